Context: an optimization exercise on an open-source flow, tuned for small area, a short achievable clock period and few clock cycles per item. The choices shown serve that exercise and are no tape-out recipe. Where RTL was checked, it was by simulation tests only, not by an equivalence proof against the original. The runs stand in the order in which they began. Some may have run side by side, so a run need not build on the results above it, and the first need not be the original design. Some runs may be left out. An edit can pass the tests and still lose a function that they never use. Only the layout flow was run in runs 4 to 6, 8 to 10, 12 to 19, 21, 23, 25, 26 and 30 to 36; the RTL was not checked for function there. No activity file was given, so power comes from the tool's default toggle rates.

File: design.v
module SME(clk,reset,chardata,isstring,ispattern,valid,match,match_index);
input clk;
input reset;
input [7:0] chardata;
input isstring;
input ispattern;
output match;
output [4:0] match_index;
output valid;
parameter BYTE = 8 ;
parameter STR_LENGTH = 32 ;
parameter PATTERN_LENGTH = 8 ;
localparam [7:0] HAT = 8'h5E ;  
localparam [7:0] DOLLAR = 8'h24 ;  
localparam [7:0] POINT = 8'h2E ;  
localparam [7:0] STAR = 8'h2A ;  
localparam [7:0] SPACE = 8'h20 ;  
localparam RD_DATA      = 3'b001 ;
localparam STR_MATCHING = 3'b010 ;
localparam DONE         = 3'b100 ;
reg [2:0] l1_curState;
wire state_RD_DATA      = l1_curState[0];
wire state_STR_MATCHING = l1_curState[1];
wire state_DONE         = l1_curState[2];
reg [BYTE-1:0] str_B_rf[0:STR_LENGTH-1];
reg [BYTE-1:0] pattern_B_rf[0:PATTERN_LENGTH-1];
reg [5:0] str_length_cnt;
reg [3:0] pattern_length_cnt;
reg isstring_d, ispattern_d;
reg [5:0] str_frame_ptr;
reg [5:0] str_char_ptr;
reg [3:0] pattern_char_ptr;
reg       star_mode_state;
reg [5:0] star_str_ptr;
reg [3:0] star_pattern_ptr;
reg       match_r;
reg [4:0] match_index_r;
wire [4:0] str_prev_ptr = str_char_ptr[4:0] - 5'd1;
wire [BYTE-1:0] current_str_char     = str_B_rf[str_char_ptr[4:0]];
wire [BYTE-1:0] previous_str_char    = str_B_rf[str_prev_ptr];
wire [BYTE-1:0] current_pattern_char = pattern_B_rf[pattern_char_ptr[2:0]];
wire patternEnd_f = pattern_char_ptr == pattern_length_cnt;
wire strEnd_f     = str_char_ptr >= str_length_cnt;
wire isHat_f    = current_pattern_char == HAT;
wire isDollar_f = current_pattern_char == DOLLAR;
wire isStar_f   = current_pattern_char == STAR;
wire isPoint_f  = current_pattern_char == POINT;
wire hatOk_f    = (str_char_ptr == 6'd0) || (previous_str_char == SPACE);
wire dollarOk_f = strEnd_f || (current_str_char == SPACE);
wire charOk_f   = !strEnd_f && (isPoint_f || current_str_char == current_pattern_char);
wire success_f = patternEnd_f || (isDollar_f && dollarOk_f);
wire advance_f = !patternEnd_f && ((isHat_f && hatOk_f) || isStar_f ||
                 (!isHat_f && !isDollar_f && !isStar_f && charOk_f));
wire [5:0] star_str_nxt = star_str_ptr + 6'd1;
wire [5:0] frame_nxt    = str_frame_ptr + 6'd1;
wire give_up_f = star_mode_state ? (star_str_ptr >= str_length_cnt)
                                 : (frame_nxt >= str_length_cnt);
wire start_f = ispattern_d && !ispattern && !isstring;
always @(posedge clk)
begin: STR_RF
    if(isstring)
        str_B_rf[isstring_d ? str_length_cnt[4:0] : 5'd0] <= chardata;
end
always @(posedge clk)
begin: PATTERN_RF
    if(ispattern)
        pattern_B_rf[ispattern_d ? pattern_length_cnt[2:0] : 3'd0] <= chardata;
end
always @(posedge clk or posedge reset)
begin: LEN_CNT
    if(reset)
    begin
        str_length_cnt     <= 0;
        pattern_length_cnt <= 0;
        isstring_d         <= 0;
        ispattern_d        <= 0;
    end
    else
    begin
        isstring_d  <= isstring;
        ispattern_d <= ispattern;
        if(isstring)
            str_length_cnt <= isstring_d ? str_length_cnt + 6'd1 : 6'd1;
        if(ispattern)
            pattern_length_cnt <= ispattern_d ? pattern_length_cnt + 4'd1 : 4'd1;
    end
end
always @(posedge clk or posedge reset)
begin: MAIN
    if(reset)
    begin
        l1_curState      <= RD_DATA;
        str_frame_ptr    <= 0;
        str_char_ptr     <= 0;
        pattern_char_ptr <= 0;
        star_mode_state  <= 0;
        star_str_ptr     <= 0;
        star_pattern_ptr <= 0;
        match_r          <= 0;
        match_index_r    <= 0;
    end
    else if(state_RD_DATA)
    begin
        str_frame_ptr    <= 0;
        str_char_ptr     <= 0;
        pattern_char_ptr <= 0;
        star_mode_state  <= 0;
        if(start_f)
            l1_curState <= STR_MATCHING;
    end
    else if(state_STR_MATCHING)
    begin
        if(success_f)
        begin
            match_r       <= 1'b1;
            match_index_r <= str_frame_ptr[4:0];
            l1_curState   <= DONE;
        end
        else if(advance_f)
        begin
            pattern_char_ptr <= pattern_char_ptr + 4'd1;
            if(isStar_f)
            begin
                star_mode_state  <= 1'b1;
                star_str_ptr     <= str_char_ptr;
                star_pattern_ptr <= pattern_char_ptr + 4'd1;
            end
            else if(!isHat_f)
                str_char_ptr <= str_char_ptr + 6'd1;
        end
        else if(give_up_f)
        begin
            match_r     <= 1'b0;
            l1_curState <= DONE;
        end
        else if(star_mode_state)
        begin
            star_str_ptr     <= star_str_nxt;
            str_char_ptr     <= star_str_nxt;
            pattern_char_ptr <= star_pattern_ptr;
        end
        else
        begin
            str_frame_ptr    <= frame_nxt;
            str_char_ptr     <= frame_nxt;
            pattern_char_ptr <= 0;
        end
    end
    else
    begin
        l1_curState <= RD_DATA;
    end
end
assign valid       = state_DONE;
assign match       = state_DONE && match_r;
assign match_index = match_index_r;
endmodule
File: run.sh
#!/bin/bash
# synth_recipe.tcl (not shown) runs the flow's synth.tcl, then flattens the netlist and writes it again
# the make line also repeats each setting of config.mk as NAME=value (left out here)
make -C /OpenROAD-flow-scripts/flow DESIGN_CONFIG=/design/flow/config.mk WORK_HOME=/design/flow/orfs CLKGATE_MAP_FILE= SYNTH_SCRIPT=/design/flow/synth_recipe.tcl finish
File: config.mk
export PLATFORM = sky130hd
export DESIGN_NAME = SME
export DESIGN_NICKNAME = SME
export VERILOG_FILES = /design/flow/design.v
export SDC_FILE = /design/flow/constraint.sdc
export NUM_CORES = 4
export LEC_CHECK = 0
export CAP_MARGIN = 20
export CORE_MARGIN = 2
export CORE_UTILIZATION = 40
export SLEW_MARGIN = 20
File: constraint.sdc
create_clock -name core_clock -period 6.5 [get_ports {clk}]
set_input_delay 1.3000 -clock core_clock [delete_from_list [all_inputs] [get_ports {clk}]]
set_output_delay 1.3000 -clock core_clock [all_outputs]
set_load 0.01 [all_outputs]
==> results.ini, run 1 <==
[status]
status = finished clean

[timing]
layout_setup_ws_ns = 1.228
finalHoldViolCount = 0
slew_headroom = 0.3008
setup_tns_ns = 0
max_freq_ghz = 0.1897
setup_viol_count_final = 0
worst_pin_slew_ns = 1.049
period_share = 0.8111
min_period_ns = 5.272
fin_worst_skew_ns = 0.01941
rsz0062_at_grt = false
drv_slew = 0
hold_slack_ns = 0.4770

[drt]
postRouteAntennaNets = 0
routedWlPerCell_um = 24.70
num_vias = 11210
drc_errors = 0
drtIter0Drc = 1541
firstDrtPassIters = 5
viasPerCell = 5.958
drt_wl_total_um = 46480

[cells_and_area]
fin_cells = 1882
final_layout_size_suffix_gt1_frac = 0.1264
syn_to_final_growth_pct = 11.23
regArea_um2 = 10820
multi_input_area_um2 = 6236
antenna_cells = 0
nFillCells = 3806
nNetsFinal = 1303

[worst_hold_path]
hold_depth = 2
worstHoldPathType = reg -> reg
min_from = star_pattern_ptr[0]

[place]
io_buffers = 18
dp_hpwl_um = 30940
dp_worst_setup_slack_ns = 1.321
place_congestion = 0.9036
place_inst = 1809

[setup_path]
crit_fanout = 99
crit_arrival_ns = 5.69
crit_type = reg -> reg
required_ns = 6.92
reg2reg_to = pattern_char_ptr[2]
rrSetupSlack_ns = 1.23
worst_r2r_path_depth = 12
cp-startpoint = str_char_ptr[0]
cpPeakStageDelay_ns = 0.82
cp.depth = 12
worst_path_most_repeated_cell = a21oi_1
crit_family = compound AO/OA/AOI/OAI gates
cp-endpoint = pattern_char_ptr[2]
worst-path-buf-inv = 2
worst_setup_path_end_kind = register
path_cells = clkinv_1 > ha_4 > buf_4 > nor3_1 > a21oi_1 > mux4_2 > nor2_1 > o211ai_1 > o21a_1 > o2bb2ai_4 > a21oi_1 > a221o_1
worst_path_max_delay_cell = o2bb2ai_4
r2r_start = str_char_ptr[0]
startpoint_type = register

[yosys]
yosysUniqueCellTypes = 79
synth_cells = 1262
ys_seq_area_frac = 0.6151
postSynth.asyncResetShare = 0.1304
ys_ff_latch = 368
synth_area_um2 = 17580
yosysWarnings = 1
ys.flop_type = edfxtp_1
syn_nets = 1299
syn_avg_cell_area_um2 = 13.93
synth_edf_count = 320

[floorplanning]
num_io_pins = 19
rows = 76
core_area_um2 = 43270
die_x_um = 213.6
design.die.area_um2 = 45640
start_util = 0.4063
die_h_um = 213.6

[clock_network]
insertion_delay_ns = 0.55
clkTransAtPathRegs_ns = 0.06
htreeDepth = 2
cts_buffers = 40
clockBufferDepth = 3
tritoncts = yes
post_cts_buffers = 0
clockRootBuffer = clkbuf_16
clock_sinks = 368
hold_buffers = 0
cts-resized-gates = 0

[global_route]
track_usage = 0.2072
antenna_found_initial = 0
grt_pass1_wl_um = 69830
grt_max_degree = 100
grt_pass1_vias = 10810
grt_overflow = 0

[power_and_ir_drop]
power.total_mw = 5.578
p_leak_nw = 6.328
power_per_cell_area_nw_per_um2 = 285.3
max-vdd-ir-drop_v = 0.0001512

[run]
maxCapViolations = 0

[tightest hold or removal path, cell delays in order (launching register included)]
cell and delay [ns]:
dfrtp_1 0.34, nand2_1 0.04, o21ai_0 0.06
[routing by layer]
| metal | track usage | wire, um | part of all wire | vias to the layer above |
|---|---|---|---|---|
| met5 | 0 | 0 | 0 | - |
| met3 | 0.03178 | 3863 | 0.083 | 71 |
| met1 | 0.3083 | 20470 | 0.44 | 5688 |
| met4 | 0.05843 | 1078 | 0.023 | 0 |
| met2 | 0.3165 | 21060 | 0.45 | 500 |
| li1 | - | - | - | 4954 |
[cell families after synthesis]
kind of cell	synth area share
flops	0.6151
simple gates	0.09324
compound gates	0.09595
mux	0.1337
buf+inv	0.03132
xor+xnor	0.01295
fa+ha+maj	0.01779
[through the flow]
step	utilization	cell area (um2)
finish	0.4519	19550
global route	0.4519	19550
CTS	0.4519	19550
detailed placement	0.4222	18270
global placement	0.4222	18270
floorplan	-	17580
[power by group]
group          internal (mW)  switching, mW  total [mW]
sequential              2.62         0.0650        2.69
clock                   1.31          0.935        2.25
combinational          0.234          0.409       0.643
total                   4.17           1.41        5.58
[cells in the mapped netlist (6+ instances only)]
master / count / area [um2]
a21oi_1: 81 / 405.4
nor2_1: 134 / 503.0
mux4_1: 14 / 367.9
nand2_1: 40 / 150.1
nand4_1: 13 / 81.33
o221ai_1: 14 / 122.6
buf_4: 10 / 75.07
mux2_2: 13 / 146.4
o21ai_0: 21 / 105.1
inv_1: 36 / 135.1
a32oi_1: 16 / 140.1
dfrtp_1: 47 / 1176
o22ai_1: 6 / 37.54
a21o_1: 9 / 67.56
buf_6: 6 / 67.56
a211oi_1: 8 / 60.06
nor2b_1: 10 / 62.56
a22oi_1: 23 / 172.7
nor3_1: 65 / 325.3
ha_1: 25 / 312.8
and3_1: 7 / 43.79
nand3_1: 25 / 125.1
mux4_2: 49 / 1104
a22o_1: 10 / 87.58
edfxtp_1: 320 / 9609
mux2i_1: 72 / 720.7
nand2b_1: 9 / 56.30
a221o_1: 6 / 60.06
and2_1: 7 / 43.79
buf_2: 20 / 100.1
xnor2_1: 21 / 183.9
clkbuf_1: 38 / 142.6
[worst min path at each step]
stage                          endpoint  slack, ns
floorplan           star_pattern_ptr[0]       0.44
global placement    star_pattern_ptr[2]       0.46
detailed placement  star_pattern_ptr[0]       0.47
CTS                 star_pattern_ptr[0]       0.48
global route        star_pattern_ptr[0]       0.52
finish              star_pattern_ptr[0]       0.48
[sequential cells by signal (all words and copies together) (netlist names)]
name and flops:
str_char_ptr 6, match_r 1, pattern_length_cnt 4, star_str_ptr 6, pattern_B_rf 64, match_index_r 5, l1_curState 3, star_mode_state 1
str_length_cnt 6, str_frame_ptr 6, isstring_d 1, star_pattern_ptr 4, pattern_char_ptr 4, ispattern_d 1, str_B_rf 256
[cell usage in the layout, fill, tap and decap left out, types with 21 or more instances in the layout]
master and instances:
a21oi_1 81, a22oi_1 23, buf_4 21, clkbuf_16 41, dfrtp_1 44, edfxtp_1 320, ha_1 24, inv_1 35
mux2i_1 72, mux4_2 49, nand2_1 40, nand3_1 25, nor2_1 134, nor3_1 65, o21ai_0 21
[area by class of cell]
type | count | area share
clock buffers | 52 | 0.05612
clock inverters | 21 | 0.009599
inverters | 38 | 0.007359
multi-input cells | 779 | 0.3189
flip-flops and latches | 368 | 0.5533
well taps | 585 | 0.03744
repair buffers | 39 | 0.01728
Testbench counts, summed over its fixed seeds: cycles 34,524, items 1,114.
==> run 2: changes to the inputs <==
==> design.v (replaced) <==
module SME(clk,reset,chardata,isstring,ispattern,valid,match,match_index);
input clk;
input reset;
input [7:0] chardata;
input isstring;
input ispattern;
output match;
output [4:0] match_index;
output valid;
localparam [6:0] HAT    = 7'h5E ;  
localparam [6:0] DOLLAR = 7'h24 ;  
localparam [6:0] POINT  = 7'h2E ;  
localparam [6:0] STAR   = 7'h2A ;  
localparam [6:0] SPACE  = 7'h20 ;  
reg  [6:0] str_B_rf [0:31];
reg  [5:0] str_length_cnt;
reg        isstring_d, ispattern_d;
reg [32:0] F;
reg  [3:0] m;
reg        star_seen;
reg        valid_r, match_r;
reg  [4:0] match_index_r;
wire [6:0] c = chardata[6:0];
wire c_hat    = c == HAT;
wire c_dollar = c == DOLLAR;
wire c_star   = c == STAR;
wire c_point  = c == POINT;
wire first    = ispattern & ~ispattern_d;
wire [31:0] inS;      
wire [31:0] sp;       
wire [31:0] eq;       
genvar j;
generate
for (j = 0; j < 32; j = j + 1) begin: POS
    assign inS[j] = str_length_cnt > j;
    assign sp[j]  = str_B_rf[j] == SPACE;
    assign eq[j]  = inS[j] & (c_point | str_B_rf[j] == c);
end
endgenerate
wire [32:0] hatmask = {sp, 1'b1};
wire [32:0] dmask   = {1'b1, ~inS | sp};
wire [32:0] pre [0:6];
assign pre[0] = F;
genvar l;
generate
for (l = 0; l < 6; l = l + 1) begin: PRE
    for (j = 0; j < 33; j = j + 1) begin: B
        if ((j >> l) & 1)
            assign pre[l+1][j] = pre[l][j] | pre[l][((j >> l) << l) - 1];
        else
            assign pre[l+1][j] = pre[l][j];
    end
end
endgenerate
reg [4:0] fs;
integer k;
always @(*) begin
    fs = 5'd0;
    for (k = 32; k >= 0; k = k - 1)
        if (F[k]) fs = k[4:0];
end
wire [4:0] fs_idx = fs - {1'b0, m};
always @(posedge clk)
begin: STR_RF
    if(isstring)
        str_B_rf[isstring_d ? str_length_cnt[4:0] : 5'd0] <= c;
end
always @(posedge clk)
begin: LEN_CNT
    if(isstring)
        str_length_cnt <= isstring_d ? str_length_cnt + 6'd1 : 6'd1;
end
always @(posedge clk or posedge reset)
begin: FLAGS
    if(reset)
    begin
        isstring_d  <= 1'b0;
        ispattern_d <= 1'b0;
        valid_r     <= 1'b0;
        match_r     <= 1'b0;
    end
    else
    begin
        isstring_d  <= isstring;
        ispattern_d <= ispattern;
        valid_r     <= ispattern_d & ~ispattern;
        match_r     <= ispattern_d & ~ispattern & (|F);
    end
end
always @(posedge clk)
begin: MATCH
    if(ispattern)
    begin
        if(c_hat)
            F <= hatmask;
        else if(c_star)
            F <= first ? {33{1'b1}} : pre[6];
        else if(c_dollar)
            F <= F & dmask;
        else
            F <= {(first ? 32'hffffffff : F[31:0]) & eq, 1'b0};
        m         <= (first ? 4'd0 : m) + {3'd0, ~c_hat & ~c_star & ~c_dollar};
        star_seen <= (first ? 1'b0 : star_seen) | c_star;
    end
    if(first)
        match_index_r <= 5'd0;
    else if(!star_seen)
        match_index_r <= fs_idx;
end
assign valid       = valid_r;
assign match       = match_r;
assign match_index = match_index_r;
endmodule
==> run 2 against run 1 <==
Still clean on timing, DRC and antenna. Worst setup slack gained 1.3 ns. Count of clock-buffer cells in the layout shrank 16. Register-to-register slack gained 2.2 ns. Synthesized cell count shrank 7.5%. Non-clock buffer count shrank 7. Power shrank 30%. Largest cell class unchanged.
==> results.ini, run 2 <==
[cells_and_area]
final_common_cell = edfxtp_1
final_layout_size_suffix_gt1_frac = 0.08467
layout_common_cells = edfxtp_1 (268), xor2_1 (118), xnor2_1 (115)
antenna_cells = 0
syn_to_final_growth_pct = 9.968
largest_reg_flops = 224
nNetsFinal = 1185

[setup_path]
crit_type = in -> reg
crit_fanout = 30
startpoint_type = input pin
worst_path_max_delay_cell = nor3b_2
crit_family = simple AND/OR/NAND/NOR gates
crit_arrival_ns = 4.27
worst-path-buf-inv = 1
path_cells = buf_4 > nor3b_2 > nand2_1 > nor2_1 > nand3_1 > o32ai_1 > a31oi_1
cp.depth = 7
worst_r2r_path_depth = 6
worst_setup_path_end_kind = register
required_ns = 6.76
cpPeakStageDelay_ns = 0.64

[place]
io_buffers = 17
dp_hpwl_um = 22650
place_congestion = 0.8793

[power_and_ir_drop]
p_leak_nw = 4.934
swShare = 0.2301
power_per_cell_area_nw_per_um2 = 248.4
pwr-share-seq = 0.524
power.total_mw = 3.889
pwr-share-comb = 0.077
power_switching_mw = 0.8949
max-vdd-ir-drop_v = 0.0001874
p_int_mw = 2.994
clkPwrFrac = 0.399

[worst_hold_path]
hold_depth = 2
worstHoldPathType = reg -> reg

[drt]
drc_errors = 0
firstDrtPassIters = 5
drt_wl_total_um = 35690
viasPerCell = 5.836
num_vias = 9582
postRouteAntennaNets = 0
routedWlPerCell_um = 21.74
drtIter0Drc = 1046

[yosys]
synth.top_cell.area_share = 0.5654
synth_most_common_cell = edfxtp_1
syn_avg_cell_area_um2 = 12.20
yosys.area_share.xor_xnor = 0.1434
postSynth.asyncResetShare = 0.01444
synth_common_cells = edfxtp_1 (268), xor2_1 (118), xnor2_1 (115), nor2_1 (96), nor4_1 (70)
ys_seq_area_frac = 0.5795
synth.area.top_cells = edfxtp_1 (57%), xor2_1 (7.3%), xnor2_1 (7.1%)
ys_ff_latch = 277
synth_edf_count = 268
synth_mux_area_frac = 0.002198
synth_area_um2 = 14230
synth_area_leader_cell = edfxtp_1
ys.flop_type = edfxtp_1
synth-compound-area-share = 0.1039
synth_top_family_by_area = XOR/XNOR gates
synth-adder-area-share = 0.01020
synth-simple-area-share = 0.1355
yosysUniqueCellTypes = 69
yosysWarnings = 1
syn_nets = 1190
synth_cells = 1167

[clock_network]
hold_buffers = 0
clkTransAtPathRegs_ns = 0.06
post_cts_buffers = 0
cts_buffers = 29
tritoncts = yes
cts-resized-gates = 0
clockRootBuffer = clkbuf_16
clock_sinks = 277
insertion_delay_ns = 0.56
clockBufferDepth = 3
htreeDepth = 1

[floorplanning]
core_area_um2 = 35310
die_x_um = 192.6
start_util = 0.4031
design.die.area_um2 = 37110
die_h_um = 192.6
rows = 69
num_io_pins = 19

[run]
maxCapViolations = 0

[global_route]
grt_pass1_vias = 9334
grt_pass1_wl_um = 55200
antenna_found_initial = 1
grt_max_degree = 44
grt_overflow = 0
track_usage = 0.1944

[timing]
rsz0062_at_grt = false
setup_tns_ns = 0
slew_headroom = 0.2776
drv_slew = 0
fin_worst_skew_ns = 0.01694
min_period_ns = 4.009
max_freq_ghz = 0.2495
setup_viol_count_final = 0
finalHoldViolCount = 0
period_share = 0.6167
worst_pin_slew_ns = 1.084

[status]
status = finished clean

[run 2: cell types whose count changed in the layout (fill, tap and decap cells not counted), moves of 38 or more]
cell / before / now
xor2_1: 5 / 118
xnor2_1: 20 / 115
mux2i_1: 72 / 2
nor4_1: 4 / 70
edfxtp_1: 320 / 268
mux4_2: 49 / 0
nor3_1: 65 / 22
dfrtp_1: 44 / 4
nor2_1: 134 / 96
[run 2: power by group through the flow]
stage                     Sequential, mW  Combinational, mW  Clock [mW]
final                               2.04              0.301        1.55
after global routing                2.04              0.333        1.65
after CTS                           2.04              0.305        1.59
after detailed placement            2.07              0.303           0
after global placement              2.07              0.299           0
after floorplan                     2.05              0.204           0
[run 2: path summary, 6_finish.rpt]
path	endpoint	startpoint	slack [ns]
setup / recovery	F[29]	chardata[5]	2.49
hold / removal	match_index_r[0]	match_index_r[0]	0.49
setup reg to reg	F[26]	F[4]	3.41
hold reg to reg	match_index_r[0]	match_index_r[0]	0.49
max in group asynchronous	valid_r	reset	5.41
min in group asynchronous	isstring_d	reset	0.94
[run 2: routing by layer]
| metal | vias up | wire length, um | global-route usage |
|---|---|---|---|
| li1 | 4425 | - | - |
| met1 | 4752 | 15780 | 0.2686 |
| met2 | 337 | 16810 | 0.3197 |
| met3 | 66 | 2160 | 0.02364 |
| met4 | 2 | 930 | 0.06048 |
| met5 | - | 13 | 0 |
[run 2: metrics by stage]
step	setup WS (ns)	util	hold slack, ns	instances	cell area [um2]
4_1_cts	2.574	0.4433	0.5005	1642	15650
5_1_grt	2.384	0.4433	0.5243	1642	15650
6_report	2.491	0.4433	0.4894	1642	15650
2_1_floorplan	3.391	-	0.5068	1167	14230
3_3_place_gp	2.078	0.4187	0.4663	1592	14780
3_5_place_dp	1.988	0.4187	0.4841	1592	14780
[run 2: kinds of logic after synthesis]
kind of cell / after synthesis
AO/OA/AOI/OAI: 213
XOR/XNOR: 233
adder cells (fa/ha/maj): 11
buffers and inverters: 86
flip-flops: 277
multiplexers: 3
AND/OR/NAND/NOR: 344
[run 2: area by class of cell]
cell class,instances,area (um2)
repair buffers,32,260.3
inverters,18,67.56
well taps,461,576.8
clock inverters,14,116.4
multi-input cells,804,5632
flip-flops and latches,277,8248
fillers,3165,19660
clock buffers,36,752.0
[run 2: worst min-delay path: cells and delay by family (launching register included)]
kind             cells  cell delay, ns
AND/OR/NAND/NOR      1            0.07
AO/OA/AOI/OAI        1            0.06
flip-flops           1            0.32
Testbench counts for the RTL of run 2, summed over its fixed seeds: cycles 12,373, items 1,114.
==> run 3: changes to the inputs <==
--- a/design.v
+++ b/design.v
@@ -16,7 +16,7 @@
 reg  [5:0] str_length_cnt;
 reg        isstring_d, ispattern_d;
 reg [32:0] F;
-reg  [3:0] m;
+reg  [4:0] off;           
 reg        star_seen;
 reg        valid_r, match_r;
 reg  [4:0] match_index_r;
@@ -25,6 +25,7 @@
 wire c_dollar = c == DOLLAR;
 wire c_star   = c == STAR;
 wire c_point  = c == POINT;
+wire c_body   = ~c_hat & ~c_star & ~c_dollar;
 wire first    = ispattern & ~ispattern_d;
 wire [31:0] inS;      
 wire [31:0] sp;       
@@ -32,13 +33,13 @@
 genvar j;
 generate
 for (j = 0; j < 32; j = j + 1) begin: POS
-    assign inS[j] = str_length_cnt > j;
+    assign inS[j] = str_length_cnt > 31 - j;
     assign sp[j]  = str_B_rf[j] == SPACE;
-    assign eq[j]  = inS[j] & (c_point | str_B_rf[j] == c);
+    assign eq[j]  = c_point | str_B_rf[j] == c;
 end
 endgenerate
-wire [32:0] hatmask = {sp, 1'b1};
-wire [32:0] dmask   = {1'b1, ~inS | sp};
+wire [32:0] hatmask = {1'b0, inS & ~{inS[30:0], 1'b0} | inS & {sp[30:0], 1'b0}};
+wire [32:0] dmask   = {1'b1, sp};
 wire [32:0] pre [0:6];
 assign pre[0] = F;
 genvar l;
@@ -59,11 +60,16 @@
     for (k = 32; k >= 0; k = k - 1)
         if (F[k]) fs = k[4:0];
 end
-wire [4:0] fs_idx = fs - {1'b0, m};
+wire [4:0] fs_idx = fs + off;
+integer i;
 always @(posedge clk)
 begin: STR_RF
     if(isstring)
-        str_B_rf[isstring_d ? str_length_cnt[4:0] : 5'd0] <= c;
+    begin
+        for (i = 0; i < 31; i = i + 1)
+            str_B_rf[i] <= str_B_rf[i+1];
+        str_B_rf[31] <= c;
+    end
 end
 always @(posedge clk)
 begin: LEN_CNT
@@ -89,19 +95,16 @@
 end
 always @(posedge clk)
 begin: MATCH
-    if(ispattern)
-    begin
-        if(c_hat)
-            F <= hatmask;
-        else if(c_star)
-            F <= first ? {33{1'b1}} : pre[6];
-        else if(c_dollar)
-            F <= F & dmask;
-        else
-            F <= {(first ? 32'hffffffff : F[31:0]) & eq, 1'b0};
-        m         <= (first ? 4'd0 : m) + {3'd0, ~c_hat & ~c_star & ~c_dollar};
-        star_seen <= (first ? 1'b0 : star_seen) | c_star;
-    end
+    if(c_hat)
+        F <= hatmask;
+    else if(c_star)
+        F <= first ? {1'b1, inS} : pre[6];
+    else if(c_dollar)
+        F <= F & dmask;
+    else
+        F <= {(first ? inS : F[31:0]) & eq, 1'b0};
+    off       <= (first ? str_length_cnt[4:0] : off) - {4'd0, c_body};
+    star_seen <= (first ? 1'b0 : star_seen) | c_star;
     if(first)
         match_index_r <= 5'd0;
     else if(!star_seen)
==> run 3 against run 2 <==
Sequential share of layout area shrank 1.8 points. Power grew 9.8%. Worst setup slack gained 0.12 ns. Area after synthesis shrank 0.87%. Global-route usage shrank 0.20 points. Register-to-register slack gained 0.04 ns. Via count grew 2.1%. First-iteration DRC count shrank 22%. Largest cell class unchanged. Hold slack lost 0.0026 ns. Cell count grew 2.4%. Still clean. Critical path depth grew 4.
==> results.ini, run 3 <==
[place]
dp_worst_setup_slack_ns = 2.115
place_congestion = 0.8855
io_buffers = 17
dp_hpwl_um = 22950
place_inst = 1627
dpl_cell_area_um2 = 14620

[global_route]
grt_pass1_wl_um = 55180
grt_pass1_vias = 9547
grt_max_degree = 128
track_usage = 0.1924
grt_overflow = 0
antenna_found_initial = 0

[yosys]
synth.top_cell.area_share = 0.4916
synth_area_leader_cell = edfxtp_1
synth_area_um2 = 14110
yosysWarnings = 2
synth_common_cells = edfxtp_1 (231), xor2_1 (151), xnor2_1 (84), nor2_1 (69), a21oi_1 (65)
postSynth.asyncResetShare = 0.01439
ys.flop_type = edfxtp_1
synth_cells = 1213
syn_avg_cell_area_um2 = 11.63
ys_ff_latch = 278
synth.area.top_cells = edfxtp_1 (49%), xor2_1 (9.4%), dfxtp_1 (6.1%)
ys_seq_area_frac = 0.5597
synth_edf_count = 231
syn_nets = 1236
yosysUniqueCellTypes = 73
synth_most_common_cell = edfxtp_1

[status]
status = finished clean

[setup_path]
startpoint_type = input pin
crit_type = in -> reg
crit_fanout = 12
rrSetupSlack_ns = 3.45
worst_setup_path_end_kind = register
crit_arrival_ns = 4.41
required_ns = 7.02

[clock_network]
clockBufferDepth = 3
cts_buffers = 29
clockRootBuffer = clkbuf_16
hold_buffers = 0
post_cts_buffers = 0
insertion_delay_ns = 0.59
htreeDepth = 1
cts-resized-gates = 0
clkTransAtPathRegs_ns = 0.06
tritoncts = yes
clock_sinks = 278

[cells_and_area]
antenna_cells = 0
largest_reg_flops = 224
fin_cells = 1681
layout_common_cells = edfxtp_1 (231), xor2_1 (151), xnor2_1 (84)
post-route-cell-area_um2 = 15530
final_common_cell = edfxtp_1
regArea_um2 = 7898
final_layout_size_suffix_gt1_frac = 0.08728
nNetsFinal = 1226
nFillCells = 3146
multi_input_area_um2 = 5824
syn_to_final_growth_pct = 10.05
final_core_util = 0.4484

[power_and_ir_drop]
swShare = 0.2548
pwr-share-comb = 0.116
max-vdd-ir-drop_v = 0.0002361
clkPwrFrac = 0.375
p_int_mw = 3.183
power_switching_mw = 1.089
pwr-share-seq = 0.510
power_per_cell_area_nw_per_um2 = 275.1
power.total_mw = 4.272
p_leak_nw = 5.137

[worst_hold_path]
worstHoldPathType = reg -> reg

[timing]
fin_worst_skew_ns = 0.02704
slew_headroom = 0.2631
setup_viol_count_final = 0
setup_tns_ns = 0
min_period_ns = 3.888
max_freq_ghz = 0.2572
worst_pin_slew_ns = 1.103
period_share = 0.5981
hold_slack_ns = 0.4868
rsz0062_at_grt = false
layout_setup_ws_ns = 2.612
drv_slew = 0
finalHoldViolCount = 0

[run]
maxCapViolations = 0

[floorplanning]
die_h_um = 191.8
num_io_pins = 19
die_x_um = 191.8
start_util = 0.4075
core_area_um2 = 34630
design.die.area_um2 = 36790
rows = 68

[drt]
viasPerCell = 5.823
postRouteAntennaNets = 0
firstDrtPassIters = 5
drc_errors = 0
drtIter0Drc = 817
num_vias = 9788
routedWlPerCell_um = 20.79
drt_wl_total_um = 34950

==> run 3: cells by family (layout without fill, tap and decap cells) <==
| logic type | Yosys count | in the layout | synth area share |
|---|---|---|---|
| AND/OR/NAND/NOR | 341 | 341 | 0.1371 |
| flip-flops | 278 | 278 | 0.5597 |
| AO/OA/AOI/OAI | 254 | 254 | 0.1158 |
| XOR/XNOR | 235 | 235 | 0.1459 |
| buffers and inverters | 90 | 103 | 0.02838 |
| adder cells (fa/ha/maj) | 11 | 11 | 0.01029 |
| multiplexers | 4 | 4 | 0.002838 |
==> run 3: power groups by stage <==
stage	combinational [mW]	sequential (mW)	clock, mW
after floorplan	0.344	2.18	0
after global placement	0.486	2.21	0
after detailed placement	0.492	2.21	0
after CTS	0.495	2.18	1.64
after global routing	0.548	2.19	1.70
final	0.494	2.18	1.60
==> run 3: worst paths after layout <==
path | startpoint | to | cells past startpoint
setup / recovery | chardata[5] | off[4] | 11
hold / removal | str_B_rf[21][3] | str_B_rf[20][3] | 0
setup reg to reg | F[31] | match_index_r[4] | 12
hold reg to reg | str_B_rf[21][3] | str_B_rf[20][3] | 0
max in group asynchronous | reset | isstring_d | 2
min in group asynchronous | reset | match_r | 2
==> run 3: area by class of cell <==
type / instances / area share
sequential: 278 / 0.5086
multi-input combinational: 845 / 0.3751
tap: 455 / 0.03666
clock buffer: 46 / 0.05278
inverter: 17 / 0.004110
clock inverter: 8 / 0.005721
timing repair buffer: 32 / 0.01700
==> run 3: worst max-delay path: stages <==
cell and delay, ns:
buf_2 0.38, or4b_1 0.67, or2_1 0.55, nand2_2 0.43
nor2_1 0.18, ha_1 0.25, ha_1 0.23, nand2_1 0.10
xnor2_1 0.13, nor2_1 0.06, a21oi_1 0.12
==> run 3: per-layer routing <==
metal / global-route usage / part of all wire / vias to the layer above
li1: - / - / 4573
met1: 0.2762 / 0.46 / 4837
met2: 0.3014 / 0.45 / 305
met3: 0.02869 / 0.062 / 73
met4: 0.05651 / 0.026 / 0
met5: 0 / 0 / -
Testbench counts for the RTL of run 3, summed over its fixed seeds: cycles 12,373, items 1,114.
==> run 4: changes to the inputs <==
--- a/design.v
+++ b/design.v
@@ -15,7 +15,7 @@
 reg  [6:0] str_B_rf [0:31];
 reg  [5:0] str_length_cnt;
 reg        isstring_d, ispattern_d;
-reg [32:0] F;
+reg [33:0] F;
 reg  [4:0] off;           
 reg        star_seen;
 reg        valid_r, match_r;
@@ -25,23 +25,21 @@
 wire c_dollar = c == DOLLAR;
 wire c_star   = c == STAR;
 wire c_point  = c == POINT;
-wire c_body   = ~c_hat & ~c_star & ~c_dollar;
+wire c_body   = ~c_hat & ~c_star;
 wire first    = ispattern & ~ispattern_d;
+wire [6:0] cc = (c_hat | c_dollar) ? SPACE : c;
 wire [31:0] inS;      
-wire [31:0] sp;       
 wire [31:0] eq;       
 genvar j;
 generate
 for (j = 0; j < 32; j = j + 1) begin: POS
     assign inS[j] = str_length_cnt > 31 - j;
-    assign sp[j]  = str_B_rf[j] == SPACE;
-    assign eq[j]  = c_point | str_B_rf[j] == c;
+    assign eq[j]  = c_point | str_B_rf[j] == cc;
 end
 endgenerate
-wire [32:0] hatmask = {1'b0, inS & ~{inS[30:0], 1'b0} | inS & {sp[30:0], 1'b0}};
-wire [32:0] dmask   = {1'b1, sp};
+wire [32:0] start = {1'b0, inS & ~{inS[30:0], 1'b0}};
 wire [32:0] pre [0:6];
-assign pre[0] = F;
+assign pre[0] = F[32:0];
 genvar l;
 generate
 for (l = 0; l < 6; l = l + 1) begin: PRE
@@ -57,7 +55,7 @@
 integer k;
 always @(*) begin
     fs = 5'd0;
-    for (k = 32; k >= 0; k = k - 1)
+    for (k = 33; k >= 0; k = k - 1)
         if (F[k]) fs = k[4:0];
 end
 wire [4:0] fs_idx = fs + off;
@@ -95,14 +93,11 @@
 end
 always @(posedge clk)
 begin: MATCH
-    if(c_hat)
-        F <= hatmask;
-    else if(c_star)
-        F <= first ? {1'b1, inS} : pre[6];
-    else if(c_dollar)
-        F <= F & dmask;
+    if(c_star)
+        F <= first ? {2'b01, inS} : {1'b0, pre[6]};
     else
-        F <= {(first ? inS : F[31:0]) & eq, 1'b0};
+        F <= {(first ? 1'b0 : F[32]) & c_dollar,
+              (first ? inS : F[31:0]) & eq, 1'b0} | {1'b0, start & {33{c_hat}}};
     off       <= (first ? str_length_cnt[4:0] : off) - {4'd0, c_body};
     star_seen <= (first ? 1'b0 : star_seen) | c_star;
     if(first)
--- a/config.mk
+++ b/config.mk
@@ -5,7 +5,9 @@
 export SDC_FILE = /design/flow/constraint.sdc
 export NUM_CORES = 4
 export LEC_CHECK = 0
+export ABC_CLOCK_PERIOD_IN_PS = 1500
 export CAP_MARGIN = 20
 export CORE_MARGIN = 2
 export CORE_UTILIZATION = 40
+export SETUP_SLACK_MARGIN = 4.2
 export SLEW_MARGIN = 20
==> run 4 against run 3 <==
Register-to-register slack better by 0.31 ns. Area after synthesis rose by 2.3%. Routed wire length up 39%. First-iteration DRC count up 54%. Global-route usage grew 5.1 points. Clock power increased by 13%. Critical path type unchanged.
==> results.ini, run 4 <==
[cells_and_area]
largest_reg_flops = 224
layout_common_cells = edfxtp_1 (231), xnor2_1 (94), nor2_1 (85)
syn_to_final_growth_pct = 34.60
final_common_cell = edfxtp_1
final_layout_size_suffix_gt1_frac = 0.3018
nNetsFinal = 1480
regArea_um2 = 7949
post-route-cell-area_um2 = 19430
multi_input_area_um2 = 7495
fin_cells = 1942
antenna_cells = 0
nFillCells = 2893

[clock_network]
cts_buffers = 30
insertion_delay_ns = 0.58
clkTransAtPathRegs_ns = 0.07
clockBufferDepth = 3
tritoncts = yes
hold_buffers = 0
clockRootBuffer = clkbuf_16
htreeDepth = 1
clock_sinks = 279

[power_and_ir_drop]
p_leak_nw = 6.763
max-vdd-ir-drop_v = 0.0002484
power_per_cell_area_nw_per_um2 = 244.1
power.total_mw = 4.743

[yosys]
synth.area.top_cells = edfxtp_1 (48%), xnor2_1 (6.5%), dfxtp_1 (6.1%)
syn_avg_cell_area_um2 = 11.00
ys.flop_type = edfxtp_1
synth_common_cells = edfxtp_1 (231), xnor2_1 (107), nor2_1 (98), a21oi_1 (94), nand2_1 (82)
yosysUniqueCellTypes = 80
ys_seq_area_frac = 0.5484
synth_edf_count = 231
synth_cells = 1312
postSynth.asyncResetShare = 0.01434
synth_area_um2 = 14440
synth_most_common_cell = edfxtp_1
ys_ff_latch = 279
synth.top_cell.area_share = 0.4805
yosysWarnings = 2
syn_nets = 1335
synth_area_leader_cell = edfxtp_1

[setup_path]
crit_arrival_ns = 3.30
required_ns = 7.01
worst_r2r_path_depth = 13
reg2reg_to = match_index_r[4]
crit_fanout = 5
worst_setup_path_end_kind = register
crit_type = in -> reg
rrSetupSlack_ns = 3.76
r2r_start = F[10]
startpoint_type = input pin

[global_route]
track_usage = 0.2437
grt_pass1_vias = 11530
grt_pass1_wl_um = 70970
grt_overflow = 0
antenna_found_initial = 0
grt_max_degree = 143

[place]
place_congestion = 0.9402
dp_hpwl_um = 26530
dpl_cell_area_um2 = 15220
place_inst = 1738
io_buffers = 17

[floorplanning]
rows = 69
die_x_um = 194.0
core_area_um2 = 35570
num_io_pins = 19
start_util = 0.4059
design.die.area_um2 = 37630
die_h_um = 194.0

[drt]
drtIter0Drc = 1259
firstDrtPassIters = 5
routedWlPerCell_um = 25.01
drc_errors = 0
postRouteAntennaNets = 0
viasPerCell = 6.213
num_vias = 12070
drt_wl_total_um = 48570

[timing]
worst_pin_slew_ns = 0.8312
drv_slew = 0
rsz0062_at_grt = true
fin_worst_skew_ns = 0.01213
min_period_ns = 2.798
setup_tns_ns = 0
setup_viol_count_final = 0
period_share = 0.4304
slew_headroom = 0.4459
max_freq_ghz = 0.3574
finalHoldViolCount = 0
hold_slack_ns = 0.4661

[worst_hold_path]
worstHoldPathType = reg -> reg
min_from = str_B_rf[16][0]
hold_depth = 0
holdPathEnd = str_B_rf[15][0]

[status]
status = finished clean

[run]
maxCapViolations = 0

==> run 4: final cells by class <==
cell class	count	share of cell area
Sequential cell	279	0.4091
Multi-Input combinational cell	942	0.3857
Tap cell	461	0.02968
Clock inverter	22	0.01191
Timing Repair Buffer	186	0.1195
Inverter	18	0.003606
Clock buffer	34	0.04050
==> run 4: kinds of logic after synthesis <==
kind of cell	count (synthesis)	synth area share
adders and majority gates	11	0.01005
muxes	7	0.004940
AOI/OAI and AO/OA	372	0.1736
xor gates and xnor gates	161	0.09768
DFF	279	0.5484
buffers and inverters	96	0.02877
and+or+nand+nor	386	0.1365
==> run 4: timing repair <==
item,in CTS,in global routing
endpoints found under the setup margin,145,53
setup buffers,96,36
pin swaps,95,71
endpoints found under the hold margin,0,0
gates cloned,14,2
gates resized for setup,308,116
==> run 4: how the worst max path moves through the flow <==
stage / from / endpoint / slack, ns / depth (start not counted)
after floorplan: chardata[0] / F[18] / 3.43 / 8
after global placement: chardata[2] / F[6] / 1.63 / 7
after detailed placement: chardata[2] / F[6] / 1.58 / 7
after CTS: chardata[0] / F[18] / 3.71 / 7
after global routing: F[10] / match_index_r[4] / 3.66 / 13
final: chardata[0] / F[6] / 3.70 / 10
==> run 4: critical path: stages <==
cell      delay (ns)
buf_16          0.11
and4bb_4        0.42
buf_12          0.13
nand2_8         0.07
buf_12          0.13
buf_16          0.14
nor3b_2         0.19
a21oi_1         0.08
or4b_4          0.57
a31oi_1         0.13
==> run 4: layer usage <==
layer  routed length [um]  vias up  track usage
met3                 4139      166      0.04644
met5                    0        -            0
met1                19330     5990       0.3259
li1                     -     5299            -
met4                 2172        0      0.07772
met2                22930      611       0.4004
==> run 4: where the power goes <==
group,internal [mW],switching (mW)
Combinational,0.351,0.405
Sequential,2.07,0.110
Clock,1.06,0.744
Total,3.48,1.26
==> run 4: stage by stage <==
step           worst slack, ns  utilization
5_1_grt                  3.658       0.5463
6_report                 3.702       0.5463
3_5_place_dp             1.575       0.4280
3_3_place_gp             1.633       0.4280
2_1_floorplan            3.428            -
4_1_cts                  3.714       0.5225
==> run 5: changes to the inputs <==
==> config.mk (replaced) <==
export PLATFORM = sky130hd
export DESIGN_NAME = SME
export DESIGN_NICKNAME = SME
export VERILOG_FILES = /design/flow/design.v
export SDC_FILE = /design/flow/constraint.sdc
export NUM_CORES = 4
export LEC_CHECK = 0
export ABC_CLOCK_PERIOD_IN_PS = 2700
export CAP_MARGIN = 20
export CORE_MARGIN = 2
export CORE_UTILIZATION = 40
export SETUP_SLACK_MARGIN = 3.8
export SLEW_MARGIN = 20
==> run 5 against run 4 <==
First-iteration DRC count decreased by 19%. Register-to-register slack got worse by 0.05 ns. Sequential share of layout area up 3.4 points. Synthesized cell count is the same. Worst setup slack improved by 0.0078 ns. Hold slack improved by 0.0031 ns. Utilization shrank 4.4 points. Maximum frequency up 0.28%. Combinational power is 16% lower. Clock skew increased by 0.0032 ns. Critical path depth is 1 lower.
==> results.ini, run 5 <==
[global_route]
antenna_found_initial = 0
track_usage = 0.2206
grt_overflow = 0
grt_pass1_wl_um = 64590
grt_max_degree = 176
grt_pass1_vias = 10690

[clock_network]
clkTransAtPathRegs_ns = 0.06
tritoncts = yes
cts_buffers = 31
hold_buffers = 0
insertion_delay_ns = 0.58
clockBufferDepth = 3
htreeDepth = 1
clock_sinks = 279
clockRootBuffer = clkbuf_16

[cells_and_area]
final_common_cell = edfxtp_1
final_layout_size_suffix_gt1_frac = 0.2061
antenna_cells = 0
largest_reg_flops = 224
multi_input_area_um2 = 6804
layout_common_cells = edfxtp_1 (231), xnor2_1 (105), nor2_1 (88)
regArea_um2 = 7929
syn_to_final_growth_pct = 23.86
nFillCells = 3143
fin_cells = 1892
nNetsFinal = 1430

[yosys]
yosysWarnings = 2
synth.area.top_cells = edfxtp_1 (48%), xnor2_1 (6.5%), dfxtp_1 (6.1%)
yosysUniqueCellTypes = 80
synth_cells = 1312
synth-compound-area-share = 0.1736
synth_area_leader_cell = edfxtp_1
syn_nets = 1335
synth_mux_area_frac = 0.004940
synth_most_common_cell = edfxtp_1
synth.top_cell.area_share = 0.4805
postSynth.asyncResetShare = 0.01434
ys_seq_area_frac = 0.5484
synth-adder-area-share = 0.01005
yosys.area_share.xor_xnor = 0.09768
synth_top_family_by_area = compound AO/OA/AOI/OAI gates
ys.flop_type = edfxtp_1
synth_area_um2 = 14440
synth_edf_count = 231
syn_avg_cell_area_um2 = 11.00
synth_common_cells = edfxtp_1 (231), xnor2_1 (107), nor2_1 (98), a21oi_1 (94), nand2_1 (82)
synth-simple-area-share = 0.1365
ys_ff_latch = 279

[power_and_ir_drop]
swShare = 0.2659
pwr-share-comb = 0.142
p_leak_nw = 6.140
clkPwrFrac = 0.374
power_switching_mw = 1.195
pwr-share-seq = 0.484
p_int_mw = 3.299
max-vdd-ir-drop_v = 0.0002729
power_per_cell_area_nw_per_um2 = 251.4

[status]
status = finished clean

[timing]
max_freq_ghz = 0.3584
setup_tns_ns = 0
rsz0062_at_grt = true
slew_headroom = 0.2321
min_period_ns = 2.790
drv_slew = 0
finalHoldViolCount = 0
worst_pin_slew_ns = 1.152
period_share = 0.4292
fin_worst_skew_ns = 0.01536
setup_viol_count_final = 0

[drt]
viasPerCell = 5.995
dr_wl_met3_um = 3126
routed-wl-met2_um = 20700
num_vias = 11340
wl_met1_um = 18440
drc_errors = 0
routedWlPerCell_um = 23.04
postRouteAntennaNets = 0
drtIter0Drc = 1015
firstDrtPassIters = 7
drt_wl_total_um = 43600
routed.top_layer = met4

[floorplanning]
design.die.area_um2 = 37630
num_io_pins = 19
rows = 69
start_util = 0.4059
die_h_um = 194.0
core_area_um2 = 35570
die_x_um = 194.0

[place]
place_congestion = 0.9207
place_inst = 1743
io_buffers = 17
dp_hpwl_um = 26870

[setup_path]
required_ns = 7.00
crit_fanout = 11
worst_setup_path_end_kind = register
startpoint_type = input pin
crit_type = in -> reg
crit_arrival_ns = 3.29

[run]
maxCapViolations = 0

[worst_hold_path]
worstHoldPathType = reg -> reg

-- run 5: cell counts after synthesis --
No cell type changed its count.
-- run 5: cells by family after synthesis --
logic type               Yosys count
AO/OA/AOI/OAI                    372
XOR/XNOR                         161
adder cells (fa/ha/maj)           11
buffers and inverters             96
flip-flops                       279
multiplexers                       7
AND/OR/NAND/NOR                  386
-- run 5: critical path, cell delays in order --
cell and delay [ns]:
buf_6 0.11, and4bb_4 0.45, buf_12 0.14, nand2_8 0.09, buf_12 0.17, or4_4 0.42
a221oi_2 0.22, o211ai_1 0.22, a31oi_1 0.17
-- run 5: area by class of cell --
type,count,share of cell area
clock buffer,33,0.04380
clock inverter,24,0.009586
inverter,18,0.003849
multi-input combinational,940,0.3805
sequential,279,0.4434
tap,461,0.03226
timing repair buffer,137,0.08656
-- run 5: routing by layer --
metal  vias up  track usage
li1       5194            -
met1      5591       0.2980
met2       460       0.3642
met3        98      0.04035
met4         0      0.06145
met5         -            0
-- run 5: metrics by stage --
| step | utilization | power, mW | hold WS (ns) | worst slack, ns | area [um2] |
|---|---|---|---|---|---|
| final | 0.5027 | 4.495 | 0.4692 | 3.710 | 17880 |
| after floorplan | - | 2.559 | 0.4333 | 3.428 | 14700 |
| after global routing | 0.5027 | 4.670 | 0.4720 | 3.602 | 17880 |
| after CTS | 0.4786 | 4.477 | 0.4679 | 3.684 | 17030 |
| after detailed placement | 0.4285 | 2.759 | 0.4540 | 1.650 | 15240 |
| after global placement | 0.4285 | 2.745 | 0.4482 | 1.684 | 15240 |
-- run 5: power by group through the flow --
| stage | Combinational (mW) | Clock, mW | Sequential [mW] |
|---|---|---|---|
| after floorplan | 0.377 | 0 | 2.18 |
| after global placement | 0.543 | 0 | 2.20 |
| final | 0.637 | 1.68 | 2.18 |
| after CTS | 0.591 | 1.71 | 2.17 |
| after global routing | 0.695 | 1.78 | 2.19 |
| after detailed placement | 0.550 | 0 | 2.21 |
-- run 5: path summary, 6_finish.rpt --
| path | cells after the start | endpoint | slack [ns] | startpoint |
|---|---|---|---|---|
| setup / recovery | 9 | F[8] | 3.71 | chardata[5] |
| hold / removal | 0 | str_B_rf[27][3] | 0.47 | str_B_rf[28][3] |
| setup reg to reg | 12 | match_index_r[4] | 3.71 | F[23] |
| hold reg to reg | 0 | str_B_rf[27][3] | 0.47 | str_B_rf[28][3] |
| max in group asynchronous | 2 | isstring_d | 5.46 | reset |
| min in group asynchronous | 2 | valid_r | 0.89 | reset |
-- run 5: timing repair --
| item | in CTS | in global routing |
|---|---|---|
| cloned | 4 | 5 |
| hold endpoints to repair | 0 | 0 |
| gates resized for setup | 113 | 89 |
| buffers inserted | 36 | 47 |
| pin swaps | 25 | 35 |
| setup endpoints to repair | 52 | 30 |
==> run 6: changes to the inputs <==
--- a/config.mk
+++ b/config.mk
@@ -5,7 +5,7 @@
 export SDC_FILE = /design/flow/constraint.sdc
 export NUM_CORES = 4
 export LEC_CHECK = 0
-export ABC_CLOCK_PERIOD_IN_PS = 2700
+export ABC_AREA = 1
 export CAP_MARGIN = 20
 export CORE_MARGIN = 2
 export CORE_UTILIZATION = 40
==> run 6 against run 5 <==
Cell count is 9.8% lower. Critical path depth rose by 33. Non-clock buffer count shrank 27. Die area shrank 8.7%. Area after synthesis fell by 8.9%. Utilization grew 0.57 points. Synthesized cell count shrank 13%. Count of clock-buffer cells in the layout is 1 higher. Flip-flop and latch count unchanged. Largest cell class unchanged.
==> results.ini, run 6 <==
[drt]
firstDrtPassIters = 7
drt_wl_total_um = 32870
drc_errors = 0
postRouteAntennaNets = 0
num_vias = 9006
drtIter0Drc = 791
routedWlPerCell_um = 19.27
viasPerCell = 5.279

[yosys]
synth_edf_count = 231
synth_cells = 1143
synth_common_cells = edfxtp_1 (231), xor2_1 (128), nand2_1 (114), xnor2_1 (98), inv_1 (97)
syn_nets = 1166
synth_area_um2 = 13150
synth_most_common_cell = edfxtp_1
synth.area.top_cells = edfxtp_1 (53%), xor2_1 (8.5%), dfxtp_1 (6.7%)
synth_area_leader_cell = edfxtp_1
syn_avg_cell_area_um2 = 11.50
ys_ff_latch = 279
postSynth.asyncResetShare = 0.01434
ys_seq_area_frac = 0.6021
yosysUniqueCellTypes = 48
ys.flop_type = edfxtp_1
synth.top_cell.area_share = 0.5275
yosysWarnings = 2

[power_and_ir_drop]
p_leak_nw = 6.437
power_per_cell_area_nw_per_um2 = 270.7
power.total_mw = 4.466
max-vdd-ir-drop_v = 0.0001961

[clock_network]
cts_buffers = 30
clock_sinks = 279
clockBufferDepth = 3
hold_buffers = 0
insertion_delay_ns = 0.57
clockRootBuffer = clkbuf_16
tritoncts = yes
htreeDepth = 1
clkTransAtPathRegs_ns = 0.06

[timing]
drv_slew = 0
max_freq_ghz = 0.3001
setup_tns_ns = 0
finalHoldViolCount = 0
slew_headroom = 0.4246
setup_viol_count_final = 0
period_share = 0.5126
rsz0062_at_grt = true
fin_worst_skew_ns = 0.01421
min_period_ns = 3.332
worst_pin_slew_ns = 0.8630

[setup_path]
startpoint_type = register
worst_path_max_delay_cell = fa_2
crit_arrival_ns = 3.85
worst_path_most_repeated_cell = nand2_1
crit_fanout = 2
cpPeakStageDelay_ns = 0.35
required_ns = 7.02
crit_type = reg -> reg
worst_setup_path_end_kind = register

[cells_and_area]
layout_common_cells = edfxtp_1 (231), xor2_1 (127), nand2_1 (112)
antenna_cells = 0
syn_to_final_growth_pct = 25.48
nNetsFinal = 1265
nFillCells = 2764
largest_reg_flops = 224
final_common_cell = edfxtp_1
final_layout_size_suffix_gt1_frac = 0.1859

[run]
maxCapViolations = 0

[floorplanning]
start_util = 0.4052
num_io_pins = 19
core_area_um2 = 32450
die_h_um = 185.3
rows = 66
die_x_um = 185.3
design.die.area_um2 = 34340

[place]
dp_hpwl_um = 17250
place_congestion = 0.9086
io_buffers = 17

[global_route]
grt_max_degree = 154
grt_overflow = 0
track_usage = 0.1899
grt_pass1_wl_um = 49880
grt_pass1_vias = 8938
antenna_found_initial = 0

[worst_hold_path]
worstHoldPathType = reg -> reg

[status]
status = finished clean

## run 6: routing by layer
| layer | vias up | routed length (um) | track usage |
|---|---|---|---|
| met5 | - | 0 | 0 |
| met4 | 0 | 755 | 0.04254 |
| met3 | 55 | 1908 | 0.02654 |
| met2 | 237 | 15760 | 0.3225 |
| met1 | 4500 | 14450 | 0.2578 |
| li1 | 4214 | - | - |
## run 6: final timing paths
kind	from	to	slack [ns]	cells after the start
min reg2reg	str_B_rf[19][0]	str_B_rf[18][0]	0.46	0
min	str_B_rf[19][0]	str_B_rf[18][0]	0.46	0
max	F[32]	match_index_r[4]	3.17	42
max in group asynchronous	reset	match_r	5.44	2
min in group asynchronous	reset	valid_r	0.92	2
max reg2reg	F[32]	match_index_r[4]	3.17	42
## run 6: metrics by stage
stage,setup slack [ns],utilization,std cells,hold slack (ns),cell area (um2)
after detailed placement,1.577,0.4266,1571,0.4538,13840
after floorplan,3.165,-,1143,0.4422,13210
after global routing,2.747,0.5084,1706,0.4719,16500
after global placement,1.639,0.4266,1571,0.4481,13840
final,3.168,0.5084,1706,0.4628,16500
after CTS,3.098,0.4939,1682,0.4667,16030
## run 6: cells by family (layout without fill, tap and decap cells)
kind of cell,count (synthesis),in the layout,synth area share
and+or+nand+nor,287,289,0.09914
AOI/OAI and AO/OA,194,194,0.09306
xor gates and xnor gates,226,226,0.1505
DFF,279,279,0.6021
buffers and inverters,146,265,0.04415
adders and majority gates,11,11,0.01104
## run 6: cell type report
| cell class | instances | area [um2] | share of cell area |
|---|---|---|---|
| Sequential cell | 279 | 7920 | 0.4800 |
| Clock buffer | 34 | 787.0 | 0.04769 |
| Tap cell | 442 | 553.0 | 0.03352 |
| Inverter | 101 | 421.7 | 0.02555 |
| Timing Repair Buffer | 110 | 1364 | 0.08265 |
| Multi-Input combinational cell | 720 | 5265 | 0.3191 |
| Clock inverter | 20 | 190.2 | 0.01153 |
## run 6: where the power goes
group	internal (mW)	switching [mW]	total, mW
clock network	1.02	0.703	1.72
registers	2.07	0.0827	2.15
logic	0.261	0.335	0.597
total	3.35	1.12	4.47
## run 6: timing repair
action                     in CTS  in global routing
buffers inserted               47                 22
setup endpoints to repair      53                 38
resized for setup             137                 47
gates cloned                   10                  2
pin swaps                      40                 41
## run 6: worst max-delay path: cells and delay by family (launching register included)
family,cells,cell delay [ns]
buffers and inverters,2,0.09
AOI/OAI and AO/OA,2,0.15
and+or+nand+nor,35,2.05
xor gates and xnor gates,1,0.15
adders and majority gates,2,0.51
DFF,1,0.33
==> run 7: changes to the inputs <==
--- a/design.v
+++ b/design.v
@@ -15,7 +15,7 @@
 reg  [6:0] str_B_rf [0:31];
 reg  [5:0] str_length_cnt;
 reg        isstring_d, ispattern_d;
-reg [33:0] F;
+reg [32:0] F;
 reg  [4:0] off;           
 reg        star_seen;
 reg        valid_r, match_r;
@@ -25,21 +25,23 @@
 wire c_dollar = c == DOLLAR;
 wire c_star   = c == STAR;
 wire c_point  = c == POINT;
-wire c_body   = ~c_hat & ~c_star;
+wire c_body   = ~c_hat & ~c_star & ~c_dollar;
 wire first    = ispattern & ~ispattern_d;
-wire [6:0] cc = (c_hat | c_dollar) ? SPACE : c;
 wire [31:0] inS;      
+wire [31:0] sp;       
 wire [31:0] eq;       
 genvar j;
 generate
 for (j = 0; j < 32; j = j + 1) begin: POS
     assign inS[j] = str_length_cnt > 31 - j;
-    assign eq[j]  = c_point | str_B_rf[j] == cc;
+    assign sp[j]  = str_B_rf[j] == SPACE;
+    assign eq[j]  = c_point | str_B_rf[j] == c;
 end
 endgenerate
-wire [32:0] start = {1'b0, inS & ~{inS[30:0], 1'b0}};
+wire [32:0] hatmask = {1'b0, inS & ~{inS[30:0], 1'b0} | inS & {sp[30:0], 1'b0}};
+wire [32:0] dmask   = {1'b1, sp};
 wire [32:0] pre [0:6];
-assign pre[0] = F[32:0];
+assign pre[0] = F;
 genvar l;
 generate
 for (l = 0; l < 6; l = l + 1) begin: PRE
@@ -55,7 +57,7 @@
 integer k;
 always @(*) begin
     fs = 5'd0;
-    for (k = 33; k >= 0; k = k - 1)
+    for (k = 32; k >= 0; k = k - 1)
         if (F[k]) fs = k[4:0];
 end
 wire [4:0] fs_idx = fs + off;
@@ -93,11 +95,14 @@
 end
 always @(posedge clk)
 begin: MATCH
-    if(c_star)
-        F <= first ? {2'b01, inS} : {1'b0, pre[6]};
+    if(c_hat)
+        F <= hatmask;
+    else if(c_star)
+        F <= first ? {1'b1, inS} : pre[6];
+    else if(c_dollar)
+        F <= F & dmask;
     else
-        F <= {(first ? 1'b0 : F[32]) & c_dollar,
-              (first ? inS : F[31:0]) & eq, 1'b0} | {1'b0, start & {33{c_hat}}};
+        F <= {(first ? inS : F[31:0]) & eq, 1'b0};
     off       <= (first ? str_length_cnt[4:0] : off) - {4'd0, c_body};
     star_seen <= (first ? 1'b0 : star_seen) | c_star;
     if(first)
==> run 7 against run 6 <==
Still clean on timing, DRC and antenna. Cell count increased by 15%. First-iteration DRC count rose by 45%. Maximum frequency is 1.2% lower. Area after synthesis is 8.9% higher. Die area is 8.7% higher. Critical path type unchanged. Largest cell class unchanged. Largest power group unchanged. Highest routed layer unchanged.
==> results.ini, run 7 <==
[drt]
postRouteAntennaNets = 0
routedWlPerCell_um = 20.60
viasPerCell = 5.625
drt_wl_total_um = 40500
drtIter0Drc = 1150
drc_errors = 0
firstDrtPassIters = 7
num_vias = 11060

[timing]
layout_setup_ws_ns = 3.129
max_freq_ghz = 0.2966
fin_worst_skew_ns = 0.01309
setup_viol_count_final = 0
slew_headroom = 0.4207
setup_tns_ns = 0
rsz0062_at_grt = true
worst_pin_slew_ns = 0.8690
period_share = 0.5186
drv_slew = 0
min_period_ns = 3.371
finalHoldViolCount = 0

[floorplanning]
core_area_um2 = 35400
die_x_um = 193.2
num_io_pins = 19
start_util = 0.4045
rows = 69
design.die.area_um2 = 37330
die_h_um = 193.2

[yosys]
synth_cells = 1422
ys_seq_area_frac = 0.5516
ys.flop_type = edfxtp_1
postSynth.asyncResetShare = 0.01439
syn_avg_cell_area_um2 = 10.07
synth_area_leader_cell = edfxtp_1
synth_edf_count = 231
ys_ff_latch = 278
synth.top_cell.area_share = 0.4844
synth.area.top_cells = edfxtp_1 (48%), xnor2_1 (7.2%), dfxtp_1 (6.0%)
synth_common_cells = edfxtp_1 (231), nand2_1 (211), inv_1 (120), xnor2_1 (117), o21ai_0 (96)
yosysWarnings = 2
syn_nets = 1445
synth_most_common_cell = edfxtp_1
synth_area_um2 = 14320
yosysUniqueCellTypes = 55

[setup_path]
worst_path_most_repeated_cell = nand2_1
worst_path_max_delay_cell = fa_2
worst_setup_path_end_kind = register
crit_arrival_ns = 3.81
startpoint_type = register
crit_type = reg -> reg
r2r_start = F[30]
required_ns = 6.94
cp-startpoint = F[30]
crit_fanout = 2
cpPeakStageDelay_ns = 0.35

[clock_network]
tritoncts = yes
clkTransAtPathRegs_ns = 0.06
hold_buffers = 0
clock_sinks = 278
insertion_delay_ns = 0.55
cts_buffers = 29
clockBufferDepth = 3
htreeDepth = 1
clockRootBuffer = clkbuf_16

[place]
dp_worst_setup_slack_ns = 1.664
io_buffers = 17
dp_hpwl_um = 23310
place_congestion = 0.8923

[power_and_ir_drop]
power.total_mw = 4.329
max-vdd-ir-drop_v = 0.0001921
p_leak_nw = 6.378
power_per_cell_area_nw_per_um2 = 254.9

[status]
status = finished clean

[cells_and_area]
final_layout_size_suffix_gt1_frac = 0.1322
antenna_cells = 0
final_common_cell = edfxtp_1
layout_common_cells = edfxtp_1 (231), nand2_1 (209), xnor2_1 (115)
syn_to_final_growth_pct = 18.61
largest_reg_flops = 224
nNetsFinal = 1506

[worst_hold_path]
min_from = match_index_r[0]
worstHoldPathType = reg -> reg

[global_route]
grt_pass1_vias = 10630
track_usage = 0.2085
grt_overflow = 0
grt_pass1_wl_um = 61590
antenna_found_initial = 0
grt_max_degree = 149

[run]
maxCapViolations = 0

run 7: changes by cell type after synthesis, sizes merged, moves of 12 or more:
| cell | delta |
|---|---|
| nand2 | +96 |
| nor4 | +43 |
| or2 | +12 |
| a21oi | -17 |
| o211ai | +14 |
| o41ai | -16 |
| o21ai | +41 |
| xor2 | -62 |
| buf | +18 |
| inv | +32 |
| xnor2 | +19 |
| nand3 | +64 |
run 7: power breakdown:
group / switching, mW / internal [mW]
clock network: 0.681 / 0.896
registers: 0.103 / 2.06
logic: 0.340 / 0.245
run 7: worst paths after layout:
kind	to	slack (ns)	depth (start not counted)
setup / recovery	match_index_r[4]	3.13	40
hold / removal	match_index_r[0]	0.46	2
setup reg to reg	match_index_r[4]	3.13	40
hold reg to reg	match_index_r[0]	0.46	2
max in group asynchronous	match_r	5.43	2
min in group asynchronous	isstring_d	0.92	2
run 7: repair_timing:
| item | CTS | global route |
|---|---|---|
| endpoints found under the setup margin | 52 | 34 |
| hold endpoints to repair | 0 | 0 |
| resized for setup | 67 | 64 |
| setup buffers | 28 | 22 |
| gates cloned | 9 | 0 |
| pin swaps | 6 | 24 |
run 7: layer usage:
layer	track usage	share of wire	up-vias
li1	-	-	5149
met1	0.2862	0.44	5462
met5	0	0	-
met2	0.3446	0.47	374
met3	0.02999	0.066	74
met4	0.05966	0.025	0
run 7: cell type report:
class,count,area (um2)
tap,461,576.8
sequential,278,7901
fill,3233,18410
clock inverter,7,56.30
timing repair inverter,3,21.27
multi-input combinational,951,5923
inverter,132,614.3
clock buffer,46,819.5
timing repair buffer,88,1071
run 7: logic make-up after synthesis:
family | after synthesis | share of synthesized area
AOI/OAI and AO/OA | 227 | 0.09848
adders and majority gates | 11 | 0.01014
DFF | 278 | 0.5516
xor gates and xnor gates | 183 | 0.1119
buffers and inverters | 193 | 0.05365
and+or+nand+nor | 530 | 0.1742
run 7: stage by stage:
step	area, um2	cells	utilization	hold slack, ns
4_1_cts	16490	1944	0.4660	0.4576
3_5_place_dp	14950	1854	0.4223	0.4509
5_1_grt	16980	1966	0.4798	0.4637
6_report	16980	1966	0.4798	0.4600
3_3_place_gp	14950	1854	0.4223	0.4479
2_1_floorplan	14430	1422	-	0.4503
run 7: worst max-delay path, delay by kind of cell, from the launching register on:
| kind | cells | cell delay (ns) |
|---|---|---|
| AND/OR/NAND/NOR | 32 | 1.80 |
| adder cells (fa/ha/maj) | 2 | 0.51 |
| XOR/XNOR | 2 | 0.36 |
| flip-flops | 1 | 0.34 |
| AO/OA/AOI/OAI | 2 | 0.18 |
| buffers and inverters | 2 | 0.09 |
Testbench counts for the RTL of run 7, summed over its fixed seeds: cycles 12,373, items 1,114.
==> run 8: changes to the inputs <==
--- a/design.v
+++ b/design.v
@@ -15,7 +15,7 @@
 reg  [6:0] str_B_rf [0:31];
 reg  [5:0] str_length_cnt;
 reg        isstring_d, ispattern_d;
-reg [32:0] F;
+reg [33:0] F;
 reg  [4:0] off;           
 reg        star_seen;
 reg        valid_r, match_r;
@@ -25,7 +25,6 @@
 wire c_dollar = c == DOLLAR;
 wire c_star   = c == STAR;
 wire c_point  = c == POINT;
-wire c_body   = ~c_hat & ~c_star & ~c_dollar;
 wire first    = ispattern & ~ispattern_d;
 wire [31:0] inS;      
 wire [31:0] sp;       
@@ -38,10 +37,9 @@
     assign eq[j]  = c_point | str_B_rf[j] == c;
 end
 endgenerate
-wire [32:0] hatmask = {1'b0, inS & ~{inS[30:0], 1'b0} | inS & {sp[30:0], 1'b0}};
-wire [32:0] dmask   = {1'b1, sp};
+wire [31:0] start = inS & ~{inS[30:0], 1'b0};
 wire [32:0] pre [0:6];
-assign pre[0] = F;
+assign pre[0] = F[32:0];
 genvar l;
 generate
 for (l = 0; l < 6; l = l + 1) begin: PRE
@@ -53,14 +51,22 @@
     end
 end
 endgenerate
+wire [33:0] F_hat  = {2'b00, inS & sp, 1'b0} | {2'b00, start};
+wire [33:0] F_dol  = {F[32], F[31:0] & sp, 1'b0};
+wire [33:0] F_star = first ? {2'b01, inS} : {1'b0, pre[6]};
+wire [33:0] F_lit  = {1'b0, (first ? inS : F[31:0]) & eq, 1'b0};
 reg [4:0] fs;
 integer k;
 always @(*) begin
     fs = 5'd0;
-    for (k = 32; k >= 0; k = k - 1)
+    for (k = 33; k >= 0; k = k - 1)
         if (F[k]) fs = k[4:0];
 end
 wire [4:0] fs_idx = fs + off;
+wire [4:0] len5   = str_length_cnt[4:0];
+wire [4:0] len_m1 = len5 - 5'd1;
+wire [4:0] off_m1 = off - 5'd1;
+wire       c_cnt  = ~c_hat & ~c_star;
 integer i;
 always @(posedge clk)
 begin: STR_RF
@@ -95,15 +101,8 @@
 end
 always @(posedge clk)
 begin: MATCH
-    if(c_hat)
-        F <= hatmask;
-    else if(c_star)
-        F <= first ? {1'b1, inS} : pre[6];
-    else if(c_dollar)
-        F <= F & dmask;
-    else
-        F <= {(first ? inS : F[31:0]) & eq, 1'b0};
-    off       <= (first ? str_length_cnt[4:0] : off) - {4'd0, c_body};
+    F <= c_hat ? F_hat : c_dollar ? F_dol : c_star ? F_star : F_lit;
+    off <= first ? (c_cnt ? len_m1 : len5) : (c_cnt ? off_m1 : off);
     star_seen <= (first ? 1'b0 : star_seen) | c_star;
     if(first)
         match_index_r <= 5'd0;
--- a/config.mk
+++ b/config.mk
@@ -5,7 +5,7 @@
 export SDC_FILE = /design/flow/constraint.sdc
 export NUM_CORES = 4
 export LEC_CHECK = 0
-export ABC_AREA = 1
+export ABC_CLOCK_PERIOD_IN_PS = 2700
 export CAP_MARGIN = 20
 export CORE_MARGIN = 2
 export CORE_UTILIZATION = 40
==> run 8 against run 7 <==
Cell count shrank 13%. Cell area shrank 4.4%. Clock skew grew 0.0021 ns. Power grew 3.4%. Sequential share of layout area grew 2.6 points. Area after synthesis shrank 0.52%. Combinational power shrank about 10%.
==> results.ini, run 8 <==
[timing]
period_share = 0.4394
finalHoldViolCount = 0
setup_tns_ns = 0
drv_slew = 0
worst_pin_slew_ns = 1.057
fin_worst_skew_ns = 0.01517
max_freq_ghz = 0.3501
rsz0062_at_grt = true
slew_headroom = 0.2956
min_period_ns = 2.856
setup_viol_count_final = 0

[yosys]
synth_most_common_cell = edfxtp_1
postSynth.asyncResetShare = 0.01434
synth.area.top_cells = edfxtp_1 (50%), xnor2_1 (7.6%), xor2_1 (7.1%)
ys_ff_latch = 279
synth_cells = 1202
synth_common_cells = edfxtp_1 (236), xnor2_1 (123), xor2_1 (115), nor2_1 (74), nand2_1 (65)
ys.flop_type = edfxtp_1
synth.top_cell.area_share = 0.4975
synth_edf_count = 236
synth_area_um2 = 14240
yosysUniqueCellTypes = 69
synth_area_leader_cell = edfxtp_1
ys_seq_area_frac = 0.5593
syn_nets = 1224
yosysWarnings = 2
syn_avg_cell_area_um2 = 11.85

[setup_path]
crit_arrival_ns = 3.31
required_ns = 6.95
worst_setup_path_end_kind = register
worst_r2r_path_depth = 13
reg2reg_to = match_index_r[4]
crit_type = reg -> reg
crit_fanout = 9
startpoint_type = register
r2r_start = F[28]
rrSetupSlack_ns = 3.64

[global_route]
met3_usage = 0.03364
busiest_layer = met2
grt_overflow = 0
grt.met1_usage = 0.2812
track_usage = 0.1997
grt_pass1_vias = 9931
antenna_found_initial = 1
grt_max_degree = 126
met2_usage = 0.3135
grt_pass1_wl_um = 57370

[power_and_ir_drop]
max-vdd-ir-drop_v = 0.0002475
power_per_cell_area_nw_per_um2 = 275.8
p_leak_nw = 5.430
power.total_mw = 4.479

[floorplanning]
die_h_um = 192.7
rows = 69
design.die.area_um2 = 37140
num_io_pins = 19
die_x_um = 192.7
start_util = 0.4034
core_area_um2 = 35310

[clock_network]
clkTransAtPathRegs_ns = 0.06
clockRootBuffer = clkbuf_16
clockBufferDepth = 3
cts_buffers = 30
hold_buffers = 0
insertion_delay_ns = 0.57
htreeDepth = 1
tritoncts = yes
clock_sinks = 279

[drt]
routedWlPerCell_um = 21.79
viasPerCell = 5.979
drc_errors = 0
drtIter0Drc = 829
postRouteAntennaNets = 0
drt_wl_total_um = 37080
num_vias = 10180
firstDrtPassIters = 5

[cells_and_area]
nNetsFinal = 1239
final_core_util = 0.4600
syn_to_final_growth_pct = 14.02
post-route-cell-area_um2 = 16240
layout_common_cells = edfxtp_1 (236), xnor2_1 (123), xor2_1 (115)
nFillCells = 3194
final_layout_size_suffix_gt1_frac = 0.1394
antenna_cells = 0
final_common_cell = edfxtp_1
largest_reg_flops = 224

[worst_hold_path]
min_from = str_B_rf[12][3]
worstHoldPathType = reg -> reg
hold_depth = 0
holdPathEnd = str_B_rf[11][3]

[place]
io_buffers = 17
place_congestion = 0.9041
dpl_cell_area_um2 = 14760
dp_hpwl_um = 23200

[run]
maxCapViolations = 0

[status]
status = finished clean

## run 8: per-layer routing
metal | vias up | share of wire | wire [um]
li1 | 4633 | - | -
met1 | 5024 | 0.44 | 16440
met2 | 418 | 0.45 | 16810
met3 | 102 | 0.073 | 2696
met4 | 0 | 0.031 | 1131
met5 | - | 0 | 0
## run 8: critical path: stages, from the launching register on
cell and delay, ns:
dfxtp_2 0.37, o311a_1 0.39, o221ai_2 0.25, o2111ai_2 0.15, a221oi_2 0.32, ha_2 0.25, inv_2 0.04, fa_2 0.35
inv_2 0.05, a21o_1 0.12, a21oi_2 0.06, xnor2_1 0.16, xnor2_1 0.15, a21oi_1 0.08
## run 8: logic make-up after synthesis
logic type / synth area share
buf+inv: 0.02802
compound gates: 0.1188
flops: 0.5593
xor+xnor: 0.1463
mux: 0.002108
fa+ha+maj: 0.009311
simple gates: 0.1361
## run 8: per-stage QoR
stage          worst slack [ns]  instances  hold slack, ns
5_1_grt                   3.550       1702          0.5084
3_3_place_gp              2.462       1620          0.4680
6_report                  3.644       1702          0.4866
4_1_cts                   3.582       1697          0.4890
3_5_place_dp              2.422       1620          0.4707
2_1_floorplan             3.565       1202          0.4516
## run 8: power breakdown
group	switching, mW	total, mW	internal [mW]
logic	0.302	0.526	0.224
clock network	0.697	1.76	1.06
registers	0.116	2.20	2.08
## run 8: layout make-up
type                    instances  area (um2)  area share
clock buffers                  40       838.3     0.05161
multi-input cells             839        6076      0.3741
well taps                     461       576.8     0.03551
inverters                      17       63.81    0.003929
flip-flops and latches        279        7980      0.4913
repair buffers                 50       520.5     0.03205
clock inverters                16       186.4     0.01148
## run 8: worst max-delay path by stage
stage	startpoint	endpoint	depth (start not counted)
2_1_floorplan	chardata[2]	off[3]	7
3_3_place_gp	chardata[5]	F[14]	8
3_5_place_dp	chardata[5]	F[14]	8
4_1_cts	F[32]	match_index_r[4]	15
5_1_grt	F[32]	match_index_r[4]	15
6_report	F[28]	match_index_r[4]	13
## run 8: timing repair
action / in CTS / in global routing
buffers inserted: 16 / 5
setup endpoints to repair: 55 / 25
gates cloned: 5 / 0
resized for setup: 59 / 19
pin swaps: 18 / 13
==> run 9: changes to the inputs <==
==> config.mk (replaced) <==
export PLATFORM = sky130hd
export DESIGN_NAME = SME
export DESIGN_NICKNAME = SME
export VERILOG_FILES = /design/flow/design.v
export SDC_FILE = /design/flow/constraint.sdc
export NUM_CORES = 4
export LEC_CHECK = 0
export ABC_CLOCK_PERIOD_IN_PS = 2000
export CAP_MARGIN = 20
export CORE_MARGIN = 2
export CORE_UTILIZATION = 40
export SETUP_SLACK_MARGIN = 4.1
export SLEW_MARGIN = 20
==> run 9 against run 8 <==
Flip-flop and latch count unchanged. First-iteration DRC count rose by 55%. Worst setup slack lost 0.027 ns. Routed wire length rose by 14%.
==> results.ini, run 9 <==
[status]
status = finished clean

[place]
place_congestion = 0.9030
io_buffers = 17
dp_hpwl_um = 22860

[drt]
firstDrtPassIters = 5
viasPerCell = 6.066
postRouteAntennaNets = 0
num_vias = 10820
drt_wl_total_um = 42270
routedWlPerCell_um = 23.71
drc_errors = 0
drtIter0Drc = 1283

[cells_and_area]
antenna_cells = 0
multi_input_area_um2 = 6703
largest_reg_flops = 224
layout_common_cells = edfxtp_1 (236), xnor2_1 (120), xor2_1 (112)
nNetsFinal = 1319
final_common_cell = edfxtp_1
regArea_um2 = 7985
syn_to_final_growth_pct = 26.32
final_layout_size_suffix_gt1_frac = 0.2489
nFillCells = 2977

[setup_path]
crit_arrival_ns = 3.33
worst_setup_path_end_kind = register
cpPeakStageDelay_ns = 0.35
worst_path_max_delay_cell = a221oi_2
startpoint_type = register
rrSetupSlack_ns = 3.62
path_cells = inv_2 > a21oi_2 > o311a_4 > o221ai_4 > o2111ai_2 > a221oi_2 > ha_2 > inv_2 > fa_2 > buf_4 > buf_6 > xor2_1 > nor2_1 > a21oi_1 > nor2_1
crit_fanout = 2
crit_type = reg -> reg
required_ns = 6.95

[timing]
min_period_ns = 2.883
fin_worst_skew_ns = 0.01427
setup_tns_ns = 0
max_freq_ghz = 0.3469
rsz0062_at_grt = true
drv_slew = 0
finalHoldViolCount = 0
slew_headroom = 0.4443
setup_viol_count_final = 0
worst_pin_slew_ns = 0.8335
period_share = 0.4435

[run]
maxCapViolations = 0

[clock_network]
tritoncts = yes
clock_sinks = 279
hold_buffers = 0
clkTransAtPathRegs_ns = 0.06
clockBufferDepth = 3
insertion_delay_ns = 0.58
htreeDepth = 1
clockRootBuffer = clkbuf_16
cts_buffers = 31

[yosys]
synth_common_cells = edfxtp_1 (236), xnor2_1 (123), xor2_1 (115), nor2_1 (74), nand2_1 (65)
synth.top_cell.area_share = 0.4975
syn_nets = 1224
synth_area_leader_cell = edfxtp_1
yosysWarnings = 2
ys_ff_latch = 279
postSynth.asyncResetShare = 0.01434
synth.area.top_cells = edfxtp_1 (50%), xnor2_1 (7.6%), xor2_1 (7.1%)
yosysUniqueCellTypes = 69
synth_cells = 1202
synth_edf_count = 236
ys.flop_type = edfxtp_1
synth_most_common_cell = edfxtp_1
synth_area_um2 = 14240
syn_avg_cell_area_um2 = 11.85
ys_seq_area_frac = 0.5593

[global_route]
grt_pass1_wl_um = 59480
grt_overflow = 0
antenna_found_initial = 0
met3_usage = 0.04292
busiest_layer = met2
met2_usage = 0.3260
grt_max_degree = 135
grt.met1_usage = 0.2885
grt_pass1_vias = 10130
track_usage = 0.2092

[power_and_ir_drop]
max-vdd-ir-drop_v = 0.0002268
power_per_cell_area_nw_per_um2 = 259.6
p_leak_nw = 6.205
power.total_mw = 4.671

[floorplanning]
num_io_pins = 19
die_h_um = 192.7
start_util = 0.4034
design.die.area_um2 = 37140
die_x_um = 192.7
core_area_um2 = 35310
rows = 69

[worst_hold_path]
worstHoldPathType = reg -> reg

-- run 9: cell counts after synthesis --
No cell type changed its count.
-- run 9: critical path, delay by kind of cell, from the launching register on --
| family | cells | cell delay (ns) |
|---|---|---|
| flops | 1 | 0.32 |
| xor+xnor | 1 | 0.14 |
| fa+ha+maj | 2 | 0.58 |
| simple gates | 2 | 0.11 |
| buf+inv | 4 | 0.33 |
| compound gates | 6 | 1.25 |
-- run 9: layout make-up --
| cell class | instances | share of cell area |
|---|---|---|
| timing repair buffer | 127 | 0.08879 |
| clock buffer | 33 | 0.04353 |
| clock inverter | 25 | 0.01585 |
| multi-input combinational | 841 | 0.3725 |
| sequential | 279 | 0.4437 |
| tap | 461 | 0.03205 |
| inverter | 17 | 0.003546 |
-- run 9: logic make-up (layout without fill, tap and decap cells) --
family | after synthesis | after routing | synth area share
AND/OR/NAND/NOR | 343 | 347 | 0.1361
flip-flops | 279 | 279 | 0.5593
AO/OA/AOI/OAI | 241 | 243 | 0.1188
XOR/XNOR | 238 | 238 | 0.1463
buffers and inverters | 88 | 202 | 0.02802
adder cells (fa/ha/maj) | 10 | 10 | 0.009311
multiplexers | 3 | 3 | 0.002108
-- run 9: report_power, final --
group / total, mW / internal (mW) / switching, mW / leakage, nW
clock: 1.85 / 1.11 / 0.740 / 0.517
combinational: 0.630 / 0.276 / 0.354 / 3.00
sequential: 2.19 / 2.08 / 0.113 / 2.69
-- run 9: worst paths after layout --
path                             startpoint                to  depth (start not counted)
setup / recovery                      F[32]  match_index_r[2]                         15
hold / removal             match_index_r[2]  match_index_r[2]                          2
setup reg to reg                      F[32]  match_index_r[2]                         15
hold reg to reg            match_index_r[2]  match_index_r[2]                          2
max in group asynchronous             reset           match_r                          2
min in group asynchronous             reset        isstring_d                          2
-- run 9: repair_timing --
action	CTS	global route
gates resized for setup	146	103
endpoints found under the setup margin	57	161
buffers inserted	44	42
pin swaps	45	56
gates cloned	9	9
-- run 9: per-stage QoR --
step | hold WS (ns) | utilization | area (um2) | instances | worst slack (ns)
final | 0.4891 | 0.5096 | 17990 | 1783 | 3.617
after global routing | 0.5044 | 0.5096 | 17990 | 1783 | 3.497
after CTS | 0.4890 | 0.4776 | 16860 | 1732 | 3.679
after detailed placement | 0.4678 | 0.4187 | 14790 | 1621 | 2.523
after global placement | 0.4635 | 0.4187 | 14790 | 1621 | 2.584
after floorplan | 0.4482 | - | 14430 | 1202 | 3.566
-- run 9: routing by layer --
metal / part of all wire / vias up
li1: - / 4814
met1: 0.42 / 5320
met2: 0.45 / 542
met3: 0.088 / 139
met4: 0.041 / 0
met5: 0 / -
==> run 10: changes to the inputs <==
--- a/design.v
+++ b/design.v
@@ -28,13 +28,13 @@
 wire first    = ispattern & ~ispattern_d;
 wire [31:0] inS;      
 wire [31:0] sp;       
-wire [31:0] eq;       
+wire [31:0] eqc;      
 genvar j;
 generate
 for (j = 0; j < 32; j = j + 1) begin: POS
     assign inS[j] = str_length_cnt > 31 - j;
     assign sp[j]  = str_B_rf[j] == SPACE;
-    assign eq[j]  = c_point | str_B_rf[j] == c;
+    assign eqc[j] = str_B_rf[j] == c;
 end
 endgenerate
 wire [31:0] start = inS & ~{inS[30:0], 1'b0};
@@ -51,18 +51,54 @@
     end
 end
 endgenerate
+wire [31:0] Fin = first ? inS : F[31:0];
 wire [33:0] F_hat  = {2'b00, inS & sp, 1'b0} | {2'b00, start};
 wire [33:0] F_dol  = {F[32], F[31:0] & sp, 1'b0};
 wire [33:0] F_star = first ? {2'b01, inS} : {1'b0, pre[6]};
-wire [33:0] F_lit  = {1'b0, (first ? inS : F[31:0]) & eq, 1'b0};
-reg [4:0] fs;
-integer k;
-always @(*) begin
-    fs = 5'd0;
-    for (k = 33; k >= 0; k = k - 1)
-        if (F[k]) fs = k[4:0];
+wire [33:0] F_pt   = {1'b0, Fin, 1'b0};
+wire [33:0] F_fix  = ({34{c_hat}} & F_hat) | ({34{c_dollar}} & F_dol) |
+                     ({34{c_star}} & F_star) | ({34{c_point}} & F_pt);
+wire [33:0] F_lit  = {1'b0, Fin & eqc, 1'b0};
+wire [63:0] Fx = {30'd0, F};
+genvar g;
+wire        a1 [0:31]; wire [0:0] i1 [0:31];
+wire        a2 [0:15]; wire [1:0] i2 [0:15];
+wire        a3 [0:7];  wire [2:0] i3 [0:7];
+wire        a4 [0:3];  wire [3:0] i4 [0:3];
+wire        a5 [0:1];  wire [4:0] i5 [0:1];
+generate
+for (g = 0; g < 32; g = g + 1) begin: L1
+    assign a1[g] = Fx[2*g] | Fx[2*g+1];
+    assign i1[g] = ~Fx[2*g];
 end
-wire [4:0] fs_idx = fs + off;
+for (g = 0; g < 16; g = g + 1) begin: L2
+    assign a2[g] = a1[2*g] | a1[2*g+1];
+    assign i2[g] = a1[2*g] ? {1'b0, i1[2*g]} : {1'b1, i1[2*g+1]};
+end
+for (g = 0; g < 8; g = g + 1) begin: L3
+    assign a3[g] = a2[2*g] | a2[2*g+1];
+    assign i3[g] = a2[2*g] ? {1'b0, i2[2*g]} : {1'b1, i2[2*g+1]};
+end
+for (g = 0; g < 4; g = g + 1) begin: L4
+    assign a4[g] = a3[2*g] | a3[2*g+1];
+    assign i4[g] = a3[2*g] ? {1'b0, i3[2*g]} : {1'b1, i3[2*g+1]};
+end
+for (g = 0; g < 2; g = g + 1) begin: L5
+    assign a5[g] = a4[2*g] | a4[2*g+1];
+    assign i5[g] = a4[2*g] ? {1'b0, i4[2*g]} : {1'b1, i4[2*g+1]};
+end
+endgenerate
+wire [4:0] fs = a5[0] ? i5[0] : i5[1];
+wire [4:0] gen = fs & off;
+wire [4:0] prp = fs ^ off;
+wire [4:0] cry;
+assign cry[0] = 1'b0;
+assign cry[1] = gen[0];
+assign cry[2] = gen[1] | prp[1] & gen[0];
+assign cry[3] = gen[2] | prp[2] & gen[1] | prp[2] & prp[1] & gen[0];
+assign cry[4] = gen[3] | prp[3] & gen[2] | prp[3] & prp[2] & gen[1] |
+                prp[3] & prp[2] & prp[1] & gen[0];
+wire [4:0] fs_idx = prp ^ cry;
 wire [4:0] len5   = str_length_cnt[4:0];
 wire [4:0] len_m1 = len5 - 5'd1;
 wire [4:0] off_m1 = off - 5'd1;
@@ -101,7 +137,7 @@
 end
 always @(posedge clk)
 begin: MATCH
-    F <= c_hat ? F_hat : c_dollar ? F_dol : c_star ? F_star : F_lit;
+    F <= F_fix | F_lit;
     off <= first ? (c_cnt ? len_m1 : len5) : (c_cnt ? off_m1 : off);
     star_seen <= (first ? 1'b0 : star_seen) | c_star;
     if(first)
==> config.mk (replaced) <==
export PLATFORM = sky130hd
export DESIGN_NAME = SME
export DESIGN_NICKNAME = SME
export VERILOG_FILES = /design/flow/design.v
export SDC_FILE = /design/flow/constraint.sdc
export NUM_CORES = 4
export LEC_CHECK = 0
export ABC_CLOCK_PERIOD_IN_PS = 2700
export CAP_MARGIN = 20
export CORE_MARGIN = 2
export CORE_UTILIZATION = 40
export SETUP_SLACK_MARGIN = 3.8
export SLEW_MARGIN = 20
==> run 10 against run 9 <==
Still clean. Critical path depth fell by 4. Sequential power barely moved. Hold slack got worse by 0.0016 ns. Utilization fell by 5.3 points. Cell count fell by 5.6%. Maximum frequency rose by 1.7%. Critical path type unchanged. Largest power group unchanged.
==> results.ini, run 10 <==
[timing]
setup_tns_ns = 0
period_share = 0.4360
slew_headroom = 0.4067
drv_slew = 0
finalHoldViolCount = 0
fin_worst_skew_ns = 0.02500
worst_pin_slew_ns = 0.8859
max_freq_ghz = 0.3528
setup_viol_count_final = 0
min_period_ns = 2.834
rsz0062_at_grt = true

[yosys]
ys_ff_latch = 279
synth_area_leader_cell = edfxtp_1
yosysUniqueCellTypes = 72
synth_edf_count = 235
synth_area_um2 = 14250
synth_common_cells = edfxtp_1 (235), xnor2_1 (128), xor2_1 (109), nand2_1 (65), nor2_1 (49)
synth_most_common_cell = edfxtp_1
postSynth.asyncResetShare = 0.01434
ys.flop_type = edfxtp_1
synth_cells = 1187
synth.area.top_cells = edfxtp_1 (50%), xnor2_1 (7.9%), xor2_1 (6.7%)
ys_seq_area_frac = 0.5584
synth.top_cell.area_share = 0.4952
syn_avg_cell_area_um2 = 12.00
yosysWarnings = 2
syn_nets = 1211

[cells_and_area]
antenna_cells = 0
nFillCells = 3211
nNetsFinal = 1224
layout_common_cells = edfxtp_1 (235), xnor2_1 (128), xor2_1 (109)
largest_reg_flops = 224
final_core_util = 0.4569
final_layout_size_suffix_gt1_frac = 0.1259
final_common_cell = edfxtp_1
syn_to_final_growth_pct = 13.21
post-route-cell-area_um2 = 16130

[drt]
firstDrtPassIters = 7
viasPerCell = 5.920
drtIter0Drc = 794
drc_errors = 0
routedWlPerCell_um = 21.26
postRouteAntennaNets = 0
drt_wl_total_um = 35810
num_vias = 9969

[power_and_ir_drop]
max-vdd-ir-drop_v = 0.0002361
power_per_cell_area_nw_per_um2 = 279.3
p_leak_nw = 5.350

[setup_path]
worst_path_max_delay_cell = or4_4
cpPeakStageDelay_ns = 0.57
reg2reg_to = match_index_r[4]
worst_setup_path_end_kind = register
crit_family = simple AND/OR/NAND/NOR gates
cp-startpoint = F[3]
cp-endpoint = match_index_r[4]
startpoint_type = register
worst_r2r_path_depth = 11
crit_fanout = 5
path_cells = or4_4 > nor4_4 > a22o_1 > o311ai_1 > nand3_2 > ha_4 > a211oi_2 > o21bai_1 > xor2_1 > or3_1 > a31oi_1
cp.depth = 11
crit_type = reg -> reg
r2r_start = F[3]
rrSetupSlack_ns = 3.67
required_ns = 6.99
crit_arrival_ns = 3.33
worst-path-buf-inv = 0

[clock_network]
clockBufferDepth = 3
insertion_delay_ns = 0.58
tritoncts = yes
cts_buffers = 30
hold_buffers = 0
clockRootBuffer = clkbuf_16
clkTransAtPathRegs_ns = 0.06
clock_sinks = 279
htreeDepth = 1

[global_route]
grt_pass1_wl_um = 56270
grt_overflow = 0
grt_pass1_vias = 9662
track_usage = 0.1950
grt_max_degree = 109
antenna_found_initial = 0

[worst_hold_path]
worstHoldPathType = reg -> reg
hold_depth = 2

[floorplanning]
die_x_um = 192.7
rows = 69
die_h_um = 192.7
design.die.area_um2 = 37150
start_util = 0.4036
core_area_um2 = 35310
num_io_pins = 19

[status]
status = finished clean

[run]
maxCapViolations = 0

[place]
io_buffers = 17
place_congestion = 0.8496
dp_hpwl_um = 22720
dpl_cell_area_um2 = 14760

[run 10: tightest hold or removal path, delay by kind of cell, from the launching register on]
family           cells  cell delay (ns)
muxes                1             0.06
DFF                  1             0.32
and+or+nand+nor      1             0.07
[run 10: metal layers]
| metal | track usage | wire length [um] | vias to the layer above |
|---|---|---|---|
| met5 | 0 | 0 | - |
| met4 | 0.05109 | 809 | 0 |
| met3 | 0.03819 | 2134 | 66 |
| met2 | 0.3052 | 16500 | 340 |
| met1 | 0.2762 | 16360 | 5004 |
| li1 | - | - | 4559 |
[run 10: logic make-up (layout without fill, tap and decap cells)]
group | Yosys count | in the layout | synth area share
compound gates | 193 | 193 | 0.09500
buf+inv | 85 | 120 | 0.02722
simple gates | 371 | 372 | 0.1555
xor+xnor | 237 | 237 | 0.1457
mux | 10 | 10 | 0.007112
fa+ha+maj | 12 | 12 | 0.01106
flops | 279 | 279 | 0.5584
[run 10: power by group]
part,switching [mW],internal (mW)
clock,0.719,1.03
combinational,0.308,0.247
sequential,0.121,2.08
total,1.15,3.36
[run 10: final cells by class]
type / instances / area, um2 / share of cell area
clock inverters: 16 / 202.7 / 0.01256
clock buffers: 39 / 804.5 / 0.04987
repair buffers: 50 / 450.4 / 0.02792
flip-flops and latches: 279 / 7965 / 0.4937
inverters: 15 / 56.30 / 0.003490
well taps: 461 / 576.8 / 0.03575
multi-input cells: 824 / 6077 / 0.3767
[run 10: worst min-delay path by stage]
stage / slack [ns] / end / start
after floorplan: 0.46 / str_B_rf[14][5] / str_B_rf[15][5]
after global placement: 0.48 / str_B_rf[17][6] / str_B_rf[18][6]
after detailed placement: 0.48 / str_B_rf[14][6] / str_B_rf[15][6]
after CTS: 0.49 / str_B_rf[28][5] / str_B_rf[29][5]
after global routing: 0.51 / str_B_rf[17][6] / str_B_rf[18][6]
final: 0.49 / match_index_r[1] / match_index_r[1]
[run 10: stage by stage]
step	instances	power (mW)	setup WS, ns	hold WS, ns
finish	1684	4.507	3.666	0.4874
floorplan	1187	2.575	3.775	0.4621
CTS	1679	4.524	3.590	0.4896
detailed placement	1608	2.759	2.589	0.4794
global placement	1608	2.747	2.583	0.4750
global route	1684	4.676	3.522	0.5081
[run 10: timing repair]
action,in CTS,in global routing
setup buffers,15,5
resized for setup,39,30
cloned,1,0
endpoints found under the setup margin,50,39
pin swaps,11,8
==> run 11: changes to the inputs <==
==> design.v: back to that of run 3 <==
==> run 11 against run 10 <==
Critical path type is now in -> reg. Worst setup slack better by 0.13 ns. Via count is 2.3% higher. Clock power increased by 4%. Critical endpoint is now F[2]. Largest cell class unchanged. Area after synthesis is 0.98% lower.
==> results.ini, run 11 <==
[drt]
drc_errors = 0
num_vias = 10200
drtIter0Drc = 904
firstDrtPassIters = 5
routedWlPerCell_um = 21.30
viasPerCell = 5.863
drt_wl_total_um = 37060
postRouteAntennaNets = 0

[yosys]
ys_seq_area_frac = 0.5597
synth_area_leader_cell = edfxtp_1
synth_most_common_cell = edfxtp_1
synth_common_cells = edfxtp_1 (231), xor2_1 (151), xnor2_1 (84), nor2_1 (69), a21oi_1 (65)
synth_area_um2 = 14110
synth.top_cell.area_share = 0.4916
ys_ff_latch = 278
synth_cells = 1213
syn_avg_cell_area_um2 = 11.63
yosysUniqueCellTypes = 73
syn_nets = 1236
synth_edf_count = 231
ys.flop_type = edfxtp_1
postSynth.asyncResetShare = 0.01439
yosysWarnings = 2
synth.area.top_cells = edfxtp_1 (49%), xor2_1 (9.4%), dfxtp_1 (6.1%)

[timing]
slew_headroom = 0.3938
setup_viol_count_final = 0
finalHoldViolCount = 0
setup_tns_ns = 0
drv_slew = 0
min_period_ns = 2.708
rsz0062_at_grt = true
fin_worst_skew_ns = 0.02203
max_freq_ghz = 0.3693
worst_pin_slew_ns = 0.9024
period_share = 0.4166

[global_route]
grt_max_degree = 130
grt_pass1_vias = 9991
antenna_found_initial = 0
met2_usage = 0.3264
grt_pass1_wl_um = 57420
grt_overflow = 0
track_usage = 0.1992
met3_usage = 0.03198
busiest_layer = met2
grt.met1_usage = 0.2721

[cells_and_area]
largest_reg_flops = 224
nFillCells = 3040
nNetsFinal = 1283
antenna_cells = 0
final_core_util = 0.4819
final_common_cell = edfxtp_1
syn_to_final_growth_pct = 18.28
layout_common_cells = edfxtp_1 (231), xor2_1 (151), xnor2_1 (83)
final_layout_size_suffix_gt1_frac = 0.1860

[clock_network]
cts_buffers = 31
clockBufferDepth = 3
clkTransAtPathRegs_ns = 0.06
clock_sinks = 278
htreeDepth = 1
insertion_delay_ns = 0.58
tritoncts = yes
clockRootBuffer = clkbuf_16

[setup_path]
cp-startpoint = chardata[4]
r2r_start = F[27]
crit_arrival_ns = 3.20
crit_type = in -> reg
required_ns = 6.99
path_cells = buf_8 > or4b_4 > buf_6 > nor2_4 > buf_6 > buf_8 > a21oi_4 > o41ai_2 > o21ai_1 > o22ai_1
worst_path_max_delay_cell = or4b_4
worst_setup_path_end_kind = register
crit_fanout = 7
rrSetupSlack_ns = 3.83
cpPeakStageDelay_ns = 0.59
startpoint_type = input pin

[floorplanning]
die_h_um = 191.8
rows = 68
die_x_um = 191.8
num_io_pins = 19
start_util = 0.4075
design.die.area_um2 = 36790
core_area_um2 = 34630

[power_and_ir_drop]
power_per_cell_area_nw_per_um2 = 273.5
max-vdd-ir-drop_v = 0.0002318
p_leak_nw = 5.680

[status]
status = finished clean

[place]
io_buffers = 17
dp_hpwl_um = 23140
place_congestion = 0.8657

[worst_hold_path]
worstHoldPathType = reg -> reg
min_from = match_index_r[2]

[run]
maxCapViolations = 0

## run 11: path summary, 6_finish.rpt
check,to,cells after the start
max,F[2],10
min,match_index_r[2],2
max reg2reg,match_index_r[3],14
min reg2reg,match_index_r[2],2
max in group asynchronous,isstring_d,2
min in group asynchronous,ispattern_d,2
## run 11: cell families (layout without fill, tap and decap cells)
group | after synthesis | count (layout) | share of synthesized area
flops | 278 | 278 | 0.5597
xor+xnor | 235 | 235 | 0.1459
buf+inv | 90 | 158 | 0.02838
mux | 4 | 4 | 0.002838
fa+ha+maj | 11 | 11 | 0.01029
simple gates | 341 | 345 | 0.1371
compound gates | 254 | 254 | 0.1158
## run 11: repair_timing
action | 4_1_cts | 5_1_grt
pin swaps | 16 | 32
buffers inserted | 23 | 26
hold buffers | 0 | 0
cloned | 4 | 1
gates resized for setup | 68 | 61
endpoints found under the setup margin | 49 | 31
## run 11: critical path, delay by kind of cell
kind | cells | cell delay (ns)
AND/OR/NAND/NOR | 2 | 0.71
AO/OA/AOI/OAI | 4 | 0.64
buffers and inverters | 4 | 0.55
## run 11: power by group
group | switching, mW | internal (mW) | total [mW]
logic | 0.313 | 0.252 | 0.566
registers | 0.113 | 2.07 | 2.18
clock network | 0.715 | 1.11 | 1.82
## run 11: through the flow
| stage | instance area [um2] | hold WS, ns | worst slack (ns) | power [mW] | cells |
|---|---|---|---|---|---|
| 2_1_floorplan | 14230 | 0.4621 | 3.249 | 2.534 | 1213 |
| 3_3_place_gp | 14690 | 0.4725 | 2.094 | 2.704 | 1628 |
| 3_5_place_dp | 14690 | 0.4753 | 2.153 | 2.710 | 1628 |
| 4_1_cts | 16180 | 0.4837 | 3.689 | 4.553 | 1713 |
| 5_1_grt | 16690 | 0.4993 | 3.653 | 4.733 | 1740 |
| 6_report | 16690 | 0.4799 | 3.792 | 4.565 | 1740 |
## run 11: cell type report
class	instances	area [um2]	share of cell area
Multi-Input combinational cell	849	6216	0.3725
Clock inverter	16	161.4	0.009672
Timing Repair Buffer	83	844.6	0.05061
Tap cell	455	569.3	0.03411
Sequential cell	278	7914	0.4742
Inverter	17	63.81	0.003824
Clock buffer	42	919.6	0.05511
## run 11: routing by layer
| metal | part of all wire | wire [um] |
|---|---|---|
| met3 | 0.065 | 2422 |
| met2 | 0.47 | 17440 |
| met1 | 0.43 | 16110 |
| met5 | 0 | 0 |
| met4 | 0.029 | 1084 |
Testbench counts for the RTL of run 11, summed over its fixed seeds: cycles 12,373, items 1,114.
==> run 12: changes to the inputs <==
--- a/design.v
+++ b/design.v
@@ -15,9 +15,11 @@
 reg  [6:0] str_B_rf [0:31];
 reg  [5:0] str_length_cnt;
 reg        isstring_d, ispattern_d;
-reg [32:0] F;
+reg [33:0] F;
 reg  [4:0] off;           
 reg        star_seen;
+reg        star_d;          
+reg  [4:0] star_idx;
 reg        valid_r, match_r;
 reg  [4:0] match_index_r;
 wire [6:0] c = chardata[6:0];
@@ -25,23 +27,21 @@
 wire c_dollar = c == DOLLAR;
 wire c_star   = c == STAR;
 wire c_point  = c == POINT;
-wire c_body   = ~c_hat & ~c_star & ~c_dollar;
 wire first    = ispattern & ~ispattern_d;
 wire [31:0] inS;      
 wire [31:0] sp;       
-wire [31:0] eq;       
+wire [31:0] eqc;      
 genvar j;
 generate
 for (j = 0; j < 32; j = j + 1) begin: POS
     assign inS[j] = str_length_cnt > 31 - j;
     assign sp[j]  = str_B_rf[j] == SPACE;
-    assign eq[j]  = c_point | str_B_rf[j] == c;
+    assign eqc[j] = str_B_rf[j] == c;
 end
 endgenerate
-wire [32:0] hatmask = {1'b0, inS & ~{inS[30:0], 1'b0} | inS & {sp[30:0], 1'b0}};
-wire [32:0] dmask   = {1'b1, sp};
+wire [31:0] start = inS & ~{inS[30:0], 1'b0};
 wire [32:0] pre [0:6];
-assign pre[0] = F;
+assign pre[0] = F[32:0];
 genvar l;
 generate
 for (l = 0; l < 6; l = l + 1) begin: PRE
@@ -53,14 +53,35 @@
     end
 end
 endgenerate
+wire [31:0] Fin = first ? inS : F[31:0];
+wire [33:0] F_hat  = {2'b00, inS & sp, 1'b0} | {2'b00, start};
+wire [33:0] F_dol  = {F[32], F[31:0] & sp, 1'b0};
+wire [33:0] F_star = first ? {2'b01, inS} : {1'b0, pre[6]};
+wire [33:0] F_pt   = {1'b0, Fin, 1'b0};
+wire [33:0] F_fix  = ({34{c_hat}} & F_hat) | ({34{c_dollar}} & F_dol) |
+                     ({34{c_star}} & F_star) | ({34{c_point}} & F_pt);
+wire [33:0] F_lit  = {1'b0, Fin & eqc, 1'b0};
 reg [4:0] fs;
 integer k;
 always @(*) begin
     fs = 5'd0;
-    for (k = 32; k >= 0; k = k - 1)
+    for (k = 33; k >= 0; k = k - 1)
         if (F[k]) fs = k[4:0];
 end
-wire [4:0] fs_idx = fs + off;
+wire [4:0] gen = fs & off;
+wire [4:0] prp = fs ^ off;
+wire [4:0] cry;
+assign cry[0] = 1'b0;
+assign cry[1] = gen[0];
+assign cry[2] = gen[1] | prp[1] & gen[0];
+assign cry[3] = gen[2] | prp[2] & gen[1] | prp[2] & prp[1] & gen[0];
+assign cry[4] = gen[3] | prp[3] & gen[2] | prp[3] & prp[2] & gen[1] |
+                prp[3] & prp[2] & prp[1] & gen[0];
+wire [4:0] fs_idx = prp ^ cry;
+wire [4:0] len5   = str_length_cnt[4:0];
+wire [4:0] len_m1 = len5 - 5'd1;
+wire [4:0] off_m1 = off - 5'd1;
+wire       c_cnt  = ~c_hat & ~c_star;
 integer i;
 always @(posedge clk)
 begin: STR_RF
@@ -95,20 +116,13 @@
 end
 always @(posedge clk)
 begin: MATCH
-    if(c_hat)
-        F <= hatmask;
-    else if(c_star)
-        F <= first ? {1'b1, inS} : pre[6];
-    else if(c_dollar)
-        F <= F & dmask;
-    else
-        F <= {(first ? inS : F[31:0]) & eq, 1'b0};
-    off       <= (first ? str_length_cnt[4:0] : off) - {4'd0, c_body};
+    F <= F_fix | F_lit;
+    off <= first ? (c_cnt ? len_m1 : len5) : (c_cnt ? off_m1 : off);
     star_seen <= (first ? 1'b0 : star_seen) | c_star;
-    if(first)
-        match_index_r <= 5'd0;
-    else if(!star_seen)
-        match_index_r <= fs_idx;
+    star_d    <= ispattern & c_star;
+    if(star_d)
+        star_idx <= fs_idx;
+    match_index_r <= (star_seen & ~star_d) ? star_idx : fs_idx;
 end
 assign valid       = valid_r;
 assign match       = match_r;
--- a/config.mk
+++ b/config.mk
@@ -5,7 +5,6 @@
 export SDC_FILE = /design/flow/constraint.sdc
 export NUM_CORES = 4
 export LEC_CHECK = 0
-export ABC_CLOCK_PERIOD_IN_PS = 2700
 export CAP_MARGIN = 20
 export CORE_MARGIN = 2
 export CORE_UTILIZATION = 40
==> run 12 against run 11 <==
Power shrank 1.7%. Area after synthesis grew 1.6%. Still clean on timing, DRC and antenna. Non-clock buffer count shrank 23. Maximum frequency shrank 2.5%.
==> results.ini, run 12 <==
[timing]
min_period_ns = 2.777
slew_headroom = 0.3209
fin_worst_skew_ns = 0.01603
setup_tns_ns = 0
worst_pin_slew_ns = 1.009
finalHoldViolCount = 0
rsz0062_at_grt = true
period_share = 0.4273
max_freq_ghz = 0.3600
setup_viol_count_final = 0
drv_slew = 0

[clock_network]
clock_sinks = 285
clkTransAtPathRegs_ns = 0.06
insertion_delay_ns = 0.57
htreeDepth = 1
clockRootBuffer = clkbuf_16
cts_buffers = 31
clockBufferDepth = 3
hold_buffers = 0
tritoncts = yes

[cells_and_area]
nFillCells = 3218
regArea_um2 = 8137
final_common_cell = edfxtp_1
syn_to_final_growth_pct = 14.59
final_core_util = 0.4639
largest_reg_flops = 224
nNetsFinal = 1229
layout_common_cells = edfxtp_1 (240), xnor2_1 (129), xor2_1 (108)
final_layout_size_suffix_gt1_frac = 0.1437
multi_input_area_um2 = 5978
antenna_cells = 0

[setup_path]
worst_setup_path_end_kind = register
required_ns = 6.96
startpoint_type = register
crit_arrival_ns = 3.24
crit_type = reg -> reg
crit_fanout = 2

[global_route]
grt_max_degree = 122
antenna_found_initial = 0
grt_pass1_vias = 9767
grt_overflow = 0
track_usage = 0.1881
grt_pass1_wl_um = 56440

[drt]
drt_wl_total_um = 36330
drc_errors = 0
postRouteAntennaNets = 0
firstDrtPassIters = 5
viasPerCell = 5.817
routedWlPerCell_um = 21.46
drtIter0Drc = 733
num_vias = 9848

[yosys]
postSynth.asyncResetShare = 0.01404
synth_cells = 1181
synth_area_leader_cell = edfxtp_1
synth.area.top_cells = edfxtp_1 (50%), xnor2_1 (7.9%), xor2_1 (6.6%)
yosysUniqueCellTypes = 74
synth.top_cell.area_share = 0.5029
ys_ff_latch = 285
synth_area_um2 = 14330
syn_avg_cell_area_um2 = 12.13
yosysWarnings = 2
synth_most_common_cell = edfxtp_1
ys_seq_area_frac = 0.5672
synth_common_cells = edfxtp_1 (240), xnor2_1 (130), xor2_1 (108), nor4_1 (66), nand2_1 (57)
ys.flop_type = edfxtp_1
syn_nets = 1203
synth_edf_count = 240

[power_and_ir_drop]
p_int_mw = 3.372
clkPwrFrac = 0.384
p_leak_nw = 5.524
pwr-share-seq = 0.498
max-vdd-ir-drop_v = 0.0002078
swShare = 0.2482
power_switching_mw = 1.113
power_per_cell_area_nw_per_um2 = 273.1
pwr-share-comb = 0.118

[worst_hold_path]
worstHoldPathType = reg -> reg

[floorplanning]
die_h_um = 193.3
core_area_um2 = 35400
rows = 69
die_x_um = 193.3
design.die.area_um2 = 37360
start_util = 0.4048
num_io_pins = 19

[place]
place_congestion = 0.8132
dp_hpwl_um = 21800
io_buffers = 17

[run]
maxCapViolations = 0

[status]
status = finished clean

==> run 12: changes by cell type after synthesis, sizes merged, moves of 20 or more <==
| cell | change |
|---|---|
| a21oi | -38 |
| nand3 | +20 |
| nand4 | +26 |
| nor2 | -23 |
| o21ai | -31 |
| xnor2 | +46 |
| xor2 | -43 |
==> run 12: metrics by stage <==
step                      power [mW]  area (um2)  cells  hold slack (ns)  setup WS (ns)
final                          4.485       16420   1693           0.4403          3.723
after global routing           4.658       16420   1693           0.4789          3.525
after CTS                      4.506       16260   1684           0.4436          3.706
after detailed placement       2.766       14900   1606           0.4335          2.416
after global placement         2.760       14900   1606           0.4382          2.403
after floorplan                2.594       14400   1181           0.4229          3.455
==> run 12: timing repair <==
item,in CTS,in global routing
gates resized for setup,52,17
endpoints found under the setup margin,54,18
gates cloned,3,2
pin swaps,14,7
buffers inserted,17,7
==> run 12: critical path, stage by stage, from the launching register on <==
cell,delay [ns]
dfxtp_4,0.34
or3_1,0.39
a221o_1,0.28
a21oi_2,0.16
o211ai_1,0.14
a221oi_2,0.31
ha_2,0.24
a211oi_2,0.06
o21bai_1,0.15
xor2_1,0.22
xnor2_1,0.12
mux2_4,0.26
==> run 12: path summary, 6_finish.rpt <==
check | startpoint | end | slack, ns | depth (start not counted)
max in group asynchronous | reset | ispattern_d | 5.45 | 2
hold reg to reg | star_seen | star_seen | 0.44 | 2
hold / removal | star_seen | star_seen | 0.44 | 2
setup / recovery | F[20] | match_index_r[4] | 3.72 | 11
min in group asynchronous | reset | match_r | 0.90 | 2
setup reg to reg | F[20] | match_index_r[4] | 3.72 | 11
==> run 12: routing by layer <==
layer / track usage / vias to the layer above / wire length [um]
li1: - / 4565 / -
met1: 0.2666 / 4917 / 16640
met2: 0.3061 / 310 / 16960
met3: 0.02737 / 56 / 1982
met4: 0.04326 / 0 / 749
met5: 0 / - / 0
==> run 12: area by class of cell <==
type                       count  area share
clock buffer                  47     0.05585
clock inverter                11    0.004953
multi-input combinational    813      0.3641
sequential                   285      0.4955
timing repair buffer          60     0.04084
inverter                      16    0.003657
tap                          461     0.03513
==> run 12: power groups by stage <==
stage	sequential (mW)	clock, mW	combinational (mW)
floorplan	2.24	0	0.352
finish	2.24	1.72	0.528
CTS	2.24	1.76	0.515
global placement	2.27	0	0.487
global route	2.25	1.83	0.581
detailed placement	2.28	0	0.491
==> run 12: cell families after synthesis <==
group | Yosys count | synth area share
xor+xnor | 238 | 0.1455
compound gates | 175 | 0.08871
fa+ha+maj | 10 | 0.008731
flops | 285 | 0.5672
simple gates | 376 | 0.1537
mux | 13 | 0.009779
buf+inv | 84 | 0.02646
==> run 13: changes to the inputs <==
--- a/config.mk
+++ b/config.mk
@@ -8,5 +8,5 @@
 export CAP_MARGIN = 20
 export CORE_MARGIN = 2
 export CORE_UTILIZATION = 40
-export SETUP_SLACK_MARGIN = 3.8
+export SETUP_SLACK_MARGIN = 4.2
 export SLEW_MARGIN = 20
==> run 13 against run 12 <==
Still clean on timing, DRC and antenna. Non-clock buffer count up 53. Maximum frequency is 2.1% lower. Global-route usage is 2.3 points higher. Clock skew shrank 0.0016 ns. Die area unchanged. First-iteration DRC count is 28% higher. Critical endpoint unchanged.
==> results.ini, run 13 <==
[status]
status = finished clean

[place]
dpl_cell_area_um2 = 14930
dp_hpwl_um = 21710
place_inst = 1606
place_congestion = 0.8467
io_buffers = 17

[power_and_ir_drop]
pwr-share-seq = 0.493
swShare = 0.2511
pwr-share-comb = 0.132
power_per_cell_area_nw_per_um2 = 256.8
p_int_mw = 3.394
p_leak_nw = 5.988
power_switching_mw = 1.138
max-vdd-ir-drop_v = 0.0002155
clkPwrFrac = 0.374
power.total_mw = 4.532

[global_route]
antenna_found_initial = 1
grt_pass1_wl_um = 62000
grt_max_degree = 121
track_usage = 0.2107
grt_pass1_vias = 10500
grt_overflow = 0

[floorplanning]
design.die.area_um2 = 37360
start_util = 0.4048
die_x_um = 193.3
rows = 69
num_io_pins = 19
core_area_um2 = 35400
die_h_um = 193.3

[clock_network]
cts_buffers = 30
tritoncts = yes
clkTransAtPathRegs_ns = 0.06
clock_sinks = 285
hold_buffers = 0
clockBufferDepth = 3
insertion_delay_ns = 0.56
clockRootBuffer = clkbuf_16
htreeDepth = 1

[yosys]
synth_common_cells = edfxtp_1 (240), xnor2_1 (130), xor2_1 (108), nor4_1 (66), nand2_1 (57)
synth_edf_count = 240
yosysUniqueCellTypes = 74
synth_most_common_cell = edfxtp_1
syn_avg_cell_area_um2 = 12.13
ys_ff_latch = 285
synth_cells = 1181
synth_area_leader_cell = edfxtp_1
synth.area.top_cells = edfxtp_1 (50%), xnor2_1 (7.9%), xor2_1 (6.6%)
syn_nets = 1203
ys.flop_type = edfxtp_1
synth.top_cell.area_share = 0.5029
postSynth.asyncResetShare = 0.01404
ys_seq_area_frac = 0.5672
yosysWarnings = 2
synth_area_um2 = 14330

[timing]
setup_viol_count_final = 0
rsz0062_at_grt = true
fin_worst_skew_ns = 0.01447
setup_tns_ns = 0
finalHoldViolCount = 0
min_period_ns = 2.837
slew_headroom = 0.4034
worst_pin_slew_ns = 0.8915
max_freq_ghz = 0.3525
period_share = 0.4365
drv_slew = 0

[drt]
drc_errors = 0
drt_wl_total_um = 40290
firstDrtPassIters = 5
routedWlPerCell_um = 23.11
drtIter0Drc = 940
postRouteAntennaNets = 0
num_vias = 10400
viasPerCell = 5.968

[cells_and_area]
syn_to_final_growth_pct = 23.12
post-route-cell-area_um2 = 17640
nFillCells = 3065
antenna_cells = 0
fin_cells = 1743
final_layout_size_suffix_gt1_frac = 0.2262
largest_reg_flops = 224
final_common_cell = edfxtp_1
layout_common_cells = edfxtp_1 (240), xnor2_1 (128), xor2_1 (108)
nNetsFinal = 1281

[setup_path]
rrSetupSlack_ns = 3.66
reg2reg_to = match_index_r[4]
crit_arrival_ns = 3.29
startpoint_type = register
cp-endpoint = match_index_r[4]
worst_r2r_path_depth = 11
worst_setup_path_end_kind = register
required_ns = 6.95
crit_type = reg -> reg
crit_fanout = 3
r2r_start = F[22]
cp-startpoint = F[22]

[worst_hold_path]
worstHoldPathType = reg -> reg

[run]
maxCapViolations = 0

[run 13: power groups by stage]
stage | clock network [mW] | registers [mW] | logic (mW)
3_5_place_dp | 0 | 2.28 | 0.493
2_1_floorplan | 0 | 2.24 | 0.354
5_1_grt | 1.80 | 2.25 | 0.650
3_3_place_gp | 0 | 2.27 | 0.489
4_1_cts | 1.72 | 2.23 | 0.576
6_report | 1.70 | 2.24 | 0.600
[run 13: kinds of logic after synthesis]
| family | after synthesis | synth area share |
|---|---|---|
| simple gates | 376 | 0.1537 |
| flops | 285 | 0.5672 |
| xor+xnor | 238 | 0.1455 |
| compound gates | 175 | 0.08871 |
| buf+inv | 84 | 0.02646 |
| mux | 13 | 0.009779 |
| fa+ha+maj | 10 | 0.008731 |
[run 13: final cells by class]
class	count	area [um2]	area share
timing repair buffer	113	1510	0.08560
inverter	16	63.81	0.003617
multi-input combinational	813	6384	0.3618
tap	461	576.8	0.03269
clock buffer	42	857.1	0.04858
clock inverter	13	112.6	0.006383
sequential	285	8139	0.4613
[run 13: worst max-delay path: stages, from the launching register on]
cell and delay (ns):
dfxtp_4 0.36, or3_1 0.39, a221o_1 0.30, a21oi_2 0.17, o211ai_1 0.15, a221oi_2 0.29, ha_2 0.25, a211oi_2 0.07
o21bai_1 0.17, xor2_1 0.22, xnor2_1 0.10, mux2_2 0.26
[run 13: worst min-delay path by stage]
stage                             endpoint        start  cells past startpoint  slack (ns)
after floorplan                  star_seen    star_seen                      2        0.42
after global placement           star_seen    star_seen                      2        0.44
after detailed placement         star_seen    star_seen                      2        0.44
after CTS                        star_seen    star_seen                      2        0.45
after global routing      match_index_r[0]  star_idx[0]                      1        0.50
final                     match_index_r[0]  star_idx[0]                      1        0.47
[run 13: per-layer routing]
metal | up-vias | part of all wire | global-route usage
met5 | - | 0.0032 | 0.02171
met4 | 5 | 0.038 | 0.07888
met3 | 125 | 0.081 | 0.04568
met2 | 468 | 0.46 | 0.3332
met1 | 5123 | 0.42 | 0.2827
li1 | 4682 | - | -
[run 13: stage by stage]
step,hold slack (ns),setup slack [ns],utilization
2_1_floorplan,0.4167,3.455,-
3_3_place_gp,0.4352,2.716,0.4217
3_5_place_dp,0.4371,2.691,0.4217
4_1_cts,0.4450,3.718,0.4920
5_1_grt,0.5003,3.478,0.4984
6_report,0.4710,3.663,0.4984
[run 13: timing repair]
item                                    in CTS  in global routing
endpoints found under the setup margin     181                 62
pin swaps                                   42                 27
cloned                                      15                  0
resized for setup                          174                 40
buffers inserted                            60                  7
==> run 14: changes to the inputs <==
--- a/config.mk
+++ b/config.mk
@@ -7,6 +7,8 @@
 export LEC_CHECK = 0
 export CAP_MARGIN = 20
 export CORE_MARGIN = 2
-export CORE_UTILIZATION = 40
-export SETUP_SLACK_MARGIN = 4.2
+export CORE_UTILIZATION = 60
+export CTS_CLUSTER_DIAMETER = 60
+export CTS_CLUSTER_SIZE = 25
+export SETUP_SLACK_MARGIN = 4.0
 export SLEW_MARGIN = 20
==> run 14 against run 13 <==
Register-to-register slack is essentially flat. Largest cell class unchanged. Critical path depth is the same. Cell count shrank 11%. Largest power group unchanged. Area after synthesis is the same. Highest routed layer is now met4. Routed wire length shrank 7.9%. Hold slack lost 0.030 ns. Maximum frequency grew 0.48%. Cell area shrank 6.2%.
==> results.ini, run 14 <==
[yosys]
synth_area_um2 = 14330
postSynth.asyncResetShare = 0.01404
synth_cells = 1181
synth_edf_count = 240
ys.flop_type = edfxtp_1
yosysUniqueCellTypes = 74
synth_common_cells = edfxtp_1 (240), xnor2_1 (130), xor2_1 (108), nor4_1 (66), nand2_1 (57)
syn_avg_cell_area_um2 = 12.13
synth_area_leader_cell = edfxtp_1
synth.top_cell.area_share = 0.5029
synth_most_common_cell = edfxtp_1
syn_nets = 1203
yosysWarnings = 2
synth.area.top_cells = edfxtp_1 (50%), xnor2_1 (7.9%), xor2_1 (6.6%)
ys_ff_latch = 285
ys_seq_area_frac = 0.5672

[place]
dp_hpwl_um = 22050
place_congestion = 0.8896
dpl_cell_area_um2 = 14740
io_buffers = 17

[global_route]
track_usage = 0.2930
antenna_found_initial = 0
grt_overflow = 0
grt_pass1_wl_um = 56370
grt_max_degree = 140
grt_pass1_vias = 9836

[timing]
slew_headroom = 0.4374
worst_pin_slew_ns = 0.8439
drv_slew = 0
period_share = 0.4344
setup_viol_count_final = 0
fin_worst_skew_ns = 0.01843
min_period_ns = 2.823
rsz0062_at_grt = true
finalHoldViolCount = 0
max_freq_ghz = 0.3542
setup_tns_ns = 0

[worst_hold_path]
min_from = star_seen
holdPathEnd = star_seen
hold_depth = 2
worstHoldPathType = reg -> reg

[drt]
postRouteAntennaNets = 0
drc_errors = 0
num_vias = 10060
firstDrtPassIters = 6
drt_wl_total_um = 37100
routedWlPerCell_um = 23.83
drtIter0Drc = 1199
viasPerCell = 6.461

[setup_path]
worst_setup_path_end_kind = register
r2r_start = F[20]
startpoint_type = register
crit_arrival_ns = 3.26
crit_fanout = 2
required_ns = 6.93
reg2reg_to = match_index_r[4]
worst_r2r_path_depth = 11
crit_type = reg -> reg
rrSetupSlack_ns = 3.68

[clock_network]
cts_buffers = 24
clockBufferDepth = 3
insertion_delay_ns = 0.55
hold_buffers = 0
clockRootBuffer = clkbuf_16
clkTransAtPathRegs_ns = 0.08
htreeDepth = 1
clock_sinks = 285
tritoncts = yes

[cells_and_area]
regArea_um2 = 8140
nFillCells = 1667
final_common_cell = edfxtp_1
final_core_util = 0.7048
largest_reg_flops = 224
antenna_cells = 0
post-route-cell-area_um2 = 16540
nNetsFinal = 1242
syn_to_final_growth_pct = 15.45
multi_input_area_um2 = 6116
final_layout_size_suffix_gt1_frac = 0.1672
layout_common_cells = edfxtp_1 (240), xnor2_1 (129), xor2_1 (108)

[floorplanning]
die_h_um = 158.5
rows = 56
core_area_um2 = 23470
die_x_um = 158.5
num_io_pins = 19
start_util = 0.6105
design.die.area_um2 = 25130

[status]
status = finished clean

[power_and_ir_drop]
power_per_cell_area_nw_per_um2 = 265.0
p_leak_nw = 5.627
max-vdd-ir-drop_v = 0.0002678

[run]
maxCapViolations = 0

==> run 14: cell counts after synthesis <==
Identical to the previous run, type by type.
==> run 14: critical path, stage by stage (launching register included) <==
cell and delay [ns]:
dfxtp_4 0.35, or3_4 0.38, a221o_1 0.29, a21oi_2 0.13, o211ai_1 0.14, a221oi_2 0.35, ha_2 0.26, a211oi_1 0.07
o21bai_1 0.16, xor2_1 0.18, xnor2_1 0.13, mux2_4 0.27
==> run 14: cell families (layout without fill, tap and decap cells) <==
logic type	Yosys count	after routing	synth area share
flops	285	285	0.5672
compound gates	175	175	0.08871
buf+inv	84	140	0.02646
xor+xnor	238	238	0.1455
mux	13	13	0.009779
fa+ha+maj	10	10	0.008731
simple gates	376	377	0.1537
==> run 14: layer usage <==
metal	GRT usage	vias to the layer above	part of all wire
met3	0.04654	89	0.070
met5	0	-	0
met2	0.4758	384	0.47
met1	0.4023	4997	0.42
li1	-	4590	-
met4	0.1030	0	0.035
==> run 14: worst max-delay path by stage <==
stage               cells after the start   startpoint  slack, ns          endpoint
finish                                 11        F[20]       3.68  match_index_r[4]
global route                           11        F[20]       3.58  match_index_r[4]
CTS                                    11        F[20]       3.73  match_index_r[4]
detailed placement                      6    ispattern       2.62             F[30]
global placement                        7    ispattern       2.61             F[31]
floorplan                               7  chardata[4]       3.46            off[2]
==> run 14: timing repair <==
action / CTS / global route
hold endpoints to repair: 0 / 0
setup buffers: 18 / 26
cloned: 3 / 2
pin swaps: 11 / 12
gates resized for setup: 74 / 40
setup endpoints to repair: 58 / 36
==> run 14: stage by stage <==
step	total power, mW	hold slack, ns	cells	setup slack, ns
floorplan	2.596	0.4167	1181	3.455
global placement	2.771	0.4312	1464	2.615
detailed placement	2.776	0.4301	1464	2.619
CTS	4.363	0.4401	1529	3.726
global route	4.532	0.4763	1557	3.578
finish	4.384	0.4406	1557	3.677
==> run 14: where the power goes <==
group	internal (mW)	total [mW]	switching, mW	leakage (nW)
Clock	0.774	1.57	0.797	0.414
Combinational	0.264	0.577	0.312	2.48
Sequential	2.12	2.24	0.112	2.74
Total	3.16	4.38	1.22	5.63
==> run 14: layout make-up <==
cell class / instances / area share
Sequential cell: 285 / 0.4921
Clock inverter: 17 / 0.01429
Tap cell: 319 / 0.02413
Clock buffer: 27 / 0.03827
Inverter: 16 / 0.003630
Multi-Input combinational cell: 813 / 0.3697
Timing Repair Buffer: 80 / 0.05793
==> run 15: changes to the inputs <==
--- a/design.v
+++ b/design.v
@@ -16,6 +16,7 @@
 reg  [5:0] str_length_cnt;
 reg        isstring_d, ispattern_d;
 reg [33:0] F;
+reg  [8:0] gany;
 reg  [4:0] off;           
 reg        star_seen;
 reg        star_d;          
@@ -61,12 +62,30 @@
 wire [33:0] F_fix  = ({34{c_hat}} & F_hat) | ({34{c_dollar}} & F_dol) |
                      ({34{c_star}} & F_star) | ({34{c_point}} & F_pt);
 wire [33:0] F_lit  = {1'b0, Fin & eqc, 1'b0};
+wire [33:0] F_next = F_fix | F_lit;
+wire [35:0] Fn_g = {2'b00, F_next};
+wire [35:0] Fg = {2'b00, F};
+wire [8:0] gfirst;               
+wire [1:0] gb [0:8];             
+genvar g;
+generate
+for (g = 0; g < 9; g = g + 1) begin: GRP
+    if (g == 0) begin: G0
+        assign gfirst[g] = gany[g];
+    end else begin: GN
+        assign gfirst[g] = gany[g] & ~|gany[g-1:0];
+    end
+    assign gb[g] = Fg[4*g]   ? 2'd0 :
+                   Fg[4*g+1] ? 2'd1 :
+                   Fg[4*g+2] ? 2'd2 : 2'd3;
+end
+endgenerate
 reg [4:0] fs;
-integer k;
+integer gi;
 always @(*) begin
     fs = 5'd0;
-    for (k = 33; k >= 0; k = k - 1)
-        if (F[k]) fs = k[4:0];
+    for (gi = 0; gi < 9; gi = gi + 1)
+        fs = fs | ({5{gfirst[gi]}} & {gi[2:0], gb[gi]});
 end
 wire [4:0] gen = fs & off;
 wire [4:0] prp = fs ^ off;
@@ -116,7 +135,9 @@
 end
 always @(posedge clk)
 begin: MATCH
-    F <= F_fix | F_lit;
+    F <= F_next;
+    for (i = 0; i < 9; i = i + 1)
+        gany[i] <= |Fn_g[4*i +: 4];
     off <= first ? (c_cnt ? len_m1 : len5) : (c_cnt ? off_m1 : off);
     star_seen <= (first ? 1'b0 : star_seen) | c_star;
     star_d    <= ispattern & c_star;
--- a/config.mk
+++ b/config.mk
@@ -7,8 +7,6 @@
 export LEC_CHECK = 0
 export CAP_MARGIN = 20
 export CORE_MARGIN = 2
-export CORE_UTILIZATION = 60
-export CTS_CLUSTER_DIAMETER = 60
-export CTS_CLUSTER_SIZE = 25
-export SETUP_SLACK_MARGIN = 4.0
+export CORE_UTILIZATION = 40
+export SETUP_SLACK_MARGIN = 3.8
 export SLEW_MARGIN = 20
==> run 15 against run 14 <==
Combinational power rose by 16%. Non-clock buffer count rose by 63. Area after synthesis up 2.8%. Maximum frequency up 0.27%. Sequential power grew 2%. Via count increased by 9.2%. First-iteration DRC count is 15% lower. Global-route usage is 7.4 points lower. Utilization down 20 points. Die area increased by 53%. Synthesized cell count up 2.9%. Highest routed layer unchanged.
==> results.ini, run 15 <==
[status]
status = finished clean

[cells_and_area]
nNetsFinal = 1353
final_layout_size_suffix_gt1_frac = 0.2308
fin_cells = 1824
final_common_cell = edfxtp_1
final_core_util = 0.5066
largest_reg_flops = 224
syn_to_final_growth_pct = 25.24
antenna_cells = 0
layout_common_cells = edfxtp_1 (240), xnor2_1 (116), xor2_1 (116)

[timing]
drv_slew = 0
slew_headroom = 0.4468
setup_tns_ns = 0
setup_viol_count_final = 0
max_freq_ghz = 0.3551
period_share = 0.4332
finalHoldViolCount = 0
worst_pin_slew_ns = 0.8298
hold_slack_ns = 0.4556
rsz0062_at_grt = true
fin_worst_skew_ns = 0.01469
min_period_ns = 2.816

[yosys]
yosys.area_share.xor_xnor = 0.1426
synth_common_cells = edfxtp_1 (240), xor2_1 (123), xnor2_1 (117), nor2_1 (60), nor4_1 (55)
synth-adder-area-share = 0.009339
yosysWarnings = 2
synth-compound-area-share = 0.09109
yosysUniqueCellTypes = 83
synth.top_cell.area_share = 0.4890
postSynth.asyncResetShare = 0.01361
synth_top_family_by_area = simple AND/OR/NAND/NOR gates
synth_mux_area_frac = 0.007980
ys_ff_latch = 294
ys.flop_type = edfxtp_1
synth_area_um2 = 14740
synth_edf_count = 240
syn_nets = 1238
synth_area_leader_cell = edfxtp_1
synth_most_common_cell = edfxtp_1
synth.area.top_cells = edfxtp_1 (49%), xor2_1 (7.3%), xnor2_1 (7.0%)
synth-simple-area-share = 0.1588
ys_seq_area_frac = 0.5637
synth_cells = 1215
syn_avg_cell_area_um2 = 12.13

[power_and_ir_drop]
p_leak_nw = 6.481
pwr-share-seq = 0.476
swShare = 0.2550
p_int_mw = 3.579
power_switching_mw = 1.225
pwr-share-comb = 0.139
power_per_cell_area_nw_per_um2 = 260.3
power.total_mw = 4.804
max-vdd-ir-drop_v = 0.0001978
clkPwrFrac = 0.384

[floorplanning]
num_io_pins = 19
rows = 70
die_x_um = 196.0
core_area_um2 = 36430
design.die.area_um2 = 38400
die_h_um = 196.0
start_util = 0.4045

[drt]
drc_errors = 0
routedWlPerCell_um = 23.73
firstDrtPassIters = 6
viasPerCell = 6.022
drt_wl_total_um = 43290
postRouteAntennaNets = 0
drtIter0Drc = 1024
num_vias = 10990

[clock_network]
htreeDepth = 2
clockRootBuffer = clkbuf_16
clockBufferDepth = 3
tritoncts = yes
clock_sinks = 294
insertion_delay_ns = 0.52
cts_buffers = 34
clkTransAtPathRegs_ns = 0.06

[run]
maxCapViolations = 0

[setup_path]
worst_r2r_path_depth = 8
worst_setup_path_end_kind = register
crit_family = simple AND/OR/NAND/NOR gates
r2r_start = str_length_cnt[1]
required_ns = 6.88
crit_type = in -> reg
startpoint_type = input pin
crit_arrival_ns = 3.20
cp-startpoint = chardata[1]
rrSetupSlack_ns = 3.76
worst_path_max_delay_cell = or4_4
path_cells = buf_16 > buf_4 > nor4_4 > buf_6 > buf_6 > and3_1 > or4_4 > or4_4
cp-endpoint = gany[7]
cp.depth = 8
worst-path-buf-inv = 4
cpPeakStageDelay_ns = 0.54
crit_fanout = 7
reg2reg_to = gany[2]

[place]
dp_hpwl_um = 24370
place_inst = 1649
io_buffers = 17
place_congestion = 0.8670

[global_route]
track_usage = 0.2192
grt_max_degree = 134
grt_pass1_vias = 10790
grt_pass1_wl_um = 63990
grt_overflow = 0
antenna_found_initial = 1

[worst_hold_path]
worstHoldPathType = reg -> reg

[run 15: how the worst min path moves through the flow]
stage	start	endpoint	slack [ns]	cells past startpoint
2_1_floorplan	star_seen	star_seen	0.42	2
3_3_place_gp	star_seen	star_seen	0.44	2
3_5_place_dp	star_seen	star_seen	0.45	2
4_1_cts	star_seen	star_seen	0.46	2
5_1_grt	star_seen	star_seen	0.48	2
6_report	star_seen	star_seen	0.46	2
[run 15: timing repair]
item	4_1_cts	5_1_grt
endpoints found under the setup margin	55	20
endpoints found under the hold margin	0	0
pin swaps	30	37
cloned	13	2
gates resized for setup	111	70
buffers inserted	69	29
hold buffers	0	0
[run 15: cell type report]
type | count | area [um2]
Inverter | 15 | 56.30
Clock buffer | 46 | 959.7
Tap cell | 468 | 585.6
Sequential cell | 294 | 8308
Fill cell | 3153 | 17980
Multi-Input combinational cell | 842 | 6645
Timing Repair Buffer | 143 | 1793
Clock inverter | 16 | 110.1
[run 15: power groups by stage]
stage	clock [mW]	sequential [mW]	combinational, mW
floorplan	0	2.30	0.367
global placement	0	2.32	0.509
detailed placement	0	2.33	0.517
CTS	1.87	2.29	0.624
global route	1.94	2.30	0.718
finish	1.85	2.29	0.668
[run 15: stage by stage]
| step | cell area [um2] | setup WS [ns] |
|---|---|---|
| detailed placement | 15380 | 2.065 |
| global route | 18460 | 3.663 |
| global placement | 15380 | 2.145 |
| floorplan | 15020 | 3.355 |
| finish | 18460 | 3.684 |
| CTS | 17840 | 3.670 |
[run 15: tightest hold or removal path, delay by kind of cell, from the launching register on]
family | cells | cell delay, ns
flops | 1 | 0.32
simple gates | 2 | 0.09
[run 15: cell families (layout without fill, tap and decap cells)]
| group | count (synthesis) | in the layout |
|---|---|---|
| buffers and inverters | 83 | 220 |
| AOI/OAI and AO/OA | 182 | 182 |
| DFF | 294 | 294 |
| adders and majority gates | 11 | 11 |
| xor gates and xnor gates | 240 | 240 |
| muxes | 11 | 11 |
| and+or+nand+nor | 394 | 398 |
[run 15: layer usage]
metal	GRT usage	share of wire
met5	0	0
met4	0.07828	0.029
met3	0.05845	0.091
met2	0.3354	0.45
met1	0.3005	0.43
==> run 16: changes to the inputs <==
--- a/design.v
+++ b/design.v
@@ -16,7 +16,6 @@
 reg  [5:0] str_length_cnt;
 reg        isstring_d, ispattern_d;
 reg [33:0] F;
-reg  [8:0] gany;
 reg  [4:0] off;           
 reg        star_seen;
 reg        star_d;          
@@ -62,30 +61,12 @@
 wire [33:0] F_fix  = ({34{c_hat}} & F_hat) | ({34{c_dollar}} & F_dol) |
                      ({34{c_star}} & F_star) | ({34{c_point}} & F_pt);
 wire [33:0] F_lit  = {1'b0, Fin & eqc, 1'b0};
-wire [33:0] F_next = F_fix | F_lit;
-wire [35:0] Fn_g = {2'b00, F_next};
-wire [35:0] Fg = {2'b00, F};
-wire [8:0] gfirst;               
-wire [1:0] gb [0:8];             
-genvar g;
-generate
-for (g = 0; g < 9; g = g + 1) begin: GRP
-    if (g == 0) begin: G0
-        assign gfirst[g] = gany[g];
-    end else begin: GN
-        assign gfirst[g] = gany[g] & ~|gany[g-1:0];
-    end
-    assign gb[g] = Fg[4*g]   ? 2'd0 :
-                   Fg[4*g+1] ? 2'd1 :
-                   Fg[4*g+2] ? 2'd2 : 2'd3;
-end
-endgenerate
 reg [4:0] fs;
-integer gi;
+integer k;
 always @(*) begin
     fs = 5'd0;
-    for (gi = 0; gi < 9; gi = gi + 1)
-        fs = fs | ({5{gfirst[gi]}} & {gi[2:0], gb[gi]});
+    for (k = 33; k >= 0; k = k - 1)
+        if (F[k]) fs = k[4:0];
 end
 wire [4:0] gen = fs & off;
 wire [4:0] prp = fs ^ off;
@@ -135,9 +116,7 @@
 end
 always @(posedge clk)
 begin: MATCH
-    F <= F_next;
-    for (i = 0; i < 9; i = i + 1)
-        gany[i] <= |Fn_g[4*i +: 4];
+    F <= F_fix | F_lit;
     off <= first ? (c_cnt ? len_m1 : len5) : (c_cnt ? off_m1 : off);
     star_seen <= (first ? 1'b0 : star_seen) | c_star;
     star_d    <= ispattern & c_star;
--- a/config.mk
+++ b/config.mk
@@ -8,5 +8,6 @@
 export CAP_MARGIN = 20
 export CORE_MARGIN = 2
 export CORE_UTILIZATION = 40
+export CTS_BUF_LIST = sky130_fd_sc_hd__clkbuf_8
 export SETUP_SLACK_MARGIN = 3.8
 export SLEW_MARGIN = 20
==> run 16 against run 15 <==
Still clean. Sequential power is 2% lower. Non-clock buffer count is 78 lower. Hold slack got worse by 0.015 ns. Combinational power down 21%. First-iteration DRC count is 27% lower. Count of clock-buffer cells in the layout rose by 13. Die area decreased by 2.7%. Area after synthesis down 2.8%. Global-route usage is 3.0 points lower. Clock skew up 0.026 ns. Critical path type is now reg -> reg. Highest routed layer unchanged.
==> results.ini, run 16 <==
[setup_path]
cpPeakStageDelay_ns = 0.38
crit_arrival_ns = 3.26
crit_type = reg -> reg
rrSetupSlack_ns = 3.74
startpoint_type = register
crit_fanout = 2
worst_setup_path_end_kind = register
path_cells = or3_1 > a221o_1 > a21oi_2 > o211ai_1 > a221oi_2 > ha_2 > a211oi_2 > o21bai_1 > xor2_1 > xnor2_1 > mux2_4
worst-path-buf-inv = 0
crit_family = compound AO/OA/AOI/OAI gates
required_ns = 7.00
worst_path_max_delay_cell = or3_1

[floorplanning]
design.die.area_um2 = 37360
die_x_um = 193.3
num_io_pins = 19
rows = 69
die_h_um = 193.3
core_area_um2 = 35400
start_util = 0.4048

[place]
dp_hpwl_um = 21800
place_inst = 1606
dpl_cell_area_um2 = 14900
place_congestion = 0.8132
io_buffers = 17

[yosys]
yosysWarnings = 2
postSynth.asyncResetShare = 0.01404
synth_common_cells = edfxtp_1 (240), xnor2_1 (130), xor2_1 (108), nor4_1 (66), nand2_1 (57)
synth_most_common_cell = edfxtp_1
ys.flop_type = edfxtp_1
synth.area.top_cells = edfxtp_1 (50%), xnor2_1 (7.9%), xor2_1 (6.6%)
yosysUniqueCellTypes = 74
syn_nets = 1203
ys_ff_latch = 285
ys_seq_area_frac = 0.5672
synth.top_cell.area_share = 0.5029
synth_edf_count = 240
synth_cells = 1181
syn_avg_cell_area_um2 = 12.13
synth_area_um2 = 14330
synth_area_leader_cell = edfxtp_1

[status]
status = finished clean

[clock_network]
insertion_delay_ns = 0.62
clkTransAtPathRegs_ns = 0.06
clockRootBuffer = clkbuf_8
clock_sinks = 285
cts_buffers = 49
tritoncts = yes
htreeDepth = 2
clockBufferDepth = 3

[timing]
setup_tns_ns = 0
rsz0062_at_grt = true
drv_slew = 0
worst_pin_slew_ns = 0.9496
min_period_ns = 2.757
setup_viol_count_final = 0
fin_worst_skew_ns = 0.04045
finalHoldViolCount = 0
hold_slack_ns = 0.4407
max_freq_ghz = 0.3627
period_share = 0.4242
slew_headroom = 0.3611

[global_route]
grt_pass1_vias = 9859
antenna_found_initial = 0
grt_overflow = 0
track_usage = 0.1895
grt_pass1_wl_um = 56580
grt_max_degree = 122

[power_and_ir_drop]
max-vdd-ir-drop_v = 0.0001786
power_per_cell_area_nw_per_um2 = 269.1
p_leak_nw = 5.653

[drt]
drc_errors = 0
num_vias = 9965
routedWlPerCell_um = 21.04
drtIter0Drc = 744
postRouteAntennaNets = 0
viasPerCell = 5.753
drt_wl_total_um = 36450
firstDrtPassIters = 5

[cells_and_area]
nFillCells = 3216
multi_input_area_um2 = 5972
nNetsFinal = 1252
largest_reg_flops = 224
antenna_cells = 0
final_core_util = 0.4653
layout_common_cells = edfxtp_1 (240), xnor2_1 (129), xor2_1 (108)
syn_to_final_growth_pct = 14.93
final_layout_size_suffix_gt1_frac = 0.1597
fin_cells = 1732
regArea_um2 = 8137
post-route-cell-area_um2 = 16470
final_common_cell = edfxtp_1

[run]
maxCapViolations = 0

[worst_hold_path]
worstHoldPathType = reg -> reg

==> run 16: timing repair <==
action                                  CTS  global route
endpoints found under the setup margin   54            17
hold endpoints to repair                  0             0
gates cloned                              3             2
hold buffers                              0             0
pin swaps                                13             7
gates resized for setup                  50            13
buffers inserted                         13            16
==> run 16: kinds of logic after synthesis <==
| family | synth area share |
|---|---|
| flip-flops | 0.5672 |
| buffers and inverters | 0.02646 |
| multiplexers | 0.009779 |
| AND/OR/NAND/NOR | 0.1537 |
| adder cells (fa/ha/maj) | 0.008731 |
| AO/OA/AOI/OAI | 0.08871 |
| XOR/XNOR | 0.1455 |
==> run 16: cell type report <==
type | instances | area share
Clock buffer | 59 | 0.04931
Clock inverter | 33 | 0.01269
Inverter | 16 | 0.003647
Multi-Input combinational cell | 813 | 0.3626
Sequential cell | 285 | 0.4940
Tap cell | 461 | 0.03502
Timing Repair Buffer | 65 | 0.04270
==> run 16: where the power goes <==
group	internal (mW)	switching (mW)	leakage, nW
registers	2.13	0.107	2.73
clock network	0.910	0.758	0.603
logic	0.237	0.291	2.32
total	3.28	1.16	5.65
==> run 16: final timing paths <==
| kind | cells after the start | end | start |
|---|---|---|---|
| worst min register to register | 2 | star_seen | star_seen |
| worst max-delay path | 11 | match_index_r[4] | F[20] |
| min in group asynchronous | 2 | ispattern_d | reset |
| max in group asynchronous | 2 | isstring_d | reset |
| worst min-delay path | 2 | star_seen | star_seen |
| worst max register to register | 11 | match_index_r[4] | F[20] |
==> run 16: metal layers <==
| metal | vias to the layer above | track usage | wire (um) |
|---|---|---|---|
| met5 | - | 0 | 0 |
| met4 | 0 | 0.06305 | 855 |
| met3 | 64 | 0.03243 | 2115 |
| met2 | 332 | 0.3017 | 16860 |
| met1 | 4945 | 0.2632 | 16610 |
| li1 | 4624 | - | - |
==> run 16: through the flow <==
step                      worst slack [ns]  total power [mW]
after floorplan                      3.455             2.594
final                                3.743             4.432
after CTS                            3.719             4.456
after detailed placement             2.416             2.766
after global routing                 3.517             4.618
after global placement               2.403             2.760
==> run 16: tightest hold or removal path: cells and delay by family (launching register included) <==
kind	cells	cell delay, ns
simple gates	2	0.09
flops	1	0.31
==> run 17: changes to the inputs <==
==> config.mk (replaced) <==
export PLATFORM = sky130hd
export DESIGN_NAME = SME
export DESIGN_NICKNAME = SME
export VERILOG_FILES = /design/flow/design.v
export SDC_FILE = /design/flow/constraint.sdc
export NUM_CORES = 4
export LEC_CHECK = 0
export CAP_MARGIN = 0
export CORE_MARGIN = 2
export CORE_UTILIZATION = 40
export SETUP_SLACK_MARGIN = 3.8
export SLEW_MARGIN = 0
==> run 17 against run 16 <==
Clock power is 3% higher. Routed wire length shrank 0.33%. Sequential share of layout area up 0.15 points. Still clean on timing, DRC and antenna.
==> results.ini, run 17 <==
[setup_path]
worst_path_max_delay_cell = or3_1
worst-path-buf-inv = 0
worst_r2r_path_depth = 11
cp-startpoint = F[20]
cpPeakStageDelay_ns = 0.39
cp-endpoint = match_index_r[4]
startpoint_type = register
rrSetupSlack_ns = 3.72
reg2reg_to = match_index_r[4]
path_cells = or3_1 > a221o_1 > a21oi_2 > o211ai_1 > a221oi_2 > ha_2 > a211oi_2 > o21bai_1 > xor2_1 > xnor2_1 > mux2_4
required_ns = 6.96
r2r_start = F[20]
crit_arrival_ns = 3.24
crit_family = compound AO/OA/AOI/OAI gates
cp.depth = 11
worst_setup_path_end_kind = register
crit_fanout = 2
crit_type = reg -> reg

[clock_network]
clockRootBuffer = clkbuf_16
clockBufferDepth = 3
insertion_delay_ns = 0.57
clkTransAtPathRegs_ns = 0.06
clock_sinks = 285
htreeDepth = 1
cts_buffers = 31
tritoncts = yes

[floorplanning]
start_util = 0.4048
rows = 69
core_area_um2 = 35400
num_io_pins = 19
die_x_um = 193.3
design.die.area_um2 = 37360
die_h_um = 193.3

[place]
io_buffers = 17
dp_worst_setup_slack_ns = 2.416
place_congestion = 0.8132
dp_hpwl_um = 21800

[global_route]
grt_max_degree = 122
grt_overflow = 0
track_usage = 0.1881
grt_pass1_vias = 9767
antenna_found_initial = 0
grt_pass1_wl_um = 56440

[yosys]
syn_avg_cell_area_um2 = 12.13
synth_most_common_cell = edfxtp_1
synth_cells = 1181
postSynth.asyncResetShare = 0.01404
synth.area.top_cells = edfxtp_1 (50%), xnor2_1 (7.9%), xor2_1 (6.6%)
synth_common_cells = edfxtp_1 (240), xnor2_1 (130), xor2_1 (108), nor4_1 (66), nand2_1 (57)
yosys.area_share.xor_xnor = 0.1455
synth_area_leader_cell = edfxtp_1
yosysUniqueCellTypes = 74
ys.flop_type = edfxtp_1
ys_ff_latch = 285
synth_edf_count = 240
synth_mux_area_frac = 0.009779
synth_top_family_by_area = simple AND/OR/NAND/NOR gates
synth.top_cell.area_share = 0.5029
synth-compound-area-share = 0.08871
synth-adder-area-share = 0.008731
ys_seq_area_frac = 0.5672
syn_nets = 1203
synth_area_um2 = 14330
synth-simple-area-share = 0.1537
yosysWarnings = 2

[power_and_ir_drop]
pwr-share-comb = 0.118
power.total_mw = 4.485
max-vdd-ir-drop_v = 0.0002078
p_leak_nw = 5.524
power_switching_mw = 1.113
pwr-share-seq = 0.498
swShare = 0.2482
clkPwrFrac = 0.384
power_per_cell_area_nw_per_um2 = 273.1
p_int_mw = 3.372

[timing]
setup_viol_count_final = 0
rsz0062_at_grt = true
fin_worst_skew_ns = 0.01603
period_share = 0.4273
finalHoldViolCount = 0
max_freq_ghz = 0.3600
slew_headroom = 0.3209
drv_slew = 0
min_period_ns = 2.777
layout_setup_ws_ns = 3.723
setup_tns_ns = 0
worst_pin_slew_ns = 1.009

[run]
maxCapViolations = 0

[drt]
firstDrtPassIters = 5
viasPerCell = 5.817
drt_wl_total_um = 36330
drtIter0Drc = 733
num_vias = 9848
postRouteAntennaNets = 0
routedWlPerCell_um = 21.46
drc_errors = 0

[cells_and_area]
syn_to_final_growth_pct = 14.59
nFillCells = 3218
nNetsFinal = 1229
regArea_um2 = 8137
largest_reg_flops = 224
antenna_cells = 0
final_layout_size_suffix_gt1_frac = 0.1437
multi_input_area_um2 = 5978
layout_common_cells = edfxtp_1 (240), xnor2_1 (129), xor2_1 (108)
final_common_cell = edfxtp_1

[status]
status = finished clean

[worst_hold_path]
worstHoldPathType = reg -> reg

-- run 17: changes by cell type in the layout (fill, tap and decap cells not counted), sizes merged --
cell,change
buf,-3
bufinv,-1
dlygate4sd2,-1
clkbuf,-13
inv,-21
-- run 17: worst min path at each step --
stage / start / depth (start not counted) / end
final: star_seen / 2 / star_seen
after global routing: star_idx[4] / 1 / match_index_r[4]
after CTS: star_seen / 2 / star_seen
after detailed placement: star_seen / 2 / star_seen
after global placement: star_seen / 2 / star_seen
after floorplan: star_seen / 2 / star_seen
-- run 17: cell type report --
type | instances | area share
Clock inverter | 11 | 0.004953
Sequential cell | 285 | 0.4955
Clock buffer | 47 | 0.05585
Multi-Input combinational cell | 813 | 0.3641
Timing Repair Buffer | 60 | 0.04084
Inverter | 16 | 0.003657
Tap cell | 461 | 0.03513
-- run 17: metrics by stage --
step	utilization	instance area (um2)	instances	hold slack (ns)
floorplan	-	14400	1181	0.4229
global placement	0.4210	14900	1606	0.4382
detailed placement	0.4210	14900	1606	0.4335
CTS	0.4592	16260	1684	0.4436
global route	0.4639	16420	1693	0.4789
finish	0.4639	16420	1693	0.4403
-- run 17: worst min-delay path: stages (launching register included) --
cell,delay [ns]
dfxtp_1,0.31
nand2_1,0.05
nand2_1,0.04
-- run 17: routing by layer --
| layer | vias to the layer above | GRT usage | share of wire |
|---|---|---|---|
| li1 | 4565 | - | - |
| met1 | 4917 | 0.2666 | 0.46 |
| met2 | 310 | 0.3061 | 0.47 |
| met3 | 56 | 0.02737 | 0.055 |
| met4 | 0 | 0.04326 | 0.021 |
| met5 | - | 0 | 0 |
-- run 17: what timing repair did --
action / 4_1_cts / 5_1_grt
gates cloned: 3 / 2
gates resized for setup: 52 / 17
pin swaps: 14 / 7
setup buffers: 17 / 7
hold buffers: 0 / 0
setup endpoints to repair: 54 / 18
-- run 17: cell families after synthesis --
kind of cell | Yosys count
buffers and inverters | 84
XOR/XNOR | 238
AND/OR/NAND/NOR | 376
multiplexers | 13
AO/OA/AOI/OAI | 175
adder cells (fa/ha/maj) | 10
flip-flops | 285
-- run 17: power groups by stage --
stage | Sequential, mW | Combinational, mW | Clock [mW]
after global routing | 2.25 | 0.581 | 1.83
after floorplan | 2.24 | 0.352 | 0
final | 2.24 | 0.528 | 1.72
after CTS | 2.24 | 0.515 | 1.76
after global placement | 2.27 | 0.487 | 0
after detailed placement | 2.28 | 0.491 | 0
==> run 18: changes to the inputs <==
--- a/config.mk
+++ b/config.mk
@@ -7,6 +7,7 @@
 export LEC_CHECK = 0
 export CAP_MARGIN = 0
 export CORE_MARGIN = 2
-export CORE_UTILIZATION = 40
+export CORE_UTILIZATION = 55
+export PLACE_DENSITY = 0.75
 export SETUP_SLACK_MARGIN = 3.8
 export SLEW_MARGIN = 0
==> run 18 against run 17 <==
Utilization up 16 points. Routed wire length down 3.6%. Global-route usage up 6.7 points. Power up 0.10%. Worst setup slack worse by 0.11 ns. Maximum frequency down 3.9%. Cell count down 8.3%. Clock skew about the same. Hold slack better by 0.0072 ns. First-iteration DRC count up 45%. Non-clock buffer count down 12. Largest power group unchanged.
==> results.ini, run 18 <==
[yosys]
synth_edf_count = 240
syn_avg_cell_area_um2 = 12.13
ys_ff_latch = 285
synth.top_cell.area_share = 0.5029
synth_most_common_cell = edfxtp_1
yosysUniqueCellTypes = 74
synth_cells = 1181
syn_nets = 1203
ys_seq_area_frac = 0.5672
synth.area.top_cells = edfxtp_1 (50%), xnor2_1 (7.9%), xor2_1 (6.6%)
synth_area_um2 = 14330
postSynth.asyncResetShare = 0.01404
synth_common_cells = edfxtp_1 (240), xnor2_1 (130), xor2_1 (108), nor4_1 (66), nand2_1 (57)
synth_area_leader_cell = edfxtp_1
ys.flop_type = edfxtp_1
yosysWarnings = 2

[drt]
routed.top_layer = met4
firstDrtPassIters = 5
wl_met1_um = 14280
routedWlPerCell_um = 22.56
dr_wl_met3_um = 3062
drt_wl_total_um = 35040
drc_errors = 0
viasPerCell = 6.553
num_vias = 10180
postRouteAntennaNets = 0
routed-wl-met2_um = 16560
drtIter0Drc = 1066

[setup_path]
worst_r2r_path_depth = 14
rrSetupSlack_ns = 3.61
worst_setup_path_end_kind = register
required_ns = 6.81
startpoint_type = register
crit_fanout = 2
r2r_start = F[20]
crit_type = reg -> reg
crit_arrival_ns = 3.20
reg2reg_to = star_idx[3]

[worst_hold_path]
min_from = star_seen
hold_depth = 2
holdPathEnd = star_seen
worstHoldPathType = reg -> reg

[power_and_ir_drop]
p_leak_nw = 5.430
power_per_cell_area_nw_per_um2 = 279.2
max-vdd-ir-drop_v = 0.0002646

[timing]
layout_setup_ws_ns = 3.610
max_freq_ghz = 0.3460
period_share = 0.4446
rsz0062_at_grt = true
finalHoldViolCount = 0
drv_slew = 0
min_period_ns = 2.890
setup_viol_count_final = 0
worst_pin_slew_ns = 0.9825
slew_headroom = 0.3450
fin_worst_skew_ns = 0.01574
hold_slack_ns = 0.4475
setup_tns_ns = 0

[place]
io_buffers = 17
dp_worst_setup_slack_ns = 2.644
dp_hpwl_um = 21590
place_inst = 1480
place_congestion = 0.9218

[floorplanning]
rows = 59
die_h_um = 165.4
design.die.area_um2 = 27360
start_util = 0.5546
num_io_pins = 19
die_x_um = 165.4
core_area_um2 = 25840

[clock_network]
clkTransAtPathRegs_ns = 0.06
tritoncts = yes
clock_sinks = 285
hold_buffers = 0
clockRootBuffer = clkbuf_16
htreeDepth = 1
clockBufferDepth = 3
insertion_delay_ns = 0.57
cts_buffers = 30

[cells_and_area]
final_common_cell = edfxtp_1
fin_cells = 1553
final_core_util = 0.6224
nFillCells = 1973
layout_common_cells = edfxtp_1 (240), xnor2_1 (128), xor2_1 (108)
syn_to_final_growth_pct = 12.22
final_layout_size_suffix_gt1_frac = 0.1346
nNetsFinal = 1217
antenna_cells = 0
largest_reg_flops = 224

[global_route]
grt_pass1_vias = 9849
grt_max_degree = 123
antenna_found_initial = 0
track_usage = 0.2550
grt_pass1_wl_um = 54100
grt_overflow = 0

[run]
maxCapViolations = 0

[status]
status = finished clean

## run 18: changes by cell type in the layout (fill, tap and decap cells not counted), sizes merged
cell          change
buf              -10
bufbuf            -2
bufinv            +1
clkbuf            -5
dlygate4sd2       -1
dlymetal6s2s      +2
or3               +1
## run 18: how the worst max path moves through the flow
stage / cells past startpoint / start / slack, ns / endpoint
after global placement: 7 / chardata[5] / 2.69 / F[11]
after detailed placement: 7 / chardata[5] / 2.64 / F[11]
after floorplan: 7 / chardata[4] / 3.46 / off[2]
after CTS: 11 / F[20] / 3.68 / match_index_r[4]
final: 14 / F[20] / 3.61 / star_idx[3]
after global routing: 14 / F[20] / 3.50 / star_idx[3]
## run 18: final cells by class
| cell class | count | area, um2 | share of cell area |
|---|---|---|---|
| clock buffer | 43 | 862.1 | 0.05361 |
| clock inverter | 12 | 118.9 | 0.007391 |
| inverter | 16 | 60.06 | 0.003735 |
| multi-input combinational | 814 | 6036 | 0.3753 |
| sequential | 285 | 8137 | 0.5060 |
| tap | 335 | 419.2 | 0.02606 |
| timing repair buffer | 48 | 449.2 | 0.02793 |
## run 18: power breakdown
part	internal [mW]	leakage (nW)	switching (mW)	total [mW]
logic	0.247	2.22	0.301	0.548
registers	2.13	2.73	0.114	2.24
clock network	0.999	0.479	0.701	1.70
## run 18: worst max-delay path, stage by stage (launching register included)
cell	delay, ns
dfxtp_4	0.35
or3_4	0.38
a221o_1	0.28
a21oi_2	0.14
o211ai_1	0.13
a221oi_2	0.33
buf_4	0.17
buf_6	0.08
buf_6	0.09
ha_4	0.13
a21oi_4	0.06
nor2b_1	0.13
nor2_1	0.07
xnor2_1	0.15
buf_4	0.15
## run 18: cells by family after synthesis
logic type	after synthesis	share of synthesized area
AOI/OAI and AO/OA	175	0.08871
xor gates and xnor gates	238	0.1455
adders and majority gates	10	0.008731
buffers and inverters	84	0.02646
DFF	285	0.5672
muxes	13	0.009779
and+or+nand+nor	376	0.1537
## run 18: metal layers
layer  vias up  global-route usage
li1       4550                   -
met1      5045              0.3525
met2       489              0.4110
met3        93             0.04196
met4         0             0.08895
met5         -                   0
## run 18: what timing repair did
action / in CTS / in global routing
setup buffers: 10 / 6
setup endpoints to repair: 52 / 21
pin swaps: 12 / 3
gates cloned: 1 / 1
resized for setup: 37 / 29
## run 18: metrics by stage
| stage | instance area (um2) | total power, mW |
|---|---|---|
| after floorplan | 14400 | 2.594 |
| after global placement | 14750 | 2.751 |
| after detailed placement | 14750 | 2.773 |
| after CTS | 15910 | 4.478 |
| after global routing | 16080 | 4.639 |
| final | 16080 | 4.490 |
==> run 19: changes to the inputs <==
==> config.mk (replaced) <==
export PLATFORM = sky130hd
export DESIGN_NAME = SME
export DESIGN_NICKNAME = SME
export VERILOG_FILES = /design/flow/design.v
export SDC_FILE = /design/flow/constraint.sdc
export NUM_CORES = 4
export LEC_CHECK = 0
export CAP_MARGIN = 20
export CORE_MARGIN = 2
export CORE_UTILIZATION = 40
export CTS_CLUSTER_DIAMETER = 80
export CTS_CLUSTER_SIZE = 30
export SETUP_SLACK_MARGIN = 3.8
export SLEW_MARGIN = 20
==> run 19 against run 18 <==
Non-clock buffer count grew 16. Count of clock-buffer cells in the layout shrank 25. Sequential power is essentially flat. Cell area shrank 0.65%. Clock skew grew 0.00054 ns. Maximum frequency grew 3.0%. Register-to-register slack gained 0.09 ns. Die area grew 37%. Hold slack gained 0.0039 ns. Critical path type unchanged. Highest routed layer unchanged.
==> results.ini, run 19 <==
[timing]
setup_tns_ns = 0
layout_setup_ws_ns = 3.695
min_period_ns = 2.805
hold_slack_ns = 0.4515
drv_slew = 0
fin_worst_skew_ns = 0.01627
period_share = 0.4315
worst_pin_slew_ns = 0.9742
rsz0062_at_grt = true
max_freq_ghz = 0.3565
finalHoldViolCount = 0
setup_viol_count_final = 0
slew_headroom = 0.3446

[setup_path]
worst-path-buf-inv = 0
worst_path_max_delay_cell = or3_1
rrSetupSlack_ns = 3.70
cpPeakStageDelay_ns = 0.38
crit_fanout = 2
crit_type = reg -> reg
reg2reg_to = match_index_r[4]
worst_r2r_path_depth = 11
required_ns = 6.92
crit_arrival_ns = 3.23
r2r_start = F[20]
startpoint_type = register
crit_family = compound AO/OA/AOI/OAI gates
cp-startpoint = F[20]
path_cells = or3_1 > a221o_1 > a21oi_2 > o211ai_1 > a221oi_2 > ha_2 > a211oi_2 > o21bai_1 > xor2_1 > xnor2_1 > mux2_4
worst_setup_path_end_kind = register

[global_route]
grt_max_degree = 122
grt_overflow = 0
grt_pass1_vias = 9613
track_usage = 0.1866
grt_pass1_wl_um = 55860
antenna_found_initial = 0

[clock_network]
clock_sinks = 285
htreeDepth = 1
tritoncts = yes
clkTransAtPathRegs_ns = 0.12
cts_buffers = 14
insertion_delay_ns = 0.52
clockBufferDepth = 3
clockRootBuffer = clkbuf_16

[place]
dp_hpwl_um = 21800
io_buffers = 17
dpl_cell_area_um2 = 14900
place_inst = 1606
place_congestion = 0.8132
dp_worst_setup_slack_ns = 2.416

[cells_and_area]
regArea_um2 = 8139
final_common_cell = edfxtp_1
final_core_util = 0.4514
largest_reg_flops = 224
antenna_cells = 0
nNetsFinal = 1216
nFillCells = 3213
multi_input_area_um2 = 5997
layout_common_cells = edfxtp_1 (240), xnor2_1 (129), xor2_1 (108)
fin_cells = 1663
post-route-cell-area_um2 = 15980
syn_to_final_growth_pct = 11.50
final_layout_size_suffix_gt1_frac = 0.1348

[yosys]
synth_cells = 1181
ys_ff_latch = 285
yosysUniqueCellTypes = 74
synth_edf_count = 240
yosysWarnings = 2
synth_area_um2 = 14330
ys_seq_area_frac = 0.5672
synth_area_leader_cell = edfxtp_1
syn_nets = 1203
synth_common_cells = edfxtp_1 (240), xnor2_1 (130), xor2_1 (108), nor4_1 (66), nand2_1 (57)
synth.area.top_cells = edfxtp_1 (50%), xnor2_1 (7.9%), xor2_1 (6.6%)
syn_avg_cell_area_um2 = 12.13
postSynth.asyncResetShare = 0.01404
ys.flop_type = edfxtp_1
synth_most_common_cell = edfxtp_1
synth.top_cell.area_share = 0.5029

[drt]
routedWlPerCell_um = 21.64
drtIter0Drc = 853
num_vias = 9813
drt_wl_total_um = 35990
firstDrtPassIters = 5
drc_errors = 0
postRouteAntennaNets = 0
viasPerCell = 5.901

[worst_hold_path]
holdPathEnd = star_seen
worstHoldPathType = reg -> reg
min_from = star_seen
hold_depth = 2

[power_and_ir_drop]
max-vdd-ir-drop_v = 0.0001934
power_switching_mw = 1.006
power_per_cell_area_nw_per_um2 = 242.8
clkPwrFrac = 0.283
pwr-share-comb = 0.142
power.total_mw = 3.880
p_leak_nw = 5.309
p_int_mw = 2.874
pwr-share-seq = 0.575
swShare = 0.2593

[floorplanning]
core_area_um2 = 35400
start_util = 0.4048
rows = 69
die_h_um = 193.3
num_io_pins = 19
design.die.area_um2 = 37360
die_x_um = 193.3

[status]
status = finished clean

[run]
maxCapViolations = 0

-- run 19: cell counts after synthesis --
Identical to the previous run, type by type.
-- run 19: cell families (layout without fill, tap and decap cells) --
kind of cell             Yosys count  in the layout  synth area share
buffers and inverters             84            104           0.02646
AO/OA/AOI/OAI                    175            175           0.08871
adder cells (fa/ha/maj)           10             10          0.008731
multiplexers                      13             13          0.009779
XOR/XNOR                         238            238            0.1455
flip-flops                       285            285            0.5672
AND/OR/NAND/NOR                  376            377            0.1537
-- run 19: worst min-delay path, delay by kind of cell, from the launching register on --
kind,cells,cell delay (ns)
AND/OR/NAND/NOR,2,0.09
flip-flops,1,0.33
-- run 19: timing repair --
| item | 4_1_cts | 5_1_grt |
|---|---|---|
| setup buffers | 21 | 7 |
| resized for setup | 53 | 22 |
| gates cloned | 4 | 1 |
| hold buffers | 0 | 0 |
| pin swaps | 13 | 11 |
| setup endpoints to repair | 51 | 20 |
-- run 19: final cells by class --
| class | count | area share |
|---|---|---|
| sequential | 285 | 0.5094 |
| inverter | 16 | 0.003759 |
| timing repair buffer | 64 | 0.04573 |
| tap | 461 | 0.03610 |
| clock buffer | 18 | 0.02490 |
| multi-input combinational | 813 | 0.3753 |
| clock inverter | 6 | 0.004777 |
-- run 19: worst max path at each step --
stage	depth (start not counted)	end
after global routing	11	match_index_r[4]
final	11	match_index_r[4]
after CTS	11	match_index_r[4]
after floorplan	7	off[2]
after global placement	8	F[15]
after detailed placement	8	F[15]
-- run 19: power groups by stage --
stage                     clock [mW]  sequential, mW  combinational, mW
final                           1.10            2.23              0.552
after global routing            1.18            2.25              0.605
after CTS                       1.12            2.23              0.529
after detailed placement           0            2.28              0.491
after global placement             0            2.27              0.487
after floorplan                    0            2.24              0.352
-- run 19: per-layer routing --
layer	GRT usage	wire length [um]
met5	0	0
met1	0.2678	16490
met3	0.02249	1984
met4	0.04976	920
met2	0.2999	16590
==> run 20: changes to the inputs <==
==> design.v: back to that of run 3 <==
--- a/config.mk
+++ b/config.mk
@@ -5,10 +5,11 @@
 export SDC_FILE = /design/flow/constraint.sdc
 export NUM_CORES = 4
 export LEC_CHECK = 0
+export ABC_CLOCK_PERIOD_IN_PS = 2700
 export CAP_MARGIN = 20
 export CORE_MARGIN = 2
 export CORE_UTILIZATION = 40
 export CTS_CLUSTER_DIAMETER = 80
 export CTS_CLUSTER_SIZE = 30
-export SETUP_SLACK_MARGIN = 3.8
+export SETUP_SLACK_MARGIN = 4.0
 export SLEW_MARGIN = 20
==> run 20 against run 19 <==
Clock power about the same. Combinational power increased by about 10%. Critical endpoint is now F[31]. Via count increased by 5.9%. Highest routed layer unchanged. Register-to-register slack improved by 0.16 ns.
==> results.ini, run 20 <==
[cells_and_area]
antenna_cells = 0
final_core_util = 0.4898
fin_cells = 1731
final_layout_size_suffix_gt1_frac = 0.2202
syn_to_final_growth_pct = 20.21
nNetsFinal = 1290
post-route-cell-area_um2 = 16960
final_common_cell = edfxtp_1
largest_reg_flops = 224
layout_common_cells = edfxtp_1 (231), xor2_1 (151), xnor2_1 (81)

[global_route]
grt_pass1_vias = 10250
grt_max_degree = 130
track_usage = 0.2085
grt_overflow = 0
antenna_found_initial = 0
grt_pass1_wl_um = 59730

[timing]
slew_headroom = 0.4264
drv_slew = 0
rsz0062_at_grt = true
period_share = 0.4273
setup_viol_count_final = 0
max_freq_ghz = 0.3601
worst_pin_slew_ns = 0.8538
min_period_ns = 2.777
setup_tns_ns = 0
finalHoldViolCount = 0
fin_worst_skew_ns = 0.03748

[yosys]
yosysUniqueCellTypes = 73
synth_common_cells = edfxtp_1 (231), xor2_1 (151), xnor2_1 (84), nor2_1 (69), a21oi_1 (65)
ys_seq_area_frac = 0.5597
synth.top_cell.area_share = 0.4916
synth_most_common_cell = edfxtp_1
ys.flop_type = edfxtp_1
ys_ff_latch = 278
yosysWarnings = 2
synth_area_leader_cell = edfxtp_1
synth_area_um2 = 14110
syn_avg_cell_area_um2 = 11.63
synth.area.top_cells = edfxtp_1 (49%), xor2_1 (9.4%), dfxtp_1 (6.1%)
synth_edf_count = 231
synth_cells = 1213
postSynth.asyncResetShare = 0.01439
syn_nets = 1236

[clock_network]
clock_sinks = 278
tritoncts = yes
clockRootBuffer = clkbuf_16
clkTransAtPathRegs_ns = 0.12
cts_buffers = 15
clockBufferDepth = 3
insertion_delay_ns = 0.54
htreeDepth = 1

[setup_path]
worst_path_max_delay_cell = or4b_4
worst-path-buf-inv = 5
worst_setup_path_end_kind = register
cpPeakStageDelay_ns = 0.58
required_ns = 6.94
crit_family = simple AND/OR/NAND/NOR gates
crit_fanout = 4
crit_type = in -> reg
startpoint_type = input pin
path_cells = buf_4 > or4b_4 > buf_12 > buf_4 > buf_6 > or2_4 > buf_12 > o221ai_2 > o211ai_1 > o21ai_1 > a21oi_1
crit_arrival_ns = 3.21

[floorplanning]
design.die.area_um2 = 36790
start_util = 0.4075
rows = 68
die_h_um = 191.8
num_io_pins = 19
die_x_um = 191.8
core_area_um2 = 34630

[place]
dpl_cell_area_um2 = 14690
io_buffers = 17
dp_hpwl_um = 23140
place_inst = 1628
place_congestion = 0.8657

[status]
status = finished clean

[drt]
postRouteAntennaNets = 0
drc_errors = 0
firstDrtPassIters = 6
num_vias = 10390
drtIter0Drc = 942
drt_wl_total_um = 38450
routedWlPerCell_um = 22.21
viasPerCell = 6.001

[power_and_ir_drop]
power_per_cell_area_nw_per_um2 = 230.6
p_leak_nw = 5.727
max-vdd-ir-drop_v = 0.0002727

[run]
maxCapViolations = 0

[worst_hold_path]
worstHoldPathType = reg -> reg

[run 20: changes by cell type after synthesis, sizes merged, moves of 8 or more]
cell	delta
a31oi	+18
nand4	-26
o221ai	-15
nand3	-20
nor3	+19
nor2	+23
xnor2	-46
xor2	+43
a21oi	+38
nand2	-18
o211ai	-11
edfxtp	-9
o21ai	+31
mux2	-8
[run 20: logic make-up after synthesis]
family,synth area share
simple gates,0.1371
flops,0.5597
compound gates,0.1158
xor+xnor,0.1459
buf+inv,0.02838
fa+ha+maj,0.01029
mux,0.002838
[run 20: power by group]
group          leakage (nW)  switching, mW  internal [mW]
clock network         0.250          0.641          0.486
registers              2.67          0.117           2.06
logic                  2.80          0.334          0.274
[run 20: area by class of cell]
class,instances,area (um2)
clock buffers,18,406.6
clock inverters,8,101.3
fillers,2994,17670
inverters,17,63.81
multi-input cells,849,6603
flip-flops and latches,278,7928
well taps,455,569.3
repair buffers,106,1290
[run 20: worst paths after layout]
| kind | slack [ns] | to | startpoint | depth (start not counted) |
|---|---|---|---|---|
| hold reg to reg | 0.49 | match_index_r[2] | match_index_r[2] | 2 |
| setup / recovery | 3.72 | F[31] | chardata[6] | 11 |
| min in group asynchronous | 0.92 | isstring_d | reset | 2 |
| max in group asynchronous | 5.41 | match_r | reset | 2 |
| setup reg to reg | 3.86 | match_index_r[4] | F[30] | 12 |
| hold / removal | 0.49 | match_index_r[2] | match_index_r[2] | 2 |
[run 20: metal layers]
layer / global-route usage / wire [um]
met5: 0 / 0
met4: 0.07249 / 1532
met3: 0.02649 / 2420
met2: 0.3377 / 17890
met1: 0.2886 / 16610
[run 20: metrics by stage]
stage                     hold slack, ns  total power, mW  worst slack [ns]
final                             0.4870            3.912             3.723
after global routing              0.5126            4.064             3.690
after CTS                         0.4906            3.897             3.807
after detailed placement          0.4753            2.710             2.153
after global placement            0.4725            2.704             2.094
after floorplan                   0.4621            2.534             3.249
[run 20: timing repair]
action,in CTS,in global routing
cloned,7,1
setup buffers,57,12
pin swaps,64,41
resized for setup,172,66
endpoints found under the hold margin,0,0
setup endpoints to repair,50,109
hold buffers,0,0
[run 20: worst reg2reg max path: stages, from the launching register on]
cell	delay [ns]
dfxtp_2	0.35
nor2_2	0.15
o31ai_4	0.09
a211oi_2	0.23
o31ai_2	0.12
a2111oi_2	0.38
nor2_2	0.12
fa_2	0.39
a21o_1	0.20
a21oi_2	0.13
xor2_1	0.18
xnor2_1	0.14
a21oi_1	0.07
Testbench counts for the RTL of run 20, summed over its fixed seeds: cycles 12,373, items 1,114.
==> run 21: changes to the inputs <==
==> design.v: back to that of run 12 <==
--- a/config.mk
+++ b/config.mk
@@ -5,7 +5,6 @@
 export SDC_FILE = /design/flow/constraint.sdc
 export NUM_CORES = 4
 export LEC_CHECK = 0
-export ABC_CLOCK_PERIOD_IN_PS = 2700
 export CAP_MARGIN = 20
 export CORE_MARGIN = 2
 export CORE_UTILIZATION = 40
==> run 21 against run 20 <==
Still clean. Hold slack got worse by 0.037 ns. Critical path depth unchanged. Power is 0.61% higher. Cell count fell by 1.4%. Die area up 1.5%. Sequential power is 2% higher. Sequential share of layout area up 1.4 points. Register-to-register slack worse by 0.21 ns. Utilization down 1.2 points. Maximum frequency decreased by 2.5%. Flip-flop and latch count rose by 7. Highest routed layer unchanged.
==> results.ini, run 21 <==
[status]
status = finished clean

[floorplanning]
start_util = 0.4048
die_h_um = 193.3
die_x_um = 193.3
design.die.area_um2 = 37360
rows = 69
num_io_pins = 19
core_area_um2 = 35400

[global_route]
antenna_found_initial = 0
track_usage = 0.2027
grt_overflow = 0
grt_pass1_wl_um = 59450
grt_max_degree = 128
grt_pass1_vias = 9801

[drt]
firstDrtPassIters = 5
drt_wl_total_um = 40010
viasPerCell = 6.029
routedWlPerCell_um = 23.45
num_vias = 10290
drtIter0Drc = 1132
drc_errors = 0
postRouteAntennaNets = 0

[place]
place_congestion = 0.8283
dp_hpwl_um = 21710
io_buffers = 17
dp_worst_setup_slack_ns = 2.482

[yosys]
syn_avg_cell_area_um2 = 12.13
ys_seq_area_frac = 0.5672
synth_most_common_cell = edfxtp_1
synth_area_um2 = 14330
synth.top_cell.area_share = 0.5029
synth.area.top_cells = edfxtp_1 (50%), xnor2_1 (7.9%), xor2_1 (6.6%)
synth_common_cells = edfxtp_1 (240), xnor2_1 (130), xor2_1 (108), nor4_1 (66), nand2_1 (57)
postSynth.asyncResetShare = 0.01404
synth_edf_count = 240
syn_nets = 1203
yosysWarnings = 2
yosysUniqueCellTypes = 74
ys_ff_latch = 285
synth_cells = 1181
ys.flop_type = edfxtp_1
synth_area_leader_cell = edfxtp_1

[power_and_ir_drop]
swShare = 0.2716
p_leak_nw = 5.670
power_switching_mw = 1.069
power_per_cell_area_nw_per_um2 = 232.7
p_int_mw = 2.867
max-vdd-ir-drop_v = 0.0002390
pwr-share-comb = 0.151
clkPwrFrac = 0.281
pwr-share-seq = 0.568

[run]
maxCapViolations = 0

[clock_network]
clock_sinks = 285
clockRootBuffer = clkbuf_16
clockBufferDepth = 3
insertion_delay_ns = 0.52
cts_buffers = 15
htreeDepth = 1
tritoncts = yes
clkTransAtPathRegs_ns = 0.11

[setup_path]
worst_path_most_repeated_cell = o21ai_0
worst-path-buf-inv = 0
cpPeakStageDelay_ns = 0.50
crit_family = compound AO/OA/AOI/OAI gates
crit_arrival_ns = 3.27
required_ns = 6.92
worst_setup_path_end_kind = register
startpoint_type = register
crit_type = reg -> reg
path_cells = nor2_1 > o31a_1 > o21ai_0 > o21ai_0 > a21oi_1 > ha_1 > a211oi_2 > o21bai_1 > xor2_1 > xnor2_1 > mux2_4
worst_path_max_delay_cell = dfxtp_1
crit_fanout = 5

[timing]
drv_slew = 0
setup_viol_count_final = 0
min_period_ns = 2.847
finalHoldViolCount = 0
fin_worst_skew_ns = 0.01713
slew_headroom = 0.3727
rsz0062_at_grt = true
setup_tns_ns = 0
hold_slack_ns = 0.4498
layout_setup_ws_ns = 3.653
worst_pin_slew_ns = 0.9410
period_share = 0.4380
max_freq_ghz = 0.3512

[cells_and_area]
syn_to_final_growth_pct = 18.05
final_layout_size_suffix_gt1_frac = 0.1912
final_common_cell = edfxtp_1
largest_reg_flops = 224
layout_common_cells = edfxtp_1 (240), xnor2_1 (129), xor2_1 (108)
antenna_cells = 0
nNetsFinal = 1259

[worst_hold_path]
worstHoldPathType = reg -> reg

-- run 21: cell types whose count changed after synthesis, sizes merged, moves of 18 or more --
cell and change:
a21oi -38, a31oi -18, nand2 +18, nand3 +20
nand4 +26, nor2 -23, nor3 -19, o21ai -31
xnor2 +46, xor2 -43
-- run 21: cell families (layout without fill, tap and decap cells) --
family / Yosys count / in the layout / share of synthesized area
simple gates: 376 / 376 / 0.1537
compound gates: 175 / 175 / 0.08871
fa+ha+maj: 10 / 10 / 0.008731
mux: 13 / 13 / 0.009779
xor+xnor: 238 / 238 / 0.1455
buf+inv: 84 / 148 / 0.02646
flops: 285 / 285 / 0.5672
-- run 21: area by class of cell --
cell class              count  area (um2)
clock inverters             7       90.09
repair buffers            107        1356
well taps                 461       576.8
fillers                  3129       18480
multi-input cells         812        6296
clock buffers              18       396.6
inverters                  16       63.81
flip-flops and latches    285        8137
-- run 21: final timing paths --
path	slack (ns)	cells after the start	endpoint	from
worst max-delay path	3.65	11	match_index_r[4]	F[31]
worst min-delay path	0.45	2	star_seen	star_seen
worst max register to register	3.65	11	match_index_r[4]	F[31]
worst min register to register	0.45	2	star_seen	star_seen
max in group asynchronous	5.41	2	isstring_d	reset
min in group asynchronous	0.94	2	match_r	reset
-- run 21: metal layers --
metal	up-vias	wire length [um]	global-route usage
met5	-	0	0
met4	0	1264	0.05230
met3	81	2714	0.02667
met2	395	18290	0.3238
met1	5184	17740	0.2918
li1	4626	-	-
-- run 21: power groups by stage --
stage | logic [mW] | registers (mW) | clock network [mW]
after floorplan | 0.353 | 2.24 | 0
after global placement | 0.486 | 2.27 | 0
after global routing | 0.648 | 2.25 | 1.18
after detailed placement | 0.493 | 2.28 | 0
after CTS | 0.565 | 2.23 | 1.13
final | 0.596 | 2.23 | 1.11
-- run 21: what timing repair did --
action                                  CTS  global route
endpoints found under the setup margin   74            49
pin swaps                                19            43
resized for setup                        88            57
buffers inserted                         40            22
cloned                                    8             5
hold buffers                              0             0
-- run 21: worst register-to-register path, stage by stage, from the launching register on --
cell	delay (ns)
dfxtp_1	0.50
nor2_1	0.08
o31a_1	0.27
o21ai_0	0.28
o21ai_0	0.16
a21oi_1	0.25
ha_1	0.32
a211oi_2	0.22
o21bai_1	0.10
xor2_1	0.16
xnor2_1	0.15
mux2_4	0.26
-- run 21: per-stage QoR --
step / power [mW] / cell area (um2) / cells / utilization
2_1_floorplan: 2.596 / 14440 / 1181 / -
5_1_grt: 4.077 / 16920 / 1706 / 0.4779
6_report: 3.936 / 16920 / 1706 / 0.4779
3_5_place_dp: 2.770 / 14920 / 1606 / 0.4214
4_1_cts: 3.928 / 16300 / 1679 / 0.4605
3_3_place_gp: 2.760 / 14920 / 1606 / 0.4214
==> run 22: changes to the inputs <==
==> design.v: back to that of run 3 <==
--- a/config.mk
+++ b/config.mk
@@ -5,10 +5,11 @@
 export SDC_FILE = /design/flow/constraint.sdc
 export NUM_CORES = 4
 export LEC_CHECK = 0
+export ABC_CLOCK_PERIOD_IN_PS = 2700
 export CAP_MARGIN = 20
 export CORE_MARGIN = 2
 export CORE_UTILIZATION = 40
 export CTS_CLUSTER_DIAMETER = 80
 export CTS_CLUSTER_SIZE = 30
-export SETUP_SLACK_MARGIN = 4.0
+export SETUP_SLACK_MARGIN = 3.6
 export SLEW_MARGIN = 20
==> run 22 against run 21 <==
Still clean on timing, DRC and antenna. Non-clock buffer count decreased by 56. Sequential power decreased by 3%. Worst setup slack got worse by 0.018 ns. Combinational power decreased by 13%. Die area decreased by 1.5%. Cell area decreased by 8.4%. Area after synthesis decreased by 1.5%. First-iteration DRC count decreased by 30%. Power decreased by 3.5%. Clock power about the same. Register-to-register slack improved by 0.04 ns. Critical endpoint is now F[15]. Largest cell class unchanged. Largest power group unchanged.
==> results.ini, run 22 <==
[setup_path]
crit_type = in -> reg
r2r_start = F[16]
worst_setup_path_end_kind = register
crit_arrival_ns = 3.29
required_ns = 6.92
worst_r2r_path_depth = 9
crit_fanout = 15
startpoint_type = input pin
rrSetupSlack_ns = 3.69
cpPeakStageDelay_ns = 0.64
path_cells = buf_6 > or4b_4 > buf_4 > or2_1 > o211ai_1 > a21oi_1 > a311o_1
worst_path_max_delay_cell = or4b_4
reg2reg_to = match_index_r[4]

[clock_network]
clkTransAtPathRegs_ns = 0.10
clockBufferDepth = 3
insertion_delay_ns = 0.54
htreeDepth = 1
tritoncts = yes
hold_buffers = 0
clock_sinks = 278
cts_buffers = 15
clockRootBuffer = clkbuf_16

[timing]
worst_pin_slew_ns = 0.9970
rsz0062_at_grt = true
drv_slew = 0
period_share = 0.4408
min_period_ns = 2.865
fin_worst_skew_ns = 0.03279
hold_slack_ns = 0.4900
slew_headroom = 0.3292
max_freq_ghz = 0.3490
layout_setup_ws_ns = 3.635
setup_viol_count_final = 0
finalHoldViolCount = 0
setup_tns_ns = 0

[floorplanning]
die_x_um = 191.8
die_h_um = 191.8
start_util = 0.4075
design.die.area_um2 = 36790
num_io_pins = 19
rows = 68
core_area_um2 = 34630

[global_route]
grt_pass1_wl_um = 55630
busiest_layer = met2
met2_usage = 0.3199
grt_overflow = 0
grt_max_degree = 122
met3_usage = 0.02521
track_usage = 0.1916
grt_pass1_vias = 9673
antenna_found_initial = 0
grt.met1_usage = 0.2641

[yosys]
synth_area_leader_cell = edfxtp_1
ys_ff_latch = 278
synth_common_cells = edfxtp_1 (231), xor2_1 (151), xnor2_1 (84), nor2_1 (69), a21oi_1 (65)
synth_area_um2 = 14110
yosysUniqueCellTypes = 73
synth.area.top_cells = edfxtp_1 (49%), xor2_1 (9.4%), dfxtp_1 (6.1%)
yosysWarnings = 2
synth_edf_count = 231
syn_nets = 1236
synth_most_common_cell = edfxtp_1
synth.top_cell.area_share = 0.4916
ys_seq_area_frac = 0.5597
postSynth.asyncResetShare = 0.01439
synth_cells = 1213
ys.flop_type = edfxtp_1
syn_avg_cell_area_um2 = 11.63

[worst_hold_path]
hold_depth = 0
min_from = str_B_rf[17][5]
worstHoldPathType = reg -> reg
holdPathEnd = str_B_rf[16][5]

[drt]
num_vias = 9786
routedWlPerCell_um = 20.87
viasPerCell = 5.846
drt_wl_total_um = 34930
postRouteAntennaNets = 0
firstDrtPassIters = 5
drtIter0Drc = 794
drc_errors = 0

[cells_and_area]
final_layout_size_suffix_gt1_frac = 0.1091
syn_to_final_growth_pct = 9.808
post-route-cell-area_um2 = 15490
antenna_cells = 0
layout_common_cells = edfxtp_1 (231), xor2_1 (151), xnor2_1 (84)
nNetsFinal = 1233
fin_cells = 1674
largest_reg_flops = 224
final_core_util = 0.4474
final_common_cell = edfxtp_1

[place]
place_inst = 1627
io_buffers = 17
dpl_cell_area_um2 = 14660
place_congestion = 0.8541
dp_worst_setup_slack_ns = 2.245
dp_hpwl_um = 23140

[power_and_ir_drop]
pwr-share-seq = 0.572
power_per_cell_area_nw_per_um2 = 245.2
pwr-share-comb = 0.136
power_switching_mw = 1.038
swShare = 0.2733
max-vdd-ir-drop_v = 0.0002288
p_leak_nw = 5.105
p_int_mw = 2.760
power.total_mw = 3.799
clkPwrFrac = 0.292

[run]
maxCapViolations = 0

[status]
status = finished clean

==> run 22: cell types whose count changed after synthesis, sizes merged, moves of 18 or more <==
cell	previous run	this run
nand3	40	20
nand4	44	18
nor2	49	72
a21oi	27	65
nor3	27	46
xnor2	130	84
xor2	108	151
nand2	58	40
a31oi	11	29
o21ai	27	58
==> run 22: worst max-delay path: cells and delay by family <==
kind / cells / cell delay (ns)
AND/OR/NAND/NOR: 2 / 1.09
AO/OA/AOI/OAI: 3 / 0.54
buffers and inverters: 2 / 0.33
==> run 22: kinds of logic (layout without fill, tap and decap cells) <==
logic type,Yosys count,count (layout),share of synthesized area
flops,278,278,0.5597
mux,4,4,0.002838
fa+ha+maj,11,11,0.01029
compound gates,254,254,0.1158
buf+inv,90,94,0.02838
simple gates,341,343,0.1371
xor+xnor,235,235,0.1459
==> run 22: metal layers <==
layer / vias up / share of wire
li1: 4569 / -
met1: 4873 / 0.45
met2: 298 / 0.48
met3: 46 / 0.053
met4: 0 / 0.020
met5: - / 0
==> run 22: power by group through the flow <==
| stage | combinational (mW) | clock (mW) | sequential [mW] |
|---|---|---|---|
| after floorplan | 0.353 | 0 | 2.18 |
| after global placement | 0.492 | 0 | 2.21 |
| after detailed placement | 0.499 | 0 | 2.21 |
| after CTS | 0.513 | 1.13 | 2.17 |
| after global routing | 0.574 | 1.19 | 2.19 |
| final | 0.517 | 1.11 | 2.17 |
==> run 22: timing repair <==
action / in CTS / in global routing
pin swaps: 6 / 7
resized for setup: 28 / 21
hold endpoints to repair: 0 / 0
cloned: 2 / 0
setup endpoints to repair: 39 / 22
setup buffers: 13 / 6
==> run 22: worst max-delay path by stage <==
stage	end	from	slack (ns)
3_3_place_gp	F[26]	chardata[5]	2.26
3_5_place_dp	F[26]	chardata[5]	2.24
4_1_cts	match_index_r[4]	F[16]	3.60
2_1_floorplan	off[4]	chardata[4]	3.25
5_1_grt	match_index_r[4]	F[12]	3.53
6_report	F[15]	chardata[6]	3.63
==> run 22: layout make-up <==
| type | instances | area [um2] |
|---|---|---|
| fill | 3177 | 19130 |
| sequential | 278 | 7901 |
| multi-input combinational | 847 | 5963 |
| tap | 455 | 569.3 |
| timing repair buffer | 51 | 496.7 |
| clock buffer | 17 | 392.9 |
| clock inverter | 9 | 106.4 |
| inverter | 17 | 63.81 |
Testbench counts for the RTL of run 22, summed over its fixed seeds: cycles 12,373, items 1,114.
==> run 23: changes to the inputs <==
--- a/design.v
+++ b/design.v
@@ -15,9 +15,11 @@
 reg  [6:0] str_B_rf [0:31];
 reg  [5:0] str_length_cnt;
 reg        isstring_d, ispattern_d;
-reg [32:0] F;
+reg [33:0] F;
 reg  [4:0] off;           
 reg        star_seen;
+reg        star_d;          
+reg  [4:0] star_idx;
 reg        valid_r, match_r;
 reg  [4:0] match_index_r;
 wire [6:0] c = chardata[6:0];
@@ -25,23 +27,21 @@
 wire c_dollar = c == DOLLAR;
 wire c_star   = c == STAR;
 wire c_point  = c == POINT;
-wire c_body   = ~c_hat & ~c_star & ~c_dollar;
 wire first    = ispattern & ~ispattern_d;
 wire [31:0] inS;      
 wire [31:0] sp;       
-wire [31:0] eq;       
+wire [31:0] eqc;      
 genvar j;
 generate
 for (j = 0; j < 32; j = j + 1) begin: POS
     assign inS[j] = str_length_cnt > 31 - j;
     assign sp[j]  = str_B_rf[j] == SPACE;
-    assign eq[j]  = c_point | str_B_rf[j] == c;
+    assign eqc[j] = str_B_rf[j] == c;
 end
 endgenerate
-wire [32:0] hatmask = {1'b0, inS & ~{inS[30:0], 1'b0} | inS & {sp[30:0], 1'b0}};
-wire [32:0] dmask   = {1'b1, sp};
+wire [31:0] start = inS & ~{inS[30:0], 1'b0};
 wire [32:0] pre [0:6];
-assign pre[0] = F;
+assign pre[0] = F[32:0];
 genvar l;
 generate
 for (l = 0; l < 6; l = l + 1) begin: PRE
@@ -53,14 +53,34 @@
     end
 end
 endgenerate
+wire c_ws = c_hat | c_dollar;
+wire [31:0] Fin = first ? inS : F[31:0];
+wire [31:0] X   = eqc | ({32{c_ws}} & sp) | {32{c_point}};
+wire [33:0] F_star = first ? {2'b01, inS} : {1'b0, pre[6]};
+wire [33:0] F_next = c_star ? F_star :
+                     ({c_dollar & ~first & F[32], Fin & X, 1'b0} |
+                      {2'b00, {32{c_hat}} & start});
 reg [4:0] fs;
 integer k;
 always @(*) begin
     fs = 5'd0;
-    for (k = 32; k >= 0; k = k - 1)
+    for (k = 33; k >= 0; k = k - 1)
         if (F[k]) fs = k[4:0];
 end
-wire [4:0] fs_idx = fs + off;
+wire [4:0] gen = fs & off;
+wire [4:0] prp = fs ^ off;
+wire [4:0] cry;
+assign cry[0] = 1'b0;
+assign cry[1] = gen[0];
+assign cry[2] = gen[1] | prp[1] & gen[0];
+assign cry[3] = gen[2] | prp[2] & gen[1] | prp[2] & prp[1] & gen[0];
+assign cry[4] = gen[3] | prp[3] & gen[2] | prp[3] & prp[2] & gen[1] |
+                prp[3] & prp[2] & prp[1] & gen[0];
+wire [4:0] fs_idx = prp ^ cry;
+wire [4:0] len5   = str_length_cnt[4:0];
+wire [4:0] len_m1 = len5 - 5'd1;
+wire [4:0] off_m1 = off - 5'd1;
+wire       c_cnt  = ~c_hat & ~c_star;
 integer i;
 always @(posedge clk)
 begin: STR_RF
@@ -95,20 +115,13 @@
 end
 always @(posedge clk)
 begin: MATCH
-    if(c_hat)
-        F <= hatmask;
-    else if(c_star)
-        F <= first ? {1'b1, inS} : pre[6];
-    else if(c_dollar)
-        F <= F & dmask;
-    else
-        F <= {(first ? inS : F[31:0]) & eq, 1'b0};
-    off       <= (first ? str_length_cnt[4:0] : off) - {4'd0, c_body};
+    F <= F_next;
+    off <= first ? (c_cnt ? len_m1 : len5) : (c_cnt ? off_m1 : off);
     star_seen <= (first ? 1'b0 : star_seen) | c_star;
-    if(first)
-        match_index_r <= 5'd0;
-    else if(!star_seen)
-        match_index_r <= fs_idx;
+    star_d    <= ispattern & c_star;
+    if(star_d)
+        star_idx <= fs_idx;
+    match_index_r <= (star_seen & ~star_d) ? star_idx : fs_idx;
 end
 assign valid       = valid_r;
 assign match       = match_r;
==> config.mk (replaced) <==
export PLATFORM = sky130hd
export DESIGN_NAME = SME
export DESIGN_NICKNAME = SME
export VERILOG_FILES = /design/flow/design.v
export SDC_FILE = /design/flow/constraint.sdc
export NUM_CORES = 4
export LEC_CHECK = 0
export CAP_MARGIN = 20
export CORE_MARGIN = 2
export CORE_UTILIZATION = 40
export CTS_CLUSTER_DIAMETER = 80
export CTS_CLUSTER_SIZE = 30
export SETUP_SLACK_MARGIN = 3.8
export SLEW_MARGIN = 20
==> run 23 against run 22 <==
Still clean on timing, DRC and antenna. Register-to-register slack got worse by 0.26 ns. Sequential power rose by 3%. Count of clock-buffer cells in the layout rose by 5. Sequential share of layout area fell by 0.36 points. Cell area rose by 3.8%. Clock power rose by 8%. Non-clock buffer count rose by 19. Routed wire length rose by 1.9%. Hold slack got worse by 0.031 ns. Largest cell class unchanged.
==> results.ini, run 23 <==
[timing]
period_share = 0.4730
slew_headroom = 0.4204
max_freq_ghz = 0.3253
setup_viol_count_final = 0
setup_tns_ns = 0
drv_slew = 0
rsz0062_at_grt = true
worst_pin_slew_ns = 0.8694
finalHoldViolCount = 0
fin_worst_skew_ns = 0.02034
min_period_ns = 3.074

[drt]
num_vias = 9584
drtIter0Drc = 943
viasPerCell = 5.869
postRouteAntennaNets = 0
drt_wl_total_um = 35600
drc_errors = 0
routedWlPerCell_um = 21.80
firstDrtPassIters = 8

[status]
status = finished clean

[yosys]
synth_cells = 1140
ys.flop_type = edfxtp_1
synth.area.top_cells = edfxtp_1 (52%), xnor2_1 (8.2%), xor2_1 (6.8%)
synth_most_common_cell = edfxtp_1
synth_area_leader_cell = edfxtp_1
yosysUniqueCellTypes = 73
syn_nets = 1162
synth.top_cell.area_share = 0.5169
synth_common_cells = edfxtp_1 (241), xnor2_1 (131), xor2_1 (109), nor2_1 (53), nor4_1 (46)
postSynth.asyncResetShare = 0.01404
yosysWarnings = 2
synth_edf_count = 241
ys_seq_area_frac = 0.5813
synth_area_um2 = 14000
syn_avg_cell_area_um2 = 12.28
ys_ff_latch = 285

[setup_path]
startpoint_type = register
worst-path-buf-inv = 0
crit_family = compound AO/OA/AOI/OAI gates
worst_setup_path_end_kind = register
crit_type = reg -> reg
crit_fanout = 2
crit_arrival_ns = 3.49
rrSetupSlack_ns = 3.43
r2r_start = F[20]
path_cells = or3_4 > a221o_1 > a21oi_2 > o221ai_2 > a221o_1 > a221oi_4 > ha_2 > a211oi_2 > nor2_1 > nor2_1 > xnor2_1 > xnor2_1 > mux2_4
required_ns = 6.92
cpPeakStageDelay_ns = 0.39
worst_r2r_path_depth = 13
reg2reg_to = match_index_r[4]
worst_path_max_delay_cell = a221o_1

[place]
dp_hpwl_um = 21530
place_congestion = 0.9400
dpl_cell_area_um2 = 14600
io_buffers = 17
place_inst = 1566

[floorplanning]
design.die.area_um2 = 36510
die_h_um = 191.1
core_area_um2 = 34540
rows = 68
die_x_um = 191.1
start_util = 0.4053
num_io_pins = 19

[global_route]
track_usage = 0.1860
grt_overflow = 0
grt_pass1_vias = 9145
grt_max_degree = 146
antenna_found_initial = 0
grt_pass1_wl_um = 53070

[clock_network]
insertion_delay_ns = 0.52
hold_buffers = 0
clock_sinks = 285
clockRootBuffer = clkbuf_16
clkTransAtPathRegs_ns = 0.10
tritoncts = yes
cts_buffers = 17
htreeDepth = 1
clockBufferDepth = 3

[cells_and_area]
final_common_cell = edfxtp_1
final_layout_size_suffix_gt1_frac = 0.1367
nNetsFinal = 1190
layout_common_cells = edfxtp_1 (241), xnor2_1 (131), xor2_1 (109)
antenna_cells = 0
post-route-cell-area_um2 = 16080
largest_reg_flops = 224
syn_to_final_growth_pct = 14.87
fin_cells = 1633

[power_and_ir_drop]
max-vdd-ir-drop_v = 0.0001366
p_leak_nw = 5.301
power_per_cell_area_nw_per_um2 = 246.5

[worst_hold_path]
holdPathEnd = star_seen
hold_depth = 2
worstHoldPathType = reg -> reg
min_from = star_seen

[run]
maxCapViolations = 0

-- run 23: cell types whose count changed in the layout (fill, tap and decap cells not counted), moves of 8 or more --
cell,previous run,this run
a21oi_1,63,33
a31oi_1,29,16
and2_1,4,12
edfxtp_1,231,241
nand4_1,18,35
nor2_1,66,49
nor4_1,63,43
nor4b_1,8,23
o21ai_0,56,33
or4b_2,24,9
xnor2_1,84,131
xor2_1,151,109
-- run 23: metrics by stage --
stage	setup WS [ns]	util	hold slack (ns)	power (mW)
6_report	3.426	0.4656	0.4588	3.964
5_1_grt	3.287	0.4656	0.4924	4.105
4_1_cts	3.390	0.4487	0.4575	3.960
3_5_place_dp	2.438	0.4227	0.4430	2.741
3_3_place_gp	2.455	0.4227	0.4436	2.735
2_1_floorplan	3.476	-	0.4229	2.573
-- run 23: kinds of logic (layout without fill, tap and decap cells) --
kind of cell    after synthesis  in the layout  share of synthesized area
xor+xnor                    240            240                     0.1501
flops                       285            285                     0.5813
simple gates                329            329                     0.1346
buf+inv                      75            113                    0.02413
compound gates              194            194                    0.09519
fa+ha+maj                    10             10                   0.008937
mux                           7              7                   0.005719
-- run 23: worst max-delay path by stage --
stage                start                to  cells after the start
6_report             F[20]  match_index_r[4]                     13
5_1_grt              F[20]  match_index_r[4]                     13
4_1_cts              F[20]  match_index_r[4]                     13
3_5_place_dp   chardata[3]             F[26]                      8
3_3_place_gp   chardata[3]             F[26]                      8
2_1_floorplan  chardata[3]             F[27]                     10
-- run 23: power breakdown --
part           switching (mW)  internal, mW  leakage (nW)
Clock                   0.658         0.543         0.270
Combinational           0.283         0.248          2.29
Sequential              0.108          2.12          2.74
Total                    1.05          2.91          5.30
-- run 23: area by class of cell --
class	count	area [um2]
Inverter	14	52.55
Sequential cell	285	8144
Tap cell	455	569.3
Fill cell	3118	18460
Clock inverter	7	96.34
Multi-Input combinational cell	780	5884
Clock buffer	22	465.4
Timing Repair Buffer	70	869.6
-- run 23: routing by layer --
metal	vias to the layer above	routed length [um]	track usage
met4	0	658	0.03580
met5	-	0	0
met3	53	2427	0.02937
li1	4390	-	-
met2	333	16010	0.2907
met1	4808	16500	0.2744
-- run 23: worst register-to-register path, delay by kind of cell, from the launching register on --
kind | cells | cell delay, ns
AOI/OAI and AO/OA | 6 | 1.34
and+or+nand+nor | 3 | 0.53
DFF | 1 | 0.36
muxes | 1 | 0.26
adders and majority gates | 1 | 0.24
xor gates and xnor gates | 2 | 0.29
-- run 23: repair_timing --
action / in CTS / in global routing
setup buffers: 8 / 24
pin swaps: 10 / 23
endpoints found under the setup margin: 54 / 43
gates resized for setup: 53 / 63
endpoints found under the hold margin: 0 / 0
cloned: 2 / 4
==> run 24: changes to the inputs <==
==> design.v: back to that of run 3 <==
--- a/config.mk
+++ b/config.mk
@@ -5,6 +5,7 @@
 export SDC_FILE = /design/flow/constraint.sdc
 export NUM_CORES = 4
 export LEC_CHECK = 0
+export ABC_CLOCK_PERIOD_IN_PS = 2700
 export CAP_MARGIN = 20
 export CORE_MARGIN = 2
 export CORE_UTILIZATION = 40
==> run 24 against run 23 <==
Critical path type is now in -> reg. Largest power group unchanged. Clock power is 7% lower. Count of clock-buffer cells in the layout fell by 4. Routed wire length grew 3.5%. Die area rose by 0.77%. First-iteration DRC count is 6.9% lower. Critical path depth fell by 2. Cell count is 4.0% higher. Cell area grew 0.17%. Power shrank 2.8%. Hold slack improved by 0.031 ns.
==> results.ini, run 24 <==
[global_route]
grt_max_degree = 130
antenna_found_initial = 0
grt_pass1_vias = 9854
grt_pass1_wl_um = 57050
track_usage = 0.1979
grt_overflow = 0

[place]
place_congestion = 0.8657
dp_hpwl_um = 23140
place_inst = 1628
io_buffers = 17

[clock_network]
insertion_delay_ns = 0.53
clock_sinks = 278
htreeDepth = 1
cts_buffers = 15
hold_buffers = 0
clockBufferDepth = 3
clockRootBuffer = clkbuf_16
tritoncts = yes
clkTransAtPathRegs_ns = 0.11

[floorplanning]
num_io_pins = 19
design.die.area_um2 = 36790
rows = 68
die_h_um = 191.8
die_x_um = 191.8
core_area_um2 = 34630
start_util = 0.4075

[yosys]
ys_seq_area_frac = 0.5597
synth_cells = 1213
yosysWarnings = 2
synth.area.top_cells = edfxtp_1 (49%), xor2_1 (9.4%), dfxtp_1 (6.1%)
synth_area_um2 = 14110
postSynth.asyncResetShare = 0.01439
synth_most_common_cell = edfxtp_1
synth_area_leader_cell = edfxtp_1
syn_nets = 1236
synth.top_cell.area_share = 0.4916
ys.flop_type = edfxtp_1
yosysUniqueCellTypes = 73
ys_ff_latch = 278
synth_edf_count = 231
syn_avg_cell_area_um2 = 11.63
synth_common_cells = edfxtp_1 (231), xor2_1 (151), xnor2_1 (84), nor2_1 (69), a21oi_1 (65)

[cells_and_area]
regArea_um2 = 7918
layout_common_cells = edfxtp_1 (231), xor2_1 (151), xnor2_1 (84)
nNetsFinal = 1257
fin_cells = 1698
syn_to_final_growth_pct = 14.17
final_layout_size_suffix_gt1_frac = 0.1657
nFillCells = 3102
antenna_cells = 0
multi_input_area_um2 = 6246
largest_reg_flops = 224
final_common_cell = edfxtp_1

[timing]
max_freq_ghz = 0.3643
slew_headroom = 0.3739
drv_slew = 0
period_share = 0.4223
setup_tns_ns = 0
setup_viol_count_final = 0
rsz0062_at_grt = true
fin_worst_skew_ns = 0.04058
min_period_ns = 2.745
worst_pin_slew_ns = 0.9319
finalHoldViolCount = 0

[setup_path]
worst-path-buf-inv = 5
crit_family = simple AND/OR/NAND/NOR gates
crit_arrival_ns = 3.20
crit_type = in -> reg
worst_path_max_delay_cell = or4b_4
cpPeakStageDelay_ns = 0.62
worst_setup_path_end_kind = register
worst_path_most_repeated_cell = buf_12
startpoint_type = input pin
required_ns = 6.96
crit_fanout = 6
path_cells = buf_12 > or4b_4 > buf_12 > nor2_4 > buf_12 > buf_8 > buf_6 > a21oi_2 > nor4b_2 > nor3_1 > a21oi_1

[power_and_ir_drop]
p_leak_nw = 5.363
max-vdd-ir-drop_v = 0.0002707
power_per_cell_area_nw_per_um2 = 239.2

[drt]
viasPerCell = 5.914
routedWlPerCell_um = 21.70
firstDrtPassIters = 5
drt_wl_total_um = 36840
drc_errors = 0
postRouteAntennaNets = 0
num_vias = 10040
drtIter0Drc = 878

[worst_hold_path]
worstHoldPathType = reg -> reg

[status]
status = finished clean

[run]
maxCapViolations = 0

==> run 24: cell count changes in the layout (fill, tap and decap cells not counted), sizes merged, moves of 16 or more <==
| cell | before | now |
|---|---|---|
| nand4 | 35 | 18 |
| xnor2 | 131 | 84 |
| o21ai | 35 | 58 |
| a21oi | 37 | 65 |
| nor2 | 53 | 74 |
| or4b | 9 | 25 |
| xor2 | 109 | 151 |
| nor4 | 48 | 65 |
==> run 24: report_power, final <==
part           switching (mW)  leakage [nW]  internal, mW
logic                   0.313          2.44         0.247
registers               0.113          2.67          2.06
clock network           0.634         0.250         0.486
==> run 24: worst paths after layout <==
kind | from | to | slack (ns) | cells past startpoint
setup / recovery | chardata[4] | F[5] | 3.75 | 11
hold / removal | str_B_rf[16][5] | str_B_rf[15][5] | 0.49 | 0
setup reg to reg | F[28] | match_index_r[4] | 3.84 | 10
hold reg to reg | str_B_rf[16][5] | str_B_rf[15][5] | 0.49 | 0
max in group asynchronous | reset | match_r | 5.41 | 2
min in group asynchronous | reset | isstring_d | 0.92 | 2
==> run 24: metal layers <==
metal,up-vias,part of all wire,global-route usage
met4,0,0.028,0.05680
met3,62,0.061,0.02467
met1,4972,0.44,0.2778
met2,376,0.47,0.3220
li1,4632,-,-
met5,-,0,0
==> run 24: through the flow <==
step / hold WS, ns / instance area [um2] / power [mW] / worst slack, ns / utilization
5_1_grt: 0.5126 / 16110 / 4.011 / 3.694 / 0.4652
2_1_floorplan: 0.4621 / 14230 / 2.534 / 3.249 / -
6_report: 0.4901 / 16110 / 3.854 / 3.755 / 0.4652
4_1_cts: 0.4906 / 15720 / 3.858 / 3.785 / 0.4538
3_3_place_gp: 0.4725 / 14690 / 2.704 / 2.094 / 0.4243
3_5_place_dp: 0.4753 / 14690 / 2.710 / 2.153 / 0.4243
==> run 24: layout make-up <==
cell class | instances | share of cell area
multi-input combinational | 849 | 0.3877
inverter | 17 | 0.003961
clock buffer | 18 | 0.02524
timing repair buffer | 73 | 0.04994
tap | 455 | 0.03534
clock inverter | 8 | 0.006291
sequential | 278 | 0.4915
==> run 24: cells by family (layout without fill, tap and decap cells) <==
| logic type | Yosys count | in the layout | share of synthesized area |
|---|---|---|---|
| buffers and inverters | 90 | 116 | 0.02838 |
| XOR/XNOR | 235 | 235 | 0.1459 |
| multiplexers | 4 | 4 | 0.002838 |
| flip-flops | 278 | 278 | 0.5597 |
| AO/OA/AOI/OAI | 254 | 254 | 0.1158 |
| AND/OR/NAND/NOR | 341 | 345 | 0.1371 |
| adder cells (fa/ha/maj) | 11 | 11 | 0.01029 |
==> run 24: repair_timing <==
action	in CTS	in global routing
pin swaps	24	33
setup endpoints to repair	47	32
gates resized for setup	80	52
buffers inserted	28	11
cloned	4	1
Testbench counts for the RTL of run 24, summed over its fixed seeds: cycles 12,373, items 1,114.
==> run 25: changes to the inputs <==
--- a/design.v
+++ b/design.v
@@ -25,6 +25,10 @@
 wire c_dollar = c == DOLLAR;
 wire c_star   = c == STAR;
 wire c_point  = c == POINT;
+wire c_hat_u    = c[5:0] == HAT[5:0];
+wire c_dollar_u = {c[6], c[4:0]} == {DOLLAR[6], DOLLAR[4:0]};
+wire c_star_u   = {c[6], c[4:0]} == {STAR[6], STAR[4:0]};
+wire c_point_u  = {c[6], c[4:0]} == {POINT[6], POINT[4:0]};
 wire c_body   = ~c_hat & ~c_star & ~c_dollar;
 wire first    = ispattern & ~ispattern_d;
 wire [31:0] inS;      
@@ -35,7 +39,7 @@
 for (j = 0; j < 32; j = j + 1) begin: POS
     assign inS[j] = str_length_cnt > 31 - j;
     assign sp[j]  = str_B_rf[j] == SPACE;
-    assign eq[j]  = c_point | str_B_rf[j] == c;
+    assign eq[j]  = (j < 16 ? c_point : c_point_u) | str_B_rf[j] == c;
 end
 endgenerate
 wire [32:0] hatmask = {1'b0, inS & ~{inS[30:0], 1'b0} | inS & {sp[30:0], 1'b0}};
@@ -96,13 +100,21 @@
 always @(posedge clk)
 begin: MATCH
     if(c_hat)
-        F <= hatmask;
+        F[15:0] <= hatmask[15:0];
     else if(c_star)
-        F <= first ? {1'b1, inS} : pre[6];
+        F[15:0] <= first ? inS[15:0] : pre[6][15:0];
     else if(c_dollar)
-        F <= F & dmask;
+        F[15:0] <= F[15:0] & dmask[15:0];
     else
-        F <= {(first ? inS : F[31:0]) & eq, 1'b0};
+        F[15:0] <= {(first ? inS[14:0] : F[14:0]) & eq[14:0], 1'b0};
+    if(c_hat_u)
+        F[32:16] <= hatmask[32:16];
+    else if(c_star_u)
+        F[32:16] <= first ? {1'b1, inS[31:16]} : pre[6][32:16];
+    else if(c_dollar_u)
+        F[32:16] <= F[32:16] & dmask[32:16];
+    else
+        F[32:16] <= (first ? inS[31:15] : F[31:15]) & eq[31:15];
     off       <= (first ? str_length_cnt[4:0] : off) - {4'd0, c_body};
     star_seen <= (first ? 1'b0 : star_seen) | c_star;
     if(first)
==> run 25 against run 24 <==
Cell area up 1.8%. Hold slack lost 0.012 ns. Synthesized cell count increased by 4.8%. Register-to-register slack got worse by 0.05 ns. Critical path depth up 4. Count of clock-buffer cells in the layout rose by 2. Clock power is 17% higher. Utilization down 0.43 points. Combinational power is 14% higher. Flip-flop and latch count stayed put. Area after synthesis is 2.2% higher. Highest routed layer unchanged.
==> results.ini, run 25 <==
[yosys]
synth-simple-area-share = 0.1406
synth.top_cell.area_share = 0.4812
synth_mux_area_frac = 0.005034
postSynth.asyncResetShare = 0.01439
ys_ff_latch = 278
yosysUniqueCellTypes = 77
synth_edf_count = 231
syn_nets = 1294
synth-compound-area-share = 0.1335
ys_seq_area_frac = 0.5478
synth.area.top_cells = edfxtp_1 (48%), xor2_1 (7.5%), xnor2_1 (6.1%)
synth_area_um2 = 14420
synth_common_cells = edfxtp_1 (231), xor2_1 (123), xnor2_1 (100), nor2_1 (83), a21oi_1 (77)
ys.flop_type = edfxtp_1
synth_area_leader_cell = edfxtp_1
synth_cells = 1271
syn_avg_cell_area_um2 = 11.34
yosys.area_share.xor_xnor = 0.1355
synth-adder-area-share = 0.01007
synth_most_common_cell = edfxtp_1
yosysWarnings = 2
synth_top_family_by_area = simple AND/OR/NAND/NOR gates

[global_route]
grt_max_degree = 140
track_usage = 0.2092
grt_pass1_vias = 10490
antenna_found_initial = 0
grt_pass1_wl_um = 61980
grt_overflow = 0

[timing]
rsz0062_at_grt = true
finalHoldViolCount = 0
worst_pin_slew_ns = 0.9098
drv_slew = 0
min_period_ns = 2.708
layout_setup_ws_ns = 3.792
fin_worst_skew_ns = 0.02778
slew_headroom = 0.3934
max_freq_ghz = 0.3692
period_share = 0.4167
setup_tns_ns = 0
setup_viol_count_final = 0

[setup_path]
worst_r2r_path_depth = 15
worst_setup_path_end_kind = register
crit_arrival_ns = 3.18
r2r_start = F[30]
startpoint_type = register
reg2reg_to = match_index_r[4]
rrSetupSlack_ns = 3.79
required_ns = 6.97
crit_type = reg -> reg
crit_fanout = 4

[worst_hold_path]
min_from = str_B_rf[6][3]
worstHoldPathType = reg -> reg
hold_depth = 0
holdPathEnd = str_B_rf[5][3]

[clock_network]
clock_sinks = 278
insertion_delay_ns = 0.54
hold_buffers = 0
htreeDepth = 1
clkTransAtPathRegs_ns = 0.11
cts_buffers = 18
clockBufferDepth = 3
tritoncts = yes
clockRootBuffer = clkbuf_16

[floorplanning]
num_io_pins = 19
die_h_um = 193.8
rows = 69
start_util = 0.4053
design.die.area_um2 = 37580
core_area_um2 = 35570
die_x_um = 193.8

[drt]
drc_errors = 0
drtIter0Drc = 1452
num_vias = 10810
viasPerCell = 6.118
postRouteAntennaNets = 0
firstDrtPassIters = 7
routedWlPerCell_um = 23.15
drt_wl_total_um = 40910

[cells_and_area]
final_common_cell = edfxtp_1
multi_input_area_um2 = 6421
regArea_um2 = 7914
final_core_util = 0.4609
nFillCells = 3215
final_layout_size_suffix_gt1_frac = 0.1531
antenna_cells = 0
largest_reg_flops = 224
nNetsFinal = 1318
fin_cells = 1767
layout_common_cells = edfxtp_1 (231), xor2_1 (123), xnor2_1 (100)
syn_to_final_growth_pct = 13.72

[place]
dp_worst_setup_slack_ns = 2.363
place_inst = 1694
place_congestion = 0.9401
io_buffers = 17
dp_hpwl_um = 25430

[run]
maxCapViolations = 0

[power_and_ir_drop]
max-vdd-ir-drop_v = 0.0002151
p_leak_nw = 5.525
power_per_cell_area_nw_per_um2 = 252.2

[status]
status = finished clean

## run 25: layout make-up
class | instances | share of cell area
Sequential cell | 278 | 0.4827
Multi-Input combinational cell | 904 | 0.3917
Timing Repair Buffer | 69 | 0.04488
Tap cell | 461 | 0.03518
Clock buffer | 20 | 0.02923
Clock inverter | 11 | 0.01084
Inverter | 24 | 0.005495
## run 25: worst max-delay path by stage
stage,cells past startpoint,slack (ns),startpoint,end
floorplan,10,3.67,chardata[4],off[4]
finish,15,3.79,F[30],match_index_r[4]
global placement,7,2.41,chardata[2],F[18]
global route,13,3.71,F[31],match_index_r[3]
CTS,8,3.80,chardata[3],F[1]
detailed placement,7,2.36,chardata[2],F[1]
## run 25: worst max-delay path, cell delays in order (launching register included)
cell and delay, ns:
dfxtp_2 0.34, nand2b_4 0.13, a21oi_2 0.14, o21ai_2 0.08, a21oi_2 0.22, o221ai_2 0.14, a221oi_2 0.32, ha_2 0.25
inv_2 0.04, fa_2 0.34, inv_2 0.05, a21o_1 0.11, a21oi_2 0.05, xor2_1 0.16, xnor2_1 0.12, a21oi_1 0.15
## run 25: what timing repair did
action,CTS,global route
cloned,4,2
buffers inserted,21,15
endpoints found under the setup margin,48,30
pin swaps,21,12
resized for setup,69,30
## run 25: cells by family after synthesis
family          count (synthesis)
simple gates                  362
compound gates                298
flops                         278
xor+xnor                      223
buf+inv                        92
fa+ha+maj                      11
mux                             7
## run 25: routing by layer
layer / up-vias / routed length, um / GRT usage / share of wire
li1: 4899 / - / - / -
met3: 89 / 3520 / 0.03757 / 0.086
met1: 5325 / 18020 / 0.3059 / 0.44
met5: - / 0 / 0 / 0
met2: 497 / 18170 / 0.3187 / 0.44
met4: 0 / 1192 / 0.05948 / 0.029
## run 25: power breakdown
part / leakage (nW) / total (mW) / internal, mW / switching, mW
logic: 2.54 / 0.637 / 0.279 / 0.358
registers: 2.67 / 2.18 / 2.06 / 0.121
clock network: 0.315 / 1.31 / 0.595 / 0.719
## run 25: per-stage QoR
step           hold slack (ns)  cell area [um2]  total power [mW]
2_1_floorplan           0.4497            14620             2.597
3_3_place_gp            0.4589            15030             2.780
3_5_place_dp            0.4685            15030             2.795
4_1_cts                 0.4783            16120             4.131
5_1_grt                 0.4926            16390             4.297
6_report                0.4778            16390             4.136
==> run 26: changes to the inputs <==
--- a/design.v
+++ b/design.v
@@ -17,6 +17,7 @@
 reg        isstring_d, ispattern_d;
 reg [32:0] F;
 reg  [4:0] off;           
+reg        dol_d;         
 reg        star_seen;
 reg        valid_r, match_r;
 reg  [4:0] match_index_r;
@@ -29,7 +30,6 @@
 wire c_dollar_u = {c[6], c[4:0]} == {DOLLAR[6], DOLLAR[4:0]};
 wire c_star_u   = {c[6], c[4:0]} == {STAR[6], STAR[4:0]};
 wire c_point_u  = {c[6], c[4:0]} == {POINT[6], POINT[4:0]};
-wire c_body   = ~c_hat & ~c_star & ~c_dollar;
 wire first    = ispattern & ~ispattern_d;
 wire [31:0] inS;      
 wire [31:0] sp;       
@@ -64,7 +64,7 @@
     for (k = 32; k >= 0; k = k - 1)
         if (F[k]) fs = k[4:0];
 end
-wire [4:0] fs_idx = fs + off;
+wire [4:0] fs_idx = fs + off + {4'd0, dol_d};
 integer i;
 always @(posedge clk)
 begin: STR_RF
@@ -115,7 +115,8 @@
         F[32:16] <= F[32:16] & dmask[32:16];
     else
         F[32:16] <= (first ? inS[31:15] : F[31:15]) & eq[31:15];
-    off       <= (first ? str_length_cnt[4:0] : off) - {4'd0, c_body};
+    off       <= first ? (c_hat ? str_length_cnt[4:0] : str_length_cnt[4:0] - 5'd1) : off - 5'd1;
+    dol_d     <= c_dollar;
     star_seen <= (first ? 1'b0 : star_seen) | c_star;
     if(first)
         match_index_r <= 5'd0;
==> run 26 against run 25 <==
Still clean. Power decreased by 4.9%. Routed wire length decreased by 5.6%. Hold slack improved by 0.0049 ns. Global-route usage decreased by 1.3 points. Critical path depth decreased by 2. Clock skew decreased by 0.0045 ns. Area after synthesis decreased by 0.59%. Critical endpoint unchanged.
==> results.ini, run 26 <==
[setup_path]
required_ns = 6.91
reg2reg_to = match_index_r[4]
cpPeakStageDelay_ns = 0.37
r2r_start = F[26]
worst_r2r_path_depth = 13
crit_family = compound AO/OA/AOI/OAI gates
crit_arrival_ns = 3.20
rrSetupSlack_ns = 3.71
worst_setup_path_end_kind = register
crit_type = reg -> reg
worst_path_max_delay_cell = dfxtp_2
startpoint_type = register
crit_fanout = 6
worst-path-buf-inv = 1
path_cells = nor2_1 > o31a_1 > o31ai_2 > a21oi_2 > o21ai_2 > a41o_1 > buf_4 > fa_2 > a21o_1 > a21oi_2 > xnor2_1 > xnor2_1 > a21oi_1

[global_route]
grt_pass1_wl_um = 58750
antenna_found_initial = 0
grt_max_degree = 151
grt_pass1_vias = 10000
grt_overflow = 0
track_usage = 0.1959

[yosys]
synth.area.top_cells = edfxtp_1 (48%), xor2_1 (7.3%), xnor2_1 (6.9%)
ys_ff_latch = 279
ys_seq_area_frac = 0.5525
synth_common_cells = edfxtp_1 (231), xor2_1 (119), xnor2_1 (113), nor2_1 (90), a21oi_1 (64)
synth.top_cell.area_share = 0.4840
synth_most_common_cell = edfxtp_1
postSynth.asyncResetShare = 0.01434
synth_cells = 1242
synth_area_um2 = 14330
syn_avg_cell_area_um2 = 11.54
yosysUniqueCellTypes = 74
synth_edf_count = 231
yosysWarnings = 2
synth_area_leader_cell = edfxtp_1
ys.flop_type = edfxtp_1
syn_nets = 1264

[floorplanning]
die_x_um = 193.3
rows = 69
die_h_um = 193.3
design.die.area_um2 = 37360
start_util = 0.4049
core_area_um2 = 35400
num_io_pins = 19

[power_and_ir_drop]
power.total_mw = 3.934
power_per_cell_area_nw_per_um2 = 244.7
p_leak_nw = 5.320
max-vdd-ir-drop_v = 0.0002084

[timing]
worst_pin_slew_ns = 0.9715
fin_worst_skew_ns = 0.02329
setup_tns_ns = 0
finalHoldViolCount = 0
drv_slew = 0
slew_headroom = 0.3523
rsz0062_at_grt = true
period_share = 0.4296
setup_viol_count_final = 0
min_period_ns = 2.792
max_freq_ghz = 0.3581

[clock_network]
htreeDepth = 1
tritoncts = yes
cts_buffers = 15
clockBufferDepth = 3
clkTransAtPathRegs_ns = 0.11
insertion_delay_ns = 0.52
clockRootBuffer = clkbuf_16
clock_sinks = 279

[cells_and_area]
layout_common_cells = edfxtp_1 (231), xor2_1 (119), xnor2_1 (111)
final_common_cell = edfxtp_1
final_layout_size_suffix_gt1_frac = 0.1355
antenna_cells = 0
largest_reg_flops = 224
nFillCells = 3217
nNetsFinal = 1261
multi_input_area_um2 = 6335
regArea_um2 = 7943
syn_to_final_growth_pct = 12.18

[worst_hold_path]
hold_depth = 0
min_from = str_B_rf[20][5]
worstHoldPathType = reg -> reg
holdPathEnd = str_B_rf[19][5]

[drt]
viasPerCell = 6.080
num_vias = 10390
firstDrtPassIters = 6
postRouteAntennaNets = 0
drtIter0Drc = 958
drc_errors = 0
routedWlPerCell_um = 22.61
drt_wl_total_um = 38620

[place]
dp_hpwl_um = 24060
io_buffers = 17
place_congestion = 0.9112

[status]
status = finished clean

[run]
maxCapViolations = 0

-- run 26: cell types whose count changed after synthesis, moves of 9 or more --
cell and delta:
a21oi_1 -13, clkbuf_1 +14, nor4_1 -9, o21ai_0 -11, o41ai_1 +13, xnor2_1 +13
-- run 26: how the worst max path moves through the flow --
stage                start          endpoint  cells past startpoint
6_report             F[26]  match_index_r[4]                     13
3_5_place_dp   chardata[2]             F[11]                      7
4_1_cts        chardata[3]             F[11]                      7
3_3_place_gp   chardata[2]             F[11]                      7
2_1_floorplan  chardata[5]              F[4]                      8
5_1_grt              F[23]  match_index_r[4]                     12
-- run 26: worst register-to-register path, cell delays in order (launching register included) --
cell and delay (ns):
dfxtp_2 0.37, nor2_1 0.15, o31a_1 0.19, o31ai_2 0.10, a21oi_2 0.21, o21ai_2 0.10, a41o_1 0.31, buf_4 0.16
fa_2 0.36, a21o_1 0.18, a21oi_2 0.16, xnor2_1 0.15, xnor2_1 0.16, a21oi_1 0.09
-- run 26: cell type report --
cell class / instances / area share
Sequential cell: 279 / 0.4940
Multi-Input combinational cell: 871 / 0.3940
Timing Repair Buffer: 52 / 0.03915
Tap cell: 461 / 0.03588
Clock buffer: 15 / 0.02335
Clock inverter: 10 / 0.008872
Inverter: 20 / 0.004670
-- run 26: timing repair --
action	4_1_cts	5_1_grt
gates resized for setup	72	50
hold buffers	0	0
cloned	2	2
pin swaps	7	17
setup buffers	14	9
endpoints found under the setup margin	49	34
-- run 26: cell families after synthesis --
| kind of cell | count (synthesis) | synth area share |
|---|---|---|
| buffers and inverters | 94 | 0.02733 |
| adder cells (fa/ha/maj) | 10 | 0.009779 |
| XOR/XNOR | 232 | 0.1418 |
| multiplexers | 4 | 0.002881 |
| AO/OA/AOI/OAI | 272 | 0.1272 |
| flip-flops | 279 | 0.5525 |
| AND/OR/NAND/NOR | 351 | 0.1386 |
-- run 26: report_power, final --
group	leakage, nW	total (mW)	internal, mW	switching, mW
Combinational	2.39	0.608	0.265	0.343
Sequential	2.68	2.19	2.07	0.122
Clock	0.251	1.14	0.528	0.610
-- run 26: metrics by stage --
stage          hold slack [ns]  cell area, um2  std cells  setup WS [ns]  utilization
6_report                0.4827           16080       1708          3.708       0.4542
5_1_grt                 0.4995           16080       1708          3.586       0.4542
4_1_cts                 0.4818           15740       1697          3.719       0.4448
3_5_place_dp            0.4765           14860       1656          2.361       0.4198
3_3_place_gp            0.4747           14860       1656          2.417       0.4198
2_1_floorplan           0.4497           14480       1242          3.771            -
-- run 26: routing by layer --
layer	vias up	GRT usage	share of wire
met1	5107	0.2778	0.43
met4	0	0.05768	0.035
met3	90	0.02946	0.074
met2	467	0.3119	0.46
li1	4721	-	-
met5	-	0	0
==> run 27: changes to the inputs <==
--- a/design.v
+++ b/design.v
@@ -17,7 +17,6 @@
 reg        isstring_d, ispattern_d;
 reg [32:0] F;
 reg  [4:0] off;           
-reg        dol_d;         
 reg        star_seen;
 reg        valid_r, match_r;
 reg  [4:0] match_index_r;
@@ -26,10 +25,7 @@
 wire c_dollar = c == DOLLAR;
 wire c_star   = c == STAR;
 wire c_point  = c == POINT;
-wire c_hat_u    = c[5:0] == HAT[5:0];
-wire c_dollar_u = {c[6], c[4:0]} == {DOLLAR[6], DOLLAR[4:0]};
-wire c_star_u   = {c[6], c[4:0]} == {STAR[6], STAR[4:0]};
-wire c_point_u  = {c[6], c[4:0]} == {POINT[6], POINT[4:0]};
+wire c_body   = ~c_hat & ~c_star & ~c_dollar;
 wire first    = ispattern & ~ispattern_d;
 wire [31:0] inS;      
 wire [31:0] sp;       
@@ -39,7 +35,7 @@
 for (j = 0; j < 32; j = j + 1) begin: POS
     assign inS[j] = str_length_cnt > 31 - j;
     assign sp[j]  = str_B_rf[j] == SPACE;
-    assign eq[j]  = (j < 16 ? c_point : c_point_u) | str_B_rf[j] == c;
+    assign eq[j]  = c_point | str_B_rf[j] == c;
 end
 endgenerate
 wire [32:0] hatmask = {1'b0, inS & ~{inS[30:0], 1'b0} | inS & {sp[30:0], 1'b0}};
@@ -64,7 +60,7 @@
     for (k = 32; k >= 0; k = k - 1)
         if (F[k]) fs = k[4:0];
 end
-wire [4:0] fs_idx = fs + off + {4'd0, dol_d};
+wire [4:0] fs_idx = fs + off;
 integer i;
 always @(posedge clk)
 begin: STR_RF
@@ -100,23 +96,14 @@
 always @(posedge clk)
 begin: MATCH
     if(c_hat)
-        F[15:0] <= hatmask[15:0];
+        F <= hatmask;
     else if(c_star)
-        F[15:0] <= first ? inS[15:0] : pre[6][15:0];
+        F <= first ? {1'b1, inS} : pre[6];
     else if(c_dollar)
-        F[15:0] <= F[15:0] & dmask[15:0];
+        F <= F & dmask;
     else
-        F[15:0] <= {(first ? inS[14:0] : F[14:0]) & eq[14:0], 1'b0};
-    if(c_hat_u)
-        F[32:16] <= hatmask[32:16];
-    else if(c_star_u)
-        F[32:16] <= first ? {1'b1, inS[31:16]} : pre[6][32:16];
-    else if(c_dollar_u)
-        F[32:16] <= F[32:16] & dmask[32:16];
-    else
-        F[32:16] <= (first ? inS[31:15] : F[31:15]) & eq[31:15];
-    off       <= first ? (c_hat ? str_length_cnt[4:0] : str_length_cnt[4:0] - 5'd1) : off - 5'd1;
-    dol_d     <= c_dollar;
+        F <= {(first ? inS : F[31:0]) & eq, 1'b0};
+    off       <= (first ? str_length_cnt[4:0] : off) - {4'd0, c_body};
     star_seen <= (first ? 1'b0 : star_seen) | c_star;
     if(first)
         match_index_r <= 5'd0;
==> flow/run.sh (new file) <==
#!/bin/bash
# The standard layout (standard.sh), with timing repair free to resize a
# gate to a cell of another footprint: the platform sets MATCH_CELL_FOOTPRINT=1,
# which limits resizing to cells of the same size.  make's full output goes to
# standard.log; the ORFS tools' own logs stay under orfs/logs.
set -euo pipefail
bash standard.sh MATCH_CELL_FOOTPRINT=0 finish > standard.log 2>&1
==> standard.sh (new file) <==
#!/bin/bash
# synth_recipe.tcl (not shown) runs the flow's synth.tcl, then flattens the netlist and writes it again
# the make line also repeats each setting of config.mk as NAME=value (left out here)
make -C /OpenROAD-flow-scripts/flow DESIGN_CONFIG=/design/flow/config.mk WORK_HOME=/design/flow/orfs CLKGATE_MAP_FILE= SYNTH_SCRIPT=/design/flow/synth_recipe.tcl "${@:-finish}"
removed: run.sh
==> run 27 against run 26 <==
Still clean on timing, DRC and antenna. Maximum frequency up 1.8%. Power decreased by 2.0%. Hold slack better by 0.0069 ns. Sequential power is essentially flat. Clock skew up 0.014 ns. Flip-flop and latch count down 1. Register-to-register slack improved by 0.16 ns.
==> results.ini, run 27 <==
[yosys]
synth_area_leader_cell = edfxtp_1
postSynth.asyncResetShare = 0.01439
synth_edf_count = 231
synth_common_cells = edfxtp_1 (231), xor2_1 (151), xnor2_1 (84), nor2_1 (69), a21oi_1 (65)
ys_seq_area_frac = 0.5597
synth_area_um2 = 14110
synth-compound-area-share = 0.1158
synth_cells = 1213
yosysUniqueCellTypes = 73
yosys.area_share.xor_xnor = 0.1459
synth_most_common_cell = edfxtp_1
synth.area.top_cells = edfxtp_1 (49%), xor2_1 (9.4%), dfxtp_1 (6.1%)
synth_top_family_by_area = XOR/XNOR gates
syn_avg_cell_area_um2 = 11.63
ys.flop_type = edfxtp_1
synth_mux_area_frac = 0.002838
yosysWarnings = 2
synth.top_cell.area_share = 0.4916
synth-adder-area-share = 0.01029
ys_ff_latch = 278
synth-simple-area-share = 0.1371
syn_nets = 1236

[drt]
drc_errors = 0
routedWlPerCell_um = 21.58
drtIter0Drc = 825
num_vias = 10020
drt_wl_total_um = 36690
viasPerCell = 5.892
firstDrtPassIters = 6
postRouteAntennaNets = 0

[cells_and_area]
antenna_cells = 0
final_common_cell = edfxtp_1
largest_reg_flops = 224
post-route-cell-area_um2 = 16200
final_layout_size_suffix_gt1_frac = 0.1711
layout_common_cells = edfxtp_1 (231), xor2_1 (151), xnor2_1 (84)
final_core_util = 0.4677
syn_to_final_growth_pct = 14.78
nNetsFinal = 1259

[place]
io_buffers = 17
dp_worst_setup_slack_ns = 2.153
dpl_cell_area_um2 = 14690
place_congestion = 0.8657
dp_hpwl_um = 23140

[setup_path]
rrSetupSlack_ns = 3.87
path_cells = buf_12 > or4b_4 > buf_12 > nor2_4 > buf_12 > buf_8 > buf_6 > a21oi_2 > nor4_2 > o31a_1
crit_type = in -> reg
startpoint_type = input pin
worst_path_max_delay_cell = or4b_4
worst_path_most_repeated_cell = buf_12
worst_setup_path_end_kind = register
cpPeakStageDelay_ns = 0.61
crit_fanout = 6
crit_arrival_ns = 3.22
required_ns = 6.98
crit_family = simple AND/OR/NAND/NOR gates
worst-path-buf-inv = 5

[floorplanning]
start_util = 0.4075
core_area_um2 = 34630
num_io_pins = 19
die_h_um = 191.8
design.die.area_um2 = 36790
die_x_um = 191.8
rows = 68

[clock_network]
cts_buffers = 15
clockBufferDepth = 3
htreeDepth = 1
insertion_delay_ns = 0.53
tritoncts = yes
clock_sinks = 278
clockRootBuffer = clkbuf_16
clkTransAtPathRegs_ns = 0.12

[timing]
drv_slew = 0
max_freq_ghz = 0.3647
worst_pin_slew_ns = 0.8525
setup_tns_ns = 0
setup_viol_count_final = 0
period_share = 0.4218
finalHoldViolCount = 0
min_period_ns = 2.742
layout_setup_ws_ns = 3.758
rsz0062_at_grt = true
slew_headroom = 0.4316
fin_worst_skew_ns = 0.03702

[global_route]
grt_pass1_wl_um = 57440
grt_pass1_vias = 9868
antenna_found_initial = 0
grt_max_degree = 130
grt_overflow = 0
track_usage = 0.2001

[run]
maxCapViolations = 0

[worst_hold_path]
worstHoldPathType = reg -> reg

[power_and_ir_drop]
p_leak_nw = 5.439
power_per_cell_area_nw_per_um2 = 238.2
max-vdd-ir-drop_v = 0.0002705

[status]
status = finished clean

==> run 27: power breakdown <==
group	internal, mW	total [mW]	leakage [nW]	switching (mW)
sequential	2.06	2.17	2.67	0.112
clock	0.486	1.12	0.250	0.632
combinational	0.253	0.567	2.52	0.313
total	2.80	3.86	5.44	1.06
==> run 27: kinds of logic after synthesis <==
| kind of cell | count (synthesis) |
|---|---|
| multiplexers | 4 |
| XOR/XNOR | 235 |
| AND/OR/NAND/NOR | 341 |
| buffers and inverters | 90 |
| flip-flops | 278 |
| AO/OA/AOI/OAI | 254 |
| adder cells (fa/ha/maj) | 11 |
==> run 27: worst paths after layout <==
path	cells after the start	endpoint	start
setup / recovery	10	F[6]	chardata[4]
hold / removal	2	match_index_r[2]	match_index_r[2]
setup reg to reg	10	match_index_r[4]	F[28]
hold reg to reg	2	match_index_r[2]	match_index_r[2]
max in group asynchronous	2	match_r	reset
min in group asynchronous	2	isstring_d	reset
==> run 27: through the flow <==
step	hold slack, ns	instances	power [mW]
floorplan	0.4621	1213	2.534
global placement	0.4725	1628	2.704
detailed placement	0.4753	1628	2.710
CTS	0.4906	1687	3.866
global route	0.5126	1700	4.018
finish	0.4895	1700	3.857
==> run 27: routing by layer <==
metal	part of all wire	routed length, um	GRT usage
met5	0	0	0
met4	0.033	1228	0.05976
met3	0.057	2074	0.02613
met2	0.47	17140	0.3248
met1	0.44	16240	0.2798
==> run 27: worst min-delay path: cells and delay by family (launching register included) <==
family           cells  cell delay, ns
AO/OA/AOI/OAI        1            0.06
AND/OR/NAND/NOR      1            0.07
flip-flops           1            0.33
==> run 27: area by class of cell <==
class | instances | area [um2]
Fill cell | 3095 | 18430
Multi-Input combinational cell | 849 | 6292
Timing Repair Buffer | 75 | 839.6
Clock inverter | 8 | 101.3
Clock buffer | 18 | 406.6
Inverter | 17 | 63.81
Tap cell | 455 | 569.3
Sequential cell | 278 | 7923
==> run 27: what timing repair did <==
action                                 4_1_cts  5_1_grt
pin swaps                                   22       37
endpoints found under the hold margin        0        0
cloned                                       5        0
setup endpoints to repair                   47       30
hold buffers                                 0        0
buffers inserted                            28       13
gates resized for setup                     85       64
Testbench counts for the RTL of run 27, summed over its fixed seeds: cycles 12,373, items 1,114.
==> run 28: changes to the inputs <==
--- a/config.mk
+++ b/config.mk
@@ -11,5 +11,5 @@
 export CORE_UTILIZATION = 40
 export CTS_CLUSTER_DIAMETER = 80
 export CTS_CLUSTER_SIZE = 30
-export SETUP_SLACK_MARGIN = 3.8
+export SETUP_SLACK_MARGIN = 4.0
 export SLEW_MARGIN = 20
==> run 28 against run 27 <==
Routed wire length rose by 4.5%. Still clean. Area after synthesis did not move. Synthesized cell count did not move. Non-clock buffer count rose by 26. Clock skew fell by 0.0027 ns. Die area did not move. Highest routed layer unchanged. Flip-flop and latch count did not move. Cell area rose by 4.3%. Via count rose by 2.9%. Combinational power rose by 9.3%. Global-route usage rose by 0.70 points. Hold slack barely moved.
==> results.ini, run 28 <==
[drt]
postRouteAntennaNets = 0
drc_errors = 0
viasPerCell = 5.970
drt_wl_total_um = 38350
drtIter0Drc = 911
routedWlPerCell_um = 22.20
firstDrtPassIters = 6
num_vias = 10310

[global_route]
grt_pass1_vias = 10210
antenna_found_initial = 0
track_usage = 0.2071
grt_overflow = 0
grt_pass1_wl_um = 59310
grt_max_degree = 130

[yosys]
synth_edf_count = 231
synth-adder-area-share = 0.01029
postSynth.asyncResetShare = 0.01439
synth.area.top_cells = edfxtp_1 (49%), xor2_1 (9.4%), dfxtp_1 (6.1%)
synth_mux_area_frac = 0.002838
synth_top_family_by_area = XOR/XNOR gates
syn_avg_cell_area_um2 = 11.63
ys_seq_area_frac = 0.5597
yosysWarnings = 2
synth.top_cell.area_share = 0.4916
yosysUniqueCellTypes = 73
ys_ff_latch = 278
synth-compound-area-share = 0.1158
synth_area_leader_cell = edfxtp_1
yosys.area_share.xor_xnor = 0.1459
synth_common_cells = edfxtp_1 (231), xor2_1 (151), xnor2_1 (84), nor2_1 (69), a21oi_1 (65)
syn_nets = 1236
synth_area_um2 = 14110
synth_cells = 1213
synth-simple-area-share = 0.1371
ys.flop_type = edfxtp_1
synth_most_common_cell = edfxtp_1

[timing]
worst_pin_slew_ns = 0.8630
fin_worst_skew_ns = 0.03428
setup_viol_count_final = 0
rsz0062_at_grt = true
layout_setup_ws_ns = 3.705
period_share = 0.4300
setup_tns_ns = 0
min_period_ns = 2.795
drv_slew = 0
finalHoldViolCount = 0
slew_headroom = 0.4247
max_freq_ghz = 0.3578

[setup_path]
crit_arrival_ns = 3.27
startpoint_type = input pin
required_ns = 6.97
crit_type = in -> reg
crit_fanout = 6
worst_r2r_path_depth = 12
worst_setup_path_end_kind = register

[floorplanning]
die_x_um = 191.8
die_h_um = 191.8
num_io_pins = 19
design.die.area_um2 = 36790
rows = 68
start_util = 0.4075
core_area_um2 = 34630

[cells_and_area]
layout_common_cells = edfxtp_1 (231), xor2_1 (151), xnor2_1 (81)
syn_to_final_growth_pct = 19.69
post-route-cell-area_um2 = 16890
nNetsFinal = 1286
fin_cells = 1727
final_common_cell = edfxtp_1
antenna_cells = 0
final_layout_size_suffix_gt1_frac = 0.2225
largest_reg_flops = 224
nFillCells = 3018
final_core_util = 0.4877

[run]
maxCapViolations = 0

[clock_network]
htreeDepth = 1
insertion_delay_ns = 0.53
clockRootBuffer = clkbuf_16
clockBufferDepth = 3
tritoncts = yes
cts_buffers = 15
clkTransAtPathRegs_ns = 0.11
clock_sinks = 278

[place]
io_buffers = 17
dpl_cell_area_um2 = 14690
dp_hpwl_um = 23140
dp_worst_setup_slack_ns = 2.153
place_congestion = 0.8657
place_inst = 1628

[power_and_ir_drop]
max-vdd-ir-drop_v = 0.0002697
p_leak_nw = 5.709
power_per_cell_area_nw_per_um2 = 232.0

[worst_hold_path]
worstHoldPathType = reg -> reg
hold_depth = 0

[status]
status = finished clean

run 28: cell types whose count changed in the layout (fill, tap and decap cells not counted), moves of 7 or more:
cell	change
o21ai_0	-7
buf_6	+12
nor3_2	+7
nor3_1	-7
a21oi_1	-7
run 28: routing by layer:
layer	part of all wire	vias to the layer above	wire [um]	GRT usage
met2	0.47	377	17830	0.3359
met4	0.036	0	1391	0.07189
met3	0.062	97	2390	0.03051
met5	0	-	0	0
met1	0.44	5142	16730	0.2836
li1	-	4694	-	-
run 28: what timing repair did:
| action | CTS | global route |
|---|---|---|
| cloned | 8 | 1 |
| resized for setup | 178 | 57 |
| endpoints found under the setup margin | 50 | 109 |
| hold buffers | 0 | 0 |
| pin swaps | 62 | 39 |
| setup buffers | 50 | 14 |
run 28: worst paths after layout:
path / end / slack (ns) / from
worst max-delay path: F[12] / 3.71 / chardata[6]
worst min-delay path: str_B_rf[15][5] / 0.49 / str_B_rf[16][5]
worst max register to register: match_index_r[4] / 3.88 / F[26]
worst min register to register: str_B_rf[15][5] / 0.49 / str_B_rf[16][5]
max in group asynchronous: match_r / 5.41 / reset
min in group asynchronous: isstring_d / 0.93 / reset
run 28: power by group:
group | leakage, nW | internal (mW) | switching (mW)
Sequential | 2.67 | 2.06 | 0.116
Clock | 0.250 | 0.486 | 0.635
Combinational | 2.79 | 0.283 | 0.338
Total | 5.71 | 2.83 | 1.09
run 28: cell families (layout without fill, tap and decap cells):
kind of cell	Yosys count	count (layout)
simple gates	341	346
flops	278	278
compound gates	254	254
xor+xnor	235	235
buf+inv	90	144
fa+ha+maj	11	11
mux	4	4
run 28: area by class of cell:
class                      instances  area [um2]  area share
clock buffer                      18       406.6     0.02408
clock inverter                     8       101.3    0.006001
inverter                          17       63.81    0.003779
multi-input combinational        850        6590      0.3902
sequential                       278        7920      0.4690
tap                              455       569.3     0.03371
timing repair buffer             101        1236     0.07320
run 28: critical path, cell delays in order:
cell	delay, ns
buf_8	0.10
or4b_4	0.62
buf_12	0.18
nor2_4	0.16
buf_12	0.13
buf_8	0.12
buf_6	0.13
o22ai_4	0.08
o31ai_2	0.27
o31a_1	0.16
run 28: per-stage QoR:
stage,hold slack [ns],power [mW]
after floorplan,0.4621,2.534
after global placement,0.4725,2.704
after detailed placement,0.4753,2.710
after CTS,0.4906,3.903
after global routing,0.5126,4.075
final,0.4892,3.919
==> run 29: changes to the inputs <==
--- a/config.mk
+++ b/config.mk
@@ -11,5 +11,5 @@
 export CORE_UTILIZATION = 40
 export CTS_CLUSTER_DIAMETER = 80
 export CTS_CLUSTER_SIZE = 30
-export SETUP_SLACK_MARGIN = 4.0
+export SETUP_SLACK_MARGIN = 4.2
 export SLEW_MARGIN = 20
==> run 29 against run 28 <==
Highest routed layer unchanged. Sequential power about the same. First-iteration DRC count increased by 1.2%. Critical path type unchanged. Hold slack about the same. Flip-flop and latch count unchanged. Clock power barely moved. Clock skew decreased by 0.014 ns. Critical path depth stayed put. Count of clock-buffer cells in the layout down 3. Combinational power decreased by 1%. Utilization rose by 0.25 points.
==> results.ini, run 29 <==
[status]
status = finished clean

[floorplanning]
die_h_um = 191.8
design.die.area_um2 = 36790
num_io_pins = 19
die_x_um = 191.8
core_area_um2 = 34630
rows = 68
start_util = 0.4075

[power_and_ir_drop]
power.total_mw = 3.926
p_leak_nw = 5.692
swShare = 0.2756
p_int_mw = 2.844
clkPwrFrac = 0.289
power_switching_mw = 1.082
power_per_cell_area_nw_per_um2 = 231.3
max-vdd-ir-drop_v = 0.0001817
pwr-share-comb = 0.156
pwr-share-seq = 0.554

[yosys]
yosysUniqueCellTypes = 73
synth_area_leader_cell = edfxtp_1
synth.top_cell.area_share = 0.4916
postSynth.asyncResetShare = 0.01439
syn_nets = 1236
synth_most_common_cell = edfxtp_1
ys_ff_latch = 278
synth_cells = 1213
synth_area_um2 = 14110
ys_seq_area_frac = 0.5597
ys.flop_type = edfxtp_1
syn_avg_cell_area_um2 = 11.63
synth_common_cells = edfxtp_1 (231), xor2_1 (151), xnor2_1 (84), nor2_1 (69), a21oi_1 (65)
synth.area.top_cells = edfxtp_1 (49%), xor2_1 (9.4%), dfxtp_1 (6.1%)
yosysWarnings = 2
synth_edf_count = 231

[global_route]
grt_pass1_wl_um = 58010
grt_pass1_vias = 10130
antenna_found_initial = 0
grt_max_degree = 117
track_usage = 0.2034
grt_overflow = 0

[drt]
drt_wl_total_um = 37700
num_vias = 10210
firstDrtPassIters = 7
drc_errors = 0
routedWlPerCell_um = 21.74
viasPerCell = 5.888
drtIter0Drc = 922
postRouteAntennaNets = 0

[setup_path]
path_cells = buf_6 > or4b_4 > buf_6 > nor2_4 > buf_12 > buf_8 > buf_4 > o221ai_2 > o21a_1 > a211oi_2
cpPeakStageDelay_ns = 0.60
crit_type = in -> reg
reg2reg_to = match_index_r[4]
crit_family = simple AND/OR/NAND/NOR gates
worst-path-buf-inv = 5
crit_arrival_ns = 3.14
startpoint_type = input pin
crit_fanout = 7
worst_setup_path_end_kind = register
rrSetupSlack_ns = 3.96
cp-endpoint = F[28]
cp-startpoint = chardata[4]
cp.depth = 10
r2r_start = F[26]
worst_path_most_repeated_cell = buf_6
worst_path_max_delay_cell = or4b_4
worst_r2r_path_depth = 12
required_ns = 6.95

[cells_and_area]
nNetsFinal = 1293
final_common_cell = edfxtp_1
post-route-cell-area_um2 = 16970
final_layout_size_suffix_gt1_frac = 0.2424
antenna_cells = 0
largest_reg_flops = 224
layout_common_cells = edfxtp_1 (231), xor2_1 (151), xnor2_1 (82)
final_core_util = 0.4901
syn_to_final_growth_pct = 20.29

[timing]
hold_slack_ns = 0.4888
max_freq_ghz = 0.3725
period_share = 0.4130
min_period_ns = 2.685
setup_viol_count_final = 0
slew_headroom = 0.4454
drv_slew = 0
setup_tns_ns = 0
worst_pin_slew_ns = 0.8289
rsz0062_at_grt = true
finalHoldViolCount = 0
fin_worst_skew_ns = 0.02024

[clock_network]
clkTransAtPathRegs_ns = 0.11
cts_buffers = 15
htreeDepth = 1
hold_buffers = 0
clockBufferDepth = 3
insertion_delay_ns = 0.53
tritoncts = yes
clock_sinks = 278
clockRootBuffer = clkbuf_16

[place]
io_buffers = 17
place_congestion = 0.8612
dpl_cell_area_um2 = 14690
dp_hpwl_um = 22600

[run]
maxCapViolations = 0

[worst_hold_path]
worstHoldPathType = reg -> reg

==> run 29: power groups by stage <==
stage | Clock (mW) | Sequential, mW | Combinational, mW
after floorplan | 0 | 2.18 | 0.354
after global placement | 0 | 2.21 | 0.492
after detailed placement | 0 | 2.21 | 0.497
after CTS | 1.16 | 2.18 | 0.574
after global routing | 1.21 | 2.19 | 0.673
final | 1.14 | 2.18 | 0.614
==> run 29: kinds of logic after synthesis <==
kind of cell,after synthesis,synth area share
buf+inv,90,0.02838
mux,4,0.002838
fa+ha+maj,11,0.01029
xor+xnor,235,0.1459
simple gates,341,0.1371
compound gates,254,0.1158
flops,278,0.5597
==> run 29: repair_timing <==
item                                    in CTS  in global routing
buffers inserted                            48                 23
cloned                                       9                  0
gates resized for setup                    209                 73
pin swaps                                   54                 44
endpoints found under the setup margin     167                 75
==> run 29: routing by layer <==
metal | GRT usage | vias to the layer above | wire length [um]
met4 | 0.07574 | 0 | 1456
li1 | - | 4691 | -
met1 | 0.2803 | 5035 | 16380
met2 | 0.3305 | 388 | 17610
met3 | 0.02357 | 95 | 2252
met5 | 0 | - | 0
==> run 29: metrics by stage <==
| step | cells | setup WS [ns] |
|---|---|---|
| after global placement | 1628 | 2.357 |
| after CTS | 1711 | 3.842 |
| after detailed placement | 1628 | 2.303 |
| after floorplan | 1213 | 3.257 |
| final | 1734 | 3.815 |
| after global routing | 1734 | 3.749 |
==> run 29: layout make-up <==
cell class	instances	area, um2
Fill cell	3005	17660
Sequential cell	278	7934
Multi-Input combinational cell	847	6610
Timing Repair Buffer	111	1281
Tap cell	455	569.3
Clock buffer	15	375.4
Clock inverter	11	138.9
Inverter	17	63.81
==> run 29: worst min-delay path by stage <==
| stage | cells after the start | start | endpoint |
|---|---|---|---|
| floorplan | 0 | str_B_rf[1][5] | str_B_rf[0][5] |
| global placement | 2 | match_index_r[3] | match_index_r[3] |
| detailed placement | 0 | str_B_rf[17][5] | str_B_rf[16][5] |
| CTS | 2 | match_index_r[2] | match_index_r[2] |
| global route | 0 | str_B_rf[18][2] | str_B_rf[17][2] |
| finish | 2 | match_index_r[2] | match_index_r[2] |
==> run 29: worst register-to-register path, stage by stage, from the launching register on <==
cell	delay, ns
dfxtp_2	0.35
nor2_2	0.15
o31ai_4	0.10
a211oi_2	0.21
o31ai_2	0.13
a2111oi_4	0.34
nor2_2	0.10
fa_2	0.37
a21o_1	0.18
a21oi_2	0.12
xor2_1	0.18
xnor2_1	0.14
a21oi_1	0.08
==> run 30: changes to the inputs <==
--- a/design.v
+++ b/design.v
@@ -17,6 +17,7 @@
 reg        isstring_d, ispattern_d;
 reg [32:0] F;
 reg  [4:0] off;           
+reg        dol_d;         
 reg        star_seen;
 reg        valid_r, match_r;
 reg  [4:0] match_index_r;
@@ -25,7 +26,10 @@
 wire c_dollar = c == DOLLAR;
 wire c_star   = c == STAR;
 wire c_point  = c == POINT;
-wire c_body   = ~c_hat & ~c_star & ~c_dollar;
+wire c_hat_u    = c[5:0] == HAT[5:0];
+wire c_dollar_u = {c[6], c[4:0]} == {DOLLAR[6], DOLLAR[4:0]};
+wire c_star_u   = {c[6], c[4:0]} == {STAR[6], STAR[4:0]};
+wire c_point_u  = {c[6], c[4:0]} == {POINT[6], POINT[4:0]};
 wire first    = ispattern & ~ispattern_d;
 wire [31:0] inS;      
 wire [31:0] sp;       
@@ -35,7 +39,7 @@
 for (j = 0; j < 32; j = j + 1) begin: POS
     assign inS[j] = str_length_cnt > 31 - j;
     assign sp[j]  = str_B_rf[j] == SPACE;
-    assign eq[j]  = c_point | str_B_rf[j] == c;
+    assign eq[j]  = (j < 16 ? c_point : c_point_u) | str_B_rf[j] == c;
 end
 endgenerate
 wire [32:0] hatmask = {1'b0, inS & ~{inS[30:0], 1'b0} | inS & {sp[30:0], 1'b0}};
@@ -60,7 +64,7 @@
     for (k = 32; k >= 0; k = k - 1)
         if (F[k]) fs = k[4:0];
 end
-wire [4:0] fs_idx = fs + off;
+wire [4:0] fs_idx = fs + off + {4'd0, dol_d};
 integer i;
 always @(posedge clk)
 begin: STR_RF
@@ -96,14 +100,23 @@
 always @(posedge clk)
 begin: MATCH
     if(c_hat)
-        F <= hatmask;
+        F[15:0] <= hatmask[15:0];
     else if(c_star)
-        F <= first ? {1'b1, inS} : pre[6];
+        F[15:0] <= first ? inS[15:0] : pre[6][15:0];
     else if(c_dollar)
-        F <= F & dmask;
+        F[15:0] <= F[15:0] & dmask[15:0];
     else
-        F <= {(first ? inS : F[31:0]) & eq, 1'b0};
-    off       <= (first ? str_length_cnt[4:0] : off) - {4'd0, c_body};
+        F[15:0] <= {(first ? inS[14:0] : F[14:0]) & eq[14:0], 1'b0};
+    if(c_hat_u)
+        F[32:16] <= hatmask[32:16];
+    else if(c_star_u)
+        F[32:16] <= first ? {1'b1, inS[31:16]} : pre[6][32:16];
+    else if(c_dollar_u)
+        F[32:16] <= F[32:16] & dmask[32:16];
+    else
+        F[32:16] <= (first ? inS[31:15] : F[31:15]) & eq[31:15];
+    off       <= first ? (c_hat ? str_length_cnt[4:0] : str_length_cnt[4:0] - 5'd1) : off - 5'd1;
+    dol_d     <= c_dollar;
     star_seen <= (first ? 1'b0 : star_seen) | c_star;
     if(first)
         match_index_r <= 5'd0;
--- a/config.mk
+++ b/config.mk
@@ -11,5 +11,5 @@
 export CORE_UTILIZATION = 40
 export CTS_CLUSTER_DIAMETER = 80
 export CTS_CLUSTER_SIZE = 30
-export SETUP_SLACK_MARGIN = 4.2
+export SETUP_SLACK_MARGIN = 4.0
 export SLEW_MARGIN = 20
==> run 30 against run 29 <==
First-iteration DRC count is 34% higher. Clock skew rose by 0.0021 ns. Still clean. Routed wire length grew 6.3%. Critical endpoint is now match_index_r[4]. Largest power group unchanged. Clock power about the same.
==> results.ini, run 30 <==
[timing]
min_period_ns = 2.863
worst_pin_slew_ns = 0.7936
period_share = 0.4404
setup_viol_count_final = 0
setup_tns_ns = 0
hold_slack_ns = 0.4851
finalHoldViolCount = 0
drv_slew = 0
rsz0062_at_grt = true
slew_headroom = 0.4709
fin_worst_skew_ns = 0.02239
max_freq_ghz = 0.3493

[setup_path]
worst_path_max_delay_cell = a2111oi_4
crit_family = compound AO/OA/AOI/OAI gates
crit_fanout = 2
worst-path-buf-inv = 0
required_ns = 6.90
rrSetupSlack_ns = 3.64
worst_r2r_path_depth = 11
crit_arrival_ns = 3.27
cp-startpoint = F[25]
crit_type = reg -> reg
startpoint_type = register
cpPeakStageDelay_ns = 0.40
reg2reg_to = match_index_r[4]
path_cells = a2111oi_4 > a21oi_2 > o221ai_2 > a221oi_2 > fa_2 > fa_2 > a21o_1 > a21oi_2 > xnor2_1 > xnor2_1 > a21oi_1
worst_setup_path_end_kind = register
r2r_start = F[25]

[yosys]
yosysWarnings = 2
syn_nets = 1264
synth_common_cells = edfxtp_1 (231), xor2_1 (119), xnor2_1 (113), nor2_1 (90), a21oi_1 (64)
synth_area_leader_cell = edfxtp_1
yosysUniqueCellTypes = 74
postSynth.asyncResetShare = 0.01434
synth_cells = 1242
syn_avg_cell_area_um2 = 11.54
ys_seq_area_frac = 0.5525
ys_ff_latch = 279
synth.area.top_cells = edfxtp_1 (48%), xor2_1 (7.3%), xnor2_1 (6.9%)
synth.top_cell.area_share = 0.4840
synth_most_common_cell = edfxtp_1
synth_area_um2 = 14330
synth_edf_count = 231
ys.flop_type = edfxtp_1

[power_and_ir_drop]
pwr-share-comb = 0.165
power_per_cell_area_nw_per_um2 = 236.3
power_switching_mw = 1.106
pwr-share-seq = 0.547
max-vdd-ir-drop_v = 0.0001856
swShare = 0.2766
clkPwrFrac = 0.289
p_int_mw = 2.893
power.total_mw = 4.000
p_leak_nw = 5.838

[drt]
postRouteAntennaNets = 0
routedWlPerCell_um = 22.72
drc_errors = 0
num_vias = 10670
drt_wl_total_um = 40070
viasPerCell = 6.048
drtIter0Drc = 1234
firstDrtPassIters = 5

[cells_and_area]
post-route-cell-area_um2 = 16930
final_common_cell = edfxtp_1
largest_reg_flops = 224
final_core_util = 0.4782
final_layout_size_suffix_gt1_frac = 0.1926
nFillCells = 3183
syn_to_final_growth_pct = 18.10
nNetsFinal = 1317
layout_common_cells = edfxtp_1 (231), xor2_1 (119), xnor2_1 (105)
antenna_cells = 0

[floorplanning]
core_area_um2 = 35400
die_x_um = 193.3
num_io_pins = 19
start_util = 0.4049
rows = 69
design.die.area_um2 = 37360
die_h_um = 193.3

[global_route]
grt_max_degree = 120
antenna_found_initial = 0
grt_pass1_vias = 10010
track_usage = 0.1999
grt_overflow = 0
grt_pass1_wl_um = 59600

[worst_hold_path]
holdPathEnd = str_B_rf[23][2]
min_from = str_B_rf[24][2]
hold_depth = 0
worstHoldPathType = reg -> reg

[run]
maxCapViolations = 0

[clock_network]
tritoncts = yes
clockRootBuffer = clkbuf_16
htreeDepth = 1
clkTransAtPathRegs_ns = 0.11
hold_buffers = 0
clockBufferDepth = 3
insertion_delay_ns = 0.52
clock_sinks = 279
cts_buffers = 15

[place]
dp_hpwl_um = 24430
place_congestion = 0.9191
io_buffers = 17
dpl_cell_area_um2 = 15000

[status]
status = finished clean

[run 30: cell count changes after synthesis, sizes merged, moves of 8 or more]
cell     before  now
nor2         72   91
xor2        151  119
o41ai         4   14
clkbuf       31   39
nand2        40   51
xnor2        84  113
o2111ai       0    8
nor3         46   25
[run 30: kinds of logic (layout without fill, tap and decap cells)]
logic type	after synthesis	in the layout	synth area share
compound gates	272	272	0.1272
xor+xnor	232	232	0.1418
fa+ha+maj	10	10	0.009779
buf+inv	94	153	0.02733
flops	279	279	0.5525
mux	4	4	0.002881
simple gates	351	353	0.1386
[run 30: worst max path at each step]
stage                     slack [ns]                to  depth (start not counted)
after floorplan                 3.79              F[4]                          9
after global placement          2.43              F[9]                          7
after detailed placement        2.40              F[9]                          7
after CTS                       3.70  match_index_r[4]                         11
after global routing            3.59  match_index_r[4]                         11
final                           3.64  match_index_r[4]                         11
[run 30: power groups by stage]
stage	Clock (mW)	Sequential, mW	Combinational [mW]
3_3_place_gp	0	2.23	0.541
4_1_cts	1.19	2.19	0.588
5_1_grt	1.24	2.20	0.708
2_1_floorplan	0	2.19	0.404
3_5_place_dp	0	2.23	0.548
6_report	1.15	2.19	0.658
[run 30: through the flow]
step	setup slack [ns]	std cells
3_5_place_dp	2.404	1659
5_1_grt	3.589	1764
4_1_cts	3.703	1708
6_report	3.637	1764
3_3_place_gp	2.426	1659
2_1_floorplan	3.788	1242
[run 30: layout make-up]
type,instances,area [um2],area share
clock buffers,18,417.9,0.02469
multi-input cells,871,6535,0.3861
clock inverters,7,118.9,0.007023
flip-flops and latches,279,7945,0.4694
well taps,461,576.8,0.03408
inverters,20,77.57,0.004583
repair buffers,108,1254,0.07407
[run 30: layer usage]
metal,vias up,GRT usage,share of wire
li1,4831,-,-
met1,5268,0.2883,0.43
met2,508,0.3153,0.46
met3,62,0.03295,0.084
met4,0,0.04806,0.022
met5,-,0,0
[run 30: timing repair]
action                                  in CTS  in global routing
buffers inserted                            21                 52
gates cloned                                 3                  4
resized for setup                          112                 65
pin swaps                                   12                 37
endpoints found under the setup margin      52                106
==> run 31: changes to the inputs <==
--- a/config.mk
+++ b/config.mk
@@ -11,5 +11,5 @@
 export CORE_UTILIZATION = 40
 export CTS_CLUSTER_DIAMETER = 80
 export CTS_CLUSTER_SIZE = 30
-export SETUP_SLACK_MARGIN = 4.0
+export SETUP_SLACK_MARGIN = 4.2
 export SLEW_MARGIN = 20
==> run 31 against run 30 <==
Flip-flop and latch count unchanged. Still clean on timing, DRC and antenna. Clock power decreased by 6%. Via count is 7.1% higher. Non-clock buffer count grew 86. Largest power group unchanged. Die area did not move. Sequential power is essentially flat.
==> results.ini, run 31 <==
[floorplanning]
die_h_um = 193.3
rows = 69
design.die.area_um2 = 37360
core_area_um2 = 35400
die_x_um = 193.3
start_util = 0.4049
num_io_pins = 19

[drt]
drtIter0Drc = 1468
firstDrtPassIters = 6
drc_errors = 0
postRouteAntennaNets = 0
num_vias = 11430
routedWlPerCell_um = 24.60
drt_wl_total_um = 45560
viasPerCell = 6.171

[setup_path]
cp-startpoint = F[19]
cpPeakStageDelay_ns = 0.39
r2r_start = F[19]
worst_path_most_repeated_cell = xnor2_1
crit_arrival_ns = 3.30
worst_r2r_path_depth = 12
worst_path_max_delay_cell = dfxtp_4
rrSetupSlack_ns = 3.60
crit_fanout = 4
reg2reg_to = match_index_r[4]
path_cells = buf_4 > nor4_4 > inv_2 > a31oi_2 > o21ai_0 > a21boi_1 > ha_2 > a21o_1 > a21oi_2 > xnor2_1 > xnor2_1 > a21oi_1
crit_type = reg -> reg
required_ns = 6.90
startpoint_type = register
worst_setup_path_end_kind = register

[timing]
finalHoldViolCount = 0
setup_tns_ns = 0
drv_slew = 0
period_share = 0.4460
setup_viol_count_final = 0
fin_worst_skew_ns = 0.02635
max_freq_ghz = 0.3449
worst_pin_slew_ns = 0.7279
rsz0062_at_grt = true
slew_headroom = 0.5147
min_period_ns = 2.899

[worst_hold_path]
holdPathEnd = str_B_rf[17][0]
min_from = str_B_rf[18][0]
worstHoldPathType = reg -> reg
hold_depth = 0

[clock_network]
cts_buffers = 15
insertion_delay_ns = 0.53
tritoncts = yes
htreeDepth = 1
clockBufferDepth = 3
clkTransAtPathRegs_ns = 0.12
clockRootBuffer = clkbuf_16
clock_sinks = 279

[global_route]
grt_overflow = 0
track_usage = 0.2316
grt_max_degree = 126
grt_pass1_wl_um = 67390
antenna_found_initial = 1
grt_pass1_vias = 11130

[yosys]
synth.top_cell.area_share = 0.4840
ys_seq_area_frac = 0.5525
synth_edf_count = 231
postSynth.asyncResetShare = 0.01434
synth_cells = 1242
synth_area_um2 = 14330
synth_area_leader_cell = edfxtp_1
yosysUniqueCellTypes = 74
syn_nets = 1264
yosysWarnings = 2
ys_ff_latch = 279
synth_common_cells = edfxtp_1 (231), xor2_1 (119), xnor2_1 (113), nor2_1 (90), a21oi_1 (64)
syn_avg_cell_area_um2 = 11.54
ys.flop_type = edfxtp_1
synth_most_common_cell = edfxtp_1
synth.area.top_cells = edfxtp_1 (48%), xor2_1 (7.3%), xnor2_1 (6.9%)

[power_and_ir_drop]
power_per_cell_area_nw_per_um2 = 222.1
p_leak_nw = 6.419
power.total_mw = 4.068
max-vdd-ir-drop_v = 0.0001745

[cells_and_area]
final_common_cell = edfxtp_1
largest_reg_flops = 224
syn_to_final_growth_pct = 27.79
nNetsFinal = 1405
layout_common_cells = edfxtp_1 (231), xor2_1 (114), buf_4 (101)
final_layout_size_suffix_gt1_frac = 0.2897
antenna_cells = 0

[status]
status = finished clean

[run]
maxCapViolations = 0

[place]
io_buffers = 17
place_congestion = 0.8837
dp_hpwl_um = 24810

## run 31: cell counts after synthesis
No cell type changed its count.
## run 31: worst max-delay path by stage
stage                            end  slack (ns)
CTS                 match_index_r[4]        3.69
global placement                F[9]        2.49
detailed placement              F[9]        2.51
global route        match_index_r[4]        3.57
floorplan                       F[4]        3.79
finish              match_index_r[4]        3.60
## run 31: power breakdown
| group | switching [mW] | leakage [nW] | internal (mW) |
|---|---|---|---|
| sequential | 0.122 | 2.68 | 2.07 |
| clock | 0.628 | 0.227 | 0.452 |
| combinational | 0.423 | 3.51 | 0.373 |
## run 31: cell type report
class,count,area (um2)
well taps,461,576.8
clock buffers,17,382.9
fillers,3016,17080
inverters,20,80.08
clock inverters,8,80.08
flip-flops and latches,279,7948
repair buffers,194,2276
multi-input cells,873,6970
## run 31: kinds of logic (layout without fill, tap and decap cells)
kind of cell,Yosys count,after routing,share of synthesized area
fa+ha+maj,10,10,0.009779
buf+inv,94,239,0.02733
compound gates,272,272,0.1272
mux,4,4,0.002881
flops,279,279,0.5525
xor+xnor,232,232,0.1418
simple gates,351,355,0.1386
## run 31: per-layer routing
layer / global-route usage / wire length [um]
met1: 0.3294 / 19030
met3: 0.03260 / 4012
met4: 0.06701 / 1526
met5: 0 / 0
met2: 0.3697 / 20990
## run 31: critical path, delay by kind of cell, from the launching register on
kind,cells,cell delay [ns]
buffers and inverters,2,0.24
AND/OR/NAND/NOR,1,0.32
XOR/XNOR,2,0.35
adder cells (fa/ha/maj),1,0.35
flip-flops,1,0.39
AO/OA/AOI/OAI,6,1.13
## run 31: through the flow
| step | setup WS [ns] | instances | utilization | instance area [um2] | hold WS, ns |
|---|---|---|---|---|---|
| finish | 3.601 | 1852 | 0.5174 | 18310 | 0.4874 |
| global route | 3.570 | 1852 | 0.5174 | 18310 | 0.5078 |
| detailed placement | 2.514 | 1659 | 0.4233 | 14980 | 0.4750 |
| floorplan | 3.788 | 1242 | - | 14790 | 0.4497 |
| CTS | 3.695 | 1806 | 0.4929 | 17450 | 0.4956 |
| global placement | 2.493 | 1659 | 0.4233 | 14980 | 0.4721 |
## run 31: what timing repair did
item	CTS	global route
hold endpoints to repair	0	0
gates resized for setup	227	99
pin swaps	87	63
setup buffers	109	44
hold buffers	0	0
setup endpoints to repair	161	47
gates cloned	13	2
==> run 32: changes to the inputs <==
==> design.v (replaced) <==
module SME(clk,reset,chardata,isstring,ispattern,valid,match,match_index);
input clk;
input reset;
input [7:0] chardata;
input isstring;
input ispattern;
output match;
output [4:0] match_index;
output valid;
localparam [6:0] HAT    = 7'h5E ;  
localparam [6:0] DOLLAR = 7'h24 ;  
localparam [6:0] POINT  = 7'h2E ;  
localparam [6:0] STAR   = 7'h2A ;  
localparam [6:0] SPACE  = 7'h20 ;  
reg  [6:0] str_B_rf [0:31];
reg  [5:0] str_length_cnt;
reg        isstring_d, ispattern_d;
reg [33:0] F;
reg  [4:0] off;           
reg        star_seen;
reg        star_d;          
reg  [4:0] star_idx;
reg        valid_r, match_r;
reg  [4:0] match_index_r;
wire [6:0] c = chardata[6:0];
wire c_hat    = c == HAT;
wire c_dollar = c == DOLLAR;
wire c_star   = c == STAR;
wire c_point  = c == POINT;
wire first    = ispattern & ~ispattern_d;
wire [31:0] inS;      
wire [31:0] sp;       
wire [31:0] eqc;      
genvar j;
generate
for (j = 0; j < 32; j = j + 1) begin: POS
    assign inS[j] = str_length_cnt > 31 - j;
    assign sp[j]  = str_B_rf[j] == SPACE;
    assign eqc[j] = str_B_rf[j] == c;
end
endgenerate
wire [31:0] start = inS & ~{inS[30:0], 1'b0};
wire [32:0] pre [0:6];
assign pre[0] = F[32:0];
genvar l;
generate
for (l = 0; l < 6; l = l + 1) begin: PRE
    for (j = 0; j < 33; j = j + 1) begin: B
        if ((j >> l) & 1)
            assign pre[l+1][j] = pre[l][j] | pre[l][((j >> l) << l) - 1];
        else
            assign pre[l+1][j] = pre[l][j];
    end
end
endgenerate
wire [31:0] Fin = first ? inS : F[31:0];
wire [33:0] F_hat  = {2'b00, inS & sp, 1'b0} | {2'b00, start};
wire [33:0] F_dol  = {F[32], F[31:0] & sp, 1'b0};
wire [33:0] F_star = first ? {2'b01, inS} : {1'b0, pre[6]};
wire [33:0] F_pt   = {1'b0, Fin, 1'b0};
wire [33:0] F_fix  = ({34{c_hat}} & F_hat) | ({34{c_dollar}} & F_dol) |
                     ({34{c_star}} & F_star) | ({34{c_point}} & F_pt);
wire [33:0] F_lit  = {1'b0, Fin & eqc, 1'b0};
wire star_mode = star_seen & ~star_d;
wire [33:0] Fe = F & {34{~star_mode}};
wire [4:0]  oe = star_mode ? star_idx : off;
reg [4:0] fs;
integer k;
always @(*) begin
    fs = 5'd0;
    for (k = 33; k >= 0; k = k - 1)
        if (Fe[k]) fs = k[4:0];
end
wire [4:0] gen = fs & oe;
wire [4:0] prp = fs ^ oe;
wire [4:0] cry;
assign cry[0] = 1'b0;
assign cry[1] = gen[0];
assign cry[2] = gen[1] | prp[1] & gen[0];
assign cry[3] = gen[2] | prp[2] & gen[1] | prp[2] & prp[1] & gen[0];
assign cry[4] = gen[3] | prp[3] & gen[2] | prp[3] & prp[2] & gen[1] |
                prp[3] & prp[2] & prp[1] & gen[0];
wire [4:0] fs_idx = prp ^ cry;
wire [4:0] len5   = str_length_cnt[4:0];
wire [4:0] len_m1 = len5 - 5'd1;
wire [4:0] off_m1 = off - 5'd1;
wire       c_cnt  = ~c_hat & ~c_star;
integer i;
always @(posedge clk)
begin: STR_RF
    if(isstring)
    begin
        for (i = 0; i < 31; i = i + 1)
            str_B_rf[i] <= str_B_rf[i+1];
        str_B_rf[31] <= c;
    end
end
always @(posedge clk)
begin: LEN_CNT
    if(isstring)
        str_length_cnt <= isstring_d ? str_length_cnt + 6'd1 : 6'd1;
end
always @(posedge clk or posedge reset)
begin: FLAGS
    if(reset)
    begin
        isstring_d  <= 1'b0;
        ispattern_d <= 1'b0;
        valid_r     <= 1'b0;
        match_r     <= 1'b0;
    end
    else
    begin
        isstring_d  <= isstring;
        ispattern_d <= ispattern;
        valid_r     <= ispattern_d & ~ispattern;
        match_r     <= ispattern_d & ~ispattern & (|F);
    end
end
always @(posedge clk)
begin: MATCH
    F <= F_fix | F_lit;
    off <= first ? (c_cnt ? len_m1 : len5) : (c_cnt ? off_m1 : off);
    star_seen <= (first ? 1'b0 : star_seen) | c_star;
    star_d    <= ispattern & c_star;
    if(star_d)
        star_idx <= fs_idx;
    match_index_r <= fs_idx;
end
assign valid       = valid_r;
assign match       = match_r;
assign match_index = match_index_r;
endmodule
==> run.sh (new file) <==
#!/bin/bash
# synth_recipe.tcl (not shown) runs the flow's synth.tcl, then flattens the netlist and writes it again
# the make line also repeats each setting of config.mk as NAME=value (left out here)
make -C /OpenROAD-flow-scripts/flow DESIGN_CONFIG=/design/flow/config.mk WORK_HOME=/design/flow/orfs CLKGATE_MAP_FILE= SYNTH_SCRIPT=/design/flow/synth_recipe.tcl finish
==> config.mk (replaced) <==
export PLATFORM = sky130hd
export DESIGN_NAME = SME
export DESIGN_NICKNAME = SME
export VERILOG_FILES = /design/flow/design.v
export SDC_FILE = /design/flow/constraint.sdc
export NUM_CORES = 4
export LEC_CHECK = 0
export CAP_MARGIN = 20
export CORE_MARGIN = 2
export CORE_UTILIZATION = 40
export CTS_CLUSTER_DIAMETER = 80
export CTS_CLUSTER_SIZE = 30
export SETUP_SLACK_MARGIN = 3.8
export SLEW_MARGIN = 20
removed: flow/run.sh
removed: standard.sh
==> run 32 against run 31 <==
Still clean on timing, DRC and antenna. Clock skew about the same. Hold slack got worse by 0.036 ns. Sequential share of layout area increased by 6.7 points. Highest routed layer unchanged.
==> results.ini, run 32 <==
[cells_and_area]
syn_to_final_growth_pct = 13.27
post-route-cell-area_um2 = 16240
regArea_um2 = 8144
final_layout_size_suffix_gt1_frac = 0.1420
nNetsFinal = 1244
multi_input_area_um2 = 6122
layout_common_cells = edfxtp_1 (240), xnor2_1 (130), xor2_1 (107)
antenna_cells = 0
final_common_cell = edfxtp_1
nFillCells = 3177
largest_reg_flops = 224

[clock_network]
clockBufferDepth = 3
cts_buffers = 17
clkTransAtPathRegs_ns = 0.11
htreeDepth = 1
hold_buffers = 0
tritoncts = yes
clock_sinks = 285
clockRootBuffer = clkbuf_16
insertion_delay_ns = 0.53

[floorplanning]
die_x_um = 193.3
core_area_um2 = 35400
die_h_um = 193.3
design.die.area_um2 = 37380
start_util = 0.4051
rows = 69
num_io_pins = 19

[drt]
drt_wl_total_um = 37000
drtIter0Drc = 985
viasPerCell = 5.831
firstDrtPassIters = 5
num_vias = 9872
postRouteAntennaNets = 0
routedWlPerCell_um = 21.85
drc_errors = 0

[yosys]
synth_edf_count = 240
synth.top_cell.area_share = 0.5026
ys_ff_latch = 285
syn_avg_cell_area_um2 = 11.89
yosysWarnings = 2
synth_cells = 1206
yosysUniqueCellTypes = 71
synth_most_common_cell = edfxtp_1
postSynth.asyncResetShare = 0.01404
synth_area_leader_cell = edfxtp_1
synth_common_cells = edfxtp_1 (240), xnor2_1 (130), xor2_1 (107), nand2_1 (68), nor4_1 (61)
ys.flop_type = edfxtp_1
syn_nets = 1228
synth.area.top_cells = edfxtp_1 (50%), xnor2_1 (7.9%), xor2_1 (6.5%)
ys_seq_area_frac = 0.5668
synth_area_um2 = 14340

[timing]
fin_worst_skew_ns = 0.02604
setup_viol_count_final = 0
worst_pin_slew_ns = 1.098
rsz0062_at_grt = true
min_period_ns = 2.763
period_share = 0.4250
slew_headroom = 0.2682
max_freq_ghz = 0.3620
finalHoldViolCount = 0
setup_tns_ns = 0
hold_slack_ns = 0.4518
drv_slew = 0

[power_and_ir_drop]
p_leak_nw = 5.454
max-vdd-ir-drop_v = 0.0002701
power.total_mw = 4.043
power_per_cell_area_nw_per_um2 = 248.9

[global_route]
grt_overflow = 0
grt_pass1_wl_um = 57730
grt_pass1_vias = 9778
antenna_found_initial = 0
busiest_layer = met2
track_usage = 0.1950
met2_usage = 0.3185
met3_usage = 0.02510
grt.met1_usage = 0.2704
grt_max_degree = 141

[setup_path]
path_cells = or2_2 > nand2b_1 > a21oi_1 > o21ai_0 > a21oi_2 > ha_1 > a21o_1 > a21oi_2 > xnor2_1 > xnor2_1
worst-path-buf-inv = 0
worst_path_max_delay_cell = dfxtp_1
startpoint_type = register
required_ns = 6.76
cpPeakStageDelay_ns = 0.39
crit_arrival_ns = 3.03
crit_type = reg -> reg
crit_family = compound AO/OA/AOI/OAI gates
crit_fanout = 6
rrSetupSlack_ns = 3.74
worst_setup_path_end_kind = register

[worst_hold_path]
worstHoldPathType = reg -> reg

[place]
place_congestion = 0.8866
io_buffers = 17
dpl_cell_area_um2 = 14950
dp_hpwl_um = 23000

[status]
status = finished clean

[run]
maxCapViolations = 0

-- run 32: where the power goes --
part	leakage (nW)	total (mW)	internal (mW)	switching (mW)
clock	0.297	1.27	0.573	0.696
combinational	2.42	0.544	0.242	0.302
sequential	2.74	2.23	2.12	0.107
-- run 32: routing by layer --
layer	share of wire	routed length (um)	up-vias
met5	0	0	-
met2	0.47	17340	278
met4	0.031	1136	0
met1	0.45	16530	4937
met3	0.054	1990	60
li1	-	-	4597
-- run 32: metrics by stage --
stage	cells	util	setup slack (ns)
finish	1693	0.4589	3.737
global route	1693	0.4589	3.619
CTS	1684	0.4527	3.778
detailed placement	1634	0.4224	2.661
global placement	1633	0.4219	2.217
floorplan	1206	-	3.786
-- run 32: worst min-delay path: stages, from the launching register on --
cell and delay, ns:
dfxtp_1 0.33, nand2_1 0.05, nand2_1 0.04
-- run 32: kinds of logic after synthesis --
| logic type | Yosys count | share of synthesized area |
|---|---|---|
| simple gates | 386 | 0.1569 |
| flops | 285 | 0.5668 |
| xor+xnor | 237 | 0.1448 |
| compound gates | 197 | 0.09197 |
| buf+inv | 82 | 0.02435 |
| fa+ha+maj | 10 | 0.008726 |
| mux | 9 | 0.006457 |
-- run 32: final cells by class --
cell class              instances  share of cell area
inverters                      14            0.003467
flip-flops and latches        285              0.5014
clock inverters                12             0.01140
repair buffers                 65             0.04507
clock buffers                  17             0.02619
well taps                     461             0.03551
multi-input cells             839              0.3769
-- run 32: what timing repair did --
item | CTS | global route
gates cloned | 4 | 0
endpoints found under the hold margin | 0 | 0
pin swaps | 8 | 11
gates resized for setup | 59 | 31
buffers inserted | 17 | 9
endpoints found under the setup margin | 52 | 17
-- run 32: worst paths after layout --
check,startpoint,endpoint,cells after the start
min,star_seen,star_seen,2
min in group asynchronous,reset,isstring_d,2
max in group asynchronous,reset,match_r,2
max,F[16],star_idx[4],10
max reg2reg,F[16],star_idx[4],10
min reg2reg,star_seen,star_seen,2
==> run 33: changes to the inputs <==
==> flow/run.sh (new file) <==
#!/bin/bash
# The standard layout (standard.sh), with timing repair free to resize a
# gate to a cell of another footprint: the platform sets MATCH_CELL_FOOTPRINT=1,
# which limits resizing to cells of the same size.  make's full output goes to
# standard.log; the ORFS tools' own logs stay under orfs/logs.
set -euo pipefail
bash standard.sh MATCH_CELL_FOOTPRINT=0 finish > standard.log 2>&1
==> standard.sh (new file) <==
#!/bin/bash
# synth_recipe.tcl (not shown) runs the flow's synth.tcl, then flattens the netlist and writes it again
# the make line also repeats each setting of config.mk as NAME=value (left out here)
make -C /OpenROAD-flow-scripts/flow DESIGN_CONFIG=/design/flow/config.mk WORK_HOME=/design/flow/orfs CLKGATE_MAP_FILE= SYNTH_SCRIPT=/design/flow/synth_recipe.tcl "${@:-finish}"
--- a/config.mk
+++ b/config.mk
@@ -10,5 +10,5 @@
 export CORE_UTILIZATION = 40
 export CTS_CLUSTER_DIAMETER = 80
 export CTS_CLUSTER_SIZE = 30
-export SETUP_SLACK_MARGIN = 3.8
+export SETUP_SLACK_MARGIN = 4.0
 export SLEW_MARGIN = 20
removed: run.sh
==> run 33 against run 32 <==
Still clean on timing, DRC and antenna. Sequential share of layout area is 1.3 points lower. Clock skew is 0.0011 ns higher. Flip-flop and latch count stayed put. Die area stayed put. Largest cell class unchanged.
==> results.ini, run 33 <==
[place]
place_inst = 1632
place_congestion = 0.8971
dpl_cell_area_um2 = 14950
dp_hpwl_um = 22630
io_buffers = 17

[clock_network]
insertion_delay_ns = 0.54
hold_buffers = 0
cts_buffers = 17
htreeDepth = 1
clock_sinks = 285
tritoncts = yes
clockRootBuffer = clkbuf_16
clkTransAtPathRegs_ns = 0.12
clockBufferDepth = 3

[setup_path]
worst_r2r_path_depth = 10
worst_setup_path_end_kind = register
worst_path_max_delay_cell = dfxtp_1
cp.depth = 10
crit_family = compound AO/OA/AOI/OAI gates
crit_type = reg -> reg
path_cells = or2_2 > nand2b_1 > a21oi_2 > o21ai_1 > a21oi_2 > ha_1 > a21o_1 > a21oi_2 > xnor2_1 > xnor2_1
startpoint_type = register
required_ns = 6.76
crit_fanout = 6
cpPeakStageDelay_ns = 0.40
worst-path-buf-inv = 0
crit_arrival_ns = 2.99
worst_path_most_repeated_cell = a21oi_2

[timing]
worst_pin_slew_ns = 0.9133
max_freq_ghz = 0.3664
min_period_ns = 2.729
slew_headroom = 0.3911
drv_slew = 0
fin_worst_skew_ns = 0.02710
rsz0062_at_grt = true
finalHoldViolCount = 0
setup_viol_count_final = 0
period_share = 0.4199
setup_tns_ns = 0

[floorplanning]
die_x_um = 193.3
core_area_um2 = 35400
design.die.area_um2 = 37380
rows = 69
num_io_pins = 19
start_util = 0.4051
die_h_um = 193.3

[run]
maxCapViolations = 0

[cells_and_area]
final_common_cell = edfxtp_1
final_layout_size_suffix_gt1_frac = 0.1838
layout_common_cells = edfxtp_1 (240), xnor2_1 (130), xor2_1 (107)
syn_to_final_growth_pct = 16.61
nNetsFinal = 1273
fin_cells = 1723
post-route-cell-area_um2 = 16720
antenna_cells = 0
largest_reg_flops = 224

[drt]
routedWlPerCell_um = 22.26
drtIter0Drc = 1145
num_vias = 10260
postRouteAntennaNets = 0
drc_errors = 0
viasPerCell = 5.952
drt_wl_total_um = 38360
firstDrtPassIters = 5

[yosys]
synth.top_cell.area_share = 0.5026
postSynth.asyncResetShare = 0.01404
ys.flop_type = edfxtp_1
ys_ff_latch = 285
synth_area_leader_cell = edfxtp_1
synth_area_um2 = 14340
synth_cells = 1206
synth.area.top_cells = edfxtp_1 (50%), xnor2_1 (7.9%), xor2_1 (6.5%)
yosysUniqueCellTypes = 71
synth_edf_count = 240
synth_most_common_cell = edfxtp_1
ys_seq_area_frac = 0.5668
syn_nets = 1228
synth_common_cells = edfxtp_1 (240), xnor2_1 (130), xor2_1 (107), nand2_1 (68), nor4_1 (61)
syn_avg_cell_area_um2 = 11.89
yosysWarnings = 2

[power_and_ir_drop]
power_per_cell_area_nw_per_um2 = 243.3
max-vdd-ir-drop_v = 0.0001923
p_leak_nw = 5.658

[global_route]
antenna_found_initial = 0
grt_overflow = 0
track_usage = 0.1972
grt_pass1_wl_um = 58420
grt_pass1_vias = 9860
grt_max_degree = 131

[status]
status = finished clean

[worst_hold_path]
hold_depth = 2
worstHoldPathType = reg -> reg

## run 33: per-layer routing
layer  global-route usage  share of wire  vias up
met1               0.2787           0.44     5120
met3              0.02458          0.066       80
met4              0.05485          0.026        0
met5                    0              0        -
met2               0.3206           0.47      384
li1                     -              -     4671
## run 33: timing repair
item / 4_1_cts / 5_1_grt
hold endpoints to repair: 0 / 0
pin swaps: 21 / 26
buffers inserted: 36 / 18
gates cloned: 6 / 1
endpoints found under the setup margin: 59 / 114
gates resized for setup: 100 / 64
## run 33: layout make-up
type,instances,area [um2]
Fill cell,3155,18680
Sequential cell,285,8162
Multi-Input combinational cell,840,6257
Timing Repair Buffer,93,1072
Tap cell,461,576.8
Clock buffer,18,429.2
Clock inverter,12,166.4
Inverter,14,56.30
## run 33: worst min-delay path: stages (launching register included)
cell and delay (ns):
dfxtp_1 0.33, nand2_1 0.05, nand2_1 0.05
## run 33: cell families (layout without fill, tap and decap cells)
family,count (synthesis),after routing,synth area share
buffers and inverters,82,137,0.02435
adders and majority gates,10,10,0.008726
muxes,9,9,0.006457
xor gates and xnor gates,237,237,0.1448
AOI/OAI and AO/OA,197,197,0.09197
and+or+nand+nor,386,387,0.1569
DFF,285,285,0.5668
## run 33: where the power goes
part           leakage [nW]  switching, mW  internal (mW)
logic                  2.64          0.322          0.270
clock network         0.283          0.713          0.538
registers              2.74          0.104           2.12
## run 33: stage by stage
stage,util,worst slack [ns],hold slack [ns],power [mW]
after global placement,0.4222,2.638,0.4267,2.756
after global routing,0.4724,3.654,0.4908,4.218
after detailed placement,0.4222,2.582,0.4304,2.762
after floorplan,-,3.790,0.4159,2.589
final,0.4724,3.771,0.4562,4.068
after CTS,0.4611,3.849,0.4464,4.059
## run 33: worst paths after layout
| path | startpoint | to | slack, ns |
|---|---|---|---|
| min in group asynchronous | reset | isstring_d | 0.96 |
| setup reg to reg | F[16] | star_idx[4] | 3.77 |
| hold / removal | star_seen | star_seen | 0.46 |
| hold reg to reg | star_seen | star_seen | 0.46 |
| setup / recovery | F[16] | star_idx[4] | 3.77 |
| max in group asynchronous | reset | valid_r | 5.34 |
==> run 34: changes to the inputs <==
--- a/design.v
+++ b/design.v
@@ -19,7 +19,8 @@
 reg  [4:0] off;           
 reg        star_seen;
 reg        star_d;          
-reg  [4:0] star_idx;
+reg  [4:0] star_fs;         
+reg  [4:0] star_off;        
 reg        valid_r, match_r;
 reg  [4:0] match_index_r;
 wire [6:0] c = chardata[6:0];
@@ -62,6 +63,7 @@
                      ({34{c_star}} & F_star) | ({34{c_point}} & F_pt);
 wire [33:0] F_lit  = {1'b0, Fin & eqc, 1'b0};
 wire star_mode = star_seen & ~star_d;
+wire [4:0]  star_idx = star_fs + star_off;
 wire [33:0] Fe = F & {34{~star_mode}};
 wire [4:0]  oe = star_mode ? star_idx : off;
 reg [4:0] fs;
@@ -124,7 +126,10 @@
     star_seen <= (first ? 1'b0 : star_seen) | c_star;
     star_d    <= ispattern & c_star;
     if(star_d)
-        star_idx <= fs_idx;
+    begin
+        star_fs  <= fs;
+        star_off <= off;
+    end
     match_index_r <= fs_idx;
 end
 assign valid       = valid_r;
==> run 34 against run 33 <==
Still clean. Cell count grew 3.8%. Non-clock buffer count up 26. Power up 1.8%. Critical endpoint is now match_index_r[4].
==> results.ini, run 34 <==
[timing]
fin_worst_skew_ns = 0.02844
slew_headroom = 0.3933
max_freq_ghz = 0.3779
min_period_ns = 2.646
setup_tns_ns = 0
rsz0062_at_grt = true
worst_pin_slew_ns = 0.9060
finalHoldViolCount = 0
drv_slew = 0
period_share = 0.4071
setup_viol_count_final = 0
hold_slack_ns = 0.4710

[cells_and_area]
post-route-cell-area_um2 = 17410
regArea_um2 = 8314
antenna_cells = 0
nNetsFinal = 1343
nFillCells = 3154
largest_reg_flops = 224
syn_to_final_growth_pct = 19.22
final_common_cell = edfxtp_1
final_layout_size_suffix_gt1_frac = 0.2027
multi_input_area_um2 = 6565
layout_common_cells = edfxtp_1 (245), xnor2_1 (134), xor2_1 (93)

[clock_network]
clockBufferDepth = 3
cts_buffers = 16
hold_buffers = 0
htreeDepth = 1
clkTransAtPathRegs_ns = 0.10
clockRootBuffer = clkbuf_16
clock_sinks = 290
tritoncts = yes
insertion_delay_ns = 0.53

[setup_path]
cp.depth = 12
crit_family = compound AO/OA/AOI/OAI gates
worst_r2r_path_depth = 12
crit_arrival_ns = 3.07
worst_path_max_delay_cell = or4_4
crit_type = reg -> reg
worst_path_most_repeated_cell = a21oi_2
worst-path-buf-inv = 1
worst_setup_path_end_kind = register
crit_fanout = 3
required_ns = 6.92
path_cells = or4_4 > o21ai_2 > nand2_1 > a21o_1 > a21oi_2 > ha_4 > buf_6 > a211o_1 > a21oi_2 > a31oi_1 > and4_4 > xnor2_2
cpPeakStageDelay_ns = 0.53
startpoint_type = register

[global_route]
antenna_found_initial = 0
grt_pass1_vias = 10220
grt_pass1_wl_um = 58870
grt_max_degree = 127
grt_overflow = 0
track_usage = 0.1987

[yosys]
synth_common_cells = edfxtp_1 (245), xnor2_1 (139), xor2_1 (93), nand2_1 (79), nor4_1 (59)
yosysUniqueCellTypes = 68
synth_edf_count = 245
yosysWarnings = 2
postSynth.asyncResetShare = 0.01379
synth.area.top_cells = edfxtp_1 (50%), xnor2_1 (8.3%), dfxtp_1 (5.6%)
syn_avg_cell_area_um2 = 11.73
synth_area_um2 = 14610
syn_nets = 1271
ys_seq_area_frac = 0.5668
synth_most_common_cell = edfxtp_1
ys.flop_type = edfxtp_1
synth_area_leader_cell = edfxtp_1
ys_ff_latch = 290
synth.top_cell.area_share = 0.5037
synth_cells = 1245

[run]
maxCapViolations = 0

[floorplanning]
start_util = 0.4086
num_io_pins = 19
rows = 69
die_x_um = 195.1
core_area_um2 = 35740
die_h_um = 195.1
design.die.area_um2 = 38060

[drt]
drc_errors = 0
drt_wl_total_um = 40590
viasPerCell = 6.044
drtIter0Drc = 1178
num_vias = 10810
routedWlPerCell_um = 22.70
postRouteAntennaNets = 0
firstDrtPassIters = 5

[power_and_ir_drop]
power_per_cell_area_nw_per_um2 = 237.9
max-vdd-ir-drop_v = 0.0001523
power.total_mw = 4.142
p_leak_nw = 5.912

[place]
dpl_cell_area_um2 = 15390
place_congestion = 0.9100
io_buffers = 17
dp_hpwl_um = 23860

[worst_hold_path]
worstHoldPathType = reg -> reg
hold_depth = 2

[status]
status = finished clean

## run 34: cell count changes after synthesis, moves of 7 or more
cell,before,now
xnor2_1,130,139
xor2_1,107,93
clkbuf_1,32,41
nand2_1,68,79
o21ai_1,0,28
or4b_1,0,10
o21ai_0,51,33
nor3_1,31,41
or4b_2,24,17
buf_2,30,14
## run 34: area by class of cell
class,instances,area share
Sequential cell,290,0.4775
Multi-Input combinational cell,870,0.3770
Timing Repair Buffer,119,0.07696
Tap cell,461,0.03313
Clock buffer,17,0.02443
Clock inverter,11,0.006467
Inverter,20,0.004455
## run 34: kinds of logic (layout without fill, tap and decap cells)
group,Yosys count,after routing,share of synthesized area
simple gates,390,391,0.1505
flops,290,290,0.5668
xor+xnor,232,232,0.1391
compound gates,225,225,0.1015
buf+inv,86,167,0.02382
fa+ha+maj,14,14,0.01251
mux,8,8,0.005740
## run 34: routing by layer
layer	track usage	part of all wire	up-vias
li1	-	-	4888
met1	0.2816	0.43	5397
met2	0.3099	0.46	457
met3	0.03990	0.087	64
met4	0.05626	0.022	0
met5	0	0	-
## run 34: report_power, final
part	leakage [nW]	switching, mW	internal, mW	total (mW)
logic	2.87	0.375	0.320	0.694
clock network	0.257	0.672	0.509	1.18
registers	2.79	0.110	2.16	2.27
total	5.91	1.16	2.98	4.14
## run 34: worst paths after layout
kind | from | to | slack, ns
worst max-delay path | F[24] | match_index_r[4] | 3.85
worst min-delay path | star_seen | star_seen | 0.47
worst max register to register | F[24] | match_index_r[4] | 3.85
worst min register to register | star_seen | star_seen | 0.47
max in group asynchronous | reset | isstring_d | 5.39
min in group asynchronous | reset | match_r | 0.95
## run 34: stage by stage
stage | util | std cells | setup WS [ns]
final | 0.4872 | 1788 | 3.854
after global routing | 0.4872 | 1788 | 3.789
after CTS | 0.4701 | 1751 | 3.906
after detailed placement | 0.4307 | 1675 | 2.383
after global placement | 0.4307 | 1675 | 2.465
after floorplan | - | 1245 | 3.723
## run 34: timing repair
| action | 4_1_cts | 5_1_grt |
|---|---|---|
| cloned | 5 | 4 |
| gates resized for setup | 117 | 51 |
| pin swaps | 28 | 36 |
| setup endpoints to repair | 56 | 36 |
| setup buffers | 43 | 33 |
| hold endpoints to repair | 0 | 0 |
## run 34: worst reg2reg max path: stages (launching register included)
cell and delay [ns]:
dfxtp_4 0.37, or4_4 0.53, o21ai_2 0.13, nand2_1 0.09, a21o_1 0.30, a21oi_2 0.22
ha_4 0.19, buf_6 0.11, a211o_1 0.11, a21oi_2 0.05, a31oi_1 0.14, and4_4 0.26
xnor2_2 0.05
==> run 35: changes to the inputs <==
==> run.sh (new file) <==
#!/bin/bash
# synth_recipe.tcl (not shown) runs the flow's synth.tcl, then flattens the netlist and writes it again
# the make line also repeats each setting of config.mk as NAME=value (left out here)
make -C /OpenROAD-flow-scripts/flow DESIGN_CONFIG=/design/flow/config.mk WORK_HOME=/design/flow/orfs CLKGATE_MAP_FILE= SYNTH_SCRIPT=/design/flow/synth_recipe.tcl finish
--- a/config.mk
+++ b/config.mk
@@ -10,5 +10,5 @@
 export CORE_UTILIZATION = 40
 export CTS_CLUSTER_DIAMETER = 80
 export CTS_CLUSTER_SIZE = 30
-export SETUP_SLACK_MARGIN = 4.0
+export SETUP_SLACK_MARGIN = 3.8
 export SLEW_MARGIN = 20
removed: flow/run.sh
removed: standard.sh
==> run 35 against run 34 <==
Still clean on timing, DRC and antenna. Flip-flop and latch count stayed put. Clock skew is 0.0059 ns higher. Hold slack worse by 0.0028 ns. Maximum frequency is 0.63% lower. Worst setup slack worse by 0.017 ns. Area after synthesis stayed put. Register-to-register slack better by 0.03 ns. Utilization is 2.6 points lower. Power is 1.9% higher. Critical path type is now reg -> out. Highest routed layer unchanged.
==> results.ini, run 35 <==
[status]
status = finished clean

[clock_network]
hold_buffers = 0
clockRootBuffer = clkbuf_16
clkTransAtPathRegs_ns = 0.12
cts_buffers = 18
htreeDepth = 1
insertion_delay_ns = 0.54
clock_sinks = 290
clockBufferDepth = 3
tritoncts = yes

[worst_hold_path]
min_from = star_seen
worstHoldPathType = reg -> reg
hold_depth = 2
holdPathEnd = star_seen

[drt]
postRouteAntennaNets = 0
drc_errors = 0
num_vias = 10210
firstDrtPassIters = 6
drt_wl_total_um = 35910
viasPerCell = 5.907
routedWlPerCell_um = 20.78
drtIter0Drc = 946

[yosys]
synth_edf_count = 245
synth.area.top_cells = edfxtp_1 (50%), xnor2_1 (8.3%), dfxtp_1 (5.6%)
synth_most_common_cell = edfxtp_1
postSynth.asyncResetShare = 0.01379
synth_cells = 1245
ys_seq_area_frac = 0.5668
synth_area_leader_cell = edfxtp_1
syn_nets = 1271
ys_ff_latch = 290
syn_avg_cell_area_um2 = 11.73
synth.top_cell.area_share = 0.5037
ys.flop_type = edfxtp_1
synth_common_cells = edfxtp_1 (245), xnor2_1 (139), xor2_1 (93), nand2_1 (79), nor4_1 (59)
yosysUniqueCellTypes = 68
synth_area_um2 = 14610
yosysWarnings = 2

[global_route]
grt_max_degree = 120
grt_pass1_vias = 10040
grt_pass1_wl_um = 56340
antenna_found_initial = 0
grt_overflow = 0
track_usage = 0.1868

[setup_path]
worst_setup_path_end_kind = output port
cpPeakStageDelay_ns = 0.53
startpoint_type = register
cp-startpoint = match_index_r[4]
worst_r2r_path_depth = 9
worst-path-buf-inv = 1
reg2reg_to = match_index_r[4]
worst_path_max_delay_cell = clkdlybuf4s50_1
crit_fanout = 1
required_ns = 5.20
rrSetupSlack_ns = 3.88
r2r_start = F[8]
path_cells = clkdlybuf4s50_1
crit_arrival_ns = 1.36
crit_family = buffers and inverters
crit_type = reg -> out

[power_and_ir_drop]
power_per_cell_area_nw_per_um2 = 256.2
max-vdd-ir-drop_v = 0.0001439
p_leak_nw = 5.408
power.total_mw = 4.223

[timing]
min_period_ns = 2.663
setup_tns_ns = 0
layout_setup_ws_ns = 3.837
finalHoldViolCount = 0
worst_pin_slew_ns = 0.9253
max_freq_ghz = 0.3755
period_share = 0.4097
hold_slack_ns = 0.4682
fin_worst_skew_ns = 0.03436
setup_viol_count_final = 0
slew_headroom = 0.3831
rsz0062_at_grt = false
drv_slew = 0

[floorplanning]
die_x_um = 195.1
core_area_um2 = 35740
die_h_um = 195.1
design.die.area_um2 = 38060
num_io_pins = 19
rows = 69
start_util = 0.4086

[run]
maxCapViolations = 0

[cells_and_area]
antenna_cells = 0
syn_to_final_growth_pct = 12.87
final_common_cell = edfxtp_1
layout_common_cells = edfxtp_1 (245), xnor2_1 (139), xor2_1 (93)
nFillCells = 3242
nNetsFinal = 1281
largest_reg_flops = 224
final_layout_size_suffix_gt1_frac = 0.1373

[place]
place_congestion = 0.9397
dp_hpwl_um = 23480
io_buffers = 17
dp_worst_setup_slack_ns = 2.431

[run 35: cell counts after synthesis]
No cell type changed its count.
[run 35: final cells by class]
| class | instances | area, um2 | share of cell area |
|---|---|---|---|
| multi-input combinational | 869 | 6332 | 0.3841 |
| tap | 461 | 576.8 | 0.03499 |
| inverter | 20 | 75.07 | 0.004554 |
| clock buffer | 20 | 479.2 | 0.02907 |
| clock inverter | 12 | 200.2 | 0.01214 |
| sequential | 290 | 8302 | 0.5036 |
| timing repair buffer | 56 | 519.2 | 0.03150 |
[run 35: metal layers]
metal  vias up  part of all wire  routed length (um)  global-route usage
li1       4767                 -                   -                   -
met1      5064              0.46               16560              0.2741
met2       315              0.45               16340              0.2909
met3        61             0.062                2228             0.02729
met4         0             0.022                 786             0.04722
met5         -                 0                   0                   0
[run 35: cell families (layout without fill, tap and decap cells)]
| logic type | after synthesis | in the layout | share of synthesized area |
|---|---|---|---|
| AND/OR/NAND/NOR | 390 | 390 | 0.1505 |
| flip-flops | 290 | 290 | 0.5668 |
| XOR/XNOR | 232 | 232 | 0.1391 |
| adder cells (fa/ha/maj) | 14 | 14 | 0.01251 |
| AO/OA/AOI/OAI | 225 | 225 | 0.1015 |
| multiplexers | 8 | 8 | 0.005740 |
| buffers and inverters | 86 | 108 | 0.02382 |
[run 35: worst max-delay path by stage]
| stage | endpoint | slack, ns | cells past startpoint |
|---|---|---|---|
| finish | match_index[4] | 3.84 | 1 |
| global route | match_index_r[4] | 3.76 | 13 |
| CTS | valid | 3.81 | 1 |
| detailed placement | F[32] | 2.43 | 9 |
| global placement | F[32] | 2.52 | 9 |
| floorplan | off[4] | 3.73 | 7 |
[run 35: power breakdown]
part | switching, mW | total (mW) | leakage (nW) | internal (mW)
clock network | 0.702 | 1.36 | 0.323 | 0.656
registers | 0.111 | 2.27 | 2.78 | 2.16
logic | 0.329 | 0.596 | 2.30 | 0.268
[run 35: repair_timing]
action                     CTS  global route
setup endpoints to repair   44            25
buffers inserted             9            14
resized for setup           49            46
pin swaps                   12            14
[run 35: per-stage QoR]
step / util / instance area [um2] / std cells
floorplan: - / 14810 / 1245
global placement: 0.4279 / 15290 / 1673
detailed placement: 0.4279 / 15290 / 1673
CTS: 0.4539 / 16220 / 1714
global route: 0.4612 / 16480 / 1728
finish: 0.4612 / 16480 / 1728
==> run 36: changes to the inputs <==
--- a/config.mk
+++ b/config.mk
@@ -10,5 +10,5 @@
 export CORE_UTILIZATION = 40
 export CTS_CLUSTER_DIAMETER = 80
 export CTS_CLUSTER_SIZE = 30
-export SETUP_SLACK_MARGIN = 3.8
+export SETUP_SLACK_MARGIN = 3.9
 export SLEW_MARGIN = 20
==> run 36 against run 35 <==
Clock skew is 0.0092 ns lower. Still clean on timing, DRC and antenna. Worst setup slack better by 0.035 ns. Flip-flop and latch count stayed put. Global-route usage is 0.74 points higher. Highest routed layer unchanged. Register-to-register slack hardly changed. Hold slack better by 0.013 ns. Clock power is 9% lower. Die area stayed put.
==> results.ini, run 36 <==
[drt]
num_vias = 10490
drc_errors = 0
drt_wl_total_um = 37670
viasPerCell = 5.981
postRouteAntennaNets = 0
firstDrtPassIters = 5
drtIter0Drc = 1078
routedWlPerCell_um = 21.47

[floorplanning]
design.die.area_um2 = 38060
die_x_um = 195.1
rows = 69
start_util = 0.4086
core_area_um2 = 35740
num_io_pins = 19
die_h_um = 195.1

[timing]
setup_tns_ns = 0
rsz0062_at_grt = true
fin_worst_skew_ns = 0.02511
min_period_ns = 2.628
worst_pin_slew_ns = 0.8664
setup_viol_count_final = 0
finalHoldViolCount = 0
drv_slew = 0
period_share = 0.4042
layout_setup_ws_ns = 3.872
max_freq_ghz = 0.3806
slew_headroom = 0.4224

[power_and_ir_drop]
swShare = 0.2736
max-vdd-ir-drop_v = 0.0001534
p_int_mw = 2.993
power_per_cell_area_nw_per_um2 = 243.8
pwr-share-comb = 0.149
clkPwrFrac = 0.300
power_switching_mw = 1.127
p_leak_nw = 5.634
pwr-share-seq = 0.551

[cells_and_area]
final_common_cell = edfxtp_1
largest_reg_flops = 224
post-route-cell-area_um2 = 16900
antenna_cells = 0
syn_to_final_growth_pct = 15.70
nNetsFinal = 1309
final_layout_size_suffix_gt1_frac = 0.1640
layout_common_cells = edfxtp_1 (245), xnor2_1 (137), xor2_1 (93)

[yosys]
postSynth.asyncResetShare = 0.01379
yosysUniqueCellTypes = 68
yosysWarnings = 2
ys_seq_area_frac = 0.5668
synth_most_common_cell = edfxtp_1
synth_edf_count = 245
synth_common_cells = edfxtp_1 (245), xnor2_1 (139), xor2_1 (93), nand2_1 (79), nor4_1 (59)
synth.top_cell.area_share = 0.5037
synth_area_leader_cell = edfxtp_1
synth_cells = 1245
ys.flop_type = edfxtp_1
syn_avg_cell_area_um2 = 11.73
syn_nets = 1271
synth_area_um2 = 14610
ys_ff_latch = 290
synth.area.top_cells = edfxtp_1 (50%), xnor2_1 (8.3%), dfxtp_1 (5.6%)

[clock_network]
insertion_delay_ns = 0.52
clkTransAtPathRegs_ns = 0.11
hold_buffers = 0
clockBufferDepth = 3
cts_buffers = 16
htreeDepth = 1
tritoncts = yes
clockRootBuffer = clkbuf_16
clock_sinks = 290

[global_route]
grt_pass1_wl_um = 58170
antenna_found_initial = 0
grt_pass1_vias = 10150
grt_overflow = 0
grt_max_degree = 123
track_usage = 0.1942

[setup_path]
crit_fanout = 5
startpoint_type = register
worst_setup_path_end_kind = register
crit_arrival_ns = 3.05
required_ns = 6.92
crit_type = reg -> reg

[status]
status = finished clean

[run]
maxCapViolations = 0

[worst_hold_path]
worstHoldPathType = reg -> reg

[place]
dp_worst_setup_slack_ns = 2.381
dpl_cell_area_um2 = 15370
place_congestion = 0.9212
dp_hpwl_um = 23710
io_buffers = 17

## run 36: changes by cell type in the layout (fill, tap and decap cells not counted), sizes merged
cell           previous run  this run
buf                      46        72
dlygate4sd2               2         8
clkdlybuf4s50             6         1
clkinv                    6         1
inv                      23        27
bufbuf                    0         3
bufinv                    2         1
clkinvlp                  1         0
dlymetal6s2s              1         0
## run 36: cell type report
| type | count | area, um2 |
|---|---|---|
| clock buffer | 19 | 432.9 |
| clock inverter | 9 | 140.1 |
| fill | 3201 | 18840 |
| inverter | 20 | 77.57 |
| multi-input combinational | 869 | 6417 |
| sequential | 290 | 8304 |
| tap | 461 | 576.8 |
| timing repair buffer | 86 | 949.7 |
## run 36: critical path, stage by stage (launching register included)
cell	delay (ns)
dfxtp_4	0.41
buf_4	0.12
nor2_1	0.05
a211oi_2	0.23
nor3_1	0.08
o31ai_1	0.31
nand3_1	0.13
and3_4	0.21
ha_4	0.23
a211o_1	0.25
a21oi_1	0.12
a31oi_1	0.05
and4_4	0.21
xnor2_2	0.12
## run 36: path summary, 6_finish.rpt
check | from | endpoint | slack [ns] | depth (start not counted)
min in group asynchronous | reset | isstring_d | 0.95 | 2
hold / removal | star_seen | star_seen | 0.48 | 2
max in group asynchronous | reset | ispattern_d | 5.41 | 2
setup reg to reg | F[25] | match_index_r[4] | 3.87 | 13
setup / recovery | F[25] | match_index_r[4] | 3.87 | 13
hold reg to reg | star_seen | star_seen | 0.48 | 2
## run 36: timing repair
action	CTS	global route
pin swaps	22	14
cloned	3	1
gates resized for setup	88	30
endpoints found under the setup margin	54	34
setup buffers	33	17
## run 36: cells by family (layout without fill, tap and decap cells)
family,count (synthesis),after routing,share of synthesized area
xor gates and xnor gates,232,232,0.1391
adders and majority gates,14,14,0.01251
and+or+nand+nor,390,390,0.1505
DFF,290,290,0.5668
AOI/OAI and AO/OA,225,225,0.1015
muxes,8,8,0.005740
buffers and inverters,86,134,0.02382
## run 36: stage by stage
step	utilization	std cells	hold WS (ns)	power [mW]
6_report	0.4728	1754	0.4807	4.120
4_1_cts	0.4637	1736	0.4749	4.110
3_3_place_gp	0.4299	1672	0.4390	2.839
3_5_place_dp	0.4299	1672	0.4488	2.848
2_1_floorplan	-	1245	0.4313	2.659
5_1_grt	0.4728	1754	0.5038	4.271
## run 36: layer usage
metal / vias to the layer above / routed length, um / GRT usage
met5: - / 0 / 0
met4: 0 / 770 / 0.04948
met3: 51 / 2527 / 0.02522
met2: 394 / 17560 / 0.3082
met1: 5235 / 16800 / 0.2819
li1: 4811 / - / -
## run 36: power by group through the flow
stage               Clock, mW  Combinational (mW)  Sequential [mW]
finish                   1.24               0.614             2.27
global route             1.32               0.669             2.28
CTS                      1.26               0.586             2.27
detailed placement          0               0.537             2.31
global placement            0               0.531             2.31
floorplan                   0               0.379             2.28
==> run 37: changes to the inputs <==
--- a/design.v
+++ b/design.v
@@ -16,7 +16,7 @@
 reg  [5:0] str_length_cnt;
 reg        isstring_d, ispattern_d;
 reg [33:0] F;
-reg  [4:0] off;           
+reg  [4:0] off;
 reg        star_seen;
 reg        star_d;          
 reg  [4:0] star_fs;         
@@ -63,9 +63,10 @@
                      ({34{c_star}} & F_star) | ({34{c_point}} & F_pt);
 wire [33:0] F_lit  = {1'b0, Fin & eqc, 1'b0};
 wire star_mode = star_seen & ~star_d;
+wire [4:0]  off_p1 = off + 5'd1;     
 wire [4:0]  star_idx = star_fs + star_off;
 wire [33:0] Fe = F & {34{~star_mode}};
-wire [4:0]  oe = star_mode ? star_idx : off;
+wire [4:0]  oe = star_mode ? star_idx : star_d ? off_p1 : off;
 reg [4:0] fs;
 integer k;
 always @(*) begin
@@ -86,7 +87,6 @@
 wire [4:0] len5   = str_length_cnt[4:0];
 wire [4:0] len_m1 = len5 - 5'd1;
 wire [4:0] off_m1 = off - 5'd1;
-wire       c_cnt  = ~c_hat & ~c_star;
 integer i;
 always @(posedge clk)
 begin: STR_RF
@@ -122,13 +122,13 @@
 always @(posedge clk)
 begin: MATCH
     F <= F_fix | F_lit;
-    off <= first ? (c_cnt ? len_m1 : len5) : (c_cnt ? off_m1 : off);
+    off <= first ? (c_hat ? len5 : len_m1) : off_m1;
     star_seen <= (first ? 1'b0 : star_seen) | c_star;
     star_d    <= ispattern & c_star;
     if(star_d)
     begin
         star_fs  <= fs;
-        star_off <= off;
+        star_off <= off_p1;      
     end
     match_index_r <= fs_idx;
 end
--- a/config.mk
+++ b/config.mk
@@ -10,5 +10,5 @@
 export CORE_UTILIZATION = 40
 export CTS_CLUSTER_DIAMETER = 80
 export CTS_CLUSTER_SIZE = 30
-export SETUP_SLACK_MARGIN = 3.9
+export SETUP_SLACK_MARGIN = 3.8
 export SLEW_MARGIN = 20
==> run 37 against run 36 <==
Still clean on timing, DRC and antenna. Sequential power barely moved. Hold slack better by 0.0026 ns. Cell count is 2.3% lower. Combinational power decreased by 13%. Critical path depth fell by 12. Via count decreased by 4.6%. Critical path type is now reg -> out. Largest power group unchanged.
==> results.ini, run 37 <==
[timing]
period_share = 0.4085
finalHoldViolCount = 0
fin_worst_skew_ns = 0.02042
hold_slack_ns = 0.4834
drv_slew = 0
max_freq_ghz = 0.3767
slew_headroom = 0.3181
setup_tns_ns = 0
rsz0062_at_grt = true
min_period_ns = 2.655
setup_viol_count_final = 0
worst_pin_slew_ns = 1.023

[cells_and_area]
antenna_cells = 0
syn_to_final_growth_pct = 10.92
largest_reg_flops = 224
nNetsFinal = 1260
final_common_cell = edfxtp_1
final_layout_size_suffix_gt1_frac = 0.1116
layout_common_cells = edfxtp_1 (240), xnor2_1 (134), xor2_1 (114)

[yosys]
yosys.area_share.xor_xnor = 0.1480
postSynth.asyncResetShare = 0.01379
ys_ff_latch = 290
synth-compound-area-share = 0.1008
yosysWarnings = 2
synth.area.top_cells = edfxtp_1 (49%), xnor2_1 (8.0%), xor2_1 (6.8%)
synth-simple-area-share = 0.1390
synth.top_cell.area_share = 0.4912
synth-adder-area-share = 0.01330
ys.flop_type = edfxtp_1
synth_top_family_by_area = XOR/XNOR gates
syn_avg_cell_area_um2 = 11.87
synth_mux_area_frac = 0.01023
synth_cells = 1236
synth_most_common_cell = edfxtp_1
yosysUniqueCellTypes = 65
synth_edf_count = 240
synth_area_um2 = 14670
syn_nets = 1263
ys_seq_area_frac = 0.5608
synth_area_leader_cell = edfxtp_1
synth_common_cells = edfxtp_1 (240), xnor2_1 (134), xor2_1 (114), nand2_1 (75), nor4_1 (59)

[place]
io_buffers = 17
dp_hpwl_um = 22720
place_congestion = 0.8527

[clock_network]
hold_buffers = 0
htreeDepth = 1
clockBufferDepth = 3
clkTransAtPathRegs_ns = 0.11
clock_sinks = 290
cts_buffers = 18
insertion_delay_ns = 0.52
tritoncts = yes
clockRootBuffer = clkbuf_16

[power_and_ir_drop]
power_per_cell_area_nw_per_um2 = 253.7
max-vdd-ir-drop_v = 0.0001231
p_leak_nw = 5.400

[global_route]
grt_overflow = 0
grt_max_degree = 125
grt_pass1_vias = 9640
track_usage = 0.1813
grt_pass1_wl_um = 54860
antenna_found_initial = 0

[floorplanning]
die_h_um = 195.5
design.die.area_um2 = 38230
start_util = 0.4037
die_x_um = 195.5
rows = 70
num_io_pins = 19
core_area_um2 = 36350

[setup_path]
cp-startpoint = match_index_r[2]
worst_r2r_path_depth = 7
required_ns = 5.20
r2r_start = F[8]
path_cells = clkdlybuf4s50_1
startpoint_type = register
crit_fanout = 1
rrSetupSlack_ns = 3.89
crit_arrival_ns = 1.35
worst_path_max_delay_cell = clkdlybuf4s50_1
reg2reg_to = F[32]
worst_setup_path_end_kind = output port
crit_family = buffers and inverters
worst-path-buf-inv = 1
crit_type = reg -> out
cpPeakStageDelay_ns = 0.52

[drt]
postRouteAntennaNets = 0
viasPerCell = 5.845
drtIter0Drc = 957
drc_errors = 0
num_vias = 10010
drt_wl_total_um = 35440
routedWlPerCell_um = 20.69
firstDrtPassIters = 5

[worst_hold_path]
min_from = str_B_rf[30][4]
worstHoldPathType = reg -> reg
holdPathEnd = str_B_rf[29][4]
hold_depth = 0

[run]
maxCapViolations = 0

[status]
status = finished clean

-- run 37: worst reg2reg max path, stage by stage (launching register included) --
cell	delay (ns)
dfxtp_1	0.40
nor4_2	0.48
nand3_1	0.26
nand4b_4	0.27
or3_4	0.39
or4_4	0.47
o21ai_1	0.15
o211ai_1	0.10
-- run 37: layout make-up --
class	instances	area (um2)
Tap cell	468	585.6
Sequential cell	290	8245
Multi-Input combinational cell	860	6227
Clock buffer	19	475.5
Inverter	18	72.57
Fill cell	3237	20070
Timing Repair Buffer	45	473.0
Clock inverter	13	195.2
-- run 37: per-stage QoR --
step	setup slack, ns	power [mW]	utilization	cell area, um2	instances
floorplan	3.719	2.642	-	14800	1236
global placement	2.547	2.805	0.4196	15250	1669
detailed placement	2.538	2.815	0.4196	15250	1669
CTS	3.802	4.151	0.4415	16050	1706
global route	3.757	4.296	0.4477	16270	1713
finish	3.845	4.130	0.4477	16270	1713
-- run 37: what timing repair did --
action                                  in CTS  in global routing
endpoints found under the setup margin      45                 19
gates cloned                                 1                  1
resized for setup                           26                 41
pin swaps                                    5                  8
buffers inserted                             4                  6
-- run 37: power by group --
part / leakage (nW) / switching [mW] / internal, mW
registers: 2.77 / 0.115 / 2.15
clock network: 0.324 / 0.734 / 0.596
logic: 2.31 / 0.299 / 0.236
-- run 37: worst max-delay path by stage --
stage | endpoint | slack, ns | cells after the start
2_1_floorplan | F[23] | 3.72 | 8
3_3_place_gp | F[31] | 2.55 | 7
3_5_place_dp | F[31] | 2.54 | 7
4_1_cts | match_index[3] | 3.80 | 1
5_1_grt | match_index_r[4] | 3.76 | 11
6_report | match_index[2] | 3.85 | 1
-- run 37: cell families after synthesis --
logic type | after synthesis
flip-flops | 290
multiplexers | 15
XOR/XNOR | 248
AO/OA/AOI/OAI | 222
buffers and inverters | 87
adder cells (fa/ha/maj) | 15
AND/OR/NAND/NOR | 359
-- run 37: per-layer routing --
metal | vias up | wire [um] | global-route usage
li1 | 4667 | - | -
met1 | 4966 | 16530 | 0.2664
met2 | 337 | 16180 | 0.2870
met3 | 42 | 2047 | 0.02193
met4 | 0 | 678 | 0.04269
met5 | - | 0 | 0
Testbench counts for the RTL of run 37, summed over its fixed seeds: cycles 12,373, items 1,114.
==> run 38: changes to the inputs <==
--- a/config.mk
+++ b/config.mk
@@ -10,5 +10,5 @@
 export CORE_UTILIZATION = 40
 export CTS_CLUSTER_DIAMETER = 80
 export CTS_CLUSTER_SIZE = 30
-export SETUP_SLACK_MARGIN = 3.8
+export SETUP_SLACK_MARGIN = 3.9
 export SLEW_MARGIN = 20
==> run 38 against run 37 <==
Critical path depth increased by 10. Die area unchanged. Hold slack improved by 0.0095 ns. Routed wire length increased by 5.9%. Critical endpoint is now match_index_r[3]. Synthesized cell count unchanged. Still clean on timing, DRC and antenna. Cell count increased by 0.64%. Maximum frequency increased by 0.57%. Combinational power increased by 6.7%. Global-route usage increased by 0.97 points.
==> results.ini, run 38 <==
[place]
dpl_cell_area_um2 = 15240
io_buffers = 17
dp_hpwl_um = 22840
place_congestion = 0.8746

[timing]
setup_tns_ns = 0
period_share = 0.4061
drv_slew = 0
hold_slack_ns = 0.4929
slew_headroom = 0.2937
rsz0062_at_grt = true
max_freq_ghz = 0.3788
setup_viol_count_final = 0
min_period_ns = 2.640
fin_worst_skew_ns = 0.03606
worst_pin_slew_ns = 1.059
finalHoldViolCount = 0

[yosys]
synth_area_leader_cell = edfxtp_1
synth_cells = 1236
ys_seq_area_frac = 0.5608
synth.area.top_cells = edfxtp_1 (49%), xnor2_1 (8.0%), xor2_1 (6.8%)
postSynth.asyncResetShare = 0.01379
synth.top_cell.area_share = 0.4912
ys_ff_latch = 290
synth_common_cells = edfxtp_1 (240), xnor2_1 (134), xor2_1 (114), nand2_1 (75), nor4_1 (59)
synth_most_common_cell = edfxtp_1
yosysWarnings = 2
synth_edf_count = 240
yosysUniqueCellTypes = 65
syn_avg_cell_area_um2 = 11.87
ys.flop_type = edfxtp_1
syn_nets = 1263
synth_area_um2 = 14670

[power_and_ir_drop]
swShare = 0.2698
pwr-share-comb = 0.143
p_leak_nw = 5.460
power.total_mw = 3.990
power_switching_mw = 1.077
pwr-share-seq = 0.567
power_per_cell_area_nw_per_um2 = 242.3
clkPwrFrac = 0.289
p_int_mw = 2.913
max-vdd-ir-drop_v = 0.0001738

[clock_network]
htreeDepth = 1
clock_sinks = 290
clkTransAtPathRegs_ns = 0.11
tritoncts = yes
insertion_delay_ns = 0.51
cts_buffers = 16
clockRootBuffer = clkbuf_16
clockBufferDepth = 3

[cells_and_area]
final_core_util = 0.4531
syn_to_final_growth_pct = 12.24
nNetsFinal = 1273
antenna_cells = 0
post-route-cell-area_um2 = 16470
final_common_cell = edfxtp_1
largest_reg_flops = 224
final_layout_size_suffix_gt1_frac = 0.1234
layout_common_cells = edfxtp_1 (240), xnor2_1 (134), xor2_1 (114)

[drt]
drt_wl_total_um = 37530
firstDrtPassIters = 5
routedWlPerCell_um = 21.77
drc_errors = 0
postRouteAntennaNets = 0
viasPerCell = 5.911
drtIter0Drc = 1061
num_vias = 10190

[setup_path]
startpoint_type = register
crit_fanout = 5
crit_arrival_ns = 3.08
worst_setup_path_end_kind = register
required_ns = 6.94
worst_r2r_path_depth = 11
crit_type = reg -> reg

[global_route]
grt_max_degree = 129
grt_overflow = 0
grt_pass1_vias = 9872
grt_pass1_wl_um = 57260
antenna_found_initial = 0
track_usage = 0.1910

[floorplanning]
rows = 70
design.die.area_um2 = 38230
num_io_pins = 19
start_util = 0.4037
die_h_um = 195.5
core_area_um2 = 36350
die_x_um = 195.5

[status]
status = finished clean

[worst_hold_path]
worstHoldPathType = reg -> reg
hold_depth = 0

[run]
maxCapViolations = 0

## run 38: path summary, 6_finish.rpt
kind / endpoint / start / slack, ns
worst max-delay path: match_index_r[3] / F[30] / 3.86
worst min-delay path: str_B_rf[10][3] / str_B_rf[11][3] / 0.49
worst max register to register: match_index_r[3] / F[30] / 3.86
worst min register to register: str_B_rf[10][3] / str_B_rf[11][3] / 0.49
max in group asynchronous: isstring_d / reset / 5.39
min in group asynchronous: match_r / reset / 0.96
## run 38: cells by family after synthesis
| family | count (synthesis) | synth area share |
|---|---|---|
| multiplexers | 15 | 0.01023 |
| flip-flops | 290 | 0.5608 |
| buffers and inverters | 87 | 0.02788 |
| AND/OR/NAND/NOR | 359 | 0.1390 |
| AO/OA/AOI/OAI | 222 | 0.1008 |
| adder cells (fa/ha/maj) | 15 | 0.01330 |
| XOR/XNOR | 248 | 0.1480 |
## run 38: timing repair
action / in CTS / in global routing
setup endpoints to repair: 113 / 133
pin swaps: 7 / 20
hold buffers: 0 / 0
endpoints found under the hold margin: 0 / 0
resized for setup: 49 / 55
setup buffers: 13 / 8
cloned: 3 / 2
## run 38: metal layers
metal  global-route usage  share of wire  up-vias
met1               0.2784           0.46     5079
li1                     -              -     4703
met4              0.04411          0.023        0
met5                    0              0        -
met3              0.02228          0.058       58
met2               0.3057           0.45      350
## run 38: power groups by stage
stage	clock network, mW	registers, mW	logic (mW)
6_report	1.15	2.26	0.572
5_1_grt	1.24	2.28	0.623
4_1_cts	1.18	2.26	0.533
3_5_place_dp	0	2.30	0.512
3_3_place_gp	0	2.30	0.503
2_1_floorplan	0	2.27	0.373
## run 38: per-stage QoR
stage | worst slack, ns | std cells
2_1_floorplan | 3.719 | 1236
3_3_place_gp | 2.664 | 1670
3_5_place_dp | 2.597 | 1670
4_1_cts | 3.904 | 1714
5_1_grt | 3.762 | 1724
6_report | 3.860 | 1724
## run 38: cell type report
| type | instances | area, um2 |
|---|---|---|
| timing repair buffer | 60 | 730.7 |
| tap | 468 | 585.6 |
| clock inverter | 9 | 88.84 |
| inverter | 18 | 70.07 |
| multi-input combinational | 860 | 6304 |
| sequential | 290 | 8247 |
| fill | 3276 | 19880 |
| clock buffer | 19 | 442.9 |
## run 38: critical path, cell delays in order (launching register included)
cell	delay, ns
dfxtp_4	0.40
nor2_4	0.05
o31ai_4	0.22
a211oi_2	0.10
o31ai_2	0.24
a311oi_1	0.15
o211a_1	0.30
a211oi_4	0.35
ha_4	0.27
a21o_1	0.21
a21oi_2	0.14
xnor2_1	0.12
==> run 39: changes to the inputs <==
--- a/config.mk
+++ b/config.mk
@@ -10,5 +10,5 @@
 export CORE_UTILIZATION = 40
 export CTS_CLUSTER_DIAMETER = 80
 export CTS_CLUSTER_SIZE = 30
-export SETUP_SLACK_MARGIN = 3.9
+export SETUP_SLACK_MARGIN = 3.7
 export SLEW_MARGIN = 20
==> run 39 against run 38 <==
Critical endpoint is now F[17]. Critical path depth shrank 2. Highest routed layer unchanged. Sequential share of layout area grew 1.4 points. Largest cell class unchanged. Maximum frequency shrank 2.9%.
==> results.ini, run 39 <==
[drt]
firstDrtPassIters = 5
drc_errors = 0
drtIter0Drc = 1089
num_vias = 9901
postRouteAntennaNets = 0
viasPerCell = 5.810
routedWlPerCell_um = 20.91
drt_wl_total_um = 35630

[cells_and_area]
nFillCells = 3298
multi_input_area_um2 = 6172
final_core_util = 0.4400
largest_reg_flops = 224
post-route-cell-area_um2 = 15990
layout_common_cells = edfxtp_1 (240), xnor2_1 (134), xor2_1 (114)
final_layout_size_suffix_gt1_frac = 0.09223
antenna_cells = 0
nNetsFinal = 1253
final_common_cell = edfxtp_1
fin_cells = 1704
syn_to_final_growth_pct = 8.996
regArea_um2 = 8235

[clock_network]
tritoncts = yes
clockBufferDepth = 3
insertion_delay_ns = 0.53
clockRootBuffer = clkbuf_16
htreeDepth = 1
hold_buffers = 0
clkTransAtPathRegs_ns = 0.11
clock_sinks = 290
cts_buffers = 16

[setup_path]
cpPeakStageDelay_ns = 0.39
crit_family = buffers and inverters
worst_path_max_delay_cell = nor3_4
worst_setup_path_end_kind = register
path_cells = buf_6 > nand3b_1 > buf_4 > nor3_4 > buf_4 > o21ai_0 > a31oi_1 > a311oi_1 > o21ai_0
worst-path-buf-inv = 3
required_ns = 6.96
startpoint_type = input pin
crit_arrival_ns = 3.18
crit_type = in -> reg
crit_fanout = 20

[yosys]
synth_most_common_cell = edfxtp_1
postSynth.asyncResetShare = 0.01379
ys_seq_area_frac = 0.5608
synth_cells = 1236
synth_common_cells = edfxtp_1 (240), xnor2_1 (134), xor2_1 (114), nand2_1 (75), nor4_1 (59)
syn_avg_cell_area_um2 = 11.87
synth_area_leader_cell = edfxtp_1
yosysWarnings = 2
syn_nets = 1263
ys_ff_latch = 290
synth.area.top_cells = edfxtp_1 (49%), xnor2_1 (8.0%), xor2_1 (6.8%)
synth_area_um2 = 14670
yosysUniqueCellTypes = 65
ys.flop_type = edfxtp_1
synth.top_cell.area_share = 0.4912
synth_edf_count = 240

[floorplanning]
die_h_um = 195.5
rows = 70
core_area_um2 = 36350
num_io_pins = 19
start_util = 0.4037
die_x_um = 195.5
design.die.area_um2 = 38230

[power_and_ir_drop]
swShare = 0.2712
power_per_cell_area_nw_per_um2 = 248.8
pwr-share-seq = 0.569
p_leak_nw = 5.258
clkPwrFrac = 0.298
pwr-share-comb = 0.133
max-vdd-ir-drop_v = 0.0001292
power_switching_mw = 1.079
power.total_mw = 3.979
p_int_mw = 2.900

[place]
place_congestion = 0.8635
dp_worst_setup_slack_ns = 2.527
io_buffers = 17
place_inst = 1669
dpl_cell_area_um2 = 15240
dp_hpwl_um = 23540

[timing]
worst_pin_slew_ns = 1.066
max_freq_ghz = 0.3677
rsz0062_at_grt = true
hold_slack_ns = 0.4859
fin_worst_skew_ns = 0.01701
finalHoldViolCount = 0
period_share = 0.4184
setup_viol_count_final = 0
layout_setup_ws_ns = 3.781
setup_tns_ns = 0
min_period_ns = 2.719
slew_headroom = 0.2894
drv_slew = 0

[run]
maxCapViolations = 0

[global_route]
grt_pass1_vias = 9604
grt_pass1_wl_um = 55480
grt_max_degree = 133
track_usage = 0.1838
grt_overflow = 0
antenna_found_initial = 0

[worst_hold_path]
worstHoldPathType = reg -> reg

[status]
status = finished clean

## run 39: timing repair
item                       CTS  global route
gates cloned                 0             1
buffers inserted             3             3
pin swaps                    3             2
gates resized for setup     17            28
setup endpoints to repair   42            23
## run 39: final cells by class
cell class	count	area share
Clock buffer	18	0.02683
Clock inverter	10	0.007432
Inverter	18	0.004225
Multi-Input combinational cell	860	0.3859
Sequential cell	290	0.5149
Tap cell	468	0.03661
Timing Repair Buffer	40	0.02402
## run 39: power groups by stage
stage	sequential, mW	clock, mW	combinational [mW]
after floorplan	2.27	0	0.369
after global placement	2.30	0	0.507
after detailed placement	2.30	0	0.514
after CTS	2.26	1.22	0.523
after global routing	2.28	1.28	0.579
final	2.26	1.18	0.530
## run 39: worst paths after layout
| kind | depth (start not counted) | from | endpoint | slack (ns) |
|---|---|---|---|---|
| worst min-delay path | 0 | str_B_rf[11][3] | str_B_rf[10][3] | 0.49 |
| worst min register to register | 0 | str_B_rf[11][3] | str_B_rf[10][3] | 0.49 |
| worst max register to register | 12 | F[26] | match_index_r[4] | 3.87 |
| worst max-delay path | 9 | chardata[1] | F[17] | 3.78 |
| max in group asynchronous | 2 | reset | match_r | 5.39 |
| min in group asynchronous | 2 | reset | isstring_d | 0.95 |
## run 39: cells by family after synthesis
kind of cell               share of synthesized area
AOI/OAI and AO/OA                             0.1008
xor gates and xnor gates                      0.1480
adders and majority gates                    0.01330
buffers and inverters                        0.02788
DFF                                           0.5608
muxes                                        0.01023
and+or+nand+nor                               0.1390
## run 39: layer usage
metal  track usage  vias to the layer above  share of wire
met5             0                        -              0
met4       0.03647                        0          0.013
met3       0.02280                       36          0.054
met2        0.2905                      297           0.46
met1        0.2725                     4905           0.48
li1              -                     4663              -
## run 39: worst reg2reg max path: stages, from the launching register on
cell and delay, ns:
dfxtp_1 0.39, nor2_1 0.17, o31ai_1 0.10, a211oi_2 0.25, o31ai_2 0.09, a311oi_1 0.33
o211a_1 0.25, a211oi_4 0.07, ha_1 0.33, inv_1 0.06, a211oi_1 0.17, o221ai_1 0.17
xnor2_1 0.14
==> run 40: changes to the inputs <==
--- a/config.mk
+++ b/config.mk
@@ -7,8 +7,8 @@
 export LEC_CHECK = 0
 export CAP_MARGIN = 20
 export CORE_MARGIN = 2
-export CORE_UTILIZATION = 40
-export CTS_CLUSTER_DIAMETER = 80
-export CTS_CLUSTER_SIZE = 30
-export SETUP_SLACK_MARGIN = 3.7
+export CORE_UTILIZATION = 50
+export CTS_CLUSTER_DIAMETER = 90
+export CTS_CLUSTER_SIZE = 36
+export SETUP_SLACK_MARGIN = 3.8
 export SLEW_MARGIN = 20
==> run 40 against run 39 <==
Still clean. First-iteration DRC count decreased by 10%. Maximum frequency increased by 0.84%. Area after synthesis unchanged. Cell area decreased by 1.1%. Cell count decreased by 5.3%. Flip-flop and latch count unchanged. Power decreased by 2.2%. Utilization increased by 11 points. Routed wire length decreased by 2.6%. Clock power decreased by 7%. Non-clock buffer count decreased by 4. Critical path type unchanged. Critical endpoint is now off[4].
==> results.ini, run 40 <==
[run]
maxCapViolations = 0

[drt]
routedWlPerCell_um = 21.51
drtIter0Drc = 978
postRouteAntennaNets = 0
num_vias = 9894
viasPerCell = 6.134
drc_errors = 0
firstDrtPassIters = 5
drt_wl_total_um = 34690

[status]
status = finished clean

[floorplanning]
die_h_um = 175.3
design.die.area_um2 = 30730
rows = 62
num_io_pins = 19
core_area_um2 = 28780
start_util = 0.5098
die_x_um = 175.3

[timing]
worst_pin_slew_ns = 0.8040
rsz0062_at_grt = true
slew_headroom = 0.4640
drv_slew = 0
setup_tns_ns = 0
min_period_ns = 2.697
period_share = 0.4149
max_freq_ghz = 0.3708
hold_slack_ns = 0.4944
finalHoldViolCount = 0
setup_viol_count_final = 0
fin_worst_skew_ns = 0.01797

[cells_and_area]
antenna_cells = 0
largest_reg_flops = 224
final_common_cell = edfxtp_1
nNetsFinal = 1248
syn_to_final_growth_pct = 7.743
final_layout_size_suffix_gt1_frac = 0.08381
layout_common_cells = edfxtp_1 (240), xnor2_1 (134), xor2_1 (114)

[yosys]
ys_ff_latch = 290
synth_mux_area_frac = 0.01023
ys.flop_type = edfxtp_1
synth_cells = 1236
synth-simple-area-share = 0.1390
yosysUniqueCellTypes = 65
syn_avg_cell_area_um2 = 11.87
synth_common_cells = edfxtp_1 (240), xnor2_1 (134), xor2_1 (114), nand2_1 (75), nor4_1 (59)
postSynth.asyncResetShare = 0.01379
synth_area_um2 = 14670
ys_seq_area_frac = 0.5608
synth_edf_count = 240
synth_top_family_by_area = XOR/XNOR gates
synth-adder-area-share = 0.01330
yosys.area_share.xor_xnor = 0.1480
synth_area_leader_cell = edfxtp_1
syn_nets = 1263
synth_most_common_cell = edfxtp_1
synth-compound-area-share = 0.1008
yosysWarnings = 2
synth.top_cell.area_share = 0.4912
synth.area.top_cells = edfxtp_1 (49%), xnor2_1 (8.0%), xor2_1 (6.8%)

[place]
dp_hpwl_um = 22710
io_buffers = 17
place_congestion = 0.8951

[worst_hold_path]
min_from = str_B_rf[30][3]
worstHoldPathType = reg -> reg
hold_depth = 0
holdPathEnd = str_B_rf[29][3]

[global_route]
grt_pass1_wl_um = 54480
busiest_layer = met2
met2_usage = 0.3506
antenna_found_initial = 0
grt_pass1_vias = 9602
met3_usage = 0.02554
grt.met1_usage = 0.3443
track_usage = 0.2255
grt_overflow = 0
grt_max_degree = 137

[clock_network]
clock_sinks = 290
insertion_delay_ns = 0.51
tritoncts = yes
htreeDepth = 1
cts_buffers = 15
clkTransAtPathRegs_ns = 0.12
clockBufferDepth = 3
clockRootBuffer = clkbuf_16

[setup_path]
required_ns = 6.88
r2r_start = F[26]
startpoint_type = input pin
rrSetupSlack_ns = 3.85
crit_type = in -> reg
reg2reg_to = match_index_r[4]
worst_setup_path_end_kind = register
crit_fanout = 21
worst_r2r_path_depth = 12
crit_arrival_ns = 3.08

[power_and_ir_drop]
p_leak_nw = 5.206
power.total_mw = 3.891
power_per_cell_area_nw_per_um2 = 246.1
max-vdd-ir-drop_v = 0.0001404

==> run 40: worst max-delay path by stage <==
stage	slack, ns	end	depth (start not counted)	start
4_1_cts	3.81	F[14]	8	chardata[6]
6_report	3.80	off[4]	7	chardata[0]
3_3_place_gp	2.62	F[18]	8	chardata[5]
5_1_grt	3.72	match_index_r[4]	9	F[24]
2_1_floorplan	3.72	F[23]	8	chardata[0]
3_5_place_dp	2.59	F[23]	8	chardata[5]
==> run 40: per-layer routing <==
layer	share of wire	vias up	wire, um
met5	0	-	0
met4	0.016	0	554
met1	0.48	4919	16520
met3	0.058	34	2016
met2	0.45	299	15600
li1	-	4642	-
==> run 40: cell type report <==
cell class | count | area [um2]
fillers | 2385 | 12970
flip-flops and latches | 290 | 8235
multi-input cells | 860 | 6178
well taps | 384 | 480.5
clock buffers | 17 | 382.9
repair buffers | 36 | 361.6
clock inverters | 8 | 97.59
inverters | 18 | 72.57
==> run 40: logic make-up after synthesis <==
group / count (synthesis)
simple gates: 359
flops: 290
xor+xnor: 248
compound gates: 222
buf+inv: 87
mux: 15
fa+ha+maj: 15
==> run 40: where the power goes <==
part           switching (mW)  total [mW]  internal (mW)
clock                   0.642        1.10          0.461
combinational           0.293       0.525          0.232
sequential              0.115        2.26           2.15
==> run 40: critical path: stages <==
cell and delay [ns]:
buf_2 0.11, nand3b_1 0.41, nor4_4 0.41, buf_6 0.29, nor2_1 0.09, xnor2_1 0.33, a21oi_1 0.12
==> run 40: what timing repair did <==
item | CTS | global route
pin swaps | 1 | 3
endpoints found under the setup margin | 44 | 11
setup buffers | 2 | 1
hold buffers | 0 | 0
gates resized for setup | 24 | 18
gates cloned | 1 | 0
==> run 40: through the flow <==
| step | setup slack [ns] | instances | utilization | instance area (um2) |
|---|---|---|---|---|
| after floorplan | 3.719 | 1236 | - | 14800 |
| after global placement | 2.622 | 1584 | 0.5260 | 15140 |
| after detailed placement | 2.587 | 1584 | 0.5260 | 15140 |
| after CTS | 3.810 | 1612 | 0.5466 | 15730 |
| after global routing | 3.724 | 1613 | 0.5493 | 15810 |
| final | 3.803 | 1613 | 0.5493 | 15810 |
==> run 41: changes to the inputs <==
--- a/config.mk
+++ b/config.mk
@@ -7,8 +7,8 @@
 export LEC_CHECK = 0
 export CAP_MARGIN = 20
 export CORE_MARGIN = 2
-export CORE_UTILIZATION = 50
+export CORE_UTILIZATION = 40
 export CTS_CLUSTER_DIAMETER = 90
-export CTS_CLUSTER_SIZE = 36
+export CTS_CLUSTER_SIZE = 40
 export SETUP_SLACK_MARGIN = 3.8
 export SLEW_MARGIN = 20
==> run 41 against run 40 <==
Count of clock-buffer cells in the layout is 1 lower. Highest routed layer unchanged. Still clean. Sequential share of layout area fell by 0.68 points. Critical path type is now reg -> out. Critical path depth shrank 6. Non-clock buffer count is 6 higher. Die area grew 24%.
==> results.ini, run 41 <==
[timing]
slew_headroom = 0.3159
drv_slew = 0
period_share = 0.4078
setup_tns_ns = 0
fin_worst_skew_ns = 0.01625
finalHoldViolCount = 0
setup_viol_count_final = 0
max_freq_ghz = 0.3772
worst_pin_slew_ns = 1.026
rsz0062_at_grt = true
min_period_ns = 2.651

[cells_and_area]
syn_to_final_growth_pct = 9.209
final_layout_size_suffix_gt1_frac = 0.1011
layout_common_cells = edfxtp_1 (240), xnor2_1 (134), xor2_1 (114)
largest_reg_flops = 224
final_common_cell = edfxtp_1
final_core_util = 0.4409
regArea_um2 = 8239
nNetsFinal = 1254
nFillCells = 3274
antenna_cells = 0
multi_input_area_um2 = 6218

[setup_path]
worst-path-buf-inv = 1
rrSetupSlack_ns = 3.87
crit_fanout = 1
required_ns = 5.20
crit_arrival_ns = 1.35
crit_type = reg -> out
cp-endpoint = match_index[0]
cp-startpoint = match_index_r[0]
crit_family = buffers and inverters
worst_r2r_path_depth = 10
startpoint_type = register
reg2reg_to = match_index_r[3]
worst_setup_path_end_kind = output port
r2r_start = F[28]
worst_path_max_delay_cell = clkdlybuf4s50_1
path_cells = clkdlybuf4s50_1
cpPeakStageDelay_ns = 0.52
cp.depth = 1

[yosys]
synth_area_leader_cell = edfxtp_1
syn_avg_cell_area_um2 = 11.87
synth_common_cells = edfxtp_1 (240), xnor2_1 (134), xor2_1 (114), nand2_1 (75), nor4_1 (59)
ys_ff_latch = 290
ys_seq_area_frac = 0.5608
ys.flop_type = edfxtp_1
synth_cells = 1236
yosysUniqueCellTypes = 65
synth.area.top_cells = edfxtp_1 (49%), xnor2_1 (8.0%), xor2_1 (6.8%)
synth.top_cell.area_share = 0.4912
synth_edf_count = 240
synth_area_um2 = 14670
syn_nets = 1263
yosysWarnings = 2
synth_most_common_cell = edfxtp_1
postSynth.asyncResetShare = 0.01379

[place]
dp_hpwl_um = 22720
place_congestion = 0.8527
io_buffers = 17

[floorplanning]
design.die.area_um2 = 38230
die_x_um = 195.5
rows = 70
core_area_um2 = 36350
die_h_um = 195.5
start_util = 0.4037
num_io_pins = 19

[clock_network]
hold_buffers = 0
htreeDepth = 1
cts_buffers = 15
clockBufferDepth = 3
insertion_delay_ns = 0.52
clock_sinks = 290
tritoncts = yes
clkTransAtPathRegs_ns = 0.09
clockRootBuffer = clkbuf_16

[drt]
num_vias = 9930
drtIter0Drc = 1072
drc_errors = 0
postRouteAntennaNets = 0
drt_wl_total_um = 35290
viasPerCell = 5.827
routedWlPerCell_um = 20.71
firstDrtPassIters = 5

[status]
status = finished clean

[global_route]
antenna_found_initial = 0
grt_overflow = 0
grt_pass1_wl_um = 54610
track_usage = 0.1803
grt_pass1_vias = 9575
grt_max_degree = 125

[power_and_ir_drop]
power_switching_mw = 1.036
pwr-share-seq = 0.584
clkPwrFrac = 0.278
p_int_mw = 2.844
power_per_cell_area_nw_per_um2 = 242.2
pwr-share-comb = 0.138
p_leak_nw = 5.279
max-vdd-ir-drop_v = 0.0001401
swShare = 0.2671

[run]
maxCapViolations = 0

[worst_hold_path]
worstHoldPathType = reg -> reg

==> run 41: cell families (layout without fill, tap and decap cells) <==
kind of cell               Yosys count  in the layout  share of synthesized area
AOI/OAI and AO/OA                  222            222                     0.1008
xor gates and xnor gates           248            248                     0.1480
adders and majority gates           15             15                    0.01330
buffers and inverters               87             86                    0.02788
DFF                                290            290                     0.5608
muxes                               15             15                    0.01023
and+or+nand+nor                    359            360                     0.1390
==> run 41: worst min-delay path by stage <==
stage	start	end	slack, ns	depth (start not counted)
6_report	str_B_rf[6][6]	str_B_rf[5][6]	0.49	0
5_1_grt	str_B_rf[7][6]	str_B_rf[6][6]	0.50	0
4_1_cts	str_B_rf[7][6]	str_B_rf[6][6]	0.49	0
3_5_place_dp	str_B_rf[31][5]	str_B_rf[30][5]	0.47	0
3_3_place_gp	str_B_rf[3][6]	str_B_rf[2][6]	0.47	0
2_1_floorplan	F[33]	match_r	0.44	1
==> run 41: stage by stage <==
step	std cells	power (mW)	setup WS [ns]	cell area [um2]	hold slack (ns)
floorplan	1236	2.642	3.719	14800	0.4395
global placement	1669	2.805	2.547	15250	0.4748
detailed placement	1669	2.815	2.538	15250	0.4737
CTS	1700	3.895	3.790	15840	0.4918
global route	1704	4.046	3.725	16020	0.5048
finish	1704	3.880	3.849	16020	0.4948
==> run 41: area by class of cell <==
type / count / share of cell area
sequential: 290 / 0.5142
multi-input combinational: 860 / 0.3881
tap: 468 / 0.03654
timing repair buffer: 42 / 0.02725
clock buffer: 16 / 0.02428
clock inverter: 10 / 0.005153
inverter: 18 / 0.004529
==> run 41: timing repair <==
item,CTS,global route
pin swaps,5,5
gates resized for setup,23,35
gates cloned,1,1
buffers inserted,4,3
setup endpoints to repair,43,24
==> run 41: per-layer routing <==
| metal | GRT usage | share of wire |
|---|---|---|
| met1 | 0.2655 | 0.47 |
| met2 | 0.2872 | 0.46 |
| met3 | 0.02591 | 0.060 |
| met4 | 0.03053 | 0.011 |
| met5 | 0 | 0 |
==> run 41: power groups by stage <==
stage / Sequential (mW) / Combinational [mW] / Clock, mW
detailed placement: 2.30 / 0.512 / 0
floorplan: 2.27 / 0.374 / 0
finish: 2.27 / 0.536 / 1.08
global route: 2.28 / 0.591 / 1.17
CTS: 2.26 / 0.525 / 1.11
global placement: 2.30 / 0.503 / 0
==> run 42: changes to the inputs <==
--- a/config.mk
+++ b/config.mk
@@ -9,6 +9,6 @@
 export CORE_MARGIN = 2
 export CORE_UTILIZATION = 40
 export CTS_CLUSTER_DIAMETER = 90
-export CTS_CLUSTER_SIZE = 40
+export CTS_CLUSTER_SIZE = 36
 export SETUP_SLACK_MARGIN = 3.8
 export SLEW_MARGIN = 20
==> run 42 against run 41 <==
Maximum frequency unchanged. Cell count unchanged. Hold slack unchanged. Count of clock-buffer cells in the layout unchanged. Clock power about the same. Non-clock buffer count unchanged. Combinational power about the same. Routed wire length unchanged. Utilization unchanged. Die area unchanged. Critical endpoint unchanged. Highest routed layer unchanged.
==> results.ini, run 42 <==
[timing]
rsz0062_at_grt = true
period_share = 0.4078
finalHoldViolCount = 0
drv_slew = 0
min_period_ns = 2.651
slew_headroom = 0.3159
setup_viol_count_final = 0
setup_tns_ns = 0
fin_worst_skew_ns = 0.01625
max_freq_ghz = 0.3772
worst_pin_slew_ns = 1.026

[drt]
dr_wl_met3_um = 2127
routed.top_layer = met4
firstDrtPassIters = 5
drc_errors = 0
drt_wl_total_um = 35290
routedWlPerCell_um = 20.71
viasPerCell = 5.827
postRouteAntennaNets = 0
routed-wl-met2_um = 16110
drtIter0Drc = 1072
wl_met1_um = 16650
num_vias = 9930

[cells_and_area]
nFillCells = 3274
layout_common_cells = edfxtp_1 (240), xnor2_1 (134), xor2_1 (114)
multi_input_area_um2 = 6218
post-route-cell-area_um2 = 16020
final_layout_size_suffix_gt1_frac = 0.1011
final_common_cell = edfxtp_1
regArea_um2 = 8239
nNetsFinal = 1254
antenna_cells = 0
syn_to_final_growth_pct = 9.209
largest_reg_flops = 224

[clock_network]
clockBufferDepth = 3
insertion_delay_ns = 0.52
cts_buffers = 15
htreeDepth = 1
hold_buffers = 0
clkTransAtPathRegs_ns = 0.09
tritoncts = yes
clockRootBuffer = clkbuf_16
clock_sinks = 290

[global_route]
grt_pass1_vias = 9575
track_usage = 0.1803
antenna_found_initial = 0
grt_overflow = 0
grt_max_degree = 125
grt_pass1_wl_um = 54610

[yosys]
ys.flop_type = edfxtp_1
synth.top_cell.area_share = 0.4912
ys_ff_latch = 290
synth-compound-area-share = 0.1008
synth.area.top_cells = edfxtp_1 (49%), xnor2_1 (8.0%), xor2_1 (6.8%)
synth_top_family_by_area = XOR/XNOR gates
postSynth.asyncResetShare = 0.01379
synth_edf_count = 240
synth_most_common_cell = edfxtp_1
synth_mux_area_frac = 0.01023
synth-adder-area-share = 0.01330
yosysUniqueCellTypes = 65
synth_common_cells = edfxtp_1 (240), xnor2_1 (134), xor2_1 (114), nand2_1 (75), nor4_1 (59)
synth_cells = 1236
syn_avg_cell_area_um2 = 11.87
synth_area_leader_cell = edfxtp_1
ys_seq_area_frac = 0.5608
synth-simple-area-share = 0.1390
yosysWarnings = 2
synth_area_um2 = 14670
syn_nets = 1263
yosys.area_share.xor_xnor = 0.1480

[power_and_ir_drop]
power_per_cell_area_nw_per_um2 = 242.2
p_int_mw = 2.844
pwr-share-seq = 0.584
swShare = 0.2671
max-vdd-ir-drop_v = 0.0001401
power_switching_mw = 1.036
clkPwrFrac = 0.278
power.total_mw = 3.880
p_leak_nw = 5.279
pwr-share-comb = 0.138

[floorplanning]
die_h_um = 195.5
design.die.area_um2 = 38230
rows = 70
core_area_um2 = 36350
die_x_um = 195.5
num_io_pins = 19
start_util = 0.4037

[worst_hold_path]
worstHoldPathType = reg -> reg
hold_depth = 0

[setup_path]
path_cells = clkdlybuf4s50_1
worst-path-buf-inv = 1
crit_family = buffers and inverters
worst_path_max_delay_cell = clkdlybuf4s50_1
worst_r2r_path_depth = 10
crit_arrival_ns = 1.35
cp.depth = 1
startpoint_type = register
crit_fanout = 1
cpPeakStageDelay_ns = 0.52
required_ns = 5.20
crit_type = reg -> out
worst_setup_path_end_kind = output port

[run]
maxCapViolations = 0

[place]
place_congestion = 0.8527
io_buffers = 17
dp_hpwl_um = 22720
dpl_cell_area_um2 = 15250

[status]
status = finished clean

[run 42: through the flow]
| stage | instances | hold slack [ns] | setup WS, ns | util |
|---|---|---|---|---|
| floorplan | 1236 | 0.4395 | 3.719 | - |
| detailed placement | 1669 | 0.4737 | 2.538 | 0.4196 |
| global route | 1704 | 0.5048 | 3.725 | 0.4409 |
| global placement | 1669 | 0.4748 | 2.547 | 0.4196 |
| CTS | 1700 | 0.4918 | 3.790 | 0.4357 |
| finish | 1704 | 0.4948 | 3.849 | 0.4409 |
[run 42: layer usage]
layer	vias up	GRT usage
met4	0	0.03053
li1	4658	-
met5	-	0
met3	33	0.02591
met1	4941	0.2655
met2	298	0.2872
[run 42: area by class of cell]
type,instances,area share
Clock buffer,16,0.02428
Clock inverter,10,0.005153
Inverter,18,0.004529
Sequential cell,290,0.5142
Multi-Input combinational cell,860,0.3881
Timing Repair Buffer,42,0.02725
Tap cell,468,0.03654
[run 42: power by group through the flow]
stage	combinational, mW	sequential [mW]	clock [mW]
final	0.536	2.27	1.08
after global routing	0.591	2.28	1.17
after CTS	0.525	2.26	1.11
after detailed placement	0.512	2.30	0
after global placement	0.503	2.30	0
after floorplan	0.374	2.27	0
[run 42: path summary, 6_finish.rpt]
check | from | end | slack [ns]
max in group asynchronous | reset | valid_r | 5.37
worst min-delay path | str_B_rf[6][6] | str_B_rf[5][6] | 0.49
worst min register to register | str_B_rf[6][6] | str_B_rf[5][6] | 0.49
worst max register to register | F[28] | match_index_r[3] | 3.87
min in group asynchronous | reset | ispattern_d | 0.96
worst max-delay path | match_index_r[0] | match_index[0] | 3.85
[run 42: cells by family after synthesis]
family	after synthesis
flip-flops	290
adder cells (fa/ha/maj)	15
AND/OR/NAND/NOR	359
XOR/XNOR	248
AO/OA/AOI/OAI	222
buffers and inverters	87
multiplexers	15
[run 42: repair_timing]
action / 4_1_cts / 5_1_grt
hold endpoints to repair: 0 / 0
buffers inserted: 4 / 3
gates cloned: 1 / 1
resized for setup: 23 / 35
pin swaps: 5 / 5
setup endpoints to repair: 43 / 24

[afterwards: timing with drivers on the ports]
Ports are ideal in the flow. The routed layouts listed here were re-timed in OpenROAD.
Step 1: set_driving_cell puts a clkbuf_16 on clk and a buf_2 on each other input, an assumption about the parent block.
Step 2 adds t to the input delays and takes it off the output delays; t is the mean of the earliest and latest rising clock arrival at the registers after step 1. Input paths then give back, and output paths get back, about the clock's delay inside the block.
a / b / c = ideal ports / drivers / drivers and shift; a / b = the first two.
| run | t, ns | setup slack, ns | hold slack, ns |
|---|---|---|---|
| run 1 | 0.596 | 1.228 / 1.228 / 1.228 | 0.477 / 0.477 / 0.477 |
| run 2 | 0.598 | 2.491 / 2.520 / 1.922 | 0.489 / 0.489 / 0.489 |
| run 3 | 0.625 | 2.612 / 2.642 / 2.017 | 0.487 / 0.487 / 0.487 |
| run 4 | 0.623 | 3.702 / 3.679 / 3.056 | 0.466 / 0.466 / 0.466 |
| run 5 | 0.623 | 3.710 / 3.713 / 3.105 | 0.469 / 0.469 / 0.469 |
| run 6 | 0.615 | 3.168 / 3.168 / 2.740 | 0.463 / 0.463 / 0.463 |
| run 7 | 0.597 | 3.129 / 3.129 / 3.129 | 0.460 / 0.460 / 0.460 |
| run 8 | 0.613 | 3.644 / 3.644 / 3.219 | 0.487 / 0.487 / 0.487 |
| run 9 | 0.623 | 3.617 / 3.617 / 3.342 | 0.489 / 0.489 / 0.489 |
| run 10 | 0.620 | 3.666 / 3.666 / 3.290 | 0.487 / 0.487 / 0.487 |
| run 11 | 0.616 | 3.792 / 3.787 / 3.171 | 0.480 / 0.480 / 0.480 |
| run 12 | 0.613 | 3.723 / 3.723 / 3.242 | 0.440 / 0.440 / 0.440 |
| run 13 | 0.613 | 3.663 / 3.663 / 3.313 | 0.471 / 0.471 / 0.471 |
| run 14 | 0.592 | 3.677 / 3.677 / 3.272 | 0.441 / 0.441 / 0.441 |
| run 15 | 0.563 | 3.684 / 3.589 / 3.026 | 0.456 / 0.456 / 0.456 |
| run 16 | 0.646 | 3.743 / 3.743 / 3.200 | 0.441 / 0.441 / 0.441 |
| run 17 | 0.613 | 3.723 / 3.723 / 3.242 | 0.440 / 0.440 / 0.440 |
| run 18 | 0.613 | 3.610 / 3.610 / 3.225 | 0.448 / 0.448 / 0.448 |
| run 19 | 0.562 | 3.695 / 3.695 / 3.309 | 0.451 / 0.451 / 0.451 |
| run 20 | 0.569 | 3.723 / 3.720 / 3.151 | 0.487 / 0.487 / 0.487 |
| run 21 | 0.562 | 3.653 / 3.653 / 3.275 | 0.450 / 0.450 / 0.450 |
| run 22 | 0.572 | 3.635 / 3.657 / 3.085 | 0.490 / 0.490 / 0.490 |
| run 23 | 0.568 | 3.426 / 3.426 / 3.119 | 0.459 / 0.459 / 0.459 |
| run 24 | 0.565 | 3.755 / 3.747 / 3.182 | 0.490 / 0.490 / 0.490 |
| run 25 | 0.582 | 3.792 / 3.792 / 3.225 | 0.478 / 0.478 / 0.478 |
| run 26 | 0.559 | 3.708 / 3.708 / 3.206 | 0.483 / 0.483 / 0.483 |
| run 27 | 0.564 | 3.758 / 3.751 / 3.187 | 0.490 / 0.490 / 0.490 |
| run 28 | 0.564 | 3.705 / 3.705 / 3.141 | 0.489 / 0.489 / 0.489 |
| run 29 | 0.571 | 3.815 / 3.822 / 3.251 | 0.489 / 0.489 / 0.489 |
| run 30 | 0.562 | 3.637 / 3.637 / 3.472 | 0.485 / 0.485 / 0.485 |
| run 31 | 0.567 | 3.601 / 3.601 / 3.408 | 0.487 / 0.487 / 0.487 |
| run 32 | 0.566 | 3.737 / 3.737 / 3.341 | 0.452 / 0.452 / 0.452 |
| run 33 | 0.576 | 3.771 / 3.771 / 3.457 | 0.456 / 0.456 / 0.456 |
| run 34 | 0.571 | 3.854 / 3.854 / 3.443 | 0.471 / 0.471 / 0.471 |
| run 35 | 0.578 | 3.837 / 3.783 / 3.332 | 0.468 / 0.468 / 0.468 |
| run 36 | 0.572 | 3.872 / 3.872 / 3.383 | 0.481 / 0.481 / 0.481 |
| run 37 | 0.571 | 3.845 / 3.794 / 3.395 | 0.483 / 0.483 / 0.483 |
| run 38 | 0.557 | 3.860 / 3.860 / 3.400 | 0.493 / 0.493 / 0.493 |
| run 39 | 0.573 | 3.781 / 3.763 / 3.220 | 0.486 / 0.486 / 0.486 |
| run 40 | 0.559 | 3.803 / 3.787 / 3.269 | 0.494 / 0.494 / 0.494 |
| run 41 | 0.561 | 3.849 / 3.796 / 3.384 | 0.495 / 0.495 / 0.495 |
| run 42 | 0.561 | 3.849 / 3.796 / 3.384 | 0.495 / 0.495 / 0.495 |
After both steps every run listed still meets setup and hold. The setup slack of run 15, which loses most, moves by -0.095 ns with the drivers and by -0.658 ns with both steps.
